This design comes from an exercise in tuning for small area on the open sky130 flow, not from production work.
The RTL was checked by simulation tests, not by an equivalence proof against the original design.
The runs stand in the order in which they began. Some may have run side by side, so a run need not build on the results above it, and the first need not be the original design.
Not every run is shown, and edits may drop behaviour that the tests do not exercise.

===== design/flow/constraint.sdc =====
create_clock -name core_clock -period 13.0 [get_ports {CLKx2}]
set_input_delay 2.6000 -clock core_clock [delete_from_list [all_inputs] [get_ports {CLKx2}]]
set_output_delay 2.6000 -clock core_clock [all_outputs]
set_load 0.01 [all_outputs]

===== design/flow/run.sh =====
#!/bin/bash
# synth_recipe.tcl (not shown) runs the flow's synth.tcl, then flattens the netlist and writes it again
# the make line also repeats each setting of config.mk as NAME=value (left out here)
make -C /OpenROAD-flow-scripts/flow DESIGN_CONFIG=/design/flow/config.mk WORK_HOME=/design/flow/orfs CLKGATE_MAP_FILE= SYNTH_SCRIPT=/design/flow/synth_recipe.tcl finish

===== design/flow/config.mk =====
export PLATFORM = sky130hd
export DESIGN_NAME = HD63701_Core
export DESIGN_NICKNAME = HD63701_Core
export VERILOG_FILES = /design/flow/design.v
export SDC_FILE = /design/flow/constraint.sdc
export NUM_CORES = 4
export LEC_CHECK = 0
export ABC_AREA = 1
export CAP_MARGIN = 20
export CORE_MARGIN = 2
export CORE_UTILIZATION = 40
export SLEW_MARGIN = 20
export SYNTH_MEMORY_MAX_BITS = 65536

===== design/flow/design.v =====
module HD63701_Core(CLKx2, RST, NMI, IRQ, IRQ2_TIM, IRQ2_SCI, RW, AD, DO, DI);
  input CLKx2;
  wire CLKx2;
  input RST;
  wire RST;
  input NMI;
  wire NMI;
  input IRQ;
  wire IRQ;
  input IRQ2_TIM;
  wire IRQ2_TIM;
  input IRQ2_SCI;
  wire IRQ2_SCI;
  output RW;
  wire RW;
  output [15:0] AD;
  wire [15:0] AD;
  output [7:0] DO;
  reg [7:0] DO;
  input [7:0] DI;
  wire [7:0] DI;
  wire _0000_;
  wire _0001_;
  wire _0002_;
  wire _0003_;
  wire _0004_;
  wire _0005_;
  wire _0006_;
  wire _0007_;
  wire _0008_;
  wire _0009_;
  wire _0010_;
  wire _0011_;
  wire _0012_;
  wire _0013_;
  wire _0014_;
  wire _0015_;
  wire _0016_;
  wire _0017_;
  wire _0018_;
  wire _0019_;
  wire _0020_;
  wire _0021_;
  wire _0022_;
  wire _0023_;
  wire _0024_;
  wire _0025_;
  wire _0026_;
  wire _0027_;
  wire _0028_;
  wire _0029_;
  wire _0030_;
  wire _0031_;
  wire _0032_;
  wire _0033_;
  wire _0034_;
  wire _0035_;
  wire _0036_;
  wire _0037_;
  wire _0038_;
  wire _0039_;
  wire _0040_;
  wire _0041_;
  wire _0042_;
  wire _0043_;
  wire _0044_;
  wire _0045_;
  wire _0046_;
  wire _0047_;
  wire _0048_;
  wire _0049_;
  wire _0050_;
  wire _0051_;
  wire _0052_;
  wire _0053_;
  wire _0054_;
  wire _0055_;
  wire _0056_;
  wire _0057_;
  wire _0058_;
  wire _0059_;
  wire _0060_;
  wire _0061_;
  wire _0062_;
  wire _0063_;
  wire _0064_;
  wire _0065_;
  wire _0066_;
  wire _0067_;
  wire _0068_;
  wire _0069_;
  wire _0070_;
  wire _0071_;
  wire _0072_;
  wire _0073_;
  wire _0074_;
  wire _0075_;
  wire _0076_;
  wire _0077_;
  wire _0078_;
  wire _0079_;
  wire _0080_;
  wire _0081_;
  wire _0082_;
  wire _0083_;
  wire _0084_;
  wire _0085_;
  wire _0086_;
  wire _0087_;
  wire _0088_;
  wire _0089_;
  wire _0090_;
  wire _0091_;
  wire _0092_;
  wire _0093_;
  wire _0094_;
  wire _0095_;
  wire _0096_;
  wire _0097_;
  wire _0098_;
  wire _0099_;
  wire _0100_;
  wire _0101_;
  wire _0102_;
  wire _0103_;
  wire _0104_;
  wire _0105_;
  wire _0106_;
  wire _0107_;
  wire _0108_;
  wire _0109_;
  wire _0110_;
  wire _0111_;
  wire _0112_;
  wire _0113_;
  wire _0114_;
  wire _0115_;
  wire _0116_;
  wire _0117_;
  wire _0118_;
  wire _0119_;
  wire _0120_;
  wire _0121_;
  wire _0122_;
  wire _0123_;
  wire _0124_;
  wire _0125_;
  wire _0126_;
  wire _0127_;
  wire _0128_;
  wire _0129_;
  wire _0130_;
  wire _0131_;
  wire _0132_;
  wire _0133_;
  wire _0134_;
  wire _0135_;
  wire _0136_;
  wire _0137_;
  wire _0138_;
  wire _0139_;
  wire _0140_;
  wire _0141_;
  wire _0142_;
  wire _0143_;
  wire _0144_;
  wire _0145_;
  wire _0146_;
  wire _0147_;
  wire _0148_;
  wire _0149_;
  wire _0150_;
  wire _0151_;
  wire _0152_;
  wire _0153_;
  wire _0154_;
  wire _0155_;
  wire _0156_;
  wire _0157_;
  wire _0158_;
  wire _0159_;
  wire _0160_;
  wire _0161_;
  wire _0162_;
  wire _0163_;
  wire _0164_;
  wire _0165_;
  wire _0166_;
  wire _0167_;
  wire _0168_;
  wire _0169_;
  wire _0170_;
  wire _0171_;
  wire _0172_;
  wire _0173_;
  wire _0174_;
  wire _0175_;
  wire _0176_;
  wire _0177_;
  wire _0178_;
  wire _0179_;
  wire _0180_;
  wire _0181_;
  wire _0182_;
  wire _0183_;
  wire _0184_;
  wire _0185_;
  wire _0186_;
  wire _0187_;
  wire _0188_;
  wire _0189_;
  wire _0190_;
  wire _0191_;
  wire _0192_;
  wire _0193_;
  wire _0194_;
  wire _0195_;
  wire _0196_;
  wire _0197_;
  wire _0198_;
  wire _0199_;
  wire _0200_;
  wire _0201_;
  wire _0202_;
  wire _0203_;
  wire _0204_;
  wire _0205_;
  wire _0206_;
  wire _0207_;
  wire _0208_;
  wire _0209_;
  wire _0210_;
  wire _0211_;
  wire _0212_;
  wire _0213_;
  wire _0214_;
  wire _0215_;
  wire _0216_;
  wire _0217_;
  wire _0218_;
  wire _0219_;
  wire _0220_;
  wire _0221_;
  wire _0222_;
  wire _0223_;
  wire _0224_;
  wire _0225_;
  wire _0226_;
  wire _0227_;
  wire _0228_;
  wire _0229_;
  wire _0230_;
  wire _0231_;
  wire _0232_;
  wire _0233_;
  wire _0234_;
  wire _0235_;
  wire _0236_;
  wire _0237_;
  wire _0238_;
  wire _0239_;
  wire _0240_;
  wire _0241_;
  wire _0242_;
  wire _0243_;
  wire _0244_;
  wire _0245_;
  wire _0246_;
  wire _0247_;
  wire _0248_;
  wire _0249_;
  wire _0250_;
  wire _0251_;
  wire _0252_;
  wire _0253_;
  wire _0254_;
  wire _0255_;
  wire _0256_;
  wire _0257_;
  wire _0258_;
  wire _0259_;
  wire _0260_;
  wire _0261_;
  wire _0262_;
  wire _0263_;
  wire _0264_;
  wire _0265_;
  wire _0266_;
  wire _0267_;
  wire _0268_;
  wire _0269_;
  wire _0270_;
  wire _0271_;
  wire _0272_;
  wire _0273_;
  wire _0274_;
  wire _0275_;
  wire _0276_;
  wire _0277_;
  wire _0278_;
  wire _0279_;
  wire _0280_;
  wire _0281_;
  wire _0282_;
  wire _0283_;
  wire _0284_;
  wire _0285_;
  wire _0286_;
  wire _0287_;
  wire _0288_;
  wire _0289_;
  wire _0290_;
  wire _0291_;
  wire _0292_;
  wire _0293_;
  wire _0294_;
  wire _0295_;
  wire _0296_;
  wire _0297_;
  wire _0298_;
  wire _0299_;
  wire _0300_;
  wire _0301_;
  wire _0302_;
  wire _0303_;
  wire _0304_;
  wire _0305_;
  wire _0306_;
  wire _0307_;
  wire _0308_;
  wire _0309_;
  wire _0310_;
  wire _0311_;
  wire _0312_;
  wire _0313_;
  wire _0314_;
  wire _0315_;
  wire _0316_;
  wire _0317_;
  wire _0318_;
  wire _0319_;
  wire _0320_;
  wire _0321_;
  wire _0322_;
  wire _0323_;
  wire _0324_;
  wire _0325_;
  wire _0326_;
  wire _0327_;
  wire _0328_;
  wire _0329_;
  wire _0330_;
  wire _0331_;
  wire _0332_;
  wire _0333_;
  wire _0334_;
  wire _0335_;
  wire _0336_;
  wire _0337_;
  wire _0338_;
  wire _0339_;
  wire _0340_;
  wire _0341_;
  wire _0342_;
  wire _0343_;
  wire _0344_;
  wire _0345_;
  wire _0346_;
  wire _0347_;
  wire _0348_;
  wire _0349_;
  wire _0350_;
  wire _0351_;
  wire _0352_;
  wire _0353_;
  wire _0354_;
  wire _0355_;
  wire _0356_;
  wire _0357_;
  wire _0358_;
  wire _0359_;
  wire _0360_;
  wire _0361_;
  wire _0362_;
  wire _0363_;
  wire _0364_;
  wire _0365_;
  wire _0366_;
  wire _0367_;
  wire _0368_;
  wire _0369_;
  wire _0370_;
  wire _0371_;
  wire _0372_;
  wire _0373_;
  wire _0374_;
  wire _0375_;
  wire _0376_;
  wire _0377_;
  wire _0378_;
  wire _0379_;
  wire _0380_;
  wire _0381_;
  wire _0382_;
  wire _0383_;
  wire _0384_;
  wire _0385_;
  wire _0386_;
  wire _0387_;
  wire _0388_;
  wire _0389_;
  wire _0390_;
  wire _0391_;
  wire _0392_;
  wire _0393_;
  wire _0394_;
  wire _0395_;
  wire _0396_;
  wire _0397_;
  wire _0398_;
  wire _0399_;
  wire _0400_;
  wire _0401_;
  wire _0402_;
  wire _0403_;
  wire _0404_;
  wire _0405_;
  wire _0406_;
  wire _0407_;
  wire _0408_;
  wire _0409_;
  wire _0410_;
  wire _0411_;
  wire _0412_;
  wire _0413_;
  wire _0414_;
  wire _0415_;
  wire _0416_;
  wire _0417_;
  wire _0418_;
  wire _0419_;
  wire _0420_;
  wire _0421_;
  wire _0422_;
  wire _0423_;
  wire _0424_;
  wire _0425_;
  wire _0426_;
  wire _0427_;
  wire _0428_;
  wire _0429_;
  wire _0430_;
  wire _0431_;
  wire _0432_;
  wire _0433_;
  wire _0434_;
  wire _0435_;
  wire _0436_;
  wire _0437_;
  wire _0438_;
  wire _0439_;
  wire _0440_;
  wire _0441_;
  wire _0442_;
  wire _0443_;
  wire _0444_;
  wire _0445_;
  wire _0446_;
  wire _0447_;
  wire _0448_;
  wire _0449_;
  wire _0450_;
  wire _0451_;
  wire _0452_;
  wire _0453_;
  wire _0454_;
  wire _0455_;
  wire _0456_;
  wire _0457_;
  wire _0458_;
  wire _0459_;
  wire _0460_;
  wire _0461_;
  wire _0462_;
  wire _0463_;
  wire _0464_;
  wire _0465_;
  wire _0466_;
  wire _0467_;
  wire _0468_;
  wire _0469_;
  wire _0470_;
  wire _0471_;
  wire _0472_;
  wire _0473_;
  wire _0474_;
  wire _0475_;
  wire _0476_;
  wire _0477_;
  wire _0478_;
  wire _0479_;
  wire _0480_;
  wire _0481_;
  wire _0482_;
  wire _0483_;
  wire _0484_;
  wire _0485_;
  wire _0486_;
  wire _0487_;
  wire _0488_;
  wire _0489_;
  wire _0490_;
  wire _0491_;
  wire _0492_;
  wire _0493_;
  wire _0494_;
  wire _0495_;
  wire _0496_;
  wire _0497_;
  wire _0498_;
  wire _0499_;
  wire _0500_;
  wire _0501_;
  wire _0502_;
  wire _0503_;
  wire _0504_;
  wire _0505_;
  wire _0506_;
  wire _0507_;
  wire _0508_;
  wire _0509_;
  wire _0510_;
  wire _0511_;
  wire _0512_;
  wire _0513_;
  wire _0514_;
  wire _0515_;
  wire _0516_;
  wire _0517_;
  wire _0518_;
  wire _0519_;
  wire _0520_;
  wire _0521_;
  wire _0522_;
  wire _0523_;
  wire _0524_;
  wire _0525_;
  wire _0526_;
  wire _0527_;
  wire _0528_;
  wire _0529_;
  wire _0530_;
  wire _0531_;
  wire _0532_;
  wire _0533_;
  wire _0534_;
  wire _0535_;
  wire _0536_;
  wire _0537_;
  wire _0538_;
  wire _0539_;
  wire _0540_;
  wire _0541_;
  wire _0542_;
  wire _0543_;
  wire _0544_;
  wire _0545_;
  wire _0546_;
  wire _0547_;
  wire _0548_;
  wire _0549_;
  wire _0550_;
  wire _0551_;
  wire _0552_;
  wire _0553_;
  wire _0554_;
  wire _0555_;
  wire _0556_;
  wire _0557_;
  wire _0558_;
  wire _0559_;
  wire _0560_;
  wire _0561_;
  wire _0562_;
  wire _0563_;
  wire _0564_;
  wire _0565_;
  wire _0566_;
  wire _0567_;
  wire _0568_;
  wire _0569_;
  wire _0570_;
  wire _0571_;
  wire _0572_;
  wire _0573_;
  wire _0574_;
  wire _0575_;
  wire _0576_;
  wire _0577_;
  wire _0578_;
  wire _0579_;
  wire _0580_;
  wire _0581_;
  wire _0582_;
  wire _0583_;
  wire _0584_;
  wire _0585_;
  wire _0586_;
  wire _0587_;
  wire _0588_;
  wire _0589_;
  wire _0590_;
  wire _0591_;
  wire _0592_;
  wire _0593_;
  wire _0594_;
  wire _0595_;
  wire _0596_;
  wire _0597_;
  wire _0598_;
  wire _0599_;
  wire _0600_;
  wire _0601_;
  wire _0602_;
  wire _0603_;
  wire _0604_;
  wire _0605_;
  wire _0606_;
  wire _0607_;
  wire _0608_;
  wire _0609_;
  wire _0610_;
  wire _0611_;
  wire _0612_;
  wire _0613_;
  wire _0614_;
  wire _0615_;
  wire _0616_;
  wire _0617_;
  wire _0618_;
  wire _0619_;
  wire _0620_;
  wire _0621_;
  wire _0622_;
  wire _0623_;
  wire _0624_;
  wire _0625_;
  wire _0626_;
  wire _0627_;
  wire _0628_;
  wire _0629_;
  wire _0630_;
  wire _0631_;
  wire _0632_;
  wire _0633_;
  wire _0634_;
  wire _0635_;
  wire _0636_;
  wire _0637_;
  wire _0638_;
  wire _0639_;
  wire _0640_;
  wire _0641_;
  wire _0642_;
  wire _0643_;
  wire _0644_;
  wire _0645_;
  wire _0646_;
  wire _0647_;
  wire _0648_;
  wire _0649_;
  wire _0650_;
  wire _0651_;
  wire _0652_;
  wire _0653_;
  wire _0654_;
  wire _0655_;
  wire _0656_;
  wire _0657_;
  wire _0658_;
  wire _0659_;
  wire _0660_;
  wire _0661_;
  wire _0662_;
  wire _0663_;
  wire _0664_;
  wire _0665_;
  wire _0666_;
  wire _0667_;
  wire _0668_;
  wire _0669_;
  wire _0670_;
  wire _0671_;
  wire _0672_;
  wire _0673_;
  wire _0674_;
  wire _0675_;
  wire _0676_;
  wire _0677_;
  wire _0678_;
  wire _0679_;
  wire _0680_;
  wire _0681_;
  wire _0682_;
  wire _0683_;
  wire _0684_;
  wire _0685_;
  wire _0686_;
  wire _0687_;
  wire _0688_;
  wire _0689_;
  wire _0690_;
  wire _0691_;
  wire _0692_;
  wire _0693_;
  wire _0694_;
  wire _0695_;
  wire _0696_;
  wire _0697_;
  wire _0698_;
  wire _0699_;
  wire _0700_;
  wire _0701_;
  wire _0702_;
  wire _0703_;
  wire _0704_;
  wire _0705_;
  wire _0706_;
  wire _0707_;
  wire _0708_;
  wire _0709_;
  wire _0710_;
  wire _0711_;
  wire _0712_;
  wire _0713_;
  wire _0714_;
  wire _0715_;
  wire _0716_;
  wire _0717_;
  wire _0718_;
  wire _0719_;
  wire _0720_;
  wire _0721_;
  wire _0722_;
  wire _0723_;
  wire _0724_;
  wire _0725_;
  wire _0726_;
  wire _0727_;
  wire _0728_;
  wire _0729_;
  wire _0730_;
  wire _0731_;
  wire _0732_;
  wire _0733_;
  wire _0734_;
  wire _0735_;
  wire _0736_;
  wire _0737_;
  wire _0738_;
  wire _0739_;
  wire _0740_;
  wire _0741_;
  wire _0742_;
  wire _0743_;
  wire _0744_;
  wire _0745_;
  wire _0746_;
  wire _0747_;
  wire _0748_;
  wire _0749_;
  wire _0750_;
  wire _0751_;
  wire _0752_;
  wire _0753_;
  wire _0754_;
  wire _0755_;
  wire _0756_;
  wire _0757_;
  wire _0758_;
  wire _0759_;
  wire _0760_;
  wire _0761_;
  wire _0762_;
  wire _0763_;
  wire _0764_;
  wire _0765_;
  wire _0766_;
  wire _0767_;
  wire _0768_;
  wire _0769_;
  wire _0770_;
  wire _0771_;
  wire _0772_;
  wire _0773_;
  wire _0774_;
  wire _0775_;
  wire _0776_;
  wire _0777_;
  wire _0778_;
  wire _0779_;
  wire _0780_;
  wire _0781_;
  wire _0782_;
  wire _0783_;
  wire _0784_;
  wire _0785_;
  wire _0786_;
  wire _0787_;
  wire _0788_;
  wire _0789_;
  wire _0790_;
  wire _0791_;
  wire _0792_;
  wire _0793_;
  wire _0794_;
  wire _0795_;
  wire _0796_;
  wire _0797_;
  wire _0798_;
  wire _0799_;
  wire _0800_;
  wire _0801_;
  wire _0802_;
  wire _0803_;
  wire _0804_;
  wire _0805_;
  wire _0806_;
  wire _0807_;
  wire _0808_;
  wire _0809_;
  wire _0810_;
  wire _0811_;
  wire _0812_;
  wire _0813_;
  wire _0814_;
  wire _0815_;
  wire _0816_;
  wire _0817_;
  wire _0818_;
  wire _0819_;
  wire _0820_;
  wire _0821_;
  wire _0822_;
  wire _0823_;
  wire _0824_;
  wire _0825_;
  wire _0826_;
  wire _0827_;
  wire _0828_;
  wire _0829_;
  wire _0830_;
  wire _0831_;
  wire _0832_;
  wire _0833_;
  wire _0834_;
  wire _0835_;
  wire _0836_;
  wire _0837_;
  wire _0838_;
  wire _0839_;
  wire _0840_;
  wire _0841_;
  wire _0842_;
  wire _0843_;
  wire _0844_;
  wire _0845_;
  wire _0846_;
  wire _0847_;
  wire _0848_;
  wire _0849_;
  wire _0850_;
  wire _0851_;
  wire _0852_;
  wire _0853_;
  wire _0854_;
  wire _0855_;
  wire _0856_;
  wire _0857_;
  wire _0858_;
  wire _0859_;
  wire _0860_;
  wire _0861_;
  wire _0862_;
  wire _0863_;
  wire _0864_;
  wire _0865_;
  wire _0866_;
  wire _0867_;
  wire _0868_;
  wire _0869_;
  wire _0870_;
  wire _0871_;
  wire _0872_;
  wire _0873_;
  wire _0874_;
  wire _0875_;
  wire _0876_;
  wire _0877_;
  wire _0878_;
  wire _0879_;
  wire _0880_;
  wire _0881_;
  wire _0882_;
  wire _0883_;
  wire _0884_;
  wire _0885_;
  wire _0886_;
  wire _0887_;
  wire _0888_;
  wire _0889_;
  wire _0890_;
  wire _0891_;
  wire _0892_;
  wire _0893_;
  wire _0894_;
  wire _0895_;
  wire _0896_;
  wire _0897_;
  wire _0898_;
  wire _0899_;
  wire _0900_;
  wire _0901_;
  wire _0902_;
  wire _0903_;
  wire _0904_;
  wire _0905_;
  wire _0906_;
  wire _0907_;
  wire _0908_;
  wire _0909_;
  wire _0910_;
  wire _0911_;
  wire _0912_;
  wire _0913_;
  wire _0914_;
  wire _0915_;
  wire _0916_;
  wire _0917_;
  wire _0918_;
  wire _0919_;
  wire _0920_;
  wire _0921_;
  wire _0922_;
  wire _0923_;
  wire _0924_;
  wire _0925_;
  wire _0926_;
  wire _0927_;
  wire _0928_;
  wire _0929_;
  wire _0930_;
  wire _0931_;
  wire _0932_;
  wire _0933_;
  wire _0934_;
  wire _0935_;
  wire _0936_;
  wire _0937_;
  wire _0938_;
  wire _0939_;
  wire _0940_;
  wire _0941_;
  wire _0942_;
  wire _0943_;
  wire _0944_;
  wire _0945_;
  wire _0946_;
  wire _0947_;
  wire _0948_;
  wire _0949_;
  wire _0950_;
  wire _0951_;
  wire _0952_;
  wire _0953_;
  wire _0954_;
  wire _0955_;
  wire _0956_;
  wire _0957_;
  wire _0958_;
  wire _0959_;
  wire _0960_;
  wire _0961_;
  wire _0962_;
  wire _0963_;
  wire _0964_;
  wire _0965_;
  wire _0966_;
  wire _0967_;
  wire _0968_;
  wire _0969_;
  wire _0970_;
  wire _0971_;
  wire _0972_;
  wire _0973_;
  wire _0974_;
  wire _0975_;
  wire _0976_;
  wire _0977_;
  wire _0978_;
  wire _0979_;
  wire _0980_;
  wire _0981_;
  wire _0982_;
  wire _0983_;
  wire _0984_;
  wire _0985_;
  wire _0986_;
  wire _0987_;
  wire _0988_;
  wire _0989_;
  wire _0990_;
  wire _0991_;
  wire _0992_;
  wire _0993_;
  wire _0994_;
  wire _0995_;
  wire _0996_;
  wire _0997_;
  wire _0998_;
  wire _0999_;
  wire _1000_;
  wire _1001_;
  wire _1002_;
  wire _1003_;
  wire _1004_;
  wire _1005_;
  wire _1006_;
  wire _1007_;
  wire _1008_;
  wire _1009_;
  wire _1010_;
  wire _1011_;
  wire _1012_;
  wire _1013_;
  wire _1014_;
  wire _1015_;
  wire _1016_;
  wire _1017_;
  wire _1018_;
  wire _1019_;
  wire _1020_;
  wire _1021_;
  wire _1022_;
  wire _1023_;
  wire _1024_;
  wire _1025_;
  wire _1026_;
  wire _1027_;
  wire _1028_;
  wire _1029_;
  wire _1030_;
  wire _1031_;
  wire _1032_;
  wire _1033_;
  wire _1034_;
  wire _1035_;
  wire _1036_;
  wire _1037_;
  wire _1038_;
  wire _1039_;
  wire _1040_;
  wire _1041_;
  wire _1042_;
  wire _1043_;
  wire _1044_;
  wire _1045_;
  wire _1046_;
  wire _1047_;
  wire _1048_;
  wire _1049_;
  wire _1050_;
  wire _1051_;
  wire _1052_;
  wire _1053_;
  wire _1054_;
  wire _1055_;
  wire _1056_;
  wire _1057_;
  wire _1058_;
  wire _1059_;
  wire _1060_;
  wire _1061_;
  wire _1062_;
  wire _1063_;
  wire _1064_;
  wire _1065_;
  wire _1066_;
  wire _1067_;
  wire _1068_;
  wire _1069_;
  wire _1070_;
  wire _1071_;
  wire _1072_;
  wire _1073_;
  wire _1074_;
  wire _1075_;
  wire _1076_;
  wire _1077_;
  wire _1078_;
  wire _1079_;
  wire _1080_;
  wire _1081_;
  wire _1082_;
  wire _1083_;
  wire _1084_;
  wire _1085_;
  wire _1086_;
  wire _1087_;
  wire _1088_;
  wire _1089_;
  wire _1090_;
  wire _1091_;
  wire _1092_;
  wire _1093_;
  wire _1094_;
  wire _1095_;
  wire _1096_;
  wire _1097_;
  wire _1098_;
  wire _1099_;
  wire _1100_;
  wire _1101_;
  wire _1102_;
  wire _1103_;
  wire _1104_;
  wire _1105_;
  wire _1106_;
  wire _1107_;
  wire _1108_;
  wire _1109_;
  wire _1110_;
  wire _1111_;
  wire _1112_;
  wire _1113_;
  wire _1114_;
  wire _1115_;
  wire _1116_;
  wire _1117_;
  wire _1118_;
  wire _1119_;
  wire _1120_;
  wire _1121_;
  wire _1122_;
  wire _1123_;
  wire _1124_;
  wire _1125_;
  wire _1126_;
  wire _1127_;
  wire _1128_;
  wire _1129_;
  wire _1130_;
  wire _1131_;
  wire _1132_;
  wire _1133_;
  wire _1134_;
  wire _1135_;
  wire _1136_;
  wire _1137_;
  wire _1138_;
  wire _1139_;
  wire _1140_;
  wire _1141_;
  wire _1142_;
  wire _1143_;
  wire _1144_;
  wire _1145_;
  wire _1146_;
  wire _1147_;
  wire _1148_;
  wire _1149_;
  wire _1150_;
  wire _1151_;
  wire _1152_;
  wire _1153_;
  wire _1154_;
  wire _1155_;
  wire _1156_;
  wire _1157_;
  wire _1158_;
  wire _1159_;
  wire _1160_;
  wire _1161_;
  wire _1162_;
  wire _1163_;
  wire _1164_;
  wire _1165_;
  wire _1166_;
  wire _1167_;
  wire _1168_;
  wire _1169_;
  wire _1170_;
  wire _1171_;
  wire _1172_;
  wire _1173_;
  wire _1174_;
  wire _1175_;
  wire _1176_;
  wire _1177_;
  wire _1178_;
  wire _1179_;
  wire _1180_;
  wire _1181_;
  wire _1182_;
  wire _1183_;
  wire _1184_;
  wire _1185_;
  wire _1186_;
  wire _1187_;
  wire _1188_;
  wire _1189_;
  wire _1190_;
  wire _1191_;
  wire _1192_;
  wire _1193_;
  wire _1194_;
  wire _1195_;
  wire _1196_;
  wire _1197_;
  wire _1198_;
  wire _1199_;
  wire _1200_;
  wire _1201_;
  wire _1202_;
  wire _1203_;
  wire _1204_;
  wire _1205_;
  wire _1206_;
  wire _1207_;
  wire _1208_;
  wire _1209_;
  wire _1210_;
  wire _1211_;
  wire _1212_;
  wire _1213_;
  wire _1214_;
  wire _1215_;
  wire _1216_;
  wire _1217_;
  wire _1218_;
  wire _1219_;
  wire _1220_;
  wire _1221_;
  wire _1222_;
  wire _1223_;
  wire _1224_;
  wire _1225_;
  wire _1226_;
  wire _1227_;
  wire _1228_;
  wire _1229_;
  wire _1230_;
  wire _1231_;
  wire _1232_;
  wire _1233_;
  wire _1234_;
  wire _1235_;
  wire _1236_;
  wire _1237_;
  wire _1238_;
  wire _1239_;
  wire _1240_;
  wire _1241_;
  wire _1242_;
  wire _1243_;
  wire _1244_;
  wire _1245_;
  wire _1246_;
  wire _1247_;
  wire _1248_;
  wire _1249_;
  wire _1250_;
  wire _1251_;
  wire _1252_;
  wire _1253_;
  wire _1254_;
  wire _1255_;
  wire _1256_;
  wire _1257_;
  wire _1258_;
  wire _1259_;
  wire _1260_;
  wire _1261_;
  wire _1262_;
  wire _1263_;
  wire _1264_;
  wire _1265_;
  wire _1266_;
  wire _1267_;
  wire _1268_;
  wire _1269_;
  wire _1270_;
  wire _1271_;
  wire _1272_;
  wire _1273_;
  wire _1274_;
  wire _1275_;
  wire _1276_;
  wire _1277_;
  wire _1278_;
  wire _1279_;
  wire _1280_;
  wire _1281_;
  wire _1282_;
  wire _1283_;
  wire _1284_;
  wire _1285_;
  wire _1286_;
  wire _1287_;
  wire _1288_;
  wire _1289_;
  wire _1290_;
  wire _1291_;
  wire _1292_;
  wire _1293_;
  wire _1294_;
  wire _1295_;
  wire _1296_;
  wire _1297_;
  wire _1298_;
  wire _1299_;
  wire _1300_;
  wire _1301_;
  wire _1302_;
  wire _1303_;
  wire _1304_;
  wire _1305_;
  wire _1306_;
  wire _1307_;
  wire _1308_;
  wire _1309_;
  wire _1310_;
  wire _1311_;
  wire _1312_;
  wire _1313_;
  wire _1314_;
  wire _1315_;
  wire _1316_;
  wire _1317_;
  wire _1318_;
  wire _1319_;
  wire _1320_;
  wire _1321_;
  wire _1322_;
  wire _1323_;
  wire _1324_;
  wire _1325_;
  wire _1326_;
  wire _1327_;
  wire _1328_;
  wire _1329_;
  wire _1330_;
  wire _1331_;
  wire _1332_;
  wire _1333_;
  wire _1334_;
  wire _1335_;
  wire _1336_;
  wire _1337_;
  wire _1338_;
  wire _1339_;
  wire _1340_;
  wire _1341_;
  wire _1342_;
  wire _1343_;
  wire _1344_;
  wire _1345_;
  wire _1346_;
  wire _1347_;
  wire _1348_;
  wire _1349_;
  wire _1350_;
  wire _1351_;
  wire _1352_;
  wire _1353_;
  wire _1354_;
  wire _1355_;
  wire _1356_;
  wire _1357_;
  wire _1358_;
  wire _1359_;
  wire _1360_;
  wire _1361_;
  wire _1362_;
  wire _1363_;
  wire _1364_;
  wire _1365_;
  wire _1366_;
  wire _1367_;
  wire _1368_;
  wire _1369_;
  wire _1370_;
  wire _1371_;
  wire _1372_;
  wire _1373_;
  wire _1374_;
  wire _1375_;
  wire _1376_;
  wire _1377_;
  wire _1378_;
  wire _1379_;
  wire _1380_;
  wire _1381_;
  wire _1382_;
  wire _1383_;
  wire _1384_;
  wire _1385_;
  wire _1386_;
  wire _1387_;
  wire _1388_;
  wire _1389_;
  wire _1390_;
  wire _1391_;
  wire _1392_;
  wire _1393_;
  wire _1394_;
  wire _1395_;
  wire _1396_;
  wire _1397_;
  wire _1398_;
  wire _1399_;
  wire _1400_;
  wire _1401_;
  wire _1402_;
  wire _1403_;
  wire _1404_;
  wire _1405_;
  wire _1406_;
  wire _1407_;
  wire _1408_;
  wire _1409_;
  wire _1410_;
  wire _1411_;
  wire _1412_;
  wire _1413_;
  wire _1414_;
  wire _1415_;
  wire _1416_;
  wire _1417_;
  wire _1418_;
  wire _1419_;
  wire _1420_;
  wire _1421_;
  wire _1422_;
  wire _1423_;
  wire _1424_;
  wire _1425_;
  wire _1426_;
  wire _1427_;
  wire _1428_;
  wire _1429_;
  wire _1430_;
  wire _1431_;
  wire _1432_;
  wire _1433_;
  wire _1434_;
  wire _1435_;
  wire _1436_;
  wire _1437_;
  wire _1438_;
  wire _1439_;
  wire _1440_;
  wire _1441_;
  wire _1442_;
  wire _1443_;
  wire _1444_;
  wire _1445_;
  wire _1446_;
  wire _1447_;
  wire _1448_;
  wire _1449_;
  wire _1450_;
  wire _1451_;
  wire _1452_;
  wire _1453_;
  wire _1454_;
  wire _1455_;
  wire _1456_;
  wire _1457_;
  wire _1458_;
  wire _1459_;
  wire _1460_;
  wire _1461_;
  wire _1462_;
  wire _1463_;
  wire _1464_;
  wire _1465_;
  wire _1466_;
  wire _1467_;
  wire _1468_;
  wire _1469_;
  wire _1470_;
  wire _1471_;
  wire _1472_;
  wire _1473_;
  wire _1474_;
  wire _1475_;
  wire _1476_;
  wire _1477_;
  wire _1478_;
  wire _1479_;
  wire _1480_;
  wire _1481_;
  wire _1482_;
  wire _1483_;
  wire _1484_;
  wire _1485_;
  wire _1486_;
  wire _1487_;
  wire _1488_;
  wire _1489_;
  wire _1490_;
  wire _1491_;
  wire _1492_;
  wire _1493_;
  wire _1494_;
  wire _1495_;
  wire _1496_;
  wire _1497_;
  wire _1498_;
  wire _1499_;
  wire _1500_;
  wire _1501_;
  wire _1502_;
  wire _1503_;
  wire _1504_;
  wire _1505_;
  wire _1506_;
  wire _1507_;
  wire _1508_;
  wire _1509_;
  wire _1510_;
  wire _1511_;
  wire _1512_;
  wire _1513_;
  wire _1514_;
  wire _1515_;
  wire _1516_;
  wire _1517_;
  wire _1518_;
  wire _1519_;
  wire _1520_;
  wire _1521_;
  wire _1522_;
  wire _1523_;
  wire _1524_;
  wire _1525_;
  wire _1526_;
  wire _1527_;
  wire _1528_;
  wire _1529_;
  wire _1530_;
  wire _1531_;
  wire _1532_;
  wire _1533_;
  wire _1534_;
  wire _1535_;
  wire _1536_;
  wire _1537_;
  wire _1538_;
  wire _1539_;
  wire _1540_;
  wire _1541_;
  wire _1542_;
  wire _1543_;
  wire _1544_;
  wire _1545_;
  wire _1546_;
  wire _1547_;
  wire _1548_;
  wire _1549_;
  wire _1550_;
  wire _1551_;
  wire _1552_;
  wire _1553_;
  wire _1554_;
  wire _1555_;
  wire _1556_;
  wire _1557_;
  wire _1558_;
  wire _1559_;
  wire _1560_;
  wire _1561_;
  wire _1562_;
  wire _1563_;
  wire _1564_;
  wire _1565_;
  wire _1566_;
  wire _1567_;
  wire _1568_;
  wire _1569_;
  wire _1570_;
  wire _1571_;
  wire _1572_;
  wire _1573_;
  wire _1574_;
  wire _1575_;
  wire _1576_;
  wire _1577_;
  wire _1578_;
  wire _1579_;
  wire _1580_;
  wire _1581_;
  wire _1582_;
  wire _1583_;
  wire _1584_;
  wire _1585_;
  wire _1586_;
  wire _1587_;
  wire _1588_;
  wire _1589_;
  wire _1590_;
  wire _1591_;
  wire _1592_;
  wire _1593_;
  wire _1594_;
  wire _1595_;
  wire _1596_;
  wire _1597_;
  wire _1598_;
  wire _1599_;
  wire _1600_;
  wire _1601_;
  wire _1602_;
  wire _1603_;
  wire _1604_;
  wire _1605_;
  wire _1606_;
  wire _1607_;
  wire _1608_;
  wire _1609_;
  wire _1610_;
  wire _1611_;
  wire _1612_;
  wire _1613_;
  wire _1614_;
  wire _1615_;
  wire _1616_;
  wire _1617_;
  wire _1618_;
  wire _1619_;
  wire _1620_;
  wire _1621_;
  wire _1622_;
  wire _1623_;
  wire _1624_;
  wire _1625_;
  wire _1626_;
  wire _1627_;
  wire _1628_;
  wire _1629_;
  wire _1630_;
  wire _1631_;
  wire _1632_;
  wire _1633_;
  wire _1634_;
  wire _1635_;
  wire _1636_;
  wire _1637_;
  wire _1638_;
  wire _1639_;
  wire _1640_;
  wire _1641_;
  wire _1642_;
  wire _1643_;
  wire _1644_;
  wire _1645_;
  wire _1646_;
  wire _1647_;
  wire _1648_;
  wire _1649_;
  wire _1650_;
  wire _1651_;
  wire _1652_;
  wire _1653_;
  wire _1654_;
  wire _1655_;
  wire _1656_;
  wire _1657_;
  wire _1658_;
  wire _1659_;
  wire _1660_;
  wire _1661_;
  wire _1662_;
  wire _1663_;
  wire _1664_;
  wire _1665_;
  wire _1666_;
  wire _1667_;
  wire _1668_;
  wire _1669_;
  wire _1670_;
  wire _1671_;
  wire _1672_;
  wire _1673_;
  wire _1674_;
  wire _1675_;
  wire _1676_;
  wire _1677_;
  wire _1678_;
  wire _1679_;
  wire _1680_;
  wire _1681_;
  wire _1682_;
  wire _1683_;
  wire _1684_;
  wire _1685_;
  wire _1686_;
  wire _1687_;
  wire _1688_;
  wire _1689_;
  wire _1690_;
  wire _1691_;
  wire _1692_;
  wire _1693_;
  wire _1694_;
  wire _1695_;
  wire _1696_;
  wire _1697_;
  wire _1698_;
  wire _1699_;
  wire _1700_;
  wire _1701_;
  wire _1702_;
  wire _1703_;
  wire _1704_;
  wire _1705_;
  wire _1706_;
  wire _1707_;
  wire _1708_;
  wire _1709_;
  wire _1710_;
  wire _1711_;
  wire _1712_;
  wire _1713_;
  wire _1714_;
  wire _1715_;
  wire _1716_;
  wire _1717_;
  wire _1718_;
  wire _1719_;
  wire _1720_;
  wire _1721_;
  wire _1722_;
  wire _1723_;
  wire _1724_;
  wire _1725_;
  wire _1726_;
  wire _1727_;
  wire _1728_;
  wire _1729_;
  wire _1730_;
  wire _1731_;
  wire _1732_;
  wire _1733_;
  wire _1734_;
  wire _1735_;
  wire _1736_;
  wire _1737_;
  wire _1738_;
  wire _1739_;
  wire _1740_;
  wire _1741_;
  wire _1742_;
  wire _1743_;
  wire _1744_;
  wire _1745_;
  wire _1746_;
  wire _1747_;
  wire _1748_;
  wire _1749_;
  wire _1750_;
  wire _1751_;
  wire _1752_;
  wire _1753_;
  wire _1754_;
  wire _1755_;
  wire _1756_;
  wire _1757_;
  wire _1758_;
  wire _1759_;
  wire _1760_;
  wire _1761_;
  wire _1762_;
  wire _1763_;
  wire _1764_;
  wire _1765_;
  wire _1766_;
  wire _1767_;
  wire _1768_;
  wire _1769_;
  wire _1770_;
  wire _1771_;
  wire _1772_;
  wire _1773_;
  wire _1774_;
  wire _1775_;
  wire _1776_;
  wire _1777_;
  wire _1778_;
  wire _1779_;
  wire _1780_;
  wire _1781_;
  wire _1782_;
  wire _1783_;
  wire _1784_;
  wire _1785_;
  wire _1786_;
  wire _1787_;
  wire _1788_;
  wire _1789_;
  wire _1790_;
  wire _1791_;
  wire _1792_;
  wire _1793_;
  wire _1794_;
  wire _1795_;
  wire _1796_;
  wire _1797_;
  wire _1798_;
  wire _1799_;
  wire _1800_;
  wire _1801_;
  wire _1802_;
  wire _1803_;
  wire _1804_;
  wire _1805_;
  wire _1806_;
  wire _1807_;
  wire _1808_;
  wire _1809_;
  wire _1810_;
  wire _1811_;
  wire _1812_;
  wire _1813_;
  wire _1814_;
  wire _1815_;
  wire _1816_;
  wire _1817_;
  wire _1818_;
  wire _1819_;
  wire _1820_;
  wire _1821_;
  wire _1822_;
  wire _1823_;
  wire _1824_;
  wire _1825_;
  wire _1826_;
  wire _1827_;
  wire _1828_;
  wire _1829_;
  wire _1830_;
  wire _1831_;
  wire _1832_;
  wire _1833_;
  wire _1834_;
  wire _1835_;
  wire _1836_;
  wire _1837_;
  wire _1838_;
  wire _1839_;
  wire _1840_;
  wire _1841_;
  wire _1842_;
  wire _1843_;
  wire _1844_;
  wire _1845_;
  wire _1846_;
  wire _1847_;
  wire _1848_;
  wire _1849_;
  wire _1850_;
  wire _1851_;
  wire _1852_;
  wire _1853_;
  wire _1854_;
  wire _1855_;
  wire _1856_;
  wire _1857_;
  wire _1858_;
  wire _1859_;
  wire _1860_;
  wire _1861_;
  wire _1862_;
  wire _1863_;
  wire _1864_;
  wire _1865_;
  wire _1866_;
  wire _1867_;
  wire _1868_;
  wire _1869_;
  wire _1870_;
  wire _1871_;
  wire _1872_;
  wire _1873_;
  wire _1874_;
  wire _1875_;
  wire _1876_;
  wire _1877_;
  wire _1878_;
  wire _1879_;
  wire _1880_;
  wire _1881_;
  wire _1882_;
  wire _1883_;
  wire _1884_;
  wire _1885_;
  wire _1886_;
  wire _1887_;
  wire _1888_;
  wire _1889_;
  wire _1890_;
  wire _1891_;
  wire _1892_;
  wire _1893_;
  wire _1894_;
  wire _1895_;
  wire _1896_;
  wire _1897_;
  wire _1898_;
  wire _1899_;
  wire _1900_;
  wire _1901_;
  wire _1902_;
  wire _1903_;
  wire _1904_;
  wire _1905_;
  wire _1906_;
  wire _1907_;
  wire _1908_;
  wire _1909_;
  wire _1910_;
  wire _1911_;
  wire _1912_;
  wire _1913_;
  wire _1914_;
  wire _1915_;
  wire _1916_;
  wire _1917_;
  wire _1918_;
  wire _1919_;
  wire _1920_;
  wire _1921_;
  wire _1922_;
  wire _1923_;
  wire _1924_;
  wire _1925_;
  wire _1926_;
  wire _1927_;
  wire _1928_;
  wire _1929_;
  wire _1930_;
  wire _1931_;
  wire _1932_;
  wire _1933_;
  wire _1934_;
  wire _1935_;
  wire _1936_;
  wire _1937_;
  wire _1938_;
  wire _1939_;
  wire _1940_;
  wire _1941_;
  wire _1942_;
  wire _1943_;
  wire _1944_;
  wire _1945_;
  wire _1946_;
  wire _1947_;
  wire _1948_;
  wire _1949_;
  wire _1950_;
  wire _1951_;
  wire _1952_;
  wire _1953_;
  wire _1954_;
  wire _1955_;
  wire _1956_;
  wire _1957_;
  wire _1958_;
  wire _1959_;
  wire _1960_;
  wire _1961_;
  wire _1962_;
  wire _1963_;
  wire _1964_;
  wire _1965_;
  wire _1966_;
  wire _1967_;
  wire _1968_;
  wire _1969_;
  wire _1970_;
  wire _1971_;
  wire _1972_;
  wire _1973_;
  wire _1974_;
  wire _1975_;
  wire _1976_;
  wire _1977_;
  wire _1978_;
  wire _1979_;
  wire _1980_;
  wire _1981_;
  wire _1982_;
  wire _1983_;
  wire _1984_;
  wire _1985_;
  wire _1986_;
  wire _1987_;
  wire _1988_;
  wire _1989_;
  wire _1990_;
  wire _1991_;
  wire _1992_;
  wire _1993_;
  wire _1994_;
  wire _1995_;
  wire _1996_;
  wire _1997_;
  wire _1998_;
  wire _1999_;
  wire _2000_;
  wire _2001_;
  wire _2002_;
  wire _2003_;
  wire _2004_;
  wire _2005_;
  wire _2006_;
  wire _2007_;
  wire _2008_;
  wire _2009_;
  wire _2010_;
  wire _2011_;
  wire _2012_;
  wire _2013_;
  wire _2014_;
  wire _2015_;
  wire _2016_;
  wire _2017_;
  wire _2018_;
  wire _2019_;
  wire _2020_;
  wire _2021_;
  wire _2022_;
  wire _2023_;
  wire _2024_;
  wire _2025_;
  wire _2026_;
  wire _2027_;
  wire _2028_;
  wire _2029_;
  wire _2030_;
  wire _2031_;
  wire _2032_;
  wire _2033_;
  wire _2034_;
  wire _2035_;
  wire _2036_;
  wire _2037_;
  wire _2038_;
  wire _2039_;
  wire _2040_;
  wire _2041_;
  wire _2042_;
  wire _2043_;
  wire _2044_;
  wire _2045_;
  wire _2046_;
  wire _2047_;
  wire _2048_;
  wire _2049_;
  wire _2050_;
  wire _2051_;
  wire _2052_;
  wire _2053_;
  wire _2054_;
  wire _2055_;
  wire _2056_;
  wire _2057_;
  wire _2058_;
  wire _2059_;
  wire _2060_;
  wire _2061_;
  wire _2062_;
  wire _2063_;
  wire _2064_;
  wire _2065_;
  wire _2066_;
  wire _2067_;
  wire _2068_;
  wire _2069_;
  wire _2070_;
  wire _2071_;
  wire _2072_;
  wire _2073_;
  wire _2074_;
  wire _2075_;
  wire _2076_;
  wire _2077_;
  wire _2078_;
  wire _2079_;
  wire _2080_;
  wire _2081_;
  wire _2082_;
  wire _2083_;
  wire _2084_;
  wire _2085_;
  wire _2086_;
  wire _2087_;
  wire _2088_;
  wire _2089_;
  wire _2090_;
  wire _2091_;
  wire _2092_;
  wire _2093_;
  wire _2094_;
  wire _2095_;
  wire _2096_;
  wire _2097_;
  wire _2098_;
  wire _2099_;
  wire _2100_;
  wire _2101_;
  wire _2102_;
  wire _2103_;
  wire _2104_;
  wire _2105_;
  wire _2106_;
  wire _2107_;
  wire _2108_;
  wire _2109_;
  wire _2110_;
  wire _2111_;
  wire _2112_;
  wire _2113_;
  wire _2114_;
  wire _2115_;
  wire _2116_;
  wire _2117_;
  wire _2118_;
  wire _2119_;
  wire _2120_;
  wire _2121_;
  wire _2122_;
  wire _2123_;
  wire _2124_;
  wire _2125_;
  wire _2126_;
  wire _2127_;
  wire _2128_;
  wire _2129_;
  wire _2130_;
  wire _2131_;
  wire _2132_;
  wire _2133_;
  wire _2134_;
  wire _2135_;
  wire _2136_;
  wire _2137_;
  wire _2138_;
  wire _2139_;
  wire _2140_;
  wire _2141_;
  wire _2142_;
  wire _2143_;
  wire _2144_;
  wire _2145_;
  wire _2146_;
  wire _2147_;
  wire _2148_;
  wire _2149_;
  wire _2150_;
  wire _2151_;
  wire _2152_;
  wire _2153_;
  wire _2154_;
  wire _2155_;
  wire _2156_;
  wire _2157_;
  wire _2158_;
  wire _2159_;
  wire _2160_;
  wire _2161_;
  wire _2162_;
  wire _2163_;
  wire _2164_;
  wire _2165_;
  wire _2166_;
  wire _2167_;
  wire _2168_;
  wire _2169_;
  wire _2170_;
  wire _2171_;
  wire _2172_;
  wire _2173_;
  wire _2174_;
  wire _2175_;
  wire _2176_;
  wire _2177_;
  wire _2178_;
  wire _2179_;
  wire _2180_;
  wire _2181_;
  wire _2182_;
  wire _2183_;
  wire _2184_;
  wire _2185_;
  wire _2186_;
  wire _2187_;
  wire _2188_;
  wire _2189_;
  wire _2190_;
  wire _2191_;
  wire _2192_;
  wire _2193_;
  wire _2194_;
  wire _2195_;
  wire _2196_;
  wire _2197_;
  wire _2198_;
  wire _2199_;
  wire _2200_;
  wire _2201_;
  wire _2202_;
  wire _2203_;
  wire _2204_;
  wire _2205_;
  wire _2206_;
  wire _2207_;
  wire _2208_;
  wire _2209_;
  wire _2210_;
  wire _2211_;
  wire _2212_;
  wire _2213_;
  wire _2214_;
  wire _2215_;
  wire _2216_;
  wire _2217_;
  wire _2218_;
  wire _2219_;
  wire _2220_;
  wire _2221_;
  wire _2222_;
  wire _2223_;
  wire _2224_;
  wire _2225_;
  wire _2226_;
  wire _2227_;
  wire _2228_;
  wire _2229_;
  wire _2230_;
  wire _2231_;
  wire _2232_;
  wire _2233_;
  wire _2234_;
  wire _2235_;
  wire _2236_;
  wire _2237_;
  wire _2238_;
  wire _2239_;
  wire _2240_;
  wire _2241_;
  wire _2242_;
  wire _2243_;
  wire _2244_;
  wire _2245_;
  wire _2246_;
  wire _2247_;
  wire _2248_;
  wire _2249_;
  wire _2250_;
  wire _2251_;
  wire _2252_;
  wire _2253_;
  wire _2254_;
  wire _2255_;
  wire _2256_;
  wire _2257_;
  wire _2258_;
  wire _2259_;
  wire _2260_;
  wire _2261_;
  wire _2262_;
  wire _2263_;
  wire _2264_;
  wire _2265_;
  wire _2266_;
  wire _2267_;
  wire _2268_;
  wire _2269_;
  wire _2270_;
  wire _2271_;
  wire _2272_;
  wire _2273_;
  wire _2274_;
  wire _2275_;
  wire _2276_;
  wire _2277_;
  wire _2278_;
  wire _2279_;
  wire _2280_;
  wire _2281_;
  wire _2282_;
  wire _2283_;
  wire _2284_;
  wire _2285_;
  wire _2286_;
  wire _2287_;
  wire _2288_;
  wire _2289_;
  wire _2290_;
  wire _2291_;
  wire _2292_;
  wire _2293_;
  wire _2294_;
  wire _2295_;
  wire _2296_;
  wire _2297_;
  wire _2298_;
  wire _2299_;
  wire _2300_;
  wire _2301_;
  wire _2302_;
  wire _2303_;
  wire _2304_;
  wire _2305_;
  wire _2306_;
  wire _2307_;
  wire _2308_;
  wire _2309_;
  wire _2310_;
  wire _2311_;
  wire _2312_;
  wire _2313_;
  wire _2314_;
  wire _2315_;
  wire _2316_;
  wire _2317_;
  wire _2318_;
  wire _2319_;
  wire _2320_;
  wire _2321_;
  wire _2322_;
  wire _2323_;
  wire _2324_;
  wire _2325_;
  wire _2326_;
  wire _2327_;
  wire _2328_;
  wire _2329_;
  wire _2330_;
  wire _2331_;
  wire _2332_;
  wire _2333_;
  wire _2334_;
  wire _2335_;
  wire _2336_;
  wire _2337_;
  wire _2338_;
  wire _2339_;
  wire _2340_;
  wire _2341_;
  wire _2342_;
  wire _2343_;
  wire _2344_;
  wire _2345_;
  wire _2346_;
  wire _2347_;
  wire _2348_;
  wire _2349_;
  wire _2350_;
  wire _2351_;
  wire _2352_;
  wire _2353_;
  wire _2354_;
  wire _2355_;
  wire _2356_;
  wire _2357_;
  wire _2358_;
  wire _2359_;
  wire _2360_;
  wire _2361_;
  wire _2362_;
  wire _2363_;
  wire _2364_;
  wire _2365_;
  wire _2366_;
  wire _2367_;
  wire _2368_;
  wire _2369_;
  wire _2370_;
  wire _2371_;
  wire _2372_;
  wire _2373_;
  wire _2374_;
  wire _2375_;
  wire _2376_;
  wire _2377_;
  wire _2378_;
  wire _2379_;
  wire _2380_;
  wire _2381_;
  wire _2382_;
  wire _2383_;
  wire _2384_;
  wire _2385_;
  wire _2386_;
  wire _2387_;
  wire _2388_;
  wire _2389_;
  wire _2390_;
  wire _2391_;
  wire _2392_;
  wire _2393_;
  wire _2394_;
  wire _2395_;
  wire _2396_;
  wire _2397_;
  wire _2398_;
  wire _2399_;
  wire _2400_;
  wire _2401_;
  wire _2402_;
  wire _2403_;
  wire _2404_;
  wire _2405_;
  wire _2406_;
  wire _2407_;
  wire _2408_;
  wire _2409_;
  wire _2410_;
  wire _2411_;
  wire _2412_;
  wire _2413_;
  wire _2414_;
  wire _2415_;
  wire _2416_;
  wire _2417_;
  wire _2418_;
  wire _2419_;
  wire _2420_;
  wire _2421_;
  wire _2422_;
  wire _2423_;
  wire _2424_;
  wire _2425_;
  wire _2426_;
  wire _2427_;
  wire _2428_;
  wire _2429_;
  wire _2430_;
  wire _2431_;
  wire _2432_;
  wire _2433_;
  wire _2434_;
  wire _2435_;
  wire _2436_;
  wire _2437_;
  wire _2438_;
  wire _2439_;
  wire _2440_;
  wire _2441_;
  wire _2442_;
  wire _2443_;
  wire _2444_;
  wire _2445_;
  wire _2446_;
  wire _2447_;
  wire _2448_;
  wire _2449_;
  wire _2450_;
  wire _2451_;
  wire _2452_;
  wire _2453_;
  wire _2454_;
  wire _2455_;
  wire _2456_;
  wire _2457_;
  wire _2458_;
  wire _2459_;
  wire _2460_;
  wire _2461_;
  wire _2462_;
  wire _2463_;
  wire _2464_;
  wire _2465_;
  wire _2466_;
  wire _2467_;
  wire _2468_;
  wire _2469_;
  wire _2470_;
  wire _2471_;
  wire _2472_;
  wire _2473_;
  wire _2474_;
  wire _2475_;
  wire _2476_;
  wire _2477_;
  wire _2478_;
  wire _2479_;
  wire _2480_;
  wire _2481_;
  wire _2482_;
  wire _2483_;
  wire _2484_;
  wire _2485_;
  wire _2486_;
  wire _2487_;
  wire _2488_;
  wire _2489_;
  wire _2490_;
  wire _2491_;
  wire _2492_;
  wire _2493_;
  wire _2494_;
  wire _2495_;
  wire _2496_;
  wire _2497_;
  wire _2498_;
  wire _2499_;
  wire _2500_;
  wire _2501_;
  wire _2502_;
  wire _2503_;
  wire _2504_;
  wire _2505_;
  wire _2506_;
  wire _2507_;
  wire _2508_;
  wire _2509_;
  wire _2510_;
  wire _2511_;
  wire _2512_;
  wire _2513_;
  wire _2514_;
  wire _2515_;
  wire _2516_;
  wire _2517_;
  wire _2518_;
  wire _2519_;
  wire _2520_;
  wire _2521_;
  wire _2522_;
  wire _2523_;
  wire _2524_;
  wire _2525_;
  wire _2526_;
  wire _2527_;
  wire _2528_;
  wire _2529_;
  wire _2530_;
  wire _2531_;
  wire _2532_;
  wire _2533_;
  wire _2534_;
  wire _2535_;
  wire _2536_;
  wire _2537_;
  wire _2538_;
  wire _2539_;
  wire _2540_;
  wire _2541_;
  wire _2542_;
  wire _2543_;
  wire _2544_;
  wire _2545_;
  wire _2546_;
  wire _2547_;
  wire _2548_;
  wire _2549_;
  wire _2550_;
  wire _2551_;
  wire _2552_;
  wire _2553_;
  wire _2554_;
  wire _2555_;
  wire _2556_;
  wire _2557_;
  wire _2558_;
  wire _2559_;
  wire _2560_;
  wire _2561_;
  wire _2562_;
  wire _2563_;
  wire _2564_;
  wire _2565_;
  wire _2566_;
  wire _2567_;
  wire _2568_;
  wire _2569_;
  wire _2570_;
  wire _2571_;
  wire _2572_;
  wire _2573_;
  wire _2574_;
  wire _2575_;
  wire _2576_;
  wire _2577_;
  wire _2578_;
  wire _2579_;
  wire _2580_;
  wire _2581_;
  wire _2582_;
  wire _2583_;
  wire _2584_;
  wire _2585_;
  wire _2586_;
  wire _2587_;
  wire _2588_;
  wire _2589_;
  wire _2590_;
  wire _2591_;
  wire _2592_;
  wire _2593_;
  wire _2594_;
  wire _2595_;
  wire _2596_;
  wire _2597_;
  wire _2598_;
  wire _2599_;
  wire _2600_;
  wire _2601_;
  wire _2602_;
  wire _2603_;
  wire _2604_;
  wire _2605_;
  wire _2606_;
  wire _2607_;
  wire _2608_;
  wire _2609_;
  wire _2610_;
  wire _2611_;
  wire _2612_;
  wire _2613_;
  wire _2614_;
  wire _2615_;
  wire _2616_;
  wire _2617_;
  wire _2618_;
  wire _2619_;
  wire _2620_;
  wire _2621_;
  wire _2622_;
  wire _2623_;
  wire _2624_;
  wire _2625_;
  wire _2626_;
  wire _2627_;
  wire _2628_;
  wire _2629_;
  wire _2630_;
  wire _2631_;
  wire _2632_;
  wire _2633_;
  wire _2634_;
  wire _2635_;
  wire _2636_;
  wire _2637_;
  wire _2638_;
  wire _2639_;
  wire _2640_;
  wire _2641_;
  wire _2642_;
  wire _2643_;
  wire _2644_;
  wire _2645_;
  wire _2646_;
  wire _2647_;
  wire _2648_;
  wire _2649_;
  wire _2650_;
  wire _2651_;
  wire _2652_;
  wire _2653_;
  wire _2654_;
  wire _2655_;
  wire _2656_;
  wire _2657_;
  wire _2658_;
  wire _2659_;
  wire _2660_;
  wire _2661_;
  wire _2662_;
  wire _2663_;
  wire _2664_;
  wire _2665_;
  wire _2666_;
  wire _2667_;
  wire _2668_;
  wire _2669_;
  wire _2670_;
  wire _2671_;
  wire _2672_;
  wire _2673_;
  wire _2674_;
  wire _2675_;
  wire _2676_;
  wire _2677_;
  wire _2678_;
  wire _2679_;
  wire _2680_;
  wire _2681_;
  wire _2682_;
  wire _2683_;
  wire _2684_;
  wire _2685_;
  wire _2686_;
  wire _2687_;
  wire _2688_;
  wire _2689_;
  wire _2690_;
  wire _2691_;
  wire _2692_;
  wire _2693_;
  wire _2694_;
  wire _2695_;
  wire _2696_;
  wire _2697_;
  wire _2698_;
  wire _2699_;
  wire _2700_;
  wire _2701_;
  wire _2702_;
  wire _2703_;
  wire _2704_;
  wire _2705_;
  wire _2706_;
  wire _2707_;
  wire _2708_;
  wire _2709_;
  wire _2710_;
  wire _2711_;
  wire _2712_;
  wire _2713_;
  wire _2714_;
  wire _2715_;
  wire _2716_;
  wire _2717_;
  wire _2718_;
  wire _2719_;
  wire _2720_;
  wire _2721_;
  wire _2722_;
  wire _2723_;
  wire _2724_;
  wire _2725_;
  wire _2726_;
  wire _2727_;
  wire _2728_;
  wire _2729_;
  wire _2730_;
  wire _2731_;
  wire _2732_;
  wire _2733_;
  wire _2734_;
  wire _2735_;
  wire _2736_;
  wire _2737_;
  wire _2738_;
  wire _2739_;
  wire _2740_;
  wire _2741_;
  wire _2742_;
  wire _2743_;
  wire _2744_;
  wire _2745_;
  wire _2746_;
  wire _2747_;
  wire _2748_;
  wire _2749_;
  wire _2750_;
  wire _2751_;
  wire _2752_;
  wire _2753_;
  wire _2754_;
  wire _2755_;
  wire _2756_;
  wire _2757_;
  wire _2758_;
  wire _2759_;
  wire _2760_;
  wire _2761_;
  wire _2762_;
  wire _2763_;
  wire _2764_;
  wire _2765_;
  wire _2766_;
  wire _2767_;
  wire _2768_;
  wire _2769_;
  wire _2770_;
  wire _2771_;
  wire _2772_;
  wire _2773_;
  wire _2774_;
  wire _2775_;
  wire _2776_;
  wire _2777_;
  wire _2778_;
  wire _2779_;
  wire _2780_;
  wire _2781_;
  wire _2782_;
  wire _2783_;
  wire _2784_;
  wire _2785_;
  wire _2786_;
  wire _2787_;
  wire _2788_;
  wire _2789_;
  wire _2790_;
  wire _2791_;
  wire _2792_;
  wire _2793_;
  wire _2794_;
  wire _2795_;
  wire _2796_;
  wire _2797_;
  wire _2798_;
  wire _2799_;
  wire _2800_;
  wire _2801_;
  wire _2802_;
  wire _2803_;
  wire _2804_;
  wire _2805_;
  wire _2806_;
  wire _2807_;
  wire _2808_;
  wire _2809_;
  wire _2810_;
  wire _2811_;
  wire _2812_;
  wire _2813_;
  wire _2814_;
  wire _2815_;
  wire _2816_;
  wire _2817_;
  wire _2818_;
  wire _2819_;
  wire _2820_;
  wire _2821_;
  wire _2822_;
  wire _2823_;
  wire _2824_;
  wire _2825_;
  wire _2826_;
  wire _2827_;
  wire _2828_;
  wire _2829_;
  wire _2830_;
  wire _2831_;
  wire _2832_;
  wire _2833_;
  wire _2834_;
  wire _2835_;
  wire _2836_;
  wire _2837_;
  wire _2838_;
  wire _2839_;
  wire _2840_;
  wire _2841_;
  wire _2842_;
  wire _2843_;
  wire _2844_;
  wire _2845_;
  wire _2846_;
  wire _2847_;
  wire _2848_;
  wire _2849_;
  wire _2850_;
  wire _2851_;
  wire _2852_;
  wire _2853_;
  wire _2854_;
  wire _2855_;
  wire _2856_;
  wire _2857_;
  wire _2858_;
  wire _2859_;
  wire _2860_;
  wire _2861_;
  wire _2862_;
  wire _2863_;
  wire _2864_;
  wire _2865_;
  wire _2866_;
  wire _2867_;
  wire _2868_;
  wire _2869_;
  wire _2870_;
  wire _2871_;
  wire _2872_;
  wire _2873_;
  wire _2874_;
  wire _2875_;
  wire _2876_;
  wire _2877_;
  wire _2878_;
  wire _2879_;
  wire _2880_;
  wire _2881_;
  wire _2882_;
  wire _2883_;
  wire _2884_;
  wire _2885_;
  wire _2886_;
  wire _2887_;
  wire _2888_;
  wire _2889_;
  wire _2890_;
  wire _2891_;
  wire _2892_;
  wire _2893_;
  wire _2894_;
  wire _2895_;
  wire _2896_;
  wire _2897_;
  wire _2898_;
  wire _2899_;
  wire _2900_;
  wire _2901_;
  wire _2902_;
  wire _2903_;
  wire _2904_;
  wire _2905_;
  wire _2906_;
  wire _2907_;
  wire _2908_;
  wire _2909_;
  wire _2910_;
  wire _2911_;
  wire _2912_;
  wire _2913_;
  wire _2914_;
  wire _2915_;
  wire _2916_;
  wire _2917_;
  wire _2918_;
  wire _2919_;
  wire _2920_;
  wire _2921_;
  wire _2922_;
  wire _2923_;
  wire _2924_;
  wire _2925_;
  wire _2926_;
  wire _2927_;
  wire _2928_;
  wire _2929_;
  wire _2930_;
  wire _2931_;
  wire _2932_;
  wire _2933_;
  wire _2934_;
  wire _2935_;
  wire _2936_;
  wire _2937_;
  wire _2938_;
  wire _2939_;
  wire _2940_;
  wire _2941_;
  wire _2942_;
  wire _2943_;
  wire _2944_;
  wire _2945_;
  wire _2946_;
  wire _2947_;
  wire _2948_;
  wire _2949_;
  wire _2950_;
  wire _2951_;
  wire _2952_;
  wire _2953_;
  wire _2954_;
  wire _2955_;
  wire _2956_;
  wire _2957_;
  wire _2958_;
  wire _2959_;
  wire _2960_;
  wire _2961_;
  wire _2962_;
  wire _2963_;
  wire _2964_;
  wire _2965_;
  wire _2966_;
  wire _2967_;
  wire _2968_;
  wire _2969_;
  wire _2970_;
  wire _2971_;
  wire _2972_;
  wire _2973_;
  wire _2974_;
  wire _2975_;
  wire _2976_;
  wire _2977_;
  wire _2978_;
  wire _2979_;
  wire _2980_;
  wire _2981_;
  wire _2982_;
  wire _2983_;
  wire _2984_;
  wire _2985_;
  wire _2986_;
  wire _2987_;
  wire _2988_;
  wire _2989_;
  wire _2990_;
  wire _2991_;
  wire _2992_;
  wire _2993_;
  wire _2994_;
  wire _2995_;
  wire _2996_;
  wire _2997_;
  wire _2998_;
  wire _2999_;
  wire _3000_;
  wire _3001_;
  wire _3002_;
  wire _3003_;
  wire _3004_;
  wire _3005_;
  wire _3006_;
  wire _3007_;
  wire _3008_;
  wire _3009_;
  wire _3010_;
  wire _3011_;
  wire _3012_;
  wire _3013_;
  wire _3014_;
  wire _3015_;
  wire _3016_;
  wire _3017_;
  wire _3018_;
  wire _3019_;
  wire _3020_;
  wire _3021_;
  wire _3022_;
  wire _3023_;
  wire _3024_;
  wire _3025_;
  wire _3026_;
  wire _3027_;
  wire _3028_;
  wire _3029_;
  wire _3030_;
  wire _3031_;
  wire _3032_;
  wire _3033_;
  wire _3034_;
  wire _3035_;
  wire _3036_;
  wire _3037_;
  wire _3038_;
  wire _3039_;
  wire _3040_;
  wire _3041_;
  wire _3042_;
  wire _3043_;
  wire _3044_;
  wire _3045_;
  wire _3046_;
  wire _3047_;
  wire _3048_;
  wire _3049_;
  wire _3050_;
  wire _3051_;
  wire _3052_;
  wire _3053_;
  wire _3054_;
  wire _3055_;
  wire _3056_;
  wire _3057_;
  wire _3058_;
  wire _3059_;
  wire _3060_;
  wire _3061_;
  wire _3062_;
  wire _3063_;
  wire _3064_;
  wire _3065_;
  wire _3066_;
  wire _3067_;
  wire _3068_;
  wire _3069_;
  wire _3070_;
  wire _3071_;
  wire _3072_;
  wire _3073_;
  wire _3074_;
  wire _3075_;
  wire _3076_;
  wire _3077_;
  wire _3078_;
  wire _3079_;
  wire _3080_;
  wire _3081_;
  wire _3082_;
  wire _3083_;
  wire _3084_;
  wire _3085_;
  wire _3086_;
  wire _3087_;
  wire _3088_;
  wire _3089_;
  wire _3090_;
  wire _3091_;
  wire _3092_;
  wire _3093_;
  wire _3094_;
  wire _3095_;
  wire _3096_;
  wire _3097_;
  wire _3098_;
  wire _3099_;
  wire _3100_;
  wire _3101_;
  wire _3102_;
  wire _3103_;
  wire _3104_;
  wire _3105_;
  wire _3106_;
  wire _3107_;
  wire _3108_;
  wire _3109_;
  wire _3110_;
  wire _3111_;
  wire _3112_;
  wire _3113_;
  wire _3114_;
  wire _3115_;
  wire _3116_;
  wire _3117_;
  wire _3118_;
  wire _3119_;
  wire _3120_;
  wire _3121_;
  wire _3122_;
  wire _3123_;
  wire _3124_;
  wire _3125_;
  wire _3126_;
  wire _3127_;
  wire _3128_;
  wire _3129_;
  wire _3130_;
  wire _3131_;
  wire _3132_;
  wire _3133_;
  wire _3134_;
  wire _3135_;
  wire _3136_;
  wire _3137_;
  wire _3138_;
  wire _3139_;
  wire _3140_;
  wire _3141_;
  wire _3142_;
  wire _3143_;
  wire _3144_;
  wire _3145_;
  wire _3146_;
  wire _3147_;
  wire _3148_;
  wire _3149_;
  wire _3150_;
  wire _3151_;
  wire _3152_;
  wire _3153_;
  wire _3154_;
  wire _3155_;
  wire _3156_;
  wire _3157_;
  wire _3158_;
  wire _3159_;
  wire _3160_;
  wire _3161_;
  wire _3162_;
  wire _3163_;
  wire _3164_;
  wire _3165_;
  wire _3166_;
  wire _3167_;
  wire _3168_;
  wire _3169_;
  wire _3170_;
  wire _3171_;
  wire _3172_;
  wire _3173_;
  wire _3174_;
  wire _3175_;
  wire _3176_;
  wire _3177_;
  wire _3178_;
  wire _3179_;
  wire _3180_;
  wire _3181_;
  wire _3182_;
  wire _3183_;
  wire _3184_;
  wire _3185_;
  wire _3186_;
  wire _3187_;
  wire _3188_;
  wire _3189_;
  wire _3190_;
  wire _3191_;
  wire _3192_;
  wire _3193_;
  wire _3194_;
  wire _3195_;
  wire _3196_;
  wire _3197_;
  wire _3198_;
  wire _3199_;
  wire _3200_;
  wire _3201_;
  wire _3202_;
  wire _3203_;
  wire _3204_;
  wire _3205_;
  wire _3206_;
  wire _3207_;
  wire _3208_;
  wire _3209_;
  wire _3210_;
  wire _3211_;
  wire _3212_;
  wire _3213_;
  wire _3214_;
  wire _3215_;
  wire _3216_;
  wire _3217_;
  wire _3218_;
  wire _3219_;
  wire _3220_;
  wire _3221_;
  wire _3222_;
  wire _3223_;
  wire _3224_;
  wire _3225_;
  wire _3226_;
  wire _3227_;
  wire _3228_;
  wire _3229_;
  wire _3230_;
  wire _3231_;
  wire _3232_;
  wire _3233_;
  wire _3234_;
  wire _3235_;
  wire _3236_;
  wire _3237_;
  wire _3238_;
  wire _3239_;
  wire _3240_;
  wire _3241_;
  wire _3242_;
  wire _3243_;
  wire _3244_;
  wire _3245_;
  wire _3246_;
  wire _3247_;
  wire _3248_;
  wire _3249_;
  wire _3250_;
  wire _3251_;
  wire _3252_;
  wire _3253_;
  wire _3254_;
  wire _3255_;
  wire _3256_;
  wire _3257_;
  wire _3258_;
  wire _3259_;
  wire _3260_;
  wire _3261_;
  wire _3262_;
  wire _3263_;
  wire _3264_;
  wire _3265_;
  wire _3266_;
  wire _3267_;
  wire _3268_;
  wire _3269_;
  wire _3270_;
  wire _3271_;
  wire _3272_;
  wire _3273_;
  wire _3274_;
  wire _3275_;
  wire _3276_;
  wire _3277_;
  wire _3278_;
  wire _3279_;
  wire _3280_;
  wire _3281_;
  wire _3282_;
  wire _3283_;
  wire _3284_;
  wire _3285_;
  wire _3286_;
  wire _3287_;
  wire _3288_;
  wire _3289_;
  wire _3290_;
  wire _3291_;
  wire _3292_;
  wire _3293_;
  wire _3294_;
  wire _3295_;
  wire _3296_;
  wire _3297_;
  wire _3298_;
  wire _3299_;
  wire _3300_;
  wire _3301_;
  wire _3302_;
  wire _3303_;
  wire _3304_;
  wire _3305_;
  wire _3306_;
  wire _3307_;
  wire _3308_;
  wire _3309_;
  wire _3310_;
  wire _3311_;
  wire _3312_;
  wire _3313_;
  wire _3314_;
  wire _3315_;
  wire _3316_;
  wire _3317_;
  wire _3318_;
  wire _3319_;
  wire _3320_;
  wire _3321_;
  wire _3322_;
  wire _3323_;
  wire _3324_;
  wire _3325_;
  wire _3326_;
  wire _3327_;
  wire _3328_;
  wire _3329_;
  wire _3330_;
  wire _3331_;
  wire _3332_;
  wire _3333_;
  wire _3334_;
  wire _3335_;
  wire _3336_;
  wire _3337_;
  wire _3338_;
  wire _3339_;
  wire _3340_;
  wire _3341_;
  wire _3342_;
  wire _3343_;
  wire _3344_;
  wire _3345_;
  wire _3346_;
  wire _3347_;
  wire _3348_;
  wire _3349_;
  wire _3350_;
  wire _3351_;
  wire _3352_;
  wire _3353_;
  wire _3354_;
  wire _3355_;
  wire _3356_;
  wire _3357_;
  wire _3358_;
  wire _3359_;
  wire _3360_;
  wire _3361_;
  wire _3362_;
  wire _3363_;
  wire _3364_;
  wire _3365_;
  wire _3366_;
  wire _3367_;
  wire _3368_;
  wire _3369_;
  wire _3370_;
  wire _3371_;
  wire _3372_;
  wire _3373_;
  wire _3374_;
  wire _3375_;
  wire _3376_;
  wire _3377_;
  wire _3378_;
  wire _3379_;
  wire _3380_;
  wire _3381_;
  wire _3382_;
  wire _3383_;
  wire _3384_;
  wire _3385_;
  wire _3386_;
  wire _3387_;
  wire _3388_;
  wire _3389_;
  wire _3390_;
  wire _3391_;
  wire _3392_;
  wire _3393_;
  wire _3394_;
  wire _3395_;
  wire _3396_;
  wire _3397_;
  wire _3398_;
  wire _3399_;
  wire _3400_;
  wire _3401_;
  wire _3402_;
  wire _3403_;
  wire _3404_;
  wire _3405_;
  wire _3406_;
  wire _3407_;
  wire _3408_;
  wire _3409_;
  wire _3410_;
  wire _3411_;
  wire _3412_;
  wire _3413_;
  wire _3414_;
  wire _3415_;
  wire _3416_;
  wire _3417_;
  wire _3418_;
  wire _3419_;
  wire _3420_;
  wire _3421_;
  wire _3422_;
  wire _3423_;
  wire _3424_;
  wire _3425_;
  wire _3426_;
  wire _3427_;
  wire _3428_;
  wire _3429_;
  wire _3430_;
  wire _3431_;
  wire _3432_;
  wire _3433_;
  wire _3434_;
  wire _3435_;
  wire _3436_;
  wire _3437_;
  wire _3438_;
  wire _3439_;
  wire _3440_;
  wire _3441_;
  wire _3442_;
  wire _3443_;
  wire _3444_;
  wire _3445_;
  wire _3446_;
  wire _3447_;
  wire _3448_;
  wire _3449_;
  wire _3450_;
  wire _3451_;
  wire _3452_;
  wire _3453_;
  wire _3454_;
  wire _3455_;
  wire _3456_;
  wire _3457_;
  wire _3458_;
  wire _3459_;
  wire _3460_;
  wire _3461_;
  wire _3462_;
  wire _3463_;
  wire _3464_;
  wire _3465_;
  wire _3466_;
  wire _3467_;
  wire _3468_;
  wire _3469_;
  wire _3470_;
  wire _3471_;
  wire _3472_;
  wire _3473_;
  wire _3474_;
  wire _3475_;
  wire _3476_;
  wire _3477_;
  wire _3478_;
  wire _3479_;
  wire _3480_;
  wire _3481_;
  wire _3482_;
  wire _3483_;
  wire _3484_;
  wire _3485_;
  wire _3486_;
  wire _3487_;
  wire _3488_;
  wire _3489_;
  wire _3490_;
  wire _3491_;
  wire _3492_;
  wire _3493_;
  wire _3494_;
  wire _3495_;
  wire _3496_;
  wire _3497_;
  wire _3498_;
  wire _3499_;
  wire _3500_;
  wire _3501_;
  wire _3502_;
  wire _3503_;
  wire _3504_;
  wire _3505_;
  wire _3506_;
  wire _3507_;
  wire _3508_;
  wire _3509_;
  wire _3510_;
  wire _3511_;
  wire _3512_;
  wire _3513_;
  wire _3514_;
  wire _3515_;
  wire _3516_;
  wire _3517_;
  wire _3518_;
  wire _3519_;
  wire _3520_;
  wire _3521_;
  wire _3522_;
  wire _3523_;
  wire _3524_;
  wire _3525_;
  wire _3526_;
  wire _3527_;
  wire _3528_;
  wire _3529_;
  wire _3530_;
  wire _3531_;
  wire _3532_;
  wire _3533_;
  wire _3534_;
  wire _3535_;
  wire _3536_;
  wire _3537_;
  wire _3538_;
  wire _3539_;
  wire _3540_;
  wire _3541_;
  wire _3542_;
  wire _3543_;
  wire _3544_;
  wire _3545_;
  wire _3546_;
  wire _3547_;
  wire _3548_;
  wire _3549_;
  wire _3550_;
  wire _3551_;
  wire _3552_;
  wire _3553_;
  wire _3554_;
  wire _3555_;
  wire _3556_;
  wire _3557_;
  wire _3558_;
  wire _3559_;
  wire _3560_;
  wire _3561_;
  wire _3562_;
  wire _3563_;
  wire _3564_;
  wire _3565_;
  wire _3566_;
  wire _3567_;
  wire _3568_;
  wire _3569_;
  wire _3570_;
  wire _3571_;
  wire _3572_;
  wire _3573_;
  wire _3574_;
  wire _3575_;
  wire _3576_;
  wire _3577_;
  wire _3578_;
  wire _3579_;
  wire _3580_;
  wire _3581_;
  wire _3582_;
  wire _3583_;
  wire _3584_;
  wire _3585_;
  wire _3586_;
  wire _3587_;
  wire _3588_;
  wire _3589_;
  wire _3590_;
  wire _3591_;
  wire _3592_;
  wire _3593_;
  wire _3594_;
  wire _3595_;
  wire _3596_;
  wire _3597_;
  wire _3598_;
  wire _3599_;
  wire _3600_;
  wire _3601_;
  wire _3602_;
  wire _3603_;
  wire _3604_;
  wire _3605_;
  wire _3606_;
  wire _3607_;
  wire _3608_;
  wire _3609_;
  wire _3610_;
  wire _3611_;
  wire _3612_;
  wire _3613_;
  wire _3614_;
  wire _3615_;
  wire _3616_;
  wire _3617_;
  wire _3618_;
  wire _3619_;
  wire _3620_;
  wire _3621_;
  wire _3622_;
  wire _3623_;
  wire _3624_;
  wire _3625_;
  wire _3626_;
  wire _3627_;
  wire _3628_;
  wire _3629_;
  wire _3630_;
  wire _3631_;
  wire _3632_;
  wire _3633_;
  wire _3634_;
  wire _3635_;
  wire _3636_;
  wire _3637_;
  wire _3638_;
  wire _3639_;
  wire _3640_;
  wire _3641_;
  wire _3642_;
  wire _3643_;
  wire _3644_;
  wire _3645_;
  wire _3646_;
  wire _3647_;
  wire _3648_;
  wire _3649_;
  wire _3650_;
  wire _3651_;
  wire _3652_;
  wire _3653_;
  wire _3654_;
  wire _3655_;
  wire _3656_;
  wire _3657_;
  wire _3658_;
  wire _3659_;
  wire _3660_;
  wire _3661_;
  wire _3662_;
  wire _3663_;
  wire _3664_;
  wire _3665_;
  wire _3666_;
  wire _3667_;
  wire _3668_;
  wire _3669_;
  wire _3670_;
  wire _3671_;
  wire _3672_;
  wire _3673_;
  wire _3674_;
  wire _3675_;
  wire _3676_;
  wire _3677_;
  wire _3678_;
  wire _3679_;
  wire _3680_;
  wire _3681_;
  wire _3682_;
  wire _3683_;
  wire _3684_;
  wire _3685_;
  wire _3686_;
  wire _3687_;
  wire _3688_;
  wire _3689_;
  wire _3690_;
  wire _3691_;
  wire _3692_;
  wire _3693_;
  wire _3694_;
  wire _3695_;
  wire _3696_;
  wire _3697_;
  wire _3698_;
  wire _3699_;
  wire _3700_;
  wire _3701_;
  wire _3702_;
  wire _3703_;
  wire _3704_;
  wire _3705_;
  wire _3706_;
  wire _3707_;
  wire _3708_;
  wire _3709_;
  wire _3710_;
  wire _3711_;
  wire _3712_;
  wire _3713_;
  wire _3714_;
  wire _3715_;
  wire _3716_;
  wire _3717_;
  wire _3718_;
  wire _3719_;
  wire _3720_;
  wire _3721_;
  wire _3722_;
  wire _3723_;
  wire _3724_;
  wire _3725_;
  wire _3726_;
  wire _3727_;
  wire _3728_;
  wire _3729_;
  wire _3730_;
  wire _3731_;
  wire _3732_;
  wire _3733_;
  wire _3734_;
  wire _3735_;
  wire _3736_;
  wire _3737_;
  wire _3738_;
  wire _3739_;
  wire _3740_;
  wire _3741_;
  wire _3742_;
  wire _3743_;
  wire _3744_;
  wire _3745_;
  wire _3746_;
  wire _3747_;
  wire _3748_;
  wire _3749_;
  wire _3750_;
  wire _3751_;
  wire _3752_;
  wire _3753_;
  wire _3754_;
  wire _3755_;
  wire _3756_;
  wire _3757_;
  wire _3758_;
  wire _3759_;
  wire _3760_;
  wire _3761_;
  wire _3762_;
  wire _3763_;
  wire _3764_;
  wire _3765_;
  wire _3766_;
  wire _3767_;
  wire _3768_;
  wire _3769_;
  wire _3770_;
  wire _3771_;
  wire _3772_;
  wire _3773_;
  wire _3774_;
  wire _3775_;
  wire _3776_;
  wire _3777_;
  wire _3778_;
  wire _3779_;
  wire _3780_;
  wire _3781_;
  wire _3782_;
  wire _3783_;
  wire _3784_;
  wire _3785_;
  wire _3786_;
  wire _3787_;
  wire _3788_;
  wire _3789_;
  wire _3790_;
  wire _3791_;
  wire _3792_;
  wire _3793_;
  wire _3794_;
  wire _3795_;
  wire _3796_;
  wire _3797_;
  wire _3798_;
  wire _3799_;
  wire _3800_;
  wire _3801_;
  wire _3802_;
  wire _3803_;
  wire _3804_;
  wire _3805_;
  wire _3806_;
  wire _3807_;
  wire _3808_;
  wire _3809_;
  wire _3810_;
  wire _3811_;
  wire _3812_;
  wire _3813_;
  wire _3814_;
  wire _3815_;
  wire _3816_;
  wire _3817_;
  wire _3818_;
  wire _3819_;
  wire _3820_;
  wire _3821_;
  wire _3822_;
  wire _3823_;
  wire _3824_;
  wire _3825_;
  wire _3826_;
  wire _3827_;
  wire _3828_;
  wire _3829_;
  wire _3830_;
  wire _3831_;
  wire _3832_;
  wire _3833_;
  wire _3834_;
  wire _3835_;
  wire _3836_;
  wire _3837_;
  wire _3838_;
  wire _3839_;
  wire _3840_;
  wire _3841_;
  wire _3842_;
  wire _3843_;
  wire _3844_;
  wire _3845_;
  wire _3846_;
  wire _3847_;
  wire _3848_;
  wire _3849_;
  wire _3850_;
  wire _3851_;
  wire _3852_;
  wire _3853_;
  wire _3854_;
  wire _3855_;
  wire _3856_;
  wire _3857_;
  wire _3858_;
  wire _3859_;
  wire _3860_;
  wire _3861_;
  wire _3862_;
  wire _3863_;
  wire _3864_;
  wire _3865_;
  wire _3866_;
  wire _3867_;
  wire _3868_;
  wire _3869_;
  wire _3870_;
  wire _3871_;
  wire _3872_;
  wire _3873_;
  wire _3874_;
  wire _3875_;
  wire _3876_;
  wire _3877_;
  wire _3878_;
  wire _3879_;
  wire _3880_;
  wire _3881_;
  wire _3882_;
  wire _3883_;
  wire _3884_;
  wire _3885_;
  wire _3886_;
  wire _3887_;
  wire _3888_;
  wire _3889_;
  wire _3890_;
  wire _3891_;
  wire _3892_;
  wire _3893_;
  wire _3894_;
  wire _3895_;
  wire _3896_;
  wire _3897_;
  wire _3898_;
  wire _3899_;
  wire _3900_;
  wire _3901_;
  wire _3902_;
  wire _3903_;
  wire _3904_;
  wire _3905_;
  wire _3906_;
  wire _3907_;
  wire _3908_;
  wire _3909_;
  wire _3910_;
  wire _3911_;
  wire _3912_;
  wire _3913_;
  wire _3914_;
  wire _3915_;
  wire _3916_;
  wire _3917_;
  wire _3918_;
  wire _3919_;
  wire _3920_;
  wire _3921_;
  wire _3922_;
  wire _3923_;
  wire _3924_;
  wire _3925_;
  wire _3926_;
  wire _3927_;
  wire _3928_;
  wire _3929_;
  wire _3930_;
  wire _3931_;
  wire _3932_;
  wire _3933_;
  wire _3934_;
  wire _3935_;
  wire _3936_;
  wire _3937_;
  wire _3938_;
  wire _3939_;
  wire _3940_;
  wire _3941_;
  wire _3942_;
  wire _3943_;
  wire _3944_;
  wire _3945_;
  wire _3946_;
  wire _3947_;
  wire _3948_;
  wire _3949_;
  wire _3950_;
  wire _3951_;
  wire _3952_;
  wire _3953_;
  wire _3954_;
  wire _3955_;
  wire _3956_;
  wire _3957_;
  wire _3958_;
  wire _3959_;
  wire _3960_;
  wire _3961_;
  wire _3962_;
  wire _3963_;
  wire _3964_;
  wire _3965_;
  wire _3966_;
  wire _3967_;
  wire _3968_;
  wire _3969_;
  wire _3970_;
  wire _3971_;
  wire _3972_;
  wire _3973_;
  wire _3974_;
  reg \EXEC.ALU.C ;
  reg \EXEC.NEN ;
  reg [15:0] \EXEC.adP.a ;
  wire [15:0] \EXEC.adP.b ;
  reg [15:0] \EXEC.incS.a ;
  wire [5:0] \EXEC.rC ;
  reg [15:0] \EXEC.rD ;
  reg [15:0] \EXEC.rE ;
  wire [15:0] \EXEC.rT ;
  reg [15:0] \EXEC.rX ;
  reg [7:0] \EXEC.vect ;
  reg [5:0] \SEQ.PHASE ;
  reg [2:0] \SEQ.kind ;
  reg [7:0] \SEQ.mcr.OPCODE ;
  reg [5:0] \SEQ.mcr.PHASE ;
  reg \SEQ.mcside ;
  reg [1:0] \SEQ.vi ;
  assign _0000_ = ~\EXEC.NEN ;
  assign _2267_ = \SEQ.mcr.PHASE [0] | \SEQ.mcr.PHASE [1];
  assign _2278_ = \SEQ.mcr.PHASE [0] & \SEQ.mcr.PHASE [1];
  assign _2289_ = _2278_ | ~(_2267_);
  assign _2300_ = ~(\SEQ.mcr.PHASE [3] | \SEQ.mcr.PHASE [2]);
  assign _2310_ = \SEQ.mcr.PHASE [4] | ~(_2300_);
  assign _2321_ = _2310_ | _2289_;
  assign _2332_ = \SEQ.mcr.PHASE [4] | ~(\SEQ.mcr.PHASE [5]);
  assign _2343_ = _2332_ | _2267_;
  assign _2354_ = _2300_ & ~(_2343_);
  assign _2365_ = _2321_ & ~(_2354_);
  assign _2376_ = _2332_ | \SEQ.mcr.PHASE [3];
  assign _2387_ = ~(_2376_ & _2365_);
  assign _2398_ = _2310_ | \SEQ.mcr.PHASE [5];
  assign _2409_ = ~(_2398_ | _2267_);
  assign _2420_ = _2409_ | _2387_;
  assign _2431_ = \SEQ.mcr.PHASE [5] | ~(\SEQ.mcr.PHASE [4]);
  assign _2442_ = ~(\SEQ.mcr.PHASE [2] | \SEQ.mcr.PHASE [1]);
  assign _2453_ = \SEQ.mcr.PHASE [3] & ~(_2442_);
  assign _2464_ = ~(_2453_ | _2431_);
  assign _2475_ = _2442_ & ~(_2332_);
  assign _2486_ = _2300_ & ~(\SEQ.mcr.PHASE [5]);
  assign _2497_ = _2486_ | _2475_;
  assign _2508_ = _2497_ | _2464_;
  assign _2519_ = ~(_2508_ | _2420_);
  assign _2520_ = \SEQ.mcside  & ~(_2519_);
  assign _2525_ = \SEQ.mcr.OPCODE [7] | ~(\SEQ.mcr.OPCODE [6]);
  assign _2534_ = ~_2525_;
  assign _2545_ = \SEQ.mcr.PHASE [3] | ~(\SEQ.mcr.PHASE [2]);
  assign _2556_ = _2545_ | _2431_;
  assign _2567_ = ~(_2556_ | _2267_);
  assign _2577_ = ~(_2567_ & _2534_);
  assign _2587_ = ~\SEQ.mcr.OPCODE [4];
  assign _2597_ = ~(\SEQ.mcr.OPCODE [3] | \SEQ.mcr.OPCODE [2]);
  assign _2605_ = ~(\SEQ.mcr.OPCODE [3] | \SEQ.mcr.OPCODE [1]);
  assign _2616_ = _2605_ | _2597_;
  assign _2627_ = \SEQ.mcr.OPCODE [1] & \SEQ.mcr.OPCODE [0];
  assign _2638_ = ~(\SEQ.mcr.OPCODE [1] | \SEQ.mcr.OPCODE [0]);
  assign _2649_ = _2638_ | _2627_;
  assign _2660_ = _2616_ & ~(_2649_);
  assign _2671_ = \SEQ.mcr.OPCODE [3] & ~(_2638_);
  assign _2682_ = ~(\SEQ.mcr.OPCODE [1] & \SEQ.mcr.OPCODE [0]);
  assign _2693_ = _2682_ & ~(_2638_);
  assign _2704_ = _2693_ ^ \SEQ.mcr.OPCODE [2];
  assign _2715_ = _2704_ | ~(_2671_);
  assign _2726_ = ~(\SEQ.mcr.OPCODE [3] & \SEQ.mcr.OPCODE [2]);
  assign _2731_ = \SEQ.mcr.OPCODE [1] & ~(_2726_);
  assign _2740_ = _2731_ | ~(_2715_);
  assign _2747_ = ~(_2740_ | _2660_);
  assign _2757_ = _2747_ | _2587_;
  assign _2768_ = ~\SEQ.mcr.OPCODE [5];
  assign _2779_ = _2587_ & ~(_2660_);
  assign _2789_ = _2779_ | _2768_;
  assign _2799_ = _2789_ | ~(_2757_);
  assign _2810_ = ~(_2799_ | _2577_);
  assign _2821_ = ~_2567_;
  assign _2832_ = ~\SEQ.mcr.OPCODE [7];
  assign _2843_ = \SEQ.mcr.OPCODE [6] | ~(\SEQ.mcr.OPCODE [5]);
  assign _2854_ = \SEQ.mcr.OPCODE [4] & ~(_2843_);
  assign _2865_ = \SEQ.mcr.OPCODE [2] | ~(\SEQ.mcr.OPCODE [3]);
  assign _2876_ = _2627_ & ~(_2865_);
  assign _2887_ = _2876_ & _2854_;
  assign _2898_ = _2832_ & ~(_2887_);
  assign _2907_ = _2898_ | _2821_;
  assign _2917_ = _2907_ & ~(_2810_);
  assign _2926_ = \SEQ.mcr.OPCODE [4] & ~(\SEQ.mcr.OPCODE [5]);
  assign _2937_ = \SEQ.mcr.OPCODE [5] & ~(\SEQ.mcr.OPCODE [4]);
  assign _2948_ = _2937_ | _2926_;
  assign _2958_ = ~_2948_;
  assign _2967_ = ~\SEQ.mcr.OPCODE [3];
  assign _2978_ = ~(\SEQ.mcr.OPCODE [2] & \SEQ.mcr.OPCODE [0]);
  assign _2988_ = _2978_ | \SEQ.mcr.OPCODE [1];
  assign _2999_ = _2988_ | _2967_;
  assign _3010_ = _2999_ | \SEQ.mcr.OPCODE [6];
  assign _3020_ = _3010_ | _2958_;
  assign _3029_ = \SEQ.mcr.OPCODE [6] & \SEQ.mcr.OPCODE [5];
  assign _3038_ = ~_3029_;
  assign _3047_ = _2731_ & ~(_3038_);
  assign _3056_ = _3047_ | _2832_;
  assign _3064_ = _3020_ & ~(_3056_);
  assign _3074_ = _3064_ | _2917_;
  assign _3083_ = _3029_ & ~(\SEQ.mcr.OPCODE [7]);
  assign _3090_ = \SEQ.mcr.OPCODE [3] | \SEQ.mcr.OPCODE [2];
  assign _3099_ = _3090_ & ~(_2605_);
  assign _3109_ = _2649_ | _3099_;
  assign _3117_ = _3109_ & ~(_2876_);
  assign _3126_ = _3117_ & ~(\SEQ.mcr.OPCODE [4]);
  assign _3135_ = _3083_ & ~(_3126_);
  assign _3143_ = _2534_ & ~(_3135_);
  assign _3151_ = \SEQ.mcr.OPCODE [6] | ~(\SEQ.mcr.OPCODE [7]);
  assign _3158_ = ~_3151_;
  assign _3166_ = ~(\SEQ.mcr.OPCODE [4] | \SEQ.mcr.OPCODE [5]);
  assign _3173_ = ~_3166_;
  assign _3183_ = \SEQ.mcr.OPCODE [0] & ~(\SEQ.mcr.OPCODE [1]);
  assign _3193_ = _3183_ & ~(\SEQ.mcr.OPCODE [3]);
  assign _3203_ = _2978_ & ~(_3193_);
  assign _3213_ = _3203_ | _3173_;
  assign _3223_ = \SEQ.mcr.OPCODE [3] & \SEQ.mcr.OPCODE [1];
  assign _3233_ = _2978_ | _2605_;
  assign _3243_ = _3233_ | _3223_;
  assign _3253_ = \SEQ.mcr.OPCODE [3] ? \SEQ.mcr.OPCODE [2] : \SEQ.mcr.OPCODE [0];
  assign _3263_ = ~(_3253_ & _2926_);
  assign _3273_ = _3243_ & ~(_3263_);
  assign _3283_ = _3213_ & ~(_3273_);
  assign _3292_ = _3158_ & ~(_3283_);
  assign _3302_ = \SEQ.mcr.OPCODE [6] & \SEQ.mcr.OPCODE [7];
  assign _3312_ = _2682_ | _3090_;
  assign _3321_ = \SEQ.mcr.OPCODE [0] | ~(\SEQ.mcr.OPCODE [2]);
  assign _3330_ = \SEQ.mcr.OPCODE [3] & ~(_3321_);
  assign _3338_ = _3330_ | ~(_3312_);
  assign _3346_ = _3166_ & ~(_3338_);
  assign _3355_ = ~(\SEQ.mcr.OPCODE [2] & \SEQ.mcr.OPCODE [1]);
  assign _3365_ = \SEQ.mcr.OPCODE [3] & ~(\SEQ.mcr.OPCODE [0]);
  assign _3373_ = _3365_ & ~(_3355_);
  assign _3379_ = _2926_ & ~(_3373_);
  assign _3385_ = \SEQ.mcr.OPCODE [1] & ~(\SEQ.mcr.OPCODE [3]);
  assign _3393_ = _3385_ & ~(_2978_);
  assign _3400_ = _3393_ | ~(_3379_);
  assign _3405_ = _3400_ & ~(_3346_);
  assign _3406_ = _3302_ & ~(_3405_);
  assign _3407_ = \SEQ.mcr.OPCODE [6] | \SEQ.mcr.OPCODE [7];
  assign _3408_ = ~_3407_;
  assign _3409_ = ~(\SEQ.mcr.OPCODE [4] & \SEQ.mcr.OPCODE [1]);
  assign _3410_ = _3409_ | _3090_;
  assign _3411_ = _2768_ & ~(_3410_);
  assign _3412_ = _3408_ & ~(_3411_);
  assign _3413_ = ~(\SEQ.mcr.OPCODE [4] & \SEQ.mcr.OPCODE [3]);
  assign _3414_ = _2638_ & ~(_3413_);
  assign _3415_ = _3414_ & ~(_2768_);
  assign _3416_ = _3412_ & ~(_3415_);
  assign _3417_ = _2431_ | ~(_2300_);
  assign _3418_ = \SEQ.mcr.PHASE [1] | ~(\SEQ.mcr.PHASE [0]);
  assign _3419_ = _3418_ | _3417_;
  assign _3420_ = ~\SEQ.mcr.OPCODE [0];
  assign _3421_ = _2726_ | _3420_;
  assign _3422_ = _2937_ & ~(_3421_);
  assign _3423_ = _3422_ | _3419_;
  assign _3424_ = _3423_ | _3416_;
  assign _3425_ = _3424_ | _3406_;
  assign _3426_ = ~(_3425_ | _3292_);
  assign _3427_ = _3426_ & ~(_3143_);
  assign _3428_ = _2365_ & ~(_2376_);
  assign _3429_ = ~(_3428_ | _2409_);
  assign _3430_ = \SEQ.mcr.PHASE [5] & ~(_2321_);
  assign _3431_ = _3430_ | ~(_3429_);
  assign _3432_ = ~\SEQ.mcr.PHASE [1];
  assign _3433_ = _2300_ | _3432_;
  assign _3434_ = _3433_ & ~(\SEQ.mcr.PHASE [0]);
  assign _3435_ = _3431_ & ~(_3434_);
  assign _3436_ = ~(\SEQ.mcr.PHASE [5] | \SEQ.mcr.PHASE [4]);
  assign _3437_ = _3436_ & _2278_;
  assign _3438_ = \SEQ.mcr.PHASE [0] | ~(\SEQ.mcr.PHASE [1]);
  assign _3439_ = ~(_3438_ | _2398_);
  assign _3440_ = _3439_ | _3437_;
  assign _3441_ = _3440_ | _3435_;
  assign _3442_ = _3441_ | _3427_;
  assign _3443_ = \SEQ.mcr.OPCODE [4] & ~(_2876_);
  assign _3444_ = _3443_ | _2843_;
  assign _3445_ = ~\SEQ.mcr.OPCODE [6];
  assign _3446_ = \SEQ.mcr.OPCODE [4] | ~(\SEQ.mcr.OPCODE [5]);
  assign _3447_ = _3445_ & ~(_3446_);
  assign _3448_ = _3447_ | \SEQ.mcr.OPCODE [7];
  assign _3449_ = ~(_3448_ | _3444_);
  assign _3450_ = _2556_ | ~(_3449_);
  assign _3451_ = \SEQ.mcr.PHASE [1] & ~(_3450_);
  assign _3452_ = ~(_3418_ | _2556_);
  assign _3453_ = \SEQ.mcr.OPCODE [4] & \SEQ.mcr.OPCODE [5];
  assign _3454_ = ~_3453_;
  assign _3455_ = _3151_ | _2999_;
  assign _3456_ = _3455_ | _3454_;
  assign _3457_ = _3452_ & ~(_3456_);
  assign _3458_ = ~\SEQ.mcr.PHASE [0];
  assign _3459_ = _2431_ | ~(\SEQ.mcr.PHASE [3]);
  assign _3460_ = _3449_ & ~(_3459_);
  assign _3461_ = _3460_ & ~(_3458_);
  assign _3462_ = _3461_ | _3457_;
  assign _3463_ = _3462_ | _3451_;
  assign _3464_ = _3373_ | \SEQ.mcr.OPCODE [4];
  assign _3465_ = ~(\SEQ.mcr.OPCODE [6] | \SEQ.mcr.OPCODE [4]);
  assign _3466_ = _3465_ | ~(_3464_);
  assign _3467_ = ~(_3466_ & _3010_);
  assign _3468_ = ~(_2726_ | _2638_);
  assign _3469_ = _3312_ & ~(_3468_);
  assign _3470_ = _3469_ | \SEQ.mcr.OPCODE [5];
  assign _3471_ = _3467_ & ~(_3470_);
  assign _3472_ = ~\SEQ.mcr.OPCODE [1];
  assign _3473_ = _3472_ & ~(_2978_);
  assign _3474_ = _2726_ & ~(_2587_);
  assign _3475_ = _3474_ | _3473_;
  assign _3476_ = _2616_ & ~(_2638_);
  assign _3477_ = _3476_ | _2843_;
  assign _3478_ = _3475_ & ~(_3477_);
  assign _3479_ = _3029_ & ~(_2587_);
  assign _3480_ = _3479_ & _3393_;
  assign _3481_ = _3480_ | _2832_;
  assign _3482_ = _3481_ | _3478_;
  assign _3483_ = _3482_ | _3471_;
  assign _3484_ = ~(\SEQ.mcr.OPCODE [2] | \SEQ.mcr.OPCODE [1]);
  assign _3485_ = ~_3484_;
  assign _3486_ = _3413_ | _3420_;
  assign _3487_ = _3486_ | ~(_3355_);
  assign _3488_ = _3485_ & ~(_3487_);
  assign _3489_ = _2948_ & ~(_3421_);
  assign _3490_ = _3489_ | _3038_;
  assign _3491_ = _3490_ | _3488_;
  assign _3492_ = _3117_ & ~(_3491_);
  assign _3493_ = _2865_ | _3420_;
  assign _3494_ = _2854_ & ~(_3493_);
  assign _3495_ = _3494_ | \SEQ.mcr.OPCODE [7];
  assign _3496_ = _3484_ & ~(_2967_);
  assign _3497_ = _3496_ & _2854_;
  assign _3498_ = ~(_3497_ | _3495_);
  assign _3499_ = _3498_ & ~(_3492_);
  assign _3500_ = _3438_ | _3417_;
  assign _3501_ = _3500_ | _3499_;
  assign _3502_ = _3483_ & ~(_3501_);
  assign _3503_ = _3502_ | _3463_;
  assign _3504_ = _3503_ | _3442_;
  assign _3505_ = ~_2843_;
  assign _3506_ = _3468_ & ~(_2587_);
  assign _3507_ = \SEQ.mcr.OPCODE [3] & ~(_2988_);
  assign _3508_ = _2587_ & ~(_3507_);
  assign _3509_ = \SEQ.mcr.OPCODE [2] & ~(\SEQ.mcr.OPCODE [3]);
  assign _3510_ = _3509_ & ~(_3472_);
  assign _3511_ = _3510_ | _2660_;
  assign _3512_ = _3511_ | ~(_3508_);
  assign _3513_ = _3512_ & ~(_3506_);
  assign _3514_ = _3505_ & ~(_3513_);
  assign _3515_ = ~(_3413_ | _3355_);
  assign _3516_ = _2768_ & ~(_3515_);
  assign _3517_ = \SEQ.mcr.OPCODE [6] & ~(_3516_);
  assign _3518_ = _3312_ & _2726_;
  assign _3519_ = _3518_ | _3474_;
  assign _3520_ = _3517_ & ~(_3519_);
  assign _3521_ = _3520_ | _2832_;
  assign _3522_ = _3521_ | _3514_;
  assign _3523_ = ~_3495_;
  assign _3524_ = _2627_ & ~(_2726_);
  assign _3525_ = \SEQ.mcr.OPCODE [4] & ~(_3524_);
  assign _3526_ = ~(_3525_ & _3109_);
  assign _3527_ = _2715_ & ~(_3038_);
  assign _3528_ = _3527_ & _3526_;
  assign _3529_ = _3523_ & ~(_3528_);
  assign _3530_ = _3417_ | ~(_2278_);
  assign _3531_ = _3530_ | _3529_;
  assign _3532_ = _3522_ & ~(_3531_);
  assign _3533_ = _3417_ | _2267_;
  assign _3534_ = _2832_ & ~(_3533_);
  assign _3535_ = \SEQ.mcr.OPCODE [4] & ~(_3010_);
  assign _3536_ = ~(_3535_ | _3533_);
  assign _3537_ = _3536_ & ~(_2587_);
  assign _3538_ = _3537_ | _3534_;
  assign _3539_ = ~(_3453_ & _3472_);
  assign _3540_ = ~(_3539_ | _3421_);
  assign _3541_ = _2534_ & ~(_3540_);
  assign _3542_ = _2715_ & ~(_2660_);
  assign _3543_ = _3542_ & ~(_3173_);
  assign _3544_ = _3541_ & ~(_3543_);
  assign _3545_ = _2587_ & ~(_3099_);
  assign _3546_ = _3545_ | \SEQ.mcr.OPCODE [5];
  assign _3547_ = _3509_ | _2605_;
  assign _3548_ = _3547_ & _3321_;
  assign _3549_ = _3183_ | ~(_3548_);
  assign _3550_ = ~(_3493_ & \SEQ.mcr.OPCODE [4]);
  assign _3551_ = _3549_ & ~(_3550_);
  assign _3552_ = _3551_ | _3546_;
  assign _3553_ = ~(\SEQ.mcr.OPCODE [2] | \SEQ.mcr.OPCODE [0]);
  assign _3554_ = _3553_ | _2967_;
  assign _3555_ = _3554_ & ~(_3496_);
  assign _3556_ = _3355_ & ~(_3553_);
  assign _3557_ = _3556_ | _3454_;
  assign _3558_ = _3555_ & ~(_3557_);
  assign _3559_ = _3558_ | _3407_;
  assign _3560_ = _3552_ & ~(_3559_);
  assign _3561_ = _3560_ | _3544_;
  assign _3562_ = _3538_ & ~(_3561_);
  assign _3563_ = _3562_ | _3532_;
  assign _3564_ = _3563_ | _3504_;
  assign _3565_ = _3074_ & ~(_3564_);
  assign _3566_ = _3565_ | ~(_2520_);
  assign _3567_ = ~(\SEQ.kind [2] | \SEQ.mcside );
  assign _3568_ = \SEQ.kind [0] | ~(\SEQ.kind [1]);
  assign _3569_ = _3567_ & ~(_3568_);
  assign _3570_ = _3566_ & ~(_3569_);
  assign _3571_ = _3494_ & ~(\SEQ.mcr.OPCODE [1]);
  assign _3572_ = _3571_ | \SEQ.mcr.OPCODE [7];
  assign _3573_ = _3572_ & ~(_2821_);
  assign _3574_ = _3573_ | _2810_;
  assign _3575_ = \SEQ.mcr.OPCODE [2] & ~(\SEQ.mcr.OPCODE [1]);
  assign _3576_ = _3575_ & ~(_3486_);
  assign _3577_ = _2768_ & ~(_3576_);
  assign _3578_ = _3577_ | \SEQ.mcr.OPCODE [6];
  assign _3579_ = _3468_ & ~(_3578_);
  assign _3580_ = _3579_ | _2832_;
  assign _3581_ = ~(_3580_ & _3574_);
  assign _3582_ = _2587_ & ~(_3542_);
  assign _3583_ = _3526_ & ~(_3582_);
  assign _3584_ = _3583_ | _2525_;
  assign _3585_ = _3421_ & ~(_2768_);
  assign _3586_ = \SEQ.mcr.OPCODE [4] | \SEQ.mcr.OPCODE [1];
  assign _3587_ = ~(_3586_ | _3421_);
  assign _3588_ = _2768_ & ~(_3587_);
  assign _3589_ = _3588_ & ~(_3506_);
  assign _3590_ = ~(_3589_ | _3585_);
  assign _3591_ = _3158_ & ~(_3590_);
  assign _3592_ = _2978_ & ~(_2967_);
  assign _3593_ = _3592_ & ~(_3539_);
  assign _3594_ = _3408_ & ~(_3593_);
  assign _3595_ = _3253_ | \SEQ.mcr.OPCODE [4];
  assign _3596_ = ~(_3421_ & _3302_);
  assign _3597_ = _3595_ & ~(_3596_);
  assign _3598_ = \SEQ.mcr.OPCODE [6] & ~(\SEQ.mcr.OPCODE [5]);
  assign _3599_ = _3598_ | _3530_;
  assign _3600_ = _3599_ | _3597_;
  assign _3601_ = _3600_ | _3594_;
  assign _3602_ = _3601_ | _3591_;
  assign _3603_ = _3584_ & ~(_3602_);
  assign _3604_ = ~_3452_;
  assign _3605_ = _3449_ & ~(_3604_);
  assign _3606_ = _3457_ | _3437_;
  assign _3607_ = _3606_ | _3605_;
  assign _3608_ = _3607_ | _3430_;
  assign _3609_ = \SEQ.mcr.PHASE [3] & ~(\SEQ.mcr.PHASE [0]);
  assign _3610_ = _3433_ & ~(_3609_);
  assign _3611_ = _2464_ & ~(_3610_);
  assign _3612_ = _3611_ & _3449_;
  assign _3613_ = _3460_ | _3428_;
  assign _3614_ = _3613_ | _3612_;
  assign _3615_ = _3533_ | _3407_;
  assign _3616_ = _3496_ | \SEQ.mcr.OPCODE [4];
  assign _3617_ = _3420_ & ~(_3355_);
  assign _3618_ = _2967_ & ~(_3617_);
  assign _3619_ = _3618_ | \SEQ.mcr.OPCODE [5];
  assign _3620_ = _3619_ | _3616_;
  assign _3621_ = _3090_ | \SEQ.mcr.OPCODE [0];
  assign _3622_ = _3454_ | _2671_;
  assign _3623_ = _3621_ & ~(_3622_);
  assign _3624_ = _3321_ | ~(_3385_);
  assign _3625_ = _2926_ & ~(_3624_);
  assign _3626_ = _3625_ | _3623_;
  assign _3627_ = _3626_ | ~(_3620_);
  assign _3628_ = _3627_ & ~(_3615_);
  assign _3629_ = _2525_ | ~(_2926_);
  assign _3630_ = _3629_ | _3533_;
  assign _3631_ = _3542_ & ~(_3630_);
  assign _3632_ = _3631_ | _3628_;
  assign _3633_ = _3632_ | _3614_;
  assign _3634_ = _2978_ | _3472_;
  assign _3635_ = _2948_ & ~(_3634_);
  assign _3636_ = _3445_ & ~(_3635_);
  assign _3637_ = _3636_ | _2832_;
  assign _3638_ = _3253_ | \SEQ.mcr.OPCODE [5];
  assign _3639_ = _2948_ & ~(_3233_);
  assign _3640_ = _3638_ & ~(_3639_);
  assign _3641_ = _3640_ | _3637_;
  assign _3642_ = _3413_ | _2843_;
  assign _3643_ = _3556_ & ~(_3642_);
  assign _3644_ = ~(_2978_ & _2832_);
  assign _3645_ = _3643_ & ~(_3644_);
  assign _3646_ = _3641_ & ~(_3645_);
  assign _3647_ = ~(_3646_ | _3419_);
  assign _3648_ = \SEQ.mcr.OPCODE [5] & ~(_3587_);
  assign _3649_ = ~(_3409_ | _2978_);
  assign _3650_ = _3649_ | _3151_;
  assign _3651_ = _3650_ | ~(_3648_);
  assign _3652_ = _3330_ | _2587_;
  assign _3653_ = _3652_ | _3476_;
  assign _3654_ = ~(_3302_ & \SEQ.mcr.OPCODE [5]);
  assign _3655_ = _3653_ & ~(_3654_);
  assign _3656_ = _3655_ | _3500_;
  assign _3657_ = _3651_ & ~(_3656_);
  assign _3658_ = _3554_ | _3473_;
  assign _3659_ = _3658_ | _3539_;
  assign _3660_ = _3659_ | \SEQ.mcr.OPCODE [6];
  assign _3661_ = _3373_ & ~(_3038_);
  assign _3662_ = _3661_ | \SEQ.mcr.OPCODE [7];
  assign _3663_ = _3660_ & ~(_3662_);
  assign _3664_ = _2726_ | \SEQ.mcr.OPCODE [4];
  assign _3665_ = _2693_ & ~(_3664_);
  assign _3666_ = \SEQ.mcr.OPCODE [7] & ~(_3665_);
  assign _3667_ = _3666_ | \SEQ.mcr.OPCODE [6];
  assign _3668_ = _3489_ | \SEQ.mcr.OPCODE [5];
  assign _3669_ = _3667_ & ~(_3668_);
  assign _3670_ = _3669_ | _3663_;
  assign _3671_ = _3657_ & ~(_3670_);
  assign _3672_ = _3671_ | _3647_;
  assign _3673_ = _3672_ | _3633_;
  assign _3674_ = _3673_ | _3608_;
  assign _3675_ = _3674_ | _3603_;
  assign _3676_ = _3581_ & ~(_3675_);
  assign _3677_ = _2520_ & ~(_3676_);
  assign _3678_ = _3677_ & _3570_;
  assign _3679_ = _3330_ & ~(_3539_);
  assign _3680_ = _2832_ & ~(_3679_);
  assign _3681_ = ~_3489_;
  assign _3682_ = _3527_ | \SEQ.mcr.OPCODE [7];
  assign _3683_ = \SEQ.mcr.OPCODE [3] & ~(_2627_);
  assign _3684_ = _2726_ & ~(_3683_);
  assign _3685_ = ~(_3029_ & _2587_);
  assign _3686_ = _3684_ & ~(_3685_);
  assign _3687_ = ~(_3686_ | _3682_);
  assign _3688_ = _3681_ & ~(_3687_);
  assign _3689_ = _3680_ & ~(_3688_);
  assign _3690_ = _2726_ & ~(\SEQ.mcr.OPCODE [5]);
  assign _3691_ = _3173_ & ~(_3690_);
  assign _3692_ = \SEQ.mcr.OPCODE [4] & ~(_3312_);
  assign _3693_ = _3692_ | _3691_;
  assign _3694_ = _3010_ & ~(_3693_);
  assign _3695_ = _3445_ & ~(_3694_);
  assign _3696_ = ~(_3652_ | _3518_);
  assign _3697_ = _3038_ & ~(_3696_);
  assign _3698_ = _3697_ & ~(_3695_);
  assign _3699_ = _3518_ & ~(_3649_);
  assign _3700_ = _3699_ & ~(_2832_);
  assign _3701_ = _3700_ | _3500_;
  assign _3702_ = _3701_ | _3698_;
  assign _3703_ = _3702_ | _3689_;
  assign _3704_ = \SEQ.mcr.OPCODE [5] & ~(_3518_);
  assign _3705_ = ~(_3010_ & \SEQ.mcr.OPCODE [7]);
  assign _3706_ = _3705_ | _3704_;
  assign _3707_ = _3530_ | ~(_3706_);
  assign _3708_ = _3682_ & ~(_3707_);
  assign _3709_ = _2567_ & ~(_3456_);
  assign _3710_ = _3709_ | _2387_;
  assign _3711_ = _3710_ | _3708_;
  assign _3712_ = _3711_ | _2810_;
  assign _3713_ = _3617_ | _3338_;
  assign _3714_ = _3713_ | \SEQ.mcr.OPCODE [4];
  assign _3715_ = _3699_ | ~(_3714_);
  assign _3716_ = _2587_ & ~(_3624_);
  assign _3717_ = _3648_ & ~(_3716_);
  assign _3718_ = _3715_ & ~(_3717_);
  assign _3719_ = _3445_ & ~(_3718_);
  assign _3720_ = \SEQ.mcr.OPCODE [6] & ~(_3346_);
  assign _3721_ = _2682_ | \SEQ.mcr.OPCODE [3];
  assign _3722_ = ~_2926_;
  assign _3723_ = _3421_ & ~(_3722_);
  assign _3724_ = _3723_ & _3721_;
  assign _3725_ = _3720_ & ~(_3724_);
  assign _3726_ = _3725_ | _2832_;
  assign _3727_ = _3726_ | _3719_;
  assign _3728_ = _3446_ & ~(_3029_);
  assign _3729_ = _3728_ & _3680_;
  assign _3730_ = _3729_ | _3419_;
  assign _3731_ = _3727_ & ~(_3730_);
  assign _3732_ = _2768_ & ~(_2525_);
  assign _3733_ = \SEQ.mcr.OPCODE [4] & ~(_3117_);
  assign _3734_ = _3733_ | _3445_;
  assign _3735_ = _3734_ | \SEQ.mcr.OPCODE [7];
  assign _3736_ = _2999_ & ~(_3735_);
  assign _3737_ = _3736_ | _3732_;
  assign _3738_ = ~(\SEQ.mcr.OPCODE [6] | \SEQ.mcr.OPCODE [5]);
  assign _3739_ = _3472_ & ~(_2726_);
  assign _3740_ = ~(_3739_ | _3338_);
  assign _3741_ = _3740_ & ~(\SEQ.mcr.OPCODE [4]);
  assign _3742_ = _3738_ & ~(_3741_);
  assign _3743_ = _3742_ | ~(_3346_);
  assign _3744_ = ~(_3743_ & _3536_);
  assign _3745_ = _3454_ | _2616_;
  assign _3746_ = _3684_ & ~(_3745_);
  assign _3747_ = _3412_ & ~(_3746_);
  assign _3748_ = _3747_ | _3744_;
  assign _3749_ = ~(_3748_ | _3737_);
  assign _3750_ = _3749_ | _3731_;
  assign _3751_ = _3750_ | _3712_;
  assign _3752_ = _3703_ & ~(_3751_);
  assign _3753_ = _3678_ & ~(_3752_);
  assign _3754_ = _3575_ | ~(_3547_);
  assign _3755_ = _2638_ & ~(_2865_);
  assign _3756_ = _3754_ & ~(_3755_);
  assign _3757_ = _3756_ & ~(_3524_);
  assign _3758_ = ~(_3757_ & _3740_);
  assign _3759_ = _3758_ | _3454_;
  assign _3760_ = _3330_ | \SEQ.mcr.OPCODE [5];
  assign _3761_ = ~(_3760_ & \SEQ.mcr.OPCODE [6]);
  assign _3762_ = _3761_ | _3166_;
  assign _3763_ = _2587_ & ~(_3312_);
  assign _3764_ = _3763_ | _3445_;
  assign _3765_ = _3762_ & ~(_3764_);
  assign _3766_ = _3038_ & ~(_3765_);
  assign _3767_ = _3766_ | _2832_;
  assign _3768_ = _3759_ & ~(_3767_);
  assign _3769_ = _2926_ & ~(_3739_);
  assign _3770_ = _3173_ & ~(_3769_);
  assign _3771_ = _2999_ & ~(_3770_);
  assign _3772_ = _3312_ & ~(_3652_);
  assign _3773_ = ~(_3772_ & _3757_);
  assign _3774_ = ~(_3773_ & _3648_);
  assign _3775_ = _3774_ & ~(_3771_);
  assign _3776_ = _3158_ & ~(_3775_);
  assign _3777_ = _2768_ & ~(_3407_);
  assign _3778_ = _2865_ | _2693_;
  assign _3779_ = _3407_ | _2587_;
  assign _3780_ = _3778_ & ~(_3779_);
  assign _3781_ = _3780_ | _3777_;
  assign _3782_ = _3473_ | _2768_;
  assign _3783_ = _3464_ & ~(_3782_);
  assign _3784_ = _2534_ & ~(_3783_);
  assign _3785_ = _3784_ | _3500_;
  assign _3786_ = _3785_ | _3781_;
  assign _3787_ = _3786_ | _3776_;
  assign _3788_ = _3787_ | _3768_;
  assign _3789_ = _3010_ & ~(_3505_);
  assign _3790_ = _3757_ & ~(_3789_);
  assign _3791_ = _3312_ | _2587_;
  assign _3792_ = _3421_ & ~(_3446_);
  assign _3793_ = _3792_ & _3756_;
  assign _3794_ = _3791_ & ~(_3793_);
  assign _3795_ = \SEQ.mcr.OPCODE [6] & ~(_3794_);
  assign _3796_ = _3795_ | _3790_;
  assign _3797_ = \SEQ.mcr.OPCODE [4] & ~(\SEQ.mcr.OPCODE [6]);
  assign _3798_ = _3312_ & ~(_3739_);
  assign _3799_ = _3798_ & _3797_;
  assign _3800_ = _3796_ & ~(_3799_);
  assign _3801_ = _3800_ | _2832_;
  assign _3802_ = _2967_ & ~(_2704_);
  assign _3803_ = _3686_ & ~(_3802_);
  assign _3804_ = _3523_ & ~(_3803_);
  assign _3805_ = _3804_ | _3530_;
  assign _3806_ = _3801_ & ~(_3805_);
  assign _3807_ = _2887_ & ~(_3419_);
  assign _3808_ = ~_3419_;
  assign _3809_ = _3808_ & ~(_3412_);
  assign _3810_ = _3809_ & ~(_3541_);
  assign _3811_ = _3810_ | _3807_;
  assign _3812_ = _3010_ & ~(_3454_);
  assign _3813_ = \SEQ.mcr.OPCODE [7] & ~(_3812_);
  assign _3814_ = _2768_ & ~(_3758_);
  assign _3815_ = _3813_ & ~(_3814_);
  assign _3816_ = _3811_ & ~(_3815_);
  assign _3817_ = _3451_ | _3431_;
  assign _3818_ = ~\SEQ.mcr.OPCODE [2];
  assign _3819_ = _3472_ ? _3818_ : _3509_;
  assign _3820_ = _3819_ | _3476_;
  assign _3821_ = ~_3738_;
  assign _3822_ = _3821_ | _3443_;
  assign _3823_ = _3822_ | _3820_;
  assign _3824_ = ~_3598_;
  assign _3825_ = ~_3509_;
  assign _3826_ = _2649_ & ~(_3825_);
  assign _3827_ = _3826_ & ~(_3824_);
  assign _3828_ = _3797_ & ~(_3472_);
  assign _3829_ = _3515_ | _2768_;
  assign _3830_ = _3828_ & ~(_3829_);
  assign _3831_ = _3830_ | _3827_;
  assign _3832_ = _3823_ & ~(_3831_);
  assign _3833_ = _3534_ & ~(_3832_);
  assign _3834_ = _3029_ & ~(_3312_);
  assign _3835_ = _3834_ | _2832_;
  assign _3836_ = _3722_ & ~(_3010_);
  assign _3837_ = _3836_ | _3835_;
  assign _3838_ = ~_3479_;
  assign _3839_ = _3826_ & ~(_3838_);
  assign _3840_ = _2898_ & ~(_3839_);
  assign _3841_ = _3840_ | _2821_;
  assign _3842_ = _3837_ & ~(_3841_);
  assign _3843_ = ~(_3438_ | _2556_);
  assign _3844_ = ~(_3540_ & _3408_);
  assign _3845_ = _3843_ & ~(_3844_);
  assign _3846_ = _3845_ | _3842_;
  assign _3847_ = _3846_ | _3833_;
  assign _3848_ = _3847_ | _3817_;
  assign _3849_ = _3848_ | _3816_;
  assign _3850_ = _3849_ | _3806_;
  assign _3851_ = _3788_ & ~(_3850_);
  assign _3852_ = _3851_ | ~(_2520_);
  assign _3853_ = \SEQ.kind [1] | ~(\SEQ.kind [2]);
  assign _3854_ = _3853_ | \SEQ.kind [0];
  assign _3855_ = _3854_ | \SEQ.mcside ;
  assign _3856_ = ~(_3855_ & _3852_);
  assign _3857_ = ~(_3856_ | _3569_);
  assign _3858_ = ~\SEQ.mcside ;
  assign _3859_ = ~(\SEQ.kind [1] | \SEQ.kind [2]);
  assign _3860_ = ~(_3859_ & \SEQ.kind [0]);
  assign _3861_ = _3858_ & ~(_3860_);
  assign _3862_ = _3861_ | _3569_;
  assign _3863_ = _3855_ & ~(_3862_);
  assign _3864_ = _3166_ & ~(_3634_);
  assign _3865_ = _2587_ & ~(_3233_);
  assign _3866_ = _3865_ & ~(_3824_);
  assign _3867_ = \SEQ.mcr.OPCODE [7] & ~(_3866_);
  assign _3868_ = _3867_ & ~(_3864_);
  assign _3869_ = ~(_3868_ | _3533_);
  assign _3870_ = _3778_ & ~(_3618_);
  assign _3871_ = _3870_ & _3820_;
  assign _3872_ = _2747_ & ~(_3871_);
  assign _3873_ = _3872_ | _3824_;
  assign _3874_ = _3090_ & ~(_3385_);
  assign _3875_ = _3874_ & _3554_;
  assign _3876_ = _3828_ & ~(_3875_);
  assign _3877_ = _3821_ & ~(_3876_);
  assign _3878_ = _3547_ & ~(_3553_);
  assign _3879_ = _3878_ | _3616_;
  assign _3880_ = _3321_ & _3223_;
  assign _3881_ = \SEQ.mcr.OPCODE [4] & ~(_2597_);
  assign _3882_ = _3881_ & ~(_3880_);
  assign _3883_ = _3882_ | \SEQ.mcr.OPCODE [5];
  assign _3884_ = _3883_ | ~(_3879_);
  assign _3885_ = _3884_ & ~(_3877_);
  assign _3886_ = _3885_ | \SEQ.mcr.OPCODE [7];
  assign _3887_ = _3886_ | ~(_3873_);
  assign _3888_ = ~(_3887_ & _3869_);
  assign _3889_ = _2525_ | ~(_3453_);
  assign _3890_ = _3889_ | ~(_3871_);
  assign _3891_ = _3588_ | \SEQ.mcr.OPCODE [6];
  assign _3892_ = ~(_3330_ & _2587_);
  assign _3893_ = \SEQ.mcr.OPCODE [1] & ~(_3892_);
  assign _3894_ = \SEQ.mcr.OPCODE [5] & ~(_2726_);
  assign _3895_ = _3894_ & ~(_3893_);
  assign _3896_ = _3891_ & ~(_3895_);
  assign _3897_ = \SEQ.mcr.OPCODE [7] & ~(_3896_);
  assign _3898_ = _3664_ | _3472_;
  assign _3899_ = _3506_ | _2843_;
  assign _3900_ = _3898_ & ~(_3899_);
  assign _3901_ = _3897_ & ~(_3900_);
  assign _3902_ = _3890_ & ~(_3901_);
  assign _3903_ = _2567_ & ~(_3902_);
  assign _3904_ = _3507_ & ~(_3685_);
  assign _3905_ = _2832_ & ~(_3904_);
  assign _3906_ = _3808_ & ~(_3905_);
  assign _3907_ = _3906_ | _3807_;
  assign _3908_ = _3510_ & _3465_;
  assign _3909_ = _3908_ | _2768_;
  assign _3910_ = _3864_ | ~(_3510_);
  assign _3911_ = _3909_ & ~(_3910_);
  assign _3912_ = \SEQ.mcr.OPCODE [7] & ~(_3911_);
  assign _3913_ = _3907_ & ~(_3912_);
  assign _3914_ = _3450_ | _3432_;
  assign _3915_ = _3458_ & ~(_3914_);
  assign _3916_ = _3915_ | _3431_;
  assign _3917_ = _3916_ | _3913_;
  assign _3918_ = _3510_ & ~(_3454_);
  assign _3919_ = _3918_ | ~(_3648_);
  assign _3920_ = _3577_ & ~(_3665_);
  assign _3921_ = _3920_ | \SEQ.mcr.OPCODE [6];
  assign _3922_ = _3919_ & ~(_3921_);
  assign _3923_ = _3918_ | _3166_;
  assign _3924_ = _3923_ & ~(_3761_);
  assign _3925_ = _3924_ | _2832_;
  assign _3926_ = _3925_ | _3922_;
  assign _3927_ = _3541_ | _3408_;
  assign _3928_ = _3927_ & _3444_;
  assign _3929_ = _3928_ | _3500_;
  assign _3930_ = _3926_ & ~(_3929_);
  assign _3931_ = _2587_ & ~(_3871_);
  assign _3932_ = _3029_ & ~(_3525_);
  assign _3933_ = _3932_ & ~(_3931_);
  assign _3934_ = _3933_ | ~(_2898_);
  assign _3935_ = _3010_ & ~(_3738_);
  assign _3936_ = _3935_ | _3589_;
  assign _3937_ = _3690_ | _3166_;
  assign _3938_ = \SEQ.mcr.OPCODE [6] & ~(_3937_);
  assign _3939_ = \SEQ.mcr.OPCODE [5] & ~(_3716_);
  assign _3940_ = _3938_ & ~(_3939_);
  assign _3941_ = _3940_ | _2832_;
  assign _3942_ = _3936_ & ~(_3941_);
  assign _3943_ = _3942_ | _3530_;
  assign _3944_ = _3934_ & ~(_3943_);
  assign _3945_ = _3944_ | _3930_;
  assign _3946_ = _3945_ | _3917_;
  assign _3947_ = _3946_ | _3903_;
  assign _3948_ = _3888_ & ~(_3947_);
  assign _3949_ = _2520_ & ~(_3948_);
  assign _3950_ = _3863_ & ~(_3949_);
  assign _3951_ = ~(_3338_ | _2731_);
  assign _3952_ = _2926_ & ~(_3951_);
  assign _3953_ = _2671_ | \SEQ.mcr.OPCODE [4];
  assign _3954_ = _3953_ | ~(_2682_);
  assign _3955_ = \SEQ.mcr.OPCODE [2] | ~(\SEQ.mcr.OPCODE [5]);
  assign _3956_ = _3955_ | _3954_;
  assign _3957_ = _3956_ & ~(_3952_);
  assign _3958_ = _3957_ | \SEQ.mcr.OPCODE [6];
  assign _3959_ = ~(_3954_ | _3575_);
  assign _3960_ = \SEQ.mcr.OPCODE [5] & ~(_3959_);
  assign _3961_ = _3938_ & ~(_3960_);
  assign _3962_ = _3961_ | _2832_;
  assign _3963_ = _3958_ & ~(_3962_);
  assign _3964_ = \SEQ.mcr.OPCODE [2] & ~(_2693_);
  assign _3965_ = _2726_ & ~(_3365_);
  assign _3966_ = _3964_ | ~(_3965_);
  assign _3967_ = _2978_ & ~(_3966_);
  assign _3968_ = ~(_3664_ & \SEQ.mcr.OPCODE [5]);
  assign _3969_ = ~(_3968_ | _3525_);
  assign _3970_ = _3969_ & ~(_3967_);
  assign _3971_ = _2534_ & ~(_3970_);
  assign _3972_ = _3971_ | _3530_;
  assign _3973_ = _3972_ | _3963_;
  assign _3974_ = _3973_ | _3689_;
  assign _0145_ = _3338_ | _2731_;
  assign _0146_ = _0145_ | _2843_;
  assign _0147_ = ~(_0146_ & _3897_);
  assign _0148_ = _3889_ | ~(_3554_);
  assign _0149_ = _3966_ & ~(_0148_);
  assign _0150_ = _0147_ & ~(_0149_);
  assign _0151_ = _2567_ & ~(_0150_);
  assign _0152_ = _3474_ & ~(_2671_);
  assign _0153_ = _2616_ & ~(_3484_);
  assign _0154_ = _0153_ & ~(_3553_);
  assign _0155_ = _0152_ & ~(_0154_);
  assign _0156_ = _0155_ | _2768_;
  assign _0157_ = _3598_ & ~(_3330_);
  assign _0158_ = _3338_ & ~(\SEQ.mcr.OPCODE [4]);
  assign _0159_ = _2768_ & ~(_0158_);
  assign _0160_ = _0159_ | _0157_;
  assign _0161_ = _0156_ & ~(_0160_);
  assign _0162_ = _0161_ | _2832_;
  assign _0163_ = ~(_3479_ & _3473_);
  assign _0164_ = _0163_ & ~(_3448_);
  assign _0165_ = _0164_ | _3500_;
  assign _0166_ = _0162_ & ~(_0165_);
  assign _0167_ = _3845_ | _2409_;
  assign _0168_ = _0167_ | _0166_;
  assign _0169_ = _0168_ | _0151_;
  assign _0170_ = ~(_0157_ & _3966_);
  assign _0171_ = _3355_ & ~(_3496_);
  assign _0172_ = \SEQ.mcr.OPCODE [0] & ~(_0171_);
  assign _0173_ = _3385_ | _2587_;
  assign _0174_ = _0173_ | _3468_;
  assign _0175_ = ~(_0174_ | _0172_);
  assign _0176_ = _0175_ & ~(_3818_);
  assign _0177_ = _0176_ | _2768_;
  assign _0178_ = _2865_ & ~(_3509_);
  assign _0179_ = ~(_3183_ | _2605_);
  assign _0180_ = ~(_0179_ | _0178_);
  assign _0181_ = _3166_ & ~(_0180_);
  assign _0182_ = _2926_ & ~(_3819_);
  assign _0183_ = _0182_ | \SEQ.mcr.OPCODE [6];
  assign _0184_ = _0183_ | _0181_;
  assign _0185_ = _0177_ & ~(_0184_);
  assign _0186_ = _0170_ & ~(_0185_);
  assign _0187_ = _3534_ & ~(_0186_);
  assign _0188_ = _2768_ & ~(_0155_);
  assign _0189_ = _0188_ & ~(_3959_);
  assign _0190_ = _3909_ & ~(_0189_);
  assign _0191_ = \SEQ.mcr.OPCODE [7] & ~(_0190_);
  assign _0192_ = _3906_ & ~(_0191_);
  assign _0193_ = _0192_ | _0187_;
  assign _0194_ = _0193_ | _0169_;
  assign _0195_ = _3974_ & ~(_0194_);
  assign _0196_ = _2520_ & ~(_0195_);
  assign _0197_ = _3875_ & ~(\SEQ.mcr.OPCODE [5]);
  assign _0198_ = _3813_ & ~(_0197_);
  assign _0199_ = _3808_ & ~(_3927_);
  assign _0200_ = ~(_0199_ | _3807_);
  assign _0201_ = _0200_ | _0198_;
  assign _0202_ = _2958_ & ~(_3010_);
  assign _0203_ = _0202_ | _2832_;
  assign _0204_ = _2649_ & ~(_0148_);
  assign _0205_ = _2898_ & ~(_0204_);
  assign _0206_ = _0205_ | _2821_;
  assign _0207_ = _0203_ & ~(_0206_);
  assign _0208_ = _0207_ | _3817_;
  assign _0209_ = _0201_ & ~(_0208_);
  assign _0210_ = _0153_ | \SEQ.mcr.OPCODE [4];
  assign _0211_ = _3621_ & ~(_0210_);
  assign _0212_ = _3874_ & ~(_3880_);
  assign _0213_ = _2926_ & ~(_0212_);
  assign _0214_ = _0213_ | _0211_;
  assign _0215_ = _0214_ | _3877_;
  assign _0216_ = _3870_ & ~(_3373_);
  assign _0217_ = _3598_ & ~(_0216_);
  assign _0218_ = _0217_ | \SEQ.mcr.OPCODE [7];
  assign _0219_ = _0215_ & ~(_0218_);
  assign _0220_ = _3869_ & ~(_0219_);
  assign _0221_ = _3010_ & ~(\SEQ.mcr.OPCODE [5]);
  assign _0222_ = ~(_0153_ | _3365_);
  assign _0223_ = _2597_ ? _3420_ : \SEQ.mcr.OPCODE [4];
  assign _0224_ = ~(_0223_ | _0222_);
  assign _0225_ = _0224_ & ~(_0221_);
  assign _0226_ = _3739_ & ~(_3789_);
  assign _0227_ = _0226_ | _2832_;
  assign _0228_ = _0227_ | _0225_;
  assign _0229_ = ~(_3870_ | _3685_);
  assign _0230_ = _3523_ & ~(_0229_);
  assign _0231_ = _0230_ | _3530_;
  assign _0232_ = _0228_ & ~(_0231_);
  assign _0233_ = _3771_ | \SEQ.mcr.OPCODE [6];
  assign _0234_ = _0173_ | _2597_;
  assign _0235_ = _3658_ & ~(_0234_);
  assign _0236_ = _0235_ | ~(_3648_);
  assign _0237_ = _0236_ & ~(_0233_);
  assign _0238_ = _3875_ | _2768_;
  assign _0239_ = _3761_ | _2587_;
  assign _0240_ = _0238_ & ~(_0239_);
  assign _0241_ = _0240_ | _2832_;
  assign _0242_ = _0241_ | _0237_;
  assign _0243_ = _2999_ & ~(_3454_);
  assign _0244_ = _2534_ & ~(_0243_);
  assign _0245_ = _0244_ | _3500_;
  assign _0246_ = _0245_ | _3781_;
  assign _0247_ = _0242_ & ~(_0246_);
  assign _0248_ = _0247_ | _0232_;
  assign _0249_ = _0248_ | _0220_;
  assign _0250_ = _0209_ & ~(_0249_);
  assign _0251_ = _2520_ & ~(_0250_);
  assign _0252_ = _0251_ | _3861_;
  assign _0253_ = _0252_ | ~(_3855_);
  assign _0254_ = _0253_ | _0196_;
  assign _0255_ = _0254_ | _3950_;
  assign _0256_ = ~(_0255_ | _3857_);
  assign _0257_ = _3090_ & ~(_2649_);
  assign _0258_ = \SEQ.mcr.OPCODE [4] & ~(_0257_);
  assign _0259_ = _0258_ | _2768_;
  assign _0260_ = ~(_3778_ & _3421_);
  assign _0261_ = _3509_ | _3183_;
  assign _0262_ = ~(_0261_ | _0260_);
  assign _0263_ = _2587_ & ~(_0262_);
  assign _0264_ = ~_2865_;
  assign _0265_ = _3880_ | _0264_;
  assign _0266_ = _3754_ & ~(_0265_);
  assign _0267_ = _0266_ | ~(_3379_);
  assign _0268_ = _0267_ & ~(_0263_);
  assign _0269_ = ~(_0268_ | _3393_);
  assign _0270_ = _0259_ & ~(_0269_);
  assign _0271_ = ~(_0270_ | _3407_);
  assign _0272_ = ~(_3690_ & _2587_);
  assign _0273_ = _3721_ & ~(_0272_);
  assign _0274_ = _0273_ | ~(_3536_);
  assign _0275_ = _0274_ & ~(_3534_);
  assign _0276_ = _2926_ & ~(_2627_);
  assign _0277_ = _0276_ | _3937_;
  assign _0278_ = _3117_ & ~(_3464_);
  assign _0279_ = _0277_ & ~(_0278_);
  assign _0280_ = _3737_ & ~(_0279_);
  assign _0281_ = _0280_ | _0275_;
  assign _0282_ = _0281_ | _0271_;
  assign _0283_ = _3772_ | _3038_;
  assign _0284_ = _3510_ | ~(_3421_);
  assign _0285_ = ~(_0284_ | _0283_);
  assign _0286_ = ~_3302_;
  assign _0287_ = _3681_ & ~(_3706_);
  assign _0288_ = _0286_ & ~(_0287_);
  assign _0289_ = _0288_ | _0285_;
  assign _0290_ = _2534_ & ~(_2757_);
  assign _0291_ = \SEQ.mcr.OPCODE [1] & ~(_3965_);
  assign _0292_ = _0291_ | _3454_;
  assign _0293_ = _3592_ & ~(_0292_);
  assign _0294_ = _3408_ & ~(_0293_);
  assign _0295_ = _0294_ | _3530_;
  assign _0296_ = _0295_ | _3143_;
  assign _0297_ = _0296_ | _0290_;
  assign _0298_ = _0289_ & ~(_0297_);
  assign _0299_ = \SEQ.mcr.OPCODE [7] | ~(\SEQ.mcr.OPCODE [5]);
  assign _0300_ = _3489_ | _3445_;
  assign _0301_ = _3713_ | _3691_;
  assign _0302_ = _2937_ & ~(_3243_);
  assign _0303_ = _0302_ | \SEQ.mcr.OPCODE [6];
  assign _0304_ = _0301_ & ~(_0303_);
  assign _0305_ = _0300_ & ~(_0304_);
  assign _0306_ = _0305_ | ~(_3867_);
  assign _0307_ = ~(_0306_ & _0299_);
  assign _0308_ = _3493_ & ~(_3496_);
  assign _0309_ = _0308_ & ~(_3779_);
  assign _0310_ = _0309_ | _3419_;
  assign _0311_ = _0307_ & ~(_0310_);
  assign _0312_ = _3385_ & ~(_3553_);
  assign _0313_ = _3474_ & ~(_0312_);
  assign _0314_ = ~(_0313_ | _3649_);
  assign _0315_ = _3474_ & ~(_0314_);
  assign _0316_ = _0315_ | _3508_;
  assign _0317_ = _3695_ & ~(_0316_);
  assign _0318_ = ~(_3421_ & _3029_);
  assign _0319_ = _0318_ & ~(_3338_);
  assign _0320_ = \SEQ.mcr.OPCODE [4] & ~(_0319_);
  assign _0321_ = _0320_ | _2832_;
  assign _0322_ = _0321_ | _0317_;
  assign _0323_ = ~(_3665_ | _3490_);
  assign _0324_ = _0323_ & ~(_3733_);
  assign _0325_ = _3523_ & ~(_0324_);
  assign _0326_ = _0325_ | _3500_;
  assign _0327_ = _0322_ & ~(_0326_);
  assign _0328_ = _3605_ | _2409_;
  assign _0329_ = _3495_ & ~(_2821_);
  assign _0330_ = _3421_ | _2843_;
  assign _0331_ = ~(_0330_ | _3587_);
  assign _0332_ = \SEQ.mcr.OPCODE [7] & ~(_0331_);
  assign _0333_ = _0329_ & ~(_0332_);
  assign _0334_ = _2332_ | ~(\SEQ.mcr.PHASE [2]);
  assign _0335_ = _0334_ | _3438_;
  assign _0336_ = ~(_0335_ & _2365_);
  assign _0337_ = _0336_ | _3612_;
  assign _0338_ = _0337_ | _0333_;
  assign _0339_ = _0338_ | _0328_;
  assign _0340_ = _0339_ | _0327_;
  assign _0341_ = _0340_ | _0311_;
  assign _0342_ = _0341_ | _0298_;
  assign _0343_ = _0282_ & ~(_0342_);
  assign _0344_ = _2520_ & ~(_0343_);
  assign _0345_ = \SEQ.mcr.OPCODE [5] & ~(_3855_);
  assign _0346_ = _0345_ | _3861_;
  assign _0347_ = _0346_ | _0344_;
  assign _0348_ = _2937_ & ~(_0265_);
  assign _0349_ = _0348_ | _0276_;
  assign _0350_ = _2967_ & ~(_2627_);
  assign _0351_ = _0349_ & ~(_0350_);
  assign _0352_ = _0301_ & ~(_0351_);
  assign _0353_ = \SEQ.mcr.OPCODE [6] & ~(_0352_);
  assign _0354_ = ~_3865_;
  assign _0355_ = _3964_ & ~(_3413_);
  assign _0356_ = _0354_ & ~(_0355_);
  assign _0357_ = _0356_ | \SEQ.mcr.OPCODE [5];
  assign _0358_ = \SEQ.mcr.OPCODE [4] & ~(_3507_);
  assign _0359_ = _3704_ & ~(_0358_);
  assign _0360_ = _0357_ & ~(_0359_);
  assign _0361_ = _3445_ & ~(_0360_);
  assign _0362_ = _0361_ | _2832_;
  assign _0363_ = _0362_ | _0353_;
  assign _0364_ = ~_3083_;
  assign _0365_ = _0358_ & _3117_;
  assign _0366_ = ~(_0365_ | _0364_);
  assign _0367_ = _2638_ & ~(_2726_);
  assign _0368_ = ~(_0367_ | _2876_);
  assign _0369_ = ~(_0368_ & _3453_);
  assign _0370_ = _3410_ & ~(\SEQ.mcr.OPCODE [5]);
  assign _0371_ = _0370_ | _3407_;
  assign _0372_ = _0369_ & ~(_0371_);
  assign _0373_ = _0372_ | _0366_;
  assign _0374_ = _0363_ & ~(_0373_);
  assign _0375_ = _0374_ | _3419_;
  assign _0376_ = _3183_ | _2726_;
  assign _0377_ = ~(_0376_ & _3453_);
  assign _0378_ = _0377_ | _3617_;
  assign _0379_ = _3454_ & ~(_3952_);
  assign _0380_ = _0378_ & ~(_0379_);
  assign _0381_ = _0380_ | _0286_;
  assign _0382_ = _3733_ | _3490_;
  assign _0383_ = ~(_2854_ & _2649_);
  assign _0384_ = _3592_ & ~(_0383_);
  assign _0385_ = _0384_ | \SEQ.mcr.OPCODE [7];
  assign _0386_ = _0382_ & ~(_0385_);
  assign _0387_ = _3692_ | _2768_;
  assign _0388_ = _0387_ | _3508_;
  assign _0389_ = _0388_ | _0355_;
  assign _0390_ = _2926_ & ~(_3740_);
  assign _0391_ = _3739_ & _3166_;
  assign _0392_ = _0391_ | _3151_;
  assign _0393_ = _0392_ | _0390_;
  assign _0394_ = _0389_ & ~(_0393_);
  assign _0395_ = _0394_ | _3500_;
  assign _0396_ = _0395_ | _0386_;
  assign _0397_ = _0381_ & ~(_0396_);
  assign _0398_ = _3472_ ? _2726_ : _3892_;
  assign _0399_ = _0398_ | _3578_;
  assign _0400_ = _3932_ & ~(_0376_);
  assign _0401_ = _0399_ & ~(_0400_);
  assign _0402_ = _0401_ | _2832_;
  assign _0403_ = _3446_ | _2525_;
  assign _0404_ = _2660_ & ~(_0403_);
  assign _0405_ = _0404_ | _3449_;
  assign _0406_ = _0402_ & ~(_0405_);
  assign _0407_ = _2567_ & ~(_0406_);
  assign _0408_ = \SEQ.mcr.PHASE [0] & ~(_3914_);
  assign _0409_ = _0408_ | _3845_;
  assign _0410_ = _3433_ & _2420_;
  assign _0411_ = _0410_ | _3457_;
  assign _0412_ = _0411_ | _0409_;
  assign _0413_ = _0412_ | _0407_;
  assign _0414_ = _0413_ | _0397_;
  assign _0415_ = _3967_ | _2587_;
  assign _0416_ = _2587_ & ~(_2715_);
  assign _0417_ = _0416_ | _3546_;
  assign _0418_ = _0415_ & ~(_0417_);
  assign _0419_ = _3484_ | _3330_;
  assign _0420_ = _0419_ | _3826_;
  assign _0421_ = _0243_ & ~(_0420_);
  assign _0422_ = _0421_ | _3407_;
  assign _0423_ = _0422_ | _0418_;
  assign _0424_ = _3576_ & ~(_3821_);
  assign _0425_ = _0424_ | _3453_;
  assign _0426_ = _3743_ & ~(_0425_);
  assign _0427_ = \SEQ.mcr.OPCODE [7] & ~(_0426_);
  assign _0428_ = _3648_ & ~(_3735_);
  assign _0429_ = _3223_ & ~(_3553_);
  assign _0430_ = _2779_ & ~(_0429_);
  assign _0431_ = _3732_ & ~(_0430_);
  assign _0432_ = _0431_ | _3533_;
  assign _0433_ = _0432_ | _0428_;
  assign _0434_ = _0433_ | _0427_;
  assign _0435_ = _0423_ & ~(_0434_);
  assign _0436_ = _3665_ | _3490_;
  assign _0437_ = _2757_ & ~(_0436_);
  assign _0438_ = _0437_ | _3572_;
  assign _0439_ = _3355_ & ~(_3453_);
  assign _0440_ = _3740_ & ~(_0439_);
  assign _0441_ = _0440_ | _0233_;
  assign _0442_ = _3951_ & ~(_3716_);
  assign _0443_ = _3517_ & ~(_0442_);
  assign _0444_ = _0443_ | _2832_;
  assign _0445_ = _0441_ & ~(_0444_);
  assign _0446_ = _0445_ | _3530_;
  assign _0447_ = _0438_ & ~(_0446_);
  assign _0448_ = _0447_ | _0435_;
  assign _0449_ = _0448_ | _0414_;
  assign _0450_ = _0375_ & ~(_0449_);
  assign _0451_ = _2520_ & ~(_0450_);
  assign _0452_ = \SEQ.mcr.OPCODE [4] & ~(_3855_);
  assign _0453_ = _0452_ | _3862_;
  assign _0454_ = _0453_ | _0451_;
  assign _0455_ = ~(_0454_ & _0347_);
  assign _0456_ = _3694_ | _3585_;
  assign _0457_ = ~(_3693_ & \SEQ.mcr.OPCODE [6]);
  assign _0458_ = _3716_ & ~(_0457_);
  assign _0459_ = _0456_ & ~(_0458_);
  assign _0460_ = _0459_ | _3530_;
  assign _0461_ = _3454_ & ~(_3518_);
  assign _0462_ = _3421_ & ~(_0461_);
  assign _0463_ = _3720_ & ~(_0462_);
  assign _0464_ = _3704_ & ~(_3525_);
  assign _0465_ = _0464_ | _3742_;
  assign _0466_ = _0465_ | _0463_;
  assign _0467_ = _3723_ | _3500_;
  assign _0468_ = _0466_ & ~(_0467_);
  assign _0469_ = _0460_ & ~(_0468_);
  assign _0470_ = \SEQ.mcr.OPCODE [7] & ~(_0469_);
  assign _0471_ = ~(_0470_ | _3869_);
  assign _0472_ = _3616_ | _3553_;
  assign _0473_ = _0222_ & ~(_0472_);
  assign _0474_ = ~(_3652_ | _3575_);
  assign _0475_ = _0474_ | \SEQ.mcr.OPCODE [5];
  assign _0476_ = _0475_ | _0473_;
  assign _0477_ = _3385_ | ~(_3453_);
  assign _0478_ = _0477_ | ~(_3493_);
  assign _0479_ = _2715_ & ~(_0478_);
  assign _0480_ = _0479_ | _3407_;
  assign _0481_ = _0476_ & ~(_0480_);
  assign _0482_ = _3117_ & ~(_3373_);
  assign _0483_ = _2768_ & ~(_0482_);
  assign _0484_ = _2534_ & ~(_0483_);
  assign _0485_ = _0484_ | _0481_;
  assign _0486_ = _0485_ | _0471_;
  assign _0487_ = \SEQ.mcr.OPCODE [7] & ~(_3704_);
  assign _0488_ = _0487_ & ~(_0424_);
  assign _0489_ = _3574_ & ~(_0488_);
  assign _0490_ = \SEQ.mcr.OPCODE [4] & ~(_3109_);
  assign _0491_ = ~(_0490_ | _3038_);
  assign _0492_ = _3824_ & ~(_0491_);
  assign _0493_ = _2747_ & ~(_3446_);
  assign _0494_ = _0493_ | _0492_;
  assign _0495_ = _3530_ | \SEQ.mcr.OPCODE [7];
  assign _0496_ = _0495_ | _3594_;
  assign _0497_ = _0494_ & ~(_0496_);
  assign _0498_ = _3547_ | \SEQ.mcr.OPCODE [5];
  assign _0499_ = _0152_ & ~(_0498_);
  assign _0500_ = _3659_ & ~(_0499_);
  assign _0501_ = _0500_ | _3407_;
  assign _0502_ = _3489_ & ~(_3637_);
  assign _0503_ = _0501_ & ~(_0502_);
  assign _0504_ = ~(_0503_ | _3419_);
  assign _0505_ = _3893_ | _3734_;
  assign _0506_ = _3414_ | \SEQ.mcr.OPCODE [6];
  assign _0507_ = _3664_ & ~(_0506_);
  assign _0508_ = _0299_ | _3500_;
  assign _0509_ = _0508_ | _0507_;
  assign _0510_ = _0505_ & ~(_0509_);
  assign _0511_ = _2289_ & ~(_3429_);
  assign _0512_ = _0511_ | _3460_;
  assign _0513_ = _0512_ | _0510_;
  assign _0514_ = _0513_ | _0504_;
  assign _0515_ = _0514_ | _3608_;
  assign _0516_ = _0515_ | _0497_;
  assign _0517_ = _0516_ | _0489_;
  assign _0518_ = _0486_ & ~(_0517_);
  assign _0519_ = _0518_ | ~(_2520_);
  assign _0520_ = \SEQ.mcr.OPCODE [6] & ~(_3855_);
  assign _0521_ = _0520_ | _3861_;
  assign _0522_ = _0519_ & ~(_0521_);
  assign _0523_ = \SEQ.mcr.OPCODE [5] & ~(_3373_);
  assign _0524_ = _0523_ | _3578_;
  assign _0525_ = _3330_ & ~(_3038_);
  assign _0526_ = _0525_ | _2832_;
  assign _0527_ = _0524_ & ~(_0526_);
  assign _0528_ = _0527_ | _2917_;
  assign _0529_ = _0483_ | ~(_3737_);
  assign _0530_ = _0263_ | \SEQ.mcr.OPCODE [5];
  assign _0531_ = \SEQ.mcr.OPCODE [4] & ~(_0266_);
  assign _0532_ = _0531_ | _0530_;
  assign _0533_ = _3547_ | _3454_;
  assign _0534_ = ~(_0533_ | _3683_);
  assign _0535_ = _0534_ | _3407_;
  assign _0536_ = _0532_ & ~(_0535_);
  assign _0537_ = _0536_ | _0275_;
  assign _0538_ = _0529_ & ~(_0537_);
  assign _0539_ = _2740_ & ~(_2587_);
  assign _0540_ = _0323_ & ~(_0539_);
  assign _0541_ = _0540_ | ~(_2898_);
  assign _0542_ = _3799_ | _3505_;
  assign _0543_ = ~(_0542_ & _3338_);
  assign _0544_ = _3714_ & ~(_0283_);
  assign _0545_ = _0544_ | _2832_;
  assign _0546_ = _0543_ & ~(_0545_);
  assign _0547_ = _0546_ | _3530_;
  assign _0548_ = _0541_ & ~(_0547_);
  assign _0549_ = _2278_ & ~(_0334_);
  assign _0550_ = _0549_ | _3436_;
  assign _0551_ = _0550_ | _3463_;
  assign _0552_ = _2587_ & ~(_0145_);
  assign _0553_ = _0552_ | _2768_;
  assign _0554_ = _0314_ & ~(_0553_);
  assign _0555_ = _3464_ & ~(_3772_);
  assign _0556_ = _0555_ | _3151_;
  assign _0557_ = _0556_ | _0554_;
  assign _0558_ = _3713_ | _3454_;
  assign _0559_ = _3518_ & ~(\SEQ.mcr.OPCODE [4]);
  assign _0560_ = _3791_ & ~(_3760_);
  assign _0561_ = _0560_ | _0559_;
  assign _0562_ = _0558_ & ~(_0561_);
  assign _0563_ = _3302_ & ~(_0562_);
  assign _0564_ = _3447_ & ~(_3420_);
  assign _0565_ = _0564_ | _3495_;
  assign _0566_ = _0436_ & ~(_0565_);
  assign _0567_ = _0566_ | _3500_;
  assign _0568_ = _0567_ | _0563_;
  assign _0569_ = _0557_ & ~(_0568_);
  assign _0570_ = _0314_ & _3714_;
  assign _0571_ = \SEQ.mcr.OPCODE [5] & ~(_3865_);
  assign _0572_ = _0571_ | _2832_;
  assign _0573_ = _0572_ | _0570_;
  assign _0574_ = _3713_ & ~(_2832_);
  assign _0575_ = _3598_ & ~(_0574_);
  assign _0576_ = _3755_ & _2926_;
  assign _0577_ = _3781_ & ~(_0576_);
  assign _0578_ = _0577_ | _3419_;
  assign _0579_ = _0578_ | _0575_;
  assign _0580_ = _0573_ & ~(_0579_);
  assign _0581_ = _0580_ | _0569_;
  assign _0582_ = _0581_ | _0551_;
  assign _0583_ = _0582_ | _0548_;
  assign _0584_ = _0583_ | _0538_;
  assign _0585_ = _0528_ & ~(_0584_);
  assign _0586_ = _2520_ & ~(_0585_);
  assign _0587_ = \SEQ.mcr.OPCODE [7] & ~(_3855_);
  assign _0588_ = _0587_ | _3861_;
  assign _0589_ = _0588_ | _0586_;
  assign _0590_ = _0589_ | _0522_;
  assign _0591_ = _0590_ | _0455_;
  assign _0592_ = \EXEC.adP.a [7] & ~(_0591_);
  assign _0593_ = ~(_0589_ & _0522_);
  assign _0594_ = _0454_ | _0347_;
  assign _0595_ = _0594_ | _0593_;
  assign _0596_ = \EXEC.rT [15] & ~(_0595_);
  assign _0597_ = _0596_ | _0592_;
  assign _0598_ = _0347_ | ~(_0454_);
  assign _0599_ = _0521_ | ~(_0519_);
  assign _0600_ = _0589_ | _0599_;
  assign _0601_ = _0600_ | _0598_;
  assign _0602_ = \EXEC.rD [15] & ~(_0601_);
  assign _0603_ = _0593_ | _0455_;
  assign _0604_ = DI[7] & ~(_0603_);
  assign _0605_ = _0604_ | _0602_;
  assign _0606_ = _0605_ | _0597_;
  assign _0607_ = _0454_ | ~(_0347_);
  assign _0608_ = _0607_ | _0590_;
  assign _0609_ = \EXEC.incS.a [7] & ~(_0608_);
  assign _0610_ = _0600_ | _0455_;
  assign _0611_ = _0609_ | ~(_0610_);
  assign _0612_ = ~(_0589_ & _0599_);
  assign _0613_ = _0612_ | _0598_;
  assign _0614_ = \EXEC.rE [7] & ~(_0613_);
  assign _0615_ = _0598_ | _0590_;
  assign _0616_ = \EXEC.rX [7] & ~(_0615_);
  assign _0617_ = _0616_ | _0614_;
  assign _0618_ = _0617_ | _0611_;
  assign _0619_ = _0594_ | _0590_;
  assign _0620_ = ~(_0607_ | _0600_);
  assign _0621_ = _0619_ & ~(_0620_);
  assign _0622_ = \EXEC.rD [7] & ~(_0621_);
  assign _0623_ = _0612_ | _0594_;
  assign _0624_ = ~(_0598_ | _0593_);
  assign _0625_ = _0623_ & ~(_0624_);
  assign _0626_ = \EXEC.adP.b [7] & ~(_0625_);
  assign _0627_ = _0626_ | _0622_;
  assign _0628_ = _0627_ | _0618_;
  assign _0629_ = _0628_ | _0606_;
  assign _0630_ = ~(_0629_ | _0256_);
  assign _0631_ = _3854_ | _3818_;
  assign _0632_ = \SEQ.vi [0] & ~(_3860_);
  assign _0633_ = _0632_ | ~(_0631_);
  assign _0634_ = _0633_ & ~(_3863_);
  assign _0635_ = _0484_ | ~(_3869_);
  assign _0636_ = ~(_0530_ | _0474_);
  assign _0637_ = _3408_ & ~(_0636_);
  assign _0638_ = _0637_ | _0635_;
  assign _0639_ = _3464_ & ~(_3488_);
  assign _0640_ = ~(_0639_ & _0491_);
  assign _0641_ = ~(_2865_ & \SEQ.mcr.OPCODE [1]);
  assign _0642_ = _3447_ & ~(_0641_);
  assign _0643_ = _0640_ & ~(_0642_);
  assign _0644_ = _0643_ | \SEQ.mcr.OPCODE [7];
  assign _0645_ = ~(_0367_ | _3763_);
  assign _0646_ = _0645_ | \SEQ.mcr.OPCODE [5];
  assign _0647_ = _3540_ | \SEQ.mcr.OPCODE [6];
  assign _0648_ = _0646_ & ~(_0647_);
  assign _0649_ = _0648_ | _2832_;
  assign _0650_ = _3766_ & ~(_0649_);
  assign _0651_ = _0644_ & ~(_0650_);
  assign _0652_ = ~(_0651_ | _3500_);
  assign _0653_ = _2832_ & ~(_2907_);
  assign _0654_ = _0653_ | _2409_;
  assign _0655_ = _0654_ | _0408_;
  assign _0656_ = ~(_3685_ | _3117_);
  assign _0657_ = _2832_ & ~(_0656_);
  assign _0658_ = _0657_ | _3530_;
  assign _0659_ = _3312_ & ~(_0367_);
  assign _0660_ = _3445_ & ~(_0659_);
  assign _0661_ = ~(_0660_ | _3835_);
  assign _0662_ = _0661_ | _2587_;
  assign _0663_ = _2937_ & ~(_0284_);
  assign _0664_ = _0663_ | _2832_;
  assign _0665_ = _0664_ | _3692_;
  assign _0666_ = _0665_ | ~(_0662_);
  assign _0667_ = _0666_ & ~(_0658_);
  assign _0668_ = _3810_ & ~(_3813_);
  assign _0669_ = _3576_ | _2768_;
  assign _0670_ = ~(_2567_ & \SEQ.mcr.OPCODE [7]);
  assign _0671_ = _3312_ & ~(_3038_);
  assign _0672_ = _0671_ | _3798_;
  assign _0673_ = ~(_0672_ | _0670_);
  assign _0674_ = _0673_ & ~(_0669_);
  assign _0675_ = _0674_ | _0668_;
  assign _0676_ = _0675_ | _0667_;
  assign _0677_ = _0676_ | _0655_;
  assign _0678_ = _0677_ | _0652_;
  assign _0679_ = _0638_ & ~(_0678_);
  assign _0680_ = _2520_ & ~(_0679_);
  assign _0681_ = _0680_ | _0634_;
  assign _0682_ = _3854_ | _2967_;
  assign _0683_ = \SEQ.vi [1] & ~(_3860_);
  assign _0684_ = _0683_ | ~(_0682_);
  assign _0685_ = _0684_ & ~(_3863_);
  assign _0686_ = _3642_ | _3634_;
  assign _0687_ = _3869_ & ~(_0686_);
  assign _0688_ = _3690_ & ~(_0312_);
  assign _0689_ = _3419_ | _2832_;
  assign _0690_ = _0688_ & ~(_0689_);
  assign _0691_ = _0690_ | _2409_;
  assign _0692_ = _0691_ | _0675_;
  assign _0693_ = _0692_ | _0687_;
  assign _0694_ = ~(_0377_ | _0312_);
  assign _0695_ = _0694_ | \SEQ.mcr.OPCODE [6];
  assign _0696_ = _0695_ | ~(_0646_);
  assign _0697_ = ~(_0313_ | _3038_);
  assign _0698_ = _3598_ & ~(_3763_);
  assign _0699_ = _0698_ | _0697_;
  assign _0700_ = _0696_ & ~(_0699_);
  assign _0701_ = _0700_ | _2832_;
  assign _0702_ = \SEQ.mcr.OPCODE [4] & ~(_3755_);
  assign _0703_ = _0702_ | _2768_;
  assign _0704_ = _3586_ & ~(_2865_);
  assign _0705_ = _0704_ & ~(_0703_);
  assign _0706_ = _3408_ & ~(_0705_);
  assign _0707_ = _3464_ & ~(_0669_);
  assign _0708_ = _2534_ & ~(_0707_);
  assign _0709_ = _0708_ | _3500_;
  assign _0710_ = _0709_ | _0706_;
  assign _0711_ = _0701_ & ~(_0710_);
  assign _0712_ = _3571_ & ~(_0495_);
  assign _0713_ = _0658_ & ~(_0712_);
  assign _0714_ = _0666_ & ~(_0713_);
  assign _0715_ = _0714_ | _0711_;
  assign _0716_ = _0715_ | _0693_;
  assign _0717_ = _0638_ & ~(_0716_);
  assign _0718_ = _2520_ & ~(_0717_);
  assign _0719_ = _0718_ | _0685_;
  assign _0720_ = _0719_ | ~(_0681_);
  assign _0721_ = \SEQ.mcr.OPCODE [1] & ~(_3855_);
  assign _0722_ = _3880_ & _3443_;
  assign _0723_ = _0722_ | _2768_;
  assign _0724_ = _0265_ | _0173_;
  assign _0725_ = _3183_ | _3090_;
  assign _0726_ = _2587_ & ~(_0725_);
  assign _0727_ = _0726_ | _3821_;
  assign _0728_ = _3330_ | _2876_;
  assign _0729_ = _0728_ | _0727_;
  assign _0730_ = _0724_ & ~(_0729_);
  assign _0731_ = _0723_ & ~(_0730_);
  assign _0732_ = _2832_ & ~(_0731_);
  assign _0733_ = _0732_ | _0635_;
  assign _0734_ = _2587_ ? _3496_ : _3755_;
  assign _0735_ = ~(_0734_ | _3407_);
  assign _0736_ = \SEQ.mcr.OPCODE [7] & ~(_0313_);
  assign _0737_ = _3500_ | _2768_;
  assign _0738_ = _0737_ | _0736_;
  assign _0739_ = _0738_ | _0735_;
  assign _0740_ = _3735_ & ~(_0739_);
  assign _0741_ = _0712_ | _0691_;
  assign _0742_ = _0741_ | _0740_;
  assign _0743_ = _0742_ | _0409_;
  assign _0744_ = _0733_ & ~(_0743_);
  assign _0745_ = _2520_ & ~(_0744_);
  assign _0746_ = ~(_0745_ | _0721_);
  assign _0747_ = \SEQ.mcr.OPCODE [0] & ~(_3855_);
  assign _0748_ = _0713_ | ~(_0664_);
  assign _0749_ = _2768_ & ~(_3615_);
  assign _0750_ = _2649_ | \SEQ.mcr.OPCODE [4];
  assign _0751_ = _0750_ | _3965_;
  assign _0752_ = _0749_ & ~(_0751_);
  assign _0753_ = \SEQ.mcr.OPCODE [7] & ~(_2937_);
  assign _0754_ = _0753_ | _2907_;
  assign _0755_ = ~(_0754_ | _0661_);
  assign _0756_ = _0755_ | _0752_;
  assign _0757_ = _0756_ | _0408_;
  assign _0758_ = _3813_ & ~(_0688_);
  assign _0759_ = _0199_ & ~(_0758_);
  assign _0760_ = _3617_ & ~(_3413_);
  assign _0761_ = _3598_ & ~(_0760_);
  assign _0762_ = _0761_ | _0697_;
  assign _0763_ = _0695_ & ~(_0762_);
  assign _0764_ = _0763_ | _2832_;
  assign _0765_ = _0210_ & ~(_0703_);
  assign _0766_ = _3408_ & ~(_0765_);
  assign _0767_ = _0766_ | _0245_;
  assign _0768_ = _0764_ & ~(_0767_);
  assign _0769_ = _0768_ | _0759_;
  assign _0770_ = _0769_ | _0757_;
  assign _0771_ = _0748_ & ~(_0770_);
  assign _0772_ = _2520_ & ~(_0771_);
  assign _0773_ = ~(_0772_ | _0747_);
  assign _0774_ = _0773_ & ~(_0746_);
  assign _0775_ = _0720_ | ~(_0774_);
  assign _0776_ = \EXEC.incS.a [7] & ~(_0775_);
  assign _0777_ = _0773_ | ~(_0746_);
  assign _0778_ = ~(_0719_ & _0681_);
  assign _0779_ = _0778_ | _0777_;
  assign _0780_ = \EXEC.rE [7] & ~(_0779_);
  assign _0781_ = _0780_ | _0776_;
  assign _0782_ = ~(_0773_ & _0746_);
  assign _0783_ = _0681_ | ~(_0719_);
  assign _0784_ = _0783_ | _0782_;
  assign _0785_ = \EXEC.rT [15] & ~(_0784_);
  assign _0786_ = _0773_ | _0746_;
  assign _0787_ = _0786_ | _0720_;
  assign _0788_ = \EXEC.adP.a [7] & ~(_0787_);
  assign _0789_ = _0788_ | _0785_;
  assign _0790_ = _0789_ | _0781_;
  assign _0791_ = _0782_ | _0720_;
  assign _0792_ = _0719_ | _0681_;
  assign _0793_ = _0774_ & ~(_0792_);
  assign _0794_ = _0791_ & ~(_0793_);
  assign _0795_ = \EXEC.rD [7] & ~(_0794_);
  assign _0796_ = _0777_ | _0720_;
  assign _0797_ = \EXEC.rX [7] & ~(_0796_);
  assign _0798_ = _0792_ | _0777_;
  assign _0799_ = \EXEC.rD [15] & ~(_0798_);
  assign _0800_ = _0799_ | _0797_;
  assign _0801_ = _0800_ | _0795_;
  assign _0802_ = _0782_ | _0778_;
  assign _0803_ = ~(_0783_ | _0777_);
  assign _0804_ = _0802_ & ~(_0803_);
  assign _0805_ = \EXEC.adP.b [7] & ~(_0804_);
  assign _0806_ = DI[7] & ~(_0783_);
  assign _0807_ = _0792_ & ~(_0806_);
  assign _0808_ = ~(_0807_ | _0786_);
  assign _0809_ = _0808_ | _0805_;
  assign _0810_ = _0809_ | _0801_;
  assign _0811_ = _0810_ | _0790_;
  assign _0812_ = ~(_0811_ | _0256_);
  assign _0813_ = ~(_0812_ | _0630_);
  assign _0814_ = \EXEC.incS.a [6] & ~(_0775_);
  assign _0815_ = \EXEC.rE [6] & ~(_0779_);
  assign _0816_ = _0815_ | _0814_;
  assign _0817_ = \EXEC.rD [14] & ~(_0798_);
  assign _0818_ = \EXEC.rX [6] & ~(_0796_);
  assign _0819_ = _0818_ | _0817_;
  assign _0820_ = _0819_ | _0816_;
  assign _0821_ = _0786_ | _0783_;
  assign _0822_ = DI[6] & ~(_0821_);
  assign _0823_ = _0792_ | _0786_;
  assign _0824_ = _0822_ | ~(_0823_);
  assign _0825_ = \EXEC.rT [14] & ~(_0784_);
  assign _0826_ = \EXEC.adP.a [6] & ~(_0787_);
  assign _0827_ = _0826_ | _0825_;
  assign _0828_ = _0827_ | _0824_;
  assign _0829_ = \EXEC.adP.b [6] & ~(_0804_);
  assign _0830_ = \EXEC.rD [6] & ~(_0794_);
  assign _0831_ = _0830_ | _0829_;
  assign _0832_ = _0831_ | _0828_;
  assign _0833_ = _0832_ | _0820_;
  assign _0834_ = ~(_0833_ | _0256_);
  assign _0835_ = ~(_0834_ | _0630_);
  assign _0836_ = ~_0835_;
  assign _0837_ = \EXEC.rX [5] & ~(_0796_);
  assign _0838_ = \EXEC.rD [13] & ~(_0798_);
  assign _0839_ = _0838_ | _0837_;
  assign _0840_ = \EXEC.rE [5] & ~(_0779_);
  assign _0841_ = \EXEC.adP.a [5] & ~(_0787_);
  assign _0842_ = _0841_ | _0840_;
  assign _0843_ = _0842_ | _0839_;
  assign _0844_ = \EXEC.rT [13] & ~(_0784_);
  assign _0845_ = \EXEC.incS.a [5] & ~(_0775_);
  assign _0846_ = _0845_ | _0844_;
  assign _0847_ = \EXEC.rC [5] & ~(_0823_);
  assign _0848_ = DI[5] & ~(_0821_);
  assign _0849_ = _0848_ | _0847_;
  assign _0850_ = _0849_ | _0846_;
  assign _0851_ = \EXEC.rD [5] & ~(_0794_);
  assign _0852_ = \EXEC.adP.b [5] & ~(_0804_);
  assign _0853_ = _0852_ | _0851_;
  assign _0854_ = _0853_ | _0850_;
  assign _0855_ = _0854_ | _0843_;
  assign _0856_ = _0256_ ? \EXEC.rC [5] : _0855_;
  assign _0857_ = _0856_ & ~(_0630_);
  assign _0858_ = ~\EXEC.rC [4];
  assign _0859_ = \EXEC.rD [12] & ~(_0798_);
  assign _0860_ = \EXEC.incS.a [4] & ~(_0775_);
  assign _0861_ = ~(_0860_ | _0859_);
  assign _0862_ = \EXEC.rX [4] & ~(_0796_);
  assign _0863_ = \EXEC.rC [4] & ~(_0823_);
  assign _0864_ = _0863_ | _0862_;
  assign _0865_ = _0861_ & ~(_0864_);
  assign _0866_ = \EXEC.rT [12] & ~(_0784_);
  assign _0867_ = DI[4] & ~(_0821_);
  assign _0868_ = _0867_ | _0866_;
  assign _0869_ = \EXEC.adP.a [4] & ~(_0787_);
  assign _0870_ = \EXEC.rE [4] & ~(_0779_);
  assign _0871_ = _0870_ | _0869_;
  assign _0872_ = _0871_ | _0868_;
  assign _0873_ = \EXEC.rD [4] & ~(_0794_);
  assign _0874_ = \EXEC.adP.b [4] & ~(_0804_);
  assign _0875_ = _0874_ | _0873_;
  assign _0876_ = _0875_ | _0872_;
  assign _0877_ = _0865_ & ~(_0876_);
  assign _0878_ = _0256_ ? _0858_ : _0877_;
  assign _0879_ = ~(_0878_ | _0630_);
  assign _0880_ = _0784_ | ~(\EXEC.rT [11]);
  assign _0881_ = \EXEC.rC [3] & ~(_0823_);
  assign _0882_ = _0880_ & ~(_0881_);
  assign _0883_ = \EXEC.rE [3] & ~(_0779_);
  assign _0884_ = \EXEC.rD [11] & ~(_0798_);
  assign _0885_ = _0884_ | _0883_;
  assign _0886_ = _0882_ & ~(_0885_);
  assign _0887_ = \EXEC.rX [3] & ~(_0796_);
  assign _0888_ = DI[3] & ~(_0821_);
  assign _0889_ = _0888_ | _0887_;
  assign _0890_ = \EXEC.adP.a [3] & ~(_0787_);
  assign _0891_ = \EXEC.incS.a [3] & ~(_0775_);
  assign _0892_ = _0891_ | _0890_;
  assign _0893_ = _0892_ | _0889_;
  assign _0894_ = \EXEC.rD [3] & ~(_0794_);
  assign _0895_ = \EXEC.adP.b [3] & ~(_0804_);
  assign _0896_ = _0895_ | _0894_;
  assign _0897_ = _0896_ | _0893_;
  assign _0898_ = _0897_ | ~(_0886_);
  assign _0899_ = _0256_ ? \EXEC.rC [3] : _0898_;
  assign _0900_ = _0899_ & ~(_0630_);
  assign _0901_ = ~\EXEC.rC [1];
  assign _0902_ = _0821_ | ~(DI[1]);
  assign _0903_ = \EXEC.rE [1] & ~(_0779_);
  assign _0904_ = _0902_ & ~(_0903_);
  assign _0905_ = \EXEC.rD [9] & ~(_0798_);
  assign _0906_ = \EXEC.rC [1] & ~(_0823_);
  assign _0907_ = _0906_ | _0905_;
  assign _0908_ = _0904_ & ~(_0907_);
  assign _0909_ = \EXEC.incS.a [1] & ~(_0775_);
  assign _0910_ = \EXEC.rT [9] & ~(_0784_);
  assign _0911_ = _0910_ | _0909_;
  assign _0912_ = \EXEC.rX [1] & ~(_0796_);
  assign _0913_ = \EXEC.adP.a [1] & ~(_0787_);
  assign _0914_ = _0913_ | _0912_;
  assign _0915_ = _0914_ | _0911_;
  assign _0916_ = \EXEC.rD [1] & ~(_0794_);
  assign _0917_ = \EXEC.adP.b [1] & ~(_0804_);
  assign _0918_ = _0917_ | _0916_;
  assign _0919_ = _0918_ | _0915_;
  assign _0920_ = _0908_ & ~(_0919_);
  assign _0921_ = _0256_ ? _0901_ : _0920_;
  assign _0922_ = _0921_ | _0630_;
  assign _0923_ = DI[0] & ~(_0821_);
  assign _0924_ = \EXEC.incS.a [0] & ~(_0775_);
  assign _0925_ = _0924_ | _0923_;
  assign _0926_ = \EXEC.adP.a [0] & ~(_0787_);
  assign _0927_ = \EXEC.rD [8] & ~(_0798_);
  assign _0928_ = _0927_ | _0926_;
  assign _0929_ = _0928_ | _0925_;
  assign _0930_ = \EXEC.rX [0] & ~(_0796_);
  assign _0931_ = \EXEC.ALU.C  & ~(_0823_);
  assign _0932_ = _0931_ | _0930_;
  assign _0933_ = \EXEC.rE [0] & ~(_0779_);
  assign _0934_ = \EXEC.rT [8] & ~(_0784_);
  assign _0935_ = _0934_ | _0933_;
  assign _0936_ = _0935_ | _0932_;
  assign _0937_ = \EXEC.rD [0] & ~(_0794_);
  assign _0938_ = \EXEC.adP.b [0] & ~(_0804_);
  assign _0939_ = _0938_ | _0937_;
  assign _0940_ = _0939_ | _0936_;
  assign _0941_ = _0940_ | _0929_;
  assign _0942_ = _0256_ ? \EXEC.ALU.C  : _0941_;
  assign _0943_ = \EXEC.incS.a [6] & ~(_0608_);
  assign _0944_ = \EXEC.rE [6] & ~(_0613_);
  assign _0945_ = _0944_ | _0943_;
  assign _0946_ = \EXEC.rT [14] & ~(_0595_);
  assign _0947_ = \EXEC.rX [6] & ~(_0615_);
  assign _0948_ = _0947_ | _0946_;
  assign _0949_ = _0948_ | _0945_;
  assign _0950_ = \EXEC.adP.a [6] & ~(_0591_);
  assign _0951_ = _0950_ | ~(_0610_);
  assign _0952_ = \EXEC.rD [14] & ~(_0601_);
  assign _0953_ = DI[6] & ~(_0603_);
  assign _0954_ = _0953_ | _0952_;
  assign _0955_ = _0954_ | _0951_;
  assign _0956_ = \EXEC.rD [6] & ~(_0621_);
  assign _0957_ = \EXEC.adP.b [6] & ~(_0625_);
  assign _0958_ = _0957_ | _0956_;
  assign _0959_ = _0958_ | _0955_;
  assign _0960_ = _0959_ | _0949_;
  assign _0961_ = ~(_0960_ | _0256_);
  assign _0962_ = _0942_ & ~(_0961_);
  assign _0963_ = ~\EXEC.rC [5];
  assign _0964_ = ~\EXEC.incS.a [5];
  assign _0965_ = _0608_ | _0964_;
  assign _0966_ = \EXEC.rT [13] & ~(_0595_);
  assign _0967_ = _0965_ & ~(_0966_);
  assign _0968_ = \EXEC.rX [5] & ~(_0615_);
  assign _0969_ = DI[5] & ~(_0603_);
  assign _0970_ = _0969_ | _0968_;
  assign _0971_ = _0967_ & ~(_0970_);
  assign _0972_ = \EXEC.rD [13] & ~(_0601_);
  assign _0973_ = \EXEC.rC [5] & ~(_0610_);
  assign _0974_ = _0973_ | _0972_;
  assign _0975_ = \EXEC.adP.a [5] & ~(_0591_);
  assign _0976_ = \EXEC.rE [5] & ~(_0613_);
  assign _0977_ = _0976_ | _0975_;
  assign _0978_ = _0977_ | _0974_;
  assign _0979_ = \EXEC.rD [5] & ~(_0621_);
  assign _0980_ = \EXEC.adP.b [5] & ~(_0625_);
  assign _0981_ = _0980_ | _0979_;
  assign _0982_ = _0981_ | _0978_;
  assign _0983_ = _0971_ & ~(_0982_);
  assign _0984_ = _0256_ ? _0963_ : _0983_;
  assign _0985_ = ~(_0984_ | _0921_);
  assign _0986_ = ~(_0985_ | _0962_);
  assign _0987_ = _0615_ | ~(\EXEC.rX [4]);
  assign _0988_ = \EXEC.rD [12] & ~(_0601_);
  assign _0989_ = _0987_ & ~(_0988_);
  assign _0990_ = \EXEC.rC [4] & ~(_0610_);
  assign _0991_ = DI[4] & ~(_0603_);
  assign _0992_ = _0991_ | _0990_;
  assign _0993_ = _0989_ & ~(_0992_);
  assign _0994_ = \EXEC.incS.a [4] & ~(_0608_);
  assign _0995_ = \EXEC.adP.a [4] & ~(_0591_);
  assign _0996_ = _0995_ | _0994_;
  assign _0997_ = \EXEC.rT [12] & ~(_0595_);
  assign _0998_ = \EXEC.rE [4] & ~(_0613_);
  assign _0999_ = _0998_ | _0997_;
  assign _1000_ = _0999_ | _0996_;
  assign _1001_ = \EXEC.rD [4] & ~(_0621_);
  assign _1002_ = \EXEC.adP.b [4] & ~(_0625_);
  assign _1003_ = _1002_ | _1001_;
  assign _1004_ = _1003_ | _1000_;
  assign _1005_ = _0993_ & ~(_1004_);
  assign _1006_ = _0256_ ? _0858_ : _1005_;
  assign _1007_ = ~(_1006_ | _0921_);
  assign _1008_ = _0942_ & ~(_1006_);
  assign _1009_ = _0610_ & ~(_0256_);
  assign _1010_ = _1009_ | _0901_;
  assign _1011_ = ~\EXEC.rE [1];
  assign _1012_ = _0613_ | _1011_;
  assign _1013_ = \EXEC.rX [1] & ~(_0615_);
  assign _1014_ = \EXEC.rT [9] & ~(_0595_);
  assign _1015_ = _1014_ | _1013_;
  assign _1016_ = _1012_ & ~(_1015_);
  assign _1017_ = \EXEC.adP.a [1] & ~(_0591_);
  assign _1018_ = \EXEC.rD [9] & ~(_0601_);
  assign _1019_ = _1018_ | _1017_;
  assign _1020_ = \EXEC.incS.a [1] & ~(_0608_);
  assign _1021_ = DI[1] & ~(_0603_);
  assign _1022_ = _1021_ | _1020_;
  assign _1023_ = _1022_ | _1019_;
  assign _1024_ = \EXEC.rD [1] & ~(_0621_);
  assign _1025_ = \EXEC.adP.b [1] & ~(_0625_);
  assign _1026_ = _1025_ | _1024_;
  assign _1027_ = _1026_ | _1023_;
  assign _1028_ = _1016_ & ~(_1027_);
  assign _1029_ = ~(_1028_ | _0256_);
  assign _1030_ = _1010_ & ~(_1029_);
  assign _1031_ = ~(_1030_ | _0921_);
  assign _1032_ = _0601_ | ~(\EXEC.rD [8]);
  assign _1033_ = \EXEC.rT [8] & ~(_0595_);
  assign _1034_ = _1032_ & ~(_1033_);
  assign _1035_ = \EXEC.rX [0] & ~(_0615_);
  assign _1036_ = \EXEC.incS.a [0] & ~(_0608_);
  assign _1037_ = _1036_ | _1035_;
  assign _1038_ = _1034_ & ~(_1037_);
  assign _1039_ = \EXEC.adP.a [0] & ~(_0591_);
  assign _1040_ = DI[0] & ~(_0603_);
  assign _1041_ = _1040_ | _1039_;
  assign _1042_ = \EXEC.ALU.C  & ~(_0610_);
  assign _1043_ = \EXEC.rE [0] & ~(_0613_);
  assign _1044_ = _1043_ | _1042_;
  assign _1045_ = _1044_ | _1041_;
  assign _1046_ = \EXEC.rD [0] & ~(_0621_);
  assign _1047_ = \EXEC.adP.b [0] & ~(_0625_);
  assign _1048_ = _1047_ | _1046_;
  assign _1049_ = _1048_ | _1045_;
  assign _1050_ = _1038_ & ~(_1049_);
  assign _1051_ = _1050_ | _0256_;
  assign _1052_ = _0941_ & ~(_1051_);
  assign _1053_ = _1031_ & ~(_1052_);
  assign _1054_ = ~\EXEC.rC [2];
  assign _1055_ = _1009_ | _1054_;
  assign _1056_ = ~\EXEC.rD [10];
  assign _1057_ = _0601_ | _1056_;
  assign _1058_ = \EXEC.incS.a [2] & ~(_0608_);
  assign _1059_ = \EXEC.rT [10] & ~(_0595_);
  assign _1060_ = _1059_ | _1058_;
  assign _1061_ = _1057_ & ~(_1060_);
  assign _1062_ = \EXEC.rX [2] & ~(_0615_);
  assign _1063_ = DI[2] & ~(_0603_);
  assign _1064_ = _1063_ | _1062_;
  assign _1065_ = \EXEC.adP.a [2] & ~(_0591_);
  assign _1066_ = \EXEC.rE [2] & ~(_0613_);
  assign _1067_ = _1066_ | _1065_;
  assign _1068_ = _1067_ | _1064_;
  assign _1069_ = \EXEC.rD [2] & ~(_0621_);
  assign _1070_ = \EXEC.adP.b [2] & ~(_0625_);
  assign _1071_ = _1070_ | _1069_;
  assign _1072_ = _1071_ | _1068_;
  assign _1073_ = _1061_ & ~(_1072_);
  assign _1074_ = ~(_1073_ | _0256_);
  assign _1075_ = _1055_ & ~(_1074_);
  assign _1076_ = _0942_ & ~(_1075_);
  assign _1077_ = _1053_ & ~(_1076_);
  assign _1078_ = _1031_ & ~(_1077_);
  assign _1079_ = ~\EXEC.rC [3];
  assign _1080_ = _0601_ | ~(\EXEC.rD [11]);
  assign _1081_ = DI[3] & ~(_0603_);
  assign _1082_ = _1080_ & ~(_1081_);
  assign _1083_ = \EXEC.adP.a [3] & ~(_0591_);
  assign _1084_ = \EXEC.rE [3] & ~(_0613_);
  assign _1085_ = _1084_ | _1083_;
  assign _1086_ = _1082_ & ~(_1085_);
  assign _1087_ = \EXEC.incS.a [3] & ~(_0608_);
  assign _1088_ = \EXEC.rX [3] & ~(_0615_);
  assign _1089_ = _1088_ | _1087_;
  assign _1090_ = \EXEC.rT [11] & ~(_0595_);
  assign _1091_ = \EXEC.rC [3] & ~(_0610_);
  assign _1092_ = _1091_ | _1090_;
  assign _1093_ = _1092_ | _1089_;
  assign _1094_ = \EXEC.rD [3] & ~(_0621_);
  assign _1095_ = \EXEC.adP.b [3] & ~(_0625_);
  assign _1096_ = _1095_ | _1094_;
  assign _1097_ = _1096_ | _1093_;
  assign _1098_ = _1086_ & ~(_1097_);
  assign _1099_ = _0256_ ? _1079_ : _1098_;
  assign _1100_ = _0942_ & ~(_1099_);
  assign _1101_ = ~(_1100_ & _1078_);
  assign _1102_ = ~(_1075_ | _0921_);
  assign _1103_ = _1100_ ^ _1078_;
  assign _1104_ = _1103_ & _1102_;
  assign _1105_ = _1101_ & ~(_1104_);
  assign _1106_ = _1008_ | ~(_1105_);
  assign _1107_ = _1099_ | _0921_;
  assign _1108_ = ~(_1105_ ^ _1008_);
  assign _1109_ = _1108_ & _1107_;
  assign _1110_ = _1106_ & ~(_1109_);
  assign _1111_ = ~(_1110_ | _1007_);
  assign _1112_ = _0984_ | ~(_0942_);
  assign _1113_ = _1110_ ^ _1007_;
  assign _1114_ = _1113_ & _1112_;
  assign _1115_ = _1114_ | _1111_;
  assign _1116_ = _0985_ & _0962_;
  assign _1117_ = _1115_ & ~(_1116_);
  assign _1118_ = _1117_ | _0986_;
  assign _1119_ = ~(_0961_ | _0921_);
  assign _1120_ = _0630_ & ~(_1119_);
  assign _1121_ = ~(_1120_ | _1118_);
  assign _1122_ = ~(_1121_ | _0962_);
  assign _1123_ = ~(_1122_ | _0922_);
  assign _1124_ = _0798_ | _1056_;
  assign _1125_ = \EXEC.rT [10] & ~(_0784_);
  assign _1126_ = _1124_ & ~(_1125_);
  assign _1127_ = \EXEC.incS.a [2] & ~(_0775_);
  assign _1128_ = \EXEC.adP.a [2] & ~(_0787_);
  assign _1129_ = _1128_ | _1127_;
  assign _1130_ = _1126_ & ~(_1129_);
  assign _1131_ = \EXEC.rX [2] & ~(_0796_);
  assign _1132_ = DI[2] & ~(_0821_);
  assign _1133_ = _1132_ | _1131_;
  assign _1134_ = \EXEC.rC [2] & ~(_0823_);
  assign _1135_ = \EXEC.rE [2] & ~(_0779_);
  assign _1136_ = _1135_ | _1134_;
  assign _1137_ = _1136_ | _1133_;
  assign _1138_ = \EXEC.rD [2] & ~(_0794_);
  assign _1139_ = \EXEC.adP.b [2] & ~(_0804_);
  assign _1140_ = _1139_ | _1138_;
  assign _1141_ = _1140_ | _1137_;
  assign _1142_ = _1130_ & ~(_1141_);
  assign _1143_ = _0256_ ? _1054_ : _1142_;
  assign _1144_ = ~(_1143_ | _0630_);
  assign _1145_ = _1144_ | _1123_;
  assign _1146_ = _1123_ ? _1143_ : _1144_;
  assign _1147_ = _1143_ | _0961_;
  assign _1148_ = _1143_ | _1006_;
  assign _1149_ = ~(_1116_ | _0986_);
  assign _1150_ = _1149_ ^ _1115_;
  assign _1151_ = _1150_ & _1148_;
  assign _1152_ = _1150_ ^ _1148_;
  assign _1153_ = ~(_1143_ | _1099_);
  assign _1154_ = _1113_ ^ _1112_;
  assign _1155_ = _1153_ | ~(_1154_);
  assign _1156_ = ~(_1154_ ^ _1153_);
  assign _1157_ = ~(_1108_ ^ _1107_);
  assign _1158_ = ~(_1143_ | _1075_);
  assign _1159_ = ~(_1158_ & _1157_);
  assign _1160_ = _1158_ ^ _1157_;
  assign _1161_ = ~\EXEC.ALU.C ;
  assign _1162_ = _0256_ ? _1161_ : _1050_;
  assign _1163_ = ~(_1162_ | _1143_);
  assign _1164_ = ~(_1076_ ^ _1053_);
  assign _1165_ = _1163_ & ~(_1164_);
  assign _1166_ = ~(_1143_ | _1030_);
  assign _1167_ = _1166_ | _1165_;
  assign _1168_ = ~(_1103_ ^ _1102_);
  assign _1169_ = _1165_ ? _1030_ : _1166_;
  assign _1170_ = _1169_ & _1168_;
  assign _1171_ = _1167_ & ~(_1170_);
  assign _1172_ = _1171_ & _1160_;
  assign _1173_ = _1159_ & ~(_1172_);
  assign _1174_ = _1173_ & _1156_;
  assign _1175_ = _1155_ & ~(_1174_);
  assign _1176_ = _1152_ & ~(_1175_);
  assign _1177_ = _1176_ | _1151_;
  assign _1178_ = _0942_ & ~(_0630_);
  assign _1179_ = _1119_ ^ _1118_;
  assign _1180_ = _1179_ ^ _1178_;
  assign _1181_ = _1180_ | _1177_;
  assign _1182_ = ~(_1143_ | _0984_);
  assign _1183_ = _1180_ ^ _1177_;
  assign _1184_ = _1183_ & _1182_;
  assign _1185_ = _1181_ & ~(_1184_);
  assign _1186_ = _1185_ | _1147_;
  assign _1187_ = _0922_ ? _1121_ : _1122_;
  assign _1188_ = _1185_ ^ _1147_;
  assign _1189_ = _1188_ & _1187_;
  assign _1190_ = _1186_ & ~(_1189_);
  assign _1191_ = _1190_ & _1146_;
  assign _1192_ = _1145_ & ~(_1191_);
  assign _1193_ = _1192_ | _0900_;
  assign _1194_ = _0961_ | ~(_0899_);
  assign _1195_ = _1183_ ^ _1182_;
  assign _1196_ = _0899_ & ~(_1099_);
  assign _1197_ = _0899_ & ~(_1075_);
  assign _1198_ = _0899_ & ~(_1162_);
  assign _1199_ = _1169_ ^ _1168_;
  assign _1200_ = _1198_ & ~(_1199_);
  assign _1201_ = _0899_ & ~(_1030_);
  assign _1202_ = _1201_ | _1200_;
  assign _1203_ = ~(_1171_ ^ _1160_);
  assign _1204_ = _1200_ ? _1030_ : _1201_;
  assign _1205_ = _1204_ & _1203_;
  assign _1206_ = _1202_ & ~(_1205_);
  assign _1207_ = _1206_ | _1197_;
  assign _1208_ = _1173_ ^ _1156_;
  assign _1209_ = _1206_ ^ _1197_;
  assign _1210_ = _1209_ & _1208_;
  assign _1211_ = _1207_ & ~(_1210_);
  assign _1212_ = _1211_ | _1196_;
  assign _1213_ = ~(_1175_ ^ _1152_);
  assign _1214_ = _1211_ ^ _1196_;
  assign _1215_ = _1214_ & _1213_;
  assign _1216_ = _1212_ & ~(_1215_);
  assign _1217_ = _1216_ | _1195_;
  assign _1218_ = _1006_ | ~(_0899_);
  assign _1219_ = _1216_ ^ _1195_;
  assign _1220_ = _1219_ & _1218_;
  assign _1221_ = _1217_ & ~(_1220_);
  assign _1222_ = _1188_ ^ _1187_;
  assign _1223_ = ~(_1222_ & _1221_);
  assign _1224_ = _0899_ & ~(_0984_);
  assign _1225_ = _1222_ ^ _1221_;
  assign _1226_ = _1225_ & _1224_;
  assign _1227_ = _1223_ & ~(_1226_);
  assign _1228_ = _1227_ & _1194_;
  assign _1229_ = _1190_ ^ _1146_;
  assign _1230_ = _1227_ ^ _1194_;
  assign _1231_ = _1230_ & _1229_;
  assign _1232_ = _1231_ | _1228_;
  assign _1233_ = _1192_ ^ _0900_;
  assign _1234_ = _1233_ & _1232_;
  assign _1235_ = _1193_ & ~(_1234_);
  assign _1236_ = ~(_1235_ | _0879_);
  assign _1237_ = _0961_ | _0878_;
  assign _1238_ = _1233_ ^ _1232_;
  assign _1239_ = _1238_ & _1237_;
  assign _1240_ = ~(_1230_ ^ _1229_);
  assign _1241_ = _1225_ ^ _1224_;
  assign _1242_ = ~(_1005_ | _0256_);
  assign _1243_ = _1242_ & ~(_0877_);
  assign _1244_ = _1243_ | _1241_;
  assign _1245_ = ~(_1219_ ^ _1218_);
  assign _1246_ = ~(_1075_ | _0878_);
  assign _1247_ = ~(_1162_ | _0878_);
  assign _1248_ = _1204_ ^ _1203_;
  assign _1249_ = _1247_ & ~(_1248_);
  assign _1250_ = _0878_ & ~(_1030_);
  assign _1251_ = _1250_ | _1249_;
  assign _1252_ = _1209_ ^ _1208_;
  assign _1253_ = _1252_ ^ _1030_;
  assign _1254_ = _1251_ | ~(_1253_);
  assign _1255_ = _1252_ & _1030_;
  assign _1256_ = _1255_ | _0878_;
  assign _1257_ = _1254_ & ~(_1256_);
  assign _1258_ = _1257_ | _1246_;
  assign _1259_ = _1214_ ^ _1213_;
  assign _1260_ = _1257_ ? _1075_ : _1246_;
  assign _1261_ = _1260_ & _1259_;
  assign _1262_ = _1258_ & ~(_1261_);
  assign _1263_ = ~(_1262_ & _1245_);
  assign _1264_ = ~(_1099_ | _0878_);
  assign _1265_ = _1262_ ^ _1245_;
  assign _1266_ = _1265_ & _1264_;
  assign _1267_ = _1263_ & ~(_1266_);
  assign _1268_ = _1243_ ^ _1241_;
  assign _1269_ = _1268_ & _1267_;
  assign _1270_ = _1244_ & ~(_1269_);
  assign _1271_ = ~(_1270_ & _1240_);
  assign _1272_ = ~(_0984_ | _0878_);
  assign _1273_ = _1270_ ^ _1240_;
  assign _1274_ = _1273_ & _1272_;
  assign _1275_ = _1271_ & ~(_1274_);
  assign _1276_ = _1238_ ^ _1237_;
  assign _1277_ = _1276_ & _1275_;
  assign _1278_ = _1277_ | _1239_;
  assign _1279_ = _1235_ ^ _0879_;
  assign _1280_ = _1279_ & _1278_;
  assign _1281_ = ~(_1280_ | _1236_);
  assign _1282_ = _1281_ & _0857_;
  assign _1283_ = ~(_1279_ ^ _1278_);
  assign _1284_ = _0984_ | ~(_0856_);
  assign _1285_ = ~(_1273_ ^ _1272_);
  assign _1286_ = _1268_ ^ _1267_;
  assign _1287_ = ~(_1265_ ^ _1264_);
  assign _1288_ = _0856_ & ~(_1162_);
  assign _1289_ = ~(_1253_ ^ _1251_);
  assign _1290_ = _1288_ & ~(_1289_);
  assign _1291_ = _1030_ | ~(_1290_);
  assign _1292_ = ~(_1260_ ^ _1259_);
  assign _1293_ = _0856_ & ~(_1030_);
  assign _1294_ = _1290_ ? _1030_ : _1293_;
  assign _1295_ = _1294_ & _1292_;
  assign _1296_ = _1291_ & ~(_1295_);
  assign _1297_ = ~(_1296_ & _1287_);
  assign _1298_ = _1075_ | ~(_0856_);
  assign _1299_ = _1296_ ^ _1287_;
  assign _1300_ = _1299_ & _1298_;
  assign _1301_ = _1297_ & ~(_1300_);
  assign _1302_ = _1286_ | ~(_1301_);
  assign _1303_ = _0856_ & ~(_1099_);
  assign _1304_ = ~(_1301_ ^ _1286_);
  assign _1305_ = _1304_ & _1303_;
  assign _1306_ = _1302_ & ~(_1305_);
  assign _1307_ = _1306_ | _1285_;
  assign _1308_ = _0856_ & ~(_1006_);
  assign _1309_ = _1306_ ^ _1285_;
  assign _1310_ = _1309_ & _1308_;
  assign _1311_ = _1307_ & ~(_1310_);
  assign _1312_ = ~(_1311_ & _1284_);
  assign _1313_ = _1276_ ^ _1275_;
  assign _1314_ = _1311_ ^ _1284_;
  assign _1315_ = _1314_ & _1313_;
  assign _1316_ = _1312_ & ~(_1315_);
  assign _1317_ = _1316_ | _1283_;
  assign _1318_ = _0961_ | ~(_0856_);
  assign _1319_ = _1316_ ^ _1283_;
  assign _1320_ = _1319_ & _1318_;
  assign _1321_ = _1317_ & ~(_1320_);
  assign _1322_ = _1281_ ^ _0857_;
  assign _1323_ = _1322_ & _1321_;
  assign _1324_ = ~(_1323_ | _1282_);
  assign _1325_ = ~(_1324_ & _0836_);
  assign _1326_ = _1324_ ^ _0836_;
  assign _1327_ = _1322_ ^ _1321_;
  assign _1328_ = ~(_1319_ ^ _1318_);
  assign _1329_ = _1314_ ^ _1313_;
  assign _1330_ = _1099_ | _0834_;
  assign _1331_ = ~(_1162_ | _0834_);
  assign _1332_ = ~(_1294_ ^ _1292_);
  assign _1333_ = _1331_ & ~(_1332_);
  assign _1334_ = _0834_ & ~(_1030_);
  assign _1335_ = _1334_ | _1333_;
  assign _1336_ = _1299_ ^ _1298_;
  assign _1337_ = ~(_1336_ ^ _1030_);
  assign _1338_ = _1337_ | _1335_;
  assign _1339_ = _1336_ & _1030_;
  assign _1340_ = _1339_ | _0834_;
  assign _1341_ = _1338_ & ~(_1340_);
  assign _1342_ = _1075_ | ~(_1341_);
  assign _1343_ = _1304_ ^ _1303_;
  assign _1344_ = ~(_1075_ | _0834_);
  assign _1345_ = _1341_ ? _1075_ : _1344_;
  assign _1346_ = _1345_ & _1343_;
  assign _1347_ = _1342_ & ~(_1346_);
  assign _1348_ = _1347_ | _1330_;
  assign _1349_ = _1309_ ^ _1308_;
  assign _1350_ = _1347_ ^ _1330_;
  assign _1351_ = _1350_ & _1349_;
  assign _1352_ = _1348_ & ~(_1351_);
  assign _1353_ = _1352_ | _1329_;
  assign _1354_ = ~(_1006_ | _0834_);
  assign _1355_ = _1352_ ^ _1329_;
  assign _1356_ = _1355_ & _1354_;
  assign _1357_ = _1353_ & ~(_1356_);
  assign _1358_ = _1328_ | ~(_1357_);
  assign _1359_ = _0984_ | _0834_;
  assign _1360_ = ~(_1357_ ^ _1328_);
  assign _1361_ = _1360_ & _1359_;
  assign _1362_ = _1358_ & ~(_1361_);
  assign _1363_ = _1362_ | _1327_;
  assign _1364_ = _0961_ | _0834_;
  assign _1365_ = _1362_ ^ _1327_;
  assign _1366_ = _1365_ & _1364_;
  assign _1367_ = _1363_ & ~(_1366_);
  assign _1368_ = _1326_ & ~(_1367_);
  assign _1369_ = _1325_ & ~(_1368_);
  assign _1370_ = _1369_ ^ _0813_;
  assign _1371_ = ~(_0961_ | _0812_);
  assign _1372_ = ~(_1367_ ^ _1326_);
  assign _1373_ = _1372_ & ~(_1371_);
  assign _1374_ = _0984_ | _0812_;
  assign _1375_ = _1365_ ^ _1364_;
  assign _1376_ = _1375_ & _1374_;
  assign _1377_ = _1006_ | _0812_;
  assign _1378_ = _1360_ ^ _1359_;
  assign _1379_ = _1378_ & _1377_;
  assign _1380_ = _1099_ | _0812_;
  assign _1381_ = _1355_ ^ _1354_;
  assign _1382_ = _1380_ & ~(_1381_);
  assign _1383_ = ~(_1381_ ^ _1380_);
  assign _1384_ = ~(_1075_ | _0812_);
  assign _1385_ = _1350_ ^ _1349_;
  assign _1386_ = _1385_ | _1384_;
  assign _1387_ = ~(_1162_ | _0812_);
  assign _1388_ = _1337_ ^ _1335_;
  assign _1389_ = _1387_ & ~(_1388_);
  assign _1390_ = _1345_ ^ _1343_;
  assign _1391_ = ~(_1390_ & _1389_);
  assign _1392_ = ~(_1030_ | _0812_);
  assign _1393_ = _1390_ ^ _1389_;
  assign _1394_ = _1393_ & _1392_;
  assign _1395_ = _1391_ & ~(_1394_);
  assign _1396_ = ~(_1385_ ^ _1384_);
  assign _1397_ = _1395_ & ~(_1396_);
  assign _1398_ = _1386_ & ~(_1397_);
  assign _1399_ = _1383_ & ~(_1398_);
  assign _1400_ = _1399_ | _1382_;
  assign _1401_ = ~(_1378_ ^ _1377_);
  assign _1402_ = _1400_ & ~(_1401_);
  assign _1403_ = _1402_ | _1379_;
  assign _1404_ = ~(_1375_ ^ _1374_);
  assign _1405_ = _1403_ & ~(_1404_);
  assign _1406_ = _1405_ | _1376_;
  assign _1407_ = _1372_ ^ _1371_;
  assign _1408_ = _1407_ | ~(_1406_);
  assign _1409_ = _1408_ & ~(_1373_);
  assign _1410_ = _1409_ | _1370_;
  assign _1411_ = _0253_ | ~(_0196_);
  assign _1412_ = _3950_ & ~(_1411_);
  assign _1413_ = ~_3518_;
  assign _1414_ = _0262_ & ~(_0266_);
  assign _1415_ = _0222_ & ~(\SEQ.mcr.OPCODE [1]);
  assign _1416_ = ~(_1415_ | _1414_);
  assign _1417_ = _3818_ & ~(_1416_);
  assign _1418_ = _2587_ ? _1413_ : _1417_;
  assign _1419_ = \SEQ.mcr.OPCODE [5] & ~(_1418_);
  assign _1420_ = _1419_ | _3762_;
  assign _1421_ = ~(_1416_ & \SEQ.mcr.OPCODE [4]);
  assign _1422_ = _1421_ & ~(_0553_);
  assign _1423_ = _0646_ & ~(_1422_);
  assign _1424_ = _3445_ & ~(_1423_);
  assign _1425_ = _1424_ | _2832_;
  assign _1426_ = _1420_ & ~(_1425_);
  assign _1427_ = _2854_ & ~(_3778_);
  assign _1428_ = _2832_ & ~(_1427_);
  assign _1429_ = _3193_ | _3038_;
  assign _1430_ = _3443_ & ~(_1429_);
  assign _1431_ = _1428_ & ~(_1430_);
  assign _1432_ = _1431_ | _3500_;
  assign _1433_ = _1432_ | _1426_;
  assign _1434_ = _1416_ & _3518_;
  assign _1435_ = _3792_ & ~(_1434_);
  assign _1436_ = _0662_ & ~(_1435_);
  assign _1437_ = _1436_ | _3498_;
  assign _1438_ = _3548_ | _0364_;
  assign _1439_ = ~(_1438_ | _3953_);
  assign _1440_ = _1437_ & ~(_1439_);
  assign _1441_ = ~(_1440_ | _3530_);
  assign _1442_ = _1417_ & ~(\SEQ.mcr.OPCODE [5]);
  assign _1443_ = _1442_ | ~(_3813_);
  assign _1444_ = _3038_ | _2999_;
  assign _1445_ = _1444_ & ~(_3495_);
  assign _1446_ = _1445_ | _3419_;
  assign _1447_ = _1443_ & ~(_1446_);
  assign _1448_ = _0172_ | ~(_3598_);
  assign _1449_ = _1448_ | _1414_;
  assign _1450_ = _0260_ | ~(_0211_);
  assign _1451_ = _0179_ & ~(_3652_);
  assign _1452_ = _1451_ | _3821_;
  assign _1453_ = _1450_ & ~(_1452_);
  assign _1454_ = _3575_ | ~(_2854_);
  assign _1455_ = _0178_ & ~(_1454_);
  assign _1456_ = _1455_ | ~(_1428_);
  assign _1457_ = _1456_ | _1453_;
  assign _1458_ = _1449_ & ~(_1457_);
  assign _1459_ = _3869_ & ~(_1458_);
  assign _1460_ = _3845_ | _3612_;
  assign _1461_ = ~(_0659_ | _2843_);
  assign _1462_ = \SEQ.mcr.OPCODE [7] & ~(_1461_);
  assign _1463_ = _0329_ & ~(_1462_);
  assign _1464_ = _3548_ | _2577_;
  assign _1465_ = _3623_ & ~(_1464_);
  assign _1466_ = _1465_ | _1463_;
  assign _1467_ = _1466_ | _0328_;
  assign _1468_ = _1467_ | _1460_;
  assign _1469_ = _1468_ | _1459_;
  assign _1470_ = _1469_ | _1447_;
  assign _1471_ = _1470_ | _1441_;
  assign _1472_ = _1433_ & ~(_1471_);
  assign _1473_ = _2520_ & ~(_1472_);
  assign _1474_ = _3863_ & ~(_1473_);
  assign _1475_ = ~(_1474_ | _3857_);
  assign _1476_ = ~(_1475_ & _1412_);
  assign _1477_ = _1409_ & _1370_;
  assign _1478_ = _1477_ | _1476_;
  assign _1479_ = _1410_ & ~(_1478_);
  assign _1480_ = _0196_ | ~(_3855_);
  assign _1481_ = _1480_ | ~(_0252_);
  assign _1482_ = ~(_1474_ & _3852_);
  assign _1483_ = _1482_ | _3949_;
  assign _1484_ = ~(_1483_ | _1481_);
  assign _1485_ = _1474_ | ~(_3857_);
  assign _1486_ = _0254_ | ~(_3950_);
  assign _1487_ = ~(_1486_ | _1485_);
  assign _1488_ = _1487_ | _1484_;
  assign _1489_ = ~(_1486_ | _3852_);
  assign _1490_ = _1412_ & ~(_1475_);
  assign _1491_ = _1490_ | _1489_;
  assign _1492_ = _1491_ | _1488_;
  assign _1493_ = \EXEC.rT [13] & ~(_0623_);
  assign _1494_ = \EXEC.incS.a [13] & ~(_0608_);
  assign _1495_ = \EXEC.rD [13] & ~(_0619_);
  assign _1496_ = _1495_ | _1494_;
  assign _1497_ = _1496_ | _1493_;
  assign _1498_ = \EXEC.rE [13] & ~(_0613_);
  assign _1499_ = \EXEC.adP.a [13] & ~(_0591_);
  assign _1500_ = _1499_ | _1498_;
  assign _1501_ = \EXEC.rX [13] & ~(_0615_);
  assign _1502_ = _0607_ | _0593_;
  assign _1503_ = DI[5] & ~(_1502_);
  assign _1504_ = _1503_ | _1501_;
  assign _1505_ = _1504_ | _1500_;
  assign _1506_ = _1505_ | _1497_;
  assign _1507_ = ~_1412_;
  assign _1508_ = ~_1489_;
  assign _1509_ = ~\EXEC.adP.a [13];
  assign _1510_ = _0787_ | _1509_;
  assign _1511_ = \EXEC.rE [13] & ~(_0779_);
  assign _1512_ = _1510_ & ~(_1511_);
  assign _1513_ = \EXEC.rT [13] & ~(_0802_);
  assign _1514_ = \EXEC.rX [13] & ~(_0796_);
  assign _1515_ = \EXEC.rD [13] & ~(_0791_);
  assign _1516_ = _1515_ | _1514_;
  assign _1517_ = _1516_ | _1513_;
  assign _1518_ = _1512_ & ~(_1517_);
  assign _1519_ = _1518_ ? _1507_ : _1508_;
  assign _1520_ = _1519_ | ~(_1506_);
  assign _1521_ = _1506_ | ~(_1519_);
  assign _1522_ = \EXEC.rX [12] & ~(_0615_);
  assign _1523_ = \EXEC.incS.a [12] & ~(_0608_);
  assign _1524_ = \EXEC.rE [12] & ~(_0613_);
  assign _1525_ = _1524_ | _1523_;
  assign _1526_ = _1525_ | _1522_;
  assign _1527_ = DI[4] & ~(_1502_);
  assign _1528_ = \EXEC.rD [12] & ~(_0619_);
  assign _1529_ = _1528_ | _1527_;
  assign _1530_ = \EXEC.adP.a [12] & ~(_0591_);
  assign _1531_ = \EXEC.rT [12] & ~(_0623_);
  assign _1532_ = _1531_ | _1530_;
  assign _1533_ = _1532_ | _1529_;
  assign _1534_ = _1533_ | _1526_;
  assign _1535_ = ~\EXEC.adP.a [12];
  assign _1536_ = _0787_ | _1535_;
  assign _1537_ = \EXEC.rT [12] & ~(_0802_);
  assign _1538_ = _1536_ & ~(_1537_);
  assign _1539_ = \EXEC.rD [12] & ~(_0791_);
  assign _1540_ = \EXEC.rE [12] & ~(_0779_);
  assign _1541_ = \EXEC.rX [12] & ~(_0796_);
  assign _1542_ = _1541_ | _1540_;
  assign _1543_ = _1542_ | _1539_;
  assign _1544_ = _1538_ & ~(_1543_);
  assign _1545_ = _1544_ ? _1507_ : _1508_;
  assign _1546_ = _1534_ & ~(_1545_);
  assign _1547_ = _1534_ | ~(_1545_);
  assign _1548_ = \EXEC.rX [11] & ~(_0615_);
  assign _1549_ = DI[3] & ~(_1502_);
  assign _1550_ = \EXEC.rE [11] & ~(_0613_);
  assign _1551_ = _1550_ | _1549_;
  assign _1552_ = _1551_ | _1548_;
  assign _1553_ = \EXEC.rT [11] & ~(_0623_);
  assign _1554_ = \EXEC.rD [11] & ~(_0619_);
  assign _1555_ = _1554_ | _1553_;
  assign _1556_ = \EXEC.adP.a [11] & ~(_0591_);
  assign _1557_ = \EXEC.incS.a [11] & ~(_0608_);
  assign _1558_ = _1557_ | _1556_;
  assign _1559_ = _1558_ | _1555_;
  assign _1560_ = _1559_ | _1552_;
  assign _1561_ = ~_1490_;
  assign _1562_ = \EXEC.adP.a [11] & ~(_0787_);
  assign _1563_ = \EXEC.rD [11] & ~(_0791_);
  assign _1564_ = _1563_ | _1562_;
  assign _1565_ = \EXEC.rT [11] & ~(_0802_);
  assign _1566_ = \EXEC.rE [11] & ~(_0779_);
  assign _1567_ = \EXEC.rX [11] & ~(_0796_);
  assign _1568_ = _1567_ | _1566_;
  assign _1569_ = _1568_ | _1565_;
  assign _1570_ = _1569_ | _1564_;
  assign _1571_ = _1570_ ? _1508_ : _1561_;
  assign _1572_ = _1560_ & ~(_1571_);
  assign _1573_ = _1560_ | ~(_1571_);
  assign _1574_ = \EXEC.rX [10] & ~(_0615_);
  assign _1575_ = \EXEC.incS.a [10] & ~(_0608_);
  assign _1576_ = DI[2] & ~(_1502_);
  assign _1577_ = _1576_ | _1575_;
  assign _1578_ = _1577_ | _1574_;
  assign _1579_ = \EXEC.rD [10] & ~(_0619_);
  assign _1580_ = \EXEC.rE [10] & ~(_0613_);
  assign _1581_ = _1580_ | _1579_;
  assign _1582_ = \EXEC.adP.a [10] & ~(_0591_);
  assign _1583_ = \EXEC.rT [10] & ~(_0623_);
  assign _1584_ = _1583_ | _1582_;
  assign _1585_ = _1584_ | _1581_;
  assign _1586_ = _1585_ | _1578_;
  assign _1587_ = ~\EXEC.rE [10];
  assign _1588_ = _0779_ | _1587_;
  assign _1589_ = \EXEC.rT [10] & ~(_0802_);
  assign _1590_ = _1588_ & ~(_1589_);
  assign _1591_ = \EXEC.rD [10] & ~(_0791_);
  assign _1592_ = \EXEC.adP.a [10] & ~(_0787_);
  assign _1593_ = \EXEC.rX [10] & ~(_0796_);
  assign _1594_ = _1593_ | _1592_;
  assign _1595_ = _1594_ | _1591_;
  assign _1596_ = _1590_ & ~(_1595_);
  assign _1597_ = _1596_ ? _1507_ : _1508_;
  assign _1598_ = _1586_ & ~(_1597_);
  assign _1599_ = _1586_ | ~(_1597_);
  assign _1600_ = \EXEC.rT [9] & ~(_0623_);
  assign _1601_ = \EXEC.incS.a [9] & ~(_0608_);
  assign _1602_ = \EXEC.rD [9] & ~(_0619_);
  assign _1603_ = _1602_ | _1601_;
  assign _1604_ = _1603_ | _1600_;
  assign _1605_ = DI[1] & ~(_1502_);
  assign _1606_ = \EXEC.adP.a [9] & ~(_0591_);
  assign _1607_ = _1606_ | _1605_;
  assign _1608_ = \EXEC.rX [9] & ~(_0615_);
  assign _1609_ = \EXEC.rE [9] & ~(_0613_);
  assign _1610_ = _1609_ | _1608_;
  assign _1611_ = _1610_ | _1607_;
  assign _1612_ = _1611_ | _1604_;
  assign _1613_ = ~\EXEC.rE [9];
  assign _1614_ = _0779_ | _1613_;
  assign _1615_ = \EXEC.rT [9] & ~(_0802_);
  assign _1616_ = _1614_ & ~(_1615_);
  assign _1617_ = \EXEC.rD [9] & ~(_0791_);
  assign _1618_ = \EXEC.rX [9] & ~(_0796_);
  assign _1619_ = \EXEC.adP.a [9] & ~(_0787_);
  assign _1620_ = _1619_ | _1618_;
  assign _1621_ = _1620_ | _1617_;
  assign _1622_ = _1616_ & ~(_1621_);
  assign _1623_ = _1622_ ? _1507_ : _1508_;
  assign _1624_ = _1612_ & ~(_1623_);
  assign _1625_ = _1612_ | ~(_1623_);
  assign _1626_ = \EXEC.incS.a [8] & ~(_0608_);
  assign _1627_ = \EXEC.rD [8] & ~(_0619_);
  assign _1628_ = \EXEC.rT [8] & ~(_0623_);
  assign _1629_ = _1628_ | _1627_;
  assign _1630_ = ~(_1629_ | _1626_);
  assign _1631_ = \EXEC.rE [8] & ~(_0613_);
  assign _1632_ = DI[0] & ~(_1502_);
  assign _1633_ = _1632_ | _1631_;
  assign _1634_ = \EXEC.rX [8] & ~(_0615_);
  assign _1635_ = \EXEC.adP.a [8] & ~(_0591_);
  assign _1636_ = _1635_ | _1634_;
  assign _1637_ = _1636_ | _1633_;
  assign _1638_ = _1630_ & ~(_1637_);
  assign _1639_ = _0796_ | ~(\EXEC.rX [8]);
  assign _1640_ = \EXEC.rE [8] & ~(_0779_);
  assign _1641_ = _1639_ & ~(_1640_);
  assign _1642_ = \EXEC.rT [8] & ~(_0802_);
  assign _1643_ = \EXEC.rD [8] & ~(_0791_);
  assign _1644_ = \EXEC.adP.a [8] & ~(_0787_);
  assign _1645_ = _1644_ | _1643_;
  assign _1646_ = _1645_ | _1642_;
  assign _1647_ = _1641_ & ~(_1646_);
  assign _1648_ = _1647_ ? _1507_ : _1508_;
  assign _1649_ = ~(_1648_ | _1638_);
  assign _1650_ = ~(_1648_ & _1638_);
  assign _1651_ = _0811_ ? _1508_ : _1561_;
  assign _1652_ = ~(_1651_ | _0630_);
  assign _1653_ = ~(_1651_ & _0630_);
  assign _1654_ = ~(_1484_ ^ _1006_);
  assign _1655_ = ~(_1490_ ^ _0878_);
  assign _1656_ = _1655_ | _1654_;
  assign _1657_ = ~(_1484_ ^ _1162_);
  assign _1658_ = _0942_ ? _1489_ : _1490_;
  assign _1659_ = ~(_1658_ | _1657_);
  assign _1660_ = _1658_ ^ _1657_;
  assign _1661_ = _3852_ | ~(_1474_);
  assign _1662_ = _1161_ & ~(_1661_);
  assign _1663_ = _1485_ & ~(_1662_);
  assign _1664_ = _1412_ & ~(_1663_);
  assign _1665_ = \EXEC.ALU.C  & ~(_1474_);
  assign _1666_ = _1665_ & _1489_;
  assign _1667_ = _1666_ | _1488_;
  assign _1668_ = ~(_1667_ | _1664_);
  assign _1669_ = _1668_ & _1660_;
  assign _1670_ = ~(_1669_ | _1659_);
  assign _1671_ = _0921_ ? _1490_ : _1489_;
  assign _1672_ = _1671_ | _1670_;
  assign _1673_ = _1671_ ^ _1670_;
  assign _1674_ = ~(_1484_ ^ _1030_);
  assign _1675_ = _1673_ & ~(_1674_);
  assign _1676_ = _1672_ & ~(_1675_);
  assign _1677_ = _1143_ ? _1561_ : _1508_;
  assign _1678_ = _1677_ | ~(_1676_);
  assign _1679_ = ~(_1677_ ^ _1676_);
  assign _1680_ = ~(_1484_ ^ _1075_);
  assign _1681_ = _1680_ & _1679_;
  assign _1682_ = _1678_ & ~(_1681_);
  assign _1683_ = _0899_ ? _1489_ : _1490_;
  assign _1684_ = _1682_ | ~(_1683_);
  assign _1685_ = ~(_1683_ ^ _1682_);
  assign _1686_ = ~(_1484_ ^ _1099_);
  assign _1687_ = _1686_ & _1685_;
  assign _1688_ = _1684_ & ~(_1687_);
  assign _1689_ = _1655_ ^ _1654_;
  assign _1690_ = _1689_ & _1688_;
  assign _1691_ = _1656_ & ~(_1690_);
  assign _1692_ = _0856_ ? _1508_ : _1561_;
  assign _1693_ = _1692_ | ~(_1691_);
  assign _1694_ = ~(_1692_ ^ _1691_);
  assign _1695_ = ~(_1484_ ^ _0984_);
  assign _1696_ = _1695_ & _1694_;
  assign _1697_ = _1693_ & ~(_1696_);
  assign _1698_ = _0833_ ? _1508_ : _1561_;
  assign _1699_ = ~(_1698_ | _1697_);
  assign _1700_ = _1698_ ^ _1697_;
  assign _1701_ = ~(_1484_ ^ _0961_);
  assign _1702_ = _1701_ & _1700_;
  assign _1703_ = _1702_ | _1699_;
  assign _1704_ = _1703_ & _1653_;
  assign _1705_ = ~(_1704_ | _1652_);
  assign _1706_ = _1650_ & ~(_1705_);
  assign _1707_ = ~(_1706_ | _1649_);
  assign _1708_ = _1625_ & ~(_1707_);
  assign _1709_ = ~(_1708_ | _1624_);
  assign _1710_ = _1599_ & ~(_1709_);
  assign _1711_ = ~(_1710_ | _1598_);
  assign _1712_ = _1573_ & ~(_1711_);
  assign _1713_ = ~(_1712_ | _1572_);
  assign _1714_ = _1547_ & ~(_1713_);
  assign _1715_ = ~(_1714_ | _1546_);
  assign _1716_ = _1521_ & ~(_1715_);
  assign _1717_ = _1520_ & ~(_1716_);
  assign _1718_ = \EXEC.rX [14] & ~(_0615_);
  assign _1719_ = \EXEC.rD [14] & ~(_0619_);
  assign _1720_ = \EXEC.incS.a [14] & ~(_0608_);
  assign _1721_ = _1720_ | _1719_;
  assign _1722_ = _1721_ | _1718_;
  assign _1723_ = \EXEC.rE [14] & ~(_0613_);
  assign _1724_ = DI[6] & ~(_1502_);
  assign _1725_ = _1724_ | _1723_;
  assign _1726_ = \EXEC.adP.a [14] & ~(_0591_);
  assign _1727_ = \EXEC.rT [14] & ~(_0623_);
  assign _1728_ = _1727_ | _1726_;
  assign _1729_ = _1728_ | _1725_;
  assign _1730_ = _1729_ | _1722_;
  assign _1731_ = _0796_ | ~(\EXEC.rX [14]);
  assign _1732_ = \EXEC.rE [14] & ~(_0779_);
  assign _1733_ = _1731_ & ~(_1732_);
  assign _1734_ = \EXEC.adP.a [14] & ~(_0787_);
  assign _1735_ = \EXEC.rT [14] & ~(_0802_);
  assign _1736_ = \EXEC.rD [14] & ~(_0791_);
  assign _1737_ = _1736_ | _1735_;
  assign _1738_ = _1737_ | _1734_;
  assign _1739_ = _1733_ & ~(_1738_);
  assign _1740_ = _1739_ ? _0195_ : _1508_;
  assign _1741_ = _1730_ | ~(_1740_);
  assign _1742_ = _1730_ & ~(_1740_);
  assign _1743_ = _1741_ & ~(_1742_);
  assign _1744_ = _1743_ ^ _1484_;
  assign _1745_ = _1744_ ^ _1717_;
  assign _1746_ = _1492_ & ~(_1745_);
  assign _1747_ = _1481_ | ~(_3950_);
  assign _1748_ = _1475_ & ~(_1747_);
  assign _1749_ = ~(_1480_ & _0253_);
  assign _1750_ = ~(_1749_ | _1483_);
  assign _1751_ = ~(_1750_ | _1748_);
  assign _1752_ = _1739_ & ~(_1730_);
  assign _1753_ = ~(_1752_ | _1751_);
  assign _1754_ = ~(_1747_ | _1485_);
  assign _1755_ = _1754_ & ~(_1730_);
  assign _1756_ = _1482_ | _0255_;
  assign _1757_ = _1749_ | ~(_3950_);
  assign _1758_ = ~(_1757_ | _1485_);
  assign _1759_ = _1756_ & ~(_1758_);
  assign _1760_ = _1506_ & ~(_1759_);
  assign _1761_ = _1760_ | _1755_;
  assign _1762_ = _1757_ | _3857_;
  assign _1763_ = _1485_ | _3950_;
  assign _1764_ = ~(_1763_ | _0254_);
  assign _1765_ = _1762_ & ~(_1764_);
  assign _1766_ = _1765_ | \SEQ.mcr.OPCODE [1];
  assign _1767_ = ~\EXEC.rT [15];
  assign _1768_ = _0623_ | _1767_;
  assign _1769_ = \EXEC.adP.a [15] & ~(_0591_);
  assign _1770_ = DI[7] & ~(_1502_);
  assign _1771_ = _1770_ | _1769_;
  assign _1772_ = _1768_ & ~(_1771_);
  assign _1773_ = \EXEC.rE [15] & ~(_0613_);
  assign _1774_ = \EXEC.incS.a [15] & ~(_0608_);
  assign _1775_ = _1774_ | _1773_;
  assign _1776_ = \EXEC.rD [15] & ~(_0619_);
  assign _1777_ = \EXEC.rX [15] & ~(_0615_);
  assign _1778_ = _1777_ | _1776_;
  assign _1779_ = _1778_ | _1775_;
  assign _1780_ = _1772_ & ~(_1779_);
  assign _1781_ = ~(_1780_ | _1766_);
  assign _1782_ = ~(_1483_ | _0254_);
  assign _1783_ = _1749_ | ~(_1485_);
  assign _1784_ = _3950_ | ~(_0254_);
  assign _1785_ = _1783_ & ~(_1784_);
  assign _1786_ = _1785_ | _1782_;
  assign _1787_ = _1786_ & _1730_;
  assign _1788_ = _1787_ | _1781_;
  assign _1789_ = _1788_ | _1761_;
  assign _1790_ = _1789_ | _1753_;
  assign _1791_ = _1790_ | _1746_;
  assign _1792_ = _1791_ | _1479_;
  assign _1793_ = _1331_ | ~(_1332_);
  assign _1794_ = _1476_ | _1333_;
  assign _1795_ = _1793_ & ~(_1794_);
  assign _1796_ = _1701_ | _1700_;
  assign _1797_ = _1702_ | ~(_1492_);
  assign _1798_ = _1796_ & ~(_1797_);
  assign _1799_ = _1661_ | _1481_;
  assign _1800_ = _0833_ & ~(_1799_);
  assign _1801_ = _1786_ | _1748_;
  assign _1802_ = _1750_ & ~(_0833_);
  assign _1803_ = _1802_ | _1801_;
  assign _1804_ = _1803_ | _1800_;
  assign _1805_ = _0833_ & ~(_1751_);
  assign _1806_ = _1805_ | _1754_;
  assign _1807_ = _0960_ ? _1804_ : _1806_;
  assign _1808_ = ~(_1759_ | _0984_);
  assign _1809_ = _0629_ & ~(_1765_);
  assign _1810_ = _1809_ | _0256_;
  assign _1811_ = _1810_ | _1808_;
  assign _1812_ = _1811_ | _1807_;
  assign _1813_ = _1812_ | _1798_;
  assign _1814_ = _1813_ | _1795_;
  assign _0007_ = _3753_ ? _1792_ : _1814_;
  assign _1815_ = ~(_1407_ ^ _1406_);
  assign _1816_ = ~(_1815_ | _1476_);
  assign _1817_ = _1521_ & _1520_;
  assign _1818_ = _1817_ ^ _1484_;
  assign _1819_ = _1818_ ^ _1715_;
  assign _1820_ = _1492_ & ~(_1819_);
  assign _1821_ = _1730_ & ~(_1766_);
  assign _1822_ = ~(_1751_ | _1518_);
  assign _1823_ = _1822_ | _1821_;
  assign _1824_ = _1754_ & ~(_1506_);
  assign _1825_ = _1534_ & ~(_1759_);
  assign _1826_ = _1751_ & ~(_1786_);
  assign _1827_ = _1506_ & ~(_1826_);
  assign _1828_ = _1827_ | _1825_;
  assign _1829_ = _1828_ | _1824_;
  assign _1830_ = _1829_ | _1823_;
  assign _1831_ = _1830_ | _1820_;
  assign _1832_ = _1831_ | _1816_;
  assign _1833_ = _1288_ | ~(_1289_);
  assign _1834_ = _1476_ | _1290_;
  assign _1835_ = _1833_ & ~(_1834_);
  assign _1836_ = _1695_ | _1694_;
  assign _1837_ = _1696_ | ~(_1492_);
  assign _1838_ = _1836_ & ~(_1837_);
  assign _1839_ = _1748_ | _1284_;
  assign _1840_ = ~(_0983_ | _0256_);
  assign _1841_ = ~(_1840_ | _0856_);
  assign _1842_ = _1841_ | _1751_;
  assign _1843_ = _1839_ & ~(_1842_);
  assign _1844_ = ~_1754_;
  assign _1845_ = ~(_1844_ & _0984_);
  assign _1846_ = _0855_ & ~(_1799_);
  assign _1847_ = _1846_ | _1786_;
  assign _1848_ = _1840_ & ~(_1847_);
  assign _1849_ = _1845_ & ~(_1848_);
  assign _1850_ = ~(_1759_ | _1006_);
  assign _1851_ = ~(_1765_ | _0961_);
  assign _1852_ = _1851_ | _1850_;
  assign _1853_ = _1852_ | _1849_;
  assign _1854_ = _1853_ | _1843_;
  assign _1855_ = _1854_ | _1838_;
  assign _1856_ = _1855_ | _1835_;
  assign _0006_ = _3753_ ? _1832_ : _1856_;
  assign _1857_ = ~(_1404_ ^ _1403_);
  assign _1858_ = ~(_1857_ | _1476_);
  assign _1859_ = _1547_ & ~(_1546_);
  assign _1860_ = _1859_ ^ _1484_;
  assign _1861_ = _1860_ ^ _1713_;
  assign _1862_ = _1492_ & ~(_1861_);
  assign _1863_ = _1560_ & ~(_1759_);
  assign _1864_ = ~(_1751_ | _1544_);
  assign _1865_ = _1864_ | _1863_;
  assign _1866_ = _1754_ & ~(_1534_);
  assign _1867_ = _1506_ & ~(_1766_);
  assign _1868_ = _1534_ & ~(_1826_);
  assign _1869_ = _1868_ | _1867_;
  assign _1870_ = _1869_ | _1866_;
  assign _1871_ = _1870_ | _1865_;
  assign _1872_ = _1871_ | _1862_;
  assign _1873_ = _1872_ | _1858_;
  assign _1874_ = _0877_ | _0256_;
  assign _1875_ = _1006_ & _1874_;
  assign _1876_ = _1875_ | _1243_;
  assign _1877_ = _1750_ & ~(_1876_);
  assign _1878_ = _1689_ ^ _1688_;
  assign _1879_ = _1492_ & ~(_1878_);
  assign _1880_ = _1247_ | ~(_1248_);
  assign _1881_ = _1476_ | _1249_;
  assign _1882_ = _1880_ & ~(_1881_);
  assign _1883_ = ~(_1474_ | _1006_);
  assign _1884_ = _1883_ | _0454_;
  assign _1885_ = _1474_ & ~(\EXEC.rC [4]);
  assign _1886_ = _1885_ | ~(_0256_);
  assign _1887_ = _1884_ & ~(_1886_);
  assign _1888_ = _1748_ & ~(_1875_);
  assign _1889_ = ~(_1747_ | _0878_);
  assign _1890_ = ~(_1889_ | _1786_);
  assign _1891_ = ~(_1890_ | _1006_);
  assign _1892_ = ~(_1765_ | _0984_);
  assign _1893_ = _1892_ | _1891_;
  assign _1894_ = ~(_1759_ | _1099_);
  assign _1895_ = _1006_ & ~(_1844_);
  assign _1896_ = _1895_ | _1894_;
  assign _1897_ = _1896_ | _1893_;
  assign _1898_ = _1897_ | _1888_;
  assign _1899_ = _1898_ | _1887_;
  assign _1900_ = _1899_ | _1882_;
  assign _1901_ = _1900_ | _1879_;
  assign _1902_ = _1901_ | _1877_;
  assign _0005_ = _3753_ ? _1873_ : _1902_;
  assign _1903_ = ~(_1401_ ^ _1400_);
  assign _1904_ = ~(_1903_ | _1476_);
  assign _1905_ = _1573_ & ~(_1572_);
  assign _1906_ = _1905_ ^ _1484_;
  assign _1907_ = _1906_ ^ _1711_;
  assign _1908_ = _1492_ & ~(_1907_);
  assign _1909_ = ~(_1570_ | _1560_);
  assign _1910_ = ~(_1909_ | _1751_);
  assign _1911_ = _1754_ & ~(_1560_);
  assign _1912_ = _1586_ & ~(_1759_);
  assign _1913_ = _1912_ | _1911_;
  assign _1914_ = _1757_ | ~(_1475_);
  assign _1915_ = _1534_ & ~(_1914_);
  assign _1916_ = _1786_ & _1560_;
  assign _1917_ = _1916_ | _1915_;
  assign _1918_ = _1917_ | _1913_;
  assign _1919_ = _1918_ | _1910_;
  assign _1920_ = _1919_ | _1908_;
  assign _1921_ = _1920_ | _1904_;
  assign _1922_ = _1686_ | _1685_;
  assign _1923_ = _1687_ | ~(_1492_);
  assign _1924_ = _1922_ & ~(_1923_);
  assign _1925_ = _1198_ | ~(_1199_);
  assign _1926_ = _1476_ | _1200_;
  assign _1927_ = _1925_ & ~(_1926_);
  assign _1928_ = _1748_ | ~(_1196_);
  assign _1929_ = _0886_ & ~(_0897_);
  assign _1930_ = ~(_1929_ | _0256_);
  assign _1931_ = _1099_ & ~(_1930_);
  assign _1932_ = _1931_ | _1751_;
  assign _1933_ = _1928_ & ~(_1932_);
  assign _1934_ = ~(_1844_ & _1099_);
  assign _1935_ = ~(_1098_ | _0256_);
  assign _1936_ = _1930_ & ~(_1799_);
  assign _1937_ = _1936_ | _1786_;
  assign _1938_ = _1935_ & ~(_1937_);
  assign _1939_ = _1934_ & ~(_1938_);
  assign _1940_ = ~(_1759_ | _1075_);
  assign _1941_ = ~(_1765_ | _1006_);
  assign _1942_ = _1941_ | _1940_;
  assign _1943_ = _1942_ | _1939_;
  assign _1944_ = _1943_ | _1933_;
  assign _1945_ = _1944_ | _1927_;
  assign _1946_ = _1945_ | _1924_;
  assign _0004_ = _3753_ ? _1921_ : _1946_;
  assign _1947_ = ~(_1398_ ^ _1383_);
  assign _1948_ = ~(_1947_ | _1476_);
  assign _1949_ = _1599_ & ~(_1598_);
  assign _1950_ = _1949_ ^ _1484_;
  assign _1951_ = _1950_ ^ _1709_;
  assign _1952_ = _1492_ & ~(_1951_);
  assign _1953_ = _1612_ & ~(_1759_);
  assign _1954_ = ~(_1751_ | _1596_);
  assign _1955_ = _1954_ | _1953_;
  assign _1956_ = _1754_ & ~(_1586_);
  assign _1957_ = _1560_ & ~(_1766_);
  assign _1958_ = _1586_ & ~(_1826_);
  assign _1959_ = _1958_ | _1957_;
  assign _1960_ = _1959_ | _1956_;
  assign _1961_ = _1960_ | _1955_;
  assign _1962_ = _1961_ | _1952_;
  assign _1963_ = _1962_ | _1948_;
  assign _1964_ = _1680_ | _1679_;
  assign _1965_ = _1681_ | ~(_1492_);
  assign _1966_ = _1964_ & ~(_1965_);
  assign _1967_ = _1163_ | ~(_1164_);
  assign _1968_ = _1476_ | _1165_;
  assign _1969_ = _1967_ & ~(_1968_);
  assign _1970_ = _1075_ ? _1485_ : _1143_;
  assign _1971_ = ~(_1970_ | _1747_);
  assign _1972_ = ~(_1142_ | _0256_);
  assign _1973_ = _1972_ | ~(_1075_);
  assign _1974_ = _1972_ & ~(_1075_);
  assign _1975_ = _1974_ | ~(_1750_);
  assign _1976_ = _1973_ & ~(_1975_);
  assign _1977_ = _1748_ & _1972_;
  assign _1978_ = _1977_ | ~(_1075_);
  assign _1979_ = ~(_1801_ | _0256_);
  assign _1980_ = _1978_ & ~(_1979_);
  assign _1981_ = ~(_1765_ | _1099_);
  assign _1982_ = ~(_1759_ | _1030_);
  assign _1983_ = _1982_ | _1981_;
  assign _1984_ = _1983_ | _1980_;
  assign _1985_ = _1984_ | _1976_;
  assign _1986_ = _1985_ | _1971_;
  assign _1987_ = _1986_ | _1969_;
  assign _1988_ = _1987_ | _1966_;
  assign _0003_ = _3753_ ? _1963_ : _1988_;
  assign _1989_ = ~(_1396_ ^ _1395_);
  assign _1990_ = ~(_1989_ | _1476_);
  assign _1991_ = _1625_ & ~(_1624_);
  assign _1992_ = _1991_ ^ _1484_;
  assign _1993_ = _1992_ ^ _1707_;
  assign _1994_ = _1492_ & ~(_1993_);
  assign _1995_ = _1622_ & ~(_1612_);
  assign _1996_ = ~(_1995_ | _1751_);
  assign _1997_ = _1754_ & ~(_1612_);
  assign _1998_ = ~(_1759_ | _1638_);
  assign _1999_ = _1998_ | _1997_;
  assign _2000_ = _1586_ & ~(_1766_);
  assign _2001_ = _1786_ & _1612_;
  assign _2002_ = _2001_ | _2000_;
  assign _2003_ = _2002_ | _1999_;
  assign _2004_ = _2003_ | _1996_;
  assign _2005_ = _2004_ | _1994_;
  assign _2006_ = _2005_ | _1990_;
  assign _2007_ = ~(_1674_ ^ _1673_);
  assign _2008_ = _1492_ & ~(_2007_);
  assign _2009_ = _0942_ & ~(_1030_);
  assign _2010_ = ~(_1162_ | _0921_);
  assign _2011_ = _2010_ | _2009_;
  assign _2012_ = _2010_ & _2009_;
  assign _2013_ = _2012_ | _1476_;
  assign _2014_ = _2011_ & ~(_2013_);
  assign _2015_ = ~(_0920_ | _0256_);
  assign _2016_ = _1030_ & ~(_2015_);
  assign _2017_ = _1748_ | ~(_2015_);
  assign _2018_ = ~(_2017_ | _1030_);
  assign _2019_ = ~(_2018_ | _1751_);
  assign _2020_ = _2019_ & ~(_2016_);
  assign _2021_ = ~(_1759_ | _1162_);
  assign _2022_ = _1799_ | _0921_;
  assign _2023_ = ~_0746_;
  assign _2024_ = _1474_ & ~(_2023_);
  assign _2025_ = _0256_ & ~(_2024_);
  assign _2026_ = _2025_ | _1786_;
  assign _2027_ = _2022_ & ~(_2026_);
  assign _2028_ = ~(_2027_ | _1030_);
  assign _2029_ = _2028_ | _2021_;
  assign _2030_ = ~(_1765_ | _1075_);
  assign _2031_ = _0746_ | _0255_;
  assign _2032_ = _2031_ | ~(_1475_);
  assign _2033_ = _2032_ & ~(_1754_);
  assign _2034_ = _1030_ & ~(_2033_);
  assign _2035_ = _2034_ | _2030_;
  assign _2036_ = _2035_ | _2029_;
  assign _2037_ = _2036_ | _2020_;
  assign _2038_ = _2037_ | _2014_;
  assign _2039_ = _2038_ | _2008_;
  assign _0002_ = _3753_ ? _2006_ : _2039_;
  assign _2040_ = _1393_ | _1392_;
  assign _2041_ = _1476_ | _1394_;
  assign _2042_ = _2040_ & ~(_2041_);
  assign _2043_ = _1650_ & ~(_1649_);
  assign _2044_ = _2043_ ^ _1484_;
  assign _2045_ = _2044_ ^ _1705_;
  assign _2046_ = _1492_ & ~(_2045_);
  assign _2047_ = ~(_1759_ | _0630_);
  assign _2048_ = _1647_ & _1638_;
  assign _2049_ = ~(_2048_ | _1751_);
  assign _2050_ = _1612_ & ~(_1766_);
  assign _2051_ = _1638_ ? _1754_ : _1786_;
  assign _2052_ = _2051_ | _2050_;
  assign _2053_ = _2052_ | _2049_;
  assign _2054_ = _2053_ | _2047_;
  assign _2055_ = _2054_ | _2046_;
  assign _2056_ = _2055_ | _2042_;
  assign _2057_ = _1668_ ^ _1660_;
  assign _2058_ = _1492_ & ~(_2057_);
  assign _2059_ = ~(_1765_ | _1030_);
  assign _2060_ = _1162_ ? _1754_ : _1786_;
  assign _2061_ = _2060_ | _2059_;
  assign _2062_ = _0941_ & ~(_0256_);
  assign _2063_ = _2062_ | ~(_1162_);
  assign _2064_ = _1751_ | _1052_;
  assign _2065_ = _2063_ & ~(_2064_);
  assign _2066_ = _1747_ & _1476_;
  assign _2067_ = _1052_ & ~(_2066_);
  assign _2068_ = \EXEC.ALU.C  & ~(_1756_);
  assign _2069_ = _1474_ | _0773_;
  assign _2070_ = \EXEC.ALU.C  & ~(_0773_);
  assign _2071_ = _2070_ | _1665_;
  assign _2072_ = _2069_ & ~(_2071_);
  assign _2073_ = _0256_ & ~(_2072_);
  assign _2074_ = _2073_ | _2068_;
  assign _2075_ = _2074_ | _2067_;
  assign _2076_ = _2075_ | _2065_;
  assign _2077_ = _2076_ | _2061_;
  assign _2078_ = _2077_ | _2058_;
  assign _0001_ = _3753_ ? _2056_ : _2078_;
  assign _2079_ = _0457_ | _2937_;
  assign _2080_ = _3648_ & ~(_0358_);
  assign _2081_ = _3695_ & ~(_2080_);
  assign _2082_ = _2079_ & ~(_2081_);
  assign _2083_ = _0294_ | _3500_;
  assign _2084_ = _2083_ | _2082_;
  assign _2085_ = _2084_ | _3737_;
  assign _2086_ = _3456_ & ~(_2832_);
  assign _2087_ = _2567_ & ~(_2086_);
  assign _2088_ = _2747_ & ~(_3838_);
  assign _2089_ = _2898_ & ~(_2088_);
  assign _2090_ = _2087_ & ~(_2089_);
  assign _2091_ = _2715_ & ~(_3838_);
  assign _2092_ = _2091_ | _3495_;
  assign _2093_ = _3518_ | _3454_;
  assign _2094_ = _2093_ & ~(_3705_);
  assign _2095_ = _2094_ | _3530_;
  assign _2096_ = _2092_ & ~(_2095_);
  assign _2097_ = _3010_ & ~(_3722_);
  assign _2098_ = _2097_ | _2832_;
  assign _2099_ = ~(_0385_ & _3808_);
  assign _2100_ = _2098_ & ~(_2099_);
  assign _2101_ = ~(_3429_ & _2321_);
  assign _2102_ = _3410_ & ~(_3746_);
  assign _2103_ = _2102_ | _3615_;
  assign _2104_ = ~(_2103_ & _3450_);
  assign _2105_ = _2104_ | _2101_;
  assign _2106_ = _2105_ | _2100_;
  assign _2107_ = _2106_ | _2096_;
  assign _2108_ = _2107_ | _2090_;
  assign _2109_ = _2085_ & ~(_2108_);
  assign _2110_ = _2109_ | ~(_2520_);
  assign _2111_ = ~(_2110_ & _3855_);
  assign _2112_ = _3582_ | ~(_0366_);
  assign _2113_ = ~(_0559_ | _3705_);
  assign _2114_ = _2113_ & ~(_3694_);
  assign _2115_ = _2112_ & ~(_2114_);
  assign _2116_ = _2115_ | _3500_;
  assign _2117_ = _3707_ | ~(_3455_);
  assign _2118_ = ~(_2117_ | _3687_);
  assign _2119_ = ~(_3010_ & _2948_);
  assign _2120_ = _3906_ & ~(_2119_);
  assign _2121_ = _3436_ & ~(_2278_);
  assign _2122_ = _2121_ | _2120_;
  assign _2123_ = _2122_ | _2118_;
  assign _2124_ = _2123_ | _2810_;
  assign _2125_ = _2116_ & ~(_2124_);
  assign _2126_ = _2125_ | ~(_2520_);
  assign _2127_ = _2126_ & _3855_;
  assign _2128_ = _2127_ | ~(_2111_);
  assign _2129_ = ~(_2128_ | \EXEC.rE [0]);
  assign _2130_ = ~\EXEC.adP.a [0];
  assign _2131_ = _2111_ | ~(_2126_);
  assign _2132_ = _2131_ | _2130_;
  assign _2133_ = _2126_ | _2111_;
  assign _2134_ = \EXEC.rX [0] & ~(_2133_);
  assign _2135_ = \EXEC.incS.a [0] & ~(_2110_);
  assign _2136_ = _2135_ | ~(_2128_);
  assign _2137_ = _2136_ | _2134_;
  assign _2138_ = _2132_ & ~(_2137_);
  assign _2139_ = _2138_ | _2129_;
  assign _2140_ = ~(_0552_ & _3505_);
  assign _2141_ = _3968_ | ~(_3312_);
  assign _2142_ = ~(_2141_ & _3760_);
  assign _2143_ = _2142_ & ~(_3764_);
  assign _2144_ = ~(_3586_ & _3409_);
  assign _2145_ = _3338_ & ~(_2144_);
  assign _2146_ = _3738_ & ~(_2145_);
  assign _2147_ = _2146_ | _3799_;
  assign _2148_ = _2147_ | _2143_;
  assign _2149_ = _2140_ & ~(_2148_);
  assign _2150_ = _2149_ | _2832_;
  assign _2151_ = _3497_ | \SEQ.mcr.OPCODE [7];
  assign _2152_ = _3491_ & ~(_2151_);
  assign _2153_ = _2152_ | _3500_;
  assign _2154_ = _2150_ & ~(_2153_);
  assign _2155_ = _0354_ & ~(_3762_);
  assign _2156_ = ~(_0284_ & _2587_);
  assign _2157_ = ~(_3770_ & _3445_);
  assign _2158_ = _2156_ & ~(_2157_);
  assign _2159_ = _2158_ | _2832_;
  assign _2160_ = _2159_ | _2155_;
  assign _2161_ = \SEQ.mcr.OPCODE [4] & ~(_3496_);
  assign _2162_ = _2161_ | _2768_;
  assign _2163_ = _0499_ | _3407_;
  assign _2164_ = _2162_ & ~(_2163_);
  assign _2165_ = _2534_ & ~(_3648_);
  assign _2166_ = _2165_ | _3419_;
  assign _2167_ = _2166_ | _2164_;
  assign _2168_ = _2160_ & ~(_2167_);
  assign _2169_ = _0487_ | _3158_;
  assign _2170_ = _3540_ | _3469_;
  assign _2171_ = ~(_2170_ | _3578_);
  assign _2172_ = _2169_ & ~(_2171_);
  assign _2173_ = _0329_ & ~(_2172_);
  assign _2174_ = _1460_ | _2354_;
  assign _2175_ = _2174_ | _3607_;
  assign _2176_ = _2175_ | _2173_;
  assign _2177_ = _2176_ | _2168_;
  assign _2178_ = _2177_ | _2154_;
  assign _2179_ = ~(_2799_ & _2534_);
  assign _2180_ = _3693_ | _3445_;
  assign _2181_ = _0671_ & _3892_;
  assign _2182_ = _2180_ & ~(_2181_);
  assign _2183_ = \SEQ.mcr.OPCODE [7] & ~(_2182_);
  assign _2184_ = _3518_ | ~(_3769_);
  assign _2185_ = _3338_ & ~(_3829_);
  assign _2186_ = _2185_ | _3151_;
  assign _2187_ = _2184_ & ~(_2186_);
  assign _2188_ = _2187_ | _0295_;
  assign _2189_ = _2188_ | _2183_;
  assign _2190_ = _2179_ & ~(_2189_);
  assign _2191_ = _3536_ & ~(_0221_);
  assign _2192_ = _2191_ | _3538_;
  assign _2193_ = _0178_ | _3586_;
  assign _2194_ = ~(_2193_ & _0370_);
  assign _2195_ = _3505_ & ~(_0175_);
  assign _2196_ = _2194_ & ~(_2195_);
  assign _2197_ = _3408_ & ~(_2196_);
  assign _2198_ = _2197_ | _3737_;
  assign _2199_ = _2192_ & ~(_2198_);
  assign _2200_ = _2199_ | _2190_;
  assign _2201_ = _2200_ | _2178_;
  assign _2202_ = ~(_2201_ & _2520_);
  assign _2203_ = _3752_ & ~(_2202_);
  assign _2204_ = ~(_2203_ & _3678_);
  assign _2205_ = _0000_ & ~(_2204_);
  assign _2206_ = _3684_ & ~(_0533_);
  assign _2207_ = _3412_ & ~(_2206_);
  assign _2208_ = _2207_ | _3744_;
  assign _2209_ = _3453_ & ~(_0368_);
  assign _2210_ = _2209_ | _3407_;
  assign _2211_ = ~(_3808_ & _3010_);
  assign _2212_ = _2211_ | _0159_;
  assign _2213_ = _2210_ & ~(_2212_);
  assign _2214_ = _2208_ & ~(_2213_);
  assign _2215_ = _2214_ | _3737_;
  assign _2216_ = _3495_ & ~(_2117_);
  assign _2217_ = _0461_ & ~(_0457_);
  assign _2218_ = _2948_ & ~(_3951_);
  assign _2219_ = _2218_ | _2832_;
  assign _2220_ = _2219_ | _2217_;
  assign _2221_ = _1428_ | _3500_;
  assign _2222_ = _2220_ & ~(_2221_);
  assign _2223_ = _3439_ | ~(_3450_);
  assign _2224_ = _2223_ | _2222_;
  assign _2225_ = _2224_ | _2216_;
  assign _2226_ = _2215_ & ~(_2225_);
  assign _2227_ = _2226_ | ~(_2520_);
  assign _2228_ = _2227_ | ~(_2133_);
  assign _2229_ = _2228_ | _2205_;
  assign _2230_ = \EXEC.adP.b [0] & ~(_2133_);
  assign _2231_ = _2229_ & ~(_2230_);
  assign AD[0] = _2231_ ^ _2139_;
  assign _2232_ = ~(_1369_ & _0813_);
  assign _2233_ = _2232_ & ~(_1477_);
  assign _2234_ = ~(_2233_ | _1476_);
  assign _2235_ = _0802_ | _1767_;
  assign _2236_ = \EXEC.adP.a [15] & ~(_0787_);
  assign _2237_ = \EXEC.rX [15] & ~(_0796_);
  assign _2238_ = _2237_ | _2236_;
  assign _2239_ = _2235_ & ~(_2238_);
  assign _2240_ = _0720_ | ~(\EXEC.incS.a [15]);
  assign _2241_ = _2240_ & ~(_0806_);
  assign _2242_ = _0774_ & ~(_2241_);
  assign _2243_ = \EXEC.rD [15] & ~(_0791_);
  assign _2244_ = \EXEC.rE [15] & ~(_0779_);
  assign _2245_ = _2244_ | _2243_;
  assign _2246_ = _2245_ | _2242_;
  assign _2247_ = _2239_ & ~(_2246_);
  assign _2248_ = _2247_ ? _1411_ : _1508_;
  assign _2249_ = _2248_ & _1780_;
  assign _2250_ = _2248_ | _1780_;
  assign _2251_ = _2250_ & ~(_2249_);
  assign _2252_ = ~(_2251_ ^ _1484_);
  assign _2253_ = _1717_ & ~(_1742_);
  assign _2254_ = _1741_ & ~(_2253_);
  assign _2255_ = _2254_ ^ _2252_;
  assign _2256_ = _1492_ & ~(_2255_);
  assign _2257_ = ~(_2247_ | _0256_);
  assign _2258_ = _2257_ ^ _1780_;
  assign _2259_ = _1750_ & ~(_2258_);
  assign _2260_ = _1780_ & ~(_1844_);
  assign _2261_ = _2257_ & _1748_;
  assign _2262_ = _2261_ | _2260_;
  assign _2263_ = _1801_ & ~(_1780_);
  assign _2264_ = _1730_ & ~(_1759_);
  assign _2265_ = _2264_ | _2263_;
  assign _2266_ = _2265_ | _2262_;
  assign _2268_ = _2266_ | _2259_;
  assign _2269_ = _2268_ | _2256_;
  assign _2270_ = _2269_ | _2234_;
  assign _2271_ = _1387_ | ~(_1388_);
  assign _2272_ = _1476_ | _1389_;
  assign _2273_ = _2271_ & ~(_2272_);
  assign _2274_ = _1653_ & ~(_1652_);
  assign _2275_ = ~(_2274_ ^ _1484_);
  assign _2276_ = _1703_ | ~(_2275_);
  assign _2277_ = _1703_ & ~(_2275_);
  assign _2279_ = _2277_ | ~(_1492_);
  assign _2280_ = _2276_ & ~(_2279_);
  assign _2281_ = _0812_ ? _0629_ : _0630_;
  assign _2282_ = _2281_ & _1750_;
  assign _2283_ = _0813_ & ~(_1799_);
  assign _2284_ = _1748_ & _0811_;
  assign _2285_ = _2284_ | _1754_;
  assign _2286_ = _1474_ & ~(_1762_);
  assign _2287_ = _2286_ | _1801_;
  assign _2288_ = _0629_ ? _2287_ : _2285_;
  assign _2290_ = _0960_ & ~(_1759_);
  assign _2291_ = ~(_1766_ | _1638_);
  assign _2292_ = _1764_ & ~(_1161_);
  assign _2293_ = _2292_ | _0256_;
  assign _2294_ = _2293_ | _2291_;
  assign _2295_ = _2294_ | _2290_;
  assign _2296_ = _2295_ | _2288_;
  assign _2297_ = _2296_ | _2283_;
  assign _2298_ = _2297_ | _2282_;
  assign _2299_ = _2298_ | _2280_;
  assign _2301_ = _2299_ | _2273_;
  assign _0008_ = _3753_ ? _2270_ : _2301_;
  assign _2302_ = \EXEC.rT [15] & ~(_2133_);
  assign _2303_ = \EXEC.rT [14] & ~(_2133_);
  assign _2304_ = ~_2303_;
  assign _2305_ = \EXEC.adP.a [14] & ~(_2131_);
  assign _2306_ = \EXEC.rE [14] & ~(_2128_);
  assign _2307_ = ~(_2306_ | _2305_);
  assign _2308_ = _2110_ | ~(_2127_);
  assign _2309_ = \EXEC.incS.a [14] & ~(_2308_);
  assign _2311_ = \EXEC.rX [14] & ~(_2133_);
  assign _2312_ = _2311_ | _2309_;
  assign _2313_ = _2307_ & ~(_2312_);
  assign _2314_ = ~(_2313_ & _2304_);
  assign _2315_ = _2313_ ^ _2304_;
  assign _2316_ = \EXEC.rT [13] & ~(_2133_);
  assign _2317_ = \EXEC.adP.a [13] & ~(_2131_);
  assign _2318_ = \EXEC.incS.a [13] & ~(_2308_);
  assign _2319_ = \EXEC.rX [13] & ~(_2126_);
  assign _2320_ = _2319_ | ~(_2128_);
  assign _2322_ = _2320_ | _2318_;
  assign _2323_ = _2322_ | _2317_;
  assign _2324_ = ~\EXEC.rE [13];
  assign _2325_ = _2324_ & ~(_2128_);
  assign _2326_ = _2323_ & ~(_2325_);
  assign _2327_ = _2326_ | _2316_;
  assign _2328_ = _2326_ ^ _2316_;
  assign _2329_ = _2128_ | \EXEC.rE [12];
  assign _2330_ = _2131_ | _1535_;
  assign _2331_ = \EXEC.rX [12] & ~(_2126_);
  assign _2333_ = \EXEC.incS.a [12] & ~(_2110_);
  assign _2334_ = _2333_ | _2331_;
  assign _2335_ = _2334_ | ~(_2128_);
  assign _2336_ = _2330_ & ~(_2335_);
  assign _2337_ = _2329_ & ~(_2336_);
  assign _2338_ = \EXEC.rT [12] & ~(_2133_);
  assign _2339_ = _2338_ | _2337_;
  assign _2340_ = \EXEC.rT [11] & ~(_2133_);
  assign _2341_ = \EXEC.adP.a [11] & ~(_2131_);
  assign _2342_ = \EXEC.incS.a [11] & ~(_2308_);
  assign _2344_ = \EXEC.rX [11] & ~(_2126_);
  assign _2345_ = _2344_ | ~(_2128_);
  assign _2346_ = _2345_ | _2342_;
  assign _2347_ = _2346_ | _2341_;
  assign _2348_ = ~\EXEC.rE [11];
  assign _2349_ = _2348_ & ~(_2128_);
  assign _2350_ = _2347_ & ~(_2349_);
  assign _2351_ = ~(_2350_ | _2340_);
  assign _2352_ = _2350_ ^ _2340_;
  assign _2353_ = \EXEC.rT [10] & ~(_2133_);
  assign _2355_ = \EXEC.adP.a [10] & ~(_2131_);
  assign _2356_ = \EXEC.incS.a [10] & ~(_2308_);
  assign _2357_ = \EXEC.rX [10] & ~(_2126_);
  assign _2358_ = _2357_ | ~(_2128_);
  assign _2359_ = _2358_ | _2356_;
  assign _2360_ = _2359_ | _2355_;
  assign _2361_ = _1587_ & ~(_2128_);
  assign _2362_ = _2360_ & ~(_2361_);
  assign _2363_ = _2362_ | _2353_;
  assign _2364_ = _2362_ ^ _2353_;
  assign _2366_ = \EXEC.rT [9] & ~(_2133_);
  assign _2367_ = \EXEC.adP.a [9] & ~(_2131_);
  assign _2368_ = \EXEC.incS.a [9] & ~(_2308_);
  assign _2369_ = \EXEC.rX [9] & ~(_2126_);
  assign _2370_ = _2369_ | ~(_2128_);
  assign _2371_ = _2370_ | _2368_;
  assign _2372_ = _2371_ | _2367_;
  assign _2373_ = _1613_ & ~(_2128_);
  assign _2374_ = _2372_ & ~(_2373_);
  assign _2375_ = _2374_ | _2366_;
  assign _2377_ = _2374_ ^ _2366_;
  assign _2378_ = \EXEC.rT [8] & ~(_2133_);
  assign _2379_ = \EXEC.adP.a [8] & ~(_2131_);
  assign _2380_ = \EXEC.incS.a [8] & ~(_2308_);
  assign _2381_ = \EXEC.rX [8] & ~(_2126_);
  assign _2382_ = _2381_ | ~(_2128_);
  assign _2383_ = _2382_ | _2380_;
  assign _2384_ = _2383_ | _2379_;
  assign _2385_ = ~\EXEC.rE [8];
  assign _2386_ = _2385_ & ~(_2128_);
  assign _2388_ = _2384_ & ~(_2386_);
  assign _2389_ = _2388_ | _2378_;
  assign _2390_ = _2388_ ^ _2378_;
  assign _2391_ = \EXEC.adP.b [7] & ~(_2133_);
  assign _2392_ = \EXEC.adP.a [7] & ~(_2131_);
  assign _2393_ = \EXEC.incS.a [7] & ~(_2308_);
  assign _2394_ = \EXEC.rX [7] & ~(_2126_);
  assign _2395_ = _2394_ | ~(_2128_);
  assign _2396_ = _2395_ | _2393_;
  assign _2397_ = _2396_ | _2392_;
  assign _2399_ = ~(_2128_ | \EXEC.rE [7]);
  assign _2400_ = _2397_ & ~(_2399_);
  assign _2401_ = _2400_ | _2391_;
  assign _2402_ = _2400_ ^ _2391_;
  assign _2403_ = \EXEC.adP.b [6] & ~(_2133_);
  assign _2404_ = \EXEC.adP.a [6] & ~(_2131_);
  assign _2405_ = \EXEC.incS.a [6] & ~(_2308_);
  assign _2406_ = \EXEC.rX [6] & ~(_2126_);
  assign _2407_ = _2406_ | ~(_2128_);
  assign _2408_ = _2407_ | _2405_;
  assign _2410_ = _2408_ | _2404_;
  assign _2411_ = ~(_2128_ | \EXEC.rE [6]);
  assign _2412_ = _2410_ & ~(_2411_);
  assign _2413_ = _2412_ | _2403_;
  assign _2414_ = _2412_ ^ _2403_;
  assign _2415_ = \EXEC.adP.b [5] & ~(_2133_);
  assign _2416_ = \EXEC.adP.a [5] & ~(_2131_);
  assign _2417_ = \EXEC.incS.a [5] & ~(_2308_);
  assign _2418_ = \EXEC.rX [5] & ~(_2126_);
  assign _2419_ = _2418_ | ~(_2128_);
  assign _2421_ = _2419_ | _2417_;
  assign _2422_ = _2421_ | _2416_;
  assign _2423_ = ~(_2128_ | \EXEC.rE [5]);
  assign _2424_ = _2422_ & ~(_2423_);
  assign _2425_ = _2424_ | _2415_;
  assign _2426_ = \EXEC.adP.b [4] & ~(_2133_);
  assign _2427_ = \EXEC.adP.a [4] & ~(_2131_);
  assign _2428_ = \EXEC.incS.a [4] & ~(_2308_);
  assign _2429_ = \EXEC.rX [4] & ~(_2126_);
  assign _2430_ = _2429_ | ~(_2128_);
  assign _2432_ = _2430_ | _2428_;
  assign _2433_ = _2432_ | _2427_;
  assign _2434_ = ~(_2128_ | \EXEC.rE [4]);
  assign _2435_ = _2433_ & ~(_2434_);
  assign _2436_ = ~(_2435_ | _2426_);
  assign _2437_ = \EXEC.adP.b [3] & ~(_2133_);
  assign _2438_ = \EXEC.adP.a [3] & ~(_2131_);
  assign _2439_ = \EXEC.incS.a [3] & ~(_2308_);
  assign _2440_ = \EXEC.rX [3] & ~(_2126_);
  assign _2441_ = _2440_ | ~(_2128_);
  assign _2443_ = _2441_ | _2439_;
  assign _2444_ = _2443_ | _2438_;
  assign _2445_ = ~(_2128_ | \EXEC.rE [3]);
  assign _2446_ = _2444_ & ~(_2445_);
  assign _2447_ = ~(_2446_ | _2437_);
  assign _2448_ = ~(_2231_ | _2139_);
  assign _2449_ = \EXEC.adP.a [1] & ~(_2131_);
  assign _2450_ = \EXEC.incS.a [1] & ~(_2308_);
  assign _2451_ = \EXEC.rX [1] & ~(_2126_);
  assign _2452_ = _2451_ | ~(_2128_);
  assign _2454_ = _2452_ | _2450_;
  assign _2455_ = _2454_ | _2449_;
  assign _2456_ = _1011_ & ~(_2128_);
  assign _2457_ = _2455_ & ~(_2456_);
  assign _2458_ = ~(_2457_ | _2448_);
  assign _2459_ = \EXEC.adP.b [1] & ~(_2133_);
  assign _2460_ = _2457_ ^ _2448_;
  assign _2461_ = _2460_ & ~(_2459_);
  assign _2462_ = ~(_2461_ | _2458_);
  assign _2463_ = \EXEC.adP.a [2] & ~(_2131_);
  assign _2465_ = \EXEC.incS.a [2] & ~(_2308_);
  assign _2466_ = \EXEC.rX [2] & ~(_2126_);
  assign _2467_ = _2466_ | ~(_2128_);
  assign _2468_ = _2467_ | _2465_;
  assign _2469_ = _2468_ | _2463_;
  assign _2470_ = ~(_2128_ | \EXEC.rE [2]);
  assign _2471_ = _2469_ & ~(_2470_);
  assign _2472_ = ~(_2471_ | _2462_);
  assign _2473_ = \EXEC.adP.b [2] & ~(_2133_);
  assign _2474_ = _2471_ ^ _2462_;
  assign _2476_ = _2474_ & ~(_2473_);
  assign _2477_ = ~(_2476_ | _2472_);
  assign _2478_ = _2446_ ^ _2437_;
  assign _2479_ = _2478_ & ~(_2477_);
  assign _2480_ = ~(_2479_ | _2447_);
  assign _2481_ = _2435_ ^ _2426_;
  assign _2482_ = _2481_ & ~(_2480_);
  assign _2483_ = ~(_2482_ | _2436_);
  assign _2484_ = _2424_ ^ _2415_;
  assign _2485_ = _2484_ & ~(_2483_);
  assign _2487_ = _2425_ & ~(_2485_);
  assign _2488_ = _2414_ & ~(_2487_);
  assign _2489_ = _2413_ & ~(_2488_);
  assign _2490_ = _2402_ & ~(_2489_);
  assign _2491_ = _2401_ & ~(_2490_);
  assign _2492_ = _2390_ & ~(_2491_);
  assign _2493_ = _2389_ & ~(_2492_);
  assign _2494_ = _2377_ & ~(_2493_);
  assign _2495_ = _2375_ & ~(_2494_);
  assign _2496_ = _2364_ & ~(_2495_);
  assign _2498_ = _2363_ & ~(_2496_);
  assign _2499_ = _2352_ & ~(_2498_);
  assign _2500_ = ~(_2499_ | _2351_);
  assign _2501_ = _2338_ ^ _2337_;
  assign _2502_ = _2501_ & ~(_2500_);
  assign _2503_ = _2339_ & ~(_2502_);
  assign _2504_ = _2328_ & ~(_2503_);
  assign _2505_ = _2327_ & ~(_2504_);
  assign _2506_ = _2315_ & ~(_2505_);
  assign _2507_ = _2314_ & ~(_2506_);
  assign _2509_ = _2507_ ^ _2302_;
  assign _2510_ = \EXEC.adP.a [15] & ~(_2131_);
  assign _2511_ = \EXEC.incS.a [15] & ~(_2308_);
  assign _2512_ = \EXEC.rX [15] & ~(_2126_);
  assign _2513_ = _2512_ | ~(_2128_);
  assign _2514_ = _2513_ | _2511_;
  assign _2515_ = _2514_ | _2510_;
  assign _2516_ = ~\EXEC.rE [15];
  assign _2517_ = _2516_ & ~(_2128_);
  assign _2518_ = _2515_ & ~(_2517_);
  assign AD[15] = _2518_ ^ _2509_;
  assign AD[14] = _2505_ ^ _2315_;
  assign AD[13] = _2503_ ^ _2328_;
  assign AD[12] = _2501_ ^ _2500_;
  assign AD[11] = _2498_ ^ _2352_;
  assign AD[10] = _2495_ ^ _2364_;
  assign AD[9] = _2493_ ^ _2377_;
  assign AD[8] = _2491_ ^ _2390_;
  assign AD[7] = _2489_ ^ _2402_;
  assign AD[6] = _2487_ ^ _2414_;
  assign AD[5] = _2484_ ^ _2483_;
  assign AD[4] = _2481_ ^ _2480_;
  assign AD[3] = _2478_ ^ _2477_;
  assign AD[2] = _2474_ ^ _2473_;
  assign AD[1] = _2460_ ^ _2459_;
  assign _2521_ = ~(_3677_ | _3569_);
  assign _2522_ = _2520_ & ~(_3752_);
  assign _2523_ = _2522_ & ~(\EXEC.NEN );
  assign RW = _2523_ & ~(_2521_);
  assign _2524_ = _2202_ & ~(_2522_);
  assign _2526_ = ~_2524_;
  assign _2527_ = _2521_ | _3570_;
  assign _2528_ = _2527_ | _2526_;
  assign _2529_ = _2528_ | _0000_;
  assign _0009_ = _2529_ ? \EXEC.rC [4] : _1902_;
  assign _2530_ = _1481_ | _0000_;
  assign _2531_ = _2530_ | _1763_;
  assign _0010_ = _2531_ ? \EXEC.vect [7] : _0589_;
  assign _2532_ = _3677_ | ~(_3570_);
  assign _2533_ = _0599_ & ~(_2532_);
  assign _2535_ = _2202_ & ~(_2533_);
  assign _2536_ = ~(_2270_ | _1792_);
  assign _2537_ = _2056_ | _2006_;
  assign _2538_ = _2537_ | _1963_;
  assign _2539_ = _2538_ | _1921_;
  assign _2540_ = _2539_ | _1873_;
  assign _2541_ = _2540_ | _1832_;
  assign _2542_ = _2536_ & ~(_2541_);
  assign _2543_ = _2542_ | _2535_;
  assign _2544_ = _1411_ | _3950_;
  assign _2546_ = ~(_2544_ | _1485_);
  assign _2547_ = _3950_ | _3857_;
  assign _2548_ = ~(_2547_ | _1481_);
  assign _2549_ = _1749_ | _3950_;
  assign _2550_ = _2549_ | _3857_;
  assign _2551_ = _2203_ & ~(_2521_);
  assign _2552_ = _3408_ & ~(_0669_);
  assign _2553_ = _2552_ | _2551_;
  assign _2554_ = _2553_ | ~(_2528_);
  assign _2555_ = _2554_ | ~(_2550_);
  assign _2557_ = _2555_ | _2548_;
  assign _2558_ = ~(_2557_ | _2546_);
  assign _2559_ = _2558_ & ~(_1782_);
  assign _2560_ = ~(_2559_ | _2546_);
  assign _2561_ = _2078_ | _0000_;
  assign _2562_ = _2561_ | _2560_;
  assign _2563_ = _2562_ | _2039_;
  assign _2564_ = _2563_ | _1988_;
  assign _2565_ = _2564_ | _1946_;
  assign _2566_ = _2565_ | _1902_;
  assign _2568_ = _2566_ | _1856_;
  assign _2569_ = _2568_ | _1814_;
  assign _2570_ = _2569_ | _2301_;
  assign _2571_ = _2543_ & ~(_2570_);
  assign _2572_ = _1988_ & ~(_2529_);
  assign _2573_ = _2560_ & _2528_;
  assign _2574_ = \EXEC.NEN  & ~(_2573_);
  assign _2575_ = \EXEC.rC [2] & ~(_2574_);
  assign _2576_ = _2575_ | _2572_;
  assign _0011_ = _2576_ | _2571_;
  assign _2578_ = _2546_ | _0000_;
  assign _2579_ = _2549_ | ~(_1474_);
  assign _2580_ = _2579_ | _3856_;
  assign _2581_ = _3566_ | ~(_2521_);
  assign _2582_ = _2203_ & ~(_2581_);
  assign _2583_ = _2580_ & ~(_2582_);
  assign _2584_ = _2583_ | _2578_;
  assign _2585_ = _2580_ ? _2270_ : \EXEC.rD [15];
  assign _0012_ = _2584_ ? \EXEC.rX [15] : _2585_;
  assign _2586_ = _2522_ & ~(_2532_);
  assign _2588_ = _2580_ & ~(_2586_);
  assign _2589_ = _2588_ | _2578_;
  assign _2590_ = _2586_ & _2201_;
  assign _2591_ = _2590_ & _2270_;
  assign _2592_ = \EXEC.rX [15] & ~(_2580_);
  assign _2593_ = _2301_ & ~(_2590_);
  assign _2594_ = _2593_ | _2592_;
  assign _2595_ = _2594_ | _2591_;
  assign _0013_ = _2589_ ? \EXEC.rT [15] : _2595_;
  assign _2596_ = _2203_ & ~(_2532_);
  assign _2598_ = _3678_ & ~(_2526_);
  assign _2599_ = ~(_2598_ | _2596_);
  assign _2600_ = _2599_ | _0000_;
  assign _0014_ = _2600_ ? \EXEC.rD [6] : _1814_;
  assign _0015_ = _2600_ ? \EXEC.rD [5] : _1856_;
  assign _0016_ = _2600_ ? \EXEC.rD [4] : _1902_;
  assign _2601_ = _2527_ | ~(_2203_);
  assign _2602_ = _2270_ & ~(_2601_);
  assign _2603_ = \EXEC.adP.b [7] ^ \EXEC.adP.a [13];
  assign _2604_ = ~(\EXEC.adP.a [12] | \EXEC.adP.b [7]);
  assign _2606_ = \EXEC.adP.a [12] ^ \EXEC.adP.b [7];
  assign _2607_ = \EXEC.adP.a [11] | \EXEC.adP.b [7];
  assign _2608_ = \EXEC.adP.a [11] ^ \EXEC.adP.b [7];
  assign _2609_ = \EXEC.adP.a [10] & \EXEC.adP.b [7];
  assign _2610_ = \EXEC.adP.a [9] & \EXEC.adP.b [7];
  assign _2611_ = \EXEC.adP.a [9] ^ \EXEC.adP.b [7];
  assign _2612_ = ~\EXEC.adP.b [7];
  assign _2613_ = ~(\EXEC.adP.a [8] | \EXEC.adP.a [7]);
  assign _2614_ = _2613_ | _2612_;
  assign _2615_ = \EXEC.adP.a [6] | \EXEC.adP.b [6];
  assign _2617_ = \EXEC.adP.a [6] ^ \EXEC.adP.b [6];
  assign _2618_ = \EXEC.adP.a [5] | \EXEC.adP.b [5];
  assign _2619_ = \EXEC.adP.a [5] ^ \EXEC.adP.b [5];
  assign _2620_ = \EXEC.adP.a [4] | \EXEC.adP.b [4];
  assign _2621_ = \EXEC.adP.a [4] ^ \EXEC.adP.b [4];
  assign _2622_ = \EXEC.adP.a [3] | \EXEC.adP.b [3];
  assign _2623_ = ~(\EXEC.adP.a [2] | \EXEC.adP.b [2]);
  assign _2624_ = ~(\EXEC.adP.a [1] & \EXEC.adP.b [1]);
  assign _2625_ = \EXEC.adP.a [0] & \EXEC.adP.b [0];
  assign _2626_ = \EXEC.adP.a [1] ^ \EXEC.adP.b [1];
  assign _2628_ = _2626_ & _2625_;
  assign _2629_ = _2624_ & ~(_2628_);
  assign _2630_ = \EXEC.adP.a [2] ^ \EXEC.adP.b [2];
  assign _2631_ = _2630_ & _2629_;
  assign _2632_ = _2631_ | _2623_;
  assign _2633_ = \EXEC.adP.a [3] ^ \EXEC.adP.b [3];
  assign _2634_ = _2633_ & _2632_;
  assign _2635_ = _2622_ & ~(_2634_);
  assign _2636_ = _2621_ & ~(_2635_);
  assign _2637_ = _2620_ & ~(_2636_);
  assign _2639_ = _2619_ & ~(_2637_);
  assign _2640_ = _2618_ & ~(_2639_);
  assign _2641_ = _2617_ & ~(_2640_);
  assign _2642_ = _2615_ & ~(_2641_);
  assign _2643_ = \EXEC.adP.a [8] & \EXEC.adP.a [7];
  assign _2644_ = _2612_ & ~(_2643_);
  assign _2645_ = _2642_ & ~(_2644_);
  assign _2646_ = _2614_ & ~(_2645_);
  assign _2647_ = _2611_ & ~(_2646_);
  assign _2648_ = ~(_2647_ | _2610_);
  assign _2650_ = \EXEC.adP.a [10] ^ \EXEC.adP.b [7];
  assign _2651_ = _2650_ & ~(_2648_);
  assign _2652_ = ~(_2651_ | _2609_);
  assign _2653_ = _2652_ & _2608_;
  assign _2654_ = _2607_ & ~(_2653_);
  assign _2655_ = _2606_ & ~(_2654_);
  assign _2656_ = ~(_2655_ | _2604_);
  assign _2657_ = _2656_ & _2603_;
  assign _2658_ = \EXEC.adP.a [14] & ~(\EXEC.adP.b [7]);
  assign _2659_ = \EXEC.adP.a [14] | ~(\EXEC.adP.b [7]);
  assign _2661_ = _1509_ & ~(_2659_);
  assign _2662_ = _2657_ ? _2658_ : _2661_;
  assign _2663_ = _2662_ | \EXEC.adP.a [15];
  assign _2664_ = ~(\EXEC.rC [3] ^ \EXEC.rC [1]);
  assign _2665_ = _2664_ | _0522_;
  assign _2666_ = _0719_ & ~(_1079_);
  assign _2667_ = _0681_ & ~(_1054_);
  assign _2668_ = \EXEC.rC [1] & ~(_0746_);
  assign _2669_ = _2668_ | _2070_;
  assign _2670_ = _2669_ | _2667_;
  assign _2672_ = _2670_ | _2666_;
  assign _2673_ = _2665_ & ~(_2672_);
  assign _2674_ = _2673_ | _0589_;
  assign _2675_ = _2579_ | ~(_3856_);
  assign _2676_ = _2673_ & _0589_;
  assign _2677_ = _2676_ | _2675_;
  assign _2678_ = _2674_ & ~(_2677_);
  assign _2679_ = ~\EXEC.adP.a [15];
  assign _2680_ = _2662_ & ~(_2679_);
  assign _2681_ = _2680_ | ~(_2678_);
  assign _2683_ = _2663_ & ~(_2681_);
  assign _2684_ = ~\EXEC.adP.a [6];
  assign _2685_ = ~\EXEC.adP.a [5];
  assign _2686_ = ~\EXEC.adP.a [4];
  assign _2687_ = ~\EXEC.adP.a [3];
  assign _2688_ = _0159_ | ~(_0753_);
  assign _2689_ = _3135_ & ~(_0760_);
  assign _2690_ = _2688_ & ~(_2689_);
  assign _2691_ = _2690_ | _3500_;
  assign _2692_ = _3728_ & ~(_3868_);
  assign _2694_ = ~(_2692_ | _3419_);
  assign _2695_ = ~(_3487_ & \SEQ.mcr.OPCODE [5]);
  assign _2696_ = _0277_ | _3407_;
  assign _2697_ = _2695_ & ~(_2696_);
  assign _2698_ = ~(_2697_ | _3533_);
  assign _2699_ = _2698_ | _3845_;
  assign _2700_ = _2699_ | _2694_;
  assign _2701_ = _2691_ & ~(_2700_);
  assign _2702_ = _2701_ | ~(_2520_);
  assign _2703_ = _2702_ | _2130_;
  assign _2705_ = _2703_ | ~(\EXEC.adP.a [1]);
  assign _2706_ = \EXEC.adP.a [2] & ~(_2705_);
  assign _2707_ = _2706_ & ~(_2687_);
  assign _2708_ = _2707_ & ~(_2686_);
  assign _2709_ = _2708_ & ~(_2685_);
  assign _2710_ = _2709_ & ~(_2684_);
  assign _2711_ = ~(_2710_ & \EXEC.adP.a [7]);
  assign _2712_ = \EXEC.adP.a [8] & ~(_2711_);
  assign _2713_ = ~(_2712_ & \EXEC.adP.a [9]);
  assign _2714_ = \EXEC.adP.a [10] & ~(_2713_);
  assign _2716_ = ~(_2714_ & \EXEC.adP.a [11]);
  assign _2717_ = _2716_ | _1535_;
  assign _2718_ = \EXEC.adP.a [13] & ~(_2717_);
  assign _2719_ = _2718_ & \EXEC.adP.a [14];
  assign _2720_ = ~(_2719_ & \EXEC.adP.a [15]);
  assign _2721_ = _2601_ & ~(_2678_);
  assign _2722_ = _2679_ & ~(_2719_);
  assign _2723_ = _2722_ | ~(_2721_);
  assign _2724_ = _2720_ & ~(_2723_);
  assign _2725_ = _2724_ | _2683_;
  assign _2727_ = _2725_ | _2602_;
  assign _0017_ = _0000_ ? \EXEC.adP.a [15] : _2727_;
  assign _0018_ = _2600_ ? \EXEC.rD [3] : _1946_;
  assign _0019_ = _2600_ ? \EXEC.rD [2] : _1988_;
  assign _0020_ = _2600_ ? \EXEC.rD [1] : _2039_;
  assign _0021_ = _2600_ ? \EXEC.rD [0] : _2078_;
  assign _0022_ = \EXEC.NEN  ? \SEQ.mcr.PHASE [0] : \SEQ.PHASE [0];
  assign _2728_ = _2524_ & ~(_2581_);
  assign _2729_ = ~(_2728_ | _2596_);
  assign _2730_ = _2729_ | _0000_;
  assign _2732_ = _2596_ ? _1792_ : _1814_;
  assign _0023_ = _2730_ ? \EXEC.rD [14] : _2732_;
  assign _2733_ = _2596_ ? _1832_ : _1856_;
  assign _0024_ = _2730_ ? \EXEC.rD [13] : _2733_;
  assign _2734_ = _1475_ & ~(_2549_);
  assign _2735_ = ~(_2581_ | _3752_);
  assign _2736_ = _2735_ & _2201_;
  assign _2737_ = ~(_2736_ | _2734_);
  assign _2738_ = ~(_2737_ | _2578_);
  assign _2739_ = _2734_ | ~(_2738_);
  assign _2741_ = _2739_ | _2270_;
  assign _2742_ = _2516_ & ~(_2738_);
  assign _0025_ = _2741_ & ~(_2742_);
  assign _2743_ = _2596_ ? _1873_ : _1902_;
  assign _0026_ = _2730_ ? \EXEC.rD [12] : _2743_;
  assign _2744_ = _2596_ ? _1921_ : _1946_;
  assign _0027_ = _2730_ ? \EXEC.rD [11] : _2744_;
  assign _2745_ = _2596_ ? _1963_ : _1988_;
  assign _0028_ = _2730_ ? \EXEC.rD [10] : _2745_;
  assign _2746_ = _2596_ ? _2006_ : _2039_;
  assign _0029_ = _2730_ ? \EXEC.rD [9] : _2746_;
  assign _2748_ = ~_2548_;
  assign _2749_ = \EXEC.NEN  ? _2204_ : _2748_;
  assign _2750_ = ~\EXEC.incS.a [12];
  assign _2751_ = ~(_1799_ | _3950_);
  assign _2752_ = _2750_ & ~(_2751_);
  assign _2753_ = _2751_ | \EXEC.incS.a [10];
  assign _2754_ = _2751_ | \EXEC.incS.a [8];
  assign _2755_ = \EXEC.incS.a [6] | ~(\EXEC.incS.a [5]);
  assign _2756_ = ~(\EXEC.incS.a [1] & \EXEC.incS.a [0]);
  assign _2758_ = ~(_2756_ | _2751_);
  assign _2759_ = \EXEC.incS.a [1] | \EXEC.incS.a [0];
  assign _2760_ = _2751_ & ~(_2759_);
  assign _2761_ = \EXEC.incS.a [2] ? _2758_ : _2760_;
  assign _2762_ = \EXEC.incS.a [4] ? _2751_ : \EXEC.incS.a [3];
  assign _2763_ = ~\EXEC.incS.a [3];
  assign _2764_ = _2763_ & ~(_2751_);
  assign _2765_ = _2764_ | _2762_;
  assign _2766_ = _2761_ & ~(_2765_);
  assign _2767_ = _2751_ ^ _0964_;
  assign _2769_ = _2767_ | ~(_2766_);
  assign _2770_ = _2755_ & ~(_2769_);
  assign _2771_ = \EXEC.incS.a [7] ? _2751_ : \EXEC.incS.a [6];
  assign _2772_ = _2771_ | ~(_2770_);
  assign _2773_ = _2754_ & ~(_2772_);
  assign _2774_ = \EXEC.incS.a [9] ? _2751_ : \EXEC.incS.a [8];
  assign _2775_ = _2774_ | ~(_2773_);
  assign _2776_ = _2753_ & ~(_2775_);
  assign _2777_ = \EXEC.incS.a [11] ? _2751_ : \EXEC.incS.a [10];
  assign _2778_ = _2776_ & ~(_2777_);
  assign _2780_ = _2778_ & ~(_2752_);
  assign _2781_ = \EXEC.incS.a [13] ? _2751_ : \EXEC.incS.a [12];
  assign _2782_ = _2780_ & ~(_2781_);
  assign _2783_ = ~\EXEC.incS.a [14];
  assign _2784_ = _2751_ ^ _2783_;
  assign _2785_ = _2782_ & ~(_2784_);
  assign _2786_ = _2785_ ^ \EXEC.incS.a [15];
  assign _2787_ = \EXEC.NEN  ? _2270_ : _2786_;
  assign _0030_ = _2749_ ? \EXEC.incS.a [15] : _2787_;
  assign _2788_ = _2596_ ? _2056_ : _2078_;
  assign _0031_ = _2730_ ? \EXEC.rD [8] : _2788_;
  assign _2790_ = _3687_ & ~(_3643_);
  assign _2791_ = _3706_ & ~(_2790_);
  assign _2792_ = _2791_ | ~(_2567_);
  assign _2793_ = _3844_ & ~(_0405_);
  assign _2794_ = ~(_3083_ & _2747_);
  assign _2795_ = _3509_ & ~(_3889_);
  assign _2796_ = _3452_ & ~(_2795_);
  assign _2797_ = ~(_2796_ & _3456_);
  assign _2798_ = _2797_ | ~(_2794_);
  assign _2800_ = _2798_ & ~(_3843_);
  assign _2801_ = _2793_ & ~(_2800_);
  assign _2802_ = ~(_0292_ | _2605_);
  assign _2803_ = _3728_ & ~(_2802_);
  assign _2804_ = _3743_ & ~(_2832_);
  assign _2805_ = _2804_ | ~(_2803_);
  assign _2806_ = ~(_2805_ | _3500_);
  assign _2807_ = _3611_ | ~(_3459_);
  assign _2808_ = _3843_ | _3449_;
  assign _2809_ = _2807_ & ~(_2808_);
  assign _2811_ = _0749_ & _0722_;
  assign _2812_ = _2811_ | _2519_;
  assign _2813_ = _2812_ | _2809_;
  assign _2814_ = _3099_ & ~(_0292_);
  assign _2815_ = _2814_ | _3407_;
  assign _2816_ = _2534_ & ~(_0523_);
  assign _2817_ = _2816_ | _3694_;
  assign _2818_ = _2815_ & ~(_2817_);
  assign _2819_ = ~(_2818_ | _3530_);
  assign _2820_ = _0499_ & ~(\SEQ.mcr.OPCODE [6]);
  assign _2822_ = _2820_ | _3419_;
  assign _2823_ = _2822_ | _3868_;
  assign _2824_ = _2803_ & ~(_2823_);
  assign _2825_ = _2824_ | _2819_;
  assign _2826_ = _2825_ | _2813_;
  assign _2827_ = _2826_ | _2806_;
  assign _2828_ = _2827_ | _2801_;
  assign _2829_ = _2792_ & ~(_2828_);
  assign _2830_ = _3858_ ? _3854_ : _2829_;
  assign _2831_ = ~_2830_;
  assign _2833_ = _3530_ | ~(_2791_);
  assign _2834_ = _2805_ & ~(_3419_);
  assign _2835_ = _2740_ & ~(_0377_);
  assign _2836_ = _2835_ | _0491_;
  assign _2837_ = ~(_0491_ & _2740_);
  assign _2838_ = ~(_2837_ & _2087_);
  assign _2839_ = _2836_ & ~(_2838_);
  assign _2840_ = ~(_0222_ & _3769_);
  assign _2841_ = _0725_ & ~(_3173_);
  assign _2842_ = _3555_ & ~(_0477_);
  assign _2844_ = _2842_ | _2841_;
  assign _2845_ = _2840_ & ~(_2844_);
  assign _2846_ = _2845_ | _3407_;
  assign _2847_ = _0482_ & _3732_;
  assign _2848_ = _2847_ | _3533_;
  assign _2849_ = _2846_ & ~(_2848_);
  assign _2850_ = _3612_ | _2420_;
  assign _2851_ = _2850_ | _2849_;
  assign _2852_ = _3452_ & ~(_2793_);
  assign _2853_ = _2818_ & ~(_3500_);
  assign _2855_ = _2853_ | _2852_;
  assign _2856_ = _2855_ | _2851_;
  assign _2857_ = _2856_ | _2839_;
  assign _2858_ = _2857_ | _2834_;
  assign _2859_ = _2833_ & ~(_2858_);
  assign _2860_ = _2520_ & ~(_2859_);
  assign _2861_ = _2860_ | _3862_;
  assign _2862_ = _2831_ & ~(_2861_);
  assign _2863_ = ~(_3860_ & _3858_);
  assign _2864_ = _2791_ | _3530_;
  assign _2866_ = _3778_ & ~(_0234_);
  assign _2867_ = _2866_ | _0727_;
  assign _2868_ = _3505_ & ~(_3515_);
  assign _2869_ = _2867_ & ~(_2868_);
  assign _2870_ = _2869_ | \SEQ.mcr.OPCODE [7];
  assign _2871_ = _2870_ & ~(_0635_);
  assign _2872_ = _3611_ ? _3449_ : _3459_;
  assign _2873_ = _3437_ | ~(_2872_);
  assign _2874_ = _2873_ | ~(_2520_);
  assign _2875_ = _2793_ & ~(_3604_);
  assign _2877_ = ~(_2818_ | _3500_);
  assign _2878_ = _2877_ | _2875_;
  assign _2879_ = _2878_ | _2874_;
  assign _2880_ = _2879_ | _2871_;
  assign _2881_ = ~(_2805_ | _3419_);
  assign _2882_ = _2567_ & ~(_2839_);
  assign _2883_ = _2882_ | _2881_;
  assign _2884_ = _2883_ | _2880_;
  assign _2885_ = _2864_ & ~(_2884_);
  assign _2886_ = _2863_ & ~(_2885_);
  assign _2888_ = ~(_2886_ | _2862_);
  assign _2889_ = _2861_ & ~(_2831_);
  assign _2890_ = _2888_ & ~(_2889_);
  assign _2891_ = \EXEC.NEN  & ~(_2890_);
  assign _2892_ = ~\SEQ.PHASE [4];
  assign _2893_ = ~\SEQ.PHASE [3];
  assign _2894_ = ~(\SEQ.PHASE [1] & \SEQ.PHASE [2]);
  assign _2895_ = \SEQ.PHASE [0] & ~(_2894_);
  assign _2896_ = _2895_ & ~(_2893_);
  assign _2897_ = _2896_ ^ _2892_;
  assign _2899_ = ~(_2897_ | _2886_);
  assign _2900_ = _2889_ ? _2899_ : _2886_;
  assign _0032_ = _2891_ ? _2900_ : \SEQ.PHASE [4];
  assign _2901_ = _2891_ | \SEQ.PHASE [3];
  assign _2902_ = _2829_ | _3858_;
  assign _2903_ = _2891_ & _2902_;
  assign _2904_ = _2895_ ^ _2893_;
  assign _2905_ = _2888_ & ~(_2904_);
  assign _2906_ = _2903_ & ~(_2905_);
  assign _0033_ = _2901_ & ~(_2906_);
  assign _2908_ = _2891_ | \SEQ.PHASE [2];
  assign _2909_ = ~(\SEQ.PHASE [0] & \SEQ.PHASE [1]);
  assign _2910_ = _2909_ & ~(\SEQ.PHASE [2]);
  assign _2911_ = _2910_ | _2895_;
  assign _2912_ = _2888_ & ~(_2911_);
  assign _2913_ = _2903_ & ~(_2912_);
  assign _0034_ = _2908_ & ~(_2913_);
  assign _2914_ = _2891_ | \SEQ.PHASE [1];
  assign _2915_ = ~(\SEQ.PHASE [0] ^ \SEQ.PHASE [1]);
  assign _2916_ = _2888_ & ~(_2915_);
  assign _2918_ = _2903_ & ~(_2916_);
  assign _0035_ = _2914_ & ~(_2918_);
  assign _2919_ = ~\SEQ.PHASE [0];
  assign _2920_ = _2919_ & ~(_2886_);
  assign _2921_ = _2920_ | _2862_;
  assign _0036_ = _2891_ ? _2921_ : \SEQ.PHASE [0];
  assign _2922_ = \SEQ.PHASE [1] | \SEQ.PHASE [2];
  assign _2923_ = ~(\SEQ.PHASE [5] & \SEQ.PHASE [3]);
  assign _2924_ = _2923_ | \SEQ.PHASE [4];
  assign _2925_ = _2924_ | _2922_;
  assign _2927_ = _2919_ & ~(_2925_);
  assign _2928_ = _2893_ & ~(_2922_);
  assign _2929_ = ~\SEQ.PHASE [5];
  assign _2930_ = \SEQ.PHASE [4] & ~(\SEQ.PHASE [0]);
  assign _2931_ = ~(_2930_ & _2929_);
  assign _2932_ = _2928_ & ~(_2931_);
  assign _2933_ = ~(_2932_ | _2927_);
  assign _2934_ = ~\EXEC.vect [6];
  assign _2935_ = \EXEC.vect [4] | \EXEC.vect [5];
  assign _2936_ = _2935_ | \EXEC.vect [7];
  assign _2938_ = \EXEC.vect [0] | \EXEC.vect [1];
  assign _2939_ = \EXEC.vect [2] | \EXEC.vect [3];
  assign _2940_ = _2939_ | _2938_;
  assign _2941_ = _2940_ | _2936_;
  assign _2942_ = _2934_ & ~(_2941_);
  assign _2943_ = ~NMI;
  assign _2944_ = IRQ & ~(\EXEC.rC [4]);
  assign _2945_ = _2943_ & ~(_2944_);
  assign _2946_ = ~(IRQ2_SCI | IRQ2_TIM);
  assign _2947_ = _2946_ | \EXEC.rC [4];
  assign _2949_ = ~(_2947_ & _2945_);
  assign _2950_ = _2949_ | ~(_2927_);
  assign _2951_ = _2942_ & ~(_2950_);
  assign _2952_ = _2951_ | \EXEC.NEN ;
  assign _2953_ = _2952_ | _2933_;
  assign _2954_ = ~(_2941_ & _2934_);
  assign _2955_ = _2927_ ? _2954_ : DI[6];
  assign _0037_ = _2953_ ? \SEQ.mcr.OPCODE [6] : _2955_;
  assign _2956_ = _2927_ | DI[5];
  assign _2957_ = _2942_ | ~(_2927_);
  assign _2959_ = ~(_2957_ | \EXEC.vect [5]);
  assign _2960_ = _2956_ & ~(_2959_);
  assign _0038_ = _2953_ ? \SEQ.mcr.OPCODE [5] : _2960_;
  assign _0039_ = _2600_ ? \EXEC.rD [7] : _2301_;
  assign _2961_ = _2578_ & ~(_0901_);
  assign _2962_ = _2528_ & ~(\EXEC.rC [1]);
  assign _2963_ = ~(_2962_ | _2559_);
  assign _2964_ = ~(_2270_ ^ _1792_);
  assign _2965_ = _2964_ & ~(_2258_);
  assign _2966_ = _2258_ & ~(_2964_);
  assign _2968_ = _2966_ | _2535_;
  assign _2969_ = _2968_ | _2965_;
  assign _2970_ = ~(_2281_ ^ _1814_);
  assign _2971_ = ~(_2970_ & _2301_);
  assign _2972_ = ~(_2970_ | _2301_);
  assign _2973_ = _2972_ | ~(_2535_);
  assign _2974_ = _2971_ & ~(_2973_);
  assign _2975_ = ~(_2559_ & _2544_);
  assign _2976_ = _2975_ | _2974_;
  assign _2977_ = _2969_ & ~(_2976_);
  assign _2979_ = _2977_ | _2963_;
  assign _2980_ = ~(_2528_ | _2039_);
  assign _2981_ = _2980_ | _2578_;
  assign _2982_ = _2979_ & ~(_2981_);
  assign _0040_ = _2982_ | _2961_;
  assign _2983_ = _2574_ & ~(_2546_);
  assign _2984_ = \EXEC.ALU.C  & ~(_2983_);
  assign _2985_ = _2528_ | ~(_2078_);
  assign _2986_ = _2535_ & ~(_2056_);
  assign _2987_ = _1482_ & _1412_;
  assign _2989_ = _2987_ | _1489_;
  assign _2990_ = _1759_ & ~(_2989_);
  assign _2991_ = _2250_ & ~(_2254_);
  assign _2992_ = ~(_2991_ | _2249_);
  assign _2993_ = ~(_2992_ & _3151_);
  assign _2994_ = _3158_ & ~(_2992_);
  assign _2995_ = ~(_1780_ | _1759_);
  assign _2996_ = _2995_ | _2535_;
  assign _2997_ = _2996_ | _2994_;
  assign _2998_ = _2993_ & ~(_2997_);
  assign _3000_ = _2998_ | _2990_;
  assign _3001_ = _3000_ | _2986_;
  assign _3002_ = _1765_ | ~(_1162_);
  assign _3003_ = ~(_1765_ & _1161_);
  assign _3004_ = ~(_3003_ & _2990_);
  assign _3005_ = _3002_ & ~(_3004_);
  assign _3006_ = _3005_ | _1754_;
  assign _3007_ = _3001_ & ~(_3006_);
  assign _3008_ = _2559_ & ~(_3007_);
  assign _3009_ = _2985_ & ~(_3008_);
  assign _3011_ = ~(_3009_ | _2578_);
  assign _0041_ = _3011_ | _2984_;
  assign _3012_ = _3777_ & ~(_3898_);
  assign _3013_ = _2949_ & ~(_3012_);
  assign _3014_ = _2932_ & ~(_3013_);
  assign _3015_ = _3014_ | \EXEC.NEN ;
  assign _3016_ = _2923_ | _2894_;
  assign _3017_ = _2930_ & ~(_3016_);
  assign _3018_ = _3017_ | _2932_;
  assign _3019_ = _2925_ & ~(_3018_);
  assign _3021_ = _3019_ | _3015_;
  assign _3022_ = _3021_ ? \SEQ.kind [1] : _2919_;
  assign _3023_ = ~(_3018_ & _2949_);
  assign _3024_ = _3023_ | _3015_;
  assign _0042_ = _3024_ & _3022_;
  assign _3025_ = _2952_ | _2925_;
  assign _3026_ = _3021_ & ~(\SEQ.kind [0]);
  assign _0043_ = _3025_ & ~(_3026_);
  assign _3027_ = _2927_ | DI[4];
  assign _3028_ = ~(_2957_ | \EXEC.vect [4]);
  assign _3030_ = _3027_ & ~(_3028_);
  assign _0044_ = _2953_ ? \SEQ.mcr.OPCODE [4] : _3030_;
  assign _3031_ = _2927_ | DI[3];
  assign _3032_ = ~_2945_;
  assign _3033_ = ~(_3032_ & _2942_);
  assign _3034_ = \EXEC.vect [3] | ~(_2927_);
  assign _3035_ = _3033_ & ~(_3034_);
  assign _3036_ = _3031_ & ~(_3035_);
  assign _0045_ = _2953_ ? \SEQ.mcr.OPCODE [3] : _3036_;
  assign _3037_ = _2927_ | DI[2];
  assign _3039_ = IRQ2_TIM & ~(IRQ);
  assign _3040_ = _2943_ & ~(_3039_);
  assign _3041_ = ~_3040_;
  assign _3042_ = ~(_3041_ & _2942_);
  assign _3043_ = \EXEC.vect [2] | ~(_2927_);
  assign _3044_ = _3042_ & ~(_3043_);
  assign _3045_ = _3037_ & ~(_3044_);
  assign _0046_ = _2953_ ? \SEQ.mcr.OPCODE [2] : _3045_;
  assign _3046_ = _2927_ ? \EXEC.vect [1] : DI[1];
  assign _0047_ = _2953_ ? \SEQ.mcr.OPCODE [1] : _3046_;
  assign _3048_ = _2927_ ? \EXEC.vect [0] : DI[0];
  assign _0048_ = _2953_ ? \SEQ.mcr.OPCODE [0] : _3048_;
  assign _3049_ = _0000_ & ~(_2782_);
  assign _3050_ = _3049_ | _2749_;
  assign _3051_ = _0000_ ? _2783_ : _1792_;
  assign _0049_ = _3050_ ? \EXEC.incS.a [14] : _3051_;
  assign _3052_ = _2751_ & ~(_2750_);
  assign _3053_ = _2780_ & ~(_3052_);
  assign _3054_ = _3053_ ^ \EXEC.incS.a [13];
  assign _3055_ = \EXEC.NEN  ? _1832_ : _3054_;
  assign _0050_ = _2749_ ? \EXEC.incS.a [13] : _3055_;
  assign _3057_ = _0000_ & ~(_2778_);
  assign _3058_ = _3057_ | _2749_;
  assign _3059_ = _0000_ ? _2750_ : _1873_;
  assign _0051_ = _3058_ ? \EXEC.incS.a [12] : _3059_;
  assign _3060_ = _2751_ & \EXEC.incS.a [10];
  assign _3061_ = _2776_ & ~(_3060_);
  assign _3062_ = _3061_ ^ \EXEC.incS.a [11];
  assign _3063_ = \EXEC.NEN  ? _1921_ : _3062_;
  assign _0052_ = _2749_ ? \EXEC.incS.a [11] : _3063_;
  assign _3065_ = _2775_ & ~(\EXEC.NEN );
  assign _3066_ = _3065_ | _2749_;
  assign _3067_ = ~\EXEC.incS.a [10];
  assign _3068_ = _0000_ ? _3067_ : _1963_;
  assign _0053_ = _3066_ ? \EXEC.incS.a [10] : _3068_;
  assign _3069_ = ~\EXEC.incS.a [8];
  assign _3070_ = _2751_ & ~(_3069_);
  assign _3071_ = _2773_ & ~(_3070_);
  assign _3072_ = _3071_ ^ \EXEC.incS.a [9];
  assign _3073_ = \EXEC.NEN  ? _2006_ : _3072_;
  assign _0054_ = _2749_ ? \EXEC.incS.a [9] : _3073_;
  assign _3075_ = _2772_ & ~(\EXEC.NEN );
  assign _3076_ = _3075_ | _2749_;
  assign _3077_ = _0000_ ? _3069_ : _2056_;
  assign _0055_ = _3076_ ? \EXEC.incS.a [8] : _3077_;
  assign _3078_ = ~\EXEC.incS.a [6];
  assign _3079_ = _2751_ & ~(_3078_);
  assign _3080_ = _2770_ & ~(_3079_);
  assign _3081_ = _3080_ ^ \EXEC.incS.a [7];
  assign _3082_ = \EXEC.NEN  ? _2301_ : _3081_;
  assign _0056_ = _2749_ ? \EXEC.incS.a [7] : _3082_;
  assign _3084_ = _2769_ & ~(\EXEC.NEN );
  assign _3085_ = _3084_ | _2749_;
  assign _3086_ = _0000_ ? _3078_ : _1814_;
  assign _0057_ = _3085_ ? \EXEC.incS.a [6] : _3086_;
  assign _3087_ = _0000_ & ~(_2766_);
  assign _3088_ = _3087_ | _2749_;
  assign _3089_ = _0000_ ? _0964_ : _1856_;
  assign _0058_ = _3088_ ? \EXEC.incS.a [5] : _3089_;
  assign _0059_ = _3021_ ? \SEQ.kind [2] : \SEQ.PHASE [0];
  assign _3091_ = _2891_ | \SEQ.PHASE [5];
  assign _3092_ = _2896_ & ~(_2892_);
  assign _3093_ = _3092_ ^ _2929_;
  assign _3094_ = _2888_ & ~(_3093_);
  assign _3095_ = _2886_ & _2861_;
  assign _3096_ = _3095_ | _3094_;
  assign _3097_ = _2903_ & ~(_3096_);
  assign _0060_ = _3091_ & ~(_3097_);
  assign _0061_ = \EXEC.NEN  ? \SEQ.mcr.PHASE [5] : \SEQ.PHASE [5];
  assign _3098_ = \SEQ.mcside  | ~(\EXEC.NEN );
  assign _3100_ = _2919_ & ~(_3021_);
  assign _3101_ = _3858_ & ~(_2932_);
  assign _3102_ = _3101_ | _3100_;
  assign _3103_ = \SEQ.PHASE [5] & \SEQ.PHASE [0];
  assign _3104_ = _3103_ | \SEQ.PHASE [4];
  assign _3105_ = _2928_ & ~(_3104_);
  assign _3106_ = _3102_ & ~(_3105_);
  assign _0062_ = _3098_ & ~(_3106_);
  assign _3107_ = _2927_ | DI[7];
  assign _3108_ = ~(_2957_ | \EXEC.vect [7]);
  assign _3110_ = _3107_ & ~(_3108_);
  assign _0063_ = _2953_ ? \SEQ.mcr.OPCODE [7] : _3110_;
  assign _0064_ = _3024_ ? \SEQ.vi [1] : _3032_;
  assign _3111_ = _2751_ ^ _2763_;
  assign _3112_ = _2761_ & ~(_3111_);
  assign _3113_ = _3112_ ^ \EXEC.incS.a [4];
  assign _3114_ = \EXEC.NEN  ? _1902_ : _3113_;
  assign _0065_ = _2749_ ? \EXEC.incS.a [4] : _3114_;
  assign _3115_ = _0000_ & ~(_2761_);
  assign _3116_ = _3115_ | _2749_;
  assign _3118_ = _0000_ ? _2763_ : _1946_;
  assign _0066_ = _3116_ ? \EXEC.incS.a [3] : _3118_;
  assign _3119_ = _0000_ & ~(_2758_);
  assign _3120_ = _3119_ & ~(_2760_);
  assign _3121_ = _3120_ | _2749_;
  assign _3122_ = ~\EXEC.incS.a [2];
  assign _3123_ = _0000_ ? _3122_ : _1988_;
  assign _0067_ = _3121_ ? \EXEC.incS.a [2] : _3123_;
  assign _3124_ = _2759_ & _2756_;
  assign _3125_ = _3124_ ^ _2751_;
  assign _3127_ = \EXEC.NEN  ? _2039_ : _3125_;
  assign _0068_ = _2749_ ? \EXEC.incS.a [1] : _3127_;
  assign _3128_ = \EXEC.incS.a [0] & ~(\EXEC.NEN );
  assign _3129_ = _3128_ | _2749_;
  assign _3130_ = _2561_ & ~(_3129_);
  assign _3131_ = _2749_ & \EXEC.incS.a [0];
  assign _0069_ = _3131_ | _3130_;
  assign _3132_ = _2528_ | ~(_1856_);
  assign _3133_ = _1876_ | ~(_1902_);
  assign _3134_ = _1876_ & ~(_1901_);
  assign _3136_ = _3134_ | _2975_;
  assign _3137_ = _3133_ & ~(_3136_);
  assign _3138_ = _3132_ & ~(_3137_);
  assign _3139_ = ~(_3138_ | _2578_);
  assign _3140_ = \EXEC.rC [5] & ~(_2983_);
  assign _0070_ = _3140_ | _3139_;
  assign _0071_ = _3024_ ? \SEQ.vi [0] : _3041_;
  assign _3141_ = _2739_ | _1792_;
  assign _3142_ = ~(_2738_ | \EXEC.rE [14]);
  assign _0072_ = _3141_ & ~(_3142_);
  assign _3144_ = _2739_ | _1832_;
  assign _3145_ = _2324_ & ~(_2738_);
  assign _0073_ = _3144_ & ~(_3145_);
  assign _3146_ = _2596_ ? _2270_ : _2301_;
  assign _0074_ = _2730_ ? \EXEC.rD [15] : _3146_;
  assign _3147_ = _2739_ | _1873_;
  assign _3148_ = ~(_2738_ | \EXEC.rE [12]);
  assign _0075_ = _3147_ & ~(_3148_);
  assign _3149_ = _2739_ | _1921_;
  assign _3150_ = _2348_ & ~(_2738_);
  assign _0076_ = _3149_ & ~(_3150_);
  assign _3152_ = _2739_ | _1963_;
  assign _3153_ = _1587_ & ~(_2738_);
  assign _0077_ = _3152_ & ~(_3153_);
  assign _3154_ = _2739_ | _2006_;
  assign _3155_ = _1613_ & ~(_2738_);
  assign _0078_ = _3154_ & ~(_3155_);
  assign _3156_ = _2739_ | _2056_;
  assign _3157_ = _2385_ & ~(_2738_);
  assign _0079_ = _3156_ & ~(_3157_);
  assign _3159_ = _2734_ ? _0589_ : _2301_;
  assign _0080_ = _2738_ ? _3159_ : \EXEC.rE [7];
  assign _3160_ = _2738_ | \EXEC.rE [6];
  assign _3161_ = ~(_2738_ & _0522_);
  assign _3162_ = ~(_3161_ | _1814_);
  assign _0081_ = _3160_ & ~(_3162_);
  assign _3163_ = _2734_ ? _0347_ : _1856_;
  assign _0082_ = _2738_ ? _3163_ : \EXEC.rE [5];
  assign _3164_ = _0454_ & ~(_2550_);
  assign _3165_ = _3164_ | _1902_;
  assign _0083_ = _2738_ ? _3165_ : \EXEC.rE [4];
  assign _3167_ = _0719_ & ~(_2550_);
  assign _3168_ = _3167_ | _1946_;
  assign _0084_ = _2738_ ? _3168_ : \EXEC.rE [3];
  assign _3169_ = _2734_ ? _0681_ : _1988_;
  assign _0085_ = _2738_ ? _3169_ : \EXEC.rE [2];
  assign _3170_ = _2738_ | \EXEC.rE [1];
  assign _3171_ = ~(_2738_ & _0746_);
  assign _3172_ = ~(_3171_ | _2039_);
  assign _0086_ = _3170_ & ~(_3172_);
  assign _3174_ = _2078_ | _0747_;
  assign _0087_ = _2738_ ? _3174_ : \EXEC.rE [0];
  assign _3175_ = _1792_ & ~(_2601_);
  assign _3176_ = \EXEC.adP.b [7] & \EXEC.adP.a [13];
  assign _3177_ = _2657_ | _3176_;
  assign _3178_ = _2659_ & ~(_2658_);
  assign _3179_ = _3177_ | ~(_3178_);
  assign _3180_ = _3177_ & ~(_3178_);
  assign _3181_ = _3180_ | ~(_2678_);
  assign _3182_ = _3179_ & ~(_3181_);
  assign _3184_ = _2718_ | \EXEC.adP.a [14];
  assign _3185_ = _2719_ | ~(_2721_);
  assign _3186_ = _3184_ & ~(_3185_);
  assign _3187_ = _3186_ | _3182_;
  assign _3188_ = _3187_ | _3175_;
  assign _0088_ = _0000_ ? \EXEC.adP.a [14] : _3188_;
  assign _3189_ = _1832_ & ~(_2601_);
  assign _3190_ = _2717_ ^ _1509_;
  assign _3191_ = _3190_ | _2678_;
  assign _3192_ = _2656_ | _2603_;
  assign _3194_ = _2675_ | _2657_;
  assign _3195_ = _3192_ & ~(_3194_);
  assign _3196_ = ~(_3195_ | _2721_);
  assign _3197_ = _3191_ & ~(_3196_);
  assign _3198_ = _3197_ | _3189_;
  assign _0089_ = _0000_ ? \EXEC.adP.a [13] : _3198_;
  assign _3199_ = _2721_ & _2716_;
  assign _3200_ = \EXEC.NEN  & ~(_3199_);
  assign _3201_ = \EXEC.adP.a [12] & ~(_3200_);
  assign _3202_ = _2601_ | ~(_1873_);
  assign _3204_ = _1535_ & ~(_2716_);
  assign _3205_ = ~(_2654_ ^ _2606_);
  assign _3206_ = _2678_ & ~(_3205_);
  assign _3207_ = _3206_ | _3204_;
  assign _3208_ = _3202_ & ~(_3207_);
  assign _3209_ = \EXEC.NEN  & ~(_3208_);
  assign _0090_ = _3209_ | _3201_;
  assign _3210_ = \EXEC.adP.a [11] | \EXEC.NEN ;
  assign _3211_ = _2601_ | ~(_1921_);
  assign _3212_ = ~(_2714_ | \EXEC.adP.a [11]);
  assign _3214_ = _3199_ & ~(_3212_);
  assign _3215_ = _2652_ ^ _2608_;
  assign _3216_ = _2678_ & ~(_3215_);
  assign _3217_ = _3216_ | _0000_;
  assign _3218_ = _3217_ | _3214_;
  assign _3219_ = _3211_ & ~(_3218_);
  assign _0091_ = _3210_ & ~(_3219_);
  assign _3220_ = ~(_1963_ & \EXEC.NEN );
  assign _3221_ = ~(_3220_ | _2601_);
  assign _3222_ = ~(_2721_ & \EXEC.adP.a [10]);
  assign _3224_ = _2713_ ? _3222_ : \EXEC.adP.a [10];
  assign _3225_ = _2650_ ^ _2648_;
  assign _3226_ = _3225_ | ~(_2678_);
  assign _3227_ = ~(_3226_ & _3224_);
  assign _3228_ = _0000_ ? \EXEC.adP.a [10] : _3227_;
  assign _0092_ = _3228_ | _3221_;
  assign _3229_ = _2006_ & ~(_2601_);
  assign _3230_ = _2646_ ^ _2611_;
  assign _3231_ = _2678_ & ~(_3230_);
  assign _3232_ = ~(_2712_ ^ \EXEC.adP.a [9]);
  assign _3234_ = _2721_ & ~(_3232_);
  assign _3235_ = _3234_ | _3231_;
  assign _3236_ = _3235_ | _3229_;
  assign _0093_ = _0000_ ? \EXEC.adP.a [9] : _3236_;
  assign _3237_ = \EXEC.adP.a [8] | \EXEC.NEN ;
  assign _3238_ = _2601_ | ~(_2056_);
  assign _3239_ = ~\EXEC.adP.a [8];
  assign _3240_ = _2721_ & ~(_3239_);
  assign _3241_ = _2711_ ? _3240_ : _3239_;
  assign _3242_ = \EXEC.adP.a [7] & ~(\EXEC.adP.b [7]);
  assign _3244_ = \EXEC.adP.b [7] & ~(\EXEC.adP.a [7]);
  assign _3245_ = _2642_ ? _3242_ : _3244_;
  assign _3246_ = _3245_ ^ _3239_;
  assign _3247_ = _2678_ & ~(_3246_);
  assign _3248_ = _3247_ | _0000_;
  assign _3249_ = _3248_ | _3241_;
  assign _3250_ = _3238_ & ~(_3249_);
  assign _0094_ = _3237_ & ~(_3250_);
  assign _3251_ = _2301_ & ~(_2601_);
  assign _3252_ = ~(_3244_ | _3242_);
  assign _3254_ = _3252_ ^ _2642_;
  assign _3255_ = _2678_ & ~(_3254_);
  assign _3256_ = ~(_2710_ ^ \EXEC.adP.a [7]);
  assign _3257_ = _2721_ & ~(_3256_);
  assign _3258_ = _3257_ | _3255_;
  assign _3259_ = _3258_ | _3251_;
  assign _0095_ = _0000_ ? \EXEC.adP.a [7] : _3259_;
  assign _3260_ = _1814_ & ~(_2601_);
  assign _3261_ = _2709_ ^ _2684_;
  assign _3262_ = _2721_ & ~(_3261_);
  assign _3264_ = ~(_2640_ ^ _2617_);
  assign _3265_ = _2678_ & ~(_3264_);
  assign _3266_ = _3265_ | _3262_;
  assign _3267_ = _3266_ | _3260_;
  assign _0096_ = _0000_ ? \EXEC.adP.a [6] : _3267_;
  assign _3268_ = _1856_ & ~(_2601_);
  assign _3269_ = _2708_ ^ _2685_;
  assign _3270_ = _2721_ & ~(_3269_);
  assign _3271_ = ~(_2637_ ^ _2619_);
  assign _3272_ = _2678_ & ~(_3271_);
  assign _3274_ = _3272_ | _3270_;
  assign _3275_ = _3274_ | _3268_;
  assign _0097_ = _0000_ ? \EXEC.adP.a [5] : _3275_;
  assign _3276_ = _1902_ & ~(_2601_);
  assign _3277_ = _2707_ ^ _2686_;
  assign _3278_ = _2721_ & ~(_3277_);
  assign _3279_ = ~(_2635_ ^ _2621_);
  assign _3280_ = _2678_ & ~(_3279_);
  assign _3281_ = _3280_ | _3278_;
  assign _3282_ = _3281_ | _3276_;
  assign _0098_ = _0000_ ? \EXEC.adP.a [4] : _3282_;
  assign _3284_ = _1946_ & ~(_2601_);
  assign _3285_ = _2706_ ^ _2687_;
  assign _3286_ = _2721_ & ~(_3285_);
  assign _3287_ = _2633_ ^ _2632_;
  assign _3288_ = _2678_ & ~(_3287_);
  assign _3289_ = _3288_ | _3286_;
  assign _3290_ = _3289_ | _3284_;
  assign _0099_ = _0000_ ? \EXEC.adP.a [3] : _3290_;
  assign _3291_ = _1988_ & ~(_2601_);
  assign _3293_ = _2705_ ^ \EXEC.adP.a [2];
  assign _3294_ = _2721_ & ~(_3293_);
  assign _3295_ = _2630_ ^ _2629_;
  assign _3296_ = _2678_ & ~(_3295_);
  assign _3297_ = _3296_ | _3294_;
  assign _3298_ = _3297_ | _3291_;
  assign _0100_ = _0000_ ? \EXEC.adP.a [2] : _3298_;
  assign _3299_ = _2039_ & ~(_2601_);
  assign _3300_ = ~(_2626_ ^ _2625_);
  assign _3301_ = _2678_ & ~(_3300_);
  assign _3303_ = _2703_ ^ \EXEC.adP.a [1];
  assign _3304_ = _2721_ & ~(_3303_);
  assign _3305_ = _3304_ | _3301_;
  assign _3306_ = _3305_ | _3299_;
  assign _0101_ = _0000_ ? \EXEC.adP.a [1] : _3306_;
  assign _3307_ = _2078_ & ~(_2601_);
  assign _3308_ = ~(\EXEC.adP.a [0] ^ \EXEC.adP.b [0]);
  assign _3309_ = _2678_ & ~(_3308_);
  assign _3310_ = _2702_ ^ \EXEC.adP.a [0];
  assign _3311_ = _2721_ & ~(_3310_);
  assign _3313_ = _3311_ | _3309_;
  assign _3314_ = _3313_ | _3307_;
  assign _0102_ = _0000_ ? \EXEC.adP.a [0] : _3314_;
  assign _3315_ = \EXEC.rX [6] & ~(_2580_);
  assign _3316_ = _3315_ | _1814_;
  assign _3317_ = _2201_ ? _2586_ : _2735_;
  assign _3318_ = _2580_ & ~(_3317_);
  assign _3319_ = _3318_ | _2578_;
  assign _0103_ = _3319_ ? \EXEC.adP.b [6] : _3316_;
  assign _3320_ = \EXEC.rX [5] & ~(_2580_);
  assign _3322_ = _3320_ | _1856_;
  assign _0104_ = _3319_ ? \EXEC.adP.b [5] : _3322_;
  assign _3323_ = \EXEC.rX [4] & ~(_2580_);
  assign _3324_ = _3323_ | _1902_;
  assign _0105_ = _3319_ ? \EXEC.adP.b [4] : _3324_;
  assign _3325_ = \EXEC.rC [3] & ~(_2574_);
  assign _3326_ = _2528_ | ~(_1946_);
  assign _3327_ = _2535_ | _2270_;
  assign _3328_ = _2535_ & ~(_2301_);
  assign _3329_ = _3328_ | _2560_;
  assign _3331_ = _3327_ & ~(_3329_);
  assign _3332_ = _3326_ & ~(_3331_);
  assign _3333_ = \EXEC.NEN  & ~(_3332_);
  assign _0106_ = _3333_ | _3325_;
  assign _3334_ = \EXEC.rX [3] & ~(_2580_);
  assign _3335_ = _3334_ | _1946_;
  assign _0107_ = _3319_ ? \EXEC.adP.b [3] : _3335_;
  assign _3336_ = \EXEC.rX [2] & ~(_2580_);
  assign _3337_ = _3336_ | _1988_;
  assign _0108_ = _3319_ ? \EXEC.adP.b [2] : _3337_;
  assign _3339_ = \EXEC.rX [1] & ~(_2580_);
  assign _3340_ = _3339_ | _2039_;
  assign _0109_ = _3319_ ? \EXEC.adP.b [1] : _3340_;
  assign _3341_ = \EXEC.rX [0] & ~(_2580_);
  assign _3342_ = _3341_ | _2078_;
  assign _0110_ = _3319_ ? \EXEC.adP.b [0] : _3342_;
  assign _0111_ = \EXEC.NEN  ? \SEQ.mcr.PHASE [4] : \SEQ.PHASE [4];
  assign _3343_ = _2590_ & _1792_;
  assign _3344_ = \EXEC.rX [14] & ~(_2580_);
  assign _3345_ = _1814_ & ~(_2590_);
  assign _3347_ = _3345_ | _3344_;
  assign _3348_ = _3347_ | _3343_;
  assign _0112_ = _2589_ ? \EXEC.rT [14] : _3348_;
  assign _3349_ = _2590_ & _1832_;
  assign _3350_ = \EXEC.rX [13] & ~(_2580_);
  assign _3351_ = _1856_ & ~(_2590_);
  assign _3352_ = _3351_ | _3350_;
  assign _3353_ = _3352_ | _3349_;
  assign _0113_ = _2589_ ? \EXEC.rT [13] : _3353_;
  assign _3354_ = _2590_ & _1873_;
  assign _3356_ = \EXEC.rX [12] & ~(_2580_);
  assign _3357_ = _1902_ & ~(_2590_);
  assign _3358_ = _3357_ | _3356_;
  assign _3359_ = _3358_ | _3354_;
  assign _0114_ = _2589_ ? \EXEC.rT [12] : _3359_;
  assign _3360_ = _2590_ & _1921_;
  assign _3361_ = \EXEC.rX [11] & ~(_2580_);
  assign _3362_ = _1946_ & ~(_2590_);
  assign _3363_ = _3362_ | _3361_;
  assign _3364_ = _3363_ | _3360_;
  assign _0115_ = _2589_ ? \EXEC.rT [11] : _3364_;
  assign _3366_ = _2590_ ? _1963_ : _1988_;
  assign _3367_ = _2580_ ? _3366_ : \EXEC.rX [10];
  assign _0116_ = _2589_ ? \EXEC.rT [10] : _3367_;
  assign _3368_ = _2590_ ? _2006_ : _2039_;
  assign _3369_ = _2580_ ? _3368_ : \EXEC.rX [9];
  assign _0117_ = _2589_ ? \EXEC.rT [9] : _3369_;
  assign _3370_ = _2590_ & _2056_;
  assign _3371_ = \EXEC.rX [8] & ~(_2580_);
  assign _3372_ = _2078_ & ~(_2590_);
  assign _3374_ = _3372_ | _3371_;
  assign _3375_ = _3374_ | _3370_;
  assign _0118_ = _2589_ ? \EXEC.rT [8] : _3375_;
  assign _3376_ = \EXEC.rX [7] & ~(_2580_);
  assign _3377_ = _3376_ | _2301_;
  assign _0119_ = _3319_ ? \EXEC.adP.b [7] : _3377_;
  assign _0120_ = \EXEC.NEN  ? \SEQ.mcr.PHASE [3] : \SEQ.PHASE [3];
  assign _0121_ = \EXEC.NEN  ? \SEQ.mcr.PHASE [2] : \SEQ.PHASE [2];
  assign _3378_ = _2580_ ? _1792_ : \EXEC.rD [14];
  assign _0122_ = _2584_ ? \EXEC.rX [14] : _3378_;
  assign _3380_ = _2580_ ? _1832_ : \EXEC.rD [13];
  assign _0123_ = _2584_ ? \EXEC.rX [13] : _3380_;
  assign _3381_ = _2580_ ? _1873_ : \EXEC.rD [12];
  assign _0124_ = _2584_ ? \EXEC.rX [12] : _3381_;
  assign _3382_ = _2580_ ? _1921_ : \EXEC.rD [11];
  assign _0125_ = _2584_ ? \EXEC.rX [11] : _3382_;
  assign _3383_ = _2580_ ? _1963_ : \EXEC.rD [10];
  assign _0126_ = _2584_ ? \EXEC.rX [10] : _3383_;
  assign _3384_ = _2580_ ? _2006_ : \EXEC.rD [9];
  assign _0127_ = _2584_ ? \EXEC.rX [9] : _3384_;
  assign _3386_ = _2580_ ? _2056_ : \EXEC.rD [8];
  assign _0128_ = _2584_ ? \EXEC.rX [8] : _3386_;
  assign _3387_ = \EXEC.rD [7] & ~(_2580_);
  assign _3388_ = _3387_ | _2301_;
  assign _0129_ = _2584_ ? \EXEC.rX [7] : _3388_;
  assign _3389_ = \EXEC.rD [6] & ~(_2580_);
  assign _3390_ = _3389_ | _1814_;
  assign _0130_ = _2584_ ? \EXEC.rX [6] : _3390_;
  assign _3391_ = \EXEC.rD [5] & ~(_2580_);
  assign _3392_ = _3391_ | _1856_;
  assign _0131_ = _2584_ ? \EXEC.rX [5] : _3392_;
  assign _3394_ = \EXEC.rD [4] & ~(_2580_);
  assign _3395_ = _3394_ | _1902_;
  assign _0132_ = _2584_ ? \EXEC.rX [4] : _3395_;
  assign _3396_ = \EXEC.rD [3] & ~(_2580_);
  assign _3397_ = _3396_ | _1946_;
  assign _0133_ = _2584_ ? \EXEC.rX [3] : _3397_;
  assign _3398_ = \EXEC.rD [2] & ~(_2580_);
  assign _3399_ = _3398_ | _1988_;
  assign _0134_ = _2584_ ? \EXEC.rX [2] : _3399_;
  assign _3401_ = \EXEC.rD [1] & ~(_2580_);
  assign _3402_ = _3401_ | _2039_;
  assign _0135_ = _2584_ ? \EXEC.rX [1] : _3402_;
  assign _3403_ = \EXEC.rD [0] & ~(_2580_);
  assign _3404_ = _3403_ | _2078_;
  assign _0136_ = _2584_ ? \EXEC.rX [0] : _3404_;
  assign _0137_ = \EXEC.NEN  ? \SEQ.mcr.PHASE [1] : \SEQ.PHASE [1];
  assign _0138_ = _2531_ ? \EXEC.vect [6] : _0589_;
  assign _0139_ = _2531_ ? \EXEC.vect [5] : _0589_;
  assign _0140_ = _2531_ ? \EXEC.vect [4] : _0454_;
  assign _0141_ = _2531_ ? \EXEC.vect [3] : _0719_;
  assign _0142_ = _2531_ ? \EXEC.vect [2] : _0681_;
  assign _0143_ = _2531_ ? \EXEC.vect [1] : _2023_;
  assign _0144_ = _2531_ & \EXEC.vect [0];
  always @(posedge CLKx2)
    DO[0] <= _0001_;
  always @(posedge CLKx2)
    DO[1] <= _0002_;
  always @(posedge CLKx2)
    DO[2] <= _0003_;
  always @(posedge CLKx2)
    DO[3] <= _0004_;
  always @(posedge CLKx2)
    DO[4] <= _0005_;
  always @(posedge CLKx2)
    DO[5] <= _0006_;
  always @(posedge CLKx2)
    DO[6] <= _0007_;
  always @(posedge CLKx2)
    DO[7] <= _0008_;
  always @(posedge CLKx2, posedge RST)
    if (RST) \EXEC.ALU.C  <= 1'h0;
    else \EXEC.ALU.C  <= _0041_;
  reg \EXEC.rC_reg[1] ;
  always @(posedge CLKx2, posedge RST)
    if (RST) \EXEC.rC_reg[1]  <= 1'h0;
    else \EXEC.rC_reg[1]  <= _0040_;
  assign \EXEC.rC [1] = \EXEC.rC_reg[1] ;
  reg \EXEC.rC_reg[5] ;
  always @(posedge CLKx2, posedge RST)
    if (RST) \EXEC.rC_reg[5]  <= 1'h0;
    else \EXEC.rC_reg[5]  <= _0070_;
  assign \EXEC.rC [5] = \EXEC.rC_reg[5] ;
  reg \EXEC.rC_reg[4] ;
  always @(posedge CLKx2, posedge RST)
    if (RST) \EXEC.rC_reg[4]  <= 1'h1;
    else \EXEC.rC_reg[4]  <= _0009_;
  assign \EXEC.rC [4] = \EXEC.rC_reg[4] ;
  always @(posedge CLKx2, posedge RST)
    if (RST) \EXEC.rD [8] <= 1'h0;
    else \EXEC.rD [8] <= _0031_;
  always @(posedge CLKx2, posedge RST)
    if (RST) \EXEC.rD [9] <= 1'h0;
    else \EXEC.rD [9] <= _0029_;
  always @(posedge CLKx2, posedge RST)
    if (RST) \EXEC.rD [10] <= 1'h0;
    else \EXEC.rD [10] <= _0028_;
  always @(posedge CLKx2, posedge RST)
    if (RST) \EXEC.rD [11] <= 1'h0;
    else \EXEC.rD [11] <= _0027_;
  always @(posedge CLKx2, posedge RST)
    if (RST) \EXEC.rD [12] <= 1'h0;
    else \EXEC.rD [12] <= _0026_;
  always @(posedge CLKx2, posedge RST)
    if (RST) \EXEC.rD [13] <= 1'h0;
    else \EXEC.rD [13] <= _0024_;
  always @(posedge CLKx2, posedge RST)
    if (RST) \EXEC.rD [14] <= 1'h0;
    else \EXEC.rD [14] <= _0023_;
  always @(posedge CLKx2, posedge RST)
    if (RST) \EXEC.rD [15] <= 1'h0;
    else \EXEC.rD [15] <= _0074_;
  always @(posedge CLKx2, posedge RST)
    if (RST) \EXEC.rD [0] <= 1'h0;
    else \EXEC.rD [0] <= _0021_;
  always @(posedge CLKx2, posedge RST)
    if (RST) \EXEC.rD [1] <= 1'h0;
    else \EXEC.rD [1] <= _0020_;
  always @(posedge CLKx2, posedge RST)
    if (RST) \EXEC.rD [2] <= 1'h0;
    else \EXEC.rD [2] <= _0019_;
  always @(posedge CLKx2, posedge RST)
    if (RST) \EXEC.rD [3] <= 1'h0;
    else \EXEC.rD [3] <= _0018_;
  always @(posedge CLKx2, posedge RST)
    if (RST) \EXEC.rD [4] <= 1'h0;
    else \EXEC.rD [4] <= _0016_;
  always @(posedge CLKx2, posedge RST)
    if (RST) \EXEC.rD [5] <= 1'h0;
    else \EXEC.rD [5] <= _0015_;
  always @(posedge CLKx2, posedge RST)
    if (RST) \EXEC.rD [6] <= 1'h0;
    else \EXEC.rD [6] <= _0014_;
  always @(posedge CLKx2, posedge RST)
    if (RST) \EXEC.rD [7] <= 1'h0;
    else \EXEC.rD [7] <= _0039_;
  reg \EXEC.rC_reg[2] ;
  always @(posedge CLKx2, posedge RST)
    if (RST) \EXEC.rC_reg[2]  <= 1'h0;
    else \EXEC.rC_reg[2]  <= _0011_;
  assign \EXEC.rC [2] = \EXEC.rC_reg[2] ;
  reg \EXEC.rC_reg[3] ;
  always @(posedge CLKx2, posedge RST)
    if (RST) \EXEC.rC_reg[3]  <= 1'h0;
    else \EXEC.rC_reg[3]  <= _0106_;
  assign \EXEC.rC [3] = \EXEC.rC_reg[3] ;
  always @(posedge CLKx2, posedge RST)
    if (RST) \EXEC.vect [0] <= 1'h0;
    else \EXEC.vect [0] <= _0144_;
  always @(posedge CLKx2, posedge RST)
    if (RST) \EXEC.vect [1] <= 1'h0;
    else \EXEC.vect [1] <= _0143_;
  always @(posedge CLKx2, posedge RST)
    if (RST) \EXEC.vect [2] <= 1'h0;
    else \EXEC.vect [2] <= _0142_;
  always @(posedge CLKx2, posedge RST)
    if (RST) \EXEC.vect [3] <= 1'h0;
    else \EXEC.vect [3] <= _0141_;
  always @(posedge CLKx2, posedge RST)
    if (RST) \EXEC.vect [4] <= 1'h0;
    else \EXEC.vect [4] <= _0140_;
  always @(posedge CLKx2, posedge RST)
    if (RST) \EXEC.vect [5] <= 1'h0;
    else \EXEC.vect [5] <= _0139_;
  always @(posedge CLKx2, posedge RST)
    if (RST) \EXEC.vect [6] <= 1'h0;
    else \EXEC.vect [6] <= _0138_;
  always @(posedge CLKx2, posedge RST)
    if (RST) \EXEC.vect [7] <= 1'h0;
    else \EXEC.vect [7] <= _0010_;
  always @(posedge CLKx2, posedge RST)
    if (RST) \EXEC.rX [0] <= 1'h0;
    else \EXEC.rX [0] <= _0136_;
  always @(posedge CLKx2, posedge RST)
    if (RST) \EXEC.rX [1] <= 1'h0;
    else \EXEC.rX [1] <= _0135_;
  always @(posedge CLKx2, posedge RST)
    if (RST) \EXEC.rX [2] <= 1'h0;
    else \EXEC.rX [2] <= _0134_;
  always @(posedge CLKx2, posedge RST)
    if (RST) \EXEC.rX [3] <= 1'h0;
    else \EXEC.rX [3] <= _0133_;
  always @(posedge CLKx2, posedge RST)
    if (RST) \EXEC.rX [4] <= 1'h0;
    else \EXEC.rX [4] <= _0132_;
  always @(posedge CLKx2, posedge RST)
    if (RST) \EXEC.rX [5] <= 1'h0;
    else \EXEC.rX [5] <= _0131_;
  always @(posedge CLKx2, posedge RST)
    if (RST) \EXEC.rX [6] <= 1'h0;
    else \EXEC.rX [6] <= _0130_;
  always @(posedge CLKx2, posedge RST)
    if (RST) \EXEC.rX [7] <= 1'h0;
    else \EXEC.rX [7] <= _0129_;
  always @(posedge CLKx2, posedge RST)
    if (RST) \EXEC.rX [8] <= 1'h0;
    else \EXEC.rX [8] <= _0128_;
  always @(posedge CLKx2, posedge RST)
    if (RST) \EXEC.rX [9] <= 1'h0;
    else \EXEC.rX [9] <= _0127_;
  always @(posedge CLKx2, posedge RST)
    if (RST) \EXEC.rX [10] <= 1'h0;
    else \EXEC.rX [10] <= _0126_;
  always @(posedge CLKx2, posedge RST)
    if (RST) \EXEC.rX [11] <= 1'h0;
    else \EXEC.rX [11] <= _0125_;
  always @(posedge CLKx2, posedge RST)
    if (RST) \EXEC.rX [12] <= 1'h0;
    else \EXEC.rX [12] <= _0124_;
  always @(posedge CLKx2, posedge RST)
    if (RST) \EXEC.rX [13] <= 1'h0;
    else \EXEC.rX [13] <= _0123_;
  always @(posedge CLKx2, posedge RST)
    if (RST) \EXEC.rX [14] <= 1'h0;
    else \EXEC.rX [14] <= _0122_;
  always @(posedge CLKx2, posedge RST)
    if (RST) \EXEC.rX [15] <= 1'h0;
    else \EXEC.rX [15] <= _0012_;
  reg \EXEC.rT_reg[8] ;
  always @(posedge CLKx2, posedge RST)
    if (RST) \EXEC.rT_reg[8]  <= 1'h0;
    else \EXEC.rT_reg[8]  <= _0118_;
  assign \EXEC.rT [8] = \EXEC.rT_reg[8] ;
  reg \EXEC.rT_reg[9] ;
  always @(posedge CLKx2, posedge RST)
    if (RST) \EXEC.rT_reg[9]  <= 1'h0;
    else \EXEC.rT_reg[9]  <= _0117_;
  assign \EXEC.rT [9] = \EXEC.rT_reg[9] ;
  reg \EXEC.rT_reg[10] ;
  always @(posedge CLKx2, posedge RST)
    if (RST) \EXEC.rT_reg[10]  <= 1'h0;
    else \EXEC.rT_reg[10]  <= _0116_;
  assign \EXEC.rT [10] = \EXEC.rT_reg[10] ;
  reg \EXEC.rT_reg[11] ;
  always @(posedge CLKx2, posedge RST)
    if (RST) \EXEC.rT_reg[11]  <= 1'h0;
    else \EXEC.rT_reg[11]  <= _0115_;
  assign \EXEC.rT [11] = \EXEC.rT_reg[11] ;
  reg \EXEC.rT_reg[12] ;
  always @(posedge CLKx2, posedge RST)
    if (RST) \EXEC.rT_reg[12]  <= 1'h0;
    else \EXEC.rT_reg[12]  <= _0114_;
  assign \EXEC.rT [12] = \EXEC.rT_reg[12] ;
  reg \EXEC.rT_reg[13] ;
  always @(posedge CLKx2, posedge RST)
    if (RST) \EXEC.rT_reg[13]  <= 1'h0;
    else \EXEC.rT_reg[13]  <= _0113_;
  assign \EXEC.rT [13] = \EXEC.rT_reg[13] ;
  reg \EXEC.rT_reg[14] ;
  always @(posedge CLKx2, posedge RST)
    if (RST) \EXEC.rT_reg[14]  <= 1'h0;
    else \EXEC.rT_reg[14]  <= _0112_;
  assign \EXEC.rT [14] = \EXEC.rT_reg[14] ;
  reg \EXEC.rT_reg[15] ;
  always @(posedge CLKx2, posedge RST)
    if (RST) \EXEC.rT_reg[15]  <= 1'h0;
    else \EXEC.rT_reg[15]  <= _0013_;
  assign \EXEC.rT [15] = \EXEC.rT_reg[15] ;
  reg \EXEC.adP.b_reg[0] ;
  always @(posedge CLKx2, posedge RST)
    if (RST) \EXEC.adP.b_reg[0]  <= 1'h0;
    else \EXEC.adP.b_reg[0]  <= _0110_;
  assign \EXEC.adP.b [0] = \EXEC.adP.b_reg[0] ;
  reg \EXEC.adP.b_reg[1] ;
  always @(posedge CLKx2, posedge RST)
    if (RST) \EXEC.adP.b_reg[1]  <= 1'h0;
    else \EXEC.adP.b_reg[1]  <= _0109_;
  assign \EXEC.adP.b [1] = \EXEC.adP.b_reg[1] ;
  reg \EXEC.adP.b_reg[2] ;
  always @(posedge CLKx2, posedge RST)
    if (RST) \EXEC.adP.b_reg[2]  <= 1'h0;
    else \EXEC.adP.b_reg[2]  <= _0108_;
  assign \EXEC.adP.b [2] = \EXEC.adP.b_reg[2] ;
  reg \EXEC.adP.b_reg[3] ;
  always @(posedge CLKx2, posedge RST)
    if (RST) \EXEC.adP.b_reg[3]  <= 1'h0;
    else \EXEC.adP.b_reg[3]  <= _0107_;
  assign \EXEC.adP.b [3] = \EXEC.adP.b_reg[3] ;
  reg \EXEC.adP.b_reg[4] ;
  always @(posedge CLKx2, posedge RST)
    if (RST) \EXEC.adP.b_reg[4]  <= 1'h0;
    else \EXEC.adP.b_reg[4]  <= _0105_;
  assign \EXEC.adP.b [4] = \EXEC.adP.b_reg[4] ;
  reg \EXEC.adP.b_reg[5] ;
  always @(posedge CLKx2, posedge RST)
    if (RST) \EXEC.adP.b_reg[5]  <= 1'h0;
    else \EXEC.adP.b_reg[5]  <= _0104_;
  assign \EXEC.adP.b [5] = \EXEC.adP.b_reg[5] ;
  reg \EXEC.adP.b_reg[6] ;
  always @(posedge CLKx2, posedge RST)
    if (RST) \EXEC.adP.b_reg[6]  <= 1'h0;
    else \EXEC.adP.b_reg[6]  <= _0103_;
  assign \EXEC.adP.b [6] = \EXEC.adP.b_reg[6] ;
  reg \EXEC.adP.b_reg[7] ;
  always @(posedge CLKx2, posedge RST)
    if (RST) \EXEC.adP.b_reg[7]  <= 1'h0;
    else \EXEC.adP.b_reg[7]  <= _0119_;
  assign \EXEC.adP.b [7] = \EXEC.adP.b_reg[7] ;
  always @(posedge CLKx2, posedge RST)
    if (RST) \EXEC.adP.a [0] <= 1'h0;
    else \EXEC.adP.a [0] <= _0102_;
  always @(posedge CLKx2, posedge RST)
    if (RST) \EXEC.adP.a [1] <= 1'h0;
    else \EXEC.adP.a [1] <= _0101_;
  always @(posedge CLKx2, posedge RST)
    if (RST) \EXEC.adP.a [2] <= 1'h0;
    else \EXEC.adP.a [2] <= _0100_;
  always @(posedge CLKx2, posedge RST)
    if (RST) \EXEC.adP.a [3] <= 1'h0;
    else \EXEC.adP.a [3] <= _0099_;
  always @(posedge CLKx2, posedge RST)
    if (RST) \EXEC.adP.a [4] <= 1'h0;
    else \EXEC.adP.a [4] <= _0098_;
  always @(posedge CLKx2, posedge RST)
    if (RST) \EXEC.adP.a [5] <= 1'h0;
    else \EXEC.adP.a [5] <= _0097_;
  always @(posedge CLKx2, posedge RST)
    if (RST) \EXEC.adP.a [6] <= 1'h0;
    else \EXEC.adP.a [6] <= _0096_;
  always @(posedge CLKx2, posedge RST)
    if (RST) \EXEC.adP.a [7] <= 1'h0;
    else \EXEC.adP.a [7] <= _0095_;
  always @(posedge CLKx2, posedge RST)
    if (RST) \EXEC.adP.a [8] <= 1'h0;
    else \EXEC.adP.a [8] <= _0094_;
  always @(posedge CLKx2, posedge RST)
    if (RST) \EXEC.adP.a [9] <= 1'h0;
    else \EXEC.adP.a [9] <= _0093_;
  always @(posedge CLKx2, posedge RST)
    if (RST) \EXEC.adP.a [10] <= 1'h0;
    else \EXEC.adP.a [10] <= _0092_;
  always @(posedge CLKx2, posedge RST)
    if (RST) \EXEC.adP.a [11] <= 1'h0;
    else \EXEC.adP.a [11] <= _0091_;
  always @(posedge CLKx2, posedge RST)
    if (RST) \EXEC.adP.a [12] <= 1'h0;
    else \EXEC.adP.a [12] <= _0090_;
  always @(posedge CLKx2, posedge RST)
    if (RST) \EXEC.adP.a [13] <= 1'h0;
    else \EXEC.adP.a [13] <= _0089_;
  always @(posedge CLKx2, posedge RST)
    if (RST) \EXEC.adP.a [14] <= 1'h0;
    else \EXEC.adP.a [14] <= _0088_;
  always @(posedge CLKx2, posedge RST)
    if (RST) \EXEC.adP.a [15] <= 1'h0;
    else \EXEC.adP.a [15] <= _0017_;
  always @(posedge CLKx2, posedge RST)
    if (RST) \EXEC.rE [0] <= 1'h0;
    else \EXEC.rE [0] <= _0087_;
  always @(posedge CLKx2, posedge RST)
    if (RST) \EXEC.rE [1] <= 1'h0;
    else \EXEC.rE [1] <= _0086_;
  always @(posedge CLKx2, posedge RST)
    if (RST) \EXEC.rE [2] <= 1'h0;
    else \EXEC.rE [2] <= _0085_;
  always @(posedge CLKx2, posedge RST)
    if (RST) \EXEC.rE [3] <= 1'h0;
    else \EXEC.rE [3] <= _0084_;
  always @(posedge CLKx2, posedge RST)
    if (RST) \EXEC.rE [4] <= 1'h0;
    else \EXEC.rE [4] <= _0083_;
  always @(posedge CLKx2, posedge RST)
    if (RST) \EXEC.rE [5] <= 1'h0;
    else \EXEC.rE [5] <= _0082_;
  always @(posedge CLKx2, posedge RST)
    if (RST) \EXEC.rE [6] <= 1'h0;
    else \EXEC.rE [6] <= _0081_;
  always @(posedge CLKx2, posedge RST)
    if (RST) \EXEC.rE [7] <= 1'h0;
    else \EXEC.rE [7] <= _0080_;
  always @(posedge CLKx2, posedge RST)
    if (RST) \EXEC.rE [8] <= 1'h0;
    else \EXEC.rE [8] <= _0079_;
  always @(posedge CLKx2, posedge RST)
    if (RST) \EXEC.rE [9] <= 1'h0;
    else \EXEC.rE [9] <= _0078_;
  always @(posedge CLKx2, posedge RST)
    if (RST) \EXEC.rE [10] <= 1'h0;
    else \EXEC.rE [10] <= _0077_;
  always @(posedge CLKx2, posedge RST)
    if (RST) \EXEC.rE [11] <= 1'h0;
    else \EXEC.rE [11] <= _0076_;
  always @(posedge CLKx2, posedge RST)
    if (RST) \EXEC.rE [12] <= 1'h0;
    else \EXEC.rE [12] <= _0075_;
  always @(posedge CLKx2, posedge RST)
    if (RST) \EXEC.rE [13] <= 1'h0;
    else \EXEC.rE [13] <= _0073_;
  always @(posedge CLKx2, posedge RST)
    if (RST) \EXEC.rE [14] <= 1'h0;
    else \EXEC.rE [14] <= _0072_;
  always @(posedge CLKx2, posedge RST)
    if (RST) \EXEC.rE [15] <= 1'h0;
    else \EXEC.rE [15] <= _0025_;
  always @(posedge CLKx2, posedge RST)
    if (RST) \EXEC.incS.a [0] <= 1'h0;
    else \EXEC.incS.a [0] <= _0069_;
  always @(posedge CLKx2, posedge RST)
    if (RST) \EXEC.incS.a [1] <= 1'h0;
    else \EXEC.incS.a [1] <= _0068_;
  always @(posedge CLKx2, posedge RST)
    if (RST) \EXEC.incS.a [2] <= 1'h0;
    else \EXEC.incS.a [2] <= _0067_;
  always @(posedge CLKx2, posedge RST)
    if (RST) \EXEC.incS.a [3] <= 1'h0;
    else \EXEC.incS.a [3] <= _0066_;
  always @(posedge CLKx2, posedge RST)
    if (RST) \EXEC.incS.a [4] <= 1'h0;
    else \EXEC.incS.a [4] <= _0065_;
  always @(posedge CLKx2, posedge RST)
    if (RST) \EXEC.incS.a [5] <= 1'h0;
    else \EXEC.incS.a [5] <= _0058_;
  always @(posedge CLKx2, posedge RST)
    if (RST) \EXEC.incS.a [6] <= 1'h0;
    else \EXEC.incS.a [6] <= _0057_;
  always @(posedge CLKx2, posedge RST)
    if (RST) \EXEC.incS.a [7] <= 1'h0;
    else \EXEC.incS.a [7] <= _0056_;
  always @(posedge CLKx2, posedge RST)
    if (RST) \EXEC.incS.a [8] <= 1'h0;
    else \EXEC.incS.a [8] <= _0055_;
  always @(posedge CLKx2, posedge RST)
    if (RST) \EXEC.incS.a [9] <= 1'h0;
    else \EXEC.incS.a [9] <= _0054_;
  always @(posedge CLKx2, posedge RST)
    if (RST) \EXEC.incS.a [10] <= 1'h0;
    else \EXEC.incS.a [10] <= _0053_;
  always @(posedge CLKx2, posedge RST)
    if (RST) \EXEC.incS.a [11] <= 1'h0;
    else \EXEC.incS.a [11] <= _0052_;
  always @(posedge CLKx2, posedge RST)
    if (RST) \EXEC.incS.a [12] <= 1'h0;
    else \EXEC.incS.a [12] <= _0051_;
  always @(posedge CLKx2, posedge RST)
    if (RST) \EXEC.incS.a [13] <= 1'h0;
    else \EXEC.incS.a [13] <= _0050_;
  always @(posedge CLKx2, posedge RST)
    if (RST) \EXEC.incS.a [14] <= 1'h0;
    else \EXEC.incS.a [14] <= _0049_;
  always @(posedge CLKx2, posedge RST)
    if (RST) \EXEC.incS.a [15] <= 1'h0;
    else \EXEC.incS.a [15] <= _0030_;
  always @(posedge CLKx2, posedge RST)
    if (RST) \SEQ.kind [0] <= 1'h0;
    else \SEQ.kind [0] <= _0043_;
  always @(posedge CLKx2, posedge RST)
    if (RST) \SEQ.kind [1] <= 1'h0;
    else \SEQ.kind [1] <= _0042_;
  always @(posedge CLKx2, posedge RST)
    if (RST) \SEQ.kind [2] <= 1'h0;
    else \SEQ.kind [2] <= _0059_;
  always @(posedge CLKx2, posedge RST)
    if (RST) \SEQ.PHASE [0] <= 1'h0;
    else \SEQ.PHASE [0] <= _0036_;
  always @(posedge CLKx2, posedge RST)
    if (RST) \SEQ.PHASE [1] <= 1'h0;
    else \SEQ.PHASE [1] <= _0035_;
  always @(posedge CLKx2, posedge RST)
    if (RST) \SEQ.PHASE [2] <= 1'h0;
    else \SEQ.PHASE [2] <= _0034_;
  always @(posedge CLKx2, posedge RST)
    if (RST) \SEQ.PHASE [3] <= 1'h0;
    else \SEQ.PHASE [3] <= _0033_;
  always @(posedge CLKx2, posedge RST)
    if (RST) \SEQ.PHASE [4] <= 1'h0;
    else \SEQ.PHASE [4] <= _0032_;
  always @(posedge CLKx2, posedge RST)
    if (RST) \SEQ.PHASE [5] <= 1'h0;
    else \SEQ.PHASE [5] <= _0060_;
  always @(posedge CLKx2)
    \SEQ.mcr.PHASE [0] <= _0022_;
  always @(posedge CLKx2)
    \SEQ.mcr.PHASE [1] <= _0137_;
  always @(posedge CLKx2)
    \SEQ.mcr.PHASE [2] <= _0121_;
  always @(posedge CLKx2)
    \SEQ.mcr.PHASE [3] <= _0120_;
  always @(posedge CLKx2)
    \SEQ.mcr.PHASE [4] <= _0111_;
  always @(posedge CLKx2)
    \SEQ.mcr.PHASE [5] <= _0061_;
  always @(posedge CLKx2, posedge RST)
    if (RST) \SEQ.mcside  <= 1'h0;
    else \SEQ.mcside  <= _0062_;
  always @(posedge CLKx2, posedge RST)
    if (RST) \SEQ.mcr.OPCODE [0] <= 1'h0;
    else \SEQ.mcr.OPCODE [0] <= _0048_;
  always @(posedge CLKx2, posedge RST)
    if (RST) \SEQ.mcr.OPCODE [1] <= 1'h0;
    else \SEQ.mcr.OPCODE [1] <= _0047_;
  always @(posedge CLKx2, posedge RST)
    if (RST) \SEQ.mcr.OPCODE [2] <= 1'h0;
    else \SEQ.mcr.OPCODE [2] <= _0046_;
  always @(posedge CLKx2, posedge RST)
    if (RST) \SEQ.mcr.OPCODE [3] <= 1'h0;
    else \SEQ.mcr.OPCODE [3] <= _0045_;
  always @(posedge CLKx2, posedge RST)
    if (RST) \SEQ.mcr.OPCODE [4] <= 1'h0;
    else \SEQ.mcr.OPCODE [4] <= _0044_;
  always @(posedge CLKx2, posedge RST)
    if (RST) \SEQ.mcr.OPCODE [5] <= 1'h0;
    else \SEQ.mcr.OPCODE [5] <= _0038_;
  always @(posedge CLKx2, posedge RST)
    if (RST) \SEQ.mcr.OPCODE [6] <= 1'h0;
    else \SEQ.mcr.OPCODE [6] <= _0037_;
  always @(posedge CLKx2, posedge RST)
    if (RST) \SEQ.mcr.OPCODE [7] <= 1'h0;
    else \SEQ.mcr.OPCODE [7] <= _0063_;
  always @(posedge CLKx2, posedge RST)
    if (RST) \SEQ.vi [0] <= 1'h0;
    else \SEQ.vi [0] <= _0071_;
  always @(posedge CLKx2, posedge RST)
    if (RST) \SEQ.vi [1] <= 1'h0;
    else \SEQ.vi [1] <= _0064_;
  always @(posedge CLKx2, posedge RST)
    if (RST) \EXEC.NEN  <= 1'h0;
    else \EXEC.NEN  <= _0000_;
  assign \EXEC.adP.b [15:8] = { \EXEC.adP.b [7], \EXEC.adP.b [7], \EXEC.adP.b [7], \EXEC.adP.b [7], \EXEC.adP.b [7], \EXEC.adP.b [7], \EXEC.adP.b [7], \EXEC.adP.b [7] };
  assign \EXEC.rC [0] = \EXEC.ALU.C ;
  assign \EXEC.rT [7:0] = \EXEC.adP.b [7:0];
endmodule

==> results.yml, run 1 <==
status:
  status: "complete, but fails checks"
  violations: "negative setup slack"
critical_path:
  cp_max_fo: 13
  crit_slowest_cell: "fa_2"
  criticalPathCategory: "register to register"
  cp-end-kind: "register"
  crit_path_max_incr_delay_ns: 0.54
  start_kind: "register"
  cp.arrival_ns: 13.80
  crit_top_cell: "fa_2"
  worstPathRequired_ns: 13.40
place:
  dp_hpwl_mm: 113
  portBuffers: 38
  post-place-ws_ns: -1.29
  dp.cells: 4657
  place_congestion: 1.20
finish:
  layout_common_cells: "buf_4 (769), nand2_1 (595), inv_1 (462)"
  area_delta_synth_final_pct: 44.0
  layout_commonest_cell: "buf_4"
  instances_no_fill: 4760
  nets: 4222
  layout-drive-gt1-share_pct: 33.3
  n_fill_cell: 5119
cts:
  h-tree-depth: 4
  cts_tree: "built"
  cts_root_buffer: "clkbuf_16"
  cts_buffers: 17
  hold_buffers: 0
  clk_latency_ns: 0.47
  path_clk_slew_ns: 0.07
  cts_num_sinks: 143
  clock_tree.buffer_depth: 2
global_routing:
  grt_pass1_wl_mm: 194
  track_usage_pct: 50.1
  grt_max_degree: 84
  grt_pass1_vias: 27642
  antenna_found_initial: 5
  overflow: 0
detailed_routing:
  routed_wl_mm: 137
  drc: 0
  ant_nets: 0
  wl_per_cell_um: 28.8
  via_per_inst: 6.23
  vias: 29678
  drt_pass1_iterations: 7
  drtIter0Drc: 5120
logic_synthesis:
  yosysSeqAreaShare_pct: 17.2
  async_flop_share_pct: 90.2
  synth_cell_types: 81
  post_synth_instance_area_sq_um: 20700
  synth_edf_count: 6
  synthesis.instances: 3288
  ys_ff_latch: 143
  synth_top_flop_cell: "dfrtp_1"
  synth.avg_cell_area_sq_um: 6.31
  syn-num-nets: 3445
  yosysWarnings: 1
floorplan:
  row_count: 83
  ios: 39
  die_area_sq_um: 53700
  core_area_sq_um: 51300
  fp.dieW_um: 232
  die_height_um: 232
  start_util_pct: 40.4
sta:
  fin_ws_ns: -0.400
  fmax_mhz: 74.6
  finalHoldViolCount: 0
  worst_slew_margin_rel_pct: 23.7
  rsz0062_at_grt: "true"
  period_share_pct: 103
  fin_crit_ns: 13.40
  drv_slew: 0
  skew_ns: 0.0154
  worst_slew_pin_slew_ns: 1.14
  finalSetupViolations: 7
worst_hold_path:
  hold_path.class: "register to register"
job:
  maxCapViolCount: 0
worst max-delay path: cells and delay by family (launching register included):
family                   cells  cell delay (ns)
adder cells (fa/ha/maj)     21             6.77
AO/OA/AOI/OAI               11             1.75
buffers and inverters       15             1.80
AND/OR/NAND/NOR             24             2.52
flip-flops                   1             0.48
worst paths after layout:
kind,start,endpoint,slack [ns],cells past startpoint
worst min register to register,EXEC.rX[13],EXEC.rX[13],0.50,2
min in group asynchronous,RST,SEQ.PHASE[1],2.65,2
max in group asynchronous,RST,EXEC.rX[12],9.12,3
worst max register to register,SEQ.mcr.OPCODE[4],EXEC.rC_reg[2],-0.40,71
worst max-delay path,SEQ.mcr.OPCODE[4],EXEC.rC_reg[2],-0.40,71
worst min-delay path,EXEC.rX[13],EXEC.rX[13],0.50,2
routing by layer:
| layer | wire length, um | share of wire (%) | global-route usage [%] | up-vias |
|---|---|---|---|---|
| li1 | - | - | - | 12607 |
| met1 | 52600 | 38 | 67.0 | 13979 |
| met2 | 54000 | 39 | 71.2 | 2508 |
| met3 | 20700 | 15 | 16.4 | 584 |
| met4 | 9780 | 7.1 | 26.4 | 0 |
| met5 | 0 | 0 | 0 | - |
metrics by stage:
step	hold WS [ns]	area, sq um	utilization (%)	TNS [ns]
floorplan	0.453	20900	-	0
global placement	0.472	27300	53.3	-21.71
detailed placement	0.484	27300	53.3	-25.38
global route	0.512	29900	58.2	-10.56
finish	0.499	29900	58.2	-0.973
CTS	0.499	29000	56.5	-0.799
cells by family after synthesis:
kind of cell | share of synthesized area, %
multiplexers | 0.0543
AND/OR/NAND/NOR | 31.5
XOR/XNOR | 1.39
adder cells (fa/ha/maj) | 10.9
buffers and inverters | 12.9
AO/OA/AOI/OAI | 26.0
flip-flops | 17.2
layout make-up:
type | instances | area (sq um) | share of cell area (%)
Tap cell | 680 | 851 | 2.85
Clock inverter | 13 | 176 | 0.591
Clock buffer | 19 | 433 | 1.45
Sequential cell | 143 | 3580 | 12.0
Timing Repair Buffer | 859 | 6930 | 23.2
Inverter | 552 | 2120 | 7.09
Antenna cell | 2 | 5.00 | 0.0168
Multi-Input combinational cell | 2492 | 15800 | 52.8
cell usage after synthesis (6+ instances only):
master / count / area [sq um]
a21oi_2: 10 / 87.6
o311ai_0: 6 / 52.6
inv_1: 482 / 1810
buf_4: 9 / 67.6
nand2_2: 60 / 375
clkinv_1: 6 / 22.5
o211ai_1: 35 / 263
o22ai_1: 120 / 751
o21a_1: 11 / 82.6
buf_2: 35 / 175
a22oi_1: 20 / 150
nand2_1: 670 / 2510
a221oi_1: 31 / 272
a211oi_1: 21 / 158
or2_2: 10 / 62.6
xor2_1: 25 / 219
inv_2: 58 / 218
dfxtp_1: 8 / 160
buf_6: 14 / 158
o32ai_1: 9 / 78.8
nor4_1: 12 / 75.1
nor3_1: 47 / 235
nand3_2: 13 / 130
nor2_2: 33 / 206
xnor2_1: 8 / 70.1
ha_1: 80 / 1000
nand3_1: 156 / 781
nor2_4: 10 / 113
o2111ai_1: 15 / 131
nand2_4: 16 / 180
o221ai_1: 25 / 219
a21oi_1: 193 / 966
a31oi_1: 17 / 106
fa_1: 63 / 1260
o31ai_1: 15 / 113
o21ai_1: 40 / 200
o21ai_0: 271 / 1360
dfrtp_1: 128 / 3200
nor2_1: 345 / 1290
clkbuf_1: 39 / 146
edfxtp_1: 6 / 180
o21ai_2: 8 / 70.1
nand4_1: 32 / 200
repair_timing:
item                                   in CTS  in global routing
pin swaps                                  63                126
cloned                                      1                  0
buffers inserted                           46                 28
setup endpoints to repair                  39                 40
resized for setup                         183                183
endpoints found under the hold margin       0                  0
Power of run 1 is not shown: default switching activity piles up to over one toggle a cycle in this logic, so the estimate is an artifact.
## Run 2: large edit since run 1, in outline
design/flow/design.v: 8472 -> 8193 lines; modules unchanged: 0
  HD63701_Core: edited, 8472 -> 8193 lines, shown in part
==> module HD63701_Core as of run 2, first 115 of 8193 lines <==
module HD63701_Core(CLKx2, RST, NMI, IRQ, IRQ2_TIM, IRQ2_SCI, RW, AD, DO, DI);
  input CLKx2;
  wire CLKx2;
  input RST;
  wire RST;
  input NMI;
  wire NMI;
  input IRQ;
  wire IRQ;
  input IRQ2_TIM;
  wire IRQ2_TIM;
  input IRQ2_SCI;
  wire IRQ2_SCI;
  output RW;
  wire RW;
  output [15:0] AD;
  wire [15:0] AD;
  output [7:0] DO;
  reg [7:0] DO;
  input [7:0] DI;
  wire [7:0] DI;
  wire _0000_;
  wire _0001_;
  wire _0002_;
  wire _0003_;
  wire _0004_;
  wire _0005_;
  wire _0006_;
  wire _0007_;
  wire _0008_;
  wire _0009_;
  wire _0010_;
  wire _0011_;
  wire _0012_;
  wire _0013_;
  wire _0014_;
  wire _0015_;
  wire _0016_;
  wire _0017_;
  wire _0018_;
  wire _0019_;
  wire _0020_;
  wire _0021_;
  wire _0022_;
  wire _0023_;
  wire _0024_;
  wire _0025_;
  wire _0026_;
  wire _0027_;
  wire _0028_;
  wire _0029_;
  wire _0030_;
  wire _0031_;
  wire _0032_;
  wire _0033_;
  wire _0034_;
  wire _0035_;
  wire _0036_;
  wire _0037_;
  wire _0038_;
  wire _0039_;
  wire _0040_;
  wire _0041_;
  wire _0042_;
  wire _0043_;
  wire _0044_;
  wire _0045_;
  wire _0046_;
  wire _0047_;
  wire _0048_;
  wire _0049_;
  wire _0050_;
  wire _0051_;
  wire _0052_;
  wire _0053_;
  wire _0054_;
  wire _0055_;
  wire _0056_;
  wire _0057_;
  wire _0058_;
  wire _0059_;
  wire _0060_;
  wire _0061_;
  wire _0062_;
  wire _0063_;
  wire _0064_;
  wire _0065_;
  wire _0066_;
  wire _0067_;
  wire _0068_;
  wire _0069_;
  wire _0070_;
  wire _0071_;
  wire _0072_;
  wire _0073_;
  wire _0074_;
  wire _0075_;
  wire _0076_;
  wire _0077_;
  wire _0078_;
  wire _0079_;
  wire _0080_;
  wire _0081_;
  wire _0082_;
  wire _0083_;
  wire _0084_;
  wire _0085_;
  wire _0086_;
  wire _0087_;
  wire _0088_;
  wire _0089_;
  wire _0090_;
  wire _0091_;
  wire _0092_;
  wire _0093_;
--- a/design/flow/config.mk
+++ b/design/flow/config.mk
@@ -7,7 +7,7 @@
 export LEC_CHECK = 0
 export ABC_AREA = 1
-export CAP_MARGIN = 20
+export CAP_MARGIN = 30
 export CORE_MARGIN = 2
-export CORE_UTILIZATION = 40
+export CORE_UTILIZATION = 55
 export SLEW_MARGIN = 20
 export SYNTH_MEMORY_MAX_BITS = 65536
==> run 2 against run 1 <==
The run now fails in global routing; synthesized area is 12% lower; synthesized cell count is 11% lower.
==> results.yml, run 2 <==
status:
  status: "stopped before the end"
  lastStage: "global routing"
  error_line: "[ERROR GRT-0116] Global routing finished with congestion. Check the congestion regions in the DRC Viewer."
logic_synthesis:
  synth_top_flop_cell: "dfrtp_1"
  yosysSeqAreaShare_pct: 20.5
  syn-num-nets: 3026
  yosysWarnings: 1
  ys_ff_latch: 154
  yosysTopAreaCellShare_pct: 17.1
  synth.avg_cell_area_sq_um: 6.19
  async_flop_share_pct: 81.2
  synth_cell_types: 75
  synth_edf_count: 2
  synthesis.instances: 2938
  synth_top_area_cell: "dfrtp_1"
  synth_common_cells: "nand2_1 (542), inv_1 (459), nor2_1 (327)"
  post_synth_instance_area_sq_um: 18200
  yosys.cell_count.top_type: "nand2_1"
  synth_area_leaders: "dfrtp_1 (17%), nand2_1 (11%), inv_1 (9.5%), nor2_1 (6.7%), o21ai_0 (6.6%)"
global_routing:
  grt_max_degree: 71
cts:
  cts_num_sinks: 154
  h-tree-depth: 4
  cts_buffers: 17
  clock_tree.buffer_depth: 2
  postCtsSetupBuffers: 0
  cts-resized-gates: 0
  cts_root_buffer: "clkbuf_16"
  hold_buffers: 0
floorplan:
  ios: 39
  fp.dieW_um: 186
  start_util_pct: 55.9
  die_height_um: 186
  row_count: 66
place:
  dp_hpwl_mm: 80.0
  place_congestion: 1.36
  portBuffers: 38
[run 2: changes by cell type after synthesis, moves of 18 or more]
cell / delta
nand2_1: -128
fa_1: -46
nand2_2: -39
o21ai_0: -32
o221ai_1: +25
o22ai_1: +25
ha_1: -23
inv_1: -23
nor3_1: +23
a21oi_1: -20
buf_2: -19
dfxtp_1: +19
inv_2: -19
nor2_1: -18
[run 2: cells by family after synthesis]
| kind of cell | Yosys count | share of synthesized area, % |
|---|---|---|
| simple gates | 1239 | 30.3 |
| compound gates | 857 | 29.6 |
| buf+inv | 586 | 12.5 |
| flops | 154 | 20.5 |
| fa+ha+maj | 74 | 5.79 |
| xor+xnor | 28 | 1.35 |
[run 2: how the worst max path moves through the flow]
| stage | to | cells past startpoint | slack, ns |
|---|---|---|---|
| 4_1_cts | AD[15] | 24 | 1.85 |
| 3_3_place_gp | AD[15] | 24 | 2.54 |
| 2_1_floorplan | AD[15] | 23 | 3.21 |
| 3_5_place_dp | AD[15] | 24 | 2.41 |
[run 2: stage by stage]
stage	hold slack, ns	instances	utilization (%)	instance area, sq um	worst slack (ns)
after detailed placement	0.496	3375	58.5	19000	2.41
after global placement	0.489	3375	58.5	19000	2.54
after floorplan	0.454	2938	-	18200	3.21
after CTS	0.510	3407	60.2	19600	1.85
==> run 3: changes to the inputs <==
--- a/design/flow/config.mk
+++ b/design/flow/config.mk
@@ -9,5 +9,5 @@
 export CAP_MARGIN = 30
 export CORE_MARGIN = 2
-export CORE_UTILIZATION = 55
+export CORE_UTILIZATION = 40
 export SLEW_MARGIN = 20
 export SYNTH_MEMORY_MAX_BITS = 65536
==> run 3 against run 2 <==
The run now finishes clean; synthesized area is the same; synthesized cell count did not move.
==> results.yml, run 3 <==
global_routing:
  grt_max_degree: 74
  track_usage_pct: 56.2
  grt_pass1_vias: 24852
  antenna_found_initial: 16
  grt_pass1_wl_mm: 187
  overflow: 0
cts:
  path_clk_slew_ns: 0.08
  h-tree-depth: 4
  postCtsSetupBuffers: 0
  cts-resized-gates: 0
  cts_tree: "built"
  hold_buffers: 0
  cts_root_buffer: "clkbuf_16"
  clk_latency_ns: 0.50
  cts_num_sinks: 154
  cts_buffers: 17
  clock_tree.buffer_depth: 2
floorplan:
  start_util_pct: 40.3
  die_area_sq_um: 47200
  fp.dieW_um: 217
  core_area_sq_um: 45100
  ios: 39
  row_count: 78
  die_height_um: 217
detailed_routing:
  via_per_inst: 7.30
  wl_per_cell_um: 37.0
  drc: 0
  drtIter0Drc: 5621
  drt_pass1_iterations: 14
  routed_wl_mm: 133
  vias: 26232
  ant_nets: 0
sta:
  setup_tns_ns: 0
  worst_slew_pin_slew_ns: 1.25
  fmax_mhz: 88.1
  worst_slew_margin_rel_pct: 15.2
  fin_hold_ws_ns: 0.514
  drv_slew: 0
  rsz0062_at_grt: "false"
  fin_crit_ns: 11.35
  finalHoldViolCount: 0
  skew_ns: 0.0151
  period_share_pct: 87.3
  finalSetupViolations: 0
logic_synthesis:
  synth_edf_count: 2
  yosysTopAreaCellShare_pct: 17.1
  synth_area_leaders: "dfrtp_1 (17%), nand2_1 (11%), inv_1 (9.5%), nor2_1 (6.7%), o21ai_0 (6.6%)"
  synth.avg_cell_area_sq_um: 6.19
  synthesis.instances: 2938
  post_synth_instance_area_sq_um: 18200
  ys_ff_latch: 154
  yosysSeqAreaShare_pct: 20.5
  syn-num-nets: 3026
  yosys.cell_count.top_type: "nand2_1"
  yosysWarnings: 1
  async_flop_share_pct: 81.2
  synth_cell_types: 75
  synth_common_cells: "nand2_1 (542), inv_1 (459), nor2_1 (327)"
  synth_top_area_cell: "dfrtp_1"
  synth_top_flop_cell: "dfrtp_1"
finish:
  layout_common_cells: "nand2_1 (542), inv_1 (458), nor2_1 (326)"
  nets: 3057
  area_delta_synth_final_pct: 10.2
  layout_commonest_cell: "nand2_1"
  instances_no_fill: 3591
  layout-drive-gt1-share_pct: 7.88
critical_path:
  cp-end-kind: "output pin"
  start_kind: "register"
  cp_max_fo: 14
  criticalPathCategory: "register to output pin"
  cp.arrival_ns: 8.75
  worstPathRequired_ns: 10.40
job:
  maxCapViolCount: 0
place:
  place_congestion: 1.20
  dp_hpwl_mm: 99.1
  portBuffers: 38
  dp.cells: 3541
status:
  status: "finished clean"
worst_hold_path:
  hold_path.class: "register to register"
[run 3: cell counts after synthesis]
Identical to the previous run, type by type.
[run 3: worst max-delay path, stage by stage, from the launching register on]
cell and delay [ns]:
dfrtp_1 0.39, inv_1 0.07, nor2_1 0.40, inv_1 0.38
o21ai_0 0.25, a31oi_1 0.07, ha_1 0.26, fa_1 0.49
fa_1 0.45, fa_1 0.44, fa_1 0.46, fa_1 0.46
fa_1 0.45, fa_1 0.43, fa_1 0.43, fa_1 0.42
fa_1 0.42, fa_1 0.39, inv_1 0.08, fa_1 0.20
fa_1 0.22, fa_1 0.20, xor2_1 0.18, xor2_1 0.16
clkdlybuf4s50_1 0.55
[run 3: stage by stage]
| stage | area [sq um] | utilization [%] | setup slack, ns |
|---|---|---|---|
| after floorplan | 18200 | - | 3.21 |
| final | 20000 | 44.4 | 1.65 |
| after global placement | 19300 | 42.8 | 2.37 |
| after global routing | 20000 | 44.4 | 1.39 |
| after detailed placement | 19300 | 42.8 | 2.31 |
| after CTS | 19900 | 44.1 | 1.79 |
[run 3: final timing paths]
kind	startpoint	end	slack (ns)	cells past startpoint
min in group asynchronous	RST	EXEC.incS.a[2]	2.61	2
max	EXEC.mcam[2]	AD[15]	1.65	24
max reg2reg	EXEC.ALU.cf[1]	EXEC.rC_reg[2]	3.10	57
max in group asynchronous	RST	EXEC.mcode_reg[4]	9.03	3
min	SEQ.opcode[6]	SEQ.opcode[6]	0.51	2
min reg2reg	SEQ.opcode[6]	SEQ.opcode[6]	0.51	2
[run 3: per-layer routing]
| layer | share of wire [%] | vias up | GRT usage, % |
|---|---|---|---|
| li1 | - | 10218 | - |
| met1 | 30 | 11859 | 55.7 |
| met2 | 40 | 2955 | 80.5 |
| met3 | 16 | 1194 | 31.6 |
| met4 | 14 | 6 | 57.3 |
| met5 | 0.066 | - | 2.19 |
[run 3: layout make-up]
cell class,instances,area [sq um]
Fill cell,4769,25100
Clock buffer,18,429
Multi-Input combinational cell,2198,12200
Antenna cell,9,22.5
Sequential cell,154,3730
Tap cell,600,751
Clock inverter,14,164
Timing Repair Buffer,89,796
Inverter,509,1920
[run 3: logic make-up (layout without fill, tap and decap cells)]
group,after synthesis,after routing,synth area share (%)
compound gates,857,857,29.6
xor+xnor,28,28,1.35
fa+ha+maj,74,74,5.79
buf+inv,586,630,12.5
flops,154,154,20.5
other cells,0,9,0
simple gates,1239,1239,30.3
Power of run 3 is not shown: the default activity estimate is doubtful for this run.
--- run 4: outline of the changes from run 3 ---
design/flow/design.v: 8193 -> 8147 lines; modules unchanged: 0
  HD63701_Core: edited, 8193 -> 8147 lines, shown in part
==> module HD63701_Core as of run 4, first 115 of 8147 lines <==
module HD63701_Core(CLKx2, RST, NMI, IRQ, IRQ2_TIM, IRQ2_SCI, RW, AD, DO, DI);
  input CLKx2;
  wire CLKx2;
  input RST;
  wire RST;
  input NMI;
  wire NMI;
  input IRQ;
  wire IRQ;
  input IRQ2_TIM;
  wire IRQ2_TIM;
  input IRQ2_SCI;
  wire IRQ2_SCI;
  output RW;
  wire RW;
  output [15:0] AD;
  wire [15:0] AD;
  output [7:0] DO;
  reg [7:0] DO;
  input [7:0] DI;
  wire [7:0] DI;
  wire _0000_;
  wire _0001_;
  wire _0002_;
  wire _0003_;
  wire _0004_;
  wire _0005_;
  wire _0006_;
  wire _0007_;
  wire _0008_;
  wire _0009_;
  wire _0010_;
  wire _0011_;
  wire _0012_;
  wire _0013_;
  wire _0014_;
  wire _0015_;
  wire _0016_;
  wire _0017_;
  wire _0018_;
  wire _0019_;
  wire _0020_;
  wire _0021_;
  wire _0022_;
  wire _0023_;
  wire _0024_;
  wire _0025_;
  wire _0026_;
  wire _0027_;
  wire _0028_;
  wire _0029_;
  wire _0030_;
  wire _0031_;
  wire _0032_;
  wire _0033_;
  wire _0034_;
  wire _0035_;
  wire _0036_;
  wire _0037_;
  wire _0038_;
  wire _0039_;
  wire _0040_;
  wire _0041_;
  wire _0042_;
  wire _0043_;
  wire _0044_;
  wire _0045_;
  wire _0046_;
  wire _0047_;
  wire _0048_;
  wire _0049_;
  wire _0050_;
  wire _0051_;
  wire _0052_;
  wire _0053_;
  wire _0054_;
  wire _0055_;
  wire _0056_;
  wire _0057_;
  wire _0058_;
  wire _0059_;
  wire _0060_;
  wire _0061_;
  wire _0062_;
  wire _0063_;
  wire _0064_;
  wire _0065_;
  wire _0066_;
  wire _0067_;
  wire _0068_;
  wire _0069_;
  wire _0070_;
  wire _0071_;
  wire _0072_;
  wire _0073_;
  wire _0074_;
  wire _0075_;
  wire _0076_;
  wire _0077_;
  wire _0078_;
  wire _0079_;
  wire _0080_;
  wire _0081_;
  wire _0082_;
  wire _0083_;
  wire _0084_;
  wire _0085_;
  wire _0086_;
  wire _0087_;
  wire _0088_;
  wire _0089_;
  wire _0090_;
  wire _0091_;
  wire _0092_;
  wire _0093_;
--- a/design/flow/config.mk
+++ b/design/flow/config.mk
@@ -8,4 +8,6 @@
 export ABC_AREA = 1
 export CAP_MARGIN = 30
+export CELL_PAD_IN_SITES_DETAIL_PLACEMENT = 1
+export CELL_PAD_IN_SITES_GLOBAL_PLACEMENT = 1
 export CORE_MARGIN = 2
 export CORE_UTILIZATION = 40
==> run 4 against run 3 <==
The run now fails in global routing; synthesized cell count grew 2.4%; synthesized area shrank 0.12%.
==> results.yml, run 4 <==
cts:
  postCtsSetupBuffers: 0
  cts_buffers: 17
  cts_num_sinks: 154
  cts-resized-gates: 0
  h-tree-depth: 4
  cts_root_buffer: "clkbuf_16"
  clock_tree.buffer_depth: 2
  hold_buffers: 0
logic_synthesis:
  syn-num-nets: 3096
  yosysWarnings: 1
  synth_edf_count: 3
  synth_common_cells: "nand2_1 (680), inv_1 (449), nor2_1 (325)"
  synthSimpleGateAreaFrac_pct: 33.0
  synth_compound_area_share_pct: 27.8
  synthAdderAreaFrac_pct: 5.72
  synth_top_area_cell: "dfrtp_1"
  synth_area_leaders: "dfrtp_1 (17%), nand2_1 (14%), inv_1 (9.3%), o21ai_0 (7.1%), nor2_1 (6.7%)"
  yosysSeqAreaShare_pct: 20.6
  yosysTopAreaCellShare_pct: 17.1
  synthMuxAreaShare_pct: 0
  async_flop_share_pct: 81.2
  synth.avg_cell_area_sq_um: 6.04
  ys_ff_latch: 154
  synth_xor_area_share_pct: 0.868
  synth_top_family_by_area: "simple AND/OR/NAND/NOR gates"
  synth_cell_types: 72
  synth_top_flop_cell: "dfrtp_1"
  yosys.cell_count.top_type: "nand2_1"
  synthesis.instances: 3008
  post_synth_instance_area_sq_um: 18200
place:
  dp.cells: 3614
  portBuffers: 38
  dp_hpwl_mm: 105
  place_congestion: 1.21
floorplan:
  start_util_pct: 40.3
  fp.dieW_um: 217
  ios: 39
  die_height_um: 217
  row_count: 78
status:
  status: "stopped before the end"
  lastStage: "global routing"
  error_line: "[ERROR GRT-0116] Global routing finished with congestion. Check the congestion regions in the DRC Viewer."
global_routing:
  grt_max_degree: 65
[run 4: how the worst min path moves through the flow]
| stage | depth (start not counted) | from | slack [ns] | endpoint |
|---|---|---|---|---|
| CTS | 2 | EXEC.rT_reg[13] | 0.53 | EXEC.rT_reg[13] |
| global placement | 2 | EXEC.rT_reg[13] | 0.50 | EXEC.rT_reg[13] |
| detailed placement | 2 | EXEC.rT_reg[13] | 0.51 | EXEC.rT_reg[13] |
| floorplan | 2 | SEQ.opcode[6] | 0.48 | SEQ.opcode[6] |
[run 4: kinds of logic after synthesis]
family	Yosys count
adder cells (fa/ha/maj)	74
flip-flops	154
AND/OR/NAND/NOR	1378
buffers and inverters	563
XOR/XNOR	18
AO/OA/AOI/OAI	821
[run 4: through the flow]
step | worst slack (ns) | util (%) | area, sq um
after CTS | 1.57 | 44.1 | 19900
after floorplan | 3.29 | - | 18200
after detailed placement | 2.16 | 42.8 | 19300
after global placement | 2.31 | 42.7 | 19300
==> run 5: changes to the inputs <==
==> design/flow/design.v: back to that of run 2 <==
==> design/flow/flow/run.sh (new file) <==
#!/bin/bash
# Own flow: the standard layout (standard.sh, unchanged synthesis and
# steps), with the port buffers that placement inserts on every input and
# output made from sky130_fd_sc_hd__buf_1 instead of the default cell.
set -e
cp standard.sh std_copy.sh.log
cp config.mk config_orig.mk.log
echo 'export BUFFER_PORTS_ARGS = -buffer_cell sky130_fd_sc_hd__buf_1' >> config.mk
bash standard.sh > standard.log 2>&1
==> design/flow/standard.sh (new file) <==
#!/bin/bash
# synth_recipe.tcl (not shown) runs the flow's synth.tcl, then flattens the netlist and writes it again
# the make line also repeats each setting of config.mk as NAME=value (left out here)
make -C /OpenROAD-flow-scripts/flow DESIGN_CONFIG=/design/flow/config.mk WORK_HOME=/design/flow/orfs CLKGATE_MAP_FILE= SYNTH_SCRIPT=/design/flow/synth_recipe.tcl "${@:-finish}"
--- a/design/flow/config.mk
+++ b/design/flow/config.mk
@@ -8,8 +8,8 @@
 export ABC_AREA = 1
 export CAP_MARGIN = 30
-export CELL_PAD_IN_SITES_DETAIL_PLACEMENT = 1
-export CELL_PAD_IN_SITES_GLOBAL_PLACEMENT = 1
 export CORE_MARGIN = 2
 export CORE_UTILIZATION = 40
+export CTS_BUF_LIST = sky130_fd_sc_hd__clkbuf_8
 export SLEW_MARGIN = 20
 export SYNTH_MEMORY_MAX_BITS = 65536
+export BUFFER_PORTS_ARGS = -buffer_cell sky130_fd_sc_hd__buf_1
removed: design/flow/run.sh
==> run 5 against run 4 <==
The run now finishes clean; synthesized area is 0.12% higher; synthesized cell count shrank 2.3%.
==> results.yml, run 5 <==
status:
  status: "finished clean"
sta:
  worst_slew_pin_slew_ns: 1.15
  period_share_pct: 82.9
  finalSetupViolations: 0
  setup_tns_ns: 0
  finalHoldViolCount: 0
  worst_slew_margin_rel_pct: 22.7
  rsz0062_at_grt: "false"
  skew_ns: 0.0364
  fin_crit_ns: 10.77
  fmax_mhz: 92.8
  drv_slew: 0
finish:
  nets: 3041
  area_delta_synth_final_pct: 7.09
  layout-drive-gt1-share_pct: 7.35
  layout_commonest_cell: "nand2_1"
  layout_common_cells: "nand2_1 (542), inv_1 (458), nor2_1 (327)"
logic_synthesis:
  synthesis.instances: 2938
  syn-num-nets: 3026
  synth_edf_count: 2
  async_flop_share_pct: 81.2
  post_synth_instance_area_sq_um: 18200
  yosysTopAreaCellShare_pct: 17.1
  synth_common_cells: "nand2_1 (542), inv_1 (459), nor2_1 (327)"
  ys_ff_latch: 154
  synth_area_leaders: "dfrtp_1 (17%), nand2_1 (11%), inv_1 (9.5%), nor2_1 (6.7%), o21ai_0 (6.6%)"
  yosysWarnings: 1
  synth_top_flop_cell: "dfrtp_1"
  synth_top_area_cell: "dfrtp_1"
  synth.avg_cell_area_sq_um: 6.19
  yosysSeqAreaShare_pct: 20.5
  synth_cell_types: 75
  yosys.cell_count.top_type: "nand2_1"
floorplan:
  die_area_sq_um: 47200
  start_util_pct: 40.3
  fp.dieW_um: 217
  ios: 39
  row_count: 78
  die_height_um: 217
  core_area_sq_um: 45100
cts:
  hold_buffers: 0
  cts_root_buffer: "clkbuf_8"
  clock_tree.buffer_depth: 2
  cts_buffers: 17
  h-tree-depth: 4
  cts_tree: "built"
  path_clk_slew_ns: 0.12
  cts_num_sinks: 154
  postCtsSetupBuffers: 0
  clk_latency_ns: 0.60
  cts-resized-gates: 0
critical_path:
  start_kind: "register"
  cp.arrival_ns: 8.17
  cp_max_fo: 14
  criticalPathCategory: "register to output pin"
  path_cells: "nor2_1 > inv_1 > o21ai_0 > a31oi_1 > ha_1 > fa_1 > fa_1 > fa_1 > fa_1 > fa_1 > fa_1 > fa_1 > fa_1 > fa_1 > fa_1 > fa_1 > inv_1 > fa_1 > fa_1 > fa_1 > xor2_1 > xor2_1 > buf_1"
  cp-end-kind: "output pin"
  worstPathRequired_ns: 10.40
  crit_top_cell: "fa_1"
  crit_path_max_incr_delay_ns: 0.46
  crit_slowest_cell: "fa_1"
global_routing:
  track_usage_pct: 52.9
  grt_pass1_wl_mm: 177
  grt_pass1_vias: 23921
  overflow: 0
  grt_max_degree: 64
  antenna_found_initial: 10
place:
  place_congestion: 1.23
  dp_hpwl_mm: 94.7
  portBuffers: 38
detailed_routing:
  wl_per_cell_um: 35.3
  vias: 25527
  drc: 0
  drt_pass1_iterations: 10
  ant_nets: 0
  drtIter0Drc: 5066
  routed_wl_mm: 126
  via_per_inst: 7.15
job:
  maxCapViolCount: 0
worst_hold_path:
  hold_path.class: "register to register"
==> run 5: critical path: cells and delay by family, from the launching register on <==
family / cells / cell delay, ns
AO/OA/AOI/OAI: 2 / 0.29
XOR/XNOR: 2 / 0.32
adder cells (fa/ha/maj): 15 / 5.69
buffers and inverters: 3 / 0.52
flip-flops: 1 / 0.44
AND/OR/NAND/NOR: 1 / 0.33
==> run 5: final timing paths <==
| path | slack [ns] | depth (start not counted) | startpoint | to |
|---|---|---|---|---|
| worst min register to register | 0.53 | 2 | SEQ.ST[4] | SEQ.ST[4] |
| min in group asynchronous | 2.10 | 2 | RST | EXEC.rE[4] |
| worst max register to register | 3.54 | 56 | EXEC.ALU.cf[1] | EXEC.rC_reg[2] |
| worst min-delay path | 0.53 | 2 | SEQ.ST[4] | SEQ.ST[4] |
| worst max-delay path | 2.23 | 23 | EXEC.mcam[1] | AD[15] |
| max in group asynchronous | 9.42 | 3 | RST | EXEC.rE[11] |
==> run 5: routing by layer <==
| metal | global-route usage (%) | routed length (um) | up-vias |
|---|---|---|---|
| met2 | 77.5 | 50700 | 2708 |
| met3 | 23.4 | 19700 | 986 |
| met5 | 1.67 | 152 | - |
| li1 | - | - | 10175 |
| met1 | 55.8 | 39000 | 11654 |
| met4 | 52.0 | 16400 | 4 |
==> run 5: layout make-up <==
class | instances | area [sq um]
diodes | 6 | 15.0
clock buffers | 17 | 234
clock inverters | 15 | 199
fillers | 4965 | 25600
inverters | 509 | 1920
multi-input cells | 2198 | 12200
flip-flops and latches | 154 | 3730
well taps | 600 | 751
repair buffers | 73 | 410
==> run 5: cells by family (layout without fill, tap and decap cells) <==
logic type      count (synthesis)  count (layout)  share of synthesized area, %
compound gates                857             857                          29.6
other cells                     0               6                             0
flops                         154             154                          20.5
buf+inv                       586             614                          12.5
fa+ha+maj                      74              74                          5.79
xor+xnor                       28              28                          1.35
simple gates                 1239            1239                          30.3
==> run 5: through the flow <==
stage,setup slack (ns),utilization [%],hold WS [ns],instances,instance area [sq um]
floorplan,3.21,-,0.454,2938,18200
finish,2.23,43.2,0.529,3572,19500
global route,1.83,43.2,0.551,3566,19500
global placement,2.94,42.1,0.488,3532,19000
CTS,2.26,43.1,0.532,3565,19400
detailed placement,2.91,42.1,0.504,3533,19000
Power of run 5 is not shown: the default activity estimate is doubtful for this run.
==> run 6: changes to the inputs <==
==> design/flow/flow/run.sh (replaced) <==
#!/bin/bash
# Own flow: the standard layout (standard.sh) with three changes:
#  - the combinational cells of the standard synthesis are re-mapped with
#    ABC's area mapper (flow/remap.sh); every flip-flop of the standard
#    synthesis is kept as it is (same instances, names and cell types) and
#    its output net keeps its name (flow/fixq.py);
#  - the port buffers that placement puts on every input and output are
#    sky130_fd_sc_hd__buf_1;
#  - clock tree synthesis uses sky130_fd_sc_hd__clkbuf_8 and no dummy loads.
# Each tool's output goes to a log file in this folder.
set -euo pipefail
R=orfs/results/sky130hd/HD63701_Core/base
LIB=${FLOW_HOME:-/OpenROAD-flow-scripts/flow}/platforms/sky130hd/lib/sky130_fd_sc_hd__tt_025C_1v80.lib
cat >> config.mk <<'EOC'
export BUFFER_PORTS_ARGS = -buffer_cell sky130_fd_sc_hd__buf_1
export CTS_ARGS = -sink_clustering_enable -repair_clock_nets -buf_list sky130_fd_sc_hd__clkbuf_8 -dont_use_dummy_load
EOC
bash standard.sh synth > standard_synth.log 2>&1
cp $R/1_2_yosys.v standard_1_2_yosys.v.log
bash flow/remap.sh $R/1_2_yosys.v remap_raw.v "$LIB" > remap.log 2>&1
python3 flow/fixq.py $R/1_2_yosys.v remap_raw.v remapped.v > fixq.log 2>&1
cp remapped.v $R/1_2_yosys.v
rm -f $R/1_synth.odb $R/1_synth.sdc
bash standard.sh > standard_finish.log 2>&1
==> design/flow/flow/fixq.py (new file) <==
#!/usr/bin/env python3
# usage: fixq.py orig.v remapped.v out.v
# Gives every flip-flop's output net in the remapped netlist the name it had
# in the original netlist (flip-flop instance names are already the same).
import re, sys
def flops(txt):
    d={}
    for m in re.finditer(r'(sky130_fd_sc_hd__(?:df|edf)\w*)\s+(\S+)\s*\((.*?)\);', txt, re.S):
        pins=dict((p,n) for p,n in re.findall(r'\.(\w+)\(([^()]*)\)', m.group(3)))
        d[m.group(2)]=(m.group(1), pins)
    return d
a=open(sys.argv[1]).read(); b=open(sys.argv[2]).read()
fa=flops(a); fb=flops(b)
assert set(fa)==set(fb), 'flop sets differ'
ren={}
for k in fa:
    assert fa[k][0]==fb[k][0], 'cell type differs for '+k
    for pin in ('Q','Q_N'):
        if pin in fa[k][1]:
            qa=fa[k][1][pin].strip(); qb=fb[k][1][pin].strip()
            if qa!=qb: ren[qb]=qa
def tok(n): return n+' ' if n.startswith('\\') else n
for qb,qa in ren.items():
    if re.search(re.escape(tok(qa)), b): print('warning: name in use', qa)
for qb,qa in ren.items():
    if qb.startswith('\\'):
        b=b.replace(qb+' ', qa+(' ' if qa.startswith('\\') else ''))
    else:
        b=re.sub(r'(?<![\w$\\])'+re.escape(qb)+r'(?![\w$])', qa, b)
open(sys.argv[3],'w').write(b)
print('renamed', len(ren), 'flop outputs')
==> design/flow/flow/remap.sh (new file) <==
#!/bin/bash
# usage: remap.sh in.v out.v LIB
# Re-maps the combinational cells of the standard synthesis netlist with
# ABC's area mapper (strash; dch -f; map -a).  Flip-flop cells and their
# instance names are kept exactly as the standard synthesis made them.
set -euo pipefail
IN=$1; OUT=$2; LIB=$3
YOSYS=$(command -v yosys || echo /OpenROAD-flow-scripts/tools/install/yosys/bin/yosys)
DONT="-dont_use sky130_fd_sc_hd__probe_p_8 -dont_use sky130_fd_sc_hd__probec_p_8 -dont_use sky130_fd_sc_hd__lpflow_*"
printf "strash\ndch -f\nmap -a\ntopo\n" > $OUT.abc
$YOSYS -l $OUT.yosys.log -p "
read_liberty -ignore_miss_func $LIB
read_verilog $IN
hierarchy -top HD63701_Core
blackbox sky130_fd_sc_hd__df* sky130_fd_sc_hd__edf*
flatten
opt -purge
abc -liberty $LIB $DONT -script $OUT.abc
opt_clean -purge
hilomap -singleton -hicell sky130_fd_sc_hd__conb_1 HI -locell sky130_fd_sc_hd__conb_1 LO
insbuf -buf sky130_fd_sc_hd__buf_4 A X
splitnets
opt_clean -purge
stat -liberty $LIB
write_verilog -noattr -nohex -nodec $OUT
" > /dev/null
--- a/design/flow/config.mk
+++ b/design/flow/config.mk
@@ -10,6 +10,6 @@
 export CORE_MARGIN = 2
 export CORE_UTILIZATION = 40
-export CTS_BUF_LIST = sky130_fd_sc_hd__clkbuf_8
 export SLEW_MARGIN = 20
 export SYNTH_MEMORY_MAX_BITS = 65536
 export BUFFER_PORTS_ARGS = -buffer_cell sky130_fd_sc_hd__buf_1
+export CTS_ARGS = -sink_clustering_enable -repair_clock_nets -buf_list sky130_fd_sc_hd__clkbuf_8 -dont_use_dummy_load
==> run 6 against run 5 <==
Clock-buffer cell count is the same; die area shrank 6.2%; worst setup slack gained 0.62 ns; non-clock buffer count grew 46; still clean.
==> results.yml, run 6 <==
status:
  status: "finished clean"
sta:
  finalHoldViolCount: 0
  worst_slew_pin_slew_ns: 1.19
  period_share_pct: 78.1
  skew_ns: 0.0359
  drv_slew: 0
  worst_slew_margin_rel_pct: 20.5
  rsz0062_at_grt: "false"
  fin_crit_ns: 10.15
  fmax_mhz: 98.5
  finalSetupViolations: 0
  setup_tns_ns: 0
place:
  dp_hpwl_mm: 97.7
  place_congestion: 1.26
  portBuffers: 38
global_routing:
  grt.busiest_layer: "met1"
  use_met2_pct: 66.9
  grt_max_degree: 67
  antenna_found_initial: 7
  grt_pass1_vias: 23635
  grt_pass1_wl_mm: 170
  overflow: 0
  grt.met1_usage_pct: 68.6
  grtUsageMet3_pct: 37.3
  track_usage_pct: 54.0
critical_path:
  cp-end-kind: "output pin"
  rr_startpoint: "EXEC.ALU.cf[2]"
  worstPathRequired_ns: 10.40
  crit_path_max_incr_delay_ns: 0.65
  criticalPathCategory: "register to output pin"
  crit_top_cell: "nor2_1"
  cp_max_fo: 14
  start_kind: "register"
  crit_slowest_cell: "nor2_1"
  r2r_setup_slack_ns: 3.29
  reg2regPathDepth: 50
  r2r-end: "EXEC.rC_reg[1]"
  cp.arrival_ns: 7.55
detailed_routing:
  drtIter0Drc: 5836
  ant_nets: 0
  routed_wl_mm: 123
  via_per_inst: 7.41
  drt_pass1_iterations: 12
  vias: 26399
  drc: 0
  wl_per_cell_um: 34.6
floorplan:
  die_area_sq_um: 44200
  fp.dieW_um: 210
  ios: 39
  die_height_um: 210
  row_count: 75
  start_util_pct: 40.6
  core_area_sq_um: 41900
cts:
  cts-resized-gates: 0
  h-tree-depth: 4
  cts_tree: "built"
  clk_latency_ns: 0.52
  postCtsSetupBuffers: 0
  clock_tree.buffer_depth: 2
  path_clk_slew_ns: 0.08
  hold_buffers: 0
  cts_buffers: 17
  cts_root_buffer: "clkbuf_8"
  cts_num_sinks: 154
logic_synthesis:
  post_synth_instance_area_sq_um: 17000
  synth.avg_cell_area_sq_um: 5.93
  synthesis.instances: 2874
  yosysWarnings: 1
  syn-num-nets: 2888
worst_hold_path:
  hold_path_end: "SEQ.opcode[0]"
  hp-start: "SEQ.opcode[0]"
  hold_depth: 2
  hold_path.class: "register to register"
finish:
  area_delta_synth_final_pct: 10.2
  layout_common_cells: "nor2_1 (572), clkinv_1 (535), nand2_1 (348)"
  layout-drive-gt1-share_pct: 4.25
  layout_commonest_cell: "nor2_1"
  nets: 3026
job:
  maxCapViolCount: 0
## run 6: cell types whose count changed in the layout (fill, tap and decap cells not counted), sizes merged, moves of 17 or more
cell    previous run  this run
clkinv            15       535
inv              507         1
nand2            569       348
nor2             370       573
a21oi            173       238
a22oi             24        89
ha                57         0
nand3            154       105
buf               73       118
o22ai            148       104
a221oi            31        49
fa                17         0
## run 6: routing by layer
metal / part of all wire, % / routed length [um] / up-vias
met1: 37 / 46000 / 12147
met3: 21 / 25300 / 835
met5: 0.22 / 275 / -
li1: - / - / 10419
met2: 34 / 42400 / 2984
met4: 7.6 / 9370 / 14
## run 6: area by class of cell
type                            instances  area (sq um)
Clock buffer                           17           234
Fill cell                            4510         23200
Tap cell                              539           674
Multi-Input combinational cell       2184         11300
Antenna cell                           14          35.0
Inverter                              536          2020
Sequential cell                       154          3730
Timing Repair Buffer                  119           753
## run 6: critical path, delay by kind of cell, from the launching register on
family | cells | cell delay, ns
AOI/OAI and AO/OA | 8 | 1.01
and+or+nand+nor | 22 | 3.89
buffers and inverters | 9 | 1.67
xor gates and xnor gates | 1 | 0.17
DFF | 1 | 0.38
## run 6: worst max-delay path by stage
stage                 startpoint              to  slack (ns)  cells past startpoint
finish              EXEC.mcam[2]          AD[14]        2.85                     40
global route        EXEC.mcam[2]          AD[14]        2.14                     46
CTS                 EXEC.mcam[2]          AD[14]        3.08                     40
detailed placement         DI[0]  EXEC.rC_reg[1]        3.13                     43
global placement           DI[0]  EXEC.rC_reg[1]        3.49                     43
floorplan                  DI[0]  EXEC.rC_reg[1]        4.48                     40
## run 6: through the flow
stage / hold WS [ns] / util (%) / std cells / setup WS [ns] / instance area, sq um
2_1_floorplan: 0.468 / - / 2874 / 4.48 / 17000
3_3_place_gp: 0.513 / 44.0 / 3527 / 3.49 / 18400
3_5_place_dp: 0.518 / 44.1 / 3530 / 3.13 / 18500
4_1_cts: 0.534 / 44.6 / 3547 / 3.08 / 18700
5_1_grt: 0.558 / 44.7 / 3550 / 2.14 / 18700
6_report: 0.535 / 44.8 / 3563 / 2.85 / 18800
Power of run 6 is not shown: the default activity estimate is doubtful for this run.
==> run 7: changes to the inputs <==
--- a/design/flow/flow/run.sh
+++ b/design/flow/flow/run.sh
@@ -2,5 +2,5 @@
 # Own flow: the standard layout (standard.sh) with three changes:
 #  - the combinational cells of the standard synthesis are re-mapped with
-#    ABC's area mapper (flow/remap.sh); every flip-flop of the standard
+#    ABC's &nf mapper with area recovery (flow/remap.sh); every flip-flop of the standard
 #    synthesis is kept as it is (same instances, names and cell types) and
 #    its output net keeps its name (flow/fixq.py);
--- a/design/flow/flow/remap.sh
+++ b/design/flow/flow/remap.sh
@@ -2,5 +2,5 @@
 # usage: remap.sh in.v out.v LIB
 # Re-maps the combinational cells of the standard synthesis netlist with
-# ABC's area mapper (strash; dch -f; map -a).  Flip-flop cells and their
+# ABC's &nf mapper with area recovery, twice over.  Flip-flop cells and their
 # instance names are kept exactly as the standard synthesis made them.
 set -euo pipefail
@@ -8,5 +8,5 @@
 YOSYS=$(command -v yosys || echo /OpenROAD-flow-scripts/tools/install/yosys/bin/yosys)
 DONT="-dont_use sky130_fd_sc_hd__probe_p_8 -dont_use sky130_fd_sc_hd__probec_p_8 -dont_use sky130_fd_sc_hd__lpflow_*"
-printf "strash\ndch -f\nmap -a\ntopo\n" > $OUT.abc
+printf "&get -n\n&dch -f\n&nf -R 1000\n&put\nstrash\n&get -n\n&dch -f\n&nf -R 1000\n&put\ntopo\n" > $OUT.abc
 $YOSYS -l $OUT.yosys.log -p "
 read_liberty -ignore_miss_func $LIB
--- a/design/flow/config.mk
+++ b/design/flow/config.mk
@@ -9,5 +9,6 @@
 export CAP_MARGIN = 30
 export CORE_MARGIN = 2
-export CORE_UTILIZATION = 40
+export CORE_UTILIZATION = 35
+export PLACE_DENSITY = 0.42
 export SLEW_MARGIN = 20
 export SYNTH_MEMORY_MAX_BITS = 65536
==> run 7 against run 6 <==
Fmax fell by 5.2%; worst setup slack got worse by 0.56 ns; critical path depth fell by 1; still clean on timing, DRC and antenna; final area fell by 2.5%; critical endpoint is now EXEC.rC_reg[1]; core utilization fell by 4.5 points; first-iteration DRC count fell by 10%.
==> results.yml, run 7 <==
sta:
  fin_ws_ns: 2.29
  drv_slew: 0
  setup_tns_ns: 0
  worst_slew_margin_rel_pct: 27.7
  period_share_pct: 82.4
  skew_ns: 0.0403
  fin_crit_ns: 10.71
  finalHoldViolCount: 0
  worst_slew_pin_slew_ns: 1.06
  rsz0062_at_grt: "false"
  finalSetupViolations: 0
  fmax_mhz: 93.4
critical_path:
  cp.arrival_ns: 11.17
  reg2regPathDepth: 44
  cp_max_fo: 9
  crit_slowest_cell: "a211oi_1"
  worstPathRequired_ns: 13.46
  start_kind: "primary input"
  crit_top_cell: "o21ai_0"
  criticalPathCategory: "primary input to register"
  r2r-end: "EXEC.rC_reg[1]"
  crit_path_max_incr_delay_ns: 0.85
  rr_startpoint: "EXEC.ALU.cf[5]"
  r2r_setup_slack_ns: 2.66
  cp-end-kind: "register"
finish:
  layout_common_cells: "nand2_1 (394), nor2_1 (339), o21ai_0 (238)"
  area_delta_synth_final_pct: 13.3
  final_area_sq_um: 18300
  layout-drive-gt1-share_pct: 6.13
  layout_commonest_cell: "nand2_1"
  nets: 2577
global_routing:
  grt_pass1_vias: 22599
  track_usage_pct: 50.5
  grt_pass1_wl_mm: 172
  antenna_found_initial: 14
  grt_max_degree: 62
  overflow: 0
detailed_routing:
  wl_met1_mm: 39.8
  drtIter0Drc: 5235
  wl_met2_mm: 51.6
  ant_nets: 0
  met3_length_mm: 16.2
  via_per_inst: 7.64
  drc: 0
  drt_pass1_iterations: 14
  routed_wl_mm: 122
  wl_per_cell_um: 38.4
  vias: 24233
  routed.top_layer: "met5"
cts:
  cts_tree: "built"
  h-tree-depth: 4
  cts-resized-gates: 0
  cts_num_sinks: 154
  cts_buffers: 17
  cts_root_buffer: "clkbuf_8"
  postCtsSetupBuffers: 0
  path_clk_slew_ns: 0.10
  clk_latency_ns: 0.57
  hold_buffers: 0
  clock_tree.buffer_depth: 2
floorplan:
  die_area_sq_um: 47900
  die_height_um: 219
  row_count: 78
  start_util_pct: 35.6
  core_area_sq_um: 45500
  fp.dieW_um: 219
  ios: 39
logic_synthesis:
  synth.avg_cell_area_sq_um: 6.75
  yosysWarnings: 1
  syn-num-nets: 2408
  synthesis.instances: 2394
  post_synth_instance_area_sq_um: 16200
place:
  post-place-ws_ns: 2.13
  dp_hpwl_mm: 89.0
  place_congestion: 1.12
  placed_cell_area_sq_um: 18000
  portBuffers: 38
worst_hold_path:
  hold_path.class: "register to register"
  hp-start: "EXEC.mcam[0]"
  hold_depth: 2
  hold_path_end: "EXEC.mcam[0]"
status:
  status: "finished clean"
job:
  maxCapViolCount: 0
run 7: worst max-delay path by stage:
stage,startpoint,to,slack [ns]
finish,DI[0],EXEC.rC_reg[1],2.29
global route,DI[0],EXEC.rC_reg[1],1.84
CTS,DI[0],EXEC.rC_reg[1],2.74
detailed placement,DI[0],EXEC.rC_reg[1],2.13
global placement,DI[0],EXEC.rC_reg[1],2.31
floorplan,DI[0],EXEC.rC_reg[1],3.81
run 7: layout make-up:
class	instances	area (sq um)
Timing Repair Buffer	150	1000
Inverter	54	208
Clock buffer	17	234
Tap cell	600	751
Antenna cell	11	27.5
Fill cell	4905	27200
Sequential cell	154	3730
Multi-Input combinational cell	2186	12400
run 7: critical path: cells and delay by family:
kind                     cells  cell delay, ns
buffers and inverters        2            0.57
XOR/XNOR                     4            0.84
AND/OR/NAND/NOR             10            1.71
adder cells (fa/ha/maj)      1            0.38
multiplexers                 1            0.13
AO/OA/AOI/OAI               21            4.88
run 7: metal layers:
metal	vias up	GRT usage [%]
li1	9643	-
met1	11321	54.5
met2	2374	76.7
met3	889	19.3
met4	6	45.5
met5	-	0
run 7: through the flow:
step	hold slack, ns	instances	util, %
2_1_floorplan	0.479	2394	-
3_3_place_gp	0.556	3130	39.4
3_5_place_dp	0.555	3138	39.5
4_1_cts	0.564	3155	40.1
5_1_grt	0.606	3164	40.2
6_report	0.575	3172	40.3
Power of run 7 is not shown: the default activity estimate is doubtful for this run.

separate check: timing with driven ports:
No port has a modelled driver above. Below, the same layouts with a new extraction and two added sets of constraints.
Step 1 (the two cells are an assumption about what drives the block):
set clk [get_ports {CLKx2}]
set_driving_cell -lib_cell sky130_fd_sc_hd__clkbuf_16 $clk
set_driving_cell -lib_cell sky130_fd_sc_hd__buf_2 [delete_from_list [all_inputs] $clk]
Step 2, shift: input delay + t, output delay - t, t = (earliest + latest rising clock arrival at the registers) / 2. This alone moves slack from input paths to output paths.
Three values: no drivers, after step 1, after step 2; two values: the first two.
run | t, ns | setup WS [ns] | clock arrival spread, ns | slew at the worst register clock pin (ns) | pins driven straight from the clock port
run 1 | 0.512 | -0.400 / -0.400 / -0.723 | 0.015 / 0.015 | 0.07 / 0.07 | 1
run 3 | 0.550 | 1.646 / 1.587 / 2.137 | 0.015 / 0.015 | 0.08 / 0.08 | 1
run 5 | 0.639 | 2.227 / 2.172 / 2.811 | 0.036 / 0.037 | 0.12 / 0.12 | 1
run 6 | 0.550 | 2.846 / 2.801 / 2.761 | 0.036 / 0.036 | 0.10 / 0.10 | 1
run 7 | 0.607 | 2.290 / 2.318 / 1.711 | 0.040 / 0.041 | 0.10 / 0.10 | 1
For run 7, which loses most, drivers alone change the setup slack by +0.028 ns; drivers and shift together by -0.579 ns.
